Background: an optimization exercise with open tools, aiming at small area and a short achievable clock period. Do not read the settings as production practice.
At most, simulation tests tie the RTL to the original design; equivalence was not proved.
The runs stand in the order in which they began. Some may have run side by side, so a run need not build on the results above it, and the first need not be the original design.
Not every run is shown, and edits may drop behaviour that the tests do not exercise.
For runs 1, 2, 4 to 6, 8, 17 and 20 to 22, only the layout was checked, not whether the RTL still works.
No activity file was given, so power comes from the tool's default toggle rates.

==> run.sh <==
#!/bin/bash
# synth_recipe.tcl (not shown) runs the flow's synth.tcl, then flattens the netlist and writes it again
# the make line also repeats each setting of config.mk as NAME=value (left out here)
make -C /OpenROAD-flow-scripts/flow DESIGN_CONFIG=/design/flow/config.mk WORK_HOME=/design/flow/orfs CLKGATE_MAP_FILE= SYNTH_SCRIPT=/design/flow/synth_recipe.tcl finish
==> config.mk <==
export PLATFORM = sky130hd
export DESIGN_NAME = fpa_with_regisers
export DESIGN_NICKNAME = fpa_with_regisers
export VERILOG_FILES = /design/flow/design.v
export SDC_FILE = /design/flow/constraint.sdc
export NUM_CORES = 4
export LEC_CHECK = 0
export CAP_MARGIN = 20
export CORE_MARGIN = 2
export CORE_UTILIZATION = 45
export SLEW_MARGIN = 20
==> constraint.sdc <==
create_clock -name core_clock -period 11.0 [get_ports {clk}]
set_input_delay 2.2000 -clock core_clock [delete_from_list [all_inputs] [get_ports {clk}]]
set_output_delay 2.2000 -clock core_clock [all_outputs]
set_load 0.01 [all_outputs]
==> design.v <==
module full_adder (  
		  input a, b,  
                  input Cin, 
		  output S ,
                  output Cout
                  );  
 wire s0,c0,c1;
 assign s0 = a^b;
 assign c0 = a&b;
 assign S = s0 ^ Cin;
 assign Cout = (s0 & Cin) | c0;
endmodule  
module CLA_4bit(
   input [3:0] x,
   input [3:0] y,   
   input cO,
   output [3:0]  s,
   output p,g
);
assign s = x+y+cO;
assign g = 
(x[3]&y[3])|
(x[2]&y[2]&(x[3]|y[3]))|
(x[0]&y[0]&(x[3]|y[3])&(x[2]|y[2]))|
(x[0]&y[0]&(x[3]|y[3])&(x[2]|y[2])&(x[1]|y[1]));
assign p = (x[3]|y[3])&(x[2]|y[2])&(x[1]|y[1])&(x[0]|y[0]) ;
endmodule
module CLA_adder
  #(parameter WIDTH = 32)
  (
   input [WIDTH-1:0] A,
   input [WIDTH-1:0] B,   
   input Cin,
   output [WIDTH-1:0]  Sum,
   output Cout,
   output Overflow
   );
  wire [(WIDTH/4):0]   Cin_P;
  wire [(WIDTH/4)-1:0]   w_G, w_P;
  genvar j;
  generate
    for (j=0; j < WIDTH/4; j=j+1) 
      begin
	      CLA_4bit stage1(A[3+j*4:j*4],B[3+j*4:j*4],Cin_P[j],Sum[3+j*4:j*4],w_P[j],w_G[j]);
        assign Cin_P[j+1] = w_G[j] | (w_P[j] & Cin_P[j]);
      end
  endgenerate
  assign Cin_P[0] = Cin; 
  assign Cout = Cin_P[(WIDTH/4)];   
  assign Overflow = ~(A[WIDTH - 1] ^ B[WIDTH - 1]) & (A[WIDTH - 1] ^ Sum[WIDTH - 1]);
endmodule
module registerNbits #(parameter N = 32) (clk,reset,en, inp, out);
  input clk,reset,en;
  output reg [N-1:0] out;
  input [N-1:0] inp;
  always @(posedge clk)
  begin
    if (reset)
      out <= 'b0;
    else if(en)
      out <= inp;
  end
endmodule
module fpa_with_regisers (clk,reset,en,inputA, inputB, result, OF);
  input clk,reset,en;
  input [31:0] inputA, inputB;
  output [31:0] result;
  output OF;
  wire [32-1:0] A_reg;
  wire [32-1:0] B_reg;
  wire [32-1:0] out;
  registerNbits #(32) regA (clk,reset,en,inputA, A_reg);
  registerNbits #(32) regB (clk,reset,en,inputB, B_reg);
  fpa fpa_obj (
        .A(A_reg),
        .B(B_reg),
        .O(out),
        .OF(OF)
      );
  registerNbits #(32) outReg (clk,reset,en,out,result);
endmodule
module fpa(A, B, O, OF);
  input [31:0] A, B;
  output [31:0] O;
  output OF;
  wire [31:0] O;
  wire [7:0] a_exponent;
  wire [23:0] a_mantissa;
  wire [7:0] b_exponent;
  wire [23:0] b_mantissa;
  reg        o_sign;
  reg [7:0]  o_exponent;
  reg [24:0] o_mantissa;
  reg [31:0] adder_a_in;
  reg [31:0] adder_b_in;
  wire [31:0] adder_out;
  assign O[31] = o_sign;
  assign O[30:23] = o_exponent;
  assign O[22:0] = o_mantissa[22:0];
  wire a_sign;
  wire b_sign;
  assign a_sign = A[31];
  assign a_exponent[7:0] = A[30:23];
  assign a_mantissa[23:0] = A[23:0];
  assign b_sign = B[31];
  assign b_exponent[7:0] = B[30:23];
  assign b_mantissa[23:0] = B[23:0];
  adder A1
        (
          .a(adder_a_in),
          .b(adder_b_in),
          .out(adder_out),
          .of(OF)
        );
  always @(*)
  begin
    adder_a_in = A;
    adder_b_in = B;
    if ((a_exponent == 8'd255 && a_mantissa != 24'd0) || (b_exponent == 8'd0) && (b_mantissa == 24'd0))
    begin
      o_sign = a_sign;
      o_exponent = a_exponent;
      o_mantissa = a_mantissa;
    end
    else if ((b_exponent == 255 && b_mantissa != 0) || (a_exponent == 0) && (a_mantissa == 0))
    begin
      o_sign = b_sign;
      o_exponent = b_exponent;
      o_mantissa = b_mantissa;
    end
    else if ((a_exponent == 255) || (b_exponent == 255))
    begin
      o_sign = a_sign ^ b_sign;
      o_exponent = 255;
      o_mantissa = 0;
    end
    else
    begin  
      o_sign = adder_out[31];
      o_exponent = adder_out[30:23];
      o_mantissa = adder_out[22:0];
    end
  end
endmodule
module adder(a, b, out, of);
  input  [31:0] a, b;
  output [31:0] out;
  output of;
  wire [31:0] out;
  reg a_sign;
  reg [7:0] a_exponent;
  reg [23:0] a_mantissa;
  reg b_sign;
  reg [7:0] b_exponent;
  reg [23:0] b_mantissa;
  reg o_sign;
  reg [7:0] o_exponent;
  reg [24:0] o_mantissa;
  reg [7:0] diff;
  reg [23:0] tmp_mantissa;
  reg [7:0] tmp_exponent;
  reg  [7:0] i_e;
  reg  [24:0] i_m;
  wire [7:0] o_e;
  wire [24:0] o_m;
  addition_normaliser norm1
                      (
                        .in_e(i_e),
                        .in_m(i_m),
                        .out_e(o_e),
                        .out_m(o_m)
                      );
  assign out[31] = o_sign;
  assign out[30:23] = o_exponent;
  assign out[22:0] = o_mantissa[22:0];
  reg  [23:0] CLA_IN1;
  reg  [23:0] CLA_IN2;
  wire  [23:0] CLA_SUM;
  wire  CLA_COUT;
  CLA_adder #(24) c1(CLA_IN1, CLA_IN2, 1'b0, CLA_SUM, CLA_COUT,of);
  always @ ( * )
  begin
    diff = 8'd0;
    tmp_mantissa = 24'd0;
    i_e = 8'd0;
    i_m = 25'd0;
    a_sign = a[31];
    if(a[30:23] == 0)
    begin
      a_exponent = 8'b00000001;
      a_mantissa = {1'b0, a[22:0]};
    end
    else
    begin
      a_exponent = a[30:23];
      a_mantissa = {1'b1, a[22:0]};
    end
    b_sign = b[31];
    if(b[30:23] == 0)
    begin
      b_exponent = 8'b00000001;
      b_mantissa = {1'b0, b[22:0]};
    end
    else
    begin
      b_exponent = b[30:23];
      b_mantissa = {1'b1, b[22:0]};
    end
    if (a_exponent == b_exponent)
    begin  
      o_exponent = a_exponent;
      if (a_sign == b_sign)
      begin  
        CLA_IN1 = a_mantissa;
        CLA_IN2 = b_mantissa;
        o_mantissa[23:0]= CLA_SUM;
        o_mantissa[24] = 1;
        o_sign = a_sign;
      end
      else
      begin  
        o_mantissa[24] = 1'b0;
        if(a_mantissa > b_mantissa)
        begin
          CLA_IN1 = a_mantissa;
          CLA_IN2 = ~b_mantissa;  
          o_mantissa[23:0] = CLA_SUM;
          o_sign = a_sign;
        end
        else
        begin
          CLA_IN1 = ~a_mantissa;
          CLA_IN2 = b_mantissa;  
          o_mantissa[23:0] = CLA_SUM;
          o_sign = b_sign;
        end
      end
    end
    else
    begin  
      if (a_exponent > b_exponent)
      begin  
        o_exponent = a_exponent;
        o_sign = a_sign;
        diff = a_exponent - b_exponent;
        tmp_mantissa = b_mantissa >> diff;
        if (a_sign == b_sign)
        begin
          CLA_IN1 = a_mantissa;
          CLA_IN2 = tmp_mantissa;
          o_mantissa[23:0]= CLA_SUM;
          o_mantissa[24] = CLA_COUT;
        end
        else
        begin
          CLA_IN1 = a_mantissa;
          CLA_IN2 = ~tmp_mantissa;
          o_mantissa[23:0]= CLA_SUM;
          o_mantissa[24] = 1'b0;
        end
      end
      else
      begin  
        o_exponent = b_exponent;
        o_sign = b_sign;
        diff = b_exponent - a_exponent;
        tmp_mantissa = a_mantissa >> diff;
        if (a_sign == b_sign)
        begin
          CLA_IN1 = b_mantissa;
          CLA_IN2 = tmp_mantissa;
          o_mantissa[23:0]= CLA_SUM;
          o_mantissa[24] = CLA_COUT;
        end
        else
        begin
          CLA_IN1 = b_mantissa;
          CLA_IN2 = ~tmp_mantissa;
          o_mantissa[23:0]= CLA_SUM;
          o_mantissa[24] = 0;
        end
      end
    end
    if(o_mantissa[24] == 1)
    begin
      o_exponent = o_exponent + 1;
      o_mantissa = o_mantissa >> 1;
    end
    else if((o_mantissa[23] != 1) && (o_exponent != 0))
    begin
      i_e = o_exponent;
      i_m = o_mantissa;
      o_exponent = o_e;
      o_mantissa = o_m;
    end
  end
endmodule
module addition_normaliser(in_e, in_m, out_e, out_m);
  input [7:0] in_e;
  input [24:0] in_m;
  output [7:0] out_e;
  output [24:0] out_m;
  wire [7:0] in_e;
  wire [24:0] in_m;
  reg [7:0] out_e;
  reg [24:0] out_m;
  always @ ( * )
  begin
    out_e = in_e;
    out_m = in_m;
    if (in_m[23:3] == 21'b000000000000000000001)
    begin
      out_e = in_e - 20;
      out_m = in_m << 20;
    end
    else if (in_m[23:4] == 20'b00000000000000000001)
    begin
      out_e = in_e - 19;
      out_m = in_m << 19;
    end
    else if (in_m[23:5] == 19'b0000000000000000001)
    begin
      out_e = in_e - 18;
      out_m = in_m << 18;
    end
    else if (in_m[23:6] == 18'b000000000000000001)
    begin
      out_e = in_e - 17;
      out_m = in_m << 17;
    end
    else if (in_m[23:7] == 17'b00000000000000001)
    begin
      out_e = in_e - 16;
      out_m = in_m << 16;
    end
    else if (in_m[23:8] == 16'b0000000000000001)
    begin
      out_e = in_e - 15;
      out_m = in_m << 15;
    end
    else if (in_m[23:9] == 15'b000000000000001)
    begin
      out_e = in_e - 14;
      out_m = in_m << 14;
    end
    else if (in_m[23:10] == 14'b00000000000001)
    begin
      out_e = in_e - 13;
      out_m = in_m << 13;
    end
    else if (in_m[23:11] == 13'b0000000000001)
    begin
      out_e = in_e - 12;
      out_m = in_m << 12;
    end
    else if (in_m[23:12] == 12'b000000000001)
    begin
      out_e = in_e - 11;
      out_m = in_m << 11;
    end
    else if (in_m[23:13] == 11'b00000000001)
    begin
      out_e = in_e - 10;
      out_m = in_m << 10;
    end
    else if (in_m[23:14] == 10'b0000000001)
    begin
      out_e = in_e - 9;
      out_m = in_m << 9;
    end
    else if (in_m[23:15] == 9'b000000001)
    begin
      out_e = in_e - 8;
      out_m = in_m << 8;
    end
    else if (in_m[23:16] == 8'b00000001)
    begin
      out_e = in_e - 7;
      out_m = in_m << 7;
    end
    else if (in_m[23:17] == 7'b0000001)
    begin
      out_e = in_e - 6;
      out_m = in_m << 6;
    end
    else if (in_m[23:18] == 6'b000001)
    begin
      out_e = in_e - 5;
      out_m = in_m << 5;
    end
    else if (in_m[23:19] == 5'b00001)
    begin
      out_e = in_e - 4;
      out_m = in_m << 4;
    end
    else if (in_m[23:20] == 4'b0001)
    begin
      out_e = in_e - 3;
      out_m = in_m << 3;
    end
    else if (in_m[23:21] == 3'b001)
    begin
      out_e = in_e - 2;
      out_m = in_m << 2;
    end
    else if (in_m[23:22] == 2'b01)
    begin
      out_e = in_e - 1;
      out_m = in_m << 1;
    end
  end
endmodule
==> key figures, run 1 <==
Run status
  • Run status: no timing/DRC/antenna violations

Layout
  • Area grow syn2layout: 16.4%
  • Share of cells above drive strength 1: 11.7%
  • Post-route insts no fill: 3180
  • Fin nets: 2835

Drt
  • Post-DRT Antenna Nets: 0
  • Vias per cell: 7.46
  • DRT iter0 DRCs: 4249
  • Vias post-DR: 23700
  • # DRC: 0
  • First drt pass iteration count: 9
  • Routed WL: roughly 100000 µm
  • Wire length per cell: 32.1 µm

Worst setup path
  • Startpoint class of the critical path: flop
  • Worst reg2reg path depth: 36
  • Worst reg2reg path startpoint: regB.out[28]
  • RR Endpoint: outReg.out[6]
  • Critical path class: flop to flop
  • Critical Path End Type: flop
  • Critical path peak fanout: 12
  • Max incr delay on CP: 710 ps
  • Req. time, crit path: ~11000 ps
  • Reg2reg setup slack: 350 ps
  • Crit-path slowest cell: a221oi_1
  • WP data arrival: 10870 ps

Synthesis
  • Post-synth EDFFs: 0
  • Area fraction of the dominant cell type after synthesis: 11.1%
  • Register area share after synthesis: 11.1%
  • Largest area contributor in the netlist: dfxtp_1
  • Synth Flop Type: dfxtp_1
  • Ranking of synthesized cells by area: dfxtp_1, mux2i_1, ha_1, a21oi_1, nor2_1
  • Flop and latch count out of synthesis: 96
  • Async SR Flop Fraction: 0%
  • Post-synth net total: 2742
  • Yosys cell types: 90
  • Syn Inst Count: ~2600
  • Mean instance size in the synthesized netlist: 6.74 µm²
  • Ys Warns: 4
  • Commonest cells in the netlist: nor2_1, nand2_1, a21oi_1
  • Most numerous cell in the Yosys netlist: nor2_1
  • Mapped cell area: ~17000 µm²

Global routing
  • Largest net degree at the start of global routing: 68
  • Routing usage on met1: between 60% and 70%
  • Met2 Use GR: 70.6%
  • Vias in the first global route: 22200
  • Initial antenna violation count: 4
  • First-pass GRT wire length: 147000 µm
  • Grt ovf: 0
  • Gr busiest metal: met2
  • Met3 Use GR: 22.1%
  • GRT Overall Usage: 50.3%

Clock tree
  • Clock Path Buffers: 2
  • CTS root buf: clkbuf_16
  • CTS tree: done
  • Clock Latency Late Sink: approximately 390 ps
  • H-Tree Level Count: 3
  • CTS Sinks: 96
  • Clock transition at path regs: approximately 100 ps
  • Cts bufs inserted: 9

Placed design
  • DP HPWL: 77300 µm
  • Port Buffer Count: 99
  • RD Place Congestion: between 1 and 1.5
  • Placed cells: 3161

Hold path
  • Hold Path End: outReg.out[23]
  • Worst min path class: flop to flop
  • HP Start: outReg.out[23]
  • Hold-critical path depth: 2

Pwr
  • PD cells: 271 nW/µm²
  • Peak VDD IR: between 0.15 and 0.2 mV
  • Total power: 5460 µW
  • LEAKAGE: 0.00774 µW

Floorplan
  • Die Span Y: between 200 and 250 µm
  • Initial Utilization: 45.8%
  • Die width: 200 µm
  • I/O pin cnt: 100
  • Core area: 37800 µm²
  • Row cnt: between 70 and 80
  • Die ar.: 40000 µm²

Timing
  • RSZ-0062 raised after global routing: no
  • Hold violation total from the final report: 0
  • Final setup fails: 0
  • Setup TNS after final layout: 0 ps
  • Slew Viols, Final: 0
  • Slew @ Worst Pin: 1160 ps
  • Worst Skew: about 25 ps
  • Slew HR: 22.5%
  • Hold WS: 523 ps
  • Max Fclk: 93.9 MHz
  • Fin crit share: 96.8%
  • Crit path time final: 10650 ps

Flow run
  • # Max-Cap Violations: 0
-- logic make-up (layout without fill, tap and decap cells) --
group,count (synthesis),after routing,synth area share (%)
AO/OA/AOI/OAI,946,946,35.9
XOR/XNOR,110,110,5.68
adder cells (fa/ha/maj),107,107,8.29
buffers and inverters,309,407,6.80
flip-flops,96,96,11.1
multiplexers,146,146,9.44
other,0,2,0
AND/OR/NAND/NOR,855,855,22.8
-- worst max-delay path by stage --
stage | start | to | slack [ps]
after floorplan | regB.out[27] | outReg.out[28] | 1630
after global placement | regB.out[28] | outReg.out[14] | 240
after detailed placement | regB.out[28] | outReg.out[29] | 300
after CTS | regB.out[28] | OF | 150
after global routing | regB.out[28] | outReg.out[28] | 70
final | regB.out[28] | outReg.out[6] | 350
-- critical path: cells and delay by family (launching register included) --
family,cells,cell delay [ps]
adders and majority gates,6,2010
xor gates and xnor gates,2,560
buffers and inverters,3,290
DFF,1,450
AOI/OAI and AO/OA,11,2660
and+or+nand+nor,14,4480
-- final cells by class --
cell class                 count  area [µm²]
clock inverter                 7        72.6
antenna                        2        5.00
clock buffer                   9         225
sequential                    96        1920
fill                        3781       17600
timing repair buffer         317        2640
inverter                      74         278
multi-input combinational   2164       14400
tap                          511         639
-- power by group --
part	switching [µW]	leakage, µW	internal [µW]	total (µW)
Sequential	92.9	0.000793	402	495
Combinational	3120	0.00680	1490	4610
Clock	186	0.000148	162	348
-- through the flow --
step	setup WS [ps]	instance area, µm²	utilization, %
5_1_grt	73.0	20100	53.3
2_1_floorplan	1630	17300	-
3_3_place_gp	240	19800	52.3
6_report	352	20100	53.3
3_5_place_dp	296	19800	52.4
4_1_cts	153	20100	53.1
-- cell usage in the layout (no fill, tap or decap), types with 48 or more instances in the layout --
| master | count |
|---|---|
| a211oi_1 | 67 |
| a21oi_1 | 218 |
| buf_4 | 219 |
| clkdlybuf4s50_1 | 97 |
| dfxtp_1 | 96 |
| ha_1 | 92 |
| inv_1 | 69 |
| mux2i_1 | 117 |
| nand2_1 | 253 |
| nand3_1 | 51 |
| nor2_1 | 281 |
| nor3_1 | 69 |
| o211ai_1 | 59 |
| o21ai_0 | 204 |
| o22ai_1 | 48 |
| xnor2_1 | 90 |
-- per-layer routing --
metal	routed length [µm]	vias up
met5	98	-
met4	9120	8
met3	17400	721
met2	39000	2329
met1	36300	10900
li1	-	9796
-- what timing repair did --
item | CTS | global route
buffers inserted | 0 | 1
resized for setup | 0 | 10
setup endpoints to repair | 0 | 28
hold buffers | 0 | 0
==> run 2, diff against run 1 <==
==> design.v (replaced) <==
module CLA_adder (x, y, s, cout);
  input  [23:0] x, y;
  output [23:0] s;
  output cout;
  wire [5:0] g, p;
  wire [6:0] c;
  assign c[0] = 1'b0;
  genvar j;
  generate
    for (j = 0; j < 6; j = j + 1) begin : grp
      wire [3:0] a = x[4*j+3:4*j];
      wire [3:0] b = y[4*j+3:4*j];
      wire [3:0] o = a | b;
      assign g[j] = (a[3] & b[3]) | (a[2] & b[2] & o[3]) | (a[0] & b[0] & o[3] & o[2]);
      assign p[j] = &o;
      assign c[j+1] = g[j] | (p[j] & c[j]);
      assign s[4*j+3:4*j] = a + b + {3'd0, c[j]};
    end
  endgenerate
  assign cout = c[6];
endmodule
module fpa_with_regisers (clk, reset, en, inputA, inputB, result, OF);
  input clk, reset, en;
  input [31:0] inputA, inputB;
  output reg [31:0] result;
  output OF;
  reg  [31:0] A_reg, B_reg;
  wire [31:0] out;
  always @(posedge clk) begin
    if (reset) begin
      A_reg  <= 32'd0;
      B_reg  <= 32'd0;
      result <= 32'd0;
    end else if (en) begin
      A_reg  <= inputA;
      B_reg  <= inputB;
      result <= out;
    end
  end
  fpa fpa_obj (.A(A_reg), .B(B_reg), .O(out), .OF(OF));
endmodule
module fpa (A, B, O, OF);
  input  [31:0] A, B;
  output [31:0] O;
  output OF;
  wire [7:0]  ea_raw = A[30:23];
  wire [7:0]  eb_raw = B[30:23];
  wire        ha = |ea_raw;
  wire        hb = |eb_raw;
  wire        a_zero = ~ha & ~|A[22:0];
  wire        b_zero = ~hb & ~|B[22:0];
  wire        sel_a = (&ea_raw) | b_zero;
  wire        sel_b = (&eb_raw) | a_zero;
  wire [7:0]  ea = {ea_raw[7:1], ea_raw[0] | ~ha};
  wire [7:0]  eb = {eb_raw[7:1], eb_raw[0] | ~hb};
  wire        swap = (A[30:0] <= B[30:0]);
  wire [7:0]  e_big   = swap ? eb : ea;
  wire [7:0]  e_small = swap ? ea : eb;
  wire [23:0] m_big   = swap ? {hb, B[22:0]} : {ha, A[22:0]};
  wire [23:0] m_small = swap ? {ha, A[22:0]} : {hb, B[22:0]};
  wire        sign    = swap ? B[31] : A[31];
  wire        sub     = A[31] ^ B[31];
  wire [7:0]  d       = e_big - e_small;
  wire        eqexp   = (ea == eb);
  wire [23:0] t = m_small >> d;
  wire [23:0] y = sub ? ~t : t;
  wire [24:0] s;
  CLA_adder add (.x(m_big), .y(y), .s(s[23:0]), .cout(s[24]));
  assign OF = ~(m_big[23] ^ y[23]) & (m_big[23] ^ s[23]);
  wire        shr = ~sub & (eqexp | s[24]);
  reg  [4:0]  z;
  integer i;
  always @(*) begin
    z = 5'd0;
    for (i = 0; i <= 22; i = i + 1)
      if (s[i]) z = 5'd22 - i[4:0];
  end
  wire [22:0] nm = {s[21:0], 1'b0} << z;
  wire        nz = |s[22:3];
  reg [7:0]  o_e;
  reg [22:0] o_m;
  always @(*) begin
    if (shr) begin
      o_e = e_big + 8'd1;
      o_m = s[23:1];
    end else if (~s[23] & nz) begin
      o_e = e_big - 8'd1 - {3'd0, z};
      o_m = nm;
    end else begin
      o_e = e_big;
      o_m = s[22:0];
    end
  end
  assign O = sel_a ? A : sel_b ? B : {sign, o_e, o_m};
endmodule
==> run 2 against run 1 <==
Combinational power decreased by 56%. Clock skew shrank 11 ps. Fmax up 2.3%. Largest power group unchanged.
==> key figures, run 2 <==
Clock tree
  • Clock Latency Late Sink: 360 ps
  • H-Tree Level Count: 3
  • Cts bufs inserted: 9
  • CTS root buf: clkbuf_16
  • CTS tree: done
  • CTS Sinks: 96
  • Clock transition at path regs: 80 ps
  • Clock Path Buffers: 2

Pwr
  • Peak VDD IR: 0.0994 mV
  • LEAKAGE: 0.00587 µW
  • PD cells: 199 nW/µm²
  • Total power: 2780 µW

Synthesis
  • Commonest cells in the netlist: nor2_1, mux2i_1, dfxtp_1, nand2_1, ha_1
  • Synth Area in XOR/XNOR: between 5 and 6%
  • Most numerous cell in the Yosys netlist: nor2_1
  • Syn Inst Count: 1441
  • Synth Flop Type: dfxtp_1
  • Register area share after synthesis: approximately 17%
  • Post-synthesis simple-gate area fraction: a little under a fifth
  • Post-synth EDFFs: 0
  • Mean instance size in the synthesized netlist: 8.07 µm²
  • Mux cell area share after synthesis: 19.7%
  • Ranking of synthesized cells by area: dfxtp_1, mux2i_1, ha_1, nor2_1, mux4_2
  • Post-synth net total: around 1600
  • Area fraction of the dominant cell type after synthesis: 16.5%
  • Post-Synth Adder-Cell Area: 11.3%
  • Flop and latch count out of synthesis: between 90 and 100
  • Ys Warns: 2
  • Mapped cell area: 11600 µm²
  • Largest area contributor in the netlist: dfxtp_1
  • Async SR Flop Fraction: 0%
  • Compound-Gate Fraction of Synth Area: 21.5%
  • Yosys cell types: 89
  • Largest family of logic cells by synthesized area: compound AO/OA/AOI/OAI gates

Drt
  • Vias per cell: 6.51
  • First drt pass iteration count: 6
  • DRT iter0 DRCs: 1483
  • Wire length per cell: 26.3 µm
  • # DRC: 0
  • Routed WL: 50000 µm
  • Post-DRT Antenna Nets: 0
  • Vias post-DR: 12400

Floorplan
  • Core area: 25300 µm²
  • Die Span Y: around 160 µm
  • Die width: 165 µm
  • Initial Utilization: 46.1%
  • Row cnt: 58
  • Die ar.: 27100 µm²
  • I/O pin cnt: 100

Global routing
  • GRT Overall Usage: between 30% and 40%
  • Initial antenna violation count: 0
  • Largest net degree at the start of global routing: 67
  • First-pass GRT wire length: 73300 µm
  • Vias in the first global route: roughly 12000
  • Grt ovf: 0

Timing
  • Fin crit share: 94.7%
  • Max Fclk: approximately 96 MHz
  • Hold violation total from the final report: 0
  • Slew @ Worst Pin: 1060 ps
  • Final setup fails: 0
  • Crit path time final: 10410 ps
  • Slew HR: 29.1%
  • Worst Skew: 14.6 ps
  • Slew Viols, Final: 0

Worst setup path
  • Worst reg2reg path depth: 47
  • Crit-path slowest cell: dfxtp_1
  • Critical path class: flop to flop
  • Worst reg2reg path startpoint: B_reg[26]
  • Max incr delay on CP: 530 ps
  • Reg2reg setup slack: ~590 ps
  • Critical Path End Type: flop
  • Critical path peak fanout: 10
  • Startpoint class of the critical path: flop
  • Req. time, crit path: around 11000 ps
  • RR Endpoint: result[30]
  • WP data arrival: 10660 ps

Layout
  • Area grow syn2layout: 20.0%
  • Commonest non-fill, non-tap cell in the layout: nor2_1
  • Fin nets: 1733
  • Post-route insts no fill: 1904
  • Most frequent cells in the layout: nor2_1, mux2i_1, buf_4
  • Share of cells above drive strength 1: 16.1%
  • Fin area: 14000 µm²

Placed design
  • Placed cells: roughly 1900
  • DP HPWL: 38600 µm
  • Port Buffer Count: 99
  • Cell Area, Placed: 13400 µm²
  • RD Place Congestion: 1.00

Hold path
  • HP Start: result[1]
  • Hold-critical path depth: 2
  • Hold Path End: result[1]
  • Worst min path class: flop to flop

Flow run
  • # Max-Cap Violations: 0

Run status
  • Run status: no timing/DRC/antenna violations
run 2: changes by cell type after synthesis, moves of 24 or more:
cell / change
o211ai_1: -40
nor3_1: -50
o221ai_1: -24
xnor2_1: -57
clkbuf_1: -126
a211oi_1: -45
o21a_1: -41
o22ai_1: -37
nand2_1: -157
nor2_1: -119
a21oi_1: -147
o21ai_0: -148
run 2: power breakdown:
| part | internal [µW] | switching, µW |
|---|---|---|
| clock | 166 | 162 |
| combinational | 797 | 1230 |
| sequential | 393 | 37.5 |
run 2: per-stage QoR:
stage	utilization [%]	hold WS [ps]	setup slack, ps	TNS (ps)
after floorplan	-	494	62.8	0
after detailed placement	53.0	474	341	0
final	55.3	489	586	0
after CTS	54.2	483	279	0
after global routing	55.3	506	-24.1	-24.1
after global placement	53.0	466	122	0
run 2: area by class of cell:
cell class                      instances  area (µm²)
Fill cell                            2358       11300
Multi-Input combinational cell       1165        9120
Sequential cell                        96        1920
Timing Repair Buffer                  212        1870
Tap cell                              330         413
Inverter                               83         319
Clock buffer                           10         239
Clock inverter                          6        62.6
Timing Repair inverter                  1        7.51
Antenna cell                            1        2.50
run 2: critical path, delay by kind of cell (launching register included):
family	cells	cell delay, ps
compound gates	17	3290
fa+ha+maj	7	1990
simple gates	9	1820
mux	4	1220
buf+inv	8	1190
flops	1	530
xor+xnor	2	220
run 2: routing by layer:
| metal | track usage (%) | wire, µm |
|---|---|---|
| met4 | 16.2 | 2480 |
| met5 | 0 | 0 |
| met3 | 5.58 | 4780 |
| met1 | 52.0 | 21600 |
| met2 | 54.5 | 21200 |
run 2: logic make-up after synthesis:
group           count (synthesis)
fa+ha+maj                      98
buf+inv                       181
compound gates                352
mux                           192
flops                          96
xor+xnor                       75
simple gates                  447
run 2: how the worst max path moves through the flow:
stage                     startpoint  slack (ps)  cells after the start         end
after floorplan            B_reg[29]          60                     54  result[30]
after global placement     B_reg[26]         120                     41  result[30]
after detailed placement   B_reg[26]         340                     45  result[30]
after CTS                  B_reg[26]         280                     30          OF
after global routing       B_reg[28]         -20                     47  result[30]
final                      B_reg[26]         590                     47  result[30]
run 2: repair_timing:
action | CTS | global route
buffers inserted | 0 | 16
hold buffers | 0 | 0
gates resized for setup | 0 | 22
endpoints found under the setup margin | 0 | 12
==> run 3, diff against run 2 <==
==> design.v (replaced) <==
module CLA_adder (x, y, s, cout);
  input  [23:0] x, y;
  output [23:0] s;
  output cout;
  wire [5:0] g, p;
  wire [6:0] c;
  assign c[0] = 1'b0;
  genvar j;
  generate
    for (j = 0; j < 6; j = j + 1) begin : grp
      wire [3:0] a = x[4*j+3:4*j];
      wire [3:0] b = y[4*j+3:4*j];
      wire [3:0] o = a | b;
      assign g[j] = (a[3] & b[3]) | (a[2] & b[2] & o[3]) | (a[0] & b[0] & o[3] & o[2]);
      assign p[j] = &o;
      assign c[j+1] = g[j] | (p[j] & c[j]);
      assign s[4*j+3:4*j] = a + b + {3'd0, c[j]};
    end
  endgenerate
  assign cout = c[6];
endmodule
module fpa_with_regisers (clk, reset, en, inputA, inputB, result, OF);
  input clk, reset, en;
  input [31:0] inputA, inputB;
  output [31:0] result;
  output OF;
  wire [59:0] st_in, st_zero;
  reg  [59:0] st;      
  wire [36:0] pr_in;
  reg  [36:0] pr;      
  fpa_align al_in   (.A(inputA), .B(inputB), .st(st_in));
  fpa_align al_zero (.A(32'd0),  .B(32'd0),  .st(st_zero));
  always @(posedge clk) begin
    if (reset) begin
      st <= st_zero;
      pr <= 37'd0;
    end else if (en) begin
      st <= st_in;
      pr <= pr_in;
    end
  end
  fpa_add  ad (.st(st), .pr(pr_in), .OF(OF));
  fpa_norm nm (.pr(pr), .O(result));
endmodule
module fpa_align (A, B, st);
  input  [31:0] A, B;
  output [59:0] st;
  wire [7:0]  ea_raw = A[30:23];
  wire [7:0]  eb_raw = B[30:23];
  wire        ha = |ea_raw;
  wire        hb = |eb_raw;
  wire        a_zero = ~ha & ~|A[22:0];
  wire        b_zero = ~hb & ~|B[22:0];
  wire        sel_a = (&ea_raw) | b_zero;
  wire        sel_b = (&eb_raw) | a_zero;
  wire [7:0]  ea = {ea_raw[7:1], ea_raw[0] | ~ha};
  wire [7:0]  eb = {eb_raw[7:1], eb_raw[0] | ~hb};
  wire        swap = (A[30:0] <= B[30:0]) & ~sel_a;
  wire [7:0]  e_big   = swap ? eb_raw : ea_raw;
  wire [23:0] m_big   = swap ? {hb, B[22:0]} : {ha, A[22:0]};
  wire [23:0] m_small = swap ? {ha, A[22:0]} : {hb, B[22:0]};
  wire        sign    = swap ? B[31] : A[31];
  wire        sub     = A[31] ^ B[31];
  wire [8:0]  dab = {1'b0, ea} - {1'b0, eb};
  wire [7:0]  dba = eb - ea;
  wire [7:0]  d   = dab[8] ? dba : dab[7:0];
  wire        eqexp = (ea == eb);
  wire [23:0] t = m_small >> d;
  assign st = {sel_a | sel_b, sign, eqexp & ~sub, sub, e_big, m_big, t};
endmodule
module fpa_add (st, pr, OF);
  input  [59:0] st;
  output [36:0] pr;
  output OF;
  wire        special = st[59];
  wire        sign    = st[58];
  wire        shr_eq  = st[57];
  wire        sub     = st[56];
  wire [7:0]  e_raw   = st[55:48];
  wire [23:0] x       = st[47:24];
  wire [23:0] t       = st[23:0];
  wire [7:0]  e_big   = {e_raw[7:1], e_raw[0] | ~x[23]};
  wire [23:0] y       = sub ? ~t : t;
  wire [24:0] s;
  CLA_adder add (.x(x), .y(y), .s(s[23:0]), .cout(s[24]));
  assign OF = ~(x[23] ^ y[23]) & (x[23] ^ s[23]);
  wire        shr = shr_eq | (~sub & s[24]);
  reg  [4:0]  z;
  integer i;
  always @(*) begin
    z = 5'd0;
    for (i = 0; i <= 22; i = i + 1)
      if (s[i]) z = 5'd22 - i[4:0];
  end
  wire        nz = |s[22:3];
  reg [7:0]  o_e;
  reg [22:0] o_m;
  reg [4:0]  o_z;
  always @(*) begin
    o_z = 5'd0;
    if (special) begin
      o_e = e_raw;
      o_m = x[22:0];
    end else if (shr) begin
      o_e = e_big + 8'd1;
      o_m = s[23:1];
    end else if (~s[23] & nz) begin
      o_e = e_big - 8'd1;
      o_m = {s[21:0], 1'b0};
      o_z = z;
    end else begin
      o_e = e_big;
      o_m = s[22:0];
    end
  end
  assign pr = {sign, o_e, o_m, o_z};
endmodule
module fpa_norm (pr, O);
  input  [36:0] pr;
  output [31:0] O;
  wire [4:0] z = pr[4:0];
  assign O = {pr[36], pr[35:28] - {3'd0, z}, pr[27:5] << z};
endmodule
--- a/config.mk
+++ b/config.mk
@@ -5,6 +5,7 @@
 export SDC_FILE = /design/flow/constraint.sdc
 export NUM_CORES = 4
 export LEC_CHECK = 0
+export ABC_AREA = 1
 export CAP_MARGIN = 20
 export CORE_MARGIN = 2
 export CORE_UTILIZATION = 45
==> run 3 against run 2 <==
Still clean. Critical path depth down 27. Via count shrank 3.3%. Final area fell by 12%. Clock power increased by 3%. Non-clock buffer count down 101. Largest cell class unchanged. Highest routed layer unchanged.
==> key figures, run 3 <==
Pwr
  • Sw Ratio: 45.0%
  • LEAKAGE: 0.00569 µW
  • P_sw: 704 µW
  • Peak VDD IR: around 0.076 mV
  • PD cells: 127 nW/µm²
  • Total power: 1570 µW
  • P_int: 861 µW
  • Combinational fraction of design power: 52.3%
  • Clock Power Share: roughly 22%
  • Sequential power share: a little over a quarter

Drt
  • First drt pass iteration count: 5
  • Routed WL: 36900 µm
  • Vias post-DR: 12000
  • # DRC: 0
  • Wire length per cell: 17.1 µm
  • Post-DRT Antenna Nets: 0
  • Vias per cell: 5.54
  • DRT iter0 DRCs: between 800 and 900

Clock tree
  • # resized after CTS: 0
  • CTS Sinks: between 90 and 100
  • CTS root buf: clkbuf_16
  • Cts bufs inserted: 9
  • CTS tree: done
  • H-Tree Level Count: 3
  • Setup Fix Bufs, Post-CTS: 0
  • Number of hold buffers added after CTS: 0
  • Clock Latency Late Sink: 350 ps
  • Clock transition at path regs: 70 ps
  • Clock Path Buffers: 2

Worst setup path
  • Critical path class: flop to output port
  • Startpoint class of the critical path: flop
  • Req. time, crit path: 8800 ps
  • WP data arrival: 4250 ps
  • Worst reg2reg path depth: 31
  • Critical Path End Type: output port
  • Critical path peak fanout: 26

Floorplan
  • I/O pin cnt: 100
  • Row cnt: 57
  • Core area: roughly 24000 µm²
  • Die width: 160 µm
  • Die ar.: 25700 µm²
  • Initial Utilization: 45.5%
  • Die Span Y: 160 µm

Synthesis
  • Ys Warns: 2
  • Post-synth EDFFs: 0
  • Register area share after synthesis: 17.6%
  • Syn Inst Count: 1810
  • Commonest cells in the netlist: nand2_1, inv_1, a21oi_1
  • Flop and latch count out of synthesis: between 90 and 100
  • Area fraction of the dominant cell type after synthesis: 17.6%
  • Post-synth net total: 1984
  • Ranking of synthesized cells by area: dfxtp_1, nand2_1, ha_1, a21oi_1, nand3_1
  • Largest area contributor in the netlist: dfxtp_1
  • Most numerous cell in the Yosys netlist: nand2_1
  • Mean instance size in the synthesized netlist: a little over 6 µm²
  • Synth Flop Type: dfxtp_1
  • Async SR Flop Fraction: 0%
  • Mapped cell area: 11000 µm²
  • Yosys cell types: 48

Timing
  • Final setup fails: 0
  • Hold violation total from the final report: 0
  • Crit path time final: 6450 ps
  • Slew HR: a little under a third
  • Max Fclk: about 160 MHz
  • Hold WS: 473 ps
  • Fin crit share: 58.6%
  • Worst Skew: between 6 and 7 ps
  • Slew Viols, Final: 0
  • RSZ-0062 raised after global routing: no
  • Slew @ Worst Pin: 1040 ps
  • Setup TNS after final layout: 0 ps

Hold path
  • Worst min path class: flop to flop
  • Hold-critical path depth: 2

Placed design
  • RD Place Congestion: between 0.9 and 1
  • Port Buffer Count: 99
  • DP HPWL: 29600 µm
  • Placed cells: 2144

Layout
  • Most flop-heavy register: st
  • Area grow syn2layout: 12.2%
  • Fin nets: 2005
  • Post-layout util: 51.1%
  • Post-route insts no fill: 2160
  • Share of cells above drive strength 1: 3.32%
  • Fill cells: about 2500
  • Commonest non-fill, non-tap cell in the layout: nand2_1
  • Most frequent cells in the layout: nand2_1, inv_1, a21oi_1
  • ANT cells: 0
  • Largest register FFs: 60

Flow run
  • # Max-Cap Violations: 0

Global routing
  • Initial antenna violation count: 0
  • First-pass GRT wire length: 59200 µm
  • Vias in the first global route: 11000
  • GRT Overall Usage: between 20 and 30%
  • Grt ovf: 0
  • Largest net degree at the start of global routing: approximately 90

Run status
  • Run status: no timing/DRC/antenna violations
## run 3: changes by cell type in the layout (fill, tap and decap cells not counted), moves of 17 or more
cell | before | now
inv_1 | 79 | 216
a211oi_1 | 22 | 5
mux2_2 | 35 | 0
nor2_1 | 164 | 88
nand2_1 | 96 | 455
buf_4 | 110 | 12
mux4_2 | 26 | 0
o21ai_0 | 56 | 131
nand3_1 | 32 | 188
mux2i_1 | 130 | 4
a21oi_1 | 72 | 193
## run 3: worst paths after layout
check	from	end	slack (ps)
max reg2reg	st[56]	pr[34]	5440
min reg2reg	st[58]	st[58]	470
min	st[58]	st[58]	470
max	st[56]	OF	4550
## run 3: logic make-up after synthesis
kind of cell               share of synthesized area (%)
xor gates and xnor gates                            4.92
DFF                                                 17.6
muxes                                              0.364
adders and majority gates                           13.1
and+or+nand+nor                                     32.2
buffers and inverters                               11.7
AOI/OAI and AO/OA                                   20.1
## run 3: power by group through the flow
stage / Sequential (µW) / Clock [µW] / Combinational (µW)
after floorplan: 404 / 0 / 590
after global placement: 416 / 0 / 806
after detailed placement: 416 / 0 / 806
after CTS: 408 / 345 / 810
after global routing: 412 / 359 / 917
final: 408 / 338 / 819
## run 3: metal layers
metal  GRT usage (%)  routed length (µm)  vias to the layer above  share of wire, %
met5               0                   0                        -                 0
met4            10.4                1270                        0               3.4
met3            2.79                1580                       78               4.3
met2            49.5               17700                      387                48
met1            36.7               16300                     5463                44
li1                -                   -                     6048                 -
## run 3: final cells by class
class / instances / area, µm² / share of cell area [%]
flip-flops and latches: 97 / 1940 / 15.7
repair buffers: 111 / 1070 / 8.67
inverters: 223 / 838 / 6.79
multi-input cells: 1389 / 7780 / 63.0
clock inverters: 4 / 76.3 / 0.618
clock buffers: 12 / 236 / 1.91
well taps: 324 / 405 / 3.28
## run 3: worst max-delay path, stage by stage (launching register included)
cell and delay (ps):
dfxtp_1 310, buf_4 370, xor2_1 360, inv_1 80, ha_1 190, nor4_1 280
nand2_1 80, nand3_1 130, nand2_1 70, nand2_1 90, nand2_1 60, nand2_1 170
nand2_1 80, nand2_1 90, inv_1 60, fa_1 400, nor2_1 120, a211oi_1 90
xor2_1 160, nor2_1 130, clkdlybuf4s50_1 560
## run 3: stage by stage
stage / setup WS [ps] / area, µm²
floorplan: 5680 / 11000
global placement: 4340 / 12000
detailed placement: 4390 / 12000
CTS: 4540 / 12400
global route: 4230 / 12400
finish: 4550 / 12400
==> run 4, diff against run 3 <==
==> design.v (replaced) <==
module CLA_adder (x, y, s, cout, c23);
  input  [23:0] x, y;
  output [23:0] s;
  output cout;
  output c23;           
  wire [23:0] h = x ^ y;
  wire [23:0] a = x & y;
  wire [23:0] o = x | y;
  wire [5:0] g, p;
  genvar j;
  generate
    for (j = 0; j < 6; j = j + 1) begin : gp
      assign g[j] = a[4*j+3] | (a[4*j+2] & o[4*j+3]) | (a[4*j] & o[4*j+3] & o[4*j+2]);
      assign p[j] = &o[4*j+3:4*j];
    end
  endgenerate
  wire [6:0] c;
  assign c[0] = 1'b0;
  assign c[1] = g[0];
  assign c[2] = g[1] | (p[1] & g[0]);
  wire   g30 = g[3] | (p[3] & g[2]);
  wire   p30 = p[3] & p[2];
  assign c[3] = g[2] | (p[2] & c[2]);
  assign c[4] = g30 | (p30 & c[2]);
  assign c[5] = g[4] | (p[4] & c[4]);
  wire   g54 = g[5] | (p[5] & g[4]);
  wire   p54 = p[5] & p[4];
  assign c[6] = g54 | (p54 & c[4]);
  assign cout = c[6];
  generate
    for (j = 0; j < 6; j = j + 1) begin : sm
      wire ci = c[j];
      wire k0 = ci;
      wire k1 = a[4*j]   | (h[4*j] & ci);
      wire k2 = a[4*j+1] | (h[4*j+1] & a[4*j]) | (h[4*j+1] & h[4*j] & ci);
      wire k3 = a[4*j+2] | (h[4*j+2] & a[4*j+1]) | (h[4*j+2] & h[4*j+1] & a[4*j])
              | (h[4*j+2] & h[4*j+1] & h[4*j] & ci);
      assign s[4*j+3:4*j] = h[4*j+3:4*j] ^ {k3, k2, k1, k0};
      if (j == 5) begin : top
        assign c23 = k3;
      end
    end
  endgenerate
endmodule
module fpa_with_regisers (clk, reset, en, inputA, inputB, result, OF);
  input clk, reset, en;
  input [31:0] inputA, inputB;
  output [31:0] result;
  output OF;
  wire [60:0] st_in;
  wire        ofa_in;
  reg  [60:0] st;      
  reg         ofa;     
  reg         fresh;
  wire [36:0] pr_in;
  reg  [36:0] pr;      
  fpa_align al (.A(inputA), .B(inputB), .st(st_in), .ofa(ofa_in));
  always @(posedge clk) begin
    if (en)
      st <= st_in;
    if (reset) begin
      ofa   <= 1'b0;
      fresh <= 1'b1;
      pr    <= 37'd0;
    end else if (en) begin
      ofa   <= ofa_in;
      fresh <= 1'b0;
      pr    <= fresh ? 37'd0 : pr_in;
    end
  end
  fpa_add  ad (.st(st), .ofa(ofa), .pr(pr_in), .OF(OF));
  fpa_norm nm (.pr(pr), .O(result));
endmodule
module fpa_align (A, B, st, ofa);
  input  [31:0] A, B;
  output [60:0] st;
  output ofa;
  wire [7:0]  ea_raw = A[30:23];
  wire [7:0]  eb_raw = B[30:23];
  wire        ha = |ea_raw;
  wire        hb = |eb_raw;
  wire        a_zero = ~ha & ~|A[22:0];
  wire        b_zero = ~hb & ~|B[22:0];
  wire        sel_a = (&ea_raw) | b_zero;
  wire        sel_b = (&eb_raw) | a_zero;
  wire [7:0]  ea = {ea_raw[7:1], ea_raw[0] | ~ha};
  wire [7:0]  eb = {eb_raw[7:1], eb_raw[0] | ~hb};
  wire        sub = A[31] ^ B[31];
  wire        swap = (A[30:0] <= B[30:0]) & ~sel_a;
  wire [7:0]  e_big   = swap ? eb_raw : ea_raw;
  wire [23:0] m_big   = swap ? {hb, B[22:0]} : {ha, A[22:0]};
  wire [23:0] m_small = swap ? {ha, A[22:0]} ^ {24{sub}} : {hb, B[22:0]} ^ {24{sub}};
  wire        h_small = swap ? ha : hb;
  wire        sign    = swap ? B[31] : A[31];
  wire [8:0]  dab = {1'b0, ea} - {1'b0, eb};
  wire [7:0]  dba = eb - ea;
  wire [7:0]  d   = dab[8] ? dba : dab[7:0];
  wire        eqexp = (ea == eb);
  wire        far = (|d[7:5]) | (d[4] & d[3]);    
  wire [47:0] ext = {{24{sub}}, m_small} >> {d[4:1], 1'b0};
  wire [23:0] yp  = far ? {24{sub}} : ext[23:0];
  wire        y23 = sub ^ (eqexp & h_small);
  assign ofa = ~(m_big[23] ^ y23);
  assign st = {sel_a | sel_b, sign, eqexp & ~sub, sub, e_big, m_big, yp, d[0]};
endmodule
module fpa_add (st, ofa, pr, OF);
  input  [60:0] st;
  input  ofa;
  output [36:0] pr;
  output OF;
  wire        special = st[60];
  wire        sign    = st[59];
  wire        shr_eq  = st[58];
  wire        sub     = st[57];
  wire [7:0]  e_raw   = st[56:49];
  wire [23:0] x       = st[48:25];
  wire [23:0] yp      = st[24:1];
  wire        d0      = st[0];
  wire [7:0]  e_big   = {e_raw[7:1], e_raw[0] | ~x[23]};
  wire [23:0] y       = d0 ? {sub, yp[23:1]} : yp;
  wire [23:0] s;
  wire        cout, c23;
  CLA_adder add (.x(x), .y(y), .s(s), .cout(cout), .c23(c23));
  assign OF = ofa & (x[23] ^ c23);
  wire        shr = shr_eq | (~sub & cout);
  reg  [4:0]  z;
  integer i;
  always @(*) begin
    z = 5'd0;
    for (i = 0; i <= 22; i = i + 1)
      if (s[i]) z = 5'd22 - i[4:0];
  end
  wire        nz = |s[22:3];
  reg [7:0]  o_e;
  reg [22:0] o_m;
  reg [4:0]  o_z;
  always @(*) begin
    o_z = 5'd0;
    if (special) begin
      o_e = e_raw;
      o_m = x[22:0];
    end else if (shr) begin
      o_e = e_big + 8'd1;
      o_m = s[23:1];
    end else if (~s[23] & nz) begin
      o_e = e_big - 8'd1 - {3'd0, z};
      o_m = {s[21:0], 1'b0};
      o_z = z;
    end else begin
      o_e = e_big;
      o_m = s[22:0];
    end
  end
  assign pr = {sign, o_e, o_m, o_z};
endmodule
module fpa_norm (pr, O);
  input  [36:0] pr;
  output [31:0] O;
  assign O = {pr[36:28], pr[27:5] << pr[4:0]};
endmodule
==> run 4 against run 3 <==
Routed wire length is 2.0% higher. Via count down 1.4%. Hold slack got worse by 13 ps. Synthesized cell count decreased by 0.83%. Critical path type is now input port to flop. Largest power group unchanged.
==> key figures, run 4 <==
Run status
  • Run status: no timing/DRC/antenna violations

Clock tree
  • Clock Path Buffers: 2
  • CTS root buf: clkbuf_16
  • Cts bufs inserted: 9
  • Setup Fix Bufs, Post-CTS: 0
  • Number of hold buffers added after CTS: 0
  • CTS Sinks: 100
  • Clock transition at path regs: 80 ps
  • CTS tree: done
  • H-Tree Level Count: 3
  • # resized after CTS: 0
  • Clock Latency Late Sink: 360 ps

Global routing
  • Routing usage on met1: 37.7%
  • GRT Overall Usage: 29.3%
  • Gr busiest metal: met2
  • First-pass GRT wire length: approximately 60000 µm
  • Largest net degree at the start of global routing: 64
  • Met2 Use GR: approximately half
  • Vias in the first global route: between 10000 and 15000
  • Grt ovf: 0
  • Met3 Use GR: 4.01%
  • Initial antenna violation count: 1

Timing
  • Hold violation total from the final report: 0
  • Slew @ Worst Pin: 877 ps
  • Worst Skew: 12.0 ps
  • RSZ-0062 raised after global routing: no
  • Setup TNS after final layout: 0 ps
  • Final setup fails: 0
  • Final WS setup: 4100 ps
  • Slew HR: 41.4%
  • Slew Viols, Final: 0
  • Crit path time final: 6900 ps
  • Max Fclk: 145 MHz
  • Fin crit share: 62.7%

Flow run
  • # Max-Cap Violations: 0

Worst setup path
  • Req. time, crit path: between 10000 and 15000 ps
  • Crit-path slowest cell: nor4_1
  • CP Cell Sequence: clkdlybuf4s50_1 > inv_1 > nand4_1 > nor4_1 > nor2_1 > inv_1 > ha_1 > inv_1 > fa_1 > nand3_1 > nand2_1 > nand2_1 > nand2_2 > mux2i_1 > xor2_2 > buf_4 > inv_2 > a211oi_2 > nand2_2 > o21ai_2 > o21ai_1
  • Max incr delay on CP: 590 ps
  • Startpoint class of the critical path: input port
  • Critical Path End Type: flop
  • Most frequent CP cell: inv_1
  • WP data arrival: about 7000 ps
  • Worst reg2reg path startpoint: st[0]
  • CP Launch Point: inputB[24]
  • Critical path class: input port to flop
  • Critical path peak fanout: 30

Synthesis
  • Most numerous cell in the Yosys netlist: nand2_1
  • Ranking of synthesized cells by area: nand2_1, edfxtp_1, nand3_1, ha_1, dfxtp_1
  • Commonest cells in the netlist: nand2_1, nand3_1, inv_1
  • Async SR Flop Fraction: 0%
  • Yosys cell types: 52
  • Post-synth net total: roughly 2000
  • Synth Flop Type: edfxtp_1
  • Largest area contributor in the netlist: nand2_1
  • Area fraction of the dominant cell type after synthesis: 19.3%
  • Flop and latch count out of synthesis: 100
  • Post-synth EDFFs: 61
  • Syn Inst Count: about 1800
  • Mapped cell area: ~11000 µm²
  • Register area share after synthesis: 23.4%
  • Ys Warns: 2
  • Mean instance size in the synthesized netlist: 6.21 µm²

Layout
  • Multi-input logic area: 7350 µm²
  • Area grow syn2layout: 13.2%
  • Fin area: around 13000 µm²
  • Fin nets: 2000
  • Commonest non-fill, non-tap cell in the layout: nand2_1
  • Most flop-heavy register: st
  • Most frequent cells in the layout: nand2_1, nand3_1, inv_1
  • Reg area: approximately 2600 µm²
  • Fill cells: 2595
  • Largest register FFs: 61
  • Share of cells above drive strength 1: 4.14%

Floorplan
  • Initial Utilization: 45.8%
  • Row cnt: 57
  • I/O pin cnt: 100
  • Die width: 161 µm
  • Die Span Y: 161 µm
  • Die ar.: around 26000 µm²
  • Core area: 24300 µm²

Pwr
  • LEAKAGE: 0.00593 µW
  • Total power: 1970 µW
  • PD cells: 156 nW/µm²
  • Peak VDD IR: 0.0981 mV

Placed design
  • Cell Area, Placed: 12300 µm²
  • Port Buffer Count: 99
  • RD Place Congestion: about 0.9
  • DP HPWL: roughly 30000 µm
  • Pre-CTS WS: 3780 ps

Drt
  • Post-DRT Antenna Nets: 0
  • Routed WL: ~38000 µm
  • First drt pass iteration count: 6
  • Vias post-DR: 11800
  • Vias per cell: 5.46
  • Wire length per cell: 17.4 µm
  • DRT iter0 DRCs: between 1000 and 1500
  • # DRC: 0

Hold path
  • HP Start: fresh
  • Worst min path class: flop to flop
-- run 4: final timing paths --
check        endpoint  slack, ps  cells after the start
min             fresh        460                      2
max reg2reg    pr[35]       5040                     27
min reg2reg     fresh        460                      2
max            st[16]       4100                     21
-- run 4: metrics by stage --
step                instances  hold slack, ps  util (%)
detailed placement       2145             442      50.5
finish                   2162             460      51.9
floorplan                1795             420         -
global placement         2145             437      50.5
global route             2161             481      51.9
CTS                      2161             458      51.9
-- run 4: layer usage --
layer	up-vias	routed length [µm]
li1	6004	-
met3	63	1840
met5	-	0
met4	0	1420
met1	5407	16700
met2	329	17700
-- run 4: worst max-delay path, delay by kind of cell --
family	cells	cell delay, ps
AOI/OAI and AO/OA	3	960
xor gates and xnor gates	1	160
adders and majority gates	2	560
and+or+nand+nor	8	1410
buffers and inverters	6	1390
muxes	1	290
-- run 4: power breakdown --
group	internal [µW]	total [µW]	switching (µW)	leakage (µW)
registers	449	485	36.1	0.000913
logic	376	1130	755	0.00485
clock network	197	358	160	0.000167
-- run 4: area by class of cell --
| class | instances | area share, % |
|---|---|---|
| Clock inverter | 6 | 0.684 |
| Sequential cell | 100 | 20.7 |
| Multi-Input combinational cell | 1391 | 58.3 |
| Tap cell | 324 | 3.21 |
| Clock buffer | 10 | 1.98 |
| Antenna cell | 1 | 0.0198 |
| Timing Repair Buffer | 114 | 8.71 |
| Inverter | 216 | 6.42 |
-- run 4: cells by family after synthesis --
family                     synth area share [%]
and+or+nand+nor                            37.7
DFF                                        23.4
muxes                                     0.651
buffers and inverters                      10.9
xor gates and xnor gates                   1.74
adders and majority gates                  11.9
AOI/OAI and AO/OA                          13.7
==> run 5, diff against run 4 <==
==> flow/run.sh (new file) <==
#!/bin/bash
# Layout flow: the standard ORFS flow, with two settings changed:
#  - no full/half-adder cell extraction in synthesis (ABC maps the arithmetic);
#  - repair_timing aims for a setup slack margin that matches the period this
#    design can reach rather than the design's much longer clock period.
# The SDC, the clock period and every other step are the standard flow's own.
set -uo pipefail
bash standard.sh ADDER_MAP_FILE= SETUP_SLACK_MARGIN=6.0 finish > standard.log 2>&1
==> standard.sh (new file) <==
#!/bin/bash
# synth_recipe.tcl (not shown) runs the flow's synth.tcl, then flattens the netlist and writes it again
# the make line also repeats each setting of config.mk as NAME=value (left out here)
make -C /OpenROAD-flow-scripts/flow DESIGN_CONFIG=/design/flow/config.mk WORK_HOME=/design/flow/orfs CLKGATE_MAP_FILE= SYNTH_SCRIPT=/design/flow/synth_recipe.tcl "${@:-finish}"
removed: run.sh
==> run 5 against run 4 <==
Routed wire length decreased by 0.28%. Fmax increased by 31%. Critical path depth decreased by 5. Non-clock buffer count increased by 155. Largest cell class unchanged. Clock skew increased by 3.7 ps. Sequential power about the same. Hold slack improved by 5.1 ps. Combinational power about the same. Still clean on timing, DRC and antenna. Core utilization increased by 12 points. Synthesized area decreased by 8.9%. Via count increased by 2.7%.
==> key figures, run 5 <==
Run status
  • Run status: no timing/DRC/antenna violations

Synthesis
  • Register area share after synthesis: 25.7%
  • Most numerous cell in the Yosys netlist: nand2_1
  • Mapped cell area: ~10000 µm²
  • Mean instance size in the synthesized netlist: 6.04 µm²
  • Yosys cell types: 58
  • Post-synth net total: 1749
  • Post-synth EDFFs: 61
  • Async SR Flop Fraction: 0%
  • Area fraction of the dominant cell type after synthesis: roughly a fifth
  • Ys Warns: 2
  • Syn Inst Count: 1682
  • Synth Flop Type: edfxtp_1
  • Commonest cells in the netlist: nand2_1, inv_1, o21ai_0
  • Largest area contributor in the netlist: nand2_1
  • Flop and latch count out of synthesis: 100
  • Ranking of synthesized cells by area: nand2_1, edfxtp_1, o21ai_0, dfxtp_1, inv_1

Timing
  • Slew Viols, Final: 0
  • RSZ-0062 raised after global routing: yes
  • Setup TNS after final layout: 0 ps
  • Slew HR: just over 40%
  • Fin crit share: 47.9%
  • Final setup fails: 0
  • Slew @ Worst Pin: around 890 ps
  • Crit path time final: 5270 ps
  • Hold violation total from the final report: 0
  • Worst Skew: between 15 and 20 ps
  • Max Fclk: between 150 and 200 MHz
  • Hold WS: 465 ps

Worst setup path
  • Startpoint class of the critical path: input port
  • Critical Path End Type: flop
  • WP data arrival: 5350 ps
  • Critical path peak fanout: 7
  • Critical path class: input port to flop
  • Req. time, crit path: ~11000 ps

Global routing
  • GRT Overall Usage: roughly 30%
  • Vias in the first global route: about 11000
  • Largest net degree at the start of global routing: 65
  • Grt ovf: 0
  • Initial antenna violation count: 2
  • First-pass GRT wire length: between 50000 and 60000 µm

Clock tree
  • Clock Path Buffers: 2
  • Cts bufs inserted: 9
  • Clock transition at path regs: 70 ps
  • CTS tree: done
  • H-Tree Level Count: 3
  • CTS root buf: clkbuf_16
  • CTS Sinks: 100
  • Clock Latency Late Sink: 350 ps

Drt
  • Highest Signal Layer: met5
  • Met2 WL post-DR: 18100 µm
  • Vias per cell: 5.59
  • Met1 wire length: 14900 µm
  • Post-DRT Antenna Nets: 0
  • Vias post-DR: 12100
  • Routed WL: 37500 µm
  • DRT iter0 DRCs: 1169
  • Met3 wire length: 2210 µm
  • Wire length per cell: approximately 17 µm
  • # DRC: 0
  • First drt pass iteration count: 6

Layout
  • Commonest non-fill, non-tap cell in the layout: nand2_1
  • Area grow syn2layout: 38.5%
  • Share of cells above drive strength 1: 27.9%
  • Most flop-heavy register: st
  • ANT cells: 0
  • Fin nets: 1948
  • Largest register FFs: 61
  • Most frequent cells in the layout: nand2_1, inv_1, buf_4

Floorplan
  • I/O pin cnt: 100
  • Die ar.: about 24000 µm²
  • Row cnt: 54
  • Initial Utilization: a little under half
  • Die Span Y: approximately 150 µm
  • Core area: 22000 µm²
  • Die width: 154 µm

Pwr
  • LEAKAGE: 0.00638 µW
  • Peak VDD IR: between 0.1 and 0.15 mV
  • PD cells: approximately 140 nW/µm²

Flow run
  • # Max-Cap Violations: 0

Placed design
  • RD Place Congestion: just under 1
  • DP HPWL: ~25000 µm
  • Port Buffer Count: just under 100

Hold path
  • Worst min path class: flop to flop
run 5: per-layer routing:
metal / up-vias / GRT usage, %
met2: 510 / 52.4
met5: - / 0
met4: 2 / 14.4
met1: 5483 / 36.8
met3: 158 / 3.89
li1: 5965 / -
run 5: report_power, final:
part           switching, µW  leakage [µW]  internal, µW  total (µW)
sequential              35.9      0.000913           449         485
combinational            720       0.00532           435        1150
clock                    153      0.000146           160         313
total                    910       0.00638          1040        1950
run 5: worst paths after layout:
check / from / end / slack, ps / cells past startpoint
min reg2reg: fresh / fresh / 460 / 2
max reg2reg: st[0] / pr[7] / 6600 / 27
max: inputA[14] / st[2] / 5730 / 16
min: fresh / fresh / 460 / 2
run 5: kinds of logic (layout without fill, tap and decap cells):
family,after synthesis,after routing,share of synthesized area (%)
muxes,16,16,1.59
AOI/OAI and AO/OA,399,399,23.0
xor gates and xnor gates,41,41,3.83
buffers and inverters,301,503,12.1
DFF,100,100,25.7
and+or+nand+nor,825,827,33.7
run 5: final cells by class:
class                           count  area [µm²]
Clock buffer                        9         225
Clock inverter                      7        65.1
Timing Repair Buffer              269        2460
Fill cell                        1992        7890
Inverter                          217         858
Sequential cell                   100        2620
Tap cell                          280         350
Timing Repair inverter              1        7.51
Multi-Input combinational cell   1283        7490
run 5: critical path, stage by stage:
cell and delay (ps):
dlygate4sd2_1 410, xnor2_2 180, nand3_2 110, nor3_2 280
nand2_1 140, o41ai_4 410, nand2_4 180, buf_12 220
buf_16 150, o21ai_2 140, xor2_1 250, nand2_1 130
a31oi_2 220, nand2_1 70, o211ai_1 110, o211ai_1 130
run 5: what timing repair did:
action / CTS / global route
pin swaps: 87 / 100
setup buffers: 118 / 25
resized for setup: 407 / 200
hold buffers: 0 / 0
setup endpoints to repair: 63 / 51
gates cloned: 12 / 5
run 5: through the flow:
step	area [µm²]	setup WS [ps]	power (µW)	utilization [%]	instances
after global routing	14100	5600	2100	64.1	2166
final	14100	5730	1950	64.1	2166
after CTS	13200	5850	1820	60.3	2136
after global placement	11200	4040	1340	50.9	1990
after floorplan	10200	6010	1120	-	1682
after detailed placement	11200	4110	1340	50.9	1990
==> run 6, diff against run 5 <==
--- a/flow/run.sh
+++ b/flow/run.sh
@@ -5,4 +5,4 @@
 #    design can reach rather than the design's much longer clock period.
 # The SDC, the clock period and every other step are the standard flow's own.
 set -uo pipefail
-bash standard.sh ADDER_MAP_FILE= SETUP_SLACK_MARGIN=6.0 finish > standard.log 2>&1
+bash standard.sh ADDER_MAP_FILE= SETUP_SLACK_MARGIN=7.0 finish > standard.log 2>&1
==> run 6 against run 5 <==
Fmax up 1.4%. Worst setup slack better by 74 ps. Critical path type unchanged. Sequential share of layout area down 2.1 points. Non-clock buffer count up 58. Synthesized area unchanged. Hold slack better by 0.56 ps. Critical endpoint unchanged. Clock skew down 3.0 ps.
==> key figures, run 6 <==
Timing
  • Max Fclk: between 150 and 200 MHz
  • Slew @ Worst Pin: 980 ps
  • Slew HR: around a third
  • Final setup fails: 0
  • Hold violation total from the final report: 0
  • RSZ-0062 raised after global routing: yes
  • Fin crit share: 47.2%
  • Slew Viols, Final: 0
  • Worst Skew: 12.7 ps
  • Crit path time final: between 5000 and 6000 ps
  • Setup TNS after final layout: 0 ps

Pwr
  • P_sw: around 1100 µW
  • Combinational fraction of design power: between 60% and 70%
  • P_int: roughly 1200 µW
  • LEAKAGE: 0.00713 µW
  • Sequential power share: 21.6%
  • PD cells: 141 nW/µm²
  • Peak VDD IR: about 0.11 mV
  • Sw Ratio: 47.8%
  • Clock Power Share: 14.1%
  • Total power: 2240 µW

Floorplan
  • Die Span Y: between 150 and 200 µm
  • Row cnt: between 50 and 60
  • Core area: 22000 µm²
  • Initial Utilization: 46.3%
  • Die width: 154 µm
  • I/O pin cnt: 100
  • Die ar.: 23800 µm²

Layout
  • Most flop-heavy register: st
  • Commonest non-fill, non-tap cell in the layout: nand2_1
  • Fill cells: 1718
  • ANT cells: 0
  • Share of cells above drive strength 1: 40.7%
  • Fin nets: 2031
  • Largest register FFs: 61
  • Area grow syn2layout: 56.5%
  • Most frequent cells in the layout: nand2_1, buf_4, inv_1

Clock tree
  • CTS root buf: clkbuf_16
  • CTS tree: done
  • CTS Sinks: 100
  • Number of hold buffers added after CTS: 0
  • Clock Latency Late Sink: 360 ps
  • H-Tree Level Count: 3
  • Clock transition at path regs: 80 ps
  • Clock Path Buffers: 2
  • Cts bufs inserted: 9

Synthesis
  • Ys Warns: 2
  • Mapped cell area: 10200 µm²
  • Largest area contributor in the netlist: nand2_1
  • Synth Flop Type: edfxtp_1
  • Ranking of synthesized cells by area: nand2_1, edfxtp_1, o21ai_0, dfxtp_1, inv_1
  • Flop and latch count out of synthesis: 100
  • Post-synth net total: 1749
  • Post-synth EDFFs: 61
  • Syn Inst Count: roughly 1700
  • Mean instance size in the synthesized netlist: a little over 6 µm²
  • Register area share after synthesis: 25.7%
  • Async SR Flop Fraction: 0%
  • Area fraction of the dominant cell type after synthesis: 20.2%
  • Commonest cells in the netlist: nand2_1, inv_1, o21ai_0
  • Most numerous cell in the Yosys netlist: nand2_1
  • Yosys cell types: 58

Hold path
  • Worst min path class: flop to flop

Worst setup path
  • WP data arrival: 5290 ps
  • RR Endpoint: pr[27]
  • Critical path peak fanout: 5
  • Critical Path End Type: flop
  • Critical path class: input port to flop
  • Reg2reg setup slack: 6260 ps
  • Worst reg2reg path startpoint: st[0]
  • Worst reg2reg path depth: 34
  • Startpoint class of the critical path: input port
  • CP endpoint: st[2]
  • Req. time, crit path: 11090 ps
  • CP Launch Point: inputB[28]

Placed design
  • DP HPWL: 25300 µm
  • Port Buffer Count: 99
  • RD Place Congestion: between 0.9 and 1

Drt
  • First drt pass iteration count: 6
  • Post-DRT Antenna Nets: 0
  • # DRC: 0
  • Vias per cell: 5.84
  • Routed WL: 43800 µm
  • Wire length per cell: 19.5 µm
  • Vias post-DR: 13100
  • DRT iter0 DRCs: 1248

Global routing
  • GRT Overall Usage: between 30 and 40%
  • Vias in the first global route: 11800
  • Grt ovf: 0
  • Largest net degree at the start of global routing: 64
  • Initial antenna violation count: 0
  • First-pass GRT wire length: approximately 63000 µm

Run status
  • Run status: no timing/DRC/antenna violations

Flow run
  • # Max-Cap Violations: 0
run 6: cell count changes in the layout (fill, tap and decap cells not counted), sizes merged, moves of 6 or more:
| cell | delta |
|---|---|
| nand2 | +16 |
| clkdlybuf4s50 | -23 |
| clkinvlp | +6 |
| dlygate4sd2 | -9 |
| buf | +92 |
run 6: critical path, stage by stage:
cell,delay [ps]
buf_2,150
inv_2,90
nand4_1,140
nor2_4,40
nor2_1,110
inv_1,90
buf_4,140
nor2_2,170
inv_1,110
a21oi_1,240
o21ai_1,130
mux2i_2,210
or2_4,180
buf_4,100
nand2_1,80
inv_1,280
nand2_4,90
nand3_4,110
nor2_4,70
buf_6,150
buf_12,130
o211ai_1,120
o211ai_1,140
run 6: final cells by class:
class                   count  area, µm²  share of cell area [%]
flip-flops and latches    100       2620                    16.5
multi-input cells        1299       8510                    53.6
clock buffers               9        225                    1.42
well taps                 280        350                    2.20
repair inverters           10       85.1                   0.535
clock inverters             7       62.6                   0.394
repair buffers            327       3100                    19.5
inverters                 217        937                    5.90
run 6: repair_timing:
item,4_1_cts,5_1_grt
resized for setup,641,396
pin swaps,105,142
endpoints found under the setup margin,118,119
cloned,37,4
endpoints found under the hold margin,0,0
setup buffers,138,65
run 6: through the flow:
stage / cells / utilization, % / setup WS (ps) / hold WS [ps] / cell area (µm²)
4_1_cts: 2180 / 64.8 / 5810 / 466 / 14200
2_1_floorplan: 1682 / - / 6110 / 420 / 10400
3_5_place_dp: 1989 / 51.7 / 4160 / 456 / 11300
3_3_place_gp: 1989 / 51.7 / 4120 / 450 / 11300
5_1_grt: 2249 / 72.4 / 5670 / 479 / 15900
6_report: 2249 / 72.4 / 5810 / 465 / 15900
run 6: worst min path at each step:
| stage | start | end | slack [ps] | cells after the start |
|---|---|---|---|---|
| CTS | pr[21] | pr[21] | 470 | 2 |
| finish | fresh | fresh | 470 | 2 |
| floorplan | fresh | fresh | 420 | 2 |
| detailed placement | pr[21] | pr[21] | 460 | 2 |
| global placement | fresh | fresh | 450 | 2 |
| global route | pr[21] | pr[21] | 480 | 2 |
run 6: power by group through the flow:
stage	combinational, µW	sequential (µW)	clock (µW)
after floorplan	676	473	0
after global placement	861	490	0
after detailed placement	865	491	0
after CTS	1170	482	319
after global routing	1540	489	332
final	1440	484	316
run 6: per-layer routing:
| layer | up-vias | global-route usage [%] | part of all wire (%) | routed length, µm |
|---|---|---|---|---|
| met5 | - | 0 | 0 | 0 |
| met4 | 0 | 21.2 | 7.0 | 3050 |
| met3 | 215 | 3.95 | 6.4 | 2800 |
| met2 | 664 | 57.6 | 48 | 20900 |
| met1 | 6079 | 40.0 | 39 | 17000 |
| li1 | 6185 | - | - | - |
run 6: cells by family (layout without fill, tap and decap cells):
family          count (synthesis)  after routing  share of synthesized area, %
flops                         100            100                          25.7
compound gates                399            399                          23.0
xor+xnor                       41             41                          3.83
mux                            16             16                          1.59
buf+inv                       301            570                          12.1
simple gates                  825            843                          33.7
==> run 7, diff against run 6 <==
--- a/design.v
+++ b/design.v
@@ -47,13 +47,13 @@
   input [31:0] inputA, inputB;
   output [31:0] result;
   output OF;
-  wire [60:0] st_in;
+  wire [59:0] st_in;
   wire        ofa_in;
-  reg  [60:0] st;      
+  reg  [59:0] st;      
   reg         ofa;     
   reg         fresh;
-  wire [36:0] pr_in;
-  reg  [36:0] pr;      
+  wire [34:0] pr_in;
+  reg  [34:0] pr;      
   fpa_align al (.A(inputA), .B(inputB), .st(st_in), .ofa(ofa_in));
   always @(posedge clk) begin
     if (en)
@@ -61,19 +61,21 @@
     if (reset) begin
       ofa   <= 1'b0;
       fresh <= 1'b1;
-      pr    <= 37'd0;
     end else if (en) begin
       ofa   <= ofa_in;
       fresh <= 1'b0;
-      pr    <= fresh ? 37'd0 : pr_in;
     end
+    if (reset | (en & fresh))
+      pr <= 35'd0;
+    else if (en)
+      pr <= pr_in;
   end
   fpa_add  ad (.st(st), .ofa(ofa), .pr(pr_in), .OF(OF));
   fpa_norm nm (.pr(pr), .O(result));
 endmodule
 module fpa_align (A, B, st, ofa);
   input  [31:0] A, B;
-  output [60:0] st;
+  output [59:0] st;
   output ofa;
   wire [7:0]  ea_raw = A[30:23];
   wire [7:0]  eb_raw = B[30:23];
@@ -97,27 +99,25 @@
   wire [7:0]  d   = dab[8] ? dba : dab[7:0];
   wire        eqexp = (ea == eb);
   wire        far = (|d[7:5]) | (d[4] & d[3]);    
-  wire [47:0] ext = {{24{sub}}, m_small} >> {d[4:1], 1'b0};
-  wire [23:0] yp  = far ? {24{sub}} : ext[23:0];
+  wire [47:0] ext = {{24{sub}}, m_small} >> d[4:0];
+  wire [23:0] y   = far ? {24{sub}} : ext[23:0];
   wire        y23 = sub ^ (eqexp & h_small);
   assign ofa = ~(m_big[23] ^ y23);
-  assign st = {sel_a | sel_b, sign, eqexp & ~sub, sub, e_big, m_big, yp, d[0]};
+  assign st = {sel_a | sel_b, sign, eqexp & ~sub, sub, e_big, m_big, y};
 endmodule
 module fpa_add (st, ofa, pr, OF);
-  input  [60:0] st;
+  input  [59:0] st;
   input  ofa;
-  output [36:0] pr;
+  output [34:0] pr;
   output OF;
-  wire        special = st[60];
-  wire        sign    = st[59];
-  wire        shr_eq  = st[58];
-  wire        sub     = st[57];
-  wire [7:0]  e_raw   = st[56:49];
-  wire [23:0] x       = st[48:25];
-  wire [23:0] yp      = st[24:1];
-  wire        d0      = st[0];
+  wire        special = st[59];
+  wire        sign    = st[58];
+  wire        shr_eq  = st[57];
+  wire        sub     = st[56];
+  wire [7:0]  e_raw   = st[55:48];
+  wire [23:0] x       = st[47:24];
+  wire [23:0] y       = st[23:0];
   wire [7:0]  e_big   = {e_raw[7:1], e_raw[0] | ~x[23]};
-  wire [23:0] y       = d0 ? {sub, yp[23:1]} : yp;
   wire [23:0] s;
   wire        cout, c23;
   CLA_adder add (.x(x), .y(y), .s(s), .cout(cout), .c23(c23));
@@ -130,22 +130,23 @@
     for (i = 0; i <= 22; i = i + 1)
       if (s[i]) z = 5'd22 - i[4:0];
   end
-  wire        nz = |s[22:3];
+  wire        norm = ~s[23] & (|s[22:3]);
+  wire [22:0] sc = {s[21:0], 1'b0} << {z[4:3], 3'b000};
   reg [7:0]  o_e;
   reg [22:0] o_m;
-  reg [4:0]  o_z;
+  reg [2:0]  o_z;
   always @(*) begin
-    o_z = 5'd0;
+    o_z = 3'd0;
     if (special) begin
       o_e = e_raw;
       o_m = x[22:0];
     end else if (shr) begin
       o_e = e_big + 8'd1;
       o_m = s[23:1];
-    end else if (~s[23] & nz) begin
+    end else if (norm) begin
       o_e = e_big - 8'd1 - {3'd0, z};
-      o_m = {s[21:0], 1'b0};
-      o_z = z;
+      o_m = sc;
+      o_z = z[2:0];
     end else begin
       o_e = e_big;
       o_m = s[22:0];
@@ -154,7 +155,7 @@
   assign pr = {sign, o_e, o_m, o_z};
 endmodule
 module fpa_norm (pr, O);
-  input  [36:0] pr;
+  input  [34:0] pr;
   output [31:0] O;
-  assign O = {pr[36:28], pr[27:5] << pr[4:0]};
+  assign O = {pr[34:26], pr[25:3] << pr[2:0]};
 endmodule
--- a/flow/run.sh
+++ b/flow/run.sh
@@ -5,4 +5,4 @@
 #    design can reach rather than the design's much longer clock period.
 # The SDC, the clock period and every other step are the standard flow's own.
 set -uo pipefail
-bash standard.sh ADDER_MAP_FILE= SETUP_SLACK_MARGIN=7.0 finish > standard.log 2>&1
+bash standard.sh ADDER_MAP_FILE= SETUP_SLACK_MARGIN=6.0 finish > standard.log 2>&1
==> run 7 against run 6 <==
Still clean on timing, DRC and antenna. Non-clock buffer count down 119. Fmax grew 4.3%. Via count shrank 6.6%. Critical path type unchanged.
==> key figures, run 7 <==
Run status
  • Run status: no timing/DRC/antenna violations

Worst setup path
  • Startpoint class of the critical path: input port
  • Worst reg2reg path startpoint: st[26]
  • Max incr delay on CP: 320 ps
  • Crit path buf inv count: 6
  • Critical path class: input port to flop
  • Most frequent CP cell: buf_4
  • CP Cell Sequence: clkbuf_2 > nor4_1 > nand2_1 > buf_4 > buf_4 > buf_4 > buf_4 > nor2_4 > a32oi_4 > buf_12 > nand2_8 > o21ai_2 > or2_1 > nand3_2 > nand3_2 > nand3_2 > nand2_2 > o211ai_1 > nand2_1
  • Critical path peak fanout: 7
  • Worst reg2reg path depth: 29
  • Delay-heaviest family, CP: simple AND/OR/NAND/NOR gates
  • Crit-path slowest cell: o211ai_1
  • WP data arrival: just over 5000 ps
  • WP depth: 19
  • Req. time, crit path: about 11000 ps
  • Reg2reg setup slack: 7090 ps
  • Critical Path End Type: flop
  • RR Endpoint: pr[31]

Timing
  • Slew Viols, Final: 0
  • Fin crit share: approximately 45%
  • Hold violation total from the final report: 0
  • Final WS setup: approximately 6000 ps
  • RSZ-0062 raised after global routing: no
  • Crit path time final: 4980 ps
  • Max Fclk: 201 MHz
  • Worst Skew: 14.7 ps
  • Slew @ Worst Pin: 845 ps
  • Slew HR: 43.4%
  • Setup TNS after final layout: 0 ps
  • Final setup fails: 0

Layout
  • Most frequent cells in the layout: nand2_1, nand3_1, o21ai_0
  • Area grow syn2layout: 33.1%
  • Most flop-heavy register: st
  • Fin nets: 1914
  • Largest register FFs: 60
  • Fin area: 13600 µm²
  • Fill cells: 2205
  • Commonest non-fill, non-tap cell in the layout: nand2_1
  • Share of cells above drive strength 1: 25.8%

Placed design
  • Cell Area, Placed: 11300 µm²
  • Pre-CTS WS: 4080 ps
  • DP HPWL: 27200 µm
  • Port Buffer Count: 99
  • RD Place Congestion: 0.970

Synthesis
  • Ranking of synthesized cells by area: edfxtp_1, nand2_1, nand3_1, o21ai_0, dfxtp_1
  • Flop and latch count out of synthesis: 97
  • Largest area contributor in the netlist: edfxtp_1
  • Commonest cells in the netlist: nand2_1, nand3_1, inv_1
  • Synth Flop Type: edfxtp_1
  • Yosys cell types: 57
  • Mapped cell area: about 10000 µm²
  • Most numerous cell in the Yosys netlist: nand2_1
  • Async SR Flop Fraction: 0%
  • Mean instance size in the synthesized netlist: about 6.0 µm²
  • Syn Inst Count: 1703
  • Register area share after synthesis: between 20% and 30%
  • Post-synth EDFFs: 60
  • Ys Warns: 2
  • Area fraction of the dominant cell type after synthesis: between 10% and 20%
  • Post-synth net total: 1770

Global routing
  • First-pass GRT wire length: 58000 µm
  • Initial antenna violation count: 2
  • Largest net degree at the start of global routing: 60
  • Vias in the first global route: 11000
  • GRT Overall Usage: about 30%
  • Grt ovf: 0

Drt
  • Post-DRT Antenna Nets: 0
  • DRT iter0 DRCs: 1196
  • First drt pass iteration count: 6
  • Routed WL: approximately 38000 µm
  • Wire length per cell: 17.8 µm
  • Vias per cell: about 5.7
  • # DRC: 0
  • Vias post-DR: 12300

Flow run
  • # Max-Cap Violations: 0

Floorplan
  • Core area: 22400 µm²
  • I/O pin cnt: 100
  • Die Span Y: 155 µm
  • Die width: between 150 and 200 µm
  • Die ar.: between 20000 and 25000 µm²
  • Initial Utilization: 45.4%
  • Row cnt: 55

Hold path
  • Hold-critical path depth: 2
  • Hold Path End: fresh
  • Worst min path class: flop to flop
  • HP Start: fresh

Clock tree
  • Clock Latency Late Sink: 360 ps
  • Number of hold buffers added after CTS: 0
  • CTS tree: done
  • Clock transition at path regs: 80 ps
  • CTS root buf: clkbuf_16
  • Clock Path Buffers: 2
  • H-Tree Level Count: 3
  • CTS Sinks: 97
  • Cts bufs inserted: 9

Pwr
  • LEAKAGE: 0.00604 µW
  • Total power: roughly 2000 µW
  • Peak VDD IR: 0.0977 mV
  • PD cells: 144 nW/µm²
-- run 7: changes by cell type after synthesis, sizes merged, moves of 23 or more --
cell / change
inv: -35
nor2: +24
a21oi: +27
nand2: -120
xor2: -23
nand3: +175
-- run 7: cells by family after synthesis --
group	Yosys count	synth area share [%]
AOI/OAI and AO/OA	370	20.3
xor gates and xnor gates	24	2.28
DFF	97	24.9
and+or+nand+nor	932	40.9
buffers and inverters	270	10.6
muxes	10	1.01
-- run 7: how the worst max path moves through the flow --
stage,from,to,slack [ps]
after global routing,inputA[9],st[9],5950
after CTS,inputB[30],st[9],6000
final,inputB[26],st[9],6020
after floorplan,inputA[18],st[0],6060
after detailed placement,inputB[23],st[9],4080
after global placement,inputA[23],st[9],3640
-- run 7: cell type report --
cell class                      instances  area (µm²)  share of cell area, %
Antenna cell                            1        2.50                 0.0184
Multi-Input combinational cell       1346        7770                   57.3
Timing Repair inverter                  3        20.0                  0.148
Tap cell                              285         357                   2.63
Sequential cell                        97        2540                   18.7
Clock inverter                          7        86.3                  0.636
Clock buffer                            9         225                   1.66
Inverter                              182         721                   5.31
Timing Repair Buffer                  208        1840                   13.6
-- run 7: power by group --
| group | switching (µW) | internal, µW | total, µW |
|---|---|---|---|
| registers | 33.4 | 439 | 472 |
| logic | 738 | 417 | 1160 |
| clock network | 151 | 181 | 333 |
| total | 923 | 1040 | 1960 |
-- run 7: tightest hold or removal path: stages (launching register included) --
cell and delay [ps]:
dfxtp_1 310, nand2_1 60, nand2_1 40
-- run 7: layer usage --
layer	vias up	part of all wire, %	global-route usage, %
li1	6042	-	-
met1	5584	41	39.0
met2	521	48	52.5
met3	124	6.2	3.81
met4	0	5.2	12.3
met5	-	0	0
-- run 7: metrics by stage --
stage | std cells | util, % | hold slack (ps)
6_report | 2138 | 60.5 | 452
3_5_place_dp | 2013 | 50.2 | 434
5_1_grt | 2138 | 60.5 | 486
4_1_cts | 2095 | 56.1 | 453
2_1_floorplan | 1703 | - | 419
3_3_place_gp | 2013 | 50.2 | 429
-- run 7: repair_timing --
action | 4_1_cts | 5_1_grt
setup endpoints to repair | 59 | 39
cloned | 12 | 5
pin swaps | 59 | 94
resized for setup | 190 | 291
buffers inserted | 54 | 37
==> run 8, diff against run 7 <==
==> design.v (replaced) <==
module CLA_adder (x, y, s, cout, c23);
  input  [23:0] x, y;
  output [23:0] s;
  output cout;
  output c23;           
  wire [23:0] h = x ^ y;
  wire [23:0] a = x & y;
  wire [23:0] o = x | y;
  wire [5:0] g, p;
  genvar j;
  generate
    for (j = 0; j < 6; j = j + 1) begin : gp
      assign g[j] = a[4*j+3] | (a[4*j+2] & o[4*j+3]) | (a[4*j] & o[4*j+3] & o[4*j+2]);
      assign p[j] = &o[4*j+3:4*j];
    end
  endgenerate
  wire g10 = g[1] | (p[1] & g[0]);
  wire g21 = g[2] | (p[2] & g[1]);
  wire p21 = p[2] & p[1];
  wire g32 = g[3] | (p[3] & g[2]);
  wire p32 = p[3] & p[2];
  wire g43 = g[4] | (p[4] & g[3]);
  wire p43 = p[4] & p[3];
  wire g54 = g[5] | (p[5] & g[4]);
  wire p54 = p[5] & p[4];
  wire [6:0] c;
  assign c[0] = 1'b0;
  assign c[1] = g[0];
  assign c[2] = g10;
  assign c[3] = g21 | (p21 & g[0]);
  assign c[4] = g32 | (p32 & g10);
  assign c[5] = g43 | (p43 & g21) | (p43 & p21 & g[0]);
  assign c[6] = g54 | (p54 & g32) | (p54 & p32 & g10);
  assign cout = c[6];
  generate
    for (j = 0; j < 6; j = j + 1) begin : sm
      wire ci = c[j];
      wire l1 = a[4*j];
      wire l2 = a[4*j+1] | (h[4*j+1] & a[4*j]);
      wire l3 = a[4*j+2] | (h[4*j+2] & a[4*j+1]) | (h[4*j+2] & h[4*j+1] & a[4*j]);
      wire t1 = h[4*j];
      wire t2 = h[4*j+1] & h[4*j];
      wire t3 = h[4*j+2] & h[4*j+1] & h[4*j];
      assign s[4*j+3:4*j] = h[4*j+3:4*j] ^ {l3 | (t3 & ci), l2 | (t2 & ci), l1 | (t1 & ci), ci};
      if (j == 5) begin : top
        assign c23 = l3 | (t3 & ci);
      end
    end
  endgenerate
endmodule
module fpa_with_regisers (clk, reset, en, inputA, inputB, result, OF);
  input clk, reset, en;
  input [31:0] inputA, inputB;
  output [31:0] result;
  output OF;
  wire [60:0] st_in;
  wire        ofa_in;
  reg  [60:0] st;      
  reg         ofa;     
  reg         fresh;
  wire [34:0] pr_in;
  reg  [34:0] pr;      
  fpa_align al (.A(inputA), .B(inputB), .st(st_in), .ofa(ofa_in));
  always @(posedge clk) begin
    if (en)
      st <= st_in;
    if (reset) begin
      ofa   <= 1'b0;
      fresh <= 1'b1;
    end else if (en) begin
      ofa   <= ofa_in;
      fresh <= 1'b0;
    end
    if (reset | (en & fresh))
      pr <= 35'd0;
    else if (en)
      pr <= pr_in;
  end
  fpa_add  ad (.st(st), .ofa(ofa), .pr(pr_in), .OF(OF));
  fpa_norm nm (.pr(pr), .O(result));
endmodule
module fpa_align (A, B, st, ofa);
  input  [31:0] A, B;
  output [60:0] st;
  output ofa;
  wire [7:0]  ea = A[30:23];
  wire [7:0]  eb = B[30:23];
  wire        ha = |ea;
  wire        hb = |eb;
  wire        a_zero = ~ha & ~|A[22:0];
  wire        b_zero = ~hb & ~|B[22:0];
  wire        sel_a = (&ea) | b_zero;
  wire        sel_b = (&eb) | a_zero;
  wire        sub = A[31] ^ B[31];
  wire        special = sel_a | sel_b;
  wire [8:0]  dab = {1'b0, ea} - {1'b0, eb};
  wire [7:0]  dba = eb - ea;
  wire        a_ge = ~dab[8];
  wire        xa = a_ge & ~(sel_b & ~sel_a);
  wire [7:0]  d  = xa ? dab[7:0] : dba;
  wire        far = (|d[7:5]) | (d[4] & d[3]);    
  wire        eqeff = (ea == eb) | ((ea[7:1] == 7'd0) & (eb[7:1] == 7'd0));
  wire [23:0] ma = {ha, A[22:0]};
  wire [23:0] mb = {hb, B[22:0]};
  wire [23:0] ma_s = (~ha & hb) ? {A[22:0], 1'b0} : ma;
  wire [23:0] mb_s = (~hb & ha) ? {B[22:0], 1'b0} : mb;
  wire [23:0] m_x = xa ? ma : mb;
  wire [23:0] m_y = xa ? mb_s : ma_s;
  wire        a_gt = ma > mb;
  wire        fix = sub & eqeff & (xa ^ a_gt);      
  wire        inv_y = sub & ~fix;
  wire [23:0] t = m_y >> d[4:0];
  wire [23:0] y = (far ? 24'd0 : t) ^ {24{inv_y}};
  wire [23:0] x = m_x ^ {24{fix}};
  wire        sign = special ? (xa ? A[31] : B[31])
                   : eqeff   ? (a_gt ? A[31] : B[31])
                   :           (xa ? A[31] : B[31]);
  wire [7:0]  e_x = xa ? ea : eb;
  wire        y23 = inv_y ^ (eqeff & (xa ? hb : ha));
  assign ofa = ~(x[23] ^ y23);
  assign st = {special, sign, eqeff & ~sub, sub, special & fix, e_x, x, y};
endmodule
module fpa_add (st, ofa, pr, OF);
  input  [60:0] st;
  input  ofa;
  output [34:0] pr;
  output OF;
  wire        special  = st[60];
  wire        sign     = st[59];
  wire        shr_eq   = st[58];
  wire        sub      = st[57];
  wire        spec_inv = st[56];
  wire [7:0]  e_raw    = st[55:48];
  wire [23:0] x        = st[47:24];
  wire [23:0] y        = st[23:0];
  wire        hx       = |e_raw;
  wire [7:0]  e_big    = {e_raw[7:1], e_raw[0] | ~hx};
  wire [23:0] s;
  wire        cout, c23;
  CLA_adder add (.x(x), .y(y), .s(s), .cout(cout), .c23(c23));
  assign OF = ofa & (x[23] ^ c23);
  wire        shr = shr_eq | (~sub & cout);
  reg  [4:0]  z;
  integer i;
  always @(*) begin
    z = 5'd0;
    for (i = 0; i <= 22; i = i + 1)
      if (s[i]) z = 5'd22 - i[4:0];
  end
  wire        norm = ~s[23] & (|s[22:3]);
  wire [22:0] sc = {s[21:0], 1'b0} << {z[4:3], 3'b000};
  reg [7:0]  o_e;
  reg [22:0] o_m;
  reg [2:0]  o_z;
  always @(*) begin
    o_z = 3'd0;
    if (special) begin
      o_e = e_raw;
      o_m = x[22:0] ^ {23{spec_inv}};
    end else if (shr) begin
      o_e = e_big + 8'd1;
      o_m = s[23:1];
    end else if (norm) begin
      o_e = e_big - 8'd1 - {3'd0, z};
      o_m = sc;
      o_z = z[2:0];
    end else begin
      o_e = e_big;
      o_m = s[22:0];
    end
  end
  assign pr = {sign, o_e, o_m, o_z};
endmodule
module fpa_norm (pr, O);
  input  [34:0] pr;
  output [31:0] O;
  assign O = {pr[34:26], pr[25:3] << pr[2:0]};
endmodule
==> run 8 against run 7 <==
Sequential power grew 2%. Clock-buffer cell count grew 1. Via count grew 2.3%. Sequential cell count grew 1. Synthesized area grew 5.9%. Critical endpoint is now st[13]. Die area grew 5.7%.
==> key figures, run 8 <==
Timing
  • Worst Skew: 16.9 ps
  • Slew HR: 35.5%
  • Setup TNS after final layout: 0 ps
  • Fin crit share: 45.6%
  • Hold violation total from the final report: 0
  • Slew Viols, Final: 0
  • Max Fclk: around 200 MHz
  • Final setup fails: 0
  • Slew @ Worst Pin: 967 ps
  • RSZ-0062 raised after global routing: yes
  • Crit path time final: 5020 ps

Global routing
  • Grt ovf: 0
  • Largest net degree at the start of global routing: 58
  • First-pass GRT wire length: slightly above 60000 µm
  • Initial antenna violation count: 0
  • Vias in the first global route: 11600
  • GRT Overall Usage: between 20% and 30%

Drt
  • Wire length per cell: 17.4 µm
  • # DRC: 0
  • Post-DRT Antenna Nets: 0
  • Routed WL: 39300 µm
  • DRT iter0 DRCs: 957
  • Vias per cell: 5.56
  • First drt pass iteration count: 7
  • Vias post-DR: 12600

Worst setup path
  • WP depth: 17
  • Critical Path End Type: flop
  • CP Launch Point: inputB[11]
  • WP data arrival: roughly 5100 ps
  • Reg2reg setup slack: 6950 ps
  • Critical path peak fanout: 6
  • Max incr delay on CP: approximately 330 ps
  • Worst reg2reg path startpoint: st[35]
  • Crit path buf inv count: 5
  • Delay-heaviest family, CP: simple AND/OR/NAND/NOR gates
  • CP Cell Sequence: buf_2 > nor4_4 > nand4_1 > o21a_1 > nand2_4 > nand2_8 > buf_6 > o21ai_1 > xor2_2 > buf_6 > clkinvlp_4 > buf_4 > a31oi_1 > nand2_1 > o21ai_0 > nand2_4 > xor2_1
  • Startpoint class of the critical path: input port
  • Critical path class: input port to flop
  • Worst reg2reg path depth: 24
  • Crit-path slowest cell: nor4_4
  • Req. time, crit path: 11100 ps

Placed design
  • DP HPWL: roughly 27000 µm
  • Placed cells: 2133
  • Port Buffer Count: 99
  • RD Place Congestion: 0.938

Floorplan
  • Die width: 159 µm
  • Core area: between 20000 and 25000 µm²
  • Die Span Y: between 150 and 200 µm
  • I/O pin cnt: 100
  • Die ar.: 25200 µm²
  • Initial Utilization: 45.8%
  • Row cnt: 56

Synthesis
  • Async SR Flop Fraction: 0%
  • Ys Warns: 2
  • Largest area contributor in the netlist: nand2_1
  • Mean instance size in the synthesized netlist: 6.00 µm²
  • Post-synth EDFFs: a little over 60
  • Area fraction of the dominant cell type after synthesis: 18.3%
  • Flop and latch count out of synthesis: between 90 and 100
  • Ranking of synthesized cells by area: nand2_1, edfxtp_1, o21ai_0, dfxtp_1, inv_1
  • Commonest cells in the netlist: nand2_1, o21ai_0, inv_1
  • Register area share after synthesis: 23.8%
  • Synth Flop Type: edfxtp_1
  • Yosys cell types: 59
  • Syn Inst Count: 1799
  • Mapped cell area: roughly 11000 µm²
  • Most numerous cell in the Yosys netlist: nand2_1
  • Post-synth net total: roughly 1900

Layout
  • Area grow syn2layout: 31.2%
  • Most flop-heavy register: st
  • Post-route insts no fill: 2258
  • Most frequent cells in the layout: nand2_1, inv_1, o21ai_0
  • Share of cells above drive strength 1: 20.1%
  • Fill cells: 2270
  • Largest register FFs: 61
  • Commonest non-fill, non-tap cell in the layout: nand2_1
  • ANT cells: 0
  • Fin nets: 2001

Hold path
  • HP Start: fresh
  • Hold-critical path depth: 2
  • Worst min path class: flop to flop

Clock tree
  • CTS tree: done
  • H-Tree Level Count: 3
  • CTS Sinks: between 90 and 100
  • Cts bufs inserted: 9
  • Number of hold buffers added after CTS: 0
  • Clock Latency Late Sink: 360 ps
  • Clock Path Buffers: 2
  • CTS root buf: clkbuf_16
  • Clock transition at path regs: approximately 80 ps

Run status
  • Run status: no timing/DRC/antenna violations

Pwr
  • Peak VDD IR: approximately 0.11 mV
  • LEAKAGE: 0.00640 µW
  • Total power: 1890 µW
  • PD cells: ~130 nW/µm²

Flow run
  • # Max-Cap Violations: 0
[run 8: changes by cell type in the layout (fill, tap and decap cells not counted), moves of 32 or more]
cell and change:
nand2_1 +95, nand3_2 -80, nand3_1 -77, inv_1 +58, xor2_1 +52, a21oi_1 -47, o21ai_0 +32
[run 8: metrics by stage]
stage               area [µm²]  setup slack, ps  utilization, %  hold slack, ps
floorplan                10800             6040               -             419
global placement         11800             3490            50.3             427
detailed placement       11800             3400            50.3             435
CTS                      13700             5920            58.0             454
global route             14200             5840            60.1             487
finish                   14200             5980            60.1             461
[run 8: power breakdown]
group / internal, µW / leakage, µW / switching [µW]
Sequential: 441 / 0.000903 / 38.5
Clock: 175 / 0.000156 / 161
Combinational: 390 / 0.00534 / 686
[run 8: metal layers]
layer	track usage (%)	vias up	routed length (µm)
met3	3.37	109	2480
met5	0	-	0
met4	12.6	0	1690
met1	37.1	5704	16200
met2	51.9	524	18900
li1	-	6215	-
[run 8: path summary, 6_finish.rpt]
path / to
setup reg to reg: pr[31]
hold reg to reg: fresh
setup / recovery: st[13]
hold / removal: fresh
[run 8: area by class of cell]
| class | count | area (µm²) | area share [%] |
|---|---|---|---|
| multi-input cells | 1389 | 7970 | 56.3 |
| flip-flops and latches | 98 | 2580 | 18.2 |
| repair buffers | 210 | 1950 | 13.8 |
| inverters | 223 | 925 | 6.53 |
| well taps | 319 | 399 | 2.82 |
| clock buffers | 10 | 250 | 1.77 |
| clock inverters | 6 | 62.6 | 0.442 |
| repair inverters | 3 | 20.0 | 0.141 |
[run 8: kinds of logic (layout without fill, tap and decap cells)]
group	Yosys count	count (layout)	share of synthesized area (%)
buffers and inverters	318	452	11.8
multiplexers	11	11	1.02
AO/OA/AOI/OAI	433	433	23.1
AND/OR/NAND/NOR	852	858	32.8
XOR/XNOR	87	87	7.37
flip-flops	98	98	23.8
[run 8: repair_timing]
| item | 4_1_cts | 5_1_grt |
|---|---|---|
| buffers inserted | 68 | 24 |
| gates resized for setup | 343 | 156 |
| pin swaps | 71 | 51 |
| endpoints found under the setup margin | 72 | 63 |
| endpoints found under the hold margin | 0 | 0 |
| cloned | 14 | 3 |
[run 8: tightest hold or removal path: cells and delay by family (launching register included)]
family / cells / cell delay (ps)
and+or+nand+nor: 2 / 100
DFF: 1 / 320
==> run 9, diff against run 8 <==
==> design.v: back to that of run 7 <==
--- a/flow/run.sh
+++ b/flow/run.sh
@@ -5,4 +5,4 @@
 #    design can reach rather than the design's much longer clock period.
 # The SDC, the clock period and every other step are the standard flow's own.
 set -uo pipefail
-bash standard.sh ADDER_MAP_FILE= SETUP_SLACK_MARGIN=6.0 finish > standard.log 2>&1
+bash standard.sh ADDER_MAP_FILE= SETUP_SLACK_MARGIN=5.5 finish > standard.log 2>&1
==> run 9 against run 8 <==
Sequential power down 1%. Die area down 5.4%. Clock power down 2%. First-iteration DRC count up 24%. Via count down 6.3%. Register-to-register slack better by 170 ps. Critical path type unchanged.
==> key figures, run 9 <==
Timing
  • Worst Skew: 14.1 ps
  • Setup TNS after final layout: 0 ps
  • Fin crit share: 48.8%
  • Hold violation total from the final report: 0
  • Crit path time final: 5370 ps
  • Final setup fails: 0
  • Slew @ Worst Pin: 966 ps
  • Slew HR: 35.6%
  • RSZ-0062 raised after global routing: no
  • Slew Viols, Final: 0
  • Max Fclk: 186 MHz

Floorplan
  • I/O pin cnt: 100
  • Die Span Y: approximately 150 µm
  • Row cnt: 55
  • Die ar.: 23900 µm²
  • Initial Utilization: between 40 and 50%
  • Die width: 155 µm
  • Core area: 22400 µm²

Synthesis
  • Area fraction of the dominant cell type after synthesis: around 18%
  • Commonest cells in the netlist: nand2_1, nand3_1, inv_1
  • Async SR Flop Fraction: 0%
  • Mean instance size in the synthesized netlist: between 5 and 6 µm²
  • Syn Inst Count: 1703
  • Post-synth EDFFs: 60
  • Most numerous cell in the Yosys netlist: nand2_1
  • Largest area contributor in the netlist: edfxtp_1
  • Synth Flop Type: edfxtp_1
  • Yosys cell types: 57
  • Post-synth net total: between 1500 and 2000
  • Flop and latch count out of synthesis: 97
  • Register area share after synthesis: 24.9%
  • Mapped cell area: between 10000 and 15000 µm²
  • Ranking of synthesized cells by area: edfxtp_1, nand2_1, nand3_1, o21ai_0, dfxtp_1
  • Ys Warns: 2

Layout
  • Area grow syn2layout: 22.3%
  • Fill cells: roughly 2300
  • Fin area: roughly 12000 µm²
  • Largest register FFs: 60
  • Fin nets: 1850
  • Post-route insts no fill: 2073
  • Share of cells above drive strength 1: 12.2%
  • Most frequent cells in the layout: nand2_1, nand3_1, inv_1
  • Post-layout util: 55.6%
  • Commonest non-fill, non-tap cell in the layout: nand2_1
  • Most flop-heavy register: st
  • ANT cells: 0

Worst setup path
  • WP data arrival: 5470 ps
  • Critical path class: input port to flop
  • Req. time, crit path: approximately 11000 ps
  • Critical Path End Type: flop
  • Startpoint class of the critical path: input port
  • Critical path peak fanout: 13

Global routing
  • First-pass GRT wire length: 55600 µm
  • Initial antenna violation count: 0
  • Vias in the first global route: 10500
  • GRT Overall Usage: 29.3%
  • Grt ovf: 0
  • Largest net degree at the start of global routing: 60

Clock tree
  • Clock transition at path regs: 80 ps
  • CTS root buf: clkbuf_16
  • H-Tree Level Count: 3
  • CTS Sinks: 97
  • CTS tree: done
  • Clock Path Buffers: 2
  • Clock Latency Late Sink: 360 ps
  • Cts bufs inserted: 9

Drt
  • Vias post-DR: 11800
  • DRT iter0 DRCs: ~1200
  • Post-DRT Antenna Nets: 0
  • Routed WL: 36200 µm
  • # DRC: 0
  • First drt pass iteration count: 6
  • Wire length per cell: 17.5 µm
  • Vias per cell: 5.67

Flow run
  • # Max-Cap Violations: 0

Pwr
  • PD cells: between 100 and 150 nW/µm²
  • Peak VDD IR: 0.0968 mV
  • LEAKAGE: 0.00560 µW
  • Total power: ~1800 µW

Placed design
  • Placed cells: slightly above 2000
  • Cell Area, Placed: ~11000 µm²
  • Port Buffer Count: slightly below 100
  • RD Place Congestion: 0.970
  • DP HPWL: 27200 µm

Hold path
  • Worst min path class: flop to flop

Run status
  • Run status: no timing/DRC/antenna violations
[run 9: cell count changes after synthesis, sizes merged, moves of 13 or more]
cell / change
o211ai: -25
xor2: -61
a31oi: -24
o21ai: -56
inv: -36
or2: +17
nand3: +159
a21oi: +47
nor2: -13
nand2: -81
[run 9: layout make-up]
type,instances,area [µm²],share of cell area [%]
clock inverters,7,86.3,0.692
multi-input cells,1344,7060,56.6
inverters,182,699,5.61
clock buffers,9,225,1.81
repair inverters,2,15.0,0.120
flip-flops and latches,97,2540,20.4
repair buffers,147,1490,11.9
well taps,285,357,2.86
[run 9: logic make-up after synthesis]
logic type / synth area share, %
mux: 1.01
buf+inv: 10.6
compound gates: 20.3
xor+xnor: 2.28
flops: 24.9
simple gates: 40.9
[run 9: worst paths after layout]
kind | startpoint | end | slack, ps | cells after the start
worst max-delay path | inputA[15] | st[9] | 5630 | 18
worst min-delay path | fresh | fresh | 450 | 2
worst max register to register | st[34] | pr[31] | 7120 | 26
worst min register to register | fresh | fresh | 450 | 2
[run 9: power breakdown]
group,switching (µW),leakage [µW],total [µW],internal (µW)
logic,676,0.00456,1040,361
registers,33.8,0.000890,473,439
clock network,149,0.000150,330,181
[run 9: per-layer routing]
layer	vias to the layer above	GRT usage [%]	share of wire (%)
met3	79	3.28	5.7
met5	-	0	0
li1	5904	-	-
met1	5340	38.4	43
met4	0	9.52	3.9
met2	437	50.3	48
[run 9: what timing repair did]
| action | CTS | global route |
|---|---|---|
| hold buffers | 0 | 0 |
| resized for setup | 30 | 108 |
| gates cloned | 7 | 6 |
| pin swaps | 6 | 25 |
| buffers inserted | 13 | 18 |
| endpoints found under the setup margin | 25 | 27 |
[run 9: per-stage QoR]
step / hold WS, ps / worst slack (ps)
floorplan: 419 / 6060
global placement: 429 / 3640
detailed placement: 434 / 4080
CTS: 453 / 5490
global route: 486 / 5490
finish: 452 / 5630
[run 9: critical path, stage by stage]
cell and delay (ps):
clkdlybuf4s50_1 450, inv_1 150, nor2_1 80, or4_1 510
nor2_2 170, nand3_2 100, o31ai_4 310, buf_12 210
nand2_8 110, nand2_4 130, o21ai_1 70, or2_1 230
nand3_1 90, nand3_1 110, nand3_1 90, nand2_1 80
o211ai_1 300, nand2_1 80
==> run 10, diff against run 9 <==
--- a/flow/run.sh
+++ b/flow/run.sh
@@ -5,4 +5,4 @@
 #    design can reach rather than the design's much longer clock period.
 # The SDC, the clock period and every other step are the standard flow's own.
 set -uo pipefail
-bash standard.sh ADDER_MAP_FILE= SETUP_SLACK_MARGIN=5.5 finish > standard.log 2>&1
+bash standard.sh ADDER_MAP_FILE= SETUP_SLACK_MARGIN=6.4 finish > standard.log 2>&1
==> run 10 against run 9 <==
Critical path type unchanged. Sequential power about the same. Final cell count up 5.1%. Total power up 12%.
==> key figures, run 10 <==
Run status
  • Run status: no timing/DRC/antenna violations

Synthesis
  • Flop and latch count out of synthesis: between 90 and 100
  • Async SR Flop Fraction: 0%
  • Mapped cell area: 10200 µm²
  • Largest area contributor in the netlist: edfxtp_1
  • Mean instance size in the synthesized netlist: 5.99 µm²
  • Synth Flop Type: edfxtp_1
  • Syn Inst Count: 1703
  • Post-synth EDFFs: 60
  • Yosys cell types: 57
  • Register area share after synthesis: 24.9%
  • Ys Warns: 2
  • Ranking of synthesized cells by area: edfxtp_1, nand2_1, nand3_1, o21ai_0, dfxtp_1
  • Most numerous cell in the Yosys netlist: nand2_1
  • Commonest cells in the netlist: nand2_1, nand3_1, inv_1
  • Post-synth net total: 1770
  • Area fraction of the dominant cell type after synthesis: 17.7%

Drt
  • # DRC: 0
  • Vias post-DR: 12800
  • Routed WL: about 41000 µm
  • DRT iter0 DRCs: roughly 1100
  • Post-DRT Antenna Nets: 0
  • First drt pass iteration count: 5
  • Wire length per cell: 18.8 µm
  • Vias per cell: about 5.9

Layout
  • Largest register FFs: 60
  • Most frequent cells in the layout: nand2_1, o21ai_0, buf_4
  • Most flop-heavy register: st
  • Commonest non-fill, non-tap cell in the layout: nand2_1
  • Share of cells above drive strength 1: 32.3%
  • Reg area: 2550 µm²
  • Multi-input logic area: 8380 µm²
  • Fin nets: slightly below 2000
  • Area grow syn2layout: 42.2%
  • Post-route insts no fill: 2179
  • ANT cells: 0
  • Fill cells: 2000

Clock tree
  • Clock Path Buffers: 2
  • Number of hold buffers added after CTS: 0
  • Clock transition at path regs: 80 ps
  • CTS tree: done
  • CTS Sinks: between 90 and 100
  • Cts bufs inserted: 9
  • Clock Latency Late Sink: 360 ps
  • CTS root buf: clkbuf_16
  • H-Tree Level Count: 3

Timing
  • Max Fclk: 200 MHz
  • Slew @ Worst Pin: around 940 ps
  • Slew HR: between 30% and 40%
  • Crit path time final: 5000 ps
  • RSZ-0062 raised after global routing: yes
  • Worst Skew: approximately 15 ps
  • Setup TNS after final layout: 0 ps
  • Slew Viols, Final: 0
  • Hold WS: 451 ps
  • Fin crit share: 45.5%
  • Hold violation total from the final report: 0
  • Final setup fails: 0

Worst setup path
  • Startpoint class of the critical path: input port
  • WP data arrival: 5100 ps
  • Max incr delay on CP: ~280 ps
  • Critical path peak fanout: 3
  • Most frequent CP cell: buf_4
  • Delay-heaviest family, CP: buffers and inverters
  • Crit-path slowest cell: or2_4
  • Critical Path End Type: flop
  • Critical path class: input port to flop
  • Crit path buf inv count: 16
  • Req. time, crit path: ~11000 ps

Placed design
  • DP HPWL: 26800 µm
  • Placed cells: slightly above 2000
  • Port Buffer Count: 99
  • RD Place Congestion: 0.962

Pwr
  • Peak VDD IR: 0.0766 mV
  • PD cells: 142 nW/µm²
  • LEAKAGE: 0.00630 µW

Global routing
  • GRT Overall Usage: about a third
  • Vias in the first global route: 12100
  • Grt ovf: 0
  • Largest net degree at the start of global routing: 55
  • Initial antenna violation count: 1
  • First-pass GRT wire length: 63100 µm

Flow run
  • # Max-Cap Violations: 0

Floorplan
  • I/O pin cnt: 100
  • Die ar.: between 20000 and 25000 µm²
  • Die width: 155 µm
  • Initial Utilization: between 40% and 50%
  • Core area: 22400 µm²
  • Die Span Y: around 150 µm
  • Row cnt: 55

Hold path
  • Worst min path class: flop to flop
## run 10: cell counts after synthesis
No cell type changed its count.
## run 10: cells by family after synthesis
| kind of cell | count (synthesis) | synth area share (%) |
|---|---|---|
| XOR/XNOR | 24 | 2.28 |
| flip-flops | 97 | 24.9 |
| buffers and inverters | 270 | 10.6 |
| AO/OA/AOI/OAI | 370 | 20.3 |
| multiplexers | 10 | 1.01 |
| AND/OR/NAND/NOR | 932 | 40.9 |
## run 10: worst register-to-register path: cells and delay by family (launching register included)
kind	cells	cell delay (ps)
and+or+nand+nor	17	1740
buffers and inverters	6	590
xor gates and xnor gates	1	570
AOI/OAI and AO/OA	3	500
DFF	1	430
## run 10: where the power goes
group	switching, µW	internal, µW
logic	807	460
clock network	157	158
registers	33.6	439
## run 10: worst paths after layout
check / startpoint / to / slack, ps / depth (start not counted)
setup / recovery: inputB[18] / st[18] / 6000 / 27
hold / removal: fresh / fresh / 450 / 2
setup reg to reg: st[34] / pr[31] / 7060 / 27
hold reg to reg: fresh / fresh / 450 / 2
## run 10: timing repair
item | CTS | global route
gates cloned | 20 | 0
endpoints found under the setup margin | 79 | 68
buffers inserted | 109 | 23
pin swaps | 117 | 88
gates resized for setup | 440 | 207
## run 10: area by class of cell
type | count | area share (%)
multi-input combinational | 1348 | 57.8
tap | 285 | 2.46
timing repair inverter | 5 | 0.242
timing repair buffer | 246 | 14.8
inverter | 182 | 5.16
sequential | 97 | 17.6
clock buffer | 9 | 1.55
clock inverter | 7 | 0.423
## run 10: metal layers
metal  track usage, %  wire length, µm  share of wire [%]
met3             4.15             2520                6.1
met1             40.5            16100                 39
met4             17.2             2770                6.8
met5                0                0                  0
met2             57.8            19600                 48
## run 10: metrics by stage
step           instance area (µm²)  total power [µW]  util, %  setup WS [ps]
2_1_floorplan                10300              1150        -           6240
3_3_place_gp                 11400              1410     50.6           3730
3_5_place_dp                 11400              1410     50.6           4070
4_1_cts                      13700              1930     61.0           6130
5_1_grt                      14500              2180     64.6           5930
6_report                     14500              2050     64.6           6000
==> run 11, diff against run 10 <==
--- a/flow/run.sh
+++ b/flow/run.sh
@@ -5,4 +5,4 @@
 #    design can reach rather than the design's much longer clock period.
 # The SDC, the clock period and every other step are the standard flow's own.
 set -uo pipefail
-bash standard.sh ADDER_MAP_FILE= SETUP_SLACK_MARGIN=6.4 finish > standard.log 2>&1
+bash standard.sh ADDER_MAP_FILE= SETUP_SLACK_MARGIN=5.5 finish > standard.log 2>&1
--- a/config.mk
+++ b/config.mk
@@ -8,5 +8,5 @@
 export ABC_AREA = 1
 export CAP_MARGIN = 20
 export CORE_MARGIN = 2
-export CORE_UTILIZATION = 45
+export CORE_UTILIZATION = 30
 export SLEW_MARGIN = 20
==> run 11 against run 10 <==
Clock power is 6.7% higher. Non-clock buffer count fell by 104. Sequential cell count stayed put. Synthesized cell count unchanged. Register-to-register slack improved by 50 ps. Sequential power about the same. Clock-buffer cell count unchanged. Routed wire length fell by 13%. Via count fell by 8.6%. Critical path type unchanged. Critical path depth shrank 10.
==> key figures, run 11 <==
Layout
  • Share of cells above drive strength 1: 10.6%
  • Largest register FFs: 60
  • ANT cells: 0
  • Area grow syn2layout: 22.2%
  • Fill cells: between 3000 and 4000
  • Fin nets: 1842
  • Most flop-heavy register: st
  • Post-layout util: a little under two fifths
  • Most frequent cells in the layout: nand2_1, nand3_1, inv_1
  • Commonest non-fill, non-tap cell in the layout: nand2_1

Worst setup path
  • Req. time, crit path: 11110 ps
  • WP data arrival: 5480 ps
  • RR Endpoint: pr[30]
  • Delay-heaviest family, CP: buffers and inverters
  • Worst reg2reg path startpoint: st[35]
  • Critical path peak fanout: 10
  • Worst reg2reg path depth: 24
  • Critical path class: input port to flop
  • Crit-path slowest cell: clkdlybuf4s50_1
  • Critical Path End Type: flop
  • CP Launch Point: inputA[28]
  • Max incr delay on CP: 520 ps
  • Crit path buf inv count: 7
  • Reg2reg setup slack: 7110 ps
  • Startpoint class of the critical path: input port
  • WP depth: 17
  • CP endpoint: st[9]
  • CP Cell Sequence: clkdlybuf4s50_1 > inv_1 > nor2_1 > inv_1 > a21oi_1 > a221oi_2 > buf_4 > buf_12 > nand2_4 > mux2_2 > xor2_2 > buf_6 > clkinvlp_4 > nand3_1 > nand2_1 > o211ai_1 > nand2_1

Global routing
  • First-pass GRT wire length: roughly 55000 µm
  • Largest net degree at the start of global routing: 56
  • Vias in the first global route: 10500
  • Grt ovf: 0
  • Initial antenna violation count: 0
  • GRT Overall Usage: 19.4%

Timing
  • Fin crit share: 48.8%
  • Slew Viols, Final: 0
  • Final setup fails: 0
  • Setup TNS after final layout: 0 ps
  • Worst Skew: 12.3 ps
  • Max Fclk: 186 MHz
  • Slew HR: 40.6%
  • Hold violation total from the final report: 0
  • Slew @ Worst Pin: about 880 ps
  • Crit path time final: roughly 5400 ps
  • Final WS setup: 5630 ps
  • Hold WS: approximately 450 ps
  • RSZ-0062 raised after global routing: no

Drt
  • # DRC: 0
  • Wire length per cell: 16.0 µm
  • First drt pass iteration count: 8
  • Vias post-DR: 11700
  • Vias per cell: 5.24
  • Routed WL: 35700 µm
  • Post-DRT Antenna Nets: 0
  • DRT iter0 DRCs: between 1000 and 1500

Floorplan
  • Core area: 33500 µm²
  • Initial Utilization: ~30%
  • Die Span Y: 188 µm
  • Die ar.: 35500 µm²
  • Row cnt: 67
  • I/O pin cnt: 100
  • Die width: between 150 and 200 µm

Clock tree
  • Clock Path Buffers: 2
  • CTS Sinks: 97
  • Clock transition at path regs: 70 ps
  • Number of hold buffers added after CTS: 0
  • CTS root buf: clkbuf_16
  • Clock Latency Late Sink: 360 ps
  • CTS tree: done
  • Cts bufs inserted: 9
  • H-Tree Level Count: 3

Synthesis
  • Mean instance size in the synthesized netlist: between 5 and 6 µm²
  • Most numerous cell in the Yosys netlist: nand2_1
  • Yosys cell types: 57
  • Largest area contributor in the netlist: edfxtp_1
  • Syn Inst Count: 1703
  • Area fraction of the dominant cell type after synthesis: around 18%
  • Ys Warns: 2
  • Post-synth EDFFs: 60
  • Commonest cells in the netlist: nand2_1, nand3_1, inv_1
  • Mapped cell area: 10200 µm²
  • Synth Flop Type: edfxtp_1
  • Post-synth net total: between 1500 and 2000
  • Flop and latch count out of synthesis: 97
  • Async SR Flop Fraction: 0%
  • Ranking of synthesized cells by area: edfxtp_1, nand2_1, nand3_1, o21ai_0, dfxtp_1
  • Register area share after synthesis: 24.9%

Flow run
  • # Max-Cap Violations: 0

Hold path
  • Hold-critical path depth: 2
  • Worst min path class: flop to flop

Placed design
  • Port Buffer Count: 99
  • DP HPWL: 26900 µm
  • RD Place Congestion: 1.00
  • Pre-CTS WS: 4140 ps

Pwr
  • LEAKAGE: about 0.0055 µW
  • PD cells: roughly 150 nW/µm²
  • Peak VDD IR: 0.0701 mV

Run status
  • Run status: no timing/DRC/antenna violations
run 11: cell types whose count changed in the layout (fill, tap and decap cells not counted), moves of 21 or more:
cell / delta
inv_1: +33
nand3_2: -100
nor2_1: +21
inv_2: -23
nand2_1: +53
buf_4: -93
nand2_2: -43
clkdlybuf4s50_1: +40
nand3_1: +119
run 11: layer usage:
metal  up-vias  wire, µm  part of all wire, %  global-route usage, %
met3        60      2230                  6.2                   2.05
li1       5896         -                    -                      -
met1      5267     16400                   46                   27.0
met2       445     16100                   45                   31.4
met5         -         0                    0                      0
met4         0      1000                  2.8                   6.19
run 11: cell families after synthesis:
logic type | count (synthesis) | share of synthesized area [%]
multiplexers | 10 | 1.01
XOR/XNOR | 24 | 2.28
AND/OR/NAND/NOR | 932 | 40.9
buffers and inverters | 270 | 10.6
AO/OA/AOI/OAI | 370 | 20.3
flip-flops | 97 | 24.9
run 11: metrics by stage:
stage                     instances  power (µW)  cell area [µm²]
after floorplan                1703        1140            10200
after global placement         2173        1390            11400
after detailed placement       2173        1400            11400
after CTS                      2212        1790            12100
after global routing           2228        1950            12500
final                          2228        1820            12500
run 11: tightest hold or removal path: stages, from the launching register on:
cell     delay (ps)
dfxtp_1         310
nand2_1          60
nand2_1          40
run 11: power breakdown:
group / total, µW / switching (µW) / internal [µW] / leakage (µW)
Sequential: 470 / 31.3 / 439 / 0.000890
Combinational: 1010 / 668 / 346 / 0.00446
Clock: 335 / 154 / 181 / 0.000150
run 11: area by class of cell:
type | instances | area [µm²] | share of cell area [%]
clock inverters | 7 | 86.3 | 0.693
inverters | 182 | 699 | 5.61
flip-flops and latches | 97 | 2540 | 20.4
well taps | 448 | 561 | 4.50
clock buffers | 9 | 225 | 1.81
repair buffers | 142 | 1430 | 11.5
repair inverters | 3 | 22.5 | 0.181
multi-input cells | 1340 | 6890 | 55.3
run 11: what timing repair did:
item / CTS / global route
setup buffers: 15 / 14
pin swaps: 7 / 18
cloned: 8 / 2
gates resized for setup: 41 / 64
endpoints found under the setup margin: 24 / 24
run 11: how the worst min path moves through the flow:
stage	startpoint	end	slack (ps)
after floorplan	fresh	fresh	420
after global placement	fresh	fresh	430
after detailed placement	fresh	fresh	440
after CTS	fresh	fresh	450
after global routing	fresh	fresh	470
final	fresh	fresh	450
==> run 12, diff against run 11 <==
--- a/config.mk
+++ b/config.mk
@@ -8,5 +8,5 @@
 export ABC_AREA = 1
 export CAP_MARGIN = 20
 export CORE_MARGIN = 2
-export CORE_UTILIZATION = 30
+export CORE_UTILIZATION = 65
 export SLEW_MARGIN = 20
==> run 12 against run 11 <==
Sequential share of layout area rose by 0.21 points. Core utilization increased by 44 points. Synthesized cell count stayed put. Total power is 1.2% higher. Critical endpoint is now st[17]. Largest power group unchanged.
==> key figures, run 12 <==
Run status
  • Run status: no timing/DRC/antenna violations

Placed design
  • DP HPWL: approximately 25000 µm
  • RD Place Congestion: 1.03
  • Port Buffer Count: 99

Synthesis
  • Register area share after synthesis: 24.9%
  • Flop and latch count out of synthesis: 97
  • Largest area contributor in the netlist: edfxtp_1
  • Post-synth net total: 1770
  • Most numerous cell in the Yosys netlist: nand2_1
  • Syn Inst Count: 1703
  • Ys Warns: 2
  • Async SR Flop Fraction: 0%
  • Commonest cells in the netlist: nand2_1, nand3_1, inv_1
  • Yosys cell types: 57
  • Mapped cell area: 10200 µm²
  • Post-synth EDFFs: 60
  • Ranking of synthesized cells by area: edfxtp_1, nand2_1, nand3_1, o21ai_0, dfxtp_1
  • Mean instance size in the synthesized netlist: approximately 6 µm²
  • Synth Flop Type: edfxtp_1
  • Area fraction of the dominant cell type after synthesis: 17.7%

Clock tree
  • Number of hold buffers added after CTS: 0
  • Clock Path Buffers: 2
  • H-Tree Level Count: 3
  • CTS root buf: clkbuf_16
  • Cts bufs inserted: 9
  • CTS tree: done
  • CTS Sinks: 97
  • Clock Latency Late Sink: roughly 360 ps
  • Clock transition at path regs: 80 ps

Layout
  • Most flop-heavy register: st
  • Fill cells: 1112
  • Area grow syn2layout: 21.0%
  • Post-layout util: 80.9%
  • Share of cells above drive strength 1: 12.5%
  • Commonest non-fill, non-tap cell in the layout: nand2_1
  • Fin nets: 1854
  • Largest register FFs: 60
  • Most frequent cells in the layout: nand2_1, nand3_1, inv_1

Drt
  • Met3 wire length: 3910 µm
  • First drt pass iteration count: 7
  • DRT iter0 DRCs: approximately 2100
  • # DRC: 0
  • Vias post-DR: 12800
  • Met2 WL post-DR: 16500 µm
  • Post-DRT Antenna Nets: 0
  • Routed WL: 35700 µm
  • Vias per cell: 6.39
  • Met1 wire length: 12900 µm
  • Highest Signal Layer: met4
  • Wire length per cell: ~18 µm

Worst setup path
  • Critical path class: input port to flop
  • Critical Path End Type: flop
  • Req. time, crit path: around 11000 ps
  • WP data arrival: 5580 ps
  • Delay-heaviest family, CP: simple AND/OR/NAND/NOR gates
  • CP Cell Sequence: clkdlybuf4s50_1 > o21ai_1 > a211oi_2 > nand2_1 > a21oi_1 > nand2_1 > nand2_1 > o21ai_0 > nand2_1 > nand3_1 > nand2_2 > o31ai_4 > buf_12 > nand2_8 > o21ai_1 > or2_1 > nand3_1 > nand3_2 > nand3_1 > nand2_1 > nand2_1 > nand2_1 > o21ai_1 > nand2_1
  • Most frequent CP cell: nand2_1
  • Crit path buf inv count: 2
  • Crit-path slowest cell: clkdlybuf4s50_1
  • Critical path peak fanout: 7
  • Reg2reg setup slack: 7060 ps
  • Max incr delay on CP: between 600 and 700 ps
  • Startpoint class of the critical path: input port

Global routing
  • Vias in the first global route: approximately 11000
  • Grt ovf: 0
  • First-pass GRT wire length: 52400 µm
  • Initial antenna violation count: 1
  • Largest net degree at the start of global routing: 80
  • GRT Overall Usage: 39.5%

Hold path
  • Worst min path class: flop to flop

Timing
  • Setup TNS after final layout: 0 ps
  • Max Fclk: around 180 MHz
  • Hold violation total from the final report: 0
  • Worst Skew: 13.1 ps
  • RSZ-0062 raised after global routing: no
  • Final setup fails: 0
  • Fin crit share: around half
  • Slew @ Worst Pin: 942 ps
  • Slew Viols, Final: 0
  • Crit path time final: 5480 ps
  • Slew HR: a little under two fifths
  • Hold WS: about 450 ps

Pwr
  • Peak VDD IR: 0.108 mV
  • LEAKAGE: approximately 0.0055 µW
  • PD cells: 149 nW/µm²

Floorplan
  • Die width: 129 µm
  • I/O pin cnt: 100
  • Core area: 15300 µm²
  • Row cnt: between 40 and 50
  • Die Span Y: ~130 µm
  • Die ar.: 16700 µm²
  • Initial Utilization: 66.8%

Flow run
  • # Max-Cap Violations: 0
[run 12: cell types whose count changed in the layout (fill, tap and decap cells not counted), moves of 5 or more]
| cell | before | now |
|---|---|---|
| nand3_2 | 12 | 25 |
| o21ai_2 | 2 | 7 |
| buf_4 | 35 | 45 |
| nand3_1 | 230 | 217 |
| clkdlybuf4s50_1 | 76 | 81 |
| o21ai_1 | 32 | 27 |
[run 12: power by group]
group	total (µW)	switching (µW)	leakage, µW	internal (µW)
Clock	298	145	0.000137	154
Combinational	1070	698	0.00451	369
Sequential	476	36.6	0.000890	439
[run 12: stage by stage]
| stage | instances | cell area, µm² | total power, µW | setup slack, ps |
|---|---|---|---|---|
| 4_1_cts | 1973 | 11700 | 1730 | 5510 |
| 5_1_grt | 2003 | 12300 | 1940 | 5380 |
| 3_5_place_dp | 1937 | 11100 | 1390 | 4230 |
| 3_3_place_gp | 1937 | 11100 | 1370 | 3870 |
| 2_1_floorplan | 1703 | 10200 | 1140 | 6060 |
| 6_report | 2004 | 12300 | 1840 | 5520 |
[run 12: path summary, 6_finish.rpt]
path,from,endpoint,depth (start not counted)
max reg2reg,st[34],pr[31],26
max,inputB[7],st[17],24
min,fresh,fresh,2
min reg2reg,fresh,fresh,2
[run 12: kinds of logic (layout without fill, tap and decap cells)]
| logic type | Yosys count | after routing | share of synthesized area, % |
|---|---|---|---|
| compound gates | 370 | 371 | 20.3 |
| xor+xnor | 24 | 24 | 2.28 |
| buf+inv | 270 | 352 | 10.6 |
| flops | 97 | 97 | 24.9 |
| mux | 10 | 10 | 1.01 |
| other cells | 0 | 1 | 0 |
| simple gates | 932 | 938 | 40.9 |
[run 12: cell type report]
class	count	area, µm²	share of cell area (%)
sequential	97	2540	20.6
clock inverter	7	45.0	0.365
multi-input combinational	1343	7040	57.1
inverter	182	701	5.68
timing repair buffer	151	1500	12.1
timing repair inverter	3	22.5	0.183
clock buffer	9	225	1.83
antenna	1	2.50	0.0203
tap	211	264	2.14
[run 12: per-layer routing]
layer,global-route usage (%),up-vias
met2,67.2,967
li1,-,5910
met3,5.74,238
met4,20.7,0
met1,48.8,5686
met5,0,-
[run 12: repair_timing]
| item | in CTS | in global routing |
|---|---|---|
| endpoints found under the setup margin | 24 | 24 |
| endpoints found under the hold margin | 0 | 0 |
| gates cloned | 10 | 4 |
| pin swaps | 5 | 21 |
| setup buffers | 10 | 26 |
| resized for setup | 31 | 98 |
[run 12: worst register-to-register path, cell delays in order (launching register included)]
cell      delay [ps]
edfxtp_1         500
nor2_1           230
inv_1             80
a31oi_1          290
nand2_4          110
nand2_2           80
a31oi_1          100
xnor2_1          580
nand2_1          140
nor2_1           170
nand2_1          120
inv_1             90
nand3_1          110
nor2_4           220
inv_2            150
nor2_2           100
nor2_1            60
inv_1             80
nor2_1            40
nand2_1           90
nand2_1           70
nand2_2          100
nand2_2           60
nand2_1           60
nand2_1           50
o21ai_1          110
inv_1             50
==> run 13, diff against run 12 <==
--- a/design.v
+++ b/design.v
@@ -52,8 +52,8 @@
   reg  [59:0] st;      
   reg         ofa;     
   reg         fresh;
-  wire [34:0] pr_in;
-  reg  [34:0] pr;      
+  wire [31:0] res_in;
+  reg  [31:0] result_r;
   fpa_align al (.A(inputA), .B(inputB), .st(st_in), .ofa(ofa_in));
   always @(posedge clk) begin
     if (en)
@@ -66,12 +66,12 @@
       fresh <= 1'b0;
     end
     if (reset | (en & fresh))
-      pr <= 35'd0;
+      result_r <= 32'd0;
     else if (en)
-      pr <= pr_in;
+      result_r <= res_in;
   end
-  fpa_add  ad (.st(st), .ofa(ofa), .pr(pr_in), .OF(OF));
-  fpa_norm nm (.pr(pr), .O(result));
+  fpa_add  ad (.st(st), .ofa(ofa), .O(res_in), .OF(OF));
+  assign result = result_r;
 endmodule
 module fpa_align (A, B, st, ofa);
   input  [31:0] A, B;
@@ -105,10 +105,10 @@
   assign ofa = ~(m_big[23] ^ y23);
   assign st = {sel_a | sel_b, sign, eqexp & ~sub, sub, e_big, m_big, y};
 endmodule
-module fpa_add (st, ofa, pr, OF);
+module fpa_add (st, ofa, O, OF);
   input  [59:0] st;
   input  ofa;
-  output [34:0] pr;
+  output [31:0] O;
   output OF;
   wire        special = st[59];
   wire        sign    = st[58];
@@ -131,12 +131,10 @@
       if (s[i]) z = 5'd22 - i[4:0];
   end
   wire        norm = ~s[23] & (|s[22:3]);
-  wire [22:0] sc = {s[21:0], 1'b0} << {z[4:3], 3'b000};
+  wire [22:0] sc = {s[21:0], 1'b0} << z;
   reg [7:0]  o_e;
   reg [22:0] o_m;
-  reg [2:0]  o_z;
   always @(*) begin
-    o_z = 3'd0;
     if (special) begin
       o_e = e_raw;
       o_m = x[22:0];
@@ -146,16 +144,10 @@
     end else if (norm) begin
       o_e = e_big - 8'd1 - {3'd0, z};
       o_m = sc;
-      o_z = z[2:0];
     end else begin
       o_e = e_big;
       o_m = s[22:0];
     end
   end
-  assign pr = {sign, o_e, o_m, o_z};
+  assign O = {sign, o_e, o_m};
 endmodule
-module fpa_norm (pr, O);
-  input  [34:0] pr;
-  output [31:0] O;
-  assign O = {pr[34:26], pr[25:3] << pr[2:0]};
-endmodule
--- a/config.mk
+++ b/config.mk
@@ -8,5 +8,5 @@
 export ABC_AREA = 1
 export CAP_MARGIN = 20
 export CORE_MARGIN = 2
-export CORE_UTILIZATION = 65
+export CORE_UTILIZATION = 30
 export SLEW_MARGIN = 20
==> run 13 against run 12 <==
Sequential power fell by 3%. Final area increased by 2.9%. Global-route usage is 20 points lower. Register-to-register slack worse by 930 ps. Clock-buffer cell count is 2 higher. Highest routed layer unchanged. Critical path type unchanged.
==> key figures, run 13 <==
Worst setup path
  • Startpoint class of the critical path: input port
  • Worst reg2reg path depth: 23
  • Critical path class: input port to flop
  • WP data arrival: 5460 ps
  • Critical path peak fanout: 29
  • Critical Path End Type: flop
  • Req. time, crit path: 11090 ps
  • RR Endpoint: result_r[1]
  • Reg2reg setup slack: 6130 ps
  • Worst reg2reg path startpoint: st[28]

Global routing
  • Vias in the first global route: 10500
  • Grt ovf: 0
  • Largest net degree at the start of global routing: 60
  • Initial antenna violation count: 0
  • First-pass GRT wire length: 56200 µm
  • GRT Overall Usage: 19.9%

Timing
  • Final WS setup: 5630 ps
  • Final setup fails: 0
  • Fin crit share: 48.8%
  • Slew HR: ~33%
  • Hold violation total from the final report: 0
  • Slew Viols, Final: 0
  • Setup TNS after final layout: 0 ps
  • RSZ-0062 raised after global routing: yes
  • Slew @ Worst Pin: roughly 1000 ps
  • Crit path time final: roughly 5400 ps
  • Max Fclk: 186 MHz
  • Worst Skew: around 15 ps

Synthesis
  • Largest area contributor in the netlist: nand2_1
  • Ys Warns: 2
  • Mean instance size in the synthesized netlist: between 5 and 6 µm²
  • Post-synth EDFFs: 60
  • Syn Inst Count: approximately 1700
  • Post-synth net total: 1815
  • Yosys cell types: between 50 and 60
  • Flop and latch count out of synthesis: 94
  • Register area share after synthesis: 24.5%
  • Async SR Flop Fraction: 0%
  • Area fraction of the dominant cell type after synthesis: 19.3%
  • Most numerous cell in the Yosys netlist: nand2_1
  • Mapped cell area: 10100 µm²
  • Commonest cells in the netlist: nand2_1, nand3_1, inv_1
  • Synth Flop Type: edfxtp_1
  • Ranking of synthesized cells by area: nand2_1, edfxtp_1, nand3_1, inv_1, dfxtp_1

Clock tree
  • Clock transition at path regs: 70 ps
  • Cts bufs inserted: 9
  • CTS tree: done
  • Number of hold buffers added after CTS: 0
  • CTS Sinks: 94
  • Clock Latency Late Sink: ~360 ps
  • CTS root buf: clkbuf_16
  • Clock Path Buffers: 2
  • H-Tree Level Count: 3

Layout
  • Fin nets: 1908
  • Post-layout util: 38.0%
  • Most frequent cells in the layout: nand2_1, nand3_1, inv_1
  • Area grow syn2layout: 25.2%
  • ANT cells: 0
  • Share of cells above drive strength 1: 11.5%
  • Fill cells: 3636
  • Largest register FFs: 60
  • Commonest non-fill, non-tap cell in the layout: nand2_1
  • Fin area: 12700 µm²
  • Most flop-heavy register: st

Drt
  • DRT iter0 DRCs: 1126
  • Post-DRT Antenna Nets: 0
  • Vias post-DR: 12000
  • Routed WL: 37700 µm
  • First drt pass iteration count: 8
  • # DRC: 0
  • Vias per cell: between 5 and 6
  • Wire length per cell: 16.4 µm

Hold path
  • HP Start: fresh
  • Worst min path class: flop to flop
  • Hold-critical path depth: 2
  • Hold Path End: fresh

Floorplan
  • Initial Utilization: a little under a third
  • Die Span Y: 188 µm
  • I/O pin cnt: 100
  • Die width: approximately 190 µm
  • Row cnt: 67
  • Die ar.: 35300 µm²
  • Core area: 33400 µm²

Pwr
  • Peak VDD IR: 0.0845 mV
  • LEAKAGE: about 0.006 µW
  • PD cells: 170 nW/µm²

Placed design
  • RD Place Congestion: 0.935
  • DP HPWL: 27700 µm
  • Pre-CTS WS: 4040 ps
  • Port Buffer Count: just under 100
  • Cell Area, Placed: 11500 µm²

Run status
  • Run status: no timing/DRC/antenna violations

Flow run
  • # Max-Cap Violations: 0
==> run 13: layer usage <==
metal	vias up	GRT usage, %	share of wire [%]
met2	536	34.3	47
li1	5944	-	-
met4	0	5.09	2.6
met1	5445	26.9	44
met3	71	1.35	5.9
met5	-	0	0
==> run 13: through the flow <==
step           instances  total power, µW  hold slack [ps]
6_report            2294             2160              457
5_1_grt             2294             2330              471
4_1_cts             2274             2090              454
3_5_place_dp        2236             1730              436
3_3_place_gp        2236             1730              430
2_1_floorplan       1748             1400              419
==> run 13: cells by family after synthesis <==
kind of cell | synth area share, %
AO/OA/AOI/OAI | 15.3
XOR/XNOR | 4.38
buffers and inverters | 10.4
flip-flops | 24.5
multiplexers | 0.803
AND/OR/NAND/NOR | 44.7
==> run 13: worst max path at each step <==
stage                           from      to  depth (start not counted)
final                     inputA[25]   st[2]                         21
after global placement    inputA[30]   st[5]                         23
after detailed placement  inputA[30]   st[5]                         23
after CTS                 inputB[27]   st[1]                         21
after floorplan           inputA[24]  st[17]                         21
after global routing       inputB[5]   st[3]                         25
==> run 13: power breakdown <==
part	internal, µW	leakage (µW)	switching (µW)
Combinational	443	0.00514	923
Clock	180	0.000147	148
Sequential	429	0.000865	34.0
Total	1050	0.00615	1100
==> run 13: worst max-delay path, stage by stage <==
cell             delay [ps]
clkdlybuf4s50_1         440
inv_1                   120
nand4_1                 160
nor2_4                  230
nor2_4                   50
nand2_2                 100
a21oi_2                  70
o21ai_1                 160
nand2_1                 120
nand2_4                 130
buf_4                   140
mux2i_1                 240
xor2_1                  210
buf_6                   290
clkinvlp_4              240
nand2_1                 110
nand2_1                  90
nand2_1                 120
nand2_1                  70
nand2_1                  70
nand3_1                  70
==> run 13: cell type report <==
cell class | instances | area [µm²] | share of cell area, %
Timing Repair Buffer | 145 | 1570 | 12.4
Clock inverter | 5 | 67.6 | 0.532
Timing Repair inverter | 4 | 30.0 | 0.237
Clock buffer | 11 | 233 | 1.83
Tap cell | 448 | 561 | 4.42
Sequential cell | 94 | 2480 | 19.6
Multi-Input combinational cell | 1384 | 6960 | 54.9
Inverter | 203 | 779 | 6.14
==> run 13: timing repair <==
item                       in CTS  in global routing
gates cloned                    5                  9
setup endpoints to repair      47                 26
resized for setup              37                142
setup buffers                  17                 11
pin swaps                       7                 20
==> run 14, diff against run 13 <==
--- a/flow/run.sh
+++ b/flow/run.sh
@@ -5,4 +5,4 @@
 #    design can reach rather than the design's much longer clock period.
 # The SDC, the clock period and every other step are the standard flow's own.
 set -uo pipefail
-bash standard.sh ADDER_MAP_FILE= SETUP_SLACK_MARGIN=5.5 finish > standard.log 2>&1
+bash standard.sh ADDER_MAP_FILE= SETUP_SLACK_MARGIN=6.0 finish > standard.log 2>&1
--- a/config.mk
+++ b/config.mk
@@ -10,3 +10,4 @@
 export CORE_MARGIN = 2
 export CORE_UTILIZATION = 30
 export SLEW_MARGIN = 20
+export SYNTH_HIERARCHICAL = 1
==> run 14 against run 13 <==
Total power is 10% higher. Synthesized area is 8.4% higher. Clock-buffer cell count is 1 lower. Global-route usage is 2.2 points higher. Largest power group unchanged.
==> key figures, run 14 <==
Run status
  • Run status: no timing/DRC/antenna violations

Synthesis
  • Largest area contributor in the netlist: nand2_1
  • Mapped cell area: 11000 µm²
  • Commonest cells in the netlist: nand2_1, nand3_1, inv_1
  • Async SR Flop Fraction: 0%
  • Post-synth EDFFs: 60
  • Yosys cell types: 52
  • Post-synth net total: just under 2000
  • Flop and latch count out of synthesis: 94
  • Mean instance size in the synthesized netlist: 5.81 µm²
  • Synth Flop Type: edfxtp_1
  • Area fraction of the dominant cell type after synthesis: 21.3%
  • Ys Warns: 8
  • Most numerous cell in the Yosys netlist: nand2_1
  • Ranking of synthesized cells by area: nand2_1, nand3_1, edfxtp_1, dfxtp_1, inv_1
  • Syn Inst Count: 1889
  • Register area share after synthesis: 22.6%

Clock tree
  • CTS tree: done
  • CTS root buf: clkbuf_16
  • Cts bufs inserted: 9
  • H-Tree Level Count: 3
  • Clock Path Buffers: 2
  • Clock transition at path regs: around 80 ps
  • Clock Latency Late Sink: 370 ps
  • Number of hold buffers added after CTS: 0
  • CTS Sinks: 94

Drt
  • Post-DRT Antenna Nets: 0
  • Met2 WL post-DR: approximately 21000 µm
  • First drt pass iteration count: 8
  • Met3 wire length: 2910 µm
  • Wire length per cell: 18.1 µm
  • Routed WL: 44900 µm
  • # DRC: 0
  • Highest Signal Layer: met4
  • Met1 wire length: 18800 µm
  • Vias post-DR: ~13000
  • Vias per cell: 5.40
  • DRT iter0 DRCs: 1481

Layout
  • Fin area: 14100 µm²
  • Commonest non-fill, non-tap cell in the layout: nand2_1
  • Fill cells: 3882
  • Post-layout util: between 30% and 40%
  • Largest register FFs: 60
  • Area grow syn2layout: 28.5%
  • Fin nets: 2069
  • Most flop-heavy register: st
  • Multi-input logic area: 8290 µm²
  • Most frequent cells in the layout: nand2_1, nand3_1, inv_1
  • Reg area: 2480 µm²
  • Share of cells above drive strength 1: 18.7%
  • ANT cells: 0

Floorplan
  • Initial Utilization: 30.2%
  • Die Span Y: slightly below 200 µm
  • Die width: 195 µm
  • Die ar.: 38200 µm²
  • Row cnt: 70
  • I/O pin cnt: 100
  • Core area: between 30000 and 40000 µm²

Hold path
  • Worst min path class: flop to flop

Flow run
  • # Max-Cap Violations: 0

Timing
  • Slew HR: a little under two fifths
  • Slew @ Worst Pin: 935 ps
  • Slew Viols, Final: 0
  • Max Fclk: between 200 and 250 MHz
  • Hold WS: 460 ps
  • RSZ-0062 raised after global routing: yes
  • Crit path time final: 4980 ps
  • Hold violation total from the final report: 0
  • Final WS setup: 6020 ps
  • Worst Skew: 19.3 ps
  • Setup TNS after final layout: 0 ps
  • Final setup fails: 0
  • Fin crit share: between 40% and 50%

Global routing
  • Vias in the first global route: 11900
  • Initial antenna violation count: 1
  • Grt ovf: 0
  • First-pass GRT wire length: approximately 66000 µm
  • Largest net degree at the start of global routing: just under 80
  • GRT Overall Usage: between 20% and 30%

Worst setup path
  • Critical Path End Type: flop
  • WP data arrival: 5100 ps
  • Critical path class: input port to flop
  • Critical path peak fanout: 7
  • Startpoint class of the critical path: input port
  • Req. time, crit path: 11120 ps

Pwr
  • PD cells: 169 nW/µm²
  • Peak VDD IR: about 0.075 mV
  • LEAKAGE: 0.00672 µW

Placed design
  • RD Place Congestion: slightly below 1
  • Cell Area, Placed: ~12000 µm²
  • Port Buffer Count: 99
  • DP HPWL: 31800 µm
  • Pre-CTS WS: 4760 ps
## run 14: cell types whose count changed after synthesis, sizes merged, moves of 4 or more
| cell | previous run | this run |
|---|---|---|
| o221ai | 3 | 7 |
| nor2 | 187 | 143 |
| xor2 | 40 | 29 |
| mux2i | 7 | 0 |
| nor4 | 17 | 12 |
| nand4 | 18 | 23 |
| or2 | 12 | 5 |
| nand3b | 9 | 1 |
| o21ai | 132 | 84 |
| buf | 25 | 50 |
| nand2 | 544 | 661 |
| clkbuf | 44 | 32 |
| nand3 | 241 | 387 |
## run 14: metrics by stage
stage,cells,power [µW]
2_1_floorplan,1889,1500
3_3_place_gp,2383,1860
3_5_place_dp,2383,1850
4_1_cts,2419,2250
5_1_grt,2475,2570
6_report,2475,2380
## run 14: kinds of logic (layout without fill, tap and decap cells)
group	after synthesis	in the layout	share of synthesized area, %
flops	94	94	22.6
compound gates	226	227	12.7
xor+xnor	36	36	2.87
buf+inv	285	384	11.3
simple gates	1247	1265	50.4
mux	1	1	0.103
## run 14: layout make-up
cell class                      instances  share of cell area, %
Sequential cell                        94                   17.6
Clock inverter                          6                  0.647
Timing Repair Buffer                  162                   11.2
Timing Repair inverter                  3                  0.239
Inverter                              203                   5.80
Multi-Input combinational cell       1529                   58.8
Tap cell                              468                   4.15
Clock buffer                           10                   1.62
## run 14: worst max-delay path, cell delays in order
cell             delay [ps]
clkdlybuf4s50_1         660
xnor2_2                 170
nand2_1                 100
nor2_2                  170
nand3_2                 120
inv_1                    80
nand4_1                 110
buf_6                   180
nand2_8                 160
buf_4                   140
nand3_1                 100
nand2_1                 100
nand2_1                 100
nand3_2                 130
nand3_1                 110
nand3_2                 120
nand3_1                 120
nand3_1                 130
nand3_1                  90
## run 14: Yosys stat by module (local to each module, per instance)
| module | flip-flops and latches | cell area (µm²) | cells | copies in the design |
|---|---|---|---|---|
| CLA_adder | 0 | 1100 | 244 | 1 |
| fpa_add | 0 | 2500 | 541 | 1 |
| fpa_align | 0 | 4250 | 895 | 1 |
| fpa_with_regisers | 94 | 3140 | 209 | 1 |
## run 14: power breakdown
part,total [µW],internal (µW),switching (µW)
clock network,351,201,150
logic,1570,498,1070
registers,461,429,32.2
total,2380,1130,1260
## run 14: worst paths after layout
| kind | startpoint | end | slack [ps] | cells after the start |
|---|---|---|---|---|
| setup / recovery | inputA[22] | st[3] | 6020 | 19 |
| hold / removal | result_r[31] | result_r[31] | 460 | 2 |
| setup reg to reg | st[24] | result_r[20] | 6540 | 24 |
| hold reg to reg | result_r[31] | result_r[31] | 460 | 2 |
## run 14: routing by layer
metal,GRT usage [%],vias to the layer above
met5,0,-
met4,9.67,0
met3,2.82,159
met2,37.2,567
met1,28.3,6150
li1,-,6498
## run 14: repair_timing
action                                  in CTS  in global routing
pin swaps                                   10                 59
gates cloned                                12                 10
gates resized for setup                     38                196
endpoints found under the setup margin      54                 63
buffers inserted                             8                 46
==> run 15, diff against run 14 <==
--- a/flow/run.sh
+++ b/flow/run.sh
@@ -5,4 +5,4 @@
 #    design can reach rather than the design's much longer clock period.
 # The SDC, the clock period and every other step are the standard flow's own.
 set -uo pipefail
-bash standard.sh ADDER_MAP_FILE= SETUP_SLACK_MARGIN=6.0 finish > standard.log 2>&1
+bash standard.sh ADDER_MAP_FILE= SETUP_SLACK_MARGIN=5.5 finish > standard.log 2>&1
==> run 15 against run 14 <==
Critical path depth up 3. Non-clock buffer count is 47 lower. Combinational power fell by 8%. Total power decreased by 5.5%. Clock skew decreased by 2.0 ps.
==> key figures, run 15 <==
Synthesis
  • Largest area contributor in the netlist: nand2_1
  • Most numerous cell in the Yosys netlist: nand2_1
  • Register area share after synthesis: between 20% and 30%
  • Area fraction of the dominant cell type after synthesis: around a fifth
  • Post-synth EDFFs: 60
  • Commonest cells in the netlist: nand2_1, nand3_1, inv_1
  • Syn Inst Count: 1889
  • Mapped cell area: 11000 µm²
  • Ranking of synthesized cells by area: nand2_1, nand3_1, edfxtp_1, dfxtp_1, inv_1
  • Mean instance size in the synthesized netlist: 5.81 µm²
  • Flop and latch count out of synthesis: 94
  • Synth Flop Type: edfxtp_1
  • Ys Warns: 8
  • Yosys cell types: 52
  • Post-synth net total: approximately 2000
  • Async SR Flop Fraction: 0%

Clock tree
  • Number of hold buffers added after CTS: 0
  • Clock Path Buffers: 2
  • Clock Latency Late Sink: 370 ps
  • Cts bufs inserted: 9
  • CTS root buf: clkbuf_16
  • Clock transition at path regs: 70 ps
  • H-Tree Level Count: 3
  • CTS Sinks: 94
  • CTS tree: done

Floorplan
  • Die Span Y: slightly below 200 µm
  • Die width: 195 µm
  • I/O pin cnt: 100
  • Die ar.: 38200 µm²
  • Core area: 36300 µm²
  • Initial Utilization: 30.2%
  • Row cnt: 70

Drt
  • First drt pass iteration count: 6
  • Vias post-DR: between 10000 and 15000
  • Routed WL: between 40000 and 50000 µm
  • Met1 wire length: ~18000 µm
  • # DRC: 0
  • DRT iter0 DRCs: 1126
  • Wire length per cell: 17.3 µm
  • Met2 WL post-DR: 19500 µm
  • Highest Signal Layer: met4
  • Post-DRT Antenna Nets: 0
  • Met3 wire length: 2750 µm
  • Vias per cell: 5.28

Layout
  • Fin nets: 2008
  • Post-layout util: 35.0%
  • Post-route insts no fill: 2414
  • Area grow syn2layout: 15.9%
  • Largest register FFs: 60
  • Most flop-heavy register: st
  • ANT cells: 0
  • Most frequent cells in the layout: nand2_1, nand3_1, inv_1
  • Commonest non-fill, non-tap cell in the layout: nand2_1
  • Share of cells above drive strength 1: under 10%
  • Fill cells: 3962

Placed design
  • DP HPWL: 31800 µm
  • RD Place Congestion: 0.971
  • Port Buffer Count: 99
  • Placed cells: approximately 2400

Global routing
  • Largest net degree at the start of global routing: 78
  • Grt ovf: 0
  • GRT Overall Usage: about a fifth
  • Initial antenna violation count: 0
  • First-pass GRT wire length: 63700 µm
  • Vias in the first global route: 11600

Worst setup path
  • Startpoint class of the critical path: input port
  • Critical Path End Type: flop
  • WP data arrival: around 5400 ps
  • Critical path class: input port to flop
  • Critical path peak fanout: 24
  • Worst reg2reg path depth: 22
  • Req. time, crit path: 11100 ps

Pwr
  • LEAKAGE: 0.00593 µW
  • Peak VDD IR: 0.0753 mV
  • PD cells: between 150 and 200 nW/µm²

Timing
  • Hold violation total from the final report: 0
  • Slew @ Worst Pin: ~910 ps
  • Crit path time final: 5320 ps
  • Final setup fails: 0
  • Slew Viols, Final: 0
  • Max Fclk: approximately 190 MHz
  • Slew HR: 39.0%
  • Setup TNS after final layout: 0 ps
  • RSZ-0062 raised after global routing: no
  • Fin crit share: 48.3%
  • Worst Skew: 17.3 ps

Hold path
  • Hold-critical path depth: 2
  • Worst min path class: flop to flop

Flow run
  • # Max-Cap Violations: 0

Run status
  • Run status: no timing/DRC/antenna violations
run 15: changes by cell type in the layout (fill, tap and decap cells not counted), sizes merged:
cell	change
nand2	-10
inv	-2
a21oi	-1
buf	-47
clkdlybuf4s50	+32
dlymetal6s2s	-30
clkinvlp	-1
dlygate4sd2	-2
run 15: cell families (layout without fill, tap and decap cells):
logic type                count (synthesis)  count (layout)  synth area share [%]
AOI/OAI and AO/OA                       226             226                  12.7
xor gates and xnor gates                 36              36                  2.87
buffers and inverters                   285             334                  11.3
DFF                                      94              94                  22.6
muxes                                     1               1                 0.103
and+or+nand+nor                        1247            1255                  50.4
run 15: final timing paths:
path                                    from           end  slack, ps
worst min register to register  result_r[31]  result_r[31]        460
worst min-delay path            result_r[31]  result_r[31]        460
worst max register to register        st[30]  result_r[20]       6090
worst max-delay path              inputA[14]         st[0]       5680
run 15: per-layer routing:
metal | global-route usage (%) | up-vias
met5 | 0 | -
met4 | 7.63 | 0
met3 | 2.64 | 84
met2 | 35.9 | 529
met1 | 27.6 | 5789
li1 | - | 6338
run 15: cell type report:
cell class | instances | area, µm² | share of cell area [%]
inverter | 203 | 782 | 6.14
tap | 468 | 586 | 4.60
clock inverter | 6 | 91.3 | 0.718
clock buffer | 10 | 229 | 1.80
sequential | 94 | 2480 | 19.5
multi-input combinational | 1518 | 7420 | 58.3
timing repair buffer | 115 | 1140 | 8.93
run 15: power breakdown:
group | internal, µW | leakage (µW) | total [µW] | switching, µW
sequential | 429 | 0.000864 | 462 | 33.1
combinational | 445 | 0.00491 | 1440 | 995
clock | 201 | 0.000154 | 351 | 149
run 15: metrics by stage:
stage / instance area, µm² / power, µW / worst slack, ps / hold slack, ps
after floorplan: 11000 / 1500 / 6680 / 461
after global placement: 12200 / 1860 / 4750 / 450
after detailed placement: 12200 / 1850 / 4760 / 454
after CTS: 12500 / 2220 / 5500 / 464
after global routing: 12700 / 2440 / 5480 / 486
final: 12700 / 2250 / 5680 / 460
run 15: critical path: stages:
cell and delay (ps):
clkdlybuf4s50_1 550, inv_1 90, nand2_1 90, nand2_1 60
nor2_1 130, nand2_1 100, nor2_1 330, nand2_1 100
nand2_1 100, nand2_1 70, nand2_2 160, nand2_8 160
nand2_4 300, nand2_1 120, nand3_1 110, nand3_1 80
nand3_1 130, nand2_1 80, nand2_1 70, nand3_1 140
nand3_1 160, nand3_1 80
run 15: what timing repair did:
action	CTS	global route
gates cloned	2	6
setup endpoints to repair	23	23
pin swaps	3	7
setup buffers	1	6
resized for setup	4	16
run 15: per-module statistics from Yosys, one instance, submodules excluded:
module	flip-flops and latches	area (µm²)	cells inside
fpa_align	0	4250	895
fpa_add	0	2500	541
CLA_adder	0	1100	244
fpa_with_regisers	94	3140	209
==> run 16, diff against run 15 <==
==> flow/run.sh (replaced) <==
#!/bin/bash
# Layout flow: the standard ORFS flow (standard.sh), with these settings changed:
#  - no full/half-adder cell extraction in synthesis (ABC maps the arithmetic);
#  - repair_timing aims for a setup slack margin of 5.5 ns, which matches the
#    period this design can reach rather than the design's much longer clock
#    period (the SDC and clock period are the standard flow's own);
#  - the delay cells (clkdlybuf4s*, dlygate*, dlymetal*) are added to the
#    platform's don't-use list, so that port buffers and repair use real buffers.
# The make output goes to standard.log; ORFS keeps each step's log under orfs/logs.
set -uo pipefail
DONT_USE="sky130_fd_sc_hd__probe_p_8 sky130_fd_sc_hd__probec_p_8 sky130_fd_sc_hd__lpflow_bleeder_1 sky130_fd_sc_hd__lpflow_clkbufkapwr_1 sky130_fd_sc_hd__lpflow_clkbufkapwr_16 sky130_fd_sc_hd__lpflow_clkbufkapwr_2 sky130_fd_sc_hd__lpflow_clkbufkapwr_4 sky130_fd_sc_hd__lpflow_clkbufkapwr_8 sky130_fd_sc_hd__lpflow_clkinvkapwr_1 sky130_fd_sc_hd__lpflow_clkinvkapwr_16 sky130_fd_sc_hd__lpflow_clkinvkapwr_2 sky130_fd_sc_hd__lpflow_clkinvkapwr_4 sky130_fd_sc_hd__lpflow_clkinvkapwr_8 sky130_fd_sc_hd__lpflow_decapkapwr_12 sky130_fd_sc_hd__lpflow_decapkapwr_3 sky130_fd_sc_hd__lpflow_decapkapwr_4 sky130_fd_sc_hd__lpflow_decapkapwr_6 sky130_fd_sc_hd__lpflow_decapkapwr_8 sky130_fd_sc_hd__lpflow_inputiso0n_1 sky130_fd_sc_hd__lpflow_inputiso0p_1 sky130_fd_sc_hd__lpflow_inputiso1n_1 sky130_fd_sc_hd__lpflow_inputiso1p_1 sky130_fd_sc_hd__lpflow_inputisolatch_1 sky130_fd_sc_hd__lpflow_isobufsrc_1 sky130_fd_sc_hd__lpflow_isobufsrc_16 sky130_fd_sc_hd__lpflow_isobufsrc_2 sky130_fd_sc_hd__lpflow_isobufsrc_4 sky130_fd_sc_hd__lpflow_isobufsrc_8 sky130_fd_sc_hd__lpflow_isobufsrckapwr_16 sky130_fd_sc_hd__lpflow_lsbuf_lh_hl_isowell_tap_1 sky130_fd_sc_hd__lpflow_lsbuf_lh_hl_isowell_tap_2 sky130_fd_sc_hd__lpflow_lsbuf_lh_hl_isowell_tap_4 sky130_fd_sc_hd__lpflow_lsbuf_lh_isowell_4 sky130_fd_sc_hd__lpflow_lsbuf_lh_isowell_tap_1 sky130_fd_sc_hd__lpflow_lsbuf_lh_isowell_tap_2 sky130_fd_sc_hd__lpflow_lsbuf_lh_isowell_tap_4 sky130_fd_sc_hd__clkdlybuf4s15_1 sky130_fd_sc_hd__clkdlybuf4s15_2 sky130_fd_sc_hd__clkdlybuf4s18_1 sky130_fd_sc_hd__clkdlybuf4s18_2 sky130_fd_sc_hd__clkdlybuf4s25_1 sky130_fd_sc_hd__clkdlybuf4s25_2 sky130_fd_sc_hd__clkdlybuf4s50_1 sky130_fd_sc_hd__clkdlybuf4s50_2 sky130_fd_sc_hd__dlygate4sd1_1 sky130_fd_sc_hd__dlygate4sd2_1 sky130_fd_sc_hd__dlygate4sd3_1 sky130_fd_sc_hd__dlymetal6s2s_1 sky130_fd_sc_hd__dlymetal6s4s_1 sky130_fd_sc_hd__dlymetal6s6s_1"
bash standard.sh ADDER_MAP_FILE= SETUP_SLACK_MARGIN=5.5 "DONT_USE_CELLS=$DONT_USE" finish > standard.log 2>&1
==> run 16 against run 15 <==
Global-route usage decreased by 0.39 points. Synthesized area unchanged. Clock-buffer cell count increased by 4. Largest cell class unchanged. Largest power group unchanged.
==> key figures, run 16 <==
Run status
  • Run status: no timing/DRC/antenna violations

Worst setup path
  • Delay-heaviest family, CP: simple AND/OR/NAND/NOR gates
  • Critical path peak fanout: 14
  • Req. time, crit path: 11200 ps
  • Crit path buf inv count: 3
  • Most frequent CP cell: nand2_1
  • Startpoint class of the critical path: input port
  • Critical path class: input port to flop
  • CP Cell Sequence: buf_1 > inv_1 > nand3_1 > nor4_1 > a22oi_4 > buf_1 > nand3_1 > nand3_1 > nand3_1 > nand2_1 > nand2_1 > nand3_1 > nand2_1 > nand2_1 > nand2_1 > nand2_1 > nand2_1
  • Crit-path slowest cell: nor4_1
  • Worst reg2reg path startpoint: st[26]
  • WP data arrival: 5550 ps
  • Critical Path End Type: flop
  • Max incr delay on CP: 900 ps
  • CP Launch Point: inputB[1]

Pwr
  • LEAKAGE: 0.00558 µW
  • Clock Power Share: 15.7%
  • Sw Ratio: around 53%
  • PD cells: 185 nW/µm²
  • Sequential power share: 21.1%
  • Combinational fraction of design power: a little over three fifths
  • P_int: ~1000 µW
  • Peak VDD IR: 0.0865 mV
  • Total power: ~2200 µW
  • P_sw: 1170 µW

Placed design
  • Port Buffer Count: 99
  • DP HPWL: around 32000 µm
  • Cell Area, Placed: 11500 µm²
  • RD Place Congestion: about 1

Synthesis
  • Largest area contributor in the netlist: nand2_1
  • Yosys cell types: 52
  • Flop and latch count out of synthesis: 94
  • Syn Inst Count: 1889
  • Register area share after synthesis: 22.6%
  • Post-synth EDFFs: 60
  • Synth Flop Type: edfxtp_1
  • Mapped cell area: 11000 µm²
  • Post-synth net total: 1956
  • Mean instance size in the synthesized netlist: 5.81 µm²
  • Commonest cells in the netlist: nand2_1, nand3_1, inv_1
  • Area fraction of the dominant cell type after synthesis: 21.3%
  • Ys Warns: 8
  • Async SR Flop Fraction: 0%
  • Most numerous cell in the Yosys netlist: nand2_1
  • Ranking of synthesized cells by area: nand2_1, nand3_1, edfxtp_1, dfxtp_1, inv_1

Timing
  • Max Fclk: ~190 MHz
  • Hold violation total from the final report: 0
  • RSZ-0062 raised after global routing: no
  • Hold WS: between 400 and 500 ps
  • Setup TNS after final layout: 0 ps
  • Crit path time final: 5350 ps
  • Slew @ Worst Pin: 1080 ps
  • Slew Viols, Final: 0
  • Final setup fails: 0
  • Fin crit share: 48.6%
  • Slew HR: 28.0%
  • Worst Skew: ~11 ps

Drt
  • Met3 wire length: between 2000 and 3000 µm
  • Met2 WL post-DR: 18600 µm
  • # DRC: 0
  • Vias post-DR: 12700
  • Wire length per cell: roughly 17 µm
  • First drt pass iteration count: 6
  • Routed WL: 40800 µm
  • DRT iter0 DRCs: 1352
  • Met1 wire length: 18000 µm
  • Post-DRT Antenna Nets: 0
  • Vias per cell: 5.30
  • Highest Signal Layer: met4

Layout
  • Commonest non-fill, non-tap cell in the layout: nand2_1
  • Most flop-heavy register: st
  • Fill cells: ~4000
  • Largest register FFs: 60
  • ANT cells: 0
  • Reg area: between 2000 and 2500 µm²
  • Area grow syn2layout: 8.58%
  • Multi-input logic area: between 7000 and 8000 µm²
  • Post-layout util: 32.8%
  • Fin nets: ~2000
  • Most frequent cells in the layout: nand2_1, nand3_1, inv_1
  • Fin area: 11900 µm²
  • Share of cells above drive strength 1: 8.32%

Floorplan
  • Row cnt: 70
  • Core area: 36300 µm²
  • Die Span Y: 195 µm
  • Die width: between 150 and 200 µm
  • Die ar.: roughly 38000 µm²
  • I/O pin cnt: 100
  • Initial Utilization: between 30% and 40%

Global routing
  • Vias in the first global route: about 11000
  • Grt ovf: 0
  • Initial antenna violation count: 0
  • First-pass GRT wire length: 62700 µm
  • GRT Overall Usage: 20.8%
  • Largest net degree at the start of global routing: 99

Clock tree
  • CTS root buf: clkbuf_16
  • CTS Sinks: 94
  • Clock transition at path regs: 70 ps
  • H-Tree Level Count: 3
  • Cts bufs inserted: 9
  • CTS tree: done
  • Clock Latency Late Sink: between 300 and 400 ps
  • Number of hold buffers added after CTS: 0
  • Clock Path Buffers: 2

Flow run
  • # Max-Cap Violations: 0

Hold path
  • HP Start: result_r[18]
  • Worst min path class: flop to flop
[run 16: cell types whose count changed in the layout (fill, tap and decap cells not counted), moves of 3 or more]
cell / previous run / this run
inv_6: 5 / 2
clkbuf_16: 9 / 12
buf_1: 0 / 104
clkdlybuf4s50_1: 97 / 0
nor2_4: 7 / 4
buf_4: 15 / 0
[run 16: Yosys stat by module (local to each module, per instance)]
module / area, µm² / flip-flops and latches / copies in the design / cells inside
fpa_with_regisers: 3140 / 94 / 1 / 209
fpa_add: 2500 / 0 / 1 / 541
CLA_adder: 1100 / 0 / 1 / 244
fpa_align: 4250 / 0 / 1 / 895
[run 16: per-layer routing]
metal / global-route usage [%] / vias up
li1: - / 6321
met1: 28.1 / 5798
met2: 33.8 / 528
met3: 2.31 / 85
met4: 8.20 / 0
met5: 0 / -
[run 16: per-stage QoR]
step / worst slack, ps / cells
6_report: 5650 / 2402
5_1_grt: 5430 / 2402
2_1_floorplan: 6680 / 1889
4_1_cts: 5560 / 2399
3_3_place_gp: 5060 / 2383
3_5_place_dp: 5070 / 2383
[run 16: logic make-up (layout without fill, tap and decap cells)]
kind of cell              Yosys count  count (layout)  synth area share (%)
AOI/OAI and AO/OA                 226             227                  12.7
xor gates and xnor gates           36              36                  2.87
buffers and inverters             285             327                  11.3
DFF                                94              94                  22.6
muxes                               1               1                 0.103
and+or+nand+nor                  1247            1249                  50.4
[run 16: path summary, 6_finish.rpt]
check        cells after the start  slack (ps)            to
max                             17        5650        st[20]
min                              2         470  result_r[18]
max reg2reg                     24        6000  result_r[20]
min reg2reg                      2         470  result_r[18]
[run 16: final cells by class]
cell class              count  area share (%)
flip-flops and latches     94            20.8
clock inverters             2           0.115
well taps                 468            4.91
clock buffers              14            2.75
repair buffers            108            3.46
multi-input cells        1513            61.5
inverters                 203            6.46
[run 16: timing repair]
action / CTS / global route
resized for setup: 1 / 3
gates cloned: 0 / 3
endpoints found under the setup margin: 2 / 22
pin swaps: 0 / 2
buffers inserted: 0 / 0
[run 16: power groups by stage]
stage | clock network (µW) | registers, µW | logic [µW]
floorplan | 0 | 460 | 1040
global placement | 0 | 472 | 1360
detailed placement | 0 | 472 | 1350
CTS | 359 | 465 | 1360
global route | 373 | 469 | 1550
finish | 347 | 464 | 1390
[run 16: worst register-to-register path, delay by kind of cell (launching register included)]
kind            cells  cell delay [ps]
buf+inv             2              810
flops               1              460
simple gates       19             2390
compound gates      3             1250
==> run 17, diff against run 16 <==
--- a/design.v
+++ b/design.v
@@ -123,31 +123,16 @@
   CLA_adder add (.x(x), .y(y), .s(s), .cout(cout), .c23(c23));
   assign OF = ofa & (x[23] ^ c23);
   wire        shr = shr_eq | (~sub & cout);
-  reg  [4:0]  z;
+  reg  [4:0]  jn;
   integer i;
   always @(*) begin
-    z = 5'd0;
-    for (i = 0; i <= 22; i = i + 1)
-      if (s[i]) z = 5'd22 - i[4:0];
+    jn = 5'd1;
+    for (i = 3; i <= 23; i = i + 1)
+      if (s[i]) jn = 5'd24 - i[4:0];
   end
-  wire        norm = ~s[23] & (|s[22:3]);
-  wire [22:0] sc = {s[21:0], 1'b0} << z;
-  reg [7:0]  o_e;
-  reg [22:0] o_m;
-  always @(*) begin
-    if (special) begin
-      o_e = e_raw;
-      o_m = x[22:0];
-    end else if (shr) begin
-      o_e = e_big + 8'd1;
-      o_m = s[23:1];
-    end else if (norm) begin
-      o_e = e_big - 8'd1 - {3'd0, z};
-      o_m = sc;
-    end else begin
-      o_e = e_big;
-      o_m = s[22:0];
-    end
-  end
+  wire [4:0]  j = shr ? 5'd0 : jn;
+  wire [23:0] sl = s << j;
+  wire [7:0]  o_e = special ? e_raw : e_big + 8'd1 - {3'd0, j};
+  wire [22:0] o_m = special ? x[22:0] : sl[23:1];
   assign O = {sign, o_e, o_m};
 endmodule
--- a/flow/run.sh
+++ b/flow/run.sh
@@ -4,8 +4,8 @@
 #  - repair_timing aims for a setup slack margin of 5.5 ns, which matches the
 #    period this design can reach rather than the design's much longer clock
 #    period (the SDC and clock period are the standard flow's own);
-#  - the delay cells (clkdlybuf4s*, dlygate*, dlymetal*) are added to the
-#    platform's don't-use list, so that port buffers and repair use real buffers.
+#  - the delay cells (clkdlybuf4s*, dlygate*, dlymetal*) are added to
+#    the platform's don't-use list, so that port buffers and repair use real buffers.
 # The make output goes to standard.log; ORFS keeps each step's log under orfs/logs.
 set -uo pipefail
 DONT_USE="sky130_fd_sc_hd__probe_p_8 sky130_fd_sc_hd__probec_p_8 sky130_fd_sc_hd__lpflow_bleeder_1 sky130_fd_sc_hd__lpflow_clkbufkapwr_1 sky130_fd_sc_hd__lpflow_clkbufkapwr_16 sky130_fd_sc_hd__lpflow_clkbufkapwr_2 sky130_fd_sc_hd__lpflow_clkbufkapwr_4 sky130_fd_sc_hd__lpflow_clkbufkapwr_8 sky130_fd_sc_hd__lpflow_clkinvkapwr_1 sky130_fd_sc_hd__lpflow_clkinvkapwr_16 sky130_fd_sc_hd__lpflow_clkinvkapwr_2 sky130_fd_sc_hd__lpflow_clkinvkapwr_4 sky130_fd_sc_hd__lpflow_clkinvkapwr_8 sky130_fd_sc_hd__lpflow_decapkapwr_12 sky130_fd_sc_hd__lpflow_decapkapwr_3 sky130_fd_sc_hd__lpflow_decapkapwr_4 sky130_fd_sc_hd__lpflow_decapkapwr_6 sky130_fd_sc_hd__lpflow_decapkapwr_8 sky130_fd_sc_hd__lpflow_inputiso0n_1 sky130_fd_sc_hd__lpflow_inputiso0p_1 sky130_fd_sc_hd__lpflow_inputiso1n_1 sky130_fd_sc_hd__lpflow_inputiso1p_1 sky130_fd_sc_hd__lpflow_inputisolatch_1 sky130_fd_sc_hd__lpflow_isobufsrc_1 sky130_fd_sc_hd__lpflow_isobufsrc_16 sky130_fd_sc_hd__lpflow_isobufsrc_2 sky130_fd_sc_hd__lpflow_isobufsrc_4 sky130_fd_sc_hd__lpflow_isobufsrc_8 sky130_fd_sc_hd__lpflow_isobufsrckapwr_16 sky130_fd_sc_hd__lpflow_lsbuf_lh_hl_isowell_tap_1 sky130_fd_sc_hd__lpflow_lsbuf_lh_hl_isowell_tap_2 sky130_fd_sc_hd__lpflow_lsbuf_lh_hl_isowell_tap_4 sky130_fd_sc_hd__lpflow_lsbuf_lh_isowell_4 sky130_fd_sc_hd__lpflow_lsbuf_lh_isowell_tap_1 sky130_fd_sc_hd__lpflow_lsbuf_lh_isowell_tap_2 sky130_fd_sc_hd__lpflow_lsbuf_lh_isowell_tap_4 sky130_fd_sc_hd__clkdlybuf4s15_1 sky130_fd_sc_hd__clkdlybuf4s15_2 sky130_fd_sc_hd__clkdlybuf4s18_1 sky130_fd_sc_hd__clkdlybuf4s18_2 sky130_fd_sc_hd__clkdlybuf4s25_1 sky130_fd_sc_hd__clkdlybuf4s25_2 sky130_fd_sc_hd__clkdlybuf4s50_1 sky130_fd_sc_hd__clkdlybuf4s50_2 sky130_fd_sc_hd__dlygate4sd1_1 sky130_fd_sc_hd__dlygate4sd2_1 sky130_fd_sc_hd__dlygate4sd3_1 sky130_fd_sc_hd__dlymetal6s2s_1 sky130_fd_sc_hd__dlymetal6s4s_1 sky130_fd_sc_hd__dlymetal6s6s_1"
--- a/config.mk
+++ b/config.mk
@@ -10,4 +10,4 @@
 export CORE_MARGIN = 2
 export CORE_UTILIZATION = 30
 export SLEW_MARGIN = 20
-export SYNTH_HIERARCHICAL = 1
+export SYNTH_HIERARCHICAL = 0
==> run 17 against run 16 <==
Still clean. Combinational power shrank 22%. Fmax grew 0.81%. Clock-buffer cell count shrank 5. Critical path type unchanged. Critical endpoint is now st[19]. Largest cell class unchanged.
==> key figures, run 17 <==
Run status
  • Run status: no timing/DRC/antenna violations

Synthesis
  • Async SR Flop Fraction: 0%
  • Syn Inst Count: 1687
  • Commonest cells in the netlist: nand2_1, nand3_1, inv_1
  • Ranking of synthesized cells by area: edfxtp_1, nand2_1, nand3_1, dfxtp_1, inv_1
  • Flop and latch count out of synthesis: 94
  • Post-synth EDFFs: 60
  • Post-synth net total: 1754
  • Most numerous cell in the Yosys netlist: nand2_1
  • Ys Warns: 2
  • Mean instance size in the synthesized netlist: 5.97 µm²
  • Register area share after synthesis: ~25%
  • Area fraction of the dominant cell type after synthesis: 17.9%
  • Mapped cell area: 10100 µm²
  • Synth Flop Type: edfxtp_1
  • Largest area contributor in the netlist: edfxtp_1
  • Yosys cell types: 62

Placed design
  • DP HPWL: 26700 µm
  • Pre-CTS WS: approximately 4300 ps
  • Port Buffer Count: 99
  • RD Place Congestion: 0.942

Global routing
  • Largest net degree at the start of global routing: 44
  • First-pass GRT wire length: 54000 µm
  • Grt ovf: 0
  • Initial antenna violation count: 0
  • Vias in the first global route: 10100
  • GRT Overall Usage: 18.8%

Pwr
  • Combinational fraction of design power: 58.4%
  • P_int: 934 µW
  • Sequential power share: around a quarter
  • Clock Power Share: between 15 and 20%
  • P_sw: between 900 and 1000 µW
  • PD cells: 164 nW/µm²
  • Peak VDD IR: 0.0854 mV
  • LEAKAGE: about 0.005 µW
  • Total power: 1870 µW
  • Sw Ratio: 50.0%

Worst setup path
  • CP Cell Sequence: buf_1 > nor4_1 > inv_1 > nor2_2 > nor2_1 > nor2_2 > inv_2 > a21oi_2 > o21bai_2 > nand2_1 > nand2_4 > nand2_1 > o21ai_2 > xor2_2 > buf_6 > clkinvlp_4 > buf_1 > nand3_1 > nand3_1 > o21ai_0 > nand2_1 > nand2_1 > o21ai_0 > nand2_1
  • Most frequent CP cell: nand2_1
  • Critical Path End Type: flop
  • Crit path buf inv count: 6
  • Critical path peak fanout: 14
  • Critical path class: input port to flop
  • Req. time, crit path: 11110 ps
  • Delay-heaviest family, CP: simple AND/OR/NAND/NOR gates
  • Max incr delay on CP: 300 ps
  • Startpoint class of the critical path: input port
  • Crit-path slowest cell: nor4_1
  • WP data arrival: between 5000 and 6000 ps

Floorplan
  • I/O pin cnt: 100
  • Die ar.: roughly 35000 µm²
  • Core area: 33300 µm²
  • Die width: 187 µm
  • Initial Utilization: 30.3%
  • Die Span Y: 187 µm
  • Row cnt: 67

Clock tree
  • Clock transition at path regs: 60 ps
  • CTS root buf: clkbuf_16
  • CTS tree: done
  • Clock Path Buffers: 2
  • Cts bufs inserted: 9
  • CTS Sinks: 94
  • Number of hold buffers added after CTS: 0
  • H-Tree Level Count: 3
  • Clock Latency Late Sink: 370 ps

Timing
  • Setup TNS after final layout: 0 ps
  • Slew HR: 31.4%
  • Max Fclk: between 150 and 200 MHz
  • Slew Viols, Final: 0
  • Final WS setup: ~5700 ps
  • Crit path time final: 5300 ps
  • Worst Skew: approximately 14 ps
  • RSZ-0062 raised after global routing: yes
  • Fin crit share: 48.2%
  • Slew @ Worst Pin: 1030 ps
  • Final setup fails: 0
  • Hold violation total from the final report: 0

Drt
  • Vias post-DR: 11400
  • Routed WL: 33900 µm
  • DRT iter0 DRCs: 1152
  • First drt pass iteration count: 6
  • Met3 wire length: 2220 µm
  • Met1 wire length: ~16000 µm
  • Met2 WL post-DR: between 10000 and 15000 µm
  • Wire length per cell: 15.3 µm
  • # DRC: 0
  • Highest Signal Layer: met4
  • Vias per cell: 5.15
  • Post-DRT Antenna Nets: 0

Layout
  • Commonest non-fill, non-tap cell in the layout: nand2_1
  • ANT cells: 0
  • Fin nets: 1833
  • Area grow syn2layout: 13.0%
  • Largest register FFs: 60
  • Most frequent cells in the layout: nand2_1, nand3_1, inv_1
  • Share of cells above drive strength 1: 9.60%
  • Post-layout util: 34.2%
  • Most flop-heavy register: st

Hold path
  • Worst min path class: flop to flop

Flow run
  • # Max-Cap Violations: 0
## run 17: path summary, 6_finish.rpt
kind / from / end / slack [ps] / cells after the start
setup / recovery: inputB[27] / st[19] / 5700 / 24
hold / removal: fresh / fresh / 450 / 2
setup reg to reg: st[28] / result_r[28] / 6910 / 28
hold reg to reg: fresh / fresh / 450 / 2
## run 17: logic make-up (layout without fill, tap and decap cells)
logic type | Yosys count | after routing | share of synthesized area [%]
AO/OA/AOI/OAI | 224 | 224 | 13.0
flip-flops | 94 | 94 | 24.6
AND/OR/NAND/NOR | 1082 | 1085 | 49.2
XOR/XNOR | 27 | 27 | 2.83
buffers and inverters | 258 | 339 | 10.1
multiplexers | 2 | 2 | 0.211
## run 17: metal layers
| layer | track usage, % | vias up |
|---|---|---|
| met5 | 0 | - |
| met4 | 5.43 | 0 |
| met3 | 1.99 | 51 |
| met2 | 28.8 | 422 |
| met1 | 27.8 | 5196 |
| li1 | - | 5768 |
## run 17: layout make-up
type / count / area (µm²)
clock buffer: 9 / 225
clock inverter: 7 / 66.3
fill: 3761 / 21900
inverter: 192 / 738
multi-input combinational: 1338 / 6750
sequential: 94 / 2480
tap: 448 / 561
timing repair buffer: 129 / 554
timing repair inverter: 2 / 12.5
## run 17: worst reg2reg max path, delay by kind of cell, from the launching register on
family,cells,cell delay [ps]
AND/OR/NAND/NOR,20,2080
AO/OA/AOI/OAI,5,810
flip-flops,1,460
buffers and inverters,3,620
## run 17: stage by stage
stage,hold WS (ps),cell area (µm²),instances
2_1_floorplan,419,10100,1687
5_1_grt,466,11400,2219
3_5_place_dp,439,10800,2179
3_3_place_gp,433,10800,2179
6_report,452,11400,2219
4_1_cts,454,11200,2203
## run 17: what timing repair did
item,CTS,global route
pin swaps,2,7
endpoints found under the setup margin,31,24
endpoints found under the hold margin,0,0
setup buffers,4,14
gates cloned,4,2
resized for setup,20,31
## run 17: power by group through the flow
| stage | clock network (µW) | registers, µW | logic, µW |
|---|---|---|---|
| final | 311 | 465 | 1090 |
| after CTS | 318 | 466 | 1050 |
| after floorplan | 0 | 465 | 811 |
| after global placement | 0 | 472 | 1030 |
| after global routing | 331 | 472 | 1220 |
| after detailed placement | 0 | 473 | 1030 |
==> run 18, diff against run 17 <==
--- a/design.v
+++ b/design.v
@@ -123,16 +123,31 @@
   CLA_adder add (.x(x), .y(y), .s(s), .cout(cout), .c23(c23));
   assign OF = ofa & (x[23] ^ c23);
   wire        shr = shr_eq | (~sub & cout);
-  reg  [4:0]  jn;
+  reg  [4:0]  z;
   integer i;
   always @(*) begin
-    jn = 5'd1;
-    for (i = 3; i <= 23; i = i + 1)
-      if (s[i]) jn = 5'd24 - i[4:0];
+    z = 5'd0;
+    for (i = 0; i <= 22; i = i + 1)
+      if (s[i]) z = 5'd22 - i[4:0];
   end
-  wire [4:0]  j = shr ? 5'd0 : jn;
-  wire [23:0] sl = s << j;
-  wire [7:0]  o_e = special ? e_raw : e_big + 8'd1 - {3'd0, j};
-  wire [22:0] o_m = special ? x[22:0] : sl[23:1];
+  wire        norm = ~s[23] & (|s[22:3]);
+  wire [22:0] sc = {s[21:0], 1'b0} << z;
+  reg [7:0]  o_e;
+  reg [22:0] o_m;
+  always @(*) begin
+    if (special) begin
+      o_e = e_raw;
+      o_m = x[22:0];
+    end else if (shr) begin
+      o_e = e_big + 8'd1;
+      o_m = s[23:1];
+    end else if (norm) begin
+      o_e = e_big - 8'd1 - {3'd0, z};
+      o_m = sc;
+    end else begin
+      o_e = e_big;
+      o_m = s[22:0];
+    end
+  end
   assign O = {sign, o_e, o_m};
 endmodule
==> flow/run.sh: back to that of run 16 <==
==> run 18 against run 17 <==
Still clean on timing, DRC and antenna. Synthesized area increased by 0.53%. Final area about the same. Sequential share of layout area about the same. Final cell count increased by 2.4%. Clock skew increased by 1.6 ps. Highest routed layer unchanged.
==> key figures, run 18 <==
Floorplan
  • Die width: ~190 µm
  • Die ar.: 35300 µm²
  • Core area: ~33000 µm²
  • I/O pin cnt: 100
  • Row cnt: 67
  • Die Span Y: 188 µm
  • Initial Utilization: 30.4%

Timing
  • Worst Skew: 16.1 ps
  • RSZ-0062 raised after global routing: no
  • Slew HR: 24.3%
  • Final setup fails: 0
  • Hold violation total from the final report: 0
  • Fin crit share: 49.2%
  • Slew Viols, Final: 0
  • Slew @ Worst Pin: 1140 ps
  • Max Fclk: 185 MHz
  • Setup TNS after final layout: 0 ps
  • Final WS setup: 5590 ps
  • Crit path time final: ~5400 ps

Clock tree
  • Cts bufs inserted: 9
  • Clock transition at path regs: 70 ps
  • H-Tree Level Count: 3
  • CTS tree: done
  • Clock Latency Late Sink: roughly 360 ps
  • Clock Path Buffers: 2
  • CTS Sinks: 94
  • CTS root buf: clkbuf_16

Worst setup path
  • Startpoint class of the critical path: input port
  • WP data arrival: 5510 ps
  • Critical path class: input port to flop
  • RR Endpoint: result_r[1]
  • Worst reg2reg path startpoint: st[29]
  • Critical Path End Type: flop
  • Reg2reg setup slack: 6010 ps
  • Worst reg2reg path depth: 23
  • Critical path peak fanout: 8
  • Req. time, crit path: roughly 11000 ps

Hold path
  • Worst min path class: flop to flop
  • HP Start: fresh
  • Hold Path End: fresh
  • Hold-critical path depth: 2

Pwr
  • LEAKAGE: roughly 0.0053 µW
  • PD cells: 180 nW/µm²
  • Peak VDD IR: between 0.08 and 0.09 mV
  • Total power: 2050 µW

Synthesis
  • Flop and latch count out of synthesis: 94
  • Register area share after synthesis: 24.5%
  • Mapped cell area: 10100 µm²
  • Synth Flop Type: edfxtp_1
  • Ys Warns: 2
  • Ranking of synthesized cells by area: nand2_1, edfxtp_1, nand3_1, inv_1, dfxtp_1
  • Commonest cells in the netlist: nand2_1, nand3_1, inv_1
  • Async SR Flop Fraction: 0%
  • Most numerous cell in the Yosys netlist: nand2_1
  • Post-synth EDFFs: 60
  • Largest area contributor in the netlist: nand2_1
  • Yosys cell types: between 50 and 60
  • Syn Inst Count: 1748
  • Post-synth net total: 1815
  • Area fraction of the dominant cell type after synthesis: 19.3%
  • Mean instance size in the synthesized netlist: 5.80 µm²

Layout
  • Largest register FFs: 60
  • Commonest non-fill, non-tap cell in the layout: nand2_1
  • Area grow syn2layout: 12.4%
  • Post-layout util: 34.1%
  • ANT cells: 0
  • Post-route insts no fill: 2273
  • Most frequent cells in the layout: nand2_1, nand3_1, inv_1
  • Fill cells: 3765
  • Reg area: 2480 µm²
  • Multi-input logic area: a little under 7000 µm²
  • Share of cells above drive strength 1: 6.90%
  • Fin nets: 1887
  • Most flop-heavy register: st

Drt
  • Wire length per cell: 15.5 µm
  • Post-DRT Antenna Nets: 0
  • Routed WL: 35200 µm
  • DRT iter0 DRCs: 1342
  • Vias per cell: 5.18
  • First drt pass iteration count: 6
  • Vias post-DR: 11800
  • # DRC: 0

Placed design
  • RD Place Congestion: 0.942
  • Pre-CTS WS: between 4000 and 5000 ps
  • Port Buffer Count: 99
  • DP HPWL: between 20000 and 30000 µm
  • Placed cells: 2237

Global routing
  • Initial antenna violation count: 0
  • First-pass GRT wire length: 54900 µm
  • Largest net degree at the start of global routing: 47
  • Grt ovf: 0
  • GRT Overall Usage: 19.2%
  • Vias in the first global route: 10500

Flow run
  • # Max-Cap Violations: 0

Run status
  • Run status: no timing/DRC/antenna violations
## run 18: worst max-delay path: stages
cell and delay [ps]:
buf_1 130, nor4_1 770, a32oi_1 620, nand2_4 340, buf_2 200, nand2_1 60
o21ai_1 150, xor2_1 230, o21ai_1 130, nand2_1 130, nand3_1 100, nand3_1 100
nand2_1 90, o21ai_0 170, nand2_1 70
## run 18: metrics by stage
stage	hold slack [ps]	area, µm²
4_1_cts	452	11200
2_1_floorplan	419	10100
6_report	452	11400
5_1_grt	482	11400
3_3_place_gp	431	10800
3_5_place_dp	434	10800
## run 18: worst max path at each step
stage	to	from	slack, ps
3_3_place_gp	st[7]	inputB[7]	4080
4_1_cts	st[17]	inputA[30]	5520
5_1_grt	st[5]	inputA[29]	5450
6_report	st[17]	inputB[7]	5590
2_1_floorplan	st[17]	inputA[24]	6010
3_5_place_dp	st[7]	inputA[30]	4050
## run 18: per-layer routing
metal / routed length [µm] / global-route usage [%] / vias up
met2: 16000 / 31.4 / 445
met3: 2060 / 1.57 / 58
li1: - / - / 5901
met4: 934 / 6.00 / 0
met1: 16200 / 26.8 / 5363
met5: 0 / 0 / -
## run 18: layout make-up
| type | count | share of cell area (%) |
|---|---|---|
| clock buffer | 9 | 1.98 |
| clock inverter | 7 | 0.637 |
| inverter | 203 | 6.79 |
| multi-input combinational | 1384 | 59.0 |
| sequential | 94 | 21.8 |
| tap | 448 | 4.92 |
| timing repair buffer | 126 | 4.70 |
| timing repair inverter | 2 | 0.132 |
## run 18: cell families after synthesis
| group | after synthesis | synth area share [%] |
|---|---|---|
| flip-flops | 94 | 24.5 |
| AO/OA/AOI/OAI | 283 | 15.3 |
| buffers and inverters | 272 | 10.4 |
| XOR/XNOR | 46 | 4.38 |
| AND/OR/NAND/NOR | 1045 | 44.7 |
| multiplexers | 8 | 0.803 |
## run 18: repair_timing
action | 4_1_cts | 5_1_grt
hold buffers | 0 | 0
gates cloned | 2 | 2
buffers inserted | 1 | 15
pin swaps | 1 | 10
setup endpoints to repair | 38 | 24
resized for setup | 12 | 41
## run 18: power by group
group          switching [µW]  internal [µW]  total, µW  leakage [µW]
registers                35.8            429        465      0.000865
logic                     882            383       1260       0.00430
clock network             157            161        318      0.000143
total                    1080            973       2050       0.00531
==> run 19, diff against run 18 <==
==> flow/run.sh (replaced) <==
#!/bin/bash
# Layout flow: the standard ORFS flow (standard.sh), with these settings changed:
#  - no full/half-adder cell extraction in synthesis (ABC maps the arithmetic);
#  - repair_timing aims for a setup slack margin of 6.0 ns, which matches the
#    period this design can reach rather than the design's much longer clock
#    period (the SDC and clock period are the standard flow's own);
#  - the delay cells (clkdlybuf4s*, dlygate*, dlymetal*) are added to
#    the platform's don't-use list, so that port buffers and repair use real buffers.
# The make output goes to standard.log; ORFS keeps each step's log under orfs/logs.
set -uo pipefail
DONT_USE="sky130_fd_sc_hd__probe_p_8 sky130_fd_sc_hd__probec_p_8 sky130_fd_sc_hd__lpflow_bleeder_1 sky130_fd_sc_hd__lpflow_clkbufkapwr_1 sky130_fd_sc_hd__lpflow_clkbufkapwr_16 sky130_fd_sc_hd__lpflow_clkbufkapwr_2 sky130_fd_sc_hd__lpflow_clkbufkapwr_4 sky130_fd_sc_hd__lpflow_clkbufkapwr_8 sky130_fd_sc_hd__lpflow_clkinvkapwr_1 sky130_fd_sc_hd__lpflow_clkinvkapwr_16 sky130_fd_sc_hd__lpflow_clkinvkapwr_2 sky130_fd_sc_hd__lpflow_clkinvkapwr_4 sky130_fd_sc_hd__lpflow_clkinvkapwr_8 sky130_fd_sc_hd__lpflow_decapkapwr_12 sky130_fd_sc_hd__lpflow_decapkapwr_3 sky130_fd_sc_hd__lpflow_decapkapwr_4 sky130_fd_sc_hd__lpflow_decapkapwr_6 sky130_fd_sc_hd__lpflow_decapkapwr_8 sky130_fd_sc_hd__lpflow_inputiso0n_1 sky130_fd_sc_hd__lpflow_inputiso0p_1 sky130_fd_sc_hd__lpflow_inputiso1n_1 sky130_fd_sc_hd__lpflow_inputiso1p_1 sky130_fd_sc_hd__lpflow_inputisolatch_1 sky130_fd_sc_hd__lpflow_isobufsrc_1 sky130_fd_sc_hd__lpflow_isobufsrc_16 sky130_fd_sc_hd__lpflow_isobufsrc_2 sky130_fd_sc_hd__lpflow_isobufsrc_4 sky130_fd_sc_hd__lpflow_isobufsrc_8 sky130_fd_sc_hd__lpflow_isobufsrckapwr_16 sky130_fd_sc_hd__lpflow_lsbuf_lh_hl_isowell_tap_1 sky130_fd_sc_hd__lpflow_lsbuf_lh_hl_isowell_tap_2 sky130_fd_sc_hd__lpflow_lsbuf_lh_hl_isowell_tap_4 sky130_fd_sc_hd__lpflow_lsbuf_lh_isowell_4 sky130_fd_sc_hd__lpflow_lsbuf_lh_isowell_tap_1 sky130_fd_sc_hd__lpflow_lsbuf_lh_isowell_tap_2 sky130_fd_sc_hd__lpflow_lsbuf_lh_isowell_tap_4 sky130_fd_sc_hd__clkdlybuf4s15_1 sky130_fd_sc_hd__clkdlybuf4s15_2 sky130_fd_sc_hd__clkdlybuf4s18_1 sky130_fd_sc_hd__clkdlybuf4s18_2 sky130_fd_sc_hd__clkdlybuf4s25_1 sky130_fd_sc_hd__clkdlybuf4s25_2 sky130_fd_sc_hd__clkdlybuf4s50_1 sky130_fd_sc_hd__clkdlybuf4s50_2 sky130_fd_sc_hd__dlygate4sd1_1 sky130_fd_sc_hd__dlygate4sd2_1 sky130_fd_sc_hd__dlygate4sd3_1 sky130_fd_sc_hd__dlymetal6s2s_1 sky130_fd_sc_hd__dlymetal6s4s_1 sky130_fd_sc_hd__dlymetal6s6s_1"
bash standard.sh ADDER_MAP_FILE= SETUP_SLACK_MARGIN=6.0 "DONT_USE_CELLS=$DONT_USE" finish > standard.log 2>&1
==> run 19 against run 18 <==
Worst setup slack improved by 210 ps. Final cell count increased by 2.7%. Final area increased by 9.6%. Die area unchanged. Critical path type unchanged. Highest routed layer unchanged. Sequential share of layout area decreased by 1.9 points. Fmax increased by 4.0%. Core utilization increased by 3.3 points.
==> key figures, run 19 <==
Run status
  • Run status: no timing/DRC/antenna violations

Worst setup path
  • Most frequent CP cell: nand3_1
  • Critical Path End Type: flop
  • Startpoint class of the critical path: input port
  • Crit-path slowest cell: nor4_1
  • Critical path class: input port to flop
  • CP Cell Sequence: buf_1 > nor4_1 > a32oi_4 > nand2_8 > buf_12 > nand2_4 > o21ai_2 > xor2_1 > buf_1 > nand2_1 > nand3_1 > nand3_2 > nand3_1 > nand3_2 > nand3_1
  • Crit path buf inv count: 3
  • Delay-heaviest family, CP: simple AND/OR/NAND/NOR gates
  • Req. time, crit path: around 11000 ps
  • Critical path peak fanout: 10
  • Max incr delay on CP: 960 ps
  • WP data arrival: between 5000 and 6000 ps

Pwr
  • Peak VDD IR: 0.0892 mV
  • Clock Power Share: 14.7%
  • LEAKAGE: 0.00574 µW
  • Sw Ratio: a little over half
  • P_sw: 1130 µW
  • P_int: 1030 µW
  • Combinational fraction of design power: 63.8%
  • PD cells: 173 nW/µm²
  • Sequential power share: 21.5%

Layout
  • Largest register FFs: 60
  • Most flop-heavy register: st
  • Area grow syn2layout: 23.1%
  • Commonest non-fill, non-tap cell in the layout: nand2_1
  • Share of cells above drive strength 1: 15.2%
  • Fin area: 12500 µm²
  • Reg area: 2480 µm²
  • Most frequent cells in the layout: nand2_1, nand3_1, inv_1
  • ANT cells: 0
  • Fin nets: between 1500 and 2000
  • Post-route insts no fill: 2334
  • Fill cells: 3647
  • Multi-input logic area: 7360 µm²

Synthesis
  • Post-synth net total: 1815
  • Async SR Flop Fraction: 0%
  • Ys Warns: 2
  • Post-synth EDFFs: 60
  • Commonest cells in the netlist: nand2_1, nand3_1, inv_1
  • Ranking of synthesized cells by area: nand2_1, edfxtp_1, nand3_1, inv_1, dfxtp_1
  • Largest area contributor in the netlist: nand2_1
  • Syn Inst Count: 1748
  • Flop and latch count out of synthesis: 94
  • Most numerous cell in the Yosys netlist: nand2_1
  • Register area share after synthesis: 24.5%
  • Area fraction of the dominant cell type after synthesis: 19.3%
  • Mean instance size in the synthesized netlist: 5.80 µm²
  • Yosys cell types: 55
  • Synth Flop Type: edfxtp_1
  • Mapped cell area: 10100 µm²

Floorplan
  • I/O pin cnt: 100
  • Die width: between 150 and 200 µm
  • Die ar.: 35300 µm²
  • Core area: 33400 µm²
  • Die Span Y: about 190 µm
  • Row cnt: 67
  • Initial Utilization: 30.4%

Timing
  • Slew HR: 25.4%
  • Worst Skew: between 15 and 20 ps
  • Fin crit share: 47.3%
  • Hold violation total from the final report: 0
  • Slew Viols, Final: 0
  • Crit path time final: 5200 ps
  • RSZ-0062 raised after global routing: yes
  • Final setup fails: 0
  • Slew @ Worst Pin: between 1000 and 1500 ps
  • Max Fclk: between 150 and 200 MHz
  • Setup TNS after final layout: 0 ps

Drt
  • Post-DRT Antenna Nets: 0
  • DRT iter0 DRCs: around 1300
  • Wire length per cell: 15.8 µm
  • Vias post-DR: between 10000 and 15000
  • Routed WL: 36800 µm
  • First drt pass iteration count: 6
  • Vias per cell: 5.24
  • # DRC: 0

Global routing
  • Grt ovf: 0
  • Gr busiest metal: met2
  • Met3 Use GR: about 1.7%
  • Largest net degree at the start of global routing: 47
  • Vias in the first global route: 10800
  • Initial antenna violation count: 0
  • First-pass GRT wire length: roughly 57000 µm
  • Routing usage on met1: 27.0%
  • Met2 Use GR: around 33%
  • GRT Overall Usage: around a fifth

Clock tree
  • Cts bufs inserted: 9
  • Clock transition at path regs: 70 ps
  • H-Tree Level Count: 3
  • Clock Path Buffers: 2
  • CTS Sinks: 94
  • CTS tree: done
  • Clock Latency Late Sink: 360 ps
  • CTS root buf: clkbuf_16

Hold path
  • Worst min path class: flop to flop

Placed design
  • DP HPWL: 27100 µm
  • RD Place Congestion: 0.942
  • Cell Area, Placed: 10800 µm²
  • Port Buffer Count: 99
  • Placed cells: 2237

Flow run
  • # Max-Cap Violations: 0
-- run 19: final timing paths --
path,cells past startpoint,endpoint,slack (ps),from
setup / recovery,15,st[2],5800,inputB[0]
hold / removal,2,fresh,460,fresh
setup reg to reg,24,result_r[1],6380,st[27]
hold reg to reg,2,fresh,460,fresh
-- run 19: worst min-delay path: stages, from the launching register on --
cell and delay (ps):
dfxtp_1 310, nand2_1 60, nand2_1 40
-- run 19: through the flow --
step           total power, µW  utilization [%]  setup WS, ps  hold slack [ps]
2_1_floorplan             1400                -          6010              419
3_3_place_gp              1680             32.5          4080              431
3_5_place_dp              1680             32.5          4050              434
4_1_cts                   2050             34.8          5990              452
5_1_grt                   2340             37.4          5660              482
6_report                  2160             37.4          5800              455
-- run 19: cells by family (layout without fill, tap and decap cells) --
logic type,count (synthesis),in the layout,share of synthesized area [%]
and+or+nand+nor,1045,1050,44.7
muxes,8,8,0.803
xor gates and xnor gates,46,46,4.38
AOI/OAI and AO/OA,283,283,15.3
DFF,94,94,24.5
buffers and inverters,272,405,10.4
-- run 19: power by group through the flow --
stage | combinational (µW) | sequential [µW] | clock (µW)
6_report | 1380 | 464 | 318
5_1_grt | 1530 | 469 | 339
4_1_cts | 1260 | 465 | 326
3_5_place_dp | 1210 | 473 | 0
3_3_place_gp | 1210 | 473 | 0
2_1_floorplan | 936 | 460 | 0
-- run 19: per-layer routing --
metal / vias up / wire, µm
met5: - / 0
met2: 546 / 16900
li1: 6023 / -
met3: 88 / 2360
met4: 0 / 1280
met1: 5573 / 16200
-- run 19: area by class of cell --
class	count	share of cell area (%)
Tap cell	448	4.49
Timing Repair inverter	2	0.120
Clock buffer	9	1.81
Clock inverter	7	0.582
Timing Repair Buffer	184	7.83
Sequential cell	94	19.9
Inverter	203	6.25
Multi-Input combinational cell	1387	59.0
-- run 19: repair_timing --
item | 4_1_cts | 5_1_grt
gates resized for setup | 90 | 168
cloned | 6 | 4
hold buffers | 0 | 0
setup buffers | 29 | 42
pin swaps | 12 | 52
setup endpoints to repair | 59 | 44
==> run 20, diff against run 19 <==
--- a/design.v
+++ b/design.v
@@ -123,31 +123,16 @@
   CLA_adder add (.x(x), .y(y), .s(s), .cout(cout), .c23(c23));
   assign OF = ofa & (x[23] ^ c23);
   wire        shr = shr_eq | (~sub & cout);
-  reg  [4:0]  z;
+  reg  [4:0]  jn;
   integer i;
   always @(*) begin
-    z = 5'd0;
-    for (i = 0; i <= 22; i = i + 1)
-      if (s[i]) z = 5'd22 - i[4:0];
+    jn = 5'd1;
+    for (i = 3; i <= 23; i = i + 1)
+      if (s[i]) jn = 5'd24 - i[4:0];
   end
-  wire        norm = ~s[23] & (|s[22:3]);
-  wire [22:0] sc = {s[21:0], 1'b0} << z;
-  reg [7:0]  o_e;
-  reg [22:0] o_m;
-  always @(*) begin
-    if (special) begin
-      o_e = e_raw;
-      o_m = x[22:0];
-    end else if (shr) begin
-      o_e = e_big + 8'd1;
-      o_m = s[23:1];
-    end else if (norm) begin
-      o_e = e_big - 8'd1 - {3'd0, z};
-      o_m = sc;
-    end else begin
-      o_e = e_big;
-      o_m = s[22:0];
-    end
-  end
+  wire [4:0]  j = shr ? 5'd0 : jn;
+  wire [23:0] sl = s << j;
+  wire [7:0]  o_e = special ? e_raw : e_big + 8'd1 - {3'd0, j};
+  wire [22:0] o_m = special ? x[22:0] : sl[23:1];
   assign O = {sign, o_e, o_m};
 endmodule
==> run 20 against run 19 <==
Synthesized area decreased by 0.53%. Sequential power about the same. Sequential cell count stayed put. Non-clock buffer count rose by 14. Clock skew shrank 1.8 ps. Critical endpoint is now st[4]. Highest routed layer unchanged.
==> key figures, run 20 <==
Timing
  • Slew Viols, Final: 0
  • Hold WS: 453 ps
  • Crit path time final: 5030 ps
  • Max Fclk: approximately 200 MHz
  • Setup TNS after final layout: 0 ps
  • Hold violation total from the final report: 0
  • Slew @ Worst Pin: 1090 ps
  • Fin crit share: 45.8%
  • Worst Skew: about 14 ps
  • RSZ-0062 raised after global routing: yes
  • Final setup fails: 0
  • Slew HR: 27.4%

Drt
  • DRT iter0 DRCs: around 1200
  • Vias per cell: 5.21
  • Wire length per cell: about 16 µm
  • Vias post-DR: 12000
  • Routed WL: 36500 µm
  • First drt pass iteration count: 5
  • Post-DRT Antenna Nets: 0
  • # DRC: 0

Floorplan
  • Die ar.: 35100 µm²
  • I/O pin cnt: 100
  • Initial Utilization: 30.3%
  • Row cnt: 67
  • Core area: 33300 µm²
  • Die width: 187 µm
  • Die Span Y: between 150 and 200 µm

Synthesis
  • Commonest cells in the netlist: nand2_1, nand3_1, inv_1
  • Ys Warns: 2
  • Register area share after synthesis: 24.6%
  • Syn Inst Count: 1687
  • Flop and latch count out of synthesis: 94
  • Mean instance size in the synthesized netlist: 5.97 µm²
  • Post-synth net total: 1754
  • Post-synth EDFFs: 60
  • Async SR Flop Fraction: 0%
  • Area fraction of the dominant cell type after synthesis: 17.9%
  • Yosys cell types: 62
  • Ranking of synthesized cells by area: edfxtp_1, nand2_1, nand3_1, dfxtp_1, inv_1
  • Synth Flop Type: edfxtp_1
  • Mapped cell area: 10100 µm²
  • Most numerous cell in the Yosys netlist: nand2_1
  • Largest area contributor in the netlist: edfxtp_1

Layout
  • Reg area: approximately 2500 µm²
  • ANT cells: 0
  • Largest register FFs: 60
  • Area grow syn2layout: 26.7%
  • Most frequent cells in the layout: nand2_1, nand3_1, inv_1
  • Fin nets: between 1500 and 2000
  • Multi-input logic area: 7520 µm²
  • Share of cells above drive strength 1: between 20% and 30%
  • Post-route insts no fill: 2294
  • Commonest non-fill, non-tap cell in the layout: nand2_1
  • Fill cells: 3618
  • Most flop-heavy register: st

Clock tree
  • CTS tree: done
  • Cts bufs inserted: 9
  • H-Tree Level Count: 3
  • Number of hold buffers added after CTS: 0
  • Clock Latency Late Sink: 370 ps
  • Clock Path Buffers: 2
  • CTS root buf: clkbuf_16
  • CTS Sinks: 94
  • Clock transition at path regs: 70 ps

Flow run
  • # Max-Cap Violations: 0

Worst setup path
  • Worst reg2reg path depth: 28
  • RR Endpoint: result_r[28]
  • Critical Path End Type: flop
  • Critical path class: input port to flop
  • WP data arrival: 5260 ps
  • CP endpoint: st[4]
  • Critical path peak fanout: 8
  • Reg2reg setup slack: 6890 ps
  • CP Launch Point: inputA[24]
  • Req. time, crit path: 11230 ps
  • Startpoint class of the critical path: input port
  • Worst reg2reg path startpoint: st[28]

Pwr
  • Peak VDD IR: 0.0844 mV
  • PD cells: 158 nW/µm²
  • LEAKAGE: 0.00572 µW

Global routing
  • First-pass GRT wire length: ~56000 µm
  • Largest net degree at the start of global routing: 44
  • Initial antenna violation count: 0
  • Vias in the first global route: 10600
  • Grt ovf: 0
  • GRT Overall Usage: 19.5%

Hold path
  • Worst min path class: flop to flop

Placed design
  • Port Buffer Count: between 90 and 100
  • Placed cells: around 2200
  • DP HPWL: 26700 µm
  • RD Place Congestion: 0.942

Run status
  • Run status: no timing/DRC/antenna violations
-- run 20: changes by cell type after synthesis, sizes merged, moves of 6 or more --
cell | before | now
nand3 | 241 | 331
o21ai | 132 | 82
nand2 | 544 | 511
nor2 | 187 | 156
a21oi | 111 | 88
xor2 | 40 | 19
inv | 200 | 186
o211ai | 15 | 29
mux2i | 7 | 1
or2 | 12 | 18
-- run 20: cell type report --
class	count	area share, %
Clock inverter	7	0.519
Clock buffer	9	1.76
Timing Repair Buffer	198	9.03
Timing Repair inverter	2	0.118
Multi-Input combinational cell	1344	58.9
Tap cell	448	4.39
Inverter	192	5.81
Sequential cell	94	19.4
-- run 20: power breakdown --
group | total, µW | leakage, µW | internal [µW] | switching (µW)
Combinational | 1240 | 0.00471 | 418 | 820
Sequential | 465 | 0.000865 | 432 | 33.6
Clock | 310 | 0.000138 | 159 | 152
-- run 20: worst min path at each step --
stage                      from  endpoint  slack (ps)  cells after the start
after global routing      fresh     fresh         470                      2
final                     fresh     fresh         450                      2
after floorplan           fresh     fresh         420                      2
after global placement    fresh     fresh         430                      2
after detailed placement  fresh     fresh         440                      2
after CTS                 fresh     fresh         450                      2
-- run 20: what timing repair did --
| item | CTS | global route |
|---|---|---|
| setup buffers | 47 | 35 |
| endpoints found under the hold margin | 0 | 0 |
| resized for setup | 72 | 243 |
| endpoints found under the setup margin | 49 | 50 |
| pin swaps | 16 | 62 |
| gates cloned | 8 | 9 |
-- run 20: metal layers --
| layer | GRT usage [%] | routed length, µm |
|---|---|---|
| met1 | 28.1 | 17000 |
| met2 | 30.4 | 16300 |
| met3 | 1.97 | 2200 |
| met4 | 6.47 | 1060 |
| met5 | 0 | 0 |
-- run 20: cells by family after synthesis --
group                  synth area share, %
AND/OR/NAND/NOR                       49.2
buffers and inverters                 10.1
flip-flops                            24.6
XOR/XNOR                              2.83
multiplexers                         0.211
AO/OA/AOI/OAI                         13.0
-- run 20: through the flow --
| stage | power [µW] | instance area, µm² | setup WS, ps | utilization (%) |
|---|---|---|---|---|
| floorplan | 1280 | 10100 | 6060 | - |
| global placement | 1500 | 10800 | 4410 | 32.4 |
| detailed placement | 1510 | 10800 | 4310 | 32.4 |
| CTS | 1890 | 11700 | 6000 | 35.1 |
| global route | 2170 | 12800 | 5840 | 38.4 |
| finish | 2010 | 12800 | 5970 | 38.4 |
-- run 20: critical path, stage by stage --
cell and delay [ps]:
buf_4 140, nor4_2 290, inv_1 130, nor2_4 130, nor2_1 60, inv_2 80, nor2_4 40, inv_2 80
a21oi_4 70, o21bai_4 160, nand2_2 80, nand2_4 100, buf_8 130, nor3_4 40, a211oi_4 280, o21ai_2 100
xor2_1 150, nor2_2 190, buf_1 120, buf_2 100, nand4_1 160, inv_4 180, nand2_1 130, nand3_1 110
==> run 21, diff against run 20 <==
==> flow/run.sh (replaced) <==
#!/bin/bash
# Layout flow: the standard ORFS flow (standard.sh), with these settings changed:
#  - no full/half-adder cell extraction in synthesis (ABC maps the arithmetic);
#  - repair_timing aims for a setup slack margin of 5.0 ns, which matches the
#    period this design can reach rather than the design's much longer clock
#    period (the SDC and clock period are the standard flow's own);
#  - the delay cells (clkdlybuf4s*, dlygate*, dlymetal*) are added to
#    the platform's don't-use list, so that port buffers and repair use real buffers.
# The make output goes to standard.log; ORFS keeps each step's log under orfs/logs.
set -uo pipefail
DONT_USE="sky130_fd_sc_hd__probe_p_8 sky130_fd_sc_hd__probec_p_8 sky130_fd_sc_hd__lpflow_bleeder_1 sky130_fd_sc_hd__lpflow_clkbufkapwr_1 sky130_fd_sc_hd__lpflow_clkbufkapwr_16 sky130_fd_sc_hd__lpflow_clkbufkapwr_2 sky130_fd_sc_hd__lpflow_clkbufkapwr_4 sky130_fd_sc_hd__lpflow_clkbufkapwr_8 sky130_fd_sc_hd__lpflow_clkinvkapwr_1 sky130_fd_sc_hd__lpflow_clkinvkapwr_16 sky130_fd_sc_hd__lpflow_clkinvkapwr_2 sky130_fd_sc_hd__lpflow_clkinvkapwr_4 sky130_fd_sc_hd__lpflow_clkinvkapwr_8 sky130_fd_sc_hd__lpflow_decapkapwr_12 sky130_fd_sc_hd__lpflow_decapkapwr_3 sky130_fd_sc_hd__lpflow_decapkapwr_4 sky130_fd_sc_hd__lpflow_decapkapwr_6 sky130_fd_sc_hd__lpflow_decapkapwr_8 sky130_fd_sc_hd__lpflow_inputiso0n_1 sky130_fd_sc_hd__lpflow_inputiso0p_1 sky130_fd_sc_hd__lpflow_inputiso1n_1 sky130_fd_sc_hd__lpflow_inputiso1p_1 sky130_fd_sc_hd__lpflow_inputisolatch_1 sky130_fd_sc_hd__lpflow_isobufsrc_1 sky130_fd_sc_hd__lpflow_isobufsrc_16 sky130_fd_sc_hd__lpflow_isobufsrc_2 sky130_fd_sc_hd__lpflow_isobufsrc_4 sky130_fd_sc_hd__lpflow_isobufsrc_8 sky130_fd_sc_hd__lpflow_isobufsrckapwr_16 sky130_fd_sc_hd__lpflow_lsbuf_lh_hl_isowell_tap_1 sky130_fd_sc_hd__lpflow_lsbuf_lh_hl_isowell_tap_2 sky130_fd_sc_hd__lpflow_lsbuf_lh_hl_isowell_tap_4 sky130_fd_sc_hd__lpflow_lsbuf_lh_isowell_4 sky130_fd_sc_hd__lpflow_lsbuf_lh_isowell_tap_1 sky130_fd_sc_hd__lpflow_lsbuf_lh_isowell_tap_2 sky130_fd_sc_hd__lpflow_lsbuf_lh_isowell_tap_4 sky130_fd_sc_hd__clkdlybuf4s15_1 sky130_fd_sc_hd__clkdlybuf4s15_2 sky130_fd_sc_hd__clkdlybuf4s18_1 sky130_fd_sc_hd__clkdlybuf4s18_2 sky130_fd_sc_hd__clkdlybuf4s25_1 sky130_fd_sc_hd__clkdlybuf4s25_2 sky130_fd_sc_hd__clkdlybuf4s50_1 sky130_fd_sc_hd__clkdlybuf4s50_2 sky130_fd_sc_hd__dlygate4sd1_1 sky130_fd_sc_hd__dlygate4sd2_1 sky130_fd_sc_hd__dlygate4sd3_1 sky130_fd_sc_hd__dlymetal6s2s_1 sky130_fd_sc_hd__dlymetal6s4s_1 sky130_fd_sc_hd__dlymetal6s6s_1"
bash standard.sh ADDER_MAP_FILE= SETUP_SLACK_MARGIN=5.0 "DONT_USE_CELLS=$DONT_USE" finish > standard.log 2>&1
==> run 21 against run 20 <==
Still clean on timing, DRC and antenna. Register-to-register slack improved by 20 ps. Hold slack barely moved. Worst setup slack got worse by 650 ps. Sequential power barely moved. Largest power group unchanged.
==> key figures, run 21 <==
Floorplan
  • Die ar.: 35100 µm²
  • Initial Utilization: 30.3%
  • Row cnt: 67
  • Core area: 33300 µm²
  • Die Span Y: 187 µm
  • I/O pin cnt: 100
  • Die width: 187 µm

Pwr
  • PD cells: 164 nW/µm²
  • Total power: between 1500 and 2000 µW
  • LEAKAGE: roughly 0.0051 µW
  • Peak VDD IR: about 0.084 mV

Run status
  • Run status: no timing/DRC/antenna violations

Layout
  • Post-route insts no fill: 2200
  • Most frequent cells in the layout: nand2_1, nand3_1, inv_1
  • Most flop-heavy register: st
  • ANT cells: 0
  • Share of cells above drive strength 1: 7.76%
  • Commonest non-fill, non-tap cell in the layout: nand2_1
  • Area grow syn2layout: 11.0%
  • Largest register FFs: 60
  • Fill cells: approximately 3800
  • Fin nets: 1814

Drt
  • Routed WL: 33000 µm
  • Vias post-DR: 11200
  • # DRC: 0
  • DRT iter0 DRCs: 1086
  • Post-DRT Antenna Nets: 0
  • Wire length per cell: 15.0 µm
  • First drt pass iteration count: 6
  • Vias per cell: between 5 and 6

Flow run
  • # Max-Cap Violations: 0

Clock tree
  • H-Tree Level Count: 3
  • Cts bufs inserted: 9
  • Clock Path Buffers: 2
  • Clock Latency Late Sink: 370 ps
  • Clock transition at path regs: 80 ps
  • CTS Sinks: 94
  • CTS tree: done
  • CTS root buf: clkbuf_16

Synthesis
  • Area fraction of the dominant cell type after synthesis: 17.9%
  • Register area share after synthesis: 24.6%
  • Most numerous cell in the Yosys netlist: nand2_1
  • Commonest cells in the netlist: nand2_1, nand3_1, inv_1
  • Flop and latch count out of synthesis: 94
  • Mapped cell area: 10100 µm²
  • Largest area contributor in the netlist: edfxtp_1
  • Mean instance size in the synthesized netlist: 5.97 µm²
  • Post-synth net total: approximately 1800
  • Ys Warns: 2
  • Post-synth EDFFs: 60
  • Synth Flop Type: edfxtp_1
  • Yosys cell types: 62
  • Syn Inst Count: 1687
  • Ranking of synthesized cells by area: edfxtp_1, nand2_1, nand3_1, dfxtp_1, inv_1
  • Async SR Flop Fraction: 0%

Timing
  • Setup TNS after final layout: 0 ps
  • Final setup fails: 0
  • Fin crit share: roughly 52%
  • Crit path time final: 5680 ps
  • RSZ-0062 raised after global routing: yes
  • Worst Skew: between 10 and 15 ps
  • Hold violation total from the final report: 0
  • Slew HR: a little under a third
  • Slew @ Worst Pin: 1020 ps
  • Max Fclk: between 150 and 200 MHz
  • Slew Viols, Final: 0

Worst setup path
  • CP Cell Sequence: buf_1 > nor4_1 > inv_1 > nor2_1 > nor2_1 > clkinv_1 > nor2_2 > inv_2 > a21oi_2 > o21bai_1 > nand2_1 > nand2_2 > nor2_1 > a21oi_1 > xor2_2 > inv_2 > nand2_1 > nand3_1 > o21ai_4 > buf_4 > nand2_1
  • Critical path peak fanout: 14
  • Crit-path slowest cell: xor2_2
  • WP data arrival: 5800 ps
  • Max incr delay on CP: 380 ps
  • Delay-heaviest family, CP: simple AND/OR/NAND/NOR gates
  • Startpoint class of the critical path: input port
  • Critical Path End Type: flop
  • Crit path buf inv count: 6
  • Critical path class: input port to flop
  • Req. time, crit path: 11120 ps

Placed design
  • Placed cells: 2179
  • RD Place Congestion: 0.942
  • DP HPWL: 26700 µm
  • Port Buffer Count: 99

Global routing
  • Grt ovf: 0
  • GRT Overall Usage: 18.5%
  • First-pass GRT wire length: 53200 µm
  • Initial antenna violation count: 0
  • Largest net degree at the start of global routing: 79
  • Vias in the first global route: 9999

Hold path
  • Worst min path class: flop to flop
[run 21: cell count changes in the layout (fill, tap and decap cells not counted), moves of 15 or more]
cell	previous run	this run
nand2_1	455	474
nor2_1	107	144
nor2_4	25	5
nor2_2	24	6
buf_6	15	0
nand2_2	47	31
clkbuf_2	18	3
inv_1	156	173
buf_2	30	3
nand3_2	54	4
nand3_1	271	323
o21ai_0	52	73
inv_2	28	10
[run 21: worst register-to-register path, delay by kind of cell, from the launching register on]
kind | cells | cell delay [ps]
buffers and inverters | 3 | 620
AOI/OAI and AO/OA | 5 | 810
and+or+nand+nor | 20 | 2080
DFF | 1 | 450
[run 21: cells by family after synthesis]
family                    after synthesis  share of synthesized area (%)
xor gates and xnor gates               27                           2.83
muxes                                   2                          0.211
AOI/OAI and AO/OA                     224                           13.0
buffers and inverters                 258                           10.1
and+or+nand+nor                      1082                           49.2
DFF                                    94                           24.6
[run 21: layout make-up]
cell class / instances / area, µm² / share of cell area, %
multi-input combinational: 1336 / 6630 / 59.3
sequential: 94 / 2480 / 22.2
inverter: 192 / 738 / 6.60
tap: 448 / 561 / 5.01
timing repair buffer: 112 / 467 / 4.17
clock buffer: 9 / 225 / 2.01
clock inverter: 7 / 66.3 / 0.593
timing repair inverter: 2 / 12.5 / 0.112
[run 21: worst paths after layout]
| check | from | end | slack, ps | cells past startpoint |
|---|---|---|---|---|
| worst max register to register | st[28] | result_r[28] | 6910 | 28 |
| worst max-delay path | inputA[27] | st[11] | 5320 | 21 |
| worst min register to register | fresh | fresh | 450 | 2 |
| worst min-delay path | fresh | fresh | 450 | 2 |
[run 21: per-layer routing]
layer	part of all wire [%]	GRT usage, %	vias up
met5	0	0	-
met4	2.0	4.98	0
met3	5.6	1.78	39
met2	43	28.3	345
met1	49	27.5	5102
li1	-	-	5727
[run 21: power breakdown]
part	leakage, µW	switching [µW]	internal (µW)
clock network	0.000138	151	159
logic	0.00407	733	331
registers	0.000865	33.6	432
total	0.00507	918	921
[run 21: through the flow]
step,setup WS [ps],cell area (µm²),hold slack (ps),util [%]
after floorplan,6060,10100,419,-
after global placement,4410,10800,433,32.4
after detailed placement,4310,10800,439,32.4
after CTS,5030,11100,454,33.3
after global routing,5000,11200,466,33.6
final,5320,11200,453,33.6
[run 21: repair_timing]
action | CTS | global route
gates cloned | 0 | 3
pin swaps | 0 | 1
hold buffers | 0 | 0
buffers inserted | 0 | 1
setup endpoints to repair | 8 | 24
gates resized for setup | 2 | 14
==> run 22, diff against run 21 <==
==> flow/run.sh (replaced) <==
#!/bin/bash
# Layout flow: the standard ORFS flow (standard.sh), with these settings changed:
#  - no full/half-adder cell extraction in synthesis (ABC maps the arithmetic);
#  - repair_timing aims for a setup slack margin of 5.7 ns, which matches the
#    period this design can reach rather than the design's much longer clock
#    period (the SDC and clock period are the standard flow's own);
#  - the delay cells (clkdlybuf4s*, dlygate*, dlymetal*) are added to
#    the platform's don't-use list, so that port buffers and repair use real buffers.
# The make output goes to standard.log; ORFS keeps each step's log under orfs/logs.
set -uo pipefail
DONT_USE="sky130_fd_sc_hd__probe_p_8 sky130_fd_sc_hd__probec_p_8 sky130_fd_sc_hd__lpflow_bleeder_1 sky130_fd_sc_hd__lpflow_clkbufkapwr_1 sky130_fd_sc_hd__lpflow_clkbufkapwr_16 sky130_fd_sc_hd__lpflow_clkbufkapwr_2 sky130_fd_sc_hd__lpflow_clkbufkapwr_4 sky130_fd_sc_hd__lpflow_clkbufkapwr_8 sky130_fd_sc_hd__lpflow_clkinvkapwr_1 sky130_fd_sc_hd__lpflow_clkinvkapwr_16 sky130_fd_sc_hd__lpflow_clkinvkapwr_2 sky130_fd_sc_hd__lpflow_clkinvkapwr_4 sky130_fd_sc_hd__lpflow_clkinvkapwr_8 sky130_fd_sc_hd__lpflow_decapkapwr_12 sky130_fd_sc_hd__lpflow_decapkapwr_3 sky130_fd_sc_hd__lpflow_decapkapwr_4 sky130_fd_sc_hd__lpflow_decapkapwr_6 sky130_fd_sc_hd__lpflow_decapkapwr_8 sky130_fd_sc_hd__lpflow_inputiso0n_1 sky130_fd_sc_hd__lpflow_inputiso0p_1 sky130_fd_sc_hd__lpflow_inputiso1n_1 sky130_fd_sc_hd__lpflow_inputiso1p_1 sky130_fd_sc_hd__lpflow_inputisolatch_1 sky130_fd_sc_hd__lpflow_isobufsrc_1 sky130_fd_sc_hd__lpflow_isobufsrc_16 sky130_fd_sc_hd__lpflow_isobufsrc_2 sky130_fd_sc_hd__lpflow_isobufsrc_4 sky130_fd_sc_hd__lpflow_isobufsrc_8 sky130_fd_sc_hd__lpflow_isobufsrckapwr_16 sky130_fd_sc_hd__lpflow_lsbuf_lh_hl_isowell_tap_1 sky130_fd_sc_hd__lpflow_lsbuf_lh_hl_isowell_tap_2 sky130_fd_sc_hd__lpflow_lsbuf_lh_hl_isowell_tap_4 sky130_fd_sc_hd__lpflow_lsbuf_lh_isowell_4 sky130_fd_sc_hd__lpflow_lsbuf_lh_isowell_tap_1 sky130_fd_sc_hd__lpflow_lsbuf_lh_isowell_tap_2 sky130_fd_sc_hd__lpflow_lsbuf_lh_isowell_tap_4 sky130_fd_sc_hd__clkdlybuf4s15_1 sky130_fd_sc_hd__clkdlybuf4s15_2 sky130_fd_sc_hd__clkdlybuf4s18_1 sky130_fd_sc_hd__clkdlybuf4s18_2 sky130_fd_sc_hd__clkdlybuf4s25_1 sky130_fd_sc_hd__clkdlybuf4s25_2 sky130_fd_sc_hd__clkdlybuf4s50_1 sky130_fd_sc_hd__clkdlybuf4s50_2 sky130_fd_sc_hd__dlygate4sd1_1 sky130_fd_sc_hd__dlygate4sd2_1 sky130_fd_sc_hd__dlygate4sd3_1 sky130_fd_sc_hd__dlymetal6s2s_1 sky130_fd_sc_hd__dlymetal6s4s_1 sky130_fd_sc_hd__dlymetal6s6s_1"
bash standard.sh ADDER_MAP_FILE= SETUP_SLACK_MARGIN=5.7 "DONT_USE_CELLS=$DONT_USE" finish > standard.log 2>&1
==> run 22 against run 21 <==
First-iteration DRC count grew 6.7%. Die area is the same. Final area grew 3.8%. Combinational power grew 5%. Synthesized cell count is the same.
==> key figures, run 22 <==
Layout
  • Area grow syn2layout: 15.2%
  • Multi-input logic area: a little under 7000 µm²
  • Most flop-heavy register: st
  • Fin area: 11600 µm²
  • Fill cells: 3749
  • Most frequent cells in the layout: nand2_1, nand3_1, inv_1
  • Share of cells above drive strength 1: 11.2%
  • Fin nets: 1850
  • Reg area: between 2000 and 2500 µm²
  • ANT cells: 0
  • Largest register FFs: 60
  • Commonest non-fill, non-tap cell in the layout: nand2_1

Timing
  • Slew Viols, Final: 0
  • RSZ-0062 raised after global routing: yes
  • Slew @ Worst Pin: approximately 1000 ps
  • Crit path time final: 5200 ps
  • Setup TNS after final layout: 0 ps
  • Final setup fails: 0
  • Max Fclk: about 190 MHz
  • Fin crit share: 47.3%
  • Slew HR: between 30% and 40%
  • Worst Skew: 14.1 ps
  • Hold violation total from the final report: 0

Synthesis
  • Flop and latch count out of synthesis: 94
  • Mean instance size in the synthesized netlist: 5.97 µm²
  • Synth Flop Type: edfxtp_1
  • Syn Inst Count: 1687
  • Largest area contributor in the netlist: edfxtp_1
  • Ranking of synthesized cells by area: edfxtp_1, nand2_1, nand3_1, dfxtp_1, inv_1
  • Commonest cells in the netlist: nand2_1, nand3_1, inv_1
  • Post-synth EDFFs: 60
  • Post-synth net total: 1754
  • Ys Warns: 2
  • Register area share after synthesis: 24.6%
  • Most numerous cell in the Yosys netlist: nand2_1
  • Area fraction of the dominant cell type after synthesis: 17.9%
  • Yosys cell types: 62
  • Async SR Flop Fraction: 0%
  • Mapped cell area: 10100 µm²

Clock tree
  • Clock Latency Late Sink: 370 ps
  • H-Tree Level Count: 3
  • Clock transition at path regs: 70 ps
  • Cts bufs inserted: 9
  • CTS tree: done
  • Clock Path Buffers: 2
  • CTS root buf: clkbuf_16
  • Number of hold buffers added after CTS: 0
  • CTS Sinks: 94

Flow run
  • # Max-Cap Violations: 0

Placed design
  • Cell Area, Placed: 10800 µm²
  • RD Place Congestion: 0.942
  • DP HPWL: 26700 µm
  • Port Buffer Count: 99

Floorplan
  • Core area: 33300 µm²
  • I/O pin cnt: 100
  • Die ar.: 35100 µm²
  • Die Span Y: 187 µm
  • Die width: roughly 190 µm
  • Initial Utilization: 30.3%
  • Row cnt: 67

Global routing
  • Initial antenna violation count: 0
  • GRT Overall Usage: 18.9%
  • Grt ovf: 0
  • Largest net degree at the start of global routing: 44
  • Vias in the first global route: 10200
  • First-pass GRT wire length: 54200 µm

Worst setup path
  • WP data arrival: 5310 ps
  • Worst reg2reg path depth: 28
  • CP Launch Point: inputB[24]
  • Worst reg2reg path startpoint: st[28]
  • Startpoint class of the critical path: input port
  • Critical Path End Type: flop
  • Req. time, crit path: roughly 11000 ps
  • Critical path peak fanout: 10
  • Critical path class: input port to flop

Drt
  • First drt pass iteration count: 7
  • Post-DRT Antenna Nets: 0
  • Wire length per cell: 15.4 µm
  • # DRC: 0
  • Vias per cell: 5.18
  • DRT iter0 DRCs: 1159
  • Vias post-DR: 11600
  • Routed WL: 34300 µm

Run status
  • Run status: no timing/DRC/antenna violations

Pwr
  • Peak VDD IR: 0.0833 mV
  • Total power: about 1900 µW
  • PD cells: 163 nW/µm²
  • LEAKAGE: ~0.0052 µW

Hold path
  • Worst min path class: flop to flop
  • HP Start: fresh
  • Hold-critical path depth: 2
## run 22: changes by cell type in the layout (fill, tap and decap cells not counted), moves of 3 or more
cell / delta
nor2_1: -20
nor2_2: +18
buf_2: +17
buf_1: +10
nand2_4: +5
o21ai_0: -5
o21ai_1: +4
buf_6: +3
nand3_1: -3
## run 22: where the power goes
group	leakage [µW]	switching (µW)	total, µW	internal, µW
logic	0.00424	758	1110	357
clock network	0.000138	152	311	159
registers	0.000865	33.8	465	432
total	0.00524	943	1890	947
## run 22: path summary, 6_finish.rpt
check	to	slack [ps]
worst max register to register	result_r[28]	6900
worst min register to register	fresh	450
worst max-delay path	st[6]	5800
worst min-delay path	fresh	450
## run 22: cell type report
type / instances / area share (%)
multi-input combinational: 1339 / 59.0
sequential: 94 / 21.4
inverter: 192 / 6.37
timing repair buffer: 145 / 5.82
tap: 448 / 4.83
clock buffer: 9 / 1.94
clock inverter: 7 / 0.571
timing repair inverter: 2 / 0.108
## run 22: cells by family (layout without fill, tap and decap cells)
logic type	Yosys count	count (layout)	share of synthesized area, %
and+or+nand+nor	1082	1086	49.2
DFF	94	94	24.6
xor gates and xnor gates	27	27	2.83
muxes	2	2	0.211
AOI/OAI and AO/OA	224	224	13.0
buffers and inverters	258	355	10.1
## run 22: what timing repair did
action | in CTS | in global routing
gates resized for setup | 36 | 46
gates cloned | 4 | 4
pin swaps | 5 | 8
endpoints found under the setup margin | 32 | 24
buffers inserted | 11 | 22
## run 22: critical path, stage by stage
cell	delay, ps
buf_1	130
inv_1	90
nor2_1	80
nor2_2	220
inv_1	80
nor2_2	140
nand2_1	150
nor4_2	260
nand4_1	190
o21ai_4	340
buf_1	190
nand2_4	110
nor2_1	130
a21oi_1	80
or2_2	300
nand3_1	100
nand3_1	110
nand3_1	100
nand3_1	140
nand3_1	110
nand3_1	70
## run 22: metrics by stage
| step | setup WS, ps | util [%] | hold slack (ps) | instances |
|---|---|---|---|---|
| 3_3_place_gp | 4410 | 32.4 | 433 | 2179 |
| 4_1_cts | 5710 | 33.9 | 454 | 2210 |
| 6_report | 5800 | 34.9 | 453 | 2236 |
| 5_1_grt | 5640 | 34.9 | 466 | 2236 |
| 3_5_place_dp | 4310 | 32.4 | 439 | 2179 |
| 2_1_floorplan | 6060 | - | 419 | 1687 |
## run 22: layer usage
layer | routed length [µm] | GRT usage [%]
met5 | 0 | 0
met4 | 911 | 5.49
met2 | 14800 | 29.0
met3 | 2070 | 1.99
met1 | 16600 | 27.7
==> run 23, diff against run 22 <==
--- a/design.v
+++ b/design.v
@@ -85,8 +85,6 @@
   wire        b_zero = ~hb & ~|B[22:0];
   wire        sel_a = (&ea_raw) | b_zero;
   wire        sel_b = (&eb_raw) | a_zero;
-  wire [7:0]  ea = {ea_raw[7:1], ea_raw[0] | ~ha};
-  wire [7:0]  eb = {eb_raw[7:1], eb_raw[0] | ~hb};
   wire        sub = A[31] ^ B[31];
   wire        swap = (A[30:0] <= B[30:0]) & ~sel_a;
   wire [7:0]  e_big   = swap ? eb_raw : ea_raw;
@@ -94,11 +92,19 @@
   wire [23:0] m_small = swap ? {ha, A[22:0]} ^ {24{sub}} : {hb, B[22:0]} ^ {24{sub}};
   wire        h_small = swap ? ha : hb;
   wire        sign    = swap ? B[31] : A[31];
-  wire [8:0]  dab = {1'b0, ea} - {1'b0, eb};
-  wire [7:0]  dba = eb - ea;
-  wire [7:0]  d   = dab[8] ? dba : dab[7:0];
-  wire        eqexp = (ea == eb);
-  wire        far = (|d[7:5]) | (d[4] & d[3]);    
+  wire [8:0]  dab = {1'b0, ea_raw} - {1'b0, eb_raw};
+  wire [7:0]  dba = eb_raw - ea_raw;
+  wire        far_ab = (|dab[7:5]) | (dab[4] & dab[3]);    
+  wire        far_ba = (|dba[7:5]) | (dba[4] & dba[3]);
+  wire [4:0]  d_raw   = dab[8] ? dba[4:0] : dab[4:0];
+  wire        far_raw = dab[8] ? far_ba : far_ab;
+  wire [7:0]  ea_m1 = ea_raw - 8'd1;
+  wire [7:0]  eb_m1 = eb_raw - 8'd1;
+  wire        far_a1 = (|ea_raw[7:5]) | ((&ea_raw[4:3]) & (|ea_raw[2:0]));    
+  wire        far_b1 = (|eb_raw[7:5]) | ((&eb_raw[4:3]) & (|eb_raw[2:0]));
+  wire [4:0]  d   = ~ha ? (hb ? eb_m1[4:0] : 5'd0) : ~hb ? ea_m1[4:0] : d_raw;
+  wire        far = ~ha ? (hb & far_b1) : ~hb ? far_a1 : far_raw;
+  wire        eqexp = (ea_raw == eb_raw) | ((ea_raw[7:1] == 7'd0) & (eb_raw[7:1] == 7'd0));
   wire [47:0] ext = {{24{sub}}, m_small} >> d[4:0];
   wire [23:0] y   = far ? {24{sub}} : ext[23:0];
   wire        y23 = sub ^ (eqexp & h_small);
==> flow/run.sh: back to that of run 17 <==
==> run 23 against run 22 <==
Synthesized area up 0.93%. Still clean. Via count shrank 0.17%. First-iteration DRC count fell by 6.5%. Critical endpoint is now st[7]. Sequential share of layout area up 0.32 points. Hold slack got worse by 1.5 ps.
==> key figures, run 23 <==
Timing
  • Slew Viols, Final: 0
  • Final WS setup: roughly 5700 ps
  • Slew @ Worst Pin: approximately 1100 ps
  • Crit path time final: 5270 ps
  • Hold violation total from the final report: 0
  • Max Fclk: 190 MHz
  • Worst Skew: a little over 20 ps
  • Hold WS: 451 ps
  • RSZ-0062 raised after global routing: yes
  • Slew HR: 27.6%
  • Setup TNS after final layout: 0 ps
  • Final setup fails: 0
  • Fin crit share: 47.9%

Worst setup path
  • Worst reg2reg path depth: 28
  • Critical path class: input port to flop
  • Startpoint class of the critical path: input port
  • Critical path peak fanout: 10
  • Max incr delay on CP: 340 ps
  • RR Endpoint: result_r[29]
  • Delay-heaviest family, CP: simple AND/OR/NAND/NOR gates
  • Reg2reg setup slack: 6870 ps
  • Crit path buf inv count: 5
  • CP Cell Sequence: buf_1 > inv_1 > nor2_1 > or2_2 > nor2_1 > nand2_1 > inv_1 > nand3_1 > a31o_1 > nand3_1 > o41ai_4 > nand2_4 > buf_2 > nand2_1 > o21ai_1 > inv_1 > nand2_1 > nand3_1 > o21ai_1 > o21ai_0 > nand2_1 > a21oi_1 > o21ai_0 > nand3_1
  • WP data arrival: 5360 ps
  • Critical Path End Type: flop
  • Crit-path slowest cell: or2_2
  • Req. time, crit path: 11090 ps
  • Worst reg2reg path startpoint: st[30]

Pwr
  • PD cells: 168 nW/µm²
  • P_sw: 972 µW
  • Sequential power share: roughly 25%
  • Sw Ratio: 50.6%
  • Combinational fraction of design power: 58.6%
  • Peak VDD IR: slightly above 0.07 mV
  • LEAKAGE: about 0.0052 µW
  • P_int: ~950 µW
  • Clock Power Share: around 17%

Synthesis
  • Largest area contributor in the netlist: edfxtp_1
  • Synth Flop Type: edfxtp_1
  • Async SR Flop Fraction: 0%
  • Flop and latch count out of synthesis: 94
  • Post-synth EDFFs: 60
  • Post-synth net total: 1768
  • Most numerous cell in the Yosys netlist: nand2_1
  • Yosys cell types: 60
  • Commonest cells in the netlist: nand2_1, nand3_1, inv_1
  • Syn Inst Count: 1701
  • Ys Warns: 2
  • Mean instance size in the synthesized netlist: 5.98 µm²
  • Mapped cell area: 10200 µm²
  • Area fraction of the dominant cell type after synthesis: 17.7%
  • Ranking of synthesized cells by area: edfxtp_1, nand2_1, nand3_1, dfxtp_1, inv_1
  • Register area share after synthesis: 24.4%

Hold path
  • Worst min path class: flop to flop
  • Hold Path End: fresh
  • HP Start: fresh
  • Hold-critical path depth: 2

Clock tree
  • CTS tree: done
  • CTS root buf: clkbuf_16
  • H-Tree Level Count: 3
  • Number of hold buffers added after CTS: 0
  • Clock Latency Late Sink: 370 ps
  • Clock Path Buffers: 2
  • Clock transition at path regs: 70 ps
  • CTS Sinks: 94
  • Cts bufs inserted: 9

Global routing
  • Grt ovf: 0
  • Largest net degree at the start of global routing: 78
  • Routing usage on met1: 26.7%
  • Met2 Use GR: 31.0%
  • Vias in the first global route: 10500
  • First-pass GRT wire length: 55100 µm
  • Gr busiest metal: met2
  • GRT Overall Usage: a little under a fifth
  • Initial antenna violation count: 0
  • Met3 Use GR: around 2.8%

Drt
  • Post-DRT Antenna Nets: 0
  • Vias post-DR: 11600
  • Wire length per cell: 15.6 µm
  • Routed WL: approximately 35000 µm
  • Vias per cell: approximately 5.2
  • First drt pass iteration count: 6
  • # DRC: 0
  • DRT iter0 DRCs: 1084

Layout
  • Share of cells above drive strength 1: 9.07%
  • Most frequent cells in the layout: nand2_1, nand3_1, inv_1
  • Commonest non-fill, non-tap cell in the layout: nand2_1
  • Largest register FFs: 60
  • Post-route insts no fill: around 2200
  • Most flop-heavy register: st
  • Post-layout util: between 30 and 40%
  • ANT cells: 0
  • Area grow syn2layout: 12.4%
  • Fin nets: 1848

Floorplan
  • Core area: ~33000 µm²
  • Row cnt: 67
  • Initial Utilization: just over 30%
  • I/O pin cnt: 100
  • Die Span Y: 188 µm
  • Die width: 188 µm
  • Die ar.: 35400 µm²

Placed design
  • Placed cells: between 2000 and 2500
  • RD Place Congestion: 0.925
  • Pre-CTS WS: 4230 ps
  • Port Buffer Count: 99
  • DP HPWL: 27300 µm

Flow run
  • # Max-Cap Violations: 0

Run status
  • Run status: no timing/DRC/antenna violations
[run 23: power by group through the flow]
stage	Combinational (µW)	Clock [µW]	Sequential (µW)
4_1_cts	1090	328	474
3_5_place_dp	1070	0	482
5_1_grt	1270	342	480
6_report	1130	321	474
3_3_place_gp	1070	0	482
2_1_floorplan	842	0	467
[run 23: repair_timing]
action	in CTS	in global routing
pin swaps	1	4
setup buffers	0	20
resized for setup	14	35
setup endpoints to repair	37	23
cloned	2	3
[run 23: worst max-delay path by stage]
stage | to | startpoint | cells past startpoint
4_1_cts | st[17] | inputB[25] | 25
3_5_place_dp | st[0] | inputB[10] | 27
6_report | st[7] | inputB[30] | 24
3_3_place_gp | st[0] | inputB[10] | 29
2_1_floorplan | st[0] | inputB[28] | 25
5_1_grt | st[0] | inputA[25] | 25
[run 23: metal layers]
metal / up-vias / routed length (µm)
met4: 0 / 835
met3: 59 / 2540
met1: 5210 / 15900
li1: 5820 / -
met2: 480 / 15600
met5: - / 0
[run 23: worst reg2reg max path: cells and delay by family (launching register included)]
kind                   cells  cell delay (ps)
and+or+nand+nor           20             2270
buffers and inverters      4              710
AOI/OAI and AO/OA          4              530
DFF                        1              490
[run 23: cells by family (layout without fill, tap and decap cells)]
family / Yosys count / after routing / share of synthesized area, %
buffers and inverters: 267 / 351 / 10.4
muxes: 4 / 4 / 0.406
and+or+nand+nor: 1020 / 1021 / 45.4
xor gates and xnor gates: 50 / 50 / 4.75
DFF: 94 / 94 / 24.4
AOI/OAI and AO/OA: 266 / 266 / 14.7
[run 23: final cells by class]
cell class	instances	area [µm²]
Fill cell	3720	22000
Timing Repair Buffer	131	607
Sequential cell	94	2480
Multi-Input combinational cell	1341	6700
Timing Repair inverter	2	15.0
Clock buffer	9	225
Clock inverter	7	63.8
Tap cell	448	561
Inverter	202	783
[run 23: per-stage QoR]
stage	total power, µW	instance area, µm²
6_report	1920	11400
5_1_grt	2090	11400
4_1_cts	1890	11200
3_5_place_dp	1560	10900
3_3_place_gp	1550	10900
2_1_floorplan	1310	10200
==> run 24, diff against run 23 <==
==> flow/run.sh: back to that of run 19 <==
--- a/config.mk
+++ b/config.mk
@@ -10,4 +10,4 @@
 export CORE_MARGIN = 2
 export CORE_UTILIZATION = 30
 export SLEW_MARGIN = 20
-export SYNTH_HIERARCHICAL = 0
+export SYNTH_HIERARCHICAL = 1
==> run 24 against run 23 <==
Clock skew fell by 14 ps. Routed wire length rose by 13%. Die area up 7.5%. Critical path depth fell by 8. Clock-buffer cell count unchanged. Final cell count rose by 9.4%. Still clean.
==> key figures, run 24 <==
Drt
  • Vias post-DR: 12800
  • First drt pass iteration count: 12
  • Met2 WL post-DR: 17000 µm
  • Wire length per cell: 16.2 µm
  • Post-DRT Antenna Nets: 0
  • # DRC: 0
  • Met3 wire length: about 2600 µm
  • DRT iter0 DRCs: 1403
  • Met1 wire length: between 15000 and 20000 µm
  • Routed WL: between 30000 and 40000 µm
  • Vias per cell: 5.23
  • Highest Signal Layer: met4

Placed design
  • RD Place Congestion: 0.962
  • Pre-CTS WS: just under 5000 ps
  • Port Buffer Count: around 100
  • Cell Area, Placed: 11500 µm²
  • DP HPWL: 30500 µm
  • Placed cells: 2397

Synthesis
  • Ranking of synthesized cells by area: nand2_1, nand3_1, edfxtp_1, dfxtp_1, inv_1
  • Ys Warns: 8
  • Mapped cell area: 11000 µm²
  • Synth Flop Type: edfxtp_1
  • Largest family of logic cells by synthesized area: simple AND/OR/NAND/NOR gates
  • Async SR Flop Fraction: 0%
  • Mux cell area share after synthesis: 0.103%
  • Flop and latch count out of synthesis: 94
  • Syn Inst Count: approximately 1900
  • Largest area contributor in the netlist: nand2_1
  • Synth Area in XOR/XNOR: 2.87%
  • Post-Synth Adder-Cell Area: 0%
  • Yosys cell types: 50
  • Post-synth net total: 1976
  • Compound-Gate Fraction of Synth Area: 9.68%
  • Post-synth EDFFs: 60
  • Mean instance size in the synthesized netlist: 5.74 µm²
  • Register area share after synthesis: 22.7%
  • Post-synthesis simple-gate area fraction: roughly 54%
  • Commonest cells in the netlist: nand2_1, nand3_1, inv_1
  • Area fraction of the dominant cell type after synthesis: ~23%
  • Most numerous cell in the Yosys netlist: nand2_1

Layout
  • Fill cells: 4007
  • Post-layout util: 34.3%
  • Commonest non-fill, non-tap cell in the layout: nand2_1
  • Largest register FFs: 60
  • Share of cells above drive strength 1: a little over a tenth
  • Fin area: 12300 µm²
  • ANT cells: 0
  • Fin nets: ~2000
  • Area grow syn2layout: 11.9%
  • Most flop-heavy register: st
  • Most frequent cells in the layout: nand2_1, nand3_1, inv_1
  • Post-route insts no fill: between 2000 and 2500

Global routing
  • GRT Overall Usage: 19.8%
  • Vias in the first global route: about 11000
  • First-pass GRT wire length: about 61000 µm
  • Grt ovf: 0
  • Initial antenna violation count: 0
  • Largest net degree at the start of global routing: 54

Worst setup path
  • Crit-path slowest cell: nor2_4
  • Critical path peak fanout: 10
  • Most frequent CP cell: nand3_1
  • Delay-heaviest family, CP: simple AND/OR/NAND/NOR gates
  • Max incr delay on CP: about 300 ps
  • WP data arrival: 4940 ps
  • Reg2reg setup slack: 6740 ps
  • Startpoint class of the critical path: input port
  • Crit path buf inv count: 4
  • CP Cell Sequence: clkbuf_2 > inv_1 > nand2_1 > nor2_1 > nand2_1 > nor2_4 > inv_2 > nand2_1 > nand3_1 > o21ai_4 > buf_4 > nand3_1 > nand3_1 > nand3_1 > nand3_1 > nand3_1
  • Critical Path End Type: flop
  • Req. time, crit path: 11090 ps
  • Critical path class: input port to flop

Timing
  • Fin crit share: 44.1%
  • Slew Viols, Final: 0
  • Hold violation total from the final report: 0
  • Slew HR: 25.6%
  • RSZ-0062 raised after global routing: no
  • Crit path time final: 4850 ps
  • Worst Skew: 6.89 ps
  • Slew @ Worst Pin: approximately 1100 ps
  • Final setup fails: 0
  • Setup TNS after final layout: 0 ps
  • Max Fclk: 206 MHz
  • Final WS setup: 6150 ps

Floorplan
  • Die Span Y: 195 µm
  • Row cnt: about 70
  • Die ar.: 38100 µm²
  • Initial Utilization: 30.6%
  • Core area: 35700 µm²
  • I/O pin cnt: 100
  • Die width: 195 µm

Pwr
  • Peak VDD IR: 0.0895 mV
  • Clock Power Share: 17.3%
  • Combinational fraction of design power: 60.1%
  • Sw Ratio: ~50%
  • LEAKAGE: 0.00588 µW
  • P_sw: 1040 µW
  • Sequential power share: 22.6%
  • PD cells: 171 nW/µm²
  • P_int: 1050 µW

Clock tree
  • Clock transition at path regs: 70 ps
  • CTS root buf: clkbuf_16
  • Clock Path Buffers: 2
  • Cts bufs inserted: 9
  • CTS Sinks: 94
  • H-Tree Level Count: 3
  • CTS tree: done
  • Clock Latency Late Sink: 350 ps

Run status
  • Run status: no timing/DRC/antenna violations

Flow run
  • # Max-Cap Violations: 0

Hold path
  • Worst min path class: flop to flop
-- run 24: metrics by stage --
| step | total power [µW] | hold WS, ps |
|---|---|---|
| after floorplan | 1400 | 461 |
| after global placement | 1670 | 453 |
| after detailed placement | 1670 | 459 |
| after CTS | 2050 | 467 |
| after global routing | 2280 | 480 |
| final | 2090 | 465 |
-- run 24: logic make-up after synthesis --
kind of cell           Yosys count
AO/OA/AOI/OAI                  170
XOR/XNOR                        35
buffers and inverters          280
flip-flops                      94
multiplexers                     1
AND/OR/NAND/NOR               1329
-- run 24: modules after synthesis, one instance, submodules excluded --
module	area [µm²]	cells
fpa_add	2260	497
fpa_align	4460	959
fpa_with_regisers	3140	209
CLA_adder	1100	244
-- run 24: worst min-delay path, stage by stage, from the launching register on --
cell and delay, ps:
dfxtp_1 310, nand2_1 60, a21oi_1 50
-- run 24: layout make-up --
type                            count  area [µm²]  share of cell area, %
Sequential cell                    94        2480                   20.2
Timing Repair inverter              2        13.8                  0.112
Clock inverter                      7         119                  0.970
Clock buffer                        9         225                   1.84
Multi-Input combinational cell   1543        7500                   61.2
Timing Repair Buffer              126         556                   4.53
Inverter                          202         790                   6.44
Tap cell                          461         577                   4.71
-- run 24: what timing repair did --
item | 4_1_cts | 5_1_grt
hold buffers | 0 | 0
endpoints found under the setup margin | 34 | 29
gates resized for setup | 19 | 57
hold endpoints to repair | 0 | 0
cloned | 4 | 6
buffers inserted | 0 | 21
pin swaps | 1 | 7
-- run 24: worst paths after layout --
path	cells after the start	end	start
setup / recovery	16	st[1]	inputB[24]
setup reg to reg	29	result_r[30]	st[26]
hold / removal	2	result_r[31]	result_r[31]
hold reg to reg	2	result_r[31]	result_r[31]
-- run 24: per-layer routing --
| layer | vias up | GRT usage [%] |
|---|---|---|
| met5 | - | 0 |
| met4 | 0 | 7.80 |
| met3 | 108 | 2.45 |
| met2 | 542 | 30.7 |
| met1 | 5744 | 27.9 |
| li1 | 6394 | - |
-- run 24: power by group through the flow --
stage | combinational (µW) | sequential, µW | clock (µW)
after CTS | 1210 | 473 | 368
after global placement | 1190 | 480 | 0
final | 1260 | 472 | 362
after floorplan | 935 | 469 | 0
after global routing | 1420 | 479 | 378
after detailed placement | 1190 | 481 | 0
==> run 25, diff against run 24 <==
==> flow/run.sh (replaced) <==
#!/bin/bash
# Layout flow: the standard ORFS flow (standard.sh), with these settings changed:
#  - no full/half-adder cell extraction in synthesis (ABC maps the arithmetic);
#  - repair_timing aims for a setup slack margin of 6.0 ns, which matches the
#    period this design can reach rather than the design's much longer clock
#    period (the SDC and clock period are the standard flow's own);
#  - the delay cells (clkdlybuf4s*, dlygate*, dlymetal*) and a few weak cells are added to
#    the platform's don't-use list, so that port buffers and repair use real buffers.
# The make output goes to standard.log; ORFS keeps each step's log under orfs/logs.
set -uo pipefail
DONT_USE="sky130_fd_sc_hd__probe_p_8 sky130_fd_sc_hd__probec_p_8 sky130_fd_sc_hd__lpflow_bleeder_1 sky130_fd_sc_hd__lpflow_clkbufkapwr_1 sky130_fd_sc_hd__lpflow_clkbufkapwr_16 sky130_fd_sc_hd__lpflow_clkbufkapwr_2 sky130_fd_sc_hd__lpflow_clkbufkapwr_4 sky130_fd_sc_hd__lpflow_clkbufkapwr_8 sky130_fd_sc_hd__lpflow_clkinvkapwr_1 sky130_fd_sc_hd__lpflow_clkinvkapwr_16 sky130_fd_sc_hd__lpflow_clkinvkapwr_2 sky130_fd_sc_hd__lpflow_clkinvkapwr_4 sky130_fd_sc_hd__lpflow_clkinvkapwr_8 sky130_fd_sc_hd__lpflow_decapkapwr_12 sky130_fd_sc_hd__lpflow_decapkapwr_3 sky130_fd_sc_hd__lpflow_decapkapwr_4 sky130_fd_sc_hd__lpflow_decapkapwr_6 sky130_fd_sc_hd__lpflow_decapkapwr_8 sky130_fd_sc_hd__lpflow_inputiso0n_1 sky130_fd_sc_hd__lpflow_inputiso0p_1 sky130_fd_sc_hd__lpflow_inputiso1n_1 sky130_fd_sc_hd__lpflow_inputiso1p_1 sky130_fd_sc_hd__lpflow_inputisolatch_1 sky130_fd_sc_hd__lpflow_isobufsrc_1 sky130_fd_sc_hd__lpflow_isobufsrc_16 sky130_fd_sc_hd__lpflow_isobufsrc_2 sky130_fd_sc_hd__lpflow_isobufsrc_4 sky130_fd_sc_hd__lpflow_isobufsrc_8 sky130_fd_sc_hd__lpflow_isobufsrckapwr_16 sky130_fd_sc_hd__lpflow_lsbuf_lh_hl_isowell_tap_1 sky130_fd_sc_hd__lpflow_lsbuf_lh_hl_isowell_tap_2 sky130_fd_sc_hd__lpflow_lsbuf_lh_hl_isowell_tap_4 sky130_fd_sc_hd__lpflow_lsbuf_lh_isowell_4 sky130_fd_sc_hd__lpflow_lsbuf_lh_isowell_tap_1 sky130_fd_sc_hd__lpflow_lsbuf_lh_isowell_tap_2 sky130_fd_sc_hd__lpflow_lsbuf_lh_isowell_tap_4 sky130_fd_sc_hd__clkdlybuf4s15_1 sky130_fd_sc_hd__clkdlybuf4s15_2 sky130_fd_sc_hd__clkdlybuf4s18_1 sky130_fd_sc_hd__clkdlybuf4s18_2 sky130_fd_sc_hd__clkdlybuf4s25_1 sky130_fd_sc_hd__clkdlybuf4s25_2 sky130_fd_sc_hd__clkdlybuf4s50_1 sky130_fd_sc_hd__clkdlybuf4s50_2 sky130_fd_sc_hd__dlygate4sd1_1 sky130_fd_sc_hd__dlygate4sd2_1 sky130_fd_sc_hd__dlygate4sd3_1 sky130_fd_sc_hd__dlymetal6s2s_1 sky130_fd_sc_hd__dlymetal6s4s_1 sky130_fd_sc_hd__dlymetal6s6s_1 sky130_fd_sc_hd__a2111oi_0 sky130_fd_sc_hd__a21boi_0 sky130_fd_sc_hd__and2_0 sky130_fd_sc_hd__o21ai_0 sky130_fd_sc_hd__o311ai_0 sky130_fd_sc_hd__or2_0"
bash standard.sh ADDER_MAP_FILE= SETUP_SLACK_MARGIN=6.0 "DONT_USE_CELLS=$DONT_USE" finish > standard.log 2>&1
==> run 25 against run 24 <==
Sequential cell count stayed put. Worst setup slack got worse by 8.6 ps. Still clean. Synthesized area grew 0.17%. Largest cell class unchanged. Clock power down about 20%. Sequential share of layout area about the same. Fmax down 0.18%. Final cell count rose by 0.57%. Hold slack hardly changed. Critical path type unchanged. Routed wire length is 4.1% higher. Final area up 0.13%.
==> key figures, run 25 <==
Clock tree
  • Number of hold buffers added after CTS: 0
  • Clock transition at path regs: 70 ps
  • Clock Path Buffers: 2
  • Clock Latency Late Sink: 350 ps
  • CTS tree: done
  • CTS Sinks: 94
  • H-Tree Level Count: 3
  • Cts bufs inserted: 9
  • CTS root buf: clkbuf_16

Synthesis
  • Post-synthesis simple-gate area fraction: 53.6%
  • Synth Area in XOR/XNOR: slightly below 3%
  • Async SR Flop Fraction: 0%
  • Post-Synth Adder-Cell Area: 0%
  • Mux cell area share after synthesis: 0.103%
  • Area fraction of the dominant cell type after synthesis: 23.0%
  • Synth Flop Type: edfxtp_1
  • Largest area contributor in the netlist: nand2_1
  • Yosys cell types: 51
  • Compound-Gate Fraction of Synth Area: 9.67%
  • Post-synth EDFFs: 60
  • Ranking of synthesized cells by area: nand2_1, nand3_1, edfxtp_1, dfxtp_1, inv_1
  • Syn Inst Count: around 1900
  • Mapped cell area: 11000 µm²
  • Commonest cells in the netlist: nand2_1, nand3_1, inv_1
  • Ys Warns: 8
  • Mean instance size in the synthesized netlist: about 5.8 µm²
  • Largest family of logic cells by synthesized area: simple AND/OR/NAND/NOR gates
  • Most numerous cell in the Yosys netlist: nand2_1
  • Register area share after synthesis: 22.6%
  • Post-synth net total: 1972
  • Flop and latch count out of synthesis: 94

Timing
  • Slew @ Worst Pin: between 900 and 1000 ps
  • Hold violation total from the final report: 0
  • RSZ-0062 raised after global routing: yes
  • Setup TNS after final layout: 0 ps
  • Final WS setup: 6140 ps
  • Crit path time final: 4860 ps
  • Final setup fails: 0
  • Worst Skew: 10.1 ps
  • Slew Viols, Final: 0
  • Fin crit share: between 40% and 50%
  • Slew HR: 37.1%
  • Max Fclk: 206 MHz

Floorplan
  • Die Span Y: between 150 and 200 µm
  • Initial Utilization: 30.2%
  • Core area: 36300 µm²
  • I/O pin cnt: 100
  • Row cnt: 70
  • Die width: 195 µm
  • Die ar.: about 38000 µm²

Global routing
  • Initial antenna violation count: 0
  • GRT Overall Usage: 21.0%
  • First-pass GRT wire length: 64100 µm
  • Vias in the first global route: 11600
  • Grt ovf: 0
  • Largest net degree at the start of global routing: 59

Drt
  • Highest Signal Layer: met4
  • Post-DRT Antenna Nets: 0
  • First drt pass iteration count: 6
  • Vias post-DR: approximately 13000
  • Vias per cell: between 5 and 6
  • Met1 wire length: 18500 µm
  • Met2 WL post-DR: 18400 µm
  • # DRC: 0
  • Wire length per cell: between 15 and 20 µm
  • Routed WL: slightly above 40000 µm
  • DRT iter0 DRCs: 1577
  • Met3 wire length: approximately 3100 µm

Worst setup path
  • CP Launch Point: inputB[3]
  • Startpoint class of the critical path: input port
  • Req. time, crit path: between 10000 and 15000 ps
  • Reg2reg setup slack: roughly 6600 ps
  • Critical path class: input port to flop
  • RR Endpoint: result_r[30]
  • Critical Path End Type: flop
  • Critical path peak fanout: 12
  • Worst reg2reg path startpoint: st[30]
  • CP endpoint: st[0]
  • Worst reg2reg path depth: 27
  • WP data arrival: 4960 ps

Layout
  • Most frequent cells in the layout: nand2_1, nand3_1, inv_1
  • Fin nets: 2052
  • Share of cells above drive strength 1: a little under an eighth
  • Multi-input logic area: between 7000 and 8000 µm²
  • Fill cells: 4088
  • Commonest non-fill, non-tap cell in the layout: nand2_1
  • Area grow syn2layout: 11.9%
  • Largest register FFs: 60
  • Reg area: 2480 µm²
  • Most flop-heavy register: st
  • ANT cells: 0

Flow run
  • # Max-Cap Violations: 0

Placed design
  • Pre-CTS WS: approximately 4600 ps
  • RD Place Congestion: 0.988
  • Port Buffer Count: 99
  • DP HPWL: 31500 µm

Hold path
  • HP Start: result_r[31]
  • Worst min path class: flop to flop

Pwr
  • LEAKAGE: 0.00585 µW
  • Peak VDD IR: about 0.077 mV
  • PD cells: 167 nW/µm²

Run status
  • Run status: no timing/DRC/antenna violations
## run 25: changes by cell type after synthesis, sizes merged
cell    change
a21o        +1
nand3       +1
o21bai      -1
o21a        +1
inv         -2
and2        +1
o211ai      +1
o21ai       -2
nand2       -3
clkbuf      -8
buf         +8
nor2        -1
## run 25: how the worst min path moves through the flow
stage | endpoint | slack, ps | cells after the start
after floorplan | ofa | 450 | 2
after global placement | result_r[15] | 460 | 2
after detailed placement | result_r[0] | 460 | 2
after CTS | result_r[0] | 470 | 2
after global routing | result_r[18] | 490 | 2
final | result_r[31] | 460 | 2
## run 25: area by class of cell
cell class | instances | share of cell area, %
Clock inverter | 7 | 0.398
Multi-Input combinational cell | 1540 | 61.3
Tap cell | 468 | 4.77
Sequential cell | 94 | 20.2
Timing Repair inverter | 3 | 0.143
Clock buffer | 9 | 1.83
Timing Repair Buffer | 137 | 4.99
Inverter | 200 | 6.33
## run 25: repair_timing
action,4_1_cts,5_1_grt
buffers inserted,2,28
pin swaps,2,5
endpoints found under the setup margin,57,30
gates cloned,6,4
resized for setup,23,39
## run 25: per-module statistics from Yosys (local to each module, per instance)
module,flops+latches,cells inside
fpa_add,0,494
fpa_with_regisers,94,209
fpa_align,0,958
CLA_adder,0,244
## run 25: worst max-delay path, stage by stage
cell and delay [ps]:
buf_1 170, nor4_1 550, nand4_1 170, nor2_1 290, a21oi_4 140, buf_2 210, nand2_4 190, nand2_1 100
nand3_1 110, nand3_1 130, nand3_1 140, nand3_1 170, nand3_1 150, nand2_1 80, nand2_1 80, nand3_1 60
## run 25: metrics by stage
step | hold slack [ps] | total power (µW) | util [%] | std cells | cell area (µm²)
3_3_place_gp | 457 | 1690 | 31.7 | 2402 | 11500
6_report | 465 | 2040 | 33.8 | 2458 | 12300
3_5_place_dp | 458 | 1690 | 31.7 | 2402 | 11500
5_1_grt | 489 | 2230 | 33.8 | 2458 | 12300
2_1_floorplan | 453 | 1410 | - | 1905 | 11000
4_1_cts | 466 | 2000 | 32.9 | 2426 | 12000
## run 25: routing by layer
metal | global-route usage (%) | vias up
li1 | - | 6422
met1 | 29.4 | 5812
met2 | 34.0 | 588
met3 | 2.47 | 81
met4 | 5.85 | 0
met5 | 0 | -
## run 25: where the power goes
group	leakage (µW)	total, µW	internal [µW]	switching (µW)
logic	0.00486	1280	401	881
registers	0.000863	472	435	36.7
clock network	0.000127	291	153	138
total	0.00585	2040	989	1060
## run 25: cell families after synthesis
kind of cell | Yosys count
AOI/OAI and AO/OA | 170
xor gates and xnor gates | 35
buffers and inverters | 278
DFF | 94
muxes | 1
and+or+nand+nor | 1327
==> run 26, diff against run 25 <==
==> flow/run.sh (replaced) <==
#!/bin/bash
# Layout flow: the standard ORFS flow (standard.sh), with these settings changed:
#  - no full/half-adder cell extraction in synthesis (ABC maps the arithmetic);
#  - repair_timing aims for a setup slack margin of 6.3 ns, which matches the
#    period this design can reach rather than the design's much longer clock
#    period (the SDC and clock period are the standard flow's own);
#  - the delay cells (clkdlybuf4s*, dlygate*, dlymetal*) and a few weak cells are added to
#    the platform's don't-use list, so that port buffers and repair use real buffers.
# The make output goes to standard.log; ORFS keeps each step's log under orfs/logs.
set -uo pipefail
DONT_USE="sky130_fd_sc_hd__probe_p_8 sky130_fd_sc_hd__probec_p_8 sky130_fd_sc_hd__lpflow_bleeder_1 sky130_fd_sc_hd__lpflow_clkbufkapwr_1 sky130_fd_sc_hd__lpflow_clkbufkapwr_16 sky130_fd_sc_hd__lpflow_clkbufkapwr_2 sky130_fd_sc_hd__lpflow_clkbufkapwr_4 sky130_fd_sc_hd__lpflow_clkbufkapwr_8 sky130_fd_sc_hd__lpflow_clkinvkapwr_1 sky130_fd_sc_hd__lpflow_clkinvkapwr_16 sky130_fd_sc_hd__lpflow_clkinvkapwr_2 sky130_fd_sc_hd__lpflow_clkinvkapwr_4 sky130_fd_sc_hd__lpflow_clkinvkapwr_8 sky130_fd_sc_hd__lpflow_decapkapwr_12 sky130_fd_sc_hd__lpflow_decapkapwr_3 sky130_fd_sc_hd__lpflow_decapkapwr_4 sky130_fd_sc_hd__lpflow_decapkapwr_6 sky130_fd_sc_hd__lpflow_decapkapwr_8 sky130_fd_sc_hd__lpflow_inputiso0n_1 sky130_fd_sc_hd__lpflow_inputiso0p_1 sky130_fd_sc_hd__lpflow_inputiso1n_1 sky130_fd_sc_hd__lpflow_inputiso1p_1 sky130_fd_sc_hd__lpflow_inputisolatch_1 sky130_fd_sc_hd__lpflow_isobufsrc_1 sky130_fd_sc_hd__lpflow_isobufsrc_16 sky130_fd_sc_hd__lpflow_isobufsrc_2 sky130_fd_sc_hd__lpflow_isobufsrc_4 sky130_fd_sc_hd__lpflow_isobufsrc_8 sky130_fd_sc_hd__lpflow_isobufsrckapwr_16 sky130_fd_sc_hd__lpflow_lsbuf_lh_hl_isowell_tap_1 sky130_fd_sc_hd__lpflow_lsbuf_lh_hl_isowell_tap_2 sky130_fd_sc_hd__lpflow_lsbuf_lh_hl_isowell_tap_4 sky130_fd_sc_hd__lpflow_lsbuf_lh_isowell_4 sky130_fd_sc_hd__lpflow_lsbuf_lh_isowell_tap_1 sky130_fd_sc_hd__lpflow_lsbuf_lh_isowell_tap_2 sky130_fd_sc_hd__lpflow_lsbuf_lh_isowell_tap_4 sky130_fd_sc_hd__clkdlybuf4s15_1 sky130_fd_sc_hd__clkdlybuf4s15_2 sky130_fd_sc_hd__clkdlybuf4s18_1 sky130_fd_sc_hd__clkdlybuf4s18_2 sky130_fd_sc_hd__clkdlybuf4s25_1 sky130_fd_sc_hd__clkdlybuf4s25_2 sky130_fd_sc_hd__clkdlybuf4s50_1 sky130_fd_sc_hd__clkdlybuf4s50_2 sky130_fd_sc_hd__dlygate4sd1_1 sky130_fd_sc_hd__dlygate4sd2_1 sky130_fd_sc_hd__dlygate4sd3_1 sky130_fd_sc_hd__dlymetal6s2s_1 sky130_fd_sc_hd__dlymetal6s4s_1 sky130_fd_sc_hd__dlymetal6s6s_1 sky130_fd_sc_hd__a2111oi_0 sky130_fd_sc_hd__a21boi_0 sky130_fd_sc_hd__and2_0 sky130_fd_sc_hd__o21ai_0 sky130_fd_sc_hd__o311ai_0 sky130_fd_sc_hd__or2_0"
bash standard.sh ADDER_MAP_FILE= SETUP_SLACK_MARGIN=6.3 "DONT_USE_CELLS=$DONT_USE" finish > standard.log 2>&1
==> run 26 against run 25 <==
Fmax grew 3.8%. Hold slack hardly changed. Still clean on timing, DRC and antenna. Core utilization up 3.5 points. Critical endpoint is now st[4]. Total power is 6.0% higher. Via count is 4.0% higher. Die area is the same. Synthesized cell count is the same. Sequential cell count unchanged. Clock-buffer cell count stayed put.
==> key figures, run 26 <==
Layout
  • Post-route insts no fill: between 2000 and 3000
  • Most frequent cells in the layout: nand2_1, nand3_1, inv_1
  • Fin area: 13500 µm²
  • Largest register FFs: 60
  • Commonest non-fill, non-tap cell in the layout: nand2_1
  • Area grow syn2layout: 23.5%
  • Fin nets: about 2100
  • Most flop-heavy register: st
  • Share of cells above drive strength 1: roughly a fifth
  • Reg area: 2480 µm²
  • ANT cells: 0
  • Fill cells: ~3900
  • Multi-input logic area: about 8400 µm²

Worst setup path
  • Critical path class: input port to flop
  • Critical path peak fanout: 8
  • CP Cell Sequence: buf_2 > inv_1 > nor2_4 > nor2_4 > nand3_1 > nor2_1 > nand2_2 > inv_1 > a21oi_4 > nand2_4 > nand2_8 > nand2_8 > buf_8 > nand2_1 > nand3_1 > nand3_1 > nand3_2 > nand3_2 > nand3_2 > nand3_2 > nand3_1
  • Critical Path End Type: flop
  • Startpoint class of the critical path: input port
  • WP data arrival: 4770 ps
  • Req. time, crit path: around 11000 ps
  • Worst reg2reg path depth: 31
  • Crit-path slowest cell: a21oi_4
  • Max incr delay on CP: 230 ps

Synthesis
  • Mean instance size in the synthesized netlist: about 5.8 µm²
  • Ys Warns: 8
  • Most numerous cell in the Yosys netlist: nand2_1
  • Post-synthesis simple-gate area fraction: 53.6%
  • Synth Flop Type: edfxtp_1
  • Post-Synth Adder-Cell Area: 0%
  • Mux cell area share after synthesis: less than 1%
  • Compound-Gate Fraction of Synth Area: under 10%
  • Ranking of synthesized cells by area: nand2_1, nand3_1, edfxtp_1, dfxtp_1, inv_1
  • Post-synth net total: 1972
  • Largest family of logic cells by synthesized area: simple AND/OR/NAND/NOR gates
  • Register area share after synthesis: a little under a quarter
  • Largest area contributor in the netlist: nand2_1
  • Area fraction of the dominant cell type after synthesis: 23.0%
  • Post-synth EDFFs: 60
  • Flop and latch count out of synthesis: 94
  • Async SR Flop Fraction: 0%
  • Commonest cells in the netlist: nand2_1, nand3_1, inv_1
  • Synth Area in XOR/XNOR: 2.97%
  • Yosys cell types: 51
  • Mapped cell area: 11000 µm²
  • Syn Inst Count: around 1900

Flow run
  • # Max-Cap Violations: 0

Timing
  • Fin crit share: 42.6%
  • Setup TNS after final layout: 0 ps
  • Slew HR: 39.4%
  • Max Fclk: 214 MHz
  • Slew Viols, Final: 0
  • Slew @ Worst Pin: 909 ps
  • Crit path time final: 4680 ps
  • Final WS setup: 6320 ps
  • Final setup fails: 0
  • RSZ-0062 raised after global routing: yes
  • Hold violation total from the final report: 0
  • Worst Skew: 11.4 ps

Clock tree
  • Clock transition at path regs: 70 ps
  • Cts bufs inserted: 9
  • H-Tree Level Count: 3
  • Number of hold buffers added after CTS: 0
  • CTS tree: done
  • Clock Latency Late Sink: 350 ps
  • CTS Sinks: 94
  • CTS root buf: clkbuf_16
  • Clock Path Buffers: 2

Placed design
  • Cell Area, Placed: 11500 µm²
  • DP HPWL: 31500 µm
  • RD Place Congestion: 0.988
  • Pre-CTS WS: roughly 4600 ps
  • Placed cells: 2402
  • Port Buffer Count: 99

Pwr
  • LEAKAGE: about 0.0064 µW
  • PD cells: 160 nW/µm²
  • Peak VDD IR: ~0.077 mV
  • Total power: 2170 µW

Drt
  • Routed WL: 43300 µm
  • # DRC: 0
  • DRT iter0 DRCs: 1589
  • Vias post-DR: 13400
  • Wire length per cell: 17.3 µm
  • Vias per cell: 5.36
  • Post-DRT Antenna Nets: 0
  • First drt pass iteration count: 6

Floorplan
  • I/O pin cnt: 100
  • Die Span Y: 195 µm
  • Row cnt: 70
  • Initial Utilization: 30.2%
  • Die ar.: 38100 µm²
  • Core area: 36300 µm²
  • Die width: 195 µm

Global routing
  • Grt ovf: 0
  • Initial antenna violation count: 0
  • GRT Overall Usage: 21.3%
  • Largest net degree at the start of global routing: 59
  • Vias in the first global route: approximately 12000
  • First-pass GRT wire length: 65100 µm

Hold path
  • Worst min path class: flop to flop
  • Hold-critical path depth: 2

Run status
  • Run status: no timing/DRC/antenna violations
## run 26: cell counts after synthesis
No cell type changed its count.
## run 26: area by class of cell
type | instances | share of cell area (%)
Clock inverter | 7 | 0.360
Timing Repair inverter | 4 | 0.194
Sequential cell | 94 | 18.3
Multi-Input combinational cell | 1542 | 62.1
Tap cell | 468 | 4.32
Inverter | 200 | 5.99
Clock buffer | 9 | 1.66
Timing Repair Buffer | 178 | 7.05
## run 26: per-stage QoR
| step | hold slack [ps] | utilization (%) |
|---|---|---|
| 5_1_grt | 489 | 37.3 |
| 4_1_cts | 466 | 33.5 |
| 2_1_floorplan | 453 | - |
| 6_report | 465 | 37.3 |
| 3_3_place_gp | 457 | 31.7 |
| 3_5_place_dp | 458 | 31.7 |
## run 26: worst paths after layout
check	startpoint	to	slack, ps
worst max-delay path	inputA[24]	st[4]	6320
worst min-delay path	result_r[31]	result_r[31]	460
worst max register to register	st[30]	result_r[30]	6820
worst min register to register	result_r[31]	result_r[31]	460
## run 26: worst max-delay path: cells and delay by family
kind                   cells  cell delay (ps)
buffers and inverters      4              570
AO/OA/AOI/OAI              1              230
AND/OR/NAND/NOR           16             1750
## run 26: logic make-up after synthesis
kind of cell,Yosys count
simple gates,1327
buf+inv,278
compound gates,170
flops,94
xor+xnor,35
mux,1
## run 26: timing repair
| action | 4_1_cts | 5_1_grt |
|---|---|---|
| pin swaps | 6 | 47 |
| setup buffers | 12 | 58 |
| cloned | 9 | 5 |
| resized for setup | 58 | 255 |
| setup endpoints to repair | 62 | 44 |
## run 26: modules after synthesis, one instance, submodules excluded
module,area [µm²],cells inside
fpa_align,4460,958
fpa_with_regisers,3140,209
fpa_add,2270,494
CLA_adder,1100,244
## run 26: power by group
part / switching [µW] / internal (µW)
combinational: 953 / 452
sequential: 36.7 / 435
clock: 138 / 153
total: 1130 / 1040
## run 26: metal layers
| metal | part of all wire, % | wire length [µm] | global-route usage, % |
|---|---|---|---|
| met4 | 4.4 | 1900 | 7.15 |
| met5 | 0 | 0 | 0 |
| met1 | 43 | 18600 | 29.2 |
| met3 | 8.1 | 3500 | 2.90 |
| met2 | 44 | 19200 | 34.5 |
==> run 27, diff against run 26 <==
==> flow/run.sh (replaced) <==
#!/bin/bash
# Layout flow: the standard ORFS flow (standard.sh), with these settings changed:
#  - no full/half-adder cell extraction in synthesis (ABC maps the arithmetic);
#  - repair_timing aims for a setup slack margin of 5.5 ns, which matches the
#    period this design can reach rather than the design's much longer clock
#    period (the SDC and clock period are the standard flow's own);
#  - the delay cells (clkdlybuf4s*, dlygate*, dlymetal*) and a few weak cells are added to
#    the platform's don't-use list, so that port buffers and repair use real buffers.
# The make output goes to standard.log; ORFS keeps each step's log under orfs/logs.
set -uo pipefail
DONT_USE="sky130_fd_sc_hd__probe_p_8 sky130_fd_sc_hd__probec_p_8 sky130_fd_sc_hd__lpflow_bleeder_1 sky130_fd_sc_hd__lpflow_clkbufkapwr_1 sky130_fd_sc_hd__lpflow_clkbufkapwr_16 sky130_fd_sc_hd__lpflow_clkbufkapwr_2 sky130_fd_sc_hd__lpflow_clkbufkapwr_4 sky130_fd_sc_hd__lpflow_clkbufkapwr_8 sky130_fd_sc_hd__lpflow_clkinvkapwr_1 sky130_fd_sc_hd__lpflow_clkinvkapwr_16 sky130_fd_sc_hd__lpflow_clkinvkapwr_2 sky130_fd_sc_hd__lpflow_clkinvkapwr_4 sky130_fd_sc_hd__lpflow_clkinvkapwr_8 sky130_fd_sc_hd__lpflow_decapkapwr_12 sky130_fd_sc_hd__lpflow_decapkapwr_3 sky130_fd_sc_hd__lpflow_decapkapwr_4 sky130_fd_sc_hd__lpflow_decapkapwr_6 sky130_fd_sc_hd__lpflow_decapkapwr_8 sky130_fd_sc_hd__lpflow_inputiso0n_1 sky130_fd_sc_hd__lpflow_inputiso0p_1 sky130_fd_sc_hd__lpflow_inputiso1n_1 sky130_fd_sc_hd__lpflow_inputiso1p_1 sky130_fd_sc_hd__lpflow_inputisolatch_1 sky130_fd_sc_hd__lpflow_isobufsrc_1 sky130_fd_sc_hd__lpflow_isobufsrc_16 sky130_fd_sc_hd__lpflow_isobufsrc_2 sky130_fd_sc_hd__lpflow_isobufsrc_4 sky130_fd_sc_hd__lpflow_isobufsrc_8 sky130_fd_sc_hd__lpflow_isobufsrckapwr_16 sky130_fd_sc_hd__lpflow_lsbuf_lh_hl_isowell_tap_1 sky130_fd_sc_hd__lpflow_lsbuf_lh_hl_isowell_tap_2 sky130_fd_sc_hd__lpflow_lsbuf_lh_hl_isowell_tap_4 sky130_fd_sc_hd__lpflow_lsbuf_lh_isowell_4 sky130_fd_sc_hd__lpflow_lsbuf_lh_isowell_tap_1 sky130_fd_sc_hd__lpflow_lsbuf_lh_isowell_tap_2 sky130_fd_sc_hd__lpflow_lsbuf_lh_isowell_tap_4 sky130_fd_sc_hd__clkdlybuf4s15_1 sky130_fd_sc_hd__clkdlybuf4s15_2 sky130_fd_sc_hd__clkdlybuf4s18_1 sky130_fd_sc_hd__clkdlybuf4s18_2 sky130_fd_sc_hd__clkdlybuf4s25_1 sky130_fd_sc_hd__clkdlybuf4s25_2 sky130_fd_sc_hd__clkdlybuf4s50_1 sky130_fd_sc_hd__clkdlybuf4s50_2 sky130_fd_sc_hd__dlygate4sd1_1 sky130_fd_sc_hd__dlygate4sd2_1 sky130_fd_sc_hd__dlygate4sd3_1 sky130_fd_sc_hd__dlymetal6s2s_1 sky130_fd_sc_hd__dlymetal6s4s_1 sky130_fd_sc_hd__dlymetal6s6s_1 sky130_fd_sc_hd__a2111oi_0 sky130_fd_sc_hd__a21boi_0 sky130_fd_sc_hd__and2_0 sky130_fd_sc_hd__o21ai_0 sky130_fd_sc_hd__o311ai_0 sky130_fd_sc_hd__or2_0"
bash standard.sh ADDER_MAP_FILE= SETUP_SLACK_MARGIN=5.5 "DONT_USE_CELLS=$DONT_USE" finish > standard.log 2>&1
--- a/config.mk
+++ b/config.mk
@@ -10,4 +10,4 @@
 export CORE_MARGIN = 2
 export CORE_UTILIZATION = 30
 export SLEW_MARGIN = 20
-export SYNTH_HIERARCHICAL = 1
+export SYNTH_HIERARCHICAL = 0
==> run 27 against run 26 <==
Fmax fell by 10%. Worst setup slack got worse by 540 ps. First-iteration DRC count decreased by 27%. Clock skew increased by 2.2 ps. Combinational power is 18% lower. Total power decreased by 10%. Clock-buffer cell count stayed put. Via count down 15%. Final area down 16%. Sequential power about the same. Critical endpoint unchanged. Highest routed layer unchanged.
==> key figures, run 27 <==
Run status
  • Run status: no timing/DRC/antenna violations

Synthesis
  • Synth Flop Type: edfxtp_1
  • Syn Inst Count: 1699
  • Post-synth net total: 1766
  • Post-synth EDFFs: 60
  • Flop and latch count out of synthesis: 94
  • Yosys cell types: 59
  • Ranking of synthesized cells by area: edfxtp_1, nand2_1, nand3_1, inv_1, dfxtp_1
  • Mean instance size in the synthesized netlist: 6.02 µm²
  • Area fraction of the dominant cell type after synthesis: between 10% and 20%
  • Async SR Flop Fraction: 0%
  • Most numerous cell in the Yosys netlist: nand2_1
  • Mapped cell area: 10200 µm²
  • Ys Warns: 2
  • Commonest cells in the netlist: nand2_1, nand3_1, inv_1
  • Register area share after synthesis: about 24%
  • Largest area contributor in the netlist: edfxtp_1

Pwr
  • PD cells: around 170 nW/µm²
  • Sw Ratio: 50.2%
  • Peak VDD IR: 0.0861 mV
  • P_int: slightly below 1000 µW
  • LEAKAGE: a little over 0.005 µW
  • P_sw: between 900 and 1000 µW
  • Combinational fraction of design power: 59.0%
  • Clock Power Share: 16.7%
  • Sequential power share: 24.3%

Clock tree
  • Clock Latency Late Sink: 360 ps
  • H-Tree Level Count: 3
  • CTS root buf: clkbuf_16
  • Clock Path Buffers: 2
  • Cts bufs inserted: 9
  • CTS Sinks: 94
  • CTS tree: done
  • Clock transition at path regs: 70 ps

Worst setup path
  • Req. time, crit path: 11080 ps
  • WP data arrival: 5310 ps
  • Startpoint class of the critical path: input port
  • Critical Path End Type: flop
  • Crit-path slowest cell: nor4_4
  • Critical path class: input port to flop
  • Critical path peak fanout: 28
  • Most frequent CP cell: nand3_1
  • Max incr delay on CP: 320 ps
  • CP Cell Sequence: buf_1 > nor2_1 > nor2_2 > inv_2 > nor4_4 > nand3_2 > a31o_1 > nand3_1 > o41ai_4 > buf_6 > nand2_4 > nand2_1 > o21ai_1 > xor2_1 > nand2_1 > nand3_1 > nand3_1 > nand3_1 > nand3_1 > nand3_1

Placed design
  • DP HPWL: ~27000 µm
  • Cell Area, Placed: around 11000 µm²
  • Port Buffer Count: between 90 and 100
  • RD Place Congestion: 0.923

Layout
  • Fin area: between 10000 and 15000 µm²
  • Multi-input logic area: 6810 µm²
  • Fin nets: 1832
  • Largest register FFs: 60
  • Reg area: 2480 µm²
  • Commonest non-fill, non-tap cell in the layout: nand2_1
  • ANT cells: 0
  • Most flop-heavy register: st
  • Fill cells: approximately 3800
  • Area grow syn2layout: 11.6%
  • Most frequent cells in the layout: nand2_1, nand3_1, inv_1
  • Share of cells above drive strength 1: 8.25%

Global routing
  • Initial antenna violation count: 1
  • Largest net degree at the start of global routing: 58
  • GRT Overall Usage: about a fifth
  • First-pass GRT wire length: between 50000 and 60000 µm
  • Grt ovf: 0
  • Vias in the first global route: ~10000

Timing
  • Fin crit share: between 40 and 50%
  • Worst Skew: 13.7 ps
  • Max Fclk: 191 MHz
  • Hold WS: 460 ps
  • Slew @ Worst Pin: 842 ps
  • RSZ-0062 raised after global routing: no
  • Slew Viols, Final: 0
  • Setup TNS after final layout: 0 ps
  • Hold violation total from the final report: 0
  • Final setup fails: 0
  • Slew HR: 43.5%
  • Crit path time final: 5220 ps

Hold path
  • Worst min path class: flop to flop

Drt
  • Routed WL: 35000 µm
  • First drt pass iteration count: 8
  • # DRC: 0
  • Wire length per cell: between 15 and 20 µm
  • Vias per cell: ~5.2
  • DRT iter0 DRCs: 1155
  • Post-DRT Antenna Nets: 0
  • Vias post-DR: 11500

Floorplan
  • Die width: ~190 µm
  • Core area: 33500 µm²
  • Initial Utilization: a little under a third
  • Die Span Y: between 150 and 200 µm
  • I/O pin cnt: 100
  • Die ar.: between 30000 and 40000 µm²
  • Row cnt: 67

Flow run
  • # Max-Cap Violations: 0
==> run 27: kinds of logic (layout without fill, tap and decap cells) <==
logic type,count (synthesis),after routing,share of synthesized area [%]
and+or+nand+nor,1010,1013,45.0
xor gates and xnor gates,52,52,5.00
muxes,4,4,0.404
buffers and inverters,271,339,10.5
AOI/OAI and AO/OA,268,268,14.9
DFF,94,94,24.3
==> run 27: worst paths after layout <==
path         cells after the start        from  slack [ps]            to
max                             20  inputA[27]        5780         st[4]
min                              2       fresh         460         fresh
max reg2reg                     26      st[37]        6500  result_r[22]
min reg2reg                      2       fresh         460         fresh
==> run 27: power groups by stage <==
stage / logic, µW / clock network (µW) / registers, µW
after floorplan: 860 / 0 / 468
after global placement: 1100 / 0 / 480
after detailed placement: 1100 / 0 / 481
after CTS: 1120 / 333 / 473
after global routing: 1280 / 346 / 478
final: 1150 / 324 / 473
==> run 27: area by class of cell <==
cell class              instances  area share (%)
repair buffers                117            4.11
well taps                     448            4.91
multi-input cells            1337            59.7
clock inverters                 7           0.625
repair inverters                2           0.132
inverters                     204            6.83
clock buffers                   9            1.97
flip-flops and latches         94            21.8
==> run 27: worst max-delay path, delay by kind of cell <==
kind,cells,cell delay [ps]
XOR/XNOR,1,120
AO/OA/AOI/OAI,3,460
buffers and inverters,3,470
AND/OR/NAND/NOR,13,2060
==> run 27: routing by layer <==
| metal | vias up | GRT usage [%] | routed length, µm |
|---|---|---|---|
| met5 | - | 0 | 0 |
| met4 | 0 | 4.15 | 649 |
| met3 | 53 | 2.10 | 2310 |
| met2 | 440 | 31.0 | 15500 |
| met1 | 5195 | 27.6 | 16600 |
| li1 | 5785 | - | - |
==> run 27: metrics by stage <==
stage | setup WS (ps) | total power, µW | cells | util, %
4_1_cts | 5510 | 1920 | 2207 | 33.6
3_3_place_gp | 4550 | 1580 | 2187 | 32.5
6_report | 5780 | 1940 | 2218 | 34.0
2_1_floorplan | 6170 | 1330 | 1699 | -
3_5_place_dp | 4430 | 1590 | 2187 | 32.5
5_1_grt | 5500 | 2110 | 2218 | 34.0
==> run 27: repair_timing <==
item | 4_1_cts | 5_1_grt
hold buffers | 0 | 0
pin swaps | 1 | 6
gates resized for setup | 12 | 22
buffers inserted | 1 | 9
cloned | 3 | 2
endpoints found under the setup margin | 23 | 23
==> run 28, diff against run 27 <==
--- a/design.v
+++ b/design.v
@@ -94,19 +94,22 @@
   wire        sign    = swap ? B[31] : A[31];
   wire [8:0]  dab = {1'b0, ea_raw} - {1'b0, eb_raw};
   wire [7:0]  dba = eb_raw - ea_raw;
-  wire        far_ab = (|dab[7:5]) | (dab[4] & dab[3]);    
-  wire        far_ba = (|dba[7:5]) | (dba[4] & dba[3]);
+  wire        far_ab = |dab[7:5];    
+  wire        far_ba = |dba[7:5];
   wire [4:0]  d_raw   = dab[8] ? dba[4:0] : dab[4:0];
   wire        far_raw = dab[8] ? far_ba : far_ab;
   wire [7:0]  ea_m1 = ea_raw - 8'd1;
   wire [7:0]  eb_m1 = eb_raw - 8'd1;
-  wire        far_a1 = (|ea_raw[7:5]) | ((&ea_raw[4:3]) & (|ea_raw[2:0]));    
-  wire        far_b1 = (|eb_raw[7:5]) | ((&eb_raw[4:3]) & (|eb_raw[2:0]));
+  wire        far_a1 = (|ea_raw[7:6]) | (ea_raw[5] & (|ea_raw[4:0]));    
+  wire        far_b1 = (|eb_raw[7:6]) | (eb_raw[5] & (|eb_raw[4:0]));
   wire [4:0]  d   = ~ha ? (hb ? eb_m1[4:0] : 5'd0) : ~hb ? ea_m1[4:0] : d_raw;
   wire        far = ~ha ? (hb & far_b1) : ~hb ? far_a1 : far_raw;
   wire        eqexp = (ea_raw == eb_raw) | ((ea_raw[7:1] == 7'd0) & (eb_raw[7:1] == 7'd0));
-  wire [47:0] ext = {{24{sub}}, m_small} >> d[4:0];
-  wire [23:0] y   = far ? {24{sub}} : ext[23:0];
+  wire [23:0] t1  = d[0] ? {{1{sub}}, m_small[23:1]} : m_small;
+  wire [23:0] t2  = d[1] ? {{2{sub}}, t1[23:2]} : t1;
+  wire [23:0] t4  = d[2] ? {{4{sub}}, t2[23:4]} : t2;
+  wire [23:0] t8  = d[3] ? {{8{sub}}, t4[23:8]} : t4;
+  wire [23:0] y   = far ? {24{sub}} : d[4] ? {{16{sub}}, t8[23:16]} : t8;
   wire        y23 = sub ^ (eqexp & h_small);
   assign ofa = ~(m_big[23] ^ y23);
   assign st = {sel_a | sel_b, sign, eqexp & ~sub, sub, e_big, m_big, y};
==> flow/run.sh: back to that of run 25 <==
--- a/config.mk
+++ b/config.mk
@@ -10,4 +10,4 @@
 export CORE_MARGIN = 2
 export CORE_UTILIZATION = 30
 export SLEW_MARGIN = 20
-export SYNTH_HIERARCHICAL = 0
+export SYNTH_HIERARCHICAL = 1
==> run 28 against run 27 <==
Core utilization shrank 0.076 points. Register-to-register slack gained 40 ps. Clock skew shrank 6.2 ps. Fmax grew 8.6%. Worst setup slack gained 410 ps.
==> key figures, run 28 <==
Pwr
  • LEAKAGE: around 0.0057 µW
  • Total power: 1920 µW
  • Peak VDD IR: a little under 0.09 mV
  • PD cells: 160 nW/µm²

Clock tree
  • H-Tree Level Count: 3
  • Clock Path Buffers: 2
  • CTS Sinks: 94
  • Clock Latency Late Sink: approximately 350 ps
  • Cts bufs inserted: 9
  • CTS tree: done
  • Clock transition at path regs: 60 ps
  • Number of hold buffers added after CTS: 0
  • CTS root buf: clkbuf_16

Worst setup path
  • CP endpoint: st[4]
  • Critical Path End Type: flop
  • Req. time, crit path: 11090 ps
  • Worst reg2reg path depth: 30
  • RR Endpoint: result_r[30]
  • CP Launch Point: inputB[24]
  • Worst reg2reg path startpoint: st[2]
  • Critical path class: input port to flop
  • WP data arrival: around 5000 ps
  • Critical path peak fanout: 15
  • Startpoint class of the critical path: input port
  • Reg2reg setup slack: approximately 6500 ps

Synthesis
  • Post-synth EDFFs: 60
  • Area fraction of the dominant cell type after synthesis: 22.6%
  • Ys Warns: 8
  • Syn Inst Count: ~1900
  • Synth Flop Type: edfxtp_1
  • Mapped cell area: between 10000 and 15000 µm²
  • Post-synth net total: 1917
  • Flop and latch count out of synthesis: 94
  • Yosys cell types: 49
  • Commonest cells in the netlist: nand2_1, nand3_1, inv_1
  • Most numerous cell in the Yosys netlist: nand2_1
  • Register area share after synthesis: approximately a quarter
  • Async SR Flop Fraction: 0%
  • Ranking of synthesized cells by area: nand2_1, nand3_1, edfxtp_1, dfxtp_1, inv_1
  • Mean instance size in the synthesized netlist: around 5.8 µm²
  • Largest area contributor in the netlist: nand2_1

Drt
  • Vias post-DR: 12400
  • DRT iter0 DRCs: between 1000 and 1500
  • First drt pass iteration count: 6
  • Post-DRT Antenna Nets: 0
  • # DRC: 0
  • Vias per cell: between 5 and 6
  • Routed WL: 38200 µm
  • Wire length per cell: 16.0 µm

Floorplan
  • Die width: 193 µm
  • Core area: between 30000 and 40000 µm²
  • Die Span Y: a little under 200 µm
  • Initial Utilization: between 30% and 40%
  • Row cnt: 69
  • Die ar.: 37100 µm²
  • I/O pin cnt: 100

Global routing
  • Largest net degree at the start of global routing: 51
  • Met2 Use GR: a little under a third
  • Routing usage on met1: between 20% and 30%
  • Grt ovf: 0
  • Vias in the first global route: 10800
  • GRT Overall Usage: 19.9%
  • Initial antenna violation count: 3
  • Gr busiest metal: met2
  • First-pass GRT wire length: around 58000 µm
  • Met3 Use GR: 4.31%

Placed design
  • DP HPWL: just under 30000 µm
  • Placed cells: 2343
  • Port Buffer Count: 99
  • RD Place Congestion: ~0.97

Hold path
  • Hold-critical path depth: 2
  • Worst min path class: flop to flop

Layout
  • Most frequent cells in the layout: nand2_1, nand3_1, inv_1
  • Fin nets: 1982
  • Largest register FFs: 60
  • Share of cells above drive strength 1: around 10%
  • Post-route insts no fill: 2382
  • Commonest non-fill, non-tap cell in the layout: nand2_1
  • Area grow syn2layout: 12.4%
  • Most flop-heavy register: st

Timing
  • Hold violation total from the final report: 0
  • Slew HR: 31.5%
  • Fin crit share: 43.7%
  • Max Fclk: 208 MHz
  • Worst Skew: 7.47 ps
  • Crit path time final: 4810 ps
  • Final setup fails: 0
  • RSZ-0062 raised after global routing: yes
  • Setup TNS after final layout: 0 ps
  • Slew Viols, Final: 0
  • Slew @ Worst Pin: approximately 1000 ps
  • Hold WS: roughly 470 ps

Run status
  • Run status: no timing/DRC/antenna violations

Flow run
  • # Max-Cap Violations: 0
## run 28: per-module statistics from Yosys (local to each module, per instance)
| module | times used | cell area [µm²] |
|---|---|---|
| fpa_with_regisers | 1 | 3140 |
| fpa_add | 1 | 2270 |
| fpa_align | 1 | 4160 |
| CLA_adder | 1 | 1100 |
## run 28: worst min-delay path by stage
stage	start	to	slack (ps)
5_1_grt	result_r[4]	result_r[4]	480
3_3_place_gp	result_r[0]	result_r[0]	450
4_1_cts	result_r[1]	result_r[1]	470
3_5_place_dp	result_r[1]	result_r[1]	460
2_1_floorplan	ofa	ofa	450
6_report	result_r[1]	result_r[1]	470
## run 28: cell type report
class	count	area [µm²]
Tap cell	461	577
Antenna cell	1	2.50
Multi-Input combinational cell	1484	7230
Inverter	203	801
Fill cell	3903	23300
Clock inverter	6	71.3
Timing Repair Buffer	121	581
Timing Repair inverter	2	13.8
Clock buffer	10	229
Sequential cell	94	2480
## run 28: stage by stage
step / area, µm² / utilization [%] / worst slack, ps
global route: 12000 / 33.9 / 5960
global placement: 11200 / 31.8 / 4390
CTS: 11600 / 33.0 / 6010
floorplan: 10700 / - / 6650
detailed placement: 11200 / 31.8 / 4420
finish: 12000 / 33.9 / 6190
## run 28: cells by family (layout without fill, tap and decap cells)
logic type | Yosys count | after routing | synth area share, %
buffers and inverters | 277 | 342 | 11.2
other | 0 | 1 | 0
multiplexers | 1 | 1 | 0.106
AND/OR/NAND/NOR | 1265 | 1270 | 52.2
flip-flops | 94 | 94 | 23.3
XOR/XNOR | 33 | 33 | 2.71
AO/OA/AOI/OAI | 180 | 180 | 10.5
## run 28: metal layers
metal | part of all wire [%] | vias up
met3 | 8.2 | 62
met5 | 0.034 | -
met4 | 2.4 | 2
li1 | - | 6227
met2 | 44 | 548
met1 | 46 | 5577
## run 28: report_power, final
group          internal (µW)  switching (µW)  total, µW  leakage, µW
clock                    178             135        312     0.000139
combinational            356             785       1140      0.00470
sequential               429            33.6        463     0.000864
total                    963             953       1920      0.00570
## run 28: critical path: stages
cell and delay (ps):
clkbuf_2 110, inv_1 110, nand2_1 100, nor2_1 210, inv_1 120, nor3_4 210, nand2_4 160, nand2_1 190
inv_1 150, o21ai_4 270, nand2_4 220, clkinv_8 170, nand3_1 100, nand3_1 90, nand2_1 80, nand2_1 70
nand2_1 130, nand2_1 90, nand3_1 80
## run 28: timing repair
item	CTS	global route
pin swaps	2	8
gates resized for setup	19	69
setup endpoints to repair	39	28
buffers inserted	2	10
cloned	2	8
==> run 29, diff against run 28 <==
==> flow/run.sh (replaced) <==
#!/bin/bash
# Layout flow: the standard ORFS flow (standard.sh), with these settings changed:
#  - no full/half-adder cell extraction in synthesis (ABC maps the arithmetic);
#  - repair_timing aims for a setup slack margin of 6.2 ns, which matches the
#    period this design can reach rather than the design's much longer clock
#    period (the SDC and clock period are the standard flow's own);
#  - the delay cells (clkdlybuf4s*, dlygate*, dlymetal*) and a few weak cells are added to
#    the platform's don't-use list, so that port buffers and repair use real buffers.
# The make output goes to standard.log; ORFS keeps each step's log under orfs/logs.
set -uo pipefail
DONT_USE="sky130_fd_sc_hd__probe_p_8 sky130_fd_sc_hd__probec_p_8 sky130_fd_sc_hd__lpflow_bleeder_1 sky130_fd_sc_hd__lpflow_clkbufkapwr_1 sky130_fd_sc_hd__lpflow_clkbufkapwr_16 sky130_fd_sc_hd__lpflow_clkbufkapwr_2 sky130_fd_sc_hd__lpflow_clkbufkapwr_4 sky130_fd_sc_hd__lpflow_clkbufkapwr_8 sky130_fd_sc_hd__lpflow_clkinvkapwr_1 sky130_fd_sc_hd__lpflow_clkinvkapwr_16 sky130_fd_sc_hd__lpflow_clkinvkapwr_2 sky130_fd_sc_hd__lpflow_clkinvkapwr_4 sky130_fd_sc_hd__lpflow_clkinvkapwr_8 sky130_fd_sc_hd__lpflow_decapkapwr_12 sky130_fd_sc_hd__lpflow_decapkapwr_3 sky130_fd_sc_hd__lpflow_decapkapwr_4 sky130_fd_sc_hd__lpflow_decapkapwr_6 sky130_fd_sc_hd__lpflow_decapkapwr_8 sky130_fd_sc_hd__lpflow_inputiso0n_1 sky130_fd_sc_hd__lpflow_inputiso0p_1 sky130_fd_sc_hd__lpflow_inputiso1n_1 sky130_fd_sc_hd__lpflow_inputiso1p_1 sky130_fd_sc_hd__lpflow_inputisolatch_1 sky130_fd_sc_hd__lpflow_isobufsrc_1 sky130_fd_sc_hd__lpflow_isobufsrc_16 sky130_fd_sc_hd__lpflow_isobufsrc_2 sky130_fd_sc_hd__lpflow_isobufsrc_4 sky130_fd_sc_hd__lpflow_isobufsrc_8 sky130_fd_sc_hd__lpflow_isobufsrckapwr_16 sky130_fd_sc_hd__lpflow_lsbuf_lh_hl_isowell_tap_1 sky130_fd_sc_hd__lpflow_lsbuf_lh_hl_isowell_tap_2 sky130_fd_sc_hd__lpflow_lsbuf_lh_hl_isowell_tap_4 sky130_fd_sc_hd__lpflow_lsbuf_lh_isowell_4 sky130_fd_sc_hd__lpflow_lsbuf_lh_isowell_tap_1 sky130_fd_sc_hd__lpflow_lsbuf_lh_isowell_tap_2 sky130_fd_sc_hd__lpflow_lsbuf_lh_isowell_tap_4 sky130_fd_sc_hd__clkdlybuf4s15_1 sky130_fd_sc_hd__clkdlybuf4s15_2 sky130_fd_sc_hd__clkdlybuf4s18_1 sky130_fd_sc_hd__clkdlybuf4s18_2 sky130_fd_sc_hd__clkdlybuf4s25_1 sky130_fd_sc_hd__clkdlybuf4s25_2 sky130_fd_sc_hd__clkdlybuf4s50_1 sky130_fd_sc_hd__clkdlybuf4s50_2 sky130_fd_sc_hd__dlygate4sd1_1 sky130_fd_sc_hd__dlygate4sd2_1 sky130_fd_sc_hd__dlygate4sd3_1 sky130_fd_sc_hd__dlymetal6s2s_1 sky130_fd_sc_hd__dlymetal6s4s_1 sky130_fd_sc_hd__dlymetal6s6s_1 sky130_fd_sc_hd__a2111oi_0 sky130_fd_sc_hd__a21boi_0 sky130_fd_sc_hd__and2_0 sky130_fd_sc_hd__o21ai_0 sky130_fd_sc_hd__o311ai_0 sky130_fd_sc_hd__or2_0"
bash standard.sh ADDER_MAP_FILE= SETUP_SLACK_MARGIN=6.2 "DONT_USE_CELLS=$DONT_USE" finish > standard.log 2>&1
==> run 29 against run 28 <==
Critical endpoint is now st[14]. Via count grew 2.1%. Sequential cell count is the same. Core utilization grew 1.3 points. Highest routed layer unchanged. Hold slack is essentially flat. Sequential share of layout area shrank 0.76 points. Critical path depth shrank 2. Clock skew is essentially flat. Routed wire length grew 2.5%.
==> key figures, run 29 <==
Clock tree
  • Clock Latency Late Sink: between 300 and 400 ps
  • Cts bufs inserted: 9
  • Number of hold buffers added after CTS: 0
  • CTS tree: done
  • H-Tree Level Count: 3
  • CTS root buf: clkbuf_16
  • Clock Path Buffers: 2
  • CTS Sinks: 94
  • Clock transition at path regs: about 70 ps

Timing
  • Fin crit share: between 40 and 50%
  • Final setup fails: 0
  • Final WS setup: 6320 ps
  • Hold violation total from the final report: 0
  • Slew HR: 30.9%
  • RSZ-0062 raised after global routing: yes
  • Crit path time final: 4680 ps
  • Max Fclk: 214 MHz
  • Slew Viols, Final: 0
  • Setup TNS after final layout: 0 ps
  • Worst Skew: 7.68 ps
  • Hold WS: 468 ps
  • Slew @ Worst Pin: 1040 ps

Worst setup path
  • WP data arrival: 4780 ps
  • Req. time, crit path: approximately 11000 ps
  • Worst reg2reg path startpoint: st[2]
  • Critical Path End Type: flop
  • Worst reg2reg path depth: 30
  • Crit path buf inv count: 5
  • Delay-heaviest family, CP: simple AND/OR/NAND/NOR gates
  • Startpoint class of the critical path: input port
  • CP Cell Sequence: buf_1 > nor2_1 > inv_2 > nor2_1 > inv_2 > nor3_2 > nand2_2 > inv_2 > o211ai_1 > nand2_8 > inv_6 > nand3_1 > nand2_1 > nand2_1 > nand2_1 > o211ai_1 > nand2_1
  • Reg2reg setup slack: 6660 ps
  • RR Endpoint: result_r[30]
  • CP Launch Point: inputA[24]
  • Most frequent CP cell: nand2_1
  • Critical path class: input port to flop
  • Max incr delay on CP: 350 ps
  • Critical path peak fanout: 15
  • Crit-path slowest cell: o211ai_1

Layout
  • Most flop-heavy register: st
  • Largest register FFs: 60
  • Commonest non-fill, non-tap cell in the layout: nand2_1
  • Share of cells above drive strength 1: between 10% and 20%
  • Post-route insts no fill: 2414
  • Most frequent cells in the layout: nand2_1, nand3_1, inv_1
  • Area grow syn2layout: 16.6%
  • Fin nets: 2013

Placed design
  • Port Buffer Count: 99
  • Pre-CTS WS: roughly 4400 ps
  • Placed cells: 2343
  • RD Place Congestion: 0.970
  • DP HPWL: 29800 µm

Synthesis
  • Commonest cells in the netlist: nand2_1, nand3_1, inv_1
  • Syn Inst Count: 1850
  • Post-synth net total: 1917
  • Mapped cell area: 10700 µm²
  • Largest family of logic cells by synthesized area: simple AND/OR/NAND/NOR gates
  • Compound-Gate Fraction of Synth Area: 10.5%
  • Synth Area in XOR/XNOR: 2.71%
  • Synth Flop Type: edfxtp_1
  • Flop and latch count out of synthesis: 94
  • Mux cell area share after synthesis: 0.106%
  • Register area share after synthesis: between 20% and 30%
  • Post-Synth Adder-Cell Area: 0%
  • Largest area contributor in the netlist: nand2_1
  • Ys Warns: 8
  • Async SR Flop Fraction: 0%
  • Mean instance size in the synthesized netlist: approximately 5.8 µm²
  • Ranking of synthesized cells by area: nand2_1, nand3_1, edfxtp_1, dfxtp_1, inv_1
  • Most numerous cell in the Yosys netlist: nand2_1
  • Area fraction of the dominant cell type after synthesis: 22.6%
  • Post-synthesis simple-gate area fraction: 52.2%
  • Post-synth EDFFs: 60
  • Yosys cell types: 49

Drt
  • Routed WL: 39200 µm
  • # DRC: 0
  • Wire length per cell: approximately 16 µm
  • Vias post-DR: 12700
  • Post-DRT Antenna Nets: 0
  • DRT iter0 DRCs: 1283
  • First drt pass iteration count: 7
  • Vias per cell: 5.25

Floorplan
  • Die ar.: 37100 µm²
  • Row cnt: 69
  • Die width: 193 µm
  • Core area: between 30000 and 40000 µm²
  • I/O pin cnt: 100
  • Die Span Y: 193 µm
  • Initial Utilization: a little under a third

Pwr
  • PD cells: 158 nW/µm²
  • Peak VDD IR: 0.0884 mV
  • Total power: 1960 µW
  • LEAKAGE: a little under 0.006 µW

Run status
  • Run status: no timing/DRC/antenna violations

Global routing
  • Vias in the first global route: 10900
  • Largest net degree at the start of global routing: 51
  • Initial antenna violation count: 3
  • First-pass GRT wire length: approximately 60000 µm
  • GRT Overall Usage: between 20% and 30%
  • Grt ovf: 0

Hold path
  • Hold-critical path depth: 2
  • Worst min path class: flop to flop
  • Hold Path End: result_r[1]
  • HP Start: result_r[1]

Flow run
  • # Max-Cap Violations: 0
run 29: cell count changes in the layout (fill, tap and decap cells not counted), moves of 4 or more:
cell      before  now
buf_1         94  100
buf_2          4   29
clkbuf_2      14   10
nand2_1      638  629
nand2_2       22   31
nand3_1      394  357
nand3_2        4   41
nor2_1       117  112
run 29: logic make-up (layout without fill, tap and decap cells):
family                 Yosys count  count (layout)
XOR/XNOR                        33              33
flip-flops                      94              94
buffers and inverters          277             371
multiplexers                     1               1
other                            0               2
AND/OR/NAND/NOR               1265            1272
AO/OA/AOI/OAI                  180             180
run 29: per-module statistics from Yosys (local to each module, per instance):
module / cells / times used / flops+latches
fpa_with_regisers: 209 / 1 / 94
fpa_align: 903 / 1 / 0
CLA_adder: 244 / 1 / 0
fpa_add: 494 / 1 / 0
run 29: layout make-up:
cell class / count / area (µm²)
diodes: 2 / 5.00
clock buffers: 10 / 229
clock inverters: 6 / 71.3
fillers: 3858 / 22900
inverters: 203 / 815
multi-input cells: 1486 / 7510
flip-flops and latches: 94 / 2480
well taps: 461 / 577
repair buffers: 150 / 742
repair inverters: 2 / 13.8
run 29: worst reg2reg max path: cells and delay by family (launching register included):
| family | cells | cell delay [ps] |
|---|---|---|
| flops | 1 | 440 |
| simple gates | 23 | 2460 |
| compound gates | 3 | 530 |
| buf+inv | 3 | 490 |
| xor+xnor | 1 | 330 |
run 29: through the flow:
| step | cell area [µm²] | util [%] |
|---|---|---|
| 6_report | 12400 | 35.2 |
| 5_1_grt | 12400 | 35.2 |
| 4_1_cts | 11800 | 33.3 |
| 3_5_place_dp | 11200 | 31.8 |
| 3_3_place_gp | 11200 | 31.8 |
| 2_1_floorplan | 10700 | - |
run 29: how the worst max path moves through the flow:
| stage | end | cells after the start |
|---|---|---|
| 2_1_floorplan | st[3] | 20 |
| 3_3_place_gp | st[7] | 24 |
| 3_5_place_dp | st[7] | 23 |
| 4_1_cts | st[7] | 21 |
| 5_1_grt | st[0] | 25 |
| 6_report | st[14] | 17 |
run 29: where the power goes:
part | switching (µW) | leakage (µW) | internal, µW
clock network | 135 | 0.000139 | 178
logic | 811 | 0.00489 | 377
registers | 33.8 | 0.000864 | 429
total | 980 | 0.00589 | 984
run 29: layer usage:
| layer | global-route usage, % | wire length, µm | up-vias |
|---|---|---|---|
| met4 | 6.05 | 1060 | 2 |
| met3 | 4.55 | 3440 | 79 |
| met5 | 0 | 13 | - |
| li1 | - | - | 6289 |
| met2 | 30.8 | 17100 | 565 |
| met1 | 28.1 | 17600 | 5741 |
run 29: repair_timing:
item | in CTS | in global routing
hold endpoints to repair | 0 | 0
gates cloned | 5 | 7
resized for setup | 42 | 110
setup endpoints to repair | 45 | 30
buffers inserted | 6 | 35
pin swaps | 4 | 24
==> run 30, diff against run 29 <==
--- a/design.v
+++ b/design.v
@@ -47,9 +47,9 @@
   input [31:0] inputA, inputB;
   output [31:0] result;
   output OF;
-  wire [59:0] st_in;
+  wire [60:0] st_in;
   wire        ofa_in;
-  reg  [59:0] st;      
+  reg  [60:0] st;      
   reg         ofa;     
   reg         fresh;
   wire [31:0] res_in;
@@ -75,7 +75,7 @@
 endmodule
 module fpa_align (A, B, st, ofa);
   input  [31:0] A, B;
-  output [59:0] st;
+  output [60:0] st;
   output ofa;
   wire [7:0]  ea_raw = A[30:23];
   wire [7:0]  eb_raw = B[30:23];
@@ -105,27 +105,28 @@
   wire [4:0]  d   = ~ha ? (hb ? eb_m1[4:0] : 5'd0) : ~hb ? ea_m1[4:0] : d_raw;
   wire        far = ~ha ? (hb & far_b1) : ~hb ? far_a1 : far_raw;
   wire        eqexp = (ea_raw == eb_raw) | ((ea_raw[7:1] == 7'd0) & (eb_raw[7:1] == 7'd0));
-  wire [23:0] t1  = d[0] ? {{1{sub}}, m_small[23:1]} : m_small;
-  wire [23:0] t2  = d[1] ? {{2{sub}}, t1[23:2]} : t1;
+  wire [23:0] t2  = d[1] ? {{2{sub}}, m_small[23:2]} : m_small;
   wire [23:0] t4  = d[2] ? {{4{sub}}, t2[23:4]} : t2;
   wire [23:0] t8  = d[3] ? {{8{sub}}, t4[23:8]} : t4;
-  wire [23:0] y   = far ? {24{sub}} : d[4] ? {{16{sub}}, t8[23:16]} : t8;
+  wire [23:0] yp  = far ? {24{sub}} : d[4] ? {{16{sub}}, t8[23:16]} : t8;
   wire        y23 = sub ^ (eqexp & h_small);
   assign ofa = ~(m_big[23] ^ y23);
-  assign st = {sel_a | sel_b, sign, eqexp & ~sub, sub, e_big, m_big, y};
+  assign st = {sel_a | sel_b, sign, eqexp & ~sub, sub, e_big, m_big, yp, d[0]};
 endmodule
 module fpa_add (st, ofa, O, OF);
-  input  [59:0] st;
+  input  [60:0] st;
   input  ofa;
   output [31:0] O;
   output OF;
-  wire        special = st[59];
-  wire        sign    = st[58];
-  wire        shr_eq  = st[57];
-  wire        sub     = st[56];
-  wire [7:0]  e_raw   = st[55:48];
-  wire [23:0] x       = st[47:24];
-  wire [23:0] y       = st[23:0];
+  wire        special = st[60];
+  wire        sign    = st[59];
+  wire        shr_eq  = st[58];
+  wire        sub     = st[57];
+  wire [7:0]  e_raw   = st[56:49];
+  wire [23:0] x       = st[48:25];
+  wire [23:0] yp      = st[24:1];
+  wire        d0      = st[0];
+  wire [23:0] y       = d0 ? {sub, yp[23:1]} : yp;
   wire [7:0]  e_big   = {e_raw[7:1], e_raw[0] | ~x[23]};
   wire [23:0] s;
   wire        cout, c23;
==> run 30 against run 29 <==
Still clean. Fmax fell by 0.49%. Sequential power is 1% higher. Clock power barely moved. Final area down 1.0%. Clock-buffer cell count shrank 1. Combinational power is about 10% higher. Via count decreased by 3.1%. Synthesized cell count up 0.11%. Synthesized area increased by 0.25%. Core utilization is 0.35 points lower. Largest power group unchanged.
==> key figures, run 30 <==
Clock tree
  • Clock Latency Late Sink: between 300 and 400 ps
  • CTS tree: done
  • Cts bufs inserted: 9
  • Number of hold buffers added after CTS: 0
  • H-Tree Level Count: 3
  • CTS Sinks: 95
  • Clock Path Buffers: 2
  • CTS root buf: clkbuf_16
  • Clock transition at path regs: 70 ps

Drt
  • Wire length per cell: 15.2 µm
  • First drt pass iteration count: 6
  • DRT iter0 DRCs: 1017
  • Vias post-DR: 12300
  • Vias per cell: roughly 5.1
  • # DRC: 0
  • Routed WL: 36500 µm
  • Post-DRT Antenna Nets: 0

Worst setup path
  • Worst reg2reg path startpoint: st[0]
  • WP data arrival: about 2500 ps
  • Crit-path slowest cell: edfxtp_1
  • Crit path buf inv count: 3
  • Worst reg2reg path depth: 34
  • Req. time, crit path: approximately 8800 ps
  • Critical path peak fanout: 7
  • Reg2reg setup slack: 6600 ps
  • Critical path class: flop to output port
  • CP Launch Point: st[0]
  • WP depth: 18
  • Max incr delay on CP: 390 ps
  • Critical Path End Type: output port
  • Delay-heaviest family, CP: simple AND/OR/NAND/NOR gates
  • Most frequent CP cell: nand2_4
  • CP endpoint: OF
  • CP Cell Sequence: buf_6 > buf_12 > nand2_4 > o21ai_2 > nor2_2 > nor2_1 > nor2_1 > nand2_1 > a21oi_2 > nand2_4 > nand2_4 > nand2_4 > nand2_4 > nand2_4 > nand2_2 > nand2_2 > nor2_2 > buf_2
  • Startpoint class of the critical path: flop
  • RR Endpoint: result_r[30]

Layout
  • Fin nets: between 2000 and 2500
  • Share of cells above drive strength 1: 12.6%
  • ANT cells: 0
  • Largest register FFs: 61
  • Most frequent cells in the layout: nand2_1, nand3_1, inv_1
  • Most flop-heavy register: st
  • Fill cells: around 3900
  • Area grow syn2layout: 15.2%
  • Fin area: 12300 µm²
  • Commonest non-fill, non-tap cell in the layout: nand2_1

Synthesis
  • Register area share after synthesis: 23.5%
  • Post-synth EDFFs: 61
  • Commonest cells in the netlist: nand2_1, nand3_1, inv_1
  • Post-synth net total: roughly 1900
  • Largest area contributor in the netlist: nand2_1
  • Most numerous cell in the Yosys netlist: nand2_1
  • Synth Flop Type: edfxtp_1
  • Area fraction of the dominant cell type after synthesis: between 20% and 30%
  • Flop and latch count out of synthesis: 95
  • Syn Inst Count: 1852
  • Ys Warns: 8
  • Ranking of synthesized cells by area: nand2_1, edfxtp_1, nand3_1, dfxtp_1, inv_1
  • Mean instance size in the synthesized netlist: 5.77 µm²
  • Mapped cell area: 10700 µm²
  • Async SR Flop Fraction: 0%
  • Yosys cell types: 48

Timing
  • RSZ-0062 raised after global routing: yes
  • Slew HR: between 30 and 40%
  • Crit path time final: 4700 ps
  • Final setup fails: 0
  • Max Fclk: between 200 and 250 MHz
  • Worst Skew: ~16 ps
  • Fin crit share: 42.8%
  • Slew Viols, Final: 0
  • Hold violation total from the final report: 0
  • Setup TNS after final layout: 0 ps
  • Slew @ Worst Pin: 960 ps

Run status
  • Run status: no timing/DRC/antenna violations

Global routing
  • Grt ovf: 0
  • Vias in the first global route: 10600
  • Largest net degree at the start of global routing: 55
  • GRT Overall Usage: roughly a fifth
  • First-pass GRT wire length: 55400 µm
  • Initial antenna violation count: 0

Floorplan
  • Die ar.: between 30000 and 40000 µm²
  • Die Span Y: just under 200 µm
  • Core area: 35300 µm²
  • Initial Utilization: between 30% and 40%
  • I/O pin cnt: 100
  • Die width: 193 µm
  • Row cnt: 69

Pwr
  • Peak VDD IR: 0.0989 mV
  • PD cells: 170 nW/µm²
  • LEAKAGE: 0.00580 µW

Hold path
  • HP Start: result_r[0]
  • Worst min path class: flop to flop

Placed design
  • Port Buffer Count: 99
  • DP HPWL: 27500 µm
  • RD Place Congestion: ~0.9
  • Cell Area, Placed: 11200 µm²

Flow run
  • # Max-Cap Violations: 0
[run 30: cell types whose count changed after synthesis, moves of 6 or more]
cell      delta
o21ai_1     +20
nand3_1     -45
nor2_2       +6
clkbuf_1     +8
a21oi_1     +17
o211ai_1     -6
nor2_1      +13
[run 30: worst min-delay path by stage]
stage / end / slack [ps] / cells past startpoint
after floorplan: ofa / 450 / 2
after global placement: result_r[0] / 450 / 2
after detailed placement: result_r[0] / 450 / 2
after CTS: result_r[0] / 460 / 2
after global routing: result_r[0] / 480 / 2
final: result_r[0] / 460 / 2
[run 30: per-module statistics from Yosys (local to each module, per instance)]
module	times used	flip-flops and latches
CLA_adder	1	0
fpa_add	1	0
fpa_with_regisers	1	95
fpa_align	1	0
[run 30: area by class of cell]
type	count	area (µm²)	area share (%)
Clock buffer	9	225	1.83
Multi-Input combinational cell	1485	7420	60.3
Timing Repair Buffer	144	707	5.74
Inverter	204	801	6.50
Timing Repair inverter	2	11.3	0.0914
Tap cell	461	577	4.68
Clock inverter	7	61.3	0.498
Sequential cell	95	2510	20.4
[run 30: layer usage]
metal | global-route usage, % | up-vias | part of all wire [%] | wire length (µm)
met5 | 0 | - | 0 | 0
met4 | 5.70 | 0 | 3.1 | 1130
met3 | 2.38 | 62 | 7.2 | 2630
met2 | 28.9 | 483 | 43 | 15800
met1 | 27.2 | 5509 | 46 | 16900
li1 | - | 6232 | - | -
[run 30: cell families (layout without fill, tap and decap cells)]
kind of cell / Yosys count / count (layout) / synth area share [%]
buffers and inverters: 281 / 366 / 11.4
XOR/XNOR: 34 / 34 / 2.78
AND/OR/NAND/NOR: 1232 / 1240 / 50.5
flip-flops: 95 / 95 / 23.5
AO/OA/AOI/OAI: 209 / 210 / 11.8
multiplexers: 1 / 1 / 0.105
[run 30: worst min-delay path, cell delays in order, from the launching register on]
cell	delay (ps)
dfxtp_1	310
nand2_1	60
a21oi_1	50
[run 30: timing repair]
action | in CTS | in global routing
resized for setup | 17 | 108
endpoints found under the setup margin | 57 | 56
setup buffers | 3 | 32
cloned | 4 | 9
pin swaps | 2 | 25
[run 30: metrics by stage]
stage / setup WS [ps] / utilization, % / hold slack [ps] / instances / total power (µW)
finish: 6300 / 34.9 / 462 / 2407 / 2090
global route: 6120 / 34.9 / 482 / 2407 / 2290
CTS: 6150 / 33.0 / 464 / 2366 / 2000
detailed placement: 5170 / 31.8 / 453 / 2343 / 1670
global placement: 5150 / 31.8 / 451 / 2343 / 1670
floorplan: 6680 / - / 453 / 1852 / 1420
[run 30: power by group]
| part | internal, µW | leakage (µW) | switching (µW) |
|---|---|---|---|
| combinational | 421 | 0.00478 | 893 |
| clock | 158 | 0.000141 | 153 |
| sequential | 436 | 0.000873 | 33.6 |
==> run 31, diff against run 30 <==
==> flow/run.sh (replaced) <==
#!/bin/bash
# Layout flow: the standard ORFS flow (standard.sh), with these settings changed:
#  - no full/half-adder cell extraction in synthesis (ABC maps the arithmetic);
#  - repair_timing aims for a setup slack margin of 5.8 ns, which matches the
#    period this design can reach rather than the design's much longer clock
#    period (the SDC and clock period are the standard flow's own);
#  - the delay cells (clkdlybuf4s*, dlygate*, dlymetal*) and a few weak cells are added to
#    the platform's don't-use list, so that port buffers and repair use real buffers.
# The make output goes to standard.log; ORFS keeps each step's log under orfs/logs.
set -uo pipefail
DONT_USE="sky130_fd_sc_hd__probe_p_8 sky130_fd_sc_hd__probec_p_8 sky130_fd_sc_hd__lpflow_bleeder_1 sky130_fd_sc_hd__lpflow_clkbufkapwr_1 sky130_fd_sc_hd__lpflow_clkbufkapwr_16 sky130_fd_sc_hd__lpflow_clkbufkapwr_2 sky130_fd_sc_hd__lpflow_clkbufkapwr_4 sky130_fd_sc_hd__lpflow_clkbufkapwr_8 sky130_fd_sc_hd__lpflow_clkinvkapwr_1 sky130_fd_sc_hd__lpflow_clkinvkapwr_16 sky130_fd_sc_hd__lpflow_clkinvkapwr_2 sky130_fd_sc_hd__lpflow_clkinvkapwr_4 sky130_fd_sc_hd__lpflow_clkinvkapwr_8 sky130_fd_sc_hd__lpflow_decapkapwr_12 sky130_fd_sc_hd__lpflow_decapkapwr_3 sky130_fd_sc_hd__lpflow_decapkapwr_4 sky130_fd_sc_hd__lpflow_decapkapwr_6 sky130_fd_sc_hd__lpflow_decapkapwr_8 sky130_fd_sc_hd__lpflow_inputiso0n_1 sky130_fd_sc_hd__lpflow_inputiso0p_1 sky130_fd_sc_hd__lpflow_inputiso1n_1 sky130_fd_sc_hd__lpflow_inputiso1p_1 sky130_fd_sc_hd__lpflow_inputisolatch_1 sky130_fd_sc_hd__lpflow_isobufsrc_1 sky130_fd_sc_hd__lpflow_isobufsrc_16 sky130_fd_sc_hd__lpflow_isobufsrc_2 sky130_fd_sc_hd__lpflow_isobufsrc_4 sky130_fd_sc_hd__lpflow_isobufsrc_8 sky130_fd_sc_hd__lpflow_isobufsrckapwr_16 sky130_fd_sc_hd__lpflow_lsbuf_lh_hl_isowell_tap_1 sky130_fd_sc_hd__lpflow_lsbuf_lh_hl_isowell_tap_2 sky130_fd_sc_hd__lpflow_lsbuf_lh_hl_isowell_tap_4 sky130_fd_sc_hd__lpflow_lsbuf_lh_isowell_4 sky130_fd_sc_hd__lpflow_lsbuf_lh_isowell_tap_1 sky130_fd_sc_hd__lpflow_lsbuf_lh_isowell_tap_2 sky130_fd_sc_hd__lpflow_lsbuf_lh_isowell_tap_4 sky130_fd_sc_hd__clkdlybuf4s15_1 sky130_fd_sc_hd__clkdlybuf4s15_2 sky130_fd_sc_hd__clkdlybuf4s18_1 sky130_fd_sc_hd__clkdlybuf4s18_2 sky130_fd_sc_hd__clkdlybuf4s25_1 sky130_fd_sc_hd__clkdlybuf4s25_2 sky130_fd_sc_hd__clkdlybuf4s50_1 sky130_fd_sc_hd__clkdlybuf4s50_2 sky130_fd_sc_hd__dlygate4sd1_1 sky130_fd_sc_hd__dlygate4sd2_1 sky130_fd_sc_hd__dlygate4sd3_1 sky130_fd_sc_hd__dlymetal6s2s_1 sky130_fd_sc_hd__dlymetal6s4s_1 sky130_fd_sc_hd__dlymetal6s6s_1 sky130_fd_sc_hd__a2111oi_0 sky130_fd_sc_hd__a21boi_0 sky130_fd_sc_hd__and2_0 sky130_fd_sc_hd__o21ai_0 sky130_fd_sc_hd__o311ai_0 sky130_fd_sc_hd__or2_0"
bash standard.sh ADDER_MAP_FILE= SETUP_SLACK_MARGIN=5.8 "DONT_USE_CELLS=$DONT_USE" finish > standard.log 2>&1
==> run 31 against run 30 <==
Final cell count decreased by 1.5%. Critical path depth increased by 1. Clock-buffer cell count unchanged. Clock skew about the same. Via count decreased by 3.3%.
==> key figures, run 31 <==
Clock tree
  • CTS root buf: clkbuf_16
  • Clock transition at path regs: about 70 ps
  • CTS tree: done
  • Clock Latency Late Sink: 370 ps
  • Cts bufs inserted: 9
  • CTS Sinks: 95
  • Clock Path Buffers: 2
  • H-Tree Level Count: 3

Timing
  • Fin crit share: 45.0%
  • Worst Skew: between 15 and 20 ps
  • RSZ-0062 raised after global routing: no
  • Setup TNS after final layout: 0 ps
  • Final setup fails: 0
  • Slew Viols, Final: 0
  • Slew @ Worst Pin: slightly above 1000 ps
  • Crit path time final: about 5000 ps
  • Hold violation total from the final report: 0
  • Max Fclk: 202 MHz
  • Slew HR: 31.6%

Synthesis
  • Flop and latch count out of synthesis: 95
  • Commonest cells in the netlist: nand2_1, nand3_1, inv_1
  • Post-synth EDFFs: 61
  • Mean instance size in the synthesized netlist: 5.77 µm²
  • Mapped cell area: 10700 µm²
  • Largest area contributor in the netlist: nand2_1
  • Ys Warns: 8
  • Area fraction of the dominant cell type after synthesis: approximately 23%
  • Ranking of synthesized cells by area: nand2_1, edfxtp_1, nand3_1, dfxtp_1, inv_1
  • Yosys cell types: 48
  • Async SR Flop Fraction: 0%
  • Post-synth net total: 1919
  • Most numerous cell in the Yosys netlist: nand2_1
  • Syn Inst Count: 1852
  • Register area share after synthesis: 23.5%
  • Synth Flop Type: edfxtp_1

Placed design
  • DP HPWL: 27500 µm
  • Port Buffer Count: 99
  • Placed cells: 2343
  • RD Place Congestion: 0.926

Worst setup path
  • Critical path class: input port to flop
  • Worst reg2reg path startpoint: st[0]
  • CP Launch Point: inputA[23]
  • Req. time, crit path: 11090 ps
  • WP data arrival: 5040 ps
  • Critical Path End Type: flop
  • Critical path peak fanout: 26
  • RR Endpoint: result_r[22]
  • Reg2reg setup slack: 6370 ps
  • Worst reg2reg path depth: 29
  • Startpoint class of the critical path: input port

Drt
  • Wire length per cell: 14.5 µm
  • DRT iter0 DRCs: around 940
  • Met2 WL post-DR: 14700 µm
  • Highest Signal Layer: met4
  • Met3 wire length: 2250 µm
  • Post-DRT Antenna Nets: 0
  • Met1 wire length: about 17000 µm
  • Vias post-DR: around 12000
  • First drt pass iteration count: 5
  • # DRC: 0
  • Routed WL: 34400 µm
  • Vias per cell: 5.01

Layout
  • Area grow syn2layout: 9.15%
  • Share of cells above drive strength 1: 8.64%
  • Fill cells: 3918
  • Post-route insts no fill: 2370
  • Most flop-heavy register: st
  • Reg area: 2510 µm²
  • Largest register FFs: 61
  • Commonest non-fill, non-tap cell in the layout: nand2_1
  • Most frequent cells in the layout: nand2_1, nand3_1, inv_1
  • Fin nets: 1971
  • Multi-input logic area: ~7000 µm²
  • ANT cells: 0

Hold path
  • Hold Path End: result_r[0]
  • Hold-critical path depth: 2
  • Worst min path class: flop to flop
  • HP Start: result_r[0]

Floorplan
  • Initial Utilization: 30.3%
  • Core area: approximately 35000 µm²
  • I/O pin cnt: 100
  • Die Span Y: 193 µm
  • Die ar.: ~37000 µm²
  • Die width: 193 µm
  • Row cnt: a little under 70

Global routing
  • Largest net degree at the start of global routing: between 90 and 100
  • Grt ovf: 0
  • First-pass GRT wire length: 53900 µm
  • Vias in the first global route: a little over 10000
  • GRT Overall Usage: 18.2%
  • Initial antenna violation count: 0

Pwr
  • LEAKAGE: 0.00556 µW
  • Peak VDD IR: 0.0989 mV
  • PD cells: 172 nW/µm²

Run status
  • Run status: no timing/DRC/antenna violations

Flow run
  • # Max-Cap Violations: 0
run 31: cell counts after synthesis:
Identical to the previous run, type by type.
run 31: worst max-delay path by stage:
stage                         endpoint  depth (start not counted)  slack, ps
after global placement           st[4]                         20       5150
after CTS                           OF                         16       5690
after global routing      result_r[21]                         43       5790
after floorplan                     OF                         16       6680
final                            st[7]                         19       6050
after detailed placement         st[4]                         20       5170
run 31: cell families after synthesis:
family | count (synthesis) | synth area share [%]
xor gates and xnor gates | 34 | 2.78
DFF | 95 | 23.5
muxes | 1 | 0.105
and+or+nand+nor | 1232 | 50.5
AOI/OAI and AO/OA | 209 | 11.8
buffers and inverters | 281 | 11.4
run 31: cell type report:
type,instances,area share (%)
Multi-Input combinational cell,1479,60.4
Sequential cell,95,21.5
Inverter,204,6.71
Tap cell,461,4.94
Timing Repair Buffer,115,3.95
Clock buffer,9,1.93
Clock inverter,7,0.525
run 31: power breakdown:
group	switching [µW]	internal [µW]	total [µW]	leakage [µW]
Clock	152	158	310	0.000141
Combinational	844	383	1230	0.00455
Sequential	31.1	436	467	0.000873
run 31: routing by layer:
layer	GRT usage, %	vias up
li1	-	6136
met1	26.6	5310
met2	27.6	386
met3	2.38	46
met4	5.64	0
met5	0	-
run 31: Yosys stat by module, one instance, submodules excluded:
module	flops+latches	area [µm²]
fpa_with_regisers	95	3170
fpa_add	0	2530
CLA_adder	0	1100
fpa_align	0	3890
run 31: worst max-delay path, stage by stage:
cell	delay (ps)
buf_1	170
nor2_1	160
inv_2	70
nor2_2	120
inv_2	70
nor3_2	190
nand2_2	140
clkinv_2	160
nand2_1	140
o21ai_4	630
inv_4	260
nand3_1	190
nand2_1	60
nand2_1	60
nand2_1	70
nand2_1	60
nand2_1	90
nand2_1	70
nand3_1	100
run 31: through the flow:
step | power [µW] | utilization (%) | area (µm²) | setup WS, ps | hold slack [ps]
5_1_grt | 2200 | 33.1 | 11700 | 5790 | 482
3_3_place_gp | 1670 | 31.8 | 11200 | 5150 | 451
3_5_place_dp | 1670 | 31.8 | 11200 | 5170 | 453
6_report | 2000 | 33.1 | 11700 | 6050 | 462
4_1_cts | 1990 | 32.7 | 11500 | 5690 | 464
2_1_floorplan | 1420 | - | 10700 | 6680 | 453
run 31: what timing repair did:
action	CTS	global route
gates cloned	0	3
hold buffers	0	0
buffers inserted	0	8
resized for setup	4	17
endpoints found under the hold margin	0	0
endpoints found under the setup margin	35	55
pin swaps	0	2
==> run 32, diff against run 31 <==
==> flow/run.sh: back to that of run 25 <==
==> run 32 against run 31 <==
Via count rose by 0.86%. Sequential cell count stayed put. Clock-buffer cell count did not move. Total power is 1.1% higher. Final area up 1.5%. Core utilization increased by 0.50 points. Worst setup slack improved by 160 ps. Fmax grew 3.3%. Critical path depth decreased by 3. Synthesized cell count is the same. Highest routed layer unchanged. Combinational power about the same. Still clean.
==> key figures, run 32 <==
Global routing
  • Grt ovf: 0
  • GRT Overall Usage: 18.5%
  • Vias in the first global route: 10500
  • First-pass GRT wire length: 54700 µm
  • Initial antenna violation count: 0
  • Largest net degree at the start of global routing: 55

Timing
  • Final setup fails: 0
  • Slew @ Worst Pin: just over 1000 ps
  • Hold violation total from the final report: 0
  • Worst Skew: 15.1 ps
  • Final WS setup: 6210 ps
  • Slew Viols, Final: 0
  • RSZ-0062 raised after global routing: no
  • Slew HR: between 30% and 40%
  • Crit path time final: 4790 ps
  • Setup TNS after final layout: 0 ps
  • Max Fclk: 209 MHz
  • Fin crit share: a little over two fifths

Synthesis
  • Post-synth net total: 1919
  • Register area share after synthesis: 23.5%
  • Most numerous cell in the Yosys netlist: nand2_1
  • Syn Inst Count: 1852
  • Ys Warns: 8
  • Commonest cells in the netlist: nand2_1, nand3_1, inv_1
  • Area fraction of the dominant cell type after synthesis: a little under a quarter
  • Flop and latch count out of synthesis: 95
  • Mapped cell area: approximately 11000 µm²
  • Mean instance size in the synthesized netlist: 5.77 µm²
  • Post-synth EDFFs: 61
  • Ranking of synthesized cells by area: nand2_1, edfxtp_1, nand3_1, dfxtp_1, inv_1
  • Yosys cell types: 48
  • Async SR Flop Fraction: 0%
  • Synth Flop Type: edfxtp_1
  • Largest area contributor in the netlist: nand2_1

Clock tree
  • CTS tree: done
  • CTS Sinks: 95
  • Clock Latency Late Sink: 370 ps
  • Clock transition at path regs: 70 ps
  • Clock Path Buffers: 2
  • H-Tree Level Count: 3
  • CTS root buf: clkbuf_16
  • Number of hold buffers added after CTS: 0
  • Cts bufs inserted: 9

Worst setup path
  • Critical path class: input port to flop
  • WP data arrival: 5090 ps
  • Max incr delay on CP: 570 ps
  • CP Launch Point: inputA[27]
  • Critical Path End Type: flop
  • CP Cell Sequence: buf_1 > nor2_1 > nor2_2 > nand2_1 > nor2_4 > nand4_2 > nor2_1 > nand2_1 > nand2_2 > nand2_8 > nand2_4 > nand2_1 > o21ai_1 > xor2_1 > nor2_1 > nor2_1
  • Startpoint class of the critical path: input port
  • Critical path peak fanout: 19
  • Req. time, crit path: 11300 ps
  • Most frequent CP cell: nor2_1
  • Worst reg2reg path startpoint: st[0]
  • Crit-path slowest cell: xor2_1

Hold path
  • HP Start: result_r[0]
  • Worst min path class: flop to flop

Layout
  • Most frequent cells in the layout: nand2_1, nand3_1, inv_1
  • Post-layout util: about a third
  • Most flop-heavy register: st
  • Commonest non-fill, non-tap cell in the layout: nand2_1
  • ANT cells: 0
  • Largest register FFs: 61
  • Fin nets: 1986
  • Fin area: 11800 µm²
  • Area grow syn2layout: 10.8%
  • Fill cells: 3910
  • Share of cells above drive strength 1: 9.88%

Floorplan
  • Row cnt: 69
  • Core area: ~35000 µm²
  • Die Span Y: 193 µm
  • Die width: 193 µm
  • Die ar.: 37200 µm²
  • Initial Utilization: 30.3%
  • I/O pin cnt: 100

Placed design
  • Cell Area, Placed: roughly 11000 µm²
  • Pre-CTS WS: 5170 ps
  • Port Buffer Count: approximately 100
  • RD Place Congestion: 0.926
  • DP HPWL: 27500 µm

Pwr
  • Combinational fraction of design power: 61.7%
  • Sw Ratio: between 50 and 60%
  • P_sw: 1040 µW
  • Clock Power Share: 15.3%
  • Sequential power share: between 20% and 30%
  • PD cells: 171 nW/µm²
  • P_int: 986 µW
  • Peak VDD IR: 0.0989 mV
  • LEAKAGE: around 0.0056 µW
  • Total power: 2030 µW

Flow run
  • # Max-Cap Violations: 0

Drt
  • First drt pass iteration count: 6
  • DRT iter0 DRCs: 969
  • Vias per cell: 5.02
  • Post-DRT Antenna Nets: 0
  • Vias post-DR: 12000
  • # DRC: 0
  • Routed WL: roughly 35000 µm
  • Wire length per cell: 14.8 µm

Run status
  • Run status: no timing/DRC/antenna violations
run 32: kinds of logic after synthesis:
logic type	after synthesis	synth area share, %
AO/OA/AOI/OAI	209	11.8
XOR/XNOR	34	2.78
buffers and inverters	281	11.4
flip-flops	95	23.5
multiplexers	1	0.105
AND/OR/NAND/NOR	1232	50.5
run 32: worst max-delay path, delay by kind of cell:
family	cells	cell delay, ps
AOI/OAI and AO/OA	1	130
xor gates and xnor gates	1	570
buffers and inverters	1	290
and+or+nand+nor	13	1890
run 32: final timing paths:
| kind | end | slack (ps) | depth (start not counted) |
|---|---|---|---|
| setup / recovery | ofa | 6210 | 16 |
| setup reg to reg | result_r[22] | 6470 | 29 |
| hold / removal | result_r[0] | 460 | 2 |
| hold reg to reg | result_r[0] | 460 | 2 |
run 32: area by class of cell:
cell class	instances	area [µm²]	area share, %
sequential	95	2510	21.2
clock buffer	9	225	1.90
timing repair buffer	128	547	4.62
inverter	204	793	6.70
multi-input combinational	1481	7130	60.2
tap	461	577	4.87
clock inverter	7	61.3	0.517
run 32: timing repair:
action / CTS / global route
pin swaps: 1 / 6
gates resized for setup: 7 / 39
endpoints found under the setup margin: 52 / 55
setup buffers: 1 / 20
gates cloned: 2 / 3
run 32: per-layer routing:
layer	wire length [µm]	track usage, %	vias up	share of wire [%]
met3	2310	2.42	49	6.6
li1	-	-	6183	-
met2	15100	28.2	398	43
met5	0	0	-	0
met1	16900	27.0	5350	48
met4	965	5.40	0	2.7
run 32: per-stage QoR:
stage / instances / hold slack (ps)
CTS: 2362 / 464
finish: 2385 / 461
global placement: 2343 / 451
floorplan: 1852 / 453
detailed placement: 2343 / 453
global route: 2385 / 482
run 32: modules after synthesis (local to each module, per instance):
module,flops+latches,copies in the design,cell area [µm²],cells
CLA_adder,0,1,1100,244
fpa_add,0,1,2530,560
fpa_align,0,1,3890,838
fpa_with_regisers,95,1,3170,210
run 32: power by group through the flow:
| stage | combinational [µW] | sequential (µW) | clock, µW |
|---|---|---|---|
| final | 1250 | 466 | 309 |
| after global routing | 1420 | 472 | 328 |
| after CTS | 1210 | 468 | 319 |
| after detailed placement | 1190 | 477 | 0 |
| after global placement | 1200 | 475 | 0 |
| after floorplan | 952 | 468 | 0 |
==> run 33, diff against run 32 <==
--- a/config.mk
+++ b/config.mk
@@ -8,6 +8,6 @@
 export ABC_AREA = 1
 export CAP_MARGIN = 20
 export CORE_MARGIN = 2
-export CORE_UTILIZATION = 30
+export CORE_UTILIZATION = 40
 export SLEW_MARGIN = 20
 export SYNTH_HIERARCHICAL = 1
==> run 33 against run 32 <==
Still clean. First-iteration DRC count decreased by 5.9%. Via count increased by 0.28%. Routed wire length decreased by 1.4%. Core utilization increased by 11 points. Clock-buffer cell count unchanged. Combinational power about the same. Worst setup slack improved by 3.9 ps. Register-to-register slack improved by 50 ps. Clock power increased by 5%.
==> key figures, run 33 <==
Drt
  • # DRC: 0
  • Routed WL: 34700 µm
  • Vias per cell: 5.32
  • Vias post-DR: 12000
  • Post-DRT Antenna Nets: 0
  • First drt pass iteration count: 20
  • DRT iter0 DRCs: 912
  • Wire length per cell: 15.4 µm

Flow run
  • # Max-Cap Violations: 0

Timing
  • Slew @ Worst Pin: 1090 ps
  • Fin crit share: 43.5%
  • Setup TNS after final layout: 0 ps
  • Worst Skew: 13.6 ps
  • Final setup fails: 0
  • Hold violation total from the final report: 0
  • Slew HR: 27.1%
  • Crit path time final: 4790 ps
  • RSZ-0062 raised after global routing: no
  • Slew Viols, Final: 0
  • Max Fclk: between 200 and 250 MHz

Pwr
  • P_sw: 1050 µW
  • PD cells: 174 nW/µm²
  • Sequential power share: 22.9%
  • LEAKAGE: 0.00565 µW
  • P_int: around 990 µW
  • Combinational fraction of design power: 61.3%
  • Sw Ratio: 51.3%
  • Clock Power Share: 15.8%
  • Peak VDD IR: around 0.08 mV

Floorplan
  • Core area: 26100 µm²
  • Row cnt: just under 60
  • Die width: 168 µm
  • Die Span Y: 168 µm
  • Initial Utilization: 40.9%
  • I/O pin cnt: 100
  • Die ar.: 28100 µm²

Synthesis
  • Syn Inst Count: 1852
  • Ys Warns: 8
  • Flop and latch count out of synthesis: 95
  • Synth Flop Type: edfxtp_1
  • Async SR Flop Fraction: 0%
  • Area fraction of the dominant cell type after synthesis: 22.5%
  • Largest area contributor in the netlist: nand2_1
  • Mapped cell area: 10700 µm²
  • Register area share after synthesis: a little under a quarter
  • Yosys cell types: 48
  • Most numerous cell in the Yosys netlist: nand2_1
  • Post-synth net total: 1919
  • Post-synth EDFFs: 61
  • Mean instance size in the synthesized netlist: 5.77 µm²
  • Ranking of synthesized cells by area: nand2_1, edfxtp_1, nand3_1, dfxtp_1, inv_1
  • Commonest cells in the netlist: nand2_1, nand3_1, inv_1

Layout
  • Area grow syn2layout: 9.68%
  • Most flop-heavy register: st
  • Share of cells above drive strength 1: just under 10%
  • Fin nets: 1987
  • Largest register FFs: 61
  • ANT cells: 0
  • Commonest non-fill, non-tap cell in the layout: nand2_1
  • Post-route insts no fill: 2260
  • Post-layout util: around 45%
  • Most frequent cells in the layout: nand2_1, nand3_1, inv_1

Clock tree
  • H-Tree Level Count: 3
  • CTS root buf: clkbuf_16
  • Clock Latency Late Sink: about 360 ps
  • CTS tree: done
  • Cts bufs inserted: 9
  • Clock transition at path regs: 80 ps
  • Clock Path Buffers: 2
  • CTS Sinks: 95

Worst setup path
  • Reg2reg setup slack: approximately 6500 ps
  • Crit-path slowest cell: edfxtp_1
  • WP data arrival: 2590 ps
  • Critical Path End Type: output port
  • Critical path peak fanout: 11
  • Startpoint class of the critical path: flop
  • Worst reg2reg path startpoint: st[0]
  • CP Cell Sequence: buf_4 > o21ai_1 > inv_1 > nand2_2 > nand2_1 > nor2_1 > nand3_1 > nand2_2 > nand2_2 > nand2_2 > nand2_2 > nand2_4 > nand2_2 > nand2_2 > nor2_1 > nor2_1 > buf_1
  • Most frequent CP cell: nand2_2
  • Max incr delay on CP: 490 ps
  • Critical path class: flop to output port
  • Req. time, crit path: 8800 ps
  • CP Launch Point: st[0]

Placed design
  • Port Buffer Count: 99
  • RD Place Congestion: between 0.9 and 1
  • DP HPWL: around 27000 µm
  • Placed cells: 2217

Global routing
  • First-pass GRT wire length: 55400 µm
  • Largest net degree at the start of global routing: 67
  • Vias in the first global route: roughly 11000
  • Grt ovf: 0
  • Initial antenna violation count: 0
  • GRT Overall Usage: 24.2%

Hold path
  • Worst min path class: flop to flop
  • HP Start: result_r[15]

Run status
  • Run status: no timing/DRC/antenna violations
## run 33: cell count changes in the layout (fill, tap and decap cells not counted), moves of 2 or more
cell / before / now
clkbuf_2: 3 / 7
buf_8: 0 / 2
o21ai_1: 96 / 98
o21ai_2: 8 / 6
buf_2: 22 / 13
clkinv_4: 3 / 1
clkinv_8: 0 / 2
buf_4: 1 / 3
inv_6: 3 / 5
## run 33: critical path, delay by kind of cell (launching register included)
kind,cells,cell delay [ps]
flip-flops,1,490
AO/OA/AOI/OAI,1,180
buffers and inverters,3,450
AND/OR/NAND/NOR,13,1090
## run 33: through the flow
step	total power [µW]	instance area, µm²	setup WS, ps	hold WS (ps)
final	2040	11700	6210	470
after global routing	2240	11700	5960	490
after CTS	2000	11400	6010	469
after detailed placement	1670	11100	5240	457
after global placement	1670	11100	5210	455
after floorplan	1420	10700	6680	453
## run 33: kinds of logic after synthesis
kind of cell    Yosys count  synth area share (%)
compound gates          209                  11.8
xor+xnor                 34                  2.78
flops                    95                  23.5
buf+inv                 281                  11.4
simple gates           1232                  50.5
mux                       1                 0.105
## run 33: final timing paths
check / to / cells after the start
setup / recovery: OF / 17
hold / removal: result_r[15] / 2
setup reg to reg: result_r[22] / 31
hold reg to reg: result_r[15] / 2
## run 33: Yosys stat by module (local to each module, per instance)
| module | copies in the design | area [µm²] |
|---|---|---|
| fpa_with_regisers | 1 | 3170 |
| fpa_align | 1 | 3890 |
| CLA_adder | 1 | 1100 |
| fpa_add | 1 | 2530 |
## run 33: power by group through the flow
stage               sequential, µW  combinational (µW)  clock, µW
CTS                            469                1200        329
detailed placement             478                1190          0
floorplan                      468                 952          0
global route                   474                1420        344
finish                         468                1250        323
global placement               476                1190          0
## run 33: per-layer routing
metal / wire length (µm) / GRT usage, % / up-vias
met2: 15800 / 39.4 / 414
met1: 16000 / 34.1 / 5371
met3: 2150 / 2.72 / 45
met4: 790 / 6.28 / 0
met5: 0 / 0 / -
li1: - / - / 6184
## run 33: cell type report
class	instances	area, µm²
Timing Repair Buffer	128	562
Clock buffer	9	225
Inverter	204	790
Fill cell	2894	14400
Tap cell	335	419
Sequential cell	95	2510
Clock inverter	7	81.3
Multi-Input combinational cell	1482	7140
## run 33: repair_timing
action                                  CTS  global route
pin swaps                                 2             6
hold endpoints to repair                  0             0
endpoints found under the setup margin   55            54
setup buffers                             1            20
gates cloned                              2             4
gates resized for setup                   7            44
hold buffers                              0             0
==> run 34, diff against run 33 <==
--- a/config.mk
+++ b/config.mk
@@ -8,6 +8,7 @@
 export ABC_AREA = 1
 export CAP_MARGIN = 20
 export CORE_MARGIN = 2
-export CORE_UTILIZATION = 40
+export CORE_UTILIZATION = 30
+export PLACE_DENSITY = 0.75
 export SLEW_MARGIN = 20
 export SYNTH_HIERARCHICAL = 1
==> run 34 against run 33 <==
Final cell count is 5.4% higher. Clock skew is 3.7 ps lower. Clock-buffer cell count is 1 higher. First-iteration DRC count is 42% higher. Clock power is 6% lower. Still clean. Critical endpoint is now st[5]. Fmax hardly changed. Critical path depth did not move. Hold slack got worse by 3.8 ps. Sequential power hardly changed. Non-clock buffer count shrank 3. Routed wire length is 1.5% higher. Worst setup slack improved by 4.2 ps.
==> key figures, run 34 <==
Run status
  • Run status: no timing/DRC/antenna violations

Synthesis
  • Mapped cell area: 10700 µm²
  • Synth Flop Type: edfxtp_1
  • Post-synthesis simple-gate area fraction: around half
  • Compound-Gate Fraction of Synth Area: 11.8%
  • Register area share after synthesis: 23.5%
  • Flop and latch count out of synthesis: 95
  • Yosys cell types: 48
  • Async SR Flop Fraction: 0%
  • Post-Synth Adder-Cell Area: 0%
  • Ys Warns: 8
  • Syn Inst Count: 1852
  • Mux cell area share after synthesis: 0.105%
  • Synth Area in XOR/XNOR: around 2.8%
  • Most numerous cell in the Yosys netlist: nand2_1
  • Mean instance size in the synthesized netlist: between 5 and 6 µm²
  • Post-synth EDFFs: 61
  • Largest area contributor in the netlist: nand2_1
  • Ranking of synthesized cells by area: nand2_1, edfxtp_1, nand3_1, dfxtp_1, inv_1
  • Commonest cells in the netlist: nand2_1, nand3_1, inv_1
  • Post-synth net total: 1919
  • Largest family of logic cells by synthesized area: simple AND/OR/NAND/NOR gates
  • Area fraction of the dominant cell type after synthesis: about 23%

Worst setup path
  • Critical path class: input port to flop
  • Crit path buf inv count: 5
  • Critical Path End Type: flop
  • Delay-heaviest family, CP: simple AND/OR/NAND/NOR gates
  • Crit-path slowest cell: o21ai_2
  • Most frequent CP cell: nand2_1
  • Req. time, crit path: 11100 ps
  • Max incr delay on CP: 570 ps
  • Critical path peak fanout: 23
  • WP data arrival: 4880 ps
  • Startpoint class of the critical path: input port
  • Reg2reg setup slack: 6480 ps
  • CP Cell Sequence: buf_1 > nor2_1 > inv_2 > nor2_2 > inv_2 > nor3_2 > nand2_2 > clkinv_2 > nand2_1 > o21ai_2 > inv_4 > nand3_1 > nand2_1 > nand2_1 > nand2_1 > nand2_1 > nand3_1

Global routing
  • Grt ovf: 0
  • GRT Overall Usage: between 10% and 20%
  • Vias in the first global route: approximately 11000
  • Largest net degree at the start of global routing: 73
  • First-pass GRT wire length: 55200 µm
  • Initial antenna violation count: 0

Clock tree
  • Clock Latency Late Sink: 360 ps
  • H-Tree Level Count: 3
  • CTS tree: done
  • Cts bufs inserted: 9
  • Number of hold buffers added after CTS: 0
  • CTS root buf: clkbuf_16
  • CTS Sinks: 95
  • Clock Path Buffers: 2
  • Clock transition at path regs: roughly 70 ps

Layout
  • Most frequent cells in the layout: nand2_1, nand3_1, inv_1
  • Commonest non-fill, non-tap cell in the layout: nand2_1
  • Multi-input logic area: a little over 7000 µm²
  • Most flop-heavy register: st
  • Reg area: 2510 µm²
  • Post-layout util: 33.5%
  • ANT cells: 0
  • Fin area: 11800 µm²
  • Largest register FFs: 61
  • Area grow syn2layout: 10.8%
  • Fill cells: 3929
  • Fin nets: 1984
  • Share of cells above drive strength 1: 9.73%

Drt
  • DRT iter0 DRCs: 1294
  • # DRC: 0
  • Vias per cell: between 5 and 6
  • First drt pass iteration count: 5
  • Vias post-DR: 12300
  • Wire length per cell: 14.8 µm
  • Routed WL: between 30000 and 40000 µm
  • Post-DRT Antenna Nets: 0

Floorplan
  • Core area: 35300 µm²
  • Die Span Y: 193 µm
  • Die width: between 150 and 200 µm
  • Row cnt: slightly below 70
  • I/O pin cnt: 100
  • Die ar.: 37200 µm²
  • Initial Utilization: between 30% and 40%

Placed design
  • DP HPWL: about 27000 µm
  • RD Place Congestion: roughly 0.96
  • Cell Area, Placed: 11200 µm²
  • Port Buffer Count: around 100
  • Pre-CTS WS: 5200 ps

Timing
  • Worst Skew: 9.88 ps
  • Final setup fails: 0
  • Hold violation total from the final report: 0
  • Slew HR: between 30 and 40%
  • Hold WS: 466 ps
  • Slew @ Worst Pin: roughly 1000 ps
  • Max Fclk: approximately 210 MHz
  • RSZ-0062 raised after global routing: no
  • Setup TNS after final layout: 0 ps
  • Crit path time final: 4780 ps
  • Fin crit share: 43.5%
  • Final WS setup: 6220 ps
  • Slew Viols, Final: 0

Pwr
  • PD cells: 172 nW/µm²
  • LEAKAGE: 0.00562 µW
  • Peak VDD IR: 0.125 mV

Hold path
  • Worst min path class: flop to flop

Flow run
  • # Max-Cap Violations: 0
run 34: cell counts after synthesis:
Identical to the previous run, type by type.
run 34: cell families after synthesis:
logic type             after synthesis
AND/OR/NAND/NOR                   1232
buffers and inverters              281
AO/OA/AOI/OAI                      209
flip-flops                          95
XOR/XNOR                            34
multiplexers                         1
run 34: area by class of cell:
type | instances | share of cell area (%)
sequential | 95 | 21.2
clock inverter | 6 | 0.507
timing repair buffer | 125 | 4.39
tap | 461 | 4.87
inverter | 204 | 6.74
multi-input combinational | 1482 | 60.3
clock buffer | 10 | 1.93
run 34: Yosys stat by module, one instance, submodules excluded:
module / copies in the design / area [µm²] / flip-flops and latches / cells
fpa_align: 1 / 3890 / 0 / 838
fpa_with_regisers: 1 / 3170 / 95 / 210
CLA_adder: 1 / 1100 / 0 / 244
fpa_add: 1 / 2530 / 0 / 560
run 34: repair_timing:
| action | 4_1_cts | 5_1_grt |
|---|---|---|
| resized for setup | 8 | 43 |
| gates cloned | 2 | 4 |
| setup buffers | 5 | 13 |
| setup endpoints to repair | 55 | 56 |
| hold endpoints to repair | 0 | 0 |
| pin swaps | 1 | 7 |
run 34: through the flow:
step	cells	power (µW)
2_1_floorplan	1852	1420
3_3_place_gp	2343	1660
3_5_place_dp	2343	1670
4_1_cts	2366	1980
5_1_grt	2383	2230
6_report	2383	2030
run 34: power breakdown:
group / switching [µW] / internal, µW
Combinational: 869 / 393
Clock: 145 / 160
Sequential: 31.7 / 436
run 34: layer usage:
metal | track usage, % | wire length (µm) | vias to the layer above
li1 | - | - | 6185
met1 | 27.4 | 16600 | 5492
met2 | 28.1 | 14800 | 535
met3 | 2.40 | 2790 | 66
met4 | 5.37 | 988 | 2
met5 | 0 | 40 | -
run 34: tightest hold or removal path, stage by stage, from the launching register on:
cell and delay (ps):
dfxtp_1 310, nand2_1 70, a21oi_2 40
run 34: worst paths after layout:
path                   to    startpoint  cells after the start
max                 st[5]    inputA[23]                     17
min          result_r[13]  result_r[13]                      2
max reg2reg  result_r[29]         st[0]                     36
min reg2reg  result_r[13]  result_r[13]                      2
==> run 35, diff against run 34 <==
==> flow/run.sh (replaced) <==
#!/bin/bash
# Layout flow: the standard ORFS flow (standard.sh), with these settings changed:
#  - no full/half-adder cell extraction in synthesis (ABC maps the arithmetic);
#  - repair_timing aims for a setup slack margin of 6.0 ns, which matches the
#    period this design can reach rather than the design's much longer clock
#    period (the SDC and clock period are the standard flow's own);
#  - the delay cells (clkdlybuf4s*, dlygate*, dlymetal*) and a few weak cells are added to
#    the platform's don't-use list, so that port buffers and repair use real buffers.
# The make output goes to standard.log; ORFS keeps each step's log under orfs/logs.
set -uo pipefail
DONT_USE="sky130_fd_sc_hd__probe_p_8 sky130_fd_sc_hd__probec_p_8 sky130_fd_sc_hd__lpflow_bleeder_1 sky130_fd_sc_hd__lpflow_clkbufkapwr_1 sky130_fd_sc_hd__lpflow_clkbufkapwr_16 sky130_fd_sc_hd__lpflow_clkbufkapwr_2 sky130_fd_sc_hd__lpflow_clkbufkapwr_4 sky130_fd_sc_hd__lpflow_clkbufkapwr_8 sky130_fd_sc_hd__lpflow_clkinvkapwr_1 sky130_fd_sc_hd__lpflow_clkinvkapwr_16 sky130_fd_sc_hd__lpflow_clkinvkapwr_2 sky130_fd_sc_hd__lpflow_clkinvkapwr_4 sky130_fd_sc_hd__lpflow_clkinvkapwr_8 sky130_fd_sc_hd__lpflow_decapkapwr_12 sky130_fd_sc_hd__lpflow_decapkapwr_3 sky130_fd_sc_hd__lpflow_decapkapwr_4 sky130_fd_sc_hd__lpflow_decapkapwr_6 sky130_fd_sc_hd__lpflow_decapkapwr_8 sky130_fd_sc_hd__lpflow_inputiso0n_1 sky130_fd_sc_hd__lpflow_inputiso0p_1 sky130_fd_sc_hd__lpflow_inputiso1n_1 sky130_fd_sc_hd__lpflow_inputiso1p_1 sky130_fd_sc_hd__lpflow_inputisolatch_1 sky130_fd_sc_hd__lpflow_isobufsrc_1 sky130_fd_sc_hd__lpflow_isobufsrc_16 sky130_fd_sc_hd__lpflow_isobufsrc_2 sky130_fd_sc_hd__lpflow_isobufsrc_4 sky130_fd_sc_hd__lpflow_isobufsrc_8 sky130_fd_sc_hd__lpflow_isobufsrckapwr_16 sky130_fd_sc_hd__lpflow_lsbuf_lh_hl_isowell_tap_1 sky130_fd_sc_hd__lpflow_lsbuf_lh_hl_isowell_tap_2 sky130_fd_sc_hd__lpflow_lsbuf_lh_hl_isowell_tap_4 sky130_fd_sc_hd__lpflow_lsbuf_lh_isowell_4 sky130_fd_sc_hd__lpflow_lsbuf_lh_isowell_tap_1 sky130_fd_sc_hd__lpflow_lsbuf_lh_isowell_tap_2 sky130_fd_sc_hd__lpflow_lsbuf_lh_isowell_tap_4 sky130_fd_sc_hd__clkdlybuf4s15_1 sky130_fd_sc_hd__clkdlybuf4s15_2 sky130_fd_sc_hd__clkdlybuf4s18_1 sky130_fd_sc_hd__clkdlybuf4s18_2 sky130_fd_sc_hd__clkdlybuf4s25_1 sky130_fd_sc_hd__clkdlybuf4s25_2 sky130_fd_sc_hd__clkdlybuf4s50_1 sky130_fd_sc_hd__clkdlybuf4s50_2 sky130_fd_sc_hd__dlygate4sd1_1 sky130_fd_sc_hd__dlygate4sd2_1 sky130_fd_sc_hd__dlygate4sd3_1 sky130_fd_sc_hd__dlymetal6s2s_1 sky130_fd_sc_hd__dlymetal6s4s_1 sky130_fd_sc_hd__dlymetal6s6s_1 sky130_fd_sc_hd__a2111oi_0 sky130_fd_sc_hd__a21boi_0 sky130_fd_sc_hd__and2_0 sky130_fd_sc_hd__o21ai_0 sky130_fd_sc_hd__o311ai_0 sky130_fd_sc_hd__or2_0 sky130_fd_sc_hd__buf_1 sky130_fd_sc_hd__clkbuf_1"
bash standard.sh ADDER_MAP_FILE= SETUP_SLACK_MARGIN=6.0 "DONT_USE_CELLS=$DONT_USE" finish > standard.log 2>&1
--- a/config.mk
+++ b/config.mk
@@ -9,6 +9,5 @@
 export CAP_MARGIN = 20
 export CORE_MARGIN = 2
 export CORE_UTILIZATION = 30
-export PLACE_DENSITY = 0.75
 export SLEW_MARGIN = 20
 export SYNTH_HIERARCHICAL = 1
==> run 35 against run 34 <==
The flow now stops in synthesis.
==> key figures, run 35 <==
Run status
  • Run status: aborted with a tool error
  • Halt Stage: synthesis
  • Stop Error: ERROR: TCL interpreter returned an error: ABC_DRIVER_CELL names sky130_fd_sc_hd__buf_1, which is on DONT_USE_CELLS. ABC reads the library without the cells on that lis...

Synthesis
  • Ys Warns: 2
==> run 36, diff against run 35 <==
==> flow/run.sh (replaced) <==
#!/bin/bash
# Layout flow: the standard ORFS flow (standard.sh), with these settings changed:
#  - no full/half-adder cell extraction in synthesis (ABC maps the arithmetic);
#  - repair_timing aims for a setup slack margin of 6.0 ns, which matches the
#    period this design can reach rather than the design's much longer clock
#    period (the SDC and clock period are the standard flow's own);
#  - the delay cells (clkdlybuf4s*, dlygate*, dlymetal*) and a few weak cells (so ABC
#    takes buf_2 as its driving cell) are added to
#    the platform's don't-use list, so that port buffers and repair use real buffers.
# The make output goes to standard.log; ORFS keeps each step's log under orfs/logs.
set -uo pipefail
DONT_USE="sky130_fd_sc_hd__probe_p_8 sky130_fd_sc_hd__probec_p_8 sky130_fd_sc_hd__lpflow_bleeder_1 sky130_fd_sc_hd__lpflow_clkbufkapwr_1 sky130_fd_sc_hd__lpflow_clkbufkapwr_16 sky130_fd_sc_hd__lpflow_clkbufkapwr_2 sky130_fd_sc_hd__lpflow_clkbufkapwr_4 sky130_fd_sc_hd__lpflow_clkbufkapwr_8 sky130_fd_sc_hd__lpflow_clkinvkapwr_1 sky130_fd_sc_hd__lpflow_clkinvkapwr_16 sky130_fd_sc_hd__lpflow_clkinvkapwr_2 sky130_fd_sc_hd__lpflow_clkinvkapwr_4 sky130_fd_sc_hd__lpflow_clkinvkapwr_8 sky130_fd_sc_hd__lpflow_decapkapwr_12 sky130_fd_sc_hd__lpflow_decapkapwr_3 sky130_fd_sc_hd__lpflow_decapkapwr_4 sky130_fd_sc_hd__lpflow_decapkapwr_6 sky130_fd_sc_hd__lpflow_decapkapwr_8 sky130_fd_sc_hd__lpflow_inputiso0n_1 sky130_fd_sc_hd__lpflow_inputiso0p_1 sky130_fd_sc_hd__lpflow_inputiso1n_1 sky130_fd_sc_hd__lpflow_inputiso1p_1 sky130_fd_sc_hd__lpflow_inputisolatch_1 sky130_fd_sc_hd__lpflow_isobufsrc_1 sky130_fd_sc_hd__lpflow_isobufsrc_16 sky130_fd_sc_hd__lpflow_isobufsrc_2 sky130_fd_sc_hd__lpflow_isobufsrc_4 sky130_fd_sc_hd__lpflow_isobufsrc_8 sky130_fd_sc_hd__lpflow_isobufsrckapwr_16 sky130_fd_sc_hd__lpflow_lsbuf_lh_hl_isowell_tap_1 sky130_fd_sc_hd__lpflow_lsbuf_lh_hl_isowell_tap_2 sky130_fd_sc_hd__lpflow_lsbuf_lh_hl_isowell_tap_4 sky130_fd_sc_hd__lpflow_lsbuf_lh_isowell_4 sky130_fd_sc_hd__lpflow_lsbuf_lh_isowell_tap_1 sky130_fd_sc_hd__lpflow_lsbuf_lh_isowell_tap_2 sky130_fd_sc_hd__lpflow_lsbuf_lh_isowell_tap_4 sky130_fd_sc_hd__clkdlybuf4s15_1 sky130_fd_sc_hd__clkdlybuf4s15_2 sky130_fd_sc_hd__clkdlybuf4s18_1 sky130_fd_sc_hd__clkdlybuf4s18_2 sky130_fd_sc_hd__clkdlybuf4s25_1 sky130_fd_sc_hd__clkdlybuf4s25_2 sky130_fd_sc_hd__clkdlybuf4s50_1 sky130_fd_sc_hd__clkdlybuf4s50_2 sky130_fd_sc_hd__dlygate4sd1_1 sky130_fd_sc_hd__dlygate4sd2_1 sky130_fd_sc_hd__dlygate4sd3_1 sky130_fd_sc_hd__dlymetal6s2s_1 sky130_fd_sc_hd__dlymetal6s4s_1 sky130_fd_sc_hd__dlymetal6s6s_1 sky130_fd_sc_hd__a2111oi_0 sky130_fd_sc_hd__a21boi_0 sky130_fd_sc_hd__and2_0 sky130_fd_sc_hd__o21ai_0 sky130_fd_sc_hd__o311ai_0 sky130_fd_sc_hd__or2_0 sky130_fd_sc_hd__buf_1 sky130_fd_sc_hd__clkbuf_1"
bash standard.sh ADDER_MAP_FILE= ABC_DRIVER_CELL=sky130_fd_sc_hd__buf_2 SETUP_SLACK_MARGIN=6.0 "DONT_USE_CELLS=$DONT_USE" finish > standard.log 2>&1
==> run 36 against run 35 <==
Now clean on timing, DRC and antenna.
==> key figures, run 36 <==
Layout
  • Post-layout util: about a third
  • Share of cells above drive strength 1: approximately 16%
  • Reg area: 2510 µm²
  • Fill cells: 4052
  • Fin area: between 10000 and 15000 µm²
  • Commonest non-fill, non-tap cell in the layout: nand2_1
  • Multi-input logic area: 7230 µm²
  • Most frequent cells in the layout: nand2_1, nand3_1, inv_1
  • Largest register FFs: 61
  • ANT cells: 0
  • Most flop-heavy register: st
  • Area grow syn2layout: 10.4%
  • Fin nets: 1980

Clock tree
  • Clock Latency Late Sink: about 360 ps
  • CTS root buf: clkbuf_16
  • Clock transition at path regs: about 70 ps
  • Number of hold buffers added after CTS: 0
  • H-Tree Level Count: 3
  • CTS tree: done
  • Cts bufs inserted: 9
  • Clock Path Buffers: 2
  • CTS Sinks: 95

Synthesis
  • Mean instance size in the synthesized netlist: 5.90 µm²
  • Largest area contributor in the netlist: nand2_1
  • Ranking of synthesized cells by area: nand2_1, edfxtp_1, nand3_1, dfxtp_1, inv_1
  • Post-synth net total: 1922
  • Commonest cells in the netlist: nand2_1, nand3_1, inv_1
  • Most numerous cell in the Yosys netlist: nand2_1
  • Yosys cell types: 50
  • Ys Warns: 8
  • Area fraction of the dominant cell type after synthesis: 21.7%
  • Mapped cell area: 10900 µm²
  • Synth Flop Type: edfxtp_1
  • Post-synth EDFFs: 61
  • Register area share after synthesis: 23.0%
  • Syn Inst Count: 1855
  • Async SR Flop Fraction: 0%
  • Flop and latch count out of synthesis: 95

Timing
  • Final setup fails: 0
  • Slew Viols, Final: 0
  • Slew @ Worst Pin: 960 ps
  • Fin crit share: between 40% and 50%
  • Final WS setup: 6240 ps
  • Max Fclk: around 210 MHz
  • Hold violation total from the final report: 0
  • Setup TNS after final layout: 0 ps
  • Hold WS: 466 ps
  • RSZ-0062 raised after global routing: yes
  • Crit path time final: 4760 ps
  • Slew HR: around 36%
  • Worst Skew: ~11 ps

Floorplan
  • I/O pin cnt: 100
  • Core area: 35700 µm²
  • Die Span Y: 195 µm
  • Row cnt: 69
  • Die ar.: about 38000 µm²
  • Die width: ~190 µm
  • Initial Utilization: 30.6%

Drt
  • Vias post-DR: 12100
  • DRT iter0 DRCs: 1187
  • Wire length per cell: 15.3 µm
  • # DRC: 0
  • First drt pass iteration count: 14
  • Post-DRT Antenna Nets: 0
  • Routed WL: 36300 µm
  • Vias per cell: approximately 5.1

Global routing
  • First-pass GRT wire length: between 50000 and 60000 µm
  • GRT Overall Usage: roughly a fifth
  • Grt ovf: 0
  • Initial antenna violation count: 0
  • Vias in the first global route: 10700
  • Largest net degree at the start of global routing: 97

Pwr
  • Peak VDD IR: 0.0892 mV
  • PD cells: 172 nW/µm²
  • LEAKAGE: between 0.005 and 0.006 µW

Hold path
  • Worst min path class: flop to flop

Placed design
  • Cell Area, Placed: ~12000 µm²
  • RD Place Congestion: 0.934
  • DP HPWL: 28700 µm
  • Pre-CTS WS: 5340 ps
  • Port Buffer Count: 99

Worst setup path
  • Crit path buf inv count: 5
  • Max incr delay on CP: 630 ps
  • Reg2reg setup slack: 6450 ps
  • Most frequent CP cell: nand3_1
  • Startpoint class of the critical path: input port
  • Critical path peak fanout: 26
  • WP data arrival: 4860 ps
  • Crit-path slowest cell: o21ai_4
  • Critical Path End Type: flop
  • Req. time, crit path: 11100 ps
  • CP Cell Sequence: buf_2 > nor2_2 > inv_2 > nor2_2 > inv_2 > nor3_4 > nand2_2 > clkinv_4 > nand2_1 > o21ai_4 > inv_6 > nand3_1 > nand3_1 > nand3_1 > nand2_1 > nand2_1 > nand3_1
  • Critical path class: input port to flop
  • Delay-heaviest family, CP: simple AND/OR/NAND/NOR gates

Run status
  • Run status: no timing/DRC/antenna violations

Flow run
  • # Max-Cap Violations: 0
[run 36: cell type report]
class,count,area share (%)
multi-input combinational,1481,59.9
sequential,95,20.8
inverter,204,6.57
timing repair buffer,122,5.32
tap,461,4.78
clock buffer,9,1.87
clock inverter,7,0.808
[run 36: worst paths after layout]
| kind | start | endpoint | cells past startpoint |
|---|---|---|---|
| max | inputA[23] | st[3] | 17 |
| min reg2reg | result_r[29] | result_r[29] | 2 |
| min | result_r[29] | result_r[29] | 2 |
| max reg2reg | st[0] | result_r[29] | 32 |
[run 36: cell families (layout without fill, tap and decap cells)]
logic type      after synthesis  in the layout  synth area share (%)
compound gates              209            209                  11.7
mux                           1              1                 0.103
buf+inv                     284            342                  12.2
xor+xnor                     34             34                  2.72
simple gates               1232           1237                  50.3
flops                        95             95                  23.0
[run 36: worst min-delay path, delay by kind of cell, from the launching register on]
kind	cells	cell delay (ps)
flip-flops	1	310
AND/OR/NAND/NOR	1	70
AO/OA/AOI/OAI	1	40
[run 36: what timing repair did]
action                                  CTS  global route
resized for setup                         4            22
buffers inserted                          0            15
cloned                                    0             5
endpoints found under the setup margin   31            54
pin swaps                                 0             6
[run 36: power by group]
part | total [µW] | leakage [µW] | switching, µW | internal (µW)
Combinational | 1270 | 0.00497 | 869 | 401
Sequential | 468 | 0.000873 | 32.0 | 436
Clock | 341 | 0.000159 | 157 | 184
Total | 2080 | 0.00600 | 1060 | 1020
[run 36: per-layer routing]
metal | up-vias | global-route usage, % | routed length (µm)
met1 | 5420 | 27.7 | 17600
li1 | 6187 | - | -
met3 | 37 | 2.17 | 2080
met2 | 428 | 29.4 | 16100
met4 | 0 | 3.51 | 515
met5 | - | 0 | 0
[run 36: per-module statistics from Yosys (local to each module, per instance)]
module / area (µm²) / flops+latches
fpa_with_regisers: 3180 / 95
fpa_add: 2530 / 0
fpa_align: 4110 / 0
CLA_adder: 1120 / 0
[run 36: per-stage QoR]
stage,total power [µW],cells
2_1_floorplan,1440,1855
3_3_place_gp,1690,2343
3_5_place_dp,1700,2343
4_1_cts,2050,2359
5_1_grt,2280,2379
6_report,2080,2379

afterwards: timing with drivers on the ports:
In the flow no input, the clock included, has a driving cell. The finished layouts below were timed again as built, in two steps. Step 1 (the two cells are an assumption about what drives the block):
set clk [get_ports {clk}]
set_driving_cell -lib_cell sky130_fd_sc_hd__clkbuf_16 $clk
set_driving_cell -lib_cell sky130_fd_sc_hd__buf_2 [delete_from_list [all_inputs] $clk]
Step 2 times the ports against the registers' clock, not the clock port: input delays grow and output delays shrink by t, the midpoint of the rising clock arrivals with the driver on. Three values: ideal, step 1, step 2; two values: the first two.
run	t, ns	setup slack, ns	worst hold slack (ns)	worst register clock-pin slew, ns
run 1	0.433	0.352 / 0.345 / 0.352	0.523 / 0.523 / 0.523	0.10 / 0.10
run 2	0.407	0.586 / 0.586 / 0.586	0.489 / 0.489 / 0.489	0.08 / 0.08
run 3	0.392	4.554 / 4.512 / 4.311	0.473 / 0.473 / 0.473	0.07 / 0.07
run 4	0.406	4.103 / 4.127 / 3.721	0.460 / 0.460 / 0.460	0.08 / 0.08
run 5	0.392	5.732 / 5.756 / 5.364	0.465 / 0.465 / 0.465	0.08 / 0.08
run 6	0.403	5.806 / 5.780 / 5.429	0.465 / 0.465 / 0.465	0.08 / 0.08
run 7	0.406	6.021 / 6.039 / 5.632	0.452 / 0.452 / 0.452	0.08 / 0.08
run 8	0.399	5.979 / 5.996 / 5.597	0.461 / 0.461 / 0.461	0.09 / 0.09
run 9	0.405	5.630 / 5.659 / 5.255	0.452 / 0.452 / 0.452	0.08 / 0.08
run 10	0.399	5.995 / 5.988 / 5.589	0.451 / 0.451 / 0.451	0.08 / 0.08
run 11	0.399	5.633 / 5.649 / 5.251	0.451 / 0.451 / 0.451	0.08 / 0.08
run 12	0.390	5.518 / 5.530 / 5.141	0.455 / 0.455 / 0.455	0.08 / 0.08
run 13	0.392	5.629 / 5.649 / 5.258	0.457 / 0.457 / 0.457	0.08 / 0.08
run 14	0.409	6.017 / 6.039 / 5.630	0.460 / 0.460 / 0.460	0.08 / 0.08
run 15	0.409	5.684 / 5.706 / 5.296	0.460 / 0.460 / 0.460	0.08 / 0.08
run 16	0.405	5.653 / 5.681 / 5.276	0.466 / 0.466 / 0.466	0.07 / 0.07
run 17	0.405	5.696 / 5.717 / 5.312	0.452 / 0.452 / 0.452	0.08 / 0.08
run 18	0.392	5.592 / 5.611 / 5.219	0.452 / 0.452 / 0.452	0.08 / 0.08
run 19	0.393	5.801 / 5.819 / 5.426	0.455 / 0.455 / 0.455	0.08 / 0.08
run 20	0.403	5.966 / 5.986 / 5.583	0.453 / 0.453 / 0.453	0.08 / 0.08
run 21	0.402	5.317 / 5.338 / 4.936	0.453 / 0.453 / 0.453	0.08 / 0.08
run 22	0.400	5.797 / 5.819 / 5.419	0.453 / 0.453 / 0.453	0.08 / 0.08
run 23	0.404	5.732 / 5.756 / 5.351	0.451 / 0.451 / 0.451	0.09 / 0.09
run 24	0.392	6.146 / 6.160 / 5.768	0.465 / 0.465 / 0.465	0.07 / 0.07
run 25	0.387	6.138 / 6.155 / 5.768	0.465 / 0.465 / 0.465	0.07 / 0.07
run 26	0.388	6.317 / 6.336 / 5.949	0.465 / 0.465 / 0.465	0.07 / 0.07
run 27	0.399	5.777 / 5.781 / 5.382	0.460 / 0.460 / 0.460	0.08 / 0.08
run 28	0.395	6.189 / 6.213 / 5.818	0.468 / 0.468 / 0.468	0.07 / 0.07
run 29	0.397	6.318 / 6.345 / 5.948	0.468 / 0.468 / 0.468	0.07 / 0.07
run 30	0.409	6.295 / 6.250 / 5.955	0.462 / 0.462 / 0.462	0.08 / 0.08
run 31	0.408	6.047 / 6.055 / 5.655	0.462 / 0.462 / 0.462	0.08 / 0.08
run 32	0.406	6.208 / 6.173 / 5.823	0.461 / 0.461 / 0.461	0.08 / 0.08
run 33	0.402	6.212 / 6.166 / 5.829	0.470 / 0.470 / 0.470	0.08 / 0.08
run 34	0.400	6.216 / 6.221 / 5.839	0.466 / 0.466 / 0.466	0.07 / 0.07
run 36	0.406	6.237 / 6.210 / 5.858	0.466 / 0.466 / 0.466	0.08 / 0.08
After both steps setup and hold are still met in every run listed. For run 10, which loses most, drivers alone change the setup slack by -0.007 ns; drivers and shift together by -0.406 ns.
